This design comes from an exercise in tuning for small area, a short achievable clock period and few clock cycles per item on the open sky130 flow, not from production work. At most, simulation tests tie the RTL to the original design; equivalence was not proved. The runs stand in the order in which they began. Some may have run side by side, so a run need not build on the results above it, and the first need not be the original design. Some runs may be left out. An edit can pass the tests and still lose a function that they never use. Only the layout flow was run in runs 5, 10, 11, 18 to 23, 28 to 30, 36 and 37; the RTL was not checked for function there. Power is estimated from default activity; no workload was simulated.

===== flow/run.sh =====
#!/bin/bash
# synth_recipe.tcl (not shown) runs the flow's synth.tcl, then flattens the netlist and writes it again
# the make line also repeats each setting of config.mk as NAME=value (left out here)
make -C /OpenROAD-flow-scripts/flow DESIGN_CONFIG=/design/flow/config.mk WORK_HOME=/design/flow/orfs CLKGATE_MAP_FILE= SYNTH_SCRIPT=/design/flow/synth_recipe.tcl finish

===== flow/config.mk =====
export PLATFORM = sky130hd
export DESIGN_NAME = divide
export DESIGN_NICKNAME = divide
export VERILOG_FILES = /design/flow/design.v
export SDC_FILE = /design/flow/constraint.sdc
export NUM_CORES = 4
export LEC_CHECK = 0
export CAP_MARGIN = 20
export CORE_MARGIN = 2
export CORE_UTILIZATION = 40
export SLEW_MARGIN = 20

===== flow/constraint.sdc =====
create_clock -name core_clock -period 6.0 [get_ports {clk}]
set_input_delay 1.2000 -clock core_clock [delete_from_list [all_inputs] [get_ports {clk}]]
set_output_delay 1.2000 -clock core_clock [all_outputs]
set_load 0.01 [all_outputs]

===== flow/design.v =====
module divide(clk, rst, new_inp, dvdend, len_a, dvsor, len_b, quotient, remainder, count_add, count_sub, done);
	input clk;
	input rst;
	input new_inp;
	input [31:0] dvdend, dvsor;
	input [4:0] len_a, len_b;
	output reg [31:0] quotient, remainder;
	output reg done;
	output reg [4:0] count_add, count_sub;
	wire [4:0] shift;
	reg [1:0] state;
	reg [31:0] dvsor_;
	wire [5:0] iter_comp;
	reg [5:0] iter_count;
	wire [31:0] q_1, q_2;
	assign shift = len_a - len_b; 
	assign iter_comp = shift + 1;
	assign q_1 = ((quotient ^ 1'b1) << 1 ) | 1;
	assign q_2 = (quotient << 1) | 1;
	always @(posedge clk)
	begin
		if (rst == 1'b1)
		begin
			done <= 1;
			state <= 2'b00;
			quotient <= 0;
			remainder <= 0;
			count_add <= 0;
			count_sub <= 0;
			iter_count <= 0;
			dvsor_ <= 0;
		end
		else if (state == 2'b00)
		begin
			if (new_inp == 1'b1)
			begin
			done <= 0;
			count_add <= 0;
			iter_count <= 0;
			count_sub <= 0;
			remainder <= dvdend;
			quotient <= 0;
			if (dvsor == 0)
			begin
				quotient <= -1;
				remainder <= -1;
				state <= 2'b11;
			end
			else if (len_a < len_b)
			begin
				state <= 2'b11;
			end
			else
			begin
				dvsor_ <= (dvsor << shift);
				state <= 2'b01;
			end
			end
		end
		else if (state == 2'b01)
		begin
			if(iter_count != iter_comp)
			begin
				if (remainder[31] == 1'b1) 				
				begin
					remainder <= remainder + dvsor_;
					quotient <=  q_1;
					count_add <= count_add + 1;
				end
				else
				begin
					remainder <= remainder - dvsor_;
					quotient <= q_2;
					count_sub <= count_sub + 1;
				end
				dvsor_ <= ( dvsor_ >> 1);
				iter_count <= iter_count + 1;
			end
			else
			begin
				state <= 2'b10;
			end
		end
		else if (state == 2'b10)
		begin
			if (remainder[31] == 1'b1)
			begin
				remainder <= remainder + dvsor;
				quotient <= quotient ^ 1'b1;
				count_add <= count_add + 1;
			end
			state <= 2'b11;
			iter_count <= 0;
		end
		else if (state == 2'b11)
		begin
			state <= 2'b00; 
			done <= 1;
		end
	end
endmodule

==> impl_summary.log, run 1 <==
INFO  metric outcome = finished clean
INFO  metric grt_pass1_wl = 61,050 um
INFO  metric post_dp_cell_area = 0.01286 mm^2
INFO  metric final.period_utilization = 80.36%
INFO  metric grt_max_degree = 73
INFO  metric tritoncts = yes
INFO  metric ys.warnings.count = 1
INFO  metric worst_setup_path_start_kind = register
INFO  metric detail_route.wl_per_cell = 19.61 um
INFO  metric holdBufCountCts = 0
INFO  metric drtIter0Drc = 934
INFO  metric post_synth_xor_area_fraction = 7.695%
INFO  metric max-clock-path-buffers = 2
INFO  metric horizontal_die_dimension = 170.9 um
INFO  metric yosys-top-cells-area = sky130_fd_sc_hd__dfxtp_1, sky130_fd_sc_hd__ha_1, sky130_fd_sc_hd__a21oi_1
INFO  metric rsz0062_at_grt = no
INFO  metric design.core.area = 0.02763 mm^2
INFO  metric synthDistinctLibCells = 86
INFO  metric fin_hold_ws = 0.4908 ns
INFO  metric max_freq = 207.4 MHz
INFO  metric final.setup_skew = 0.01248 ns
INFO  metric timing.setup.critical_path_class = register to register
INFO  metric synth.avg_cell_area = 7.396 um^2
INFO  metric required = 6.29 ns
INFO  metric met2_wirelength = 17,480 um
INFO  metric cts.clk_slew.worst_paths = 0.06 ns
INFO  metric drive_gt1_share = 6.542%
INFO  metric height_of_the_chip = 170.9 um
INFO  metric ios = 152
INFO  metric post-route-drc-count = 0
INFO  metric timing.final.hold_violations = 0
INFO  metric via_count_of_the_first_global_routing_pass = 11,020
INFO  metric cts_repair_resize_count = 0
INFO  metric least_margin_pin_slew = 1.057 ns
INFO  metric synthesis.area = 0.01114 mm^2
INFO  metric grt_util_all_layers = 26.65%
INFO  metric topRoutingLayerUsed = met4
INFO  metric totalNegativeSetupSlack = 0 ns
INFO  metric insertion_delay_of_the_later_clocked_pin_in_the_worst_skew_pair = 0.44 ns
INFO  metric ys_dominant_reg_cell = sky130_fd_sc_hd__dfxtp_1
INFO  metric ctsHtreeMaxLevel = 4
INFO  metric synthAdderAreaFrac = 9.751%
INFO  metric vias_per_cell = 5.928
INFO  metric synth_fp_nets = 1,668
INFO  metric route.met3.wl = 2382 um
INFO  metric synth-seq-cells = 115
INFO  metric cts_num_sinks = 115
INFO  metric number_of_antenna_repair_diodes = 0
INFO  metric met1Wirelength = 17,860 um
INFO  metric crit_fanout = 19
INFO  metric post_route_ant_nets = 0
INFO  metric net_count_final = 1,754
INFO  metric floorplan.initialDensity = 40.31%
INFO  metric worstPathArrival = 5.11 ns
INFO  metric fillerInstances = 2,789
INFO  metric synth-edff-count = 0
INFO  metric maxCapViolCount = 0
INFO  metric setup.worst_path.end_class = register
INFO  metric die_area = 0.02920 mm^2
INFO  metric synth_top_area_share = 20.67%
INFO  metric fp-row-count = 61
INFO  metric finalSetupViolations = 0
INFO  metric post_cts_setup_bufs = 0
INFO  metric synth_simple_gate_area_share = 19.40%
INFO  metric drt-total-wl = 38,890 um
INFO  metric finalInstanceArea = 0.01345 mm^2
INFO  metric hold_path.class = register to register
INFO  metric synthesis.instances = 1,506
INFO  metric sequential_fraction_of_the_synthesis_area = 20.67%
INFO  metric multiplexer_share_of_the_synthesized_area = 5.594%
INFO  metric grt_antenna_before_repair = 0
INFO  metric timing.slew.headroom = 29.56%
INFO  metric detailedRoute.firstPassIterationCount = 5
INFO  metric final_max_tran_viols = 0
INFO  metric vias = 11,760
INFO  metric cts_buffers = 17
INFO  metric dpl.hpwl = 29,160 um
INFO  metric port_buffers = 151
INFO  metric period_minus_slack = 4.822 ns
INFO  metric place_congestion = 0.9559
INFO  metric post-synth-top-area-cell = sky130_fd_sc_hd__dfxtp_1
INFO  metric post_synthesis_compound_gate_area_fraction = 30.87%
INFO  metric synth_async_sr_flop_share = 0%
INFO  metric synth_top_family_by_area = compound AO/OA/AOI/OAI gates
INFO  metric overflow = 0
INFO  metric areaGrowthSynthToFinish = 20.73%
INFO  metric cts_root_buffer = sky130_fd_sc_hd__clkbuf_16
## worst max-delay path: stages (launching register included)
cell	delay, ns
sky130_fd_sc_hd__dfxtp_1	0.86
sky130_fd_sc_hd__clkinv_1	0.70
sky130_fd_sc_hd__o41ai_1	0.25
sky130_fd_sc_hd__xnor2_1	0.13
sky130_fd_sc_hd__ha_1	0.42
sky130_fd_sc_hd__nand3_2	0.12
sky130_fd_sc_hd__or2_0	0.23
sky130_fd_sc_hd__o211a_1	0.29
sky130_fd_sc_hd__a211oi_2	0.30
sky130_fd_sc_hd__a21oi_1	0.18
sky130_fd_sc_hd__o31a_1	0.36
sky130_fd_sc_hd__o21bai_2	0.20
sky130_fd_sc_hd__xor2_1	0.12
sky130_fd_sc_hd__a2111oi_2	0.41
sky130_fd_sc_hd__nor4_2	0.09
## cell families after synthesis
group | count (synthesis)
AO/OA/AOI/OAI | 524
AND/OR/NAND/NOR | 471
buffers and inverters | 159
flip-flops | 115
XOR/XNOR | 97
adder cells (fa/ha/maj) | 85
multiplexers | 55
## through the flow
| step | std cells | setup slack (ns) | util, % |
|---|---|---|---|
| 3_5_place_dp | 1951 | 0.7822 | 46.54 |
| 6_report | 1983 | 1.178 | 48.67 |
| 2_1_floorplan | 1506 | 1.810 | - |
| 4_1_cts | 1983 | 1.214 | 48.64 |
| 5_1_grt | 1983 | 0.9196 | 48.67 |
| 3_3_place_gp | 1951 | 0.8643 | 46.54 |
## sequential cells by signal (all words and copies together), names as in the netlist
register,flops
dvsor_,32
quotient,32
remainder,32
iter_count,6
count_add,5
count_sub,5
state,2
done,1
## path summary, 6_finish.rpt
path	start	end	slack, ns	cells past startpoint
hold reg to reg	dvsor_[31]$_SDFFE_PP0P_	dvsor_[31]$_SDFFE_PP0P_	0.49	2
setup reg to reg	remainder[31]$_SDFFE_PP0P_	remainder[26]$_SDFFE_PP0P_	1.18	14
hold / removal	dvsor_[31]$_SDFFE_PP0P_	dvsor_[31]$_SDFFE_PP0P_	0.49	2
setup / recovery	remainder[31]$_SDFFE_PP0P_	remainder[26]$_SDFFE_PP0P_	1.18	14
## placed cells by master (no fill, tap or decap), types with 6 or more instances in the layout
master	count
sky130_fd_sc_hd__a21oi_1	180
sky130_fd_sc_hd__nor2_1	157
sky130_fd_sc_hd__clkdlybuf4s50_1	150
sky130_fd_sc_hd__nand2_1	141
sky130_fd_sc_hd__dfxtp_1	115
sky130_fd_sc_hd__ha_1	80
sky130_fd_sc_hd__o21ai_0	70
sky130_fd_sc_hd__a211oi_1	64
sky130_fd_sc_hd__xnor2_1	55
sky130_fd_sc_hd__inv_1	52
sky130_fd_sc_hd__mux2i_1	42
sky130_fd_sc_hd__xor2_1	38
sky130_fd_sc_hd__nor3_1	35
sky130_fd_sc_hd__a21o_1	33
sky130_fd_sc_hd__o211ai_1	33
sky130_fd_sc_hd__nand3_1	31
sky130_fd_sc_hd__nand4_1	24
sky130_fd_sc_hd__buf_4	21
sky130_fd_sc_hd__o22ai_1	19
sky130_fd_sc_hd__clkbuf_16	17
sky130_fd_sc_hd__a221oi_1	16
sky130_fd_sc_hd__nor4_1	14
sky130_fd_sc_hd__and2_1	13
sky130_fd_sc_hd__a31oi_1	13
sky130_fd_sc_hd__and3_1	11
sky130_fd_sc_hd__o21bai_1	11
sky130_fd_sc_hd__nor2b_1	9
sky130_fd_sc_hd__mux2_2	8
sky130_fd_sc_hd__a221o_1	7
sky130_fd_sc_hd__o21a_1	6
sky130_fd_sc_hd__o221ai_1	6
sky130_fd_sc_hd__a32oi_1	6
## per-layer routing
layer	vias to the layer above	GRT usage, %
met3	66	4.326
li1	5731	-
met2	416	42.49
met4	0	9.838
met1	5543	36.22
met5	-	0
## cell type report
type | count | area (um^2) | area share, %
Multi-Input combinational cell | 1232 | 8224 | 61.16
Sequential cell | 115 | 2302 | 17.12
Timing Repair Buffer | 171 | 1659 | 12.34
Tap cell | 378 | 473.0 | 3.517
Clock buffer | 17 | 425.4 | 3.164
Inverter | 55 | 206.4 | 1.535
Clock inverter | 15 | 156.4 | 1.163
## Yosys cell counts (all sizes together), types with 7 or more instances
cell    instances
ha             82
a31oi          14
nor2b          10
dfxtp         115
nand2         141
a21oi         183
o21ai          77
a21o           33
o211ai         34
nand4          24
nor2          158
mux2            8
o21a            7
xor2           40
mux2i          42
nor4           16
a211oi         66
and3           11
clkbuf         70
inv            54
a221o           7
o22ai          19
nor3           37
buf            34
a221oi         16
nand3          32
and2           13
o21bai         12
xnor2          57
Testbench counts, summed over its fixed seeds: cycles 47,567, items 4,000.
Power of run 1 is not shown: the default activity estimate is doubtful for this run.
==> run 2, diff against run 1 <==
==> flow/design.v (replaced) <==
module divide(clk, rst, new_inp, dvdend, len_a, dvsor, len_b, quotient, remainder, count_add, count_sub, done);
	input clk;
	input rst;
	input new_inp;
	input [31:0] dvdend, dvsor;
	input [4:0] len_a, len_b;
	output [31:0] quotient, remainder;
	output reg done;
	output reg [4:0] count_add, count_sub;
	reg [30:0] q;       
	reg [30:0] r;       
	reg z;              
	reg [30:0] e;       
	reg [3:0] m;        
	wire [5:0] sd = {1'b0, len_a} - {1'b0, len_b};
	wire bz = (dvsor[30:0] == 31'd0);
	wire lt = sd[5];
	wire [30:0] e0 = dvsor[30:0] << {sd[4:1], 1'b0};
	wire [32:0] t1 = {2'b00, r} - {1'b0, e, 1'b0};
	wire q1 = ~t1[32];
	wire [30:0] r1 = q1 ? t1[30:0] : r;
	wire [31:0] t2 = {1'b0, r1} - {1'b0, e};
	wire q2 = ~t2[31];
	wire [30:0] r2 = q2 ? t2[30:0] : r1;
	wire last = (m == 4'd0);
	wire start = done & new_inp;
	assign quotient = {z, q};
	assign remainder = {z, r};
	always @(posedge clk) begin
		if (done) begin
			e <= e0;
			m <= sd[4:1];
		end else begin
			e <= e >> 2;
			m <= m - 4'd1;
		end
	end
	always @(posedge clk) begin
		if (rst) begin
			done <= 1'b1;
		end else if (start) begin
			r <= dvdend[30:0] | {31{bz}};
			q <= {31{bz}};
			z <= bz;
			count_sub <= (bz | lt) ? 5'd0 : 5'd1;
			count_add <= (bz | lt) ? 5'd0 : sd[4:0] + 5'd1;
			done <= bz | lt;
		end else if (!done) begin
			r <= r2;
			q <= {q[28:0], q1, q2};
			count_add <= count_add - {4'd0, q1} - {4'd0, q2};
			count_sub <= count_sub + {4'd0, q1} + {4'd0, q2 & ~last};
			done <= last;
		end
	end
endmodule
==> run 2 against run 1 <==
Effect of this change: sequential share of layout area grew 6.8 points; first-iteration DRC count shrank 23%; worst hold slack lost 0.011 ns; routed wire length shrank 26%; maximum frequency shrank 16%; global-route usage shrank 3.1 points; largest cell class unchanged; highest routed layer unchanged.
==> impl_summary.log, run 2 <==
INFO  metric overflow = 0 (unchanged)
INFO  metric detailedRoute.firstPassIterationCount = 5 (unchanged)
INFO  metric synthesis.instances = 1,057 (was 1,506)
INFO  metric sequential_fraction_of_the_synthesis_area = 31.28% (was 20.67%)
INFO  metric period_minus_slack = 5.773 ns (was 4.822 ns)
INFO  metric cts_num_sinks = 109 (was 115)
INFO  metric final_max_tran_viols = 0 (unchanged)
INFO  metric number_of_antenna_repair_diodes = 0 (unchanged)
INFO  metric ctsHtreeMaxLevel = 3 (was 4)
INFO  metric worstHoldPathCells = 1 (was 2)
INFO  metric timing.setup.critical_path_class = register to register (unchanged)
INFO  metric final_common_cell = sky130_fd_sc_hd__clkdlybuf4s50_1 (was sky130_fd_sc_hd__a21oi_1)
INFO  metric reg_top3 = e x31, q x31, r x31 (was dvsor_ x32, quotient x32, remainder x32)
INFO  metric grt_max_degree = 50 (was 73)
INFO  metric final-instance-count-excl-fill = 1,584 (was 1,983)
INFO  metric fp-row-count = 55 (was 61)
INFO  metric net_count_final = 1,418 (was 1,754)
INFO  metric timing.final.hold_violations = 0 (unchanged)
INFO  metric required = 6.09 ns (was 6.29 ns)
INFO  metric timing.slew.headroom = 31.18% (was 29.56%)
INFO  metric yosys-top-cells-area = sky130_fd_sc_hd__edfxtp_1, sky130_fd_sc_hd__ha_1, sky130_fd_sc_hd__dfxtp_1 (was sky130_fd_sc_hd__dfxtp_1, sky130_fd_sc_hd__ha_1, sky130_fd_sc_hd__a21oi_1)
INFO  metric vias_per_cell = 5.517 (was 5.928)
INFO  metric crit_fanout = 5 (was 19)
INFO  metric synth_top_area_share = 23.54% (was 20.67%)
INFO  metric worstHoldEndpoint = m[0]$_DFF_P_ (was dvsor_[31]$_SDFFE_PP0P_)
INFO  metric place_inst = 1,564 (was 1,951)
INFO  metric r2r-start = r[5]$_DFFE_PP_ (was remainder[31]$_SDFFE_PP0P_)
INFO  metric maxCapViolCount = 0 (unchanged)
INFO  metric cts_root_buffer = sky130_fd_sc_hd__clkbuf_16 (unchanged)
INFO  metric place_congestion = 0.8879 (was 0.9559)
INFO  metric min-delay-start = m[0]$_DFF_P_ (was dvsor_[31]$_SDFFE_PP0P_)
INFO  metric ys_top_cells_by_count = sky130_fd_sc_hd__a21oi_1, sky130_fd_sc_hd__nand2_1, sky130_fd_sc_hd__edfxtp_1 (was sky130_fd_sc_hd__a21oi_1, sky130_fd_sc_hd__nor2_1, sky130_fd_sc_hd__nand2_1)
INFO  metric critical-path-slowest-cell = sky130_fd_sc_hd__edfxtp_1 (was sky130_fd_sc_hd__dfxtp_1)
INFO  metric dpl.hpwl = 21,930 um (was 29,160 um)
INFO  metric post-synth-top-area-cell = sky130_fd_sc_hd__edfxtp_1 (was sky130_fd_sc_hd__dfxtp_1)
INFO  metric grt_util_all_layers = 23.52% (was 26.65%)
INFO  metric finalSetupViolations = 0 (unchanged)
INFO  metric design.core.area = 0.02278 mm^2 (was 0.02763 mm^2)
INFO  metric regToRegEndpoint = count_sub[4]$_SDFFCE_PP0P_ (was remainder[26]$_SDFFE_PP0P_)
INFO  metric worst_r2r_path_depth = 28 (was 14)
INFO  metric synthDistinctLibCells = 75 (was 86)
INFO  metric totalNegativeSetupSlack = 0 ns (unchanged)
INFO  metric final.period_utilization = 96.22% (was 80.36%)
INFO  metric critical-path-max-stage-delay = 0.44 ns (was 0.86 ns)
INFO  metric outcome = finished clean (unchanged)
INFO  metric cts.clk_slew.worst_paths = 0.09 ns (was 0.06 ns)
INFO  metric port_buffers = 149 (was 151)
INFO  metric synth-edff-count = 73 (was 0)
INFO  metric setup.worst_path.end_class = register (unchanged)
INFO  metric areaGrowthSynthToFinish = 30.94% (was 20.73%)
INFO  metric synth.avg_cell_area = 8.810 um^2 (was 7.396 um^2)
INFO  metric height_of_the_chip = 156.6 um (was 170.9 um)
INFO  metric synthMostInstantiatedCell = sky130_fd_sc_hd__a21oi_1 (unchanged)
INFO  metric drt-total-wl = 28,890 um (was 38,890 um)
INFO  metric worstPathArrival = 5.87 ns (was 5.11 ns)
INFO  metric least_margin_pin_slew = 1.027 ns (was 1.057 ns)
INFO  metric die_area = 0.02452 mm^2 (was 0.02920 mm^2)
INFO  metric hold_path.class = register to register (unchanged)
INFO  metric detail_route.wl_per_cell = 18.24 um (was 19.61 um)
INFO  metric horizontal_die_dimension = 156.6 um (was 170.9 um)
INFO  metric grt_pass1_wl = 45,060 um (was 61,050 um)
INFO  metric ys.warnings.count = 1 (unchanged)
INFO  metric insertion_delay_of_the_later_clocked_pin_in_the_worst_skew_pair = 0.37 ns (was 0.44 ns)
INFO  metric ys_dominant_reg_cell = sky130_fd_sc_hd__edfxtp_1 (was sky130_fd_sc_hd__dfxtp_1)
INFO  metric max_freq = 173.2 MHz (was 207.4 MHz)
INFO  metric floorplan.initialDensity = 40.88% (was 40.31%)
INFO  metric tritoncts = yes (unchanged)
INFO  metric post-route-drc-count = 0 (unchanged)
INFO  metric post_route_ant_nets = 0 (unchanged)
INFO  metric synth-seq-cells = 109 (was 115)
INFO  metric ios = 152 (unchanged)
INFO  metric cts_buffers = 9 (was 17)
INFO  metric worst_setup_path_start_kind = register (unchanged)
INFO  metric mostFrequentLayoutCells = sky130_fd_sc_hd__clkdlybuf4s50_1, sky130_fd_sc_hd__nand2_1, sky130_fd_sc_hd__a21oi_1 (was sky130_fd_sc_hd__a21oi_1, sky130_fd_sc_hd__nor2_1, sky130_fd_sc_hd__clkdlybuf4s50_1)
INFO  metric final.setup_skew = 0.01572 ns (was 0.01248 ns)
INFO  metric synthesis.area = 0.009313 mm^2 (was 0.01114 mm^2)
INFO  metric grt_antenna_before_repair = 0 (unchanged)
INFO  metric drtIter0Drc = 717 (was 934)
INFO  metric synth_fp_nets = 1,209 (was 1,668)
INFO  metric max-clock-path-buffers = 2 (unchanged)
INFO  metric synth_async_sr_flop_share = 0% (unchanged)
INFO  metric drive_gt1_share = 13.53% (was 6.542%)
INFO  metric ff2ff_setup_slack = 0.23 ns (was 1.18 ns)
INFO  metric via_count_of_the_first_global_routing_pass = 8,360 (was 11,020)
INFO  metric vias = 8,739 (was 11,760)
==> run 2: cell count changes in the layout (fill, tap and decap cells not counted), sizes merged, moves of 32 or more <==
| cell | change |
|---|---|
| dfxtp | -79 |
| nor2 | -90 |
| a21oi | -83 |
| nand2 | -44 |
| buf | +77 |
| edfxtp | +73 |
| a211oi | -50 |
| a21o | +32 |
==> run 2: cell families (layout without fill, tap and decap cells) <==
logic type	count (synthesis)	in the layout	share of synthesized area (%)
AO/OA/AOI/OAI	355	355	25.29
XOR/XNOR	68	68	6.476
adder cells (fa/ha/maj)	75	75	10.48
buffers and inverters	107	321	4.783
flip-flops	109	109	31.28
multiplexers	75	75	8.384
AND/OR/NAND/NOR	268	268	13.31
==> run 2: critical path, delay by kind of cell, from the launching register on <==
kind | cells | cell delay (ns)
and+or+nand+nor | 4 | 0.36
xor gates and xnor gates | 1 | 0.14
muxes | 1 | 0.33
adders and majority gates | 4 | 1.10
buffers and inverters | 4 | 0.57
DFF | 1 | 0.44
AOI/OAI and AO/OA | 14 | 2.55
==> run 2: how the worst max path moves through the flow <==
stage / start / end / depth (start not counted)
5_1_grt: r[25]$_DFFE_PP_ / count_sub[4]$_SDFFCE_PP0P_ / 27
3_3_place_gp: r[5]$_DFFE_PP_ / q[0]$_DFFE_PP_ / 23
4_1_cts: r[5]$_DFFE_PP_ / count_add[4]$_DFFE_PP_ / 26
6_report: r[5]$_DFFE_PP_ / count_sub[4]$_SDFFCE_PP0P_ / 28
2_1_floorplan: r[17]$_DFFE_PP_ / count_sub[4]$_SDFFCE_PP0P_ / 28
3_5_place_dp: r[5]$_DFFE_PP_ / count_add[4]$_DFFE_PP_ / 26
==> run 2: area by class of cell <==
class	count	area, um^2
clock inverters	7	93.84
multi-input cells	841	6075
clock buffers	9	225.2
flip-flops and latches	109	2913
inverters	58	220.2
repair buffers	247	2276
well taps	313	391.6
fillers	2167	10580
==> run 2: repair_timing <==
item                       in CTS  in global routing
setup buffers                   0                  4
gates resized for setup         1                 17
hold buffers                    0                  0
pin swaps                       0                  7
setup endpoints to repair       1                 26
==> run 2: per-layer routing <==
metal / track usage [%] / routed length [um] / vias up
met5: 0 / 0 / -
met4: 4.980 / 363 / 0
met3: 3.877 / 1789 / 17
met2: 37.36 / 12790 / 268
met1: 33.64 / 13950 / 4119
li1: - / - / 4335
==> run 2: stage by stage <==
stage	setup slack [ns]	utilization (%)	hold WS (ns)	instance area (um^2)
2_1_floorplan	0.01978	-	0.4367	9339
3_3_place_gp	0.05562	51.63	0.4616	11760
3_5_place_dp	0.01359	51.63	0.4684	11760
4_1_cts	0.001394	53.07	0.4815	12090
5_1_grt	-0.02818	53.53	0.5113	12190
6_report	0.2268	53.53	0.4803	12190
Testbench counts for the RTL of run 2, summed over its fixed seeds: cycles 21,027, items 4,000.
Power of run 2 is not shown: the default activity estimate is doubtful for this run.
==> run 3, diff against run 2 <==
--- a/flow/config.mk
+++ b/flow/config.mk
@@ -8,4 +8,5 @@
 export CAP_MARGIN = 20
 export CORE_MARGIN = 2
 export CORE_UTILIZATION = 40
+export SETUP_SLACK_MARGIN = 2.5
 export SLEW_MARGIN = 20
==> run 3 against run 2 <==
Effect of this change: sequential cell count stayed put; routed wire length is 8.4% higher; utilization is 5.1 points higher; die area stayed put; synthesized cell count stayed put; count of clock-buffer cells in the layout stayed put; register-to-register slack hardly changed; setup slack better by 0.0014 ns.
==> impl_summary.log, run 3 <==
INFO  metric r2r-start = r[5]$_DFFE_PP_ (unchanged)
INFO  metric critical-path-max-stage-delay = 0.45 ns (was 0.44 ns)
INFO  metric seqCellArea = 0.002914 mm^2 (was 0.002913 mm^2)
INFO  metric setup.worst_path.end_class = register (unchanged)
INFO  metric min-delay-start = m[0]$_DFF_P_ (unchanged)
INFO  metric max-clock-path-buffers = 2 (unchanged)
INFO  metric port_buffers = 149 (unchanged)
INFO  metric met2_usage_in_global_routing = 36.48% (was 37.36%)
INFO  metric cts.clk_slew.worst_paths = 0.09 ns (about the same)
INFO  metric synthDistinctLibCells = 75 (unchanged)
INFO  metric sum_of_buffers_and_inverters_on_the_critical_path = 5 (was 4)
INFO  metric die_area = 0.02452 mm^2 (unchanged)
INFO  metric cts_buffers = 9 (unchanged)
INFO  metric fp-row-count = 55 (unchanged)
INFO  metric post-route-drc-count = 0 (unchanged)
INFO  metric synthesis.area = 0.009313 mm^2 (unchanged)
INFO  metric mostFrequentLayoutCells = sky130_fd_sc_hd__clkdlybuf4s50_1, sky130_fd_sc_hd__nand2_1, sky130_fd_sc_hd__buf_4 (was sky130_fd_sc_hd__clkdlybuf4s50_1, sky130_fd_sc_hd__nand2_1, sky130_fd_sc_hd__a21oi_1)
INFO  metric cts_root_buffer = sky130_fd_sc_hd__clkbuf_16 (unchanged)
INFO  metric synth_top_area_share = 23.54% (unchanged)
INFO  metric tritoncts = yes (unchanged)
INFO  metric final_common_cell = sky130_fd_sc_hd__clkdlybuf4s50_1 (unchanged)
INFO  metric detailedRoute.firstPassIterationCount = 5 (unchanged)
INFO  metric reg_top3 = e x31, q x31, r x31 (unchanged)
INFO  metric insertion_delay_of_the_later_clocked_pin_in_the_worst_skew_pair = 0.38 ns (was 0.37 ns)
INFO  metric synth_fp_nets = 1,209 (unchanged)
INFO  metric grt_util_all_layers = 24.19% (was 23.52%)
INFO  metric vias = 9,043 (was 8,739)
INFO  metric synth-edff-count = 73 (unchanged)
INFO  metric multi_input_area = 0.006777 mm^2 (was 0.006075 mm^2)
INFO  metric synth_async_sr_flop_share = 0% (unchanged)
INFO  metric timing.final.hold_violations = 0 (unchanged)
INFO  metric grt-busiest-layer = met2 (unchanged)
INFO  metric dpl.hpwl = 22,070 um (was 21,930 um)
INFO  metric ff2ff_setup_slack = 0.23 ns (about the same)
INFO  metric post_route_ant_nets = 0 (unchanged)
INFO  metric synth_simple_gate_area_share = 13.31% (unchanged)
INFO  metric grt_pass1_wl = 45,980 um (was 45,060 um)
INFO  metric post-synth-top-area-cell = sky130_fd_sc_hd__edfxtp_1 (unchanged)
INFO  metric design.core.area = 0.02278 mm^2 (unchanged)
INFO  metric synthMostInstantiatedCell = sky130_fd_sc_hd__a21oi_1 (unchanged)
INFO  metric vias_per_cell = 5.648 (was 5.517)
INFO  metric worstHoldEndpoint = m[0]$_DFF_P_ (unchanged)
INFO  metric finalSetupViolations = 0 (unchanged)
INFO  metric via_count_of_the_first_global_routing_pass = 8,358 (was 8,360)
INFO  metric ios = 152 (unchanged)
INFO  metric timing.slew.headroom = 53.47% (was 31.18%)
INFO  metric worstHoldPathCells = 1 (unchanged)
INFO  metric maxCapViolCount = 0 (unchanged)
INFO  metric yosys-top-cells-area = sky130_fd_sc_hd__edfxtp_1, sky130_fd_sc_hd__ha_1, sky130_fd_sc_hd__dfxtp_1 (unchanged)
INFO  metric number_of_antenna_repair_diodes = 0 (unchanged)
INFO  metric synthesis.instances = 1,057 (unchanged)
INFO  metric drive_gt1_share = 22.83% (was 13.53%)
INFO  metric ctsHtreeMaxLevel = 3 (unchanged)
INFO  metric grt_met1_usage = 35.57% (was 33.64%)
INFO  metric ys_top_cells_by_count = sky130_fd_sc_hd__a21oi_1, sky130_fd_sc_hd__nand2_1, sky130_fd_sc_hd__edfxtp_1 (unchanged)
INFO  metric net_count_final = 1,435 (was 1,418)
INFO  metric worst_setup_path_start_kind = register (unchanged)
INFO  metric fin_hold_ws = 0.4790 ns (was 0.4803 ns)
INFO  metric totalNegativeSetupSlack = 0 ns (unchanged)
INFO  metric post_synthesis_compound_gate_area_fraction = 25.29% (unchanged)
INFO  metric rsz0062_at_grt = yes
INFO  metric synth.avg_cell_area = 8.810 um^2 (unchanged)
INFO  metric worst_r2r_path_depth = 26 (was 28)
INFO  metric timing.setup.critical_path_class = register to register (unchanged)
INFO  metric required = 6.11 ns (was 6.09 ns)
INFO  metric post_synth_xor_area_fraction = 6.476% (unchanged)
INFO  metric detail_route.wl_per_cell = 19.56 um (was 18.24 um)
INFO  metric period_minus_slack = 5.772 ns (was 5.773 ns)
INFO  metric drtIter0Drc = 686 (was 717)
INFO  metric ys.warnings.count = 1 (unchanged)
INFO  metric grt_max_degree = 45 (was 50)
INFO  metric regToRegEndpoint = count_add[2]$_DFFE_PP_ (was count_sub[4]$_SDFFCE_PP0P_)
INFO  metric place_congestion = 0.9099 (was 0.8879)
INFO  metric least_margin_pin_slew = 0.6978 ns (was 1.027 ns)
INFO  metric synth-seq-cells = 109 (unchanged)
INFO  metric grt.met3_usage = 3.905% (was 3.877%)
INFO  metric critical-path-slowest-cell = sky130_fd_sc_hd__edfxtp_1 (unchanged)
INFO  metric final.period_utilization = 96.20% (was 96.22%)
INFO  metric synth_top_family_by_area = compound AO/OA/AOI/OAI gates (unchanged)
INFO  metric sequential_fraction_of_the_synthesis_area = 31.28% (unchanged)
INFO  metric synthAdderAreaFrac = 10.48% (unchanged)
INFO  metric final_max_tran_viols = 0 (unchanged)
INFO  metric fillerInstances = 1,992 (was 2,167)
INFO  metric drt-total-wl = 31,320 um (was 28,890 um)
INFO  metric multiplexer_share_of_the_synthesized_area = 8.384% (unchanged)
INFO  metric height_of_the_chip = 156.6 um (unchanged)
INFO  metric grt_antenna_before_repair = 0 (unchanged)
INFO  metric worstPathArrival = 5.88 ns (was 5.87 ns)
INFO  metric overflow = 0 (unchanged)
INFO  metric max_freq = 173.3 MHz (was 173.2 MHz)
INFO  metric cts_num_sinks = 109 (unchanged)
INFO  metric outcome = finished clean (unchanged)
INFO  metric crit_fanout = 5 (unchanged)
INFO  metric worst_path_dominant_cell_family = compound AO/OA/AOI/OAI gates (unchanged)
INFO  metric areaGrowthSynthToFinish = 43.48% (was 30.94%)
INFO  metric hold_path.class = register to register (unchanged)
INFO  metric ys_dominant_reg_cell = sky130_fd_sc_hd__edfxtp_1 (unchanged)
INFO  metric floorplan.initialDensity = 40.88% (unchanged)
INFO  metric horizontal_die_dimension = 156.6 um (unchanged)
INFO  metric timing.critical_path.mode_cell = sky130_fd_sc_hd__ha_4
INFO  metric final.setup_skew = 0.01601 ns (was 0.01572 ns)
[run 3: changes by cell type in the layout (fill, tap and decap cells not counted), moves of 7 or more]
cell                      before  now
sky130_fd_sc_hd__a21oi_1      95   71
sky130_fd_sc_hd__ha_1         67   43
sky130_fd_sc_hd__buf_12        3   11
sky130_fd_sc_hd__ha_4          1   20
sky130_fd_sc_hd__a21oi_2       2   25
sky130_fd_sc_hd__buf_4        93   82
sky130_fd_sc_hd__o21ai_1       1    8
sky130_fd_sc_hd__mux2i_2       1   14
sky130_fd_sc_hd__mux2i_1      50   31
sky130_fd_sc_hd__o21ai_0      55   44
[run 3: cell type report]
type                    count  area share [%]
repair buffers            262           20.37
inverters                  58           1.676
multi-input cells         841           50.72
clock inverters             7          0.7023
well taps                 313           2.931
repair inverters            2          0.1124
flip-flops and latches    109           21.81
clock buffers               9           1.686
[run 3: kinds of logic after synthesis]
group,Yosys count
adder cells (fa/ha/maj),75
XOR/XNOR,68
multiplexers,75
AND/OR/NAND/NOR,268
AO/OA/AOI/OAI,355
flip-flops,109
buffers and inverters,107
[run 3: per-stage QoR]
stage               instances  cell area, um^2  setup WS, ns  util (%)
floorplan                1057             9599        0.3590         -
global placement         1523            11700       0.03866     51.37
detailed placement       1523            11700       0.03740     51.37
CTS                      1569            12600        0.2938     55.31
global route             1601            13360       0.04710     58.66
finish                   1601            13360        0.2282     58.66
[run 3: worst max-delay path by stage]
stage | slack (ns) | endpoint | startpoint | depth (start not counted)
finish | 0.23 | count_add[2]$_DFFE_PP_ | r[5]$_DFFE_PP_ | 26
global route | 0.05 | count_add[4]$_DFFE_PP_ | r[5]$_DFFE_PP_ | 29
CTS | 0.29 | count_sub[4]$_SDFFCE_PP0P_ | r[5]$_DFFE_PP_ | 26
detailed placement | 0.04 | count_add[4]$_DFFE_PP_ | r[5]$_DFFE_PP_ | 26
global placement | 0.04 | count_add[4]$_DFFE_PP_ | e[4]$_DFF_P_ | 27
floorplan | 0.36 | count_sub[4]$_SDFFCE_PP0P_ | r[5]$_DFFE_PP_ | 27
[run 3: metal layers]
layer / part of all wire (%) / routed length [um] / vias up
met3: 6.5 / 2035 / 39
met1: 48 / 14880 / 4296
met4: 2.1 / 648 / 0
li1: - / - / 4389
met2: 44 / 13750 / 319
met5: 0 / 0 / -
[run 3: repair_timing]
| action | 4_1_cts | 5_1_grt |
|---|---|---|
| setup endpoints to repair | 74 | 62 |
| setup buffers | 25 | 23 |
| pin swaps | 11 | 29 |
| cloned | 5 | 8 |
| hold buffers | 0 | 0 |
| resized for setup | 60 | 84 |
Power of run 3 is not shown: the default activity estimate is doubtful for this run.
==> run 4, diff against run 3 <==
--- a/flow/config.mk
+++ b/flow/config.mk
@@ -5,8 +5,8 @@
 export SDC_FILE = /design/flow/constraint.sdc
 export NUM_CORES = 4
 export LEC_CHECK = 0
+export ABC_CLOCK_PERIOD_IN_PS = 3000
 export CAP_MARGIN = 20
 export CORE_MARGIN = 2
 export CORE_UTILIZATION = 40
-export SETUP_SLACK_MARGIN = 2.5
 export SLEW_MARGIN = 20
==> run 4 against run 3 <==
Effect of this change: still clean; critical path depth rose by 2; maximum frequency barely moved; sequential share of layout area rose by 2.1 points; area after synthesis did not move; setup slack got worse by 0.0014 ns; largest cell class unchanged; highest routed layer unchanged.
==> impl_summary.log, run 4 <==
INFO  metric final_max_tran_viols = 0 (unchanged)
INFO  metric critical-path-max-stage-delay = 0.44 ns (was 0.45 ns)
INFO  metric final_common_cell = sky130_fd_sc_hd__clkdlybuf4s50_1 (unchanged)
INFO  metric synthesis.instances = 1,057 (unchanged)
INFO  metric setup.worst_path.end_class = register (unchanged)
INFO  metric required = 6.09 ns (was 6.11 ns)
INFO  metric sequential_fraction_of_the_synthesis_area = 31.28% (unchanged)
INFO  metric synthMostInstantiatedCell = sky130_fd_sc_hd__a21oi_1 (unchanged)
INFO  metric tritoncts = yes (unchanged)
INFO  metric floorplan.initialDensity = 40.88% (unchanged)
INFO  metric yosys-top-cells-area = sky130_fd_sc_hd__edfxtp_1, sky130_fd_sc_hd__ha_1, sky130_fd_sc_hd__dfxtp_1 (unchanged)
INFO  metric fp-row-count = 55 (unchanged)
INFO  metric drt-total-wl = 28,890 um (was 31,320 um)
INFO  metric insertion_delay_of_the_later_clocked_pin_in_the_worst_skew_pair = 0.37 ns (was 0.38 ns)
INFO  metric synthesis.area = 0.009313 mm^2 (unchanged)
INFO  metric synth-edff-count = 73 (unchanged)
INFO  metric final.setup_skew = 0.01572 ns (was 0.01601 ns)
INFO  metric synth_fp_nets = 1,209 (unchanged)
INFO  metric worstPathArrival = 5.87 ns (was 5.88 ns)
INFO  metric grt_util_all_layers = 23.52% (was 24.19%)
INFO  metric number_of_antenna_repair_diodes = 0 (unchanged)
INFO  metric critical-path-slowest-cell = sky130_fd_sc_hd__edfxtp_1 (unchanged)
INFO  metric dpl.hpwl = 21,930 um (was 22,070 um)
INFO  metric vias = 8,739 (was 9,043)
INFO  metric max-clock-path-buffers = 2 (unchanged)
INFO  metric detailedRoute.firstPassIterationCount = 5 (unchanged)
INFO  metric design.core.area = 0.02278 mm^2 (unchanged)
INFO  metric hold_path.class = register to register (unchanged)
INFO  metric vias_per_cell = 5.517 (was 5.648)
INFO  metric via_count_of_the_first_global_routing_pass = 8,360 (was 8,358)
INFO  metric place_congestion = 0.8879 (was 0.9099)
INFO  metric synth-seq-cells = 109 (unchanged)
INFO  metric postLayoutCoreUtil = 53.53% (was 58.66%)
INFO  metric areaGrowthSynthToFinish = 30.94% (was 43.48%)
INFO  metric cts.clk_slew.worst_paths = 0.09 ns (about the same)
INFO  metric crit_fanout = 5 (unchanged)
INFO  metric maxCapViolCount = 0 (unchanged)
INFO  metric port_buffers = 149 (unchanged)
INFO  metric drtIter0Drc = 717 (was 686)
INFO  metric outcome = finished clean (unchanged)
INFO  metric ys.warnings.count = 1 (unchanged)
INFO  metric synthDistinctLibCells = 75 (unchanged)
INFO  metric die_area = 0.02452 mm^2 (unchanged)
INFO  metric ys_dominant_reg_cell = sky130_fd_sc_hd__edfxtp_1 (unchanged)
INFO  metric synth.avg_cell_area = 8.810 um^2 (unchanged)
INFO  metric grt_antenna_before_repair = 0 (unchanged)
INFO  metric mostFrequentLayoutCells = sky130_fd_sc_hd__clkdlybuf4s50_1, sky130_fd_sc_hd__nand2_1, sky130_fd_sc_hd__a21oi_1 (was sky130_fd_sc_hd__clkdlybuf4s50_1, sky130_fd_sc_hd__nand2_1, sky130_fd_sc_hd__buf_4)
INFO  metric layout_setup_ws = 0.2268 ns (was 0.2282 ns)
INFO  metric detail_route.wl_per_cell = 18.24 um (was 19.56 um)
INFO  metric synth_async_sr_flop_share = 0% (unchanged)
INFO  metric grt_pass1_wl = 45,060 um (was 45,980 um)
INFO  metric overflow = 0 (unchanged)
INFO  metric finalSetupViolations = 0 (unchanged)
INFO  metric post_route_ant_nets = 0 (unchanged)
INFO  metric worst_setup_path_start_kind = register (unchanged)
INFO  metric horizontal_die_dimension = 156.6 um (unchanged)
INFO  metric cts_buffers = 9 (unchanged)
INFO  metric timing.setup.critical_path_class = register to register (unchanged)
INFO  metric grt_max_degree = 50 (was 45)
INFO  metric final.period_utilization = 96.22% (was 96.20%)
INFO  metric height_of_the_chip = 156.6 um (unchanged)
INFO  metric cts_root_buffer = sky130_fd_sc_hd__clkbuf_16 (unchanged)
INFO  metric net_count_final = 1,418 (was 1,435)
INFO  metric cts_num_sinks = 109 (unchanged)
INFO  metric timing.final.hold_violations = 0 (unchanged)
INFO  metric ios = 152 (unchanged)
INFO  metric max_freq = 173.2 MHz (was 173.3 MHz)
INFO  metric least_margin_pin_slew = 1.027 ns (was 0.6978 ns)
INFO  metric drive_gt1_share = 13.53% (was 22.83%)
INFO  metric totalNegativeSetupSlack = 0 ns (unchanged)
INFO  metric ys_top_cells_by_count = sky130_fd_sc_hd__a21oi_1, sky130_fd_sc_hd__nand2_1, sky130_fd_sc_hd__edfxtp_1 (unchanged)
INFO  metric post-route-drc-count = 0 (unchanged)
INFO  metric ctsHtreeMaxLevel = 3 (unchanged)
INFO  metric synth_top_area_share = 23.54% (unchanged)
INFO  metric fin_hold_ws = 0.4803 ns (was 0.4790 ns)
INFO  metric reg_top3 = e x31, q x31, r x31 (unchanged)
INFO  metric post-synth-top-area-cell = sky130_fd_sc_hd__edfxtp_1 (unchanged)
INFO  metric period_minus_slack = 5.773 ns (was 5.772 ns)
INFO  metric ff2ff_setup_slack = 0.23 ns (about the same)
INFO  metric post-place-ws = 0.01359 ns (was 0.03740 ns)
INFO  metric timing.slew.headroom = 31.18% (was 53.47%)
run 4: area by class of cell:
type	count	area (um^2)
sequential	109	2913
fill	2167	10580
inverter	58	220.2
timing repair buffer	247	2276
clock buffer	9	225.2
tap	313	391.6
multi-input combinational	841	6075
clock inverter	7	93.84
run 4: final timing paths:
path / depth (start not counted) / start / endpoint
setup / recovery: 28 / r[5]$_DFFE_PP_ / count_sub[4]$_SDFFCE_PP0P_
hold / removal: 1 / m[0]$_DFF_P_ / m[0]$_DFF_P_
setup reg to reg: 28 / r[5]$_DFFE_PP_ / count_sub[4]$_SDFFCE_PP0P_
hold reg to reg: 1 / m[0]$_DFF_P_ / m[0]$_DFF_P_
run 4: kinds of logic (layout without fill, tap and decap cells):
| kind of cell | after synthesis | in the layout | synth area share (%) |
|---|---|---|---|
| adders and majority gates | 75 | 75 | 10.48 |
| and+or+nand+nor | 268 | 268 | 13.31 |
| DFF | 109 | 109 | 31.28 |
| xor gates and xnor gates | 68 | 68 | 6.476 |
| muxes | 75 | 75 | 8.384 |
| buffers and inverters | 107 | 321 | 4.783 |
| AOI/OAI and AO/OA | 355 | 355 | 25.29 |
run 4: what timing repair did:
item                                    in CTS  in global routing
resized for setup                            1                 17
gates cloned                                 0                  0
endpoints found under the setup margin       1                 26
hold buffers                                 0                  0
pin swaps                                    0                  7
setup buffers                                0                  4
run 4: routing by layer:
layer,vias to the layer above,share of wire (%),global-route usage [%]
li1,4335,-,-
met1,4119,48,33.64
met2,268,44,37.36
met3,17,6.2,3.877
met4,0,1.3,4.980
met5,-,0,0
run 4: critical path, delay by kind of cell (launching register included):
kind / cells / cell delay, ns
xor+xnor: 1 / 0.14
mux: 1 / 0.33
flops: 1 / 0.44
simple gates: 4 / 0.36
buf+inv: 4 / 0.57
compound gates: 14 / 2.55
fa+ha+maj: 4 / 1.10
run 4: per-stage QoR:
stage,cells,area (um^2)
floorplan,1057,9339
global placement,1564,11760
detailed placement,1564,11760
CTS,1580,12090
global route,1584,12190
finish,1584,12190
Power of run 4 is not shown: the default activity estimate is doubtful for this run.
==> run 5, diff against run 4 <==
==> flow/design.v (replaced) <==
module divide(clk, rst, new_inp, dvdend, len_a, dvsor, len_b, quotient, remainder, count_add, count_sub, done);
	input clk;
	input rst;
	input new_inp;
	input [31:0] dvdend, dvsor;
	input [4:0] len_a, len_b;
	output [31:0] quotient, remainder;
	output reg done;
	output [4:0] count_add, count_sub;
	reg [30:0] q;       
	reg [30:0] r;       
	reg z;              
	reg [30:0] h;       
	reg [3:0] m;        
	reg [4:0] ca;       
	reg [4:0] cs;       
	wire [5:0] sd = {1'b0, len_a} - {1'b0, len_b};
	wire bz = (dvsor[30:0] == 31'd0);
	wire lt = sd[5];
	wire [31:0] t1 = {1'b0, r} - {1'b0, h};
	wire [32:0] t2 = {2'b00, r} - {1'b0, h, 1'b0};
	wire [33:0] xa = {3'b000, r};
	wire [33:0] xb = ~{3'b000, h};
	wire [33:0] xc = ~{2'b00, h, 1'b0};
	wire [33:0] cs_s = xa ^ xb ^ xc;
	wire [33:0] cs_c = {(xa[32:0] & xb[32:0]) | (xa[32:0] & xc[32:0]) | (xb[32:0] & xc[32:0]), 1'b1};
	wire [33:0] t3 = cs_s + cs_c + 34'd1;
	wire c1 = ~t1[31];
	wire c2 = ~t2[32];
	wire c3 = ~t3[33];
	wire d1 = c2;
	wire d0 = c3 | (c1 & ~c2);
	wire [30:0] rn = c3 ? t3[30:0] : c2 ? t2[30:0] : c1 ? t1[30:0] : r;
	wire start = done & new_inp;
	assign quotient = {z, q};
	assign remainder = {z, r};
	assign count_add = ca + {4'd0, ~q[1]} + {4'd0, ~q[0]};
	assign count_sub = cs + {4'd0, q[1]};
	always @(posedge clk) begin
		if (rst)
			done <= 1'b1;
		else if (start)
			done <= bz | lt;
		else if (!done)
			done <= (m == 4'd0);
	end
	always @(posedge clk) begin
		if (done) begin
			h <= dvsor[30:0] << {sd[4:1], 1'b0};
			m <= sd[4:1];
		end else begin
			h <= h >> 2;
			m <= m - 4'd1;
		end
	end
	always @(posedge clk) begin
		if (start) begin
			r <= dvdend[30:0] | {31{bz}};
			q <= {31{bz}};
			z <= bz;
			ca <= bz ? 5'd0 : (lt | sd[0]) ? 5'd30 : 5'd29;
			cs <= bz ? 5'd31 : lt ? 5'd0 : 5'd1;
		end else if (!done) begin
			r <= rn;
			q <= {q[28:0], d1, d0};
			ca <= ca + {4'd0, ~q[1]} + {4'd0, ~q[0]};
			cs <= cs + {4'd0, q[1]} + {4'd0, q[0]};
		end
	end
endmodule
--- a/flow/config.mk
+++ b/flow/config.mk
@@ -5,8 +5,9 @@
 export SDC_FILE = /design/flow/constraint.sdc
 export NUM_CORES = 4
 export LEC_CHECK = 0
-export ABC_CLOCK_PERIOD_IN_PS = 3000
+export ABC_AREA = 1
 export CAP_MARGIN = 20
 export CORE_MARGIN = 2
 export CORE_UTILIZATION = 40
+export SETUP_SLACK_MARGIN = 3
 export SLEW_MARGIN = 20
==> run 5 against run 4 <==
Effect of this change: setup slack improved by 2.6 ns; cell count up 87%; highest routed layer unchanged; largest cell class unchanged; first-iteration DRC count is 110% higher; synthesized cell count increased by 110%; utilization increased by 2.7 points.
==> impl_summary.log, run 5 <==
INFO  metric synth_fp_nets = 2,464 (was 1,209)
INFO  metric cts.clk_slew.worst_paths = 0.09 ns (about the same)
INFO  metric cts_root_buffer = sky130_fd_sc_hd__clkbuf_16 (unchanged)
INFO  metric synth_async_sr_flop_share = 0% (unchanged)
INFO  metric holdBufCountCts = 0 (unchanged)
INFO  metric sequential_fraction_of_the_synthesis_area = 21.20% (was 31.28%)
INFO  metric period_minus_slack = 3.214 ns (was 5.773 ns)
INFO  metric max_freq = 311.2 MHz (was 173.2 MHz)
INFO  metric ys_top_cells_by_count = sky130_fd_sc_hd__nand2_1, sky130_fd_sc_hd__inv_1, sky130_fd_sc_hd__nand3_1 (was sky130_fd_sc_hd__a21oi_1, sky130_fd_sc_hd__nand2_1, sky130_fd_sc_hd__edfxtp_1)
INFO  metric postLayoutCoreUtil = 56.21% (was 53.53%)
INFO  metric design.core.area = 0.03370 mm^2 (was 0.02278 mm^2)
INFO  metric setup.worst_path.end_class = register (unchanged)
INFO  metric least_margin_pin_slew = 0.5342 ns (was 1.027 ns)
INFO  metric floorplan.initialDensity = 40.77% (was 40.88%)
INFO  metric place_congestion = 0.9818 (was 0.8879)
INFO  metric reg_top3 = h x31, q x31, r x31 (was e x31, q x31, r x31)
INFO  metric vias = 15,750 (was 8,739)
INFO  metric detailedRoute.firstPassIterationCount = 6 (was 5)
INFO  metric grt_pass1_wl = 85,830 um (was 45,060 um)
INFO  metric crit_fanout = 6 (was 5)
INFO  metric detail_route.wl_per_cell = 19.79 um (was 18.24 um)
INFO  metric grt_util_all_layers = 31.81% (was 23.52%)
INFO  metric mostFrequentLayoutCells = sky130_fd_sc_hd__nand2_1, sky130_fd_sc_hd__inv_1, sky130_fd_sc_hd__nand3_1 (was sky130_fd_sc_hd__clkdlybuf4s50_1, sky130_fd_sc_hd__nand2_1, sky130_fd_sc_hd__a21oi_1)
INFO  metric insertion_delay_of_the_later_clocked_pin_in_the_worst_skew_pair = 0.38 ns (was 0.37 ns)
INFO  metric hold_path.class = register to register (unchanged)
INFO  metric timing.setup.critical_path_class = register to register (unchanged)
INFO  metric timing.final.hold_violations = 0 (unchanged)
INFO  metric ys.warnings.count = 1 (unchanged)
INFO  metric route.met3.wl = 5303 um (was 1789 um)
INFO  metric fillerInstances = 3,290 (was 2,167)
INFO  metric die_area = 0.03585 mm^2 (was 0.02452 mm^2)
INFO  metric ys_dominant_reg_cell = sky130_fd_sc_hd__edfxtp_1 (unchanged)
INFO  metric port_buffers = 149 (unchanged)
INFO  metric outcome = finished clean (unchanged)
INFO  metric cts_buffers = 9 (unchanged)
INFO  metric final.setup_skew = 0.01715 ns (was 0.01572 ns)
INFO  metric totalNegativeSetupSlack = 0 ns (unchanged)
INFO  metric post_route_ant_nets = 0 (unchanged)
INFO  metric final.period_utilization = 53.56% (was 96.22%)
INFO  metric drt-total-wl = 58,690 um (was 28,890 um)
INFO  metric ctsHtreeMaxLevel = 3 (unchanged)
INFO  metric required = 6.14 ns (was 6.09 ns)
INFO  metric post-synth-top-area-cell = sky130_fd_sc_hd__nand2_1 (was sky130_fd_sc_hd__edfxtp_1)
INFO  metric rsz0062_at_grt = yes
INFO  metric grt_antenna_before_repair = 1 (was 0)
INFO  metric final_common_cell = sky130_fd_sc_hd__nand2_1 (was sky130_fd_sc_hd__clkdlybuf4s50_1)
INFO  metric synthMostInstantiatedCell = sky130_fd_sc_hd__nand2_1 (was sky130_fd_sc_hd__a21oi_1)
INFO  metric ios = 152 (unchanged)
INFO  metric max-clock-path-buffers = 2 (unchanged)
INFO  metric synth.avg_cell_area = 6.106 um^2 (was 8.810 um^2)
INFO  metric areaGrowthSynthToFinish = 37.87% (was 30.94%)
INFO  metric synth-edff-count = 73 (unchanged)
INFO  metric finalSetupViolations = 0 (unchanged)
INFO  metric synthDistinctLibCells = 50 (was 75)
INFO  metric timing.slew.headroom = 64.39% (was 31.18%)
INFO  metric dpl.hpwl = 41,980 um (was 21,930 um)
INFO  metric post-route-drc-count = 0 (unchanged)
INFO  metric cts_num_sinks = 109 (unchanged)
INFO  metric final_max_tran_viols = 0 (unchanged)
INFO  metric synthesis.area = 0.01374 mm^2 (was 0.009313 mm^2)
INFO  metric vias_per_cell = 5.308 (was 5.517)
INFO  metric drive_gt1_share = 17.96% (was 13.53%)
INFO  metric fp-row-count = 67 (was 55)
INFO  metric worst_setup_path_start_kind = register (unchanged)
INFO  metric overflow = 0 (unchanged)
INFO  metric maxCapViolCount = 0 (unchanged)
INFO  metric via_count_of_the_first_global_routing_pass = 14,630 (was 8,360)
INFO  metric grt_max_degree = 45 (was 50)
INFO  metric met2_wirelength = 25,360 um (was 12,790 um)
INFO  metric synthesis.instances = 2,250 (was 1,057)
INFO  metric synth-seq-cells = 109 (unchanged)
INFO  metric tritoncts = yes (unchanged)
INFO  metric synth_top_area_share = 22.24% (was 23.54%)
INFO  metric topRoutingLayerUsed = met4 (unchanged)
INFO  metric yosys-top-cells-area = sky130_fd_sc_hd__nand2_1, sky130_fd_sc_hd__edfxtp_1, sky130_fd_sc_hd__inv_1 (was sky130_fd_sc_hd__edfxtp_1, sky130_fd_sc_hd__ha_1, sky130_fd_sc_hd__dfxtp_1)
INFO  metric net_count_final = 2,726 (was 1,418)
INFO  metric met1Wirelength = 25,650 um (was 13,950 um)
INFO  metric height_of_the_chip = 189.3 um (was 156.6 um)
INFO  metric horizontal_die_dimension = 189.3 um (was 156.6 um)
INFO  metric worstPathArrival = 3.35 ns (was 5.87 ns)
INFO  metric drtIter0Drc = 1,473 (was 717)
INFO  metric ff2ff_setup_slack = 2.79 ns (was 0.23 ns)
==> run 5: cell types whose count changed after synthesis, sizes merged, moves of 24 or more <==
| cell | delta |
|---|---|
| nand3 | +153 |
| nor2 | +95 |
| mux2i | -47 |
| mux2 | -24 |
| fa | +30 |
| a21o | -63 |
| ha | +32 |
| nand2 | +732 |
| xnor2 | -27 |
| inv | +362 |
==> run 5: cell families (layout without fill, tap and decap cells) <==
group / count (synthesis) / in the layout / share of synthesized area, %
buf+inv: 473 / 740 / 13.44
compound gates: 248 / 248 / 10.56
mux: 4 / 4 / 0.2914
other cells: 0 / 1 / 0
simple gates: 1231 / 1231 / 37.05
xor+xnor: 48 / 48 / 3.060
flops: 109 / 109 / 21.20
fa+ha+maj: 137 / 137 / 14.39
==> run 5: routing by layer <==
metal / track usage [%] / up-vias
met5: 0 / -
met2: 49.45 / 659
li1: - / 7639
met3: 5.412 / 96
met4: 11.09 / 0
met1: 44.49 / 7351
==> run 5: area by class of cell <==
cell class	instances	area [um^2]	area share, %
repair buffers	296	3115	16.45
flip-flops and latches	109	2930	15.47
multi-input cells	1668	10220	53.93
diodes	1	2.502	0.01321
clock inverters	7	81.33	0.4293
clock buffers	9	225.2	1.189
repair inverters	4	67.56	0.3567
well taps	448	560.5	2.959
inverters	424	1744	9.207
==> run 5: final timing paths <==
path,to,startpoint,cells past startpoint
worst min register to register,m[0]$_DFF_P_,m[0]$_DFF_P_,1
worst max-delay path,r[11]$_DFFE_PP_,h[17]$_DFF_P_,16
worst min-delay path,m[0]$_DFF_P_,m[0]$_DFF_P_,1
worst max register to register,r[11]$_DFFE_PP_,h[17]$_DFF_P_,16
==> run 5: per-stage QoR <==
| stage | hold slack (ns) | instances | area [um^2] | worst slack, ns |
|---|---|---|---|---|
| final | 0.4847 | 2966 | 18940 | 2.786 |
| after global routing | 0.5327 | 2966 | 18940 | 2.664 |
| after CTS | 0.4820 | 2937 | 18110 | 2.835 |
| after detailed placement | 0.4671 | 2810 | 15680 | 1.787 |
| after global placement | 0.4579 | 2809 | 15660 | 1.786 |
| after floorplan | 0.4348 | 2250 | 13790 | 2.785 |
==> run 5: repair_timing <==
item / CTS / global route
gates resized for setup: 284 / 131
pin swaps: 62 / 43
cloned: 13 / 6
setup endpoints to repair: 142 / 114
setup buffers: 98 / 22
==> run 5: critical path: stages, from the launching register on <==
cell                         delay, ns
sky130_fd_sc_hd__dfxtp_2          0.34
sky130_fd_sc_hd__clkinvlp_4       0.21
sky130_fd_sc_hd__fa_1             0.59
sky130_fd_sc_hd__ha_4             0.23
sky130_fd_sc_hd__nand2_1          0.09
sky130_fd_sc_hd__nand2_1          0.09
sky130_fd_sc_hd__nand2_1          0.08
sky130_fd_sc_hd__nand2_2          0.06
sky130_fd_sc_hd__a21oi_2          0.15
sky130_fd_sc_hd__nor2_1           0.07
sky130_fd_sc_hd__nor2_2           0.21
sky130_fd_sc_hd__nand2_8          0.11
sky130_fd_sc_hd__buf_12           0.16
sky130_fd_sc_hd__buf_8            0.13
sky130_fd_sc_hd__buf_16           0.15
sky130_fd_sc_hd__a21oi_4          0.23
sky130_fd_sc_hd__a21oi_2          0.09
Power of run 5 is left out: the tool's default activity adds up to more than one toggle a clock period on the data nets, which glitch-free logic cannot reach.
==> run 6, diff against run 5 <==
==> flow/design.v (replaced) <==
module divide(clk, rst, new_inp, dvdend, len_a, dvsor, len_b, quotient, remainder, count_add, count_sub, done);
	input clk;
	input rst;
	input new_inp;
	input [31:0] dvdend, dvsor;
	input [4:0] len_a, len_b;
	output [31:0] quotient, remainder;
	output reg done;
	output [4:0] count_add, count_sub;
	reg [30:0] q;       
	reg [30:0] r;       
	reg z;              
	reg [30:0] e;       
	reg [4:0] m;        
	reg [4:0] ca;       
	reg [4:0] cs;       
	wire [5:0] sd = {1'b0, len_a} - {1'b0, len_b};
	wire bz = (dvsor[30:0] == 31'd0);
	wire lt = sd[5];
	wire [31:0] t = {1'b0, r} - {1'b0, e};
	wire qb = ~t[31];
	wire start = done & new_inp;
	assign quotient = {z, q};
	assign remainder = {z, r};
	assign count_add = ca + {4'd0, ~q[0]};
	assign count_sub = cs;
	always @(posedge clk) begin
		if (rst)
			done <= 1'b1;
		else if (start)
			done <= bz | lt;
		else if (!done)
			done <= (m == 5'd0);
	end
	always @(posedge clk) begin
		if (done) begin
			e <= dvsor[30:0] << sd[4:0];
			m <= sd[4:0];
		end else begin
			e <= e >> 1;
			m <= m - 5'd1;
		end
	end
	always @(posedge clk) begin
		if (start) begin
			r <= dvdend[30:0] | {31{bz}};
			q <= {31{bz}};
			z <= bz;
			ca <= bz ? 5'd0 : 5'd31;
			cs <= (bz | lt) ? 5'd0 : 5'd1;
		end else if (!done) begin
			if (qb)
				r <= t[30:0];
			q <= {q[29:0], qb};
			ca <= ca + {4'd0, ~q[0]};
			cs <= cs + {4'd0, q[0]};
		end
	end
endmodule
==> run 6 against run 5 <==
Effect of this change: still clean; die area shrank 38%; global-route usage shrank 8.3 points; via count decreased by 47%; first-iteration DRC count is 54% lower; maximum frequency rose by 11%; synthesized cell count down 43%; area after synthesis down 39%; worst hold slack worse by 0.0093 ns; critical endpoint is now e[28]$_DFF_P_; largest cell class unchanged.
==> impl_summary.log, run 6 <==
INFO  metric overflow = 0 (unchanged)
INFO  metric final_max_tran_viols = 0 (unchanged)
INFO  metric outcome = finished clean (unchanged)
INFO  metric timing.slew.headroom = 56.97% (was 64.39%)
INFO  metric cts_buffers = 9 (unchanged)
INFO  metric drive_gt1_share = 8.623% (was 17.96%)
INFO  metric critical-path-slowest-cell = sky130_fd_sc_hd__clkdlybuf4s50_1 (was sky130_fd_sc_hd__fa_1)
INFO  metric cellLeakagePower = 5.368 nW
INFO  metric required = 6.26 ns (was 6.14 ns)
INFO  metric worstPathArrival = 3.17 ns (was 3.35 ns)
INFO  metric synthMostInstantiatedCell = sky130_fd_sc_hd__nand2_1 (unchanged)
INFO  metric grt_max_degree = 58 (was 45)
INFO  metric sequential_fraction_of_the_synthesis_area = 35.06% (was 21.20%)
INFO  metric max-clock-path-buffers = 2 (unchanged)
INFO  metric sum_of_buffers_and_inverters_on_the_critical_path = 3 (was 4)
INFO  metric timing.setup.critical_path_class = primary input to register (was register to register)
INFO  metric critical-path-max-stage-delay = 0.51 ns (was 0.59 ns)
INFO  metric grt_util_all_layers = 23.46% (was 31.81%)
INFO  metric drt-total-wl = 26,010 um (was 58,690 um)
INFO  metric ys_dominant_reg_cell = sky130_fd_sc_hd__edfxtp_1 (unchanged)
INFO  metric areaGrowthSynthToFinish = 30.99% (was 37.87%)
INFO  metric synth_top_area_share = 26.20% (was 22.24%)
INFO  metric least_margin_pin_slew = 0.6455 ns (was 0.5342 ns)
INFO  metric final.period_utilization = 48.43% (was 53.56%)
INFO  metric insertion_delay_of_the_later_clocked_pin_in_the_worst_skew_pair = 0.37 ns (was 0.38 ns)
INFO  metric via_count_of_the_first_global_routing_pass = 7,825 (was 14,630)
INFO  metric synth_async_sr_flop_share = 0% (unchanged)
INFO  metric fin_hold_ws = 0.4754 ns (was 0.4847 ns)
INFO  metric clockPowerShare = 12.3%
INFO  metric detail_route.wl_per_cell = 15.23 um (was 19.79 um)
INFO  metric power.combinational.fraction = 62.6%
INFO  metric worstHoldPathCells = 1 (unchanged)
INFO  metric min-delay-start = m[0]$_DFF_P_ (unchanged)
INFO  metric r2r-start = r[8]$_DFFE_PP_ (was h[17]$_DFF_P_)
INFO  metric internal_power = 0.002716 W
INFO  metric ys.warnings.count = 1 (unchanged)
INFO  metric cts_num_sinks = 110 (was 109)
INFO  metric die_area = 0.02209 mm^2 (was 0.03585 mm^2)
INFO  metric worstHoldEndpoint = m[0]$_DFF_P_ (unchanged)
INFO  metric number_of_antenna_repair_diodes = 0 (was 1)
INFO  metric net_count_final = 1,554 (was 2,726)
INFO  metric power-per-cell-area = 470.9 mW/mm^2
INFO  metric ios = 152 (unchanged)
INFO  metric synthDistinctLibCells = 41 (was 50)
INFO  metric place_congestion = 0.9116 (was 0.9818)
INFO  metric hold_path.class = register to register (unchanged)
INFO  metric finalInstanceArea = 0.01096 mm^2 (was 0.01894 mm^2)
INFO  metric design.core.area = 0.02036 mm^2 (was 0.03370 mm^2)
INFO  metric totalNegativeSetupSlack = 0 ns (unchanged)
INFO  metric grt_pass1_wl = 40,530 um (was 85,830 um)
INFO  metric yosys-top-cells-area = sky130_fd_sc_hd__edfxtp_1, sky130_fd_sc_hd__nand2_1, sky130_fd_sc_hd__dfxtp_1 (was sky130_fd_sc_hd__nand2_1, sky130_fd_sc_hd__edfxtp_1, sky130_fd_sc_hd__inv_1)
INFO  metric port_buffers = 149 (unchanged)
INFO  metric mostFrequentLayoutCells = sky130_fd_sc_hd__nand2_1, sky130_fd_sc_hd__inv_1, sky130_fd_sc_hd__clkdlybuf4s50_1 (was sky130_fd_sc_hd__nand2_1, sky130_fd_sc_hd__inv_1, sky130_fd_sc_hd__nand3_1)
INFO  metric maxCapViolCount = 0 (unchanged)
INFO  metric crit_fanout = 9 (was 6)
INFO  metric setup.worst_path.end_class = register (unchanged)
INFO  metric worst_r2r_path_depth = 10 (was 16)
INFO  metric post-place-ws = 1.685 ns (was 1.787 ns)
INFO  metric synth_fp_nets = 1,396 (was 2,464)
INFO  metric drtIter0Drc = 681 (was 1,473)
INFO  metric synthesis.area = 0.008366 mm^2 (was 0.01374 mm^2)
INFO  metric post_dp_cell_area = 0.01004 mm^2 (was 0.01568 mm^2)
INFO  metric share_of_total_power_consumed_by_net_switching = 47.37%
INFO  metric p_seq_share = 25.1%
INFO  metric holdBufCountCts = 0 (unchanged)
INFO  metric ff2ff_setup_slack = 3.36 ns (was 2.79 ns)
INFO  metric fp-row-count = 52 (was 67)
INFO  metric worst_setup_path_start_kind = primary input (was register)
INFO  metric tritoncts = yes (unchanged)
INFO  metric post-route-drc-count = 0 (unchanged)
INFO  metric timing.final.hold_violations = 0 (unchanged)
INFO  metric final_common_cell = sky130_fd_sc_hd__nand2_1 (unchanged)
INFO  metric regToRegEndpoint = r[3]$_DFFE_PP_ (was r[11]$_DFFE_PP_)
INFO  metric crit_path_start = len_a[2] (was h[17]$_DFF_P_)
INFO  metric max_freq = 344.1 MHz (was 311.2 MHz)
INFO  metric rsz0062_at_grt = no (was yes)
INFO  metric count_of_cell_instances_traversed_by_the_critical_path = 11 (was 16)
INFO  metric worst_path_dominant_cell_family = buffers and inverters (was adder cells)
INFO  metric synth-seq-cells = 110 (was 109)
INFO  metric synthesis.instances = 1,275 (was 2,250)
INFO  metric vias = 8,423 (was 15,750)
INFO  metric vias_per_cell = 4.931 (was 5.308)
INFO  metric floorplan.initialDensity = 41.08% (was 40.77%)
INFO  metric synth-edff-count = 73 (unchanged)
INFO  metric grt_antenna_before_repair = 0 (was 1)
INFO  metric height_of_the_chip = 148.6 um (was 189.3 um)
INFO  metric ys_top_cells_by_count = sky130_fd_sc_hd__nand2_1, sky130_fd_sc_hd__inv_1, sky130_fd_sc_hd__nand3_1 (unchanged)
INFO  metric total_switching_power = 0.002445 W
INFO  metric layout_setup_ws = 3.094 ns (was 2.786 ns)
INFO  metric period_minus_slack = 2.906 ns (was 3.214 ns)
INFO  metric cp_cell_sequence = clkdlybuf4s50_1, ha_4, a21oi_2, nand2_1, nand2_1, nand2_2, buf_12, buf_12, or2_2, nand3_1, nand3_1 (was clkinvlp_4, fa_1, ha_4, nand2_1, nand2_1, nand2_1, nand2_2, a21oi_2, nor2_1, nor2_2, nand2_8, buf_12, buf_8, buf_16, a21oi_4, a21oi_2)
INFO  metric horizontal_die_dimension = 148.6 um (was 189.3 um)
INFO  metric post_route_ant_nets = 0 (unchanged)
INFO  metric reg_top3 = e x31, q x31, r x31 (was h x31, q x31, r x31)
INFO  metric cts_root_buffer = sky130_fd_sc_hd__clkbuf_16 (unchanged)
INFO  metric synth.avg_cell_area = 6.561 um^2 (was 6.106 um^2)
INFO  metric ctsHtreeMaxLevel = 3 (unchanged)
INFO  metric cts.clk_slew.worst_paths = 0.08 ns (was 0.09 ns)
INFO  metric power.total = 0.005160 W
INFO  metric final.setup_skew = 0.01117 ns (was 0.01715 ns)
INFO  metric power.ir.vdd_worst = 0.1776 mV
INFO  metric dpl.hpwl = 19,580 um (was 41,980 um)
INFO  metric finalSetupViolations = 0 (unchanged)
INFO  metric post-synth-top-area-cell = sky130_fd_sc_hd__edfxtp_1 (was sky130_fd_sc_hd__nand2_1)
INFO  metric detailedRoute.firstPassIterationCount = 6 (unchanged)
## run 6: cell types whose count changed after synthesis, moves of 52 or more
cell	before	now
sky130_fd_sc_hd__ha_1	102	42
sky130_fd_sc_hd__nand3_1	166	114
sky130_fd_sc_hd__inv_1	412	184
sky130_fd_sc_hd__nor2_1	155	92
sky130_fd_sc_hd__nand2_1	814	495
sky130_fd_sc_hd__a21oi_1	114	31
## run 6: routing by layer
layer / global-route usage (%) / share of wire (%)
met1: 32.45 / 47
met2: 38.63 / 47
met3: 2.454 / 4.0
met4: 7.524 / 2.1
met5: 0 / 0
## run 6: area by class of cell
cell class	instances	area, um^2
clock buffer	9	225.2
clock inverter	7	81.33
fill	2058	9407
inverter	187	721.9
multi-input combinational	933	4723
sequential	110	2937
tap	270	337.8
timing repair buffer	187	1894
timing repair inverter	5	37.54
## run 6: what timing repair did
| action | in CTS | in global routing |
|---|---|---|
| setup buffers | 14 | 12 |
| pin swaps | 21 | 21 |
| resized for setup | 72 | 37 |
| cloned | 6 | 2 |
| setup endpoints to repair | 90 | 97 |
## run 6: power groups by stage
| stage | Combinational (W) | Clock (W) | Sequential (W) |
|---|---|---|---|
| 2_1_floorplan | 0.00206 | 0 | 0.00133 |
| 3_3_place_gp | 0.00303 | 0 | 0.00131 |
| 3_5_place_dp | 0.00306 | 0 | 0.00131 |
| 4_1_cts | 0.00315 | 0.000644 | 0.00130 |
| 5_1_grt | 0.00365 | 0.000670 | 0.00132 |
| 6_report | 0.00323 | 0.000634 | 0.00130 |
## run 6: worst max-delay path by stage
stage,to,slack [ns]
3_3_place_gp,e[19]$_DFF_P_,1.74
4_1_cts,r[0]$_DFFE_PP_,2.99
2_1_floorplan,e[22]$_DFF_P_,3.03
3_5_place_dp,e[14]$_DFF_P_,1.69
5_1_grt,e[28]$_DFF_P_,3.00
6_report,e[28]$_DFF_P_,3.09
## run 6: through the flow
| step | cells | utilization, % |
|---|---|---|
| floorplan | 1275 | - |
| global placement | 1658 | 49.31 |
| detailed placement | 1658 | 49.31 |
| CTS | 1694 | 52.56 |
| global route | 1708 | 53.81 |
| finish | 1708 | 53.81 |
## run 6: logic make-up (layout without fill, tap and decap cells)
kind of cell | Yosys count | in the layout | share of synthesized area (%)
flip-flops | 110 | 110 | 35.06
AND/OR/NAND/NOR | 721 | 722 | 34.62
XOR/XNOR | 24 | 24 | 2.603
AO/OA/AOI/OAI | 139 | 139 | 9.303
multiplexers | 4 | 4 | 0.4786
buffers and inverters | 233 | 395 | 11.17
adder cells (fa/ha/maj) | 44 | 44 | 6.760
Testbench counts for the RTL of run 6, summed over its fixed seeds: cycles 36,021, items 4,000.
==> run 7, diff against run 6 <==
--- a/flow/config.mk
+++ b/flow/config.mk
@@ -9,5 +9,5 @@
 export CAP_MARGIN = 20
 export CORE_MARGIN = 2
 export CORE_UTILIZATION = 40
-export SETUP_SLACK_MARGIN = 3
+export SETUP_SLACK_MARGIN = 3.3
 export SLEW_MARGIN = 20
==> run 7 against run 6 <==
Effect of this change: still clean on timing, DRC and antenna; synthesized cell count unchanged; critical path depth down 6; register-to-register slack better by 0.11 ns; power up 8.2%; sequential cell count unchanged; non-clock buffer count up 26; combinational power up 12%; maximum frequency up 2.8%; clock power up 2%; design area up 11%; die area unchanged.
==> impl_summary.log, run 7 <==
INFO  metric synthMostInstantiatedCell = sky130_fd_sc_hd__nand2_1 (unchanged)
INFO  metric design.core.area = 0.02036 mm^2 (unchanged)
INFO  metric vias = 8,837 (was 8,423)
INFO  metric rsz0062_at_grt = yes (was no)
INFO  metric ctsHtreeMaxLevel = 3 (unchanged)
INFO  metric synthAdderAreaFrac = 6.760% (unchanged)
INFO  metric fp-row-count = 52 (unchanged)
INFO  metric fin_hold_ws = 0.4619 ns (was 0.4754 ns)
INFO  metric drive_gt1_share = 19.30% (was 8.623%)
INFO  metric fillerInstances = 1,893 (was 2,058)
INFO  metric cts.clk_slew.worst_paths = 0.09 ns (was 0.08 ns)
INFO  metric sequential_fraction_of_the_synthesis_area = 35.06% (unchanged)
INFO  metric yosys-top-cells-area = sky130_fd_sc_hd__edfxtp_1, sky130_fd_sc_hd__nand2_1, sky130_fd_sc_hd__dfxtp_1 (unchanged)
INFO  metric timing.final.hold_violations = 0 (unchanged)
INFO  metric worst_setup_path_start_kind = register (was primary input)
INFO  metric synthesis.area = 0.008366 mm^2 (unchanged)
INFO  metric vias_per_cell = 5.090 (was 4.931)
INFO  metric synth.avg_cell_area = 6.561 um^2 (unchanged)
INFO  metric share_of_total_power_consumed_by_net_switching = 47.86% (was 47.37%)
INFO  metric totalNegativeSetupSlack = 0 ns (unchanged)
INFO  metric grt_max_degree = 56 (was 58)
INFO  metric outcome = finished clean (unchanged)
INFO  metric synth_top_family_by_area = simple AND/OR/NAND/NOR gates (unchanged)
INFO  metric crit_fanout = 2 (was 9)
INFO  metric post_synth_xor_area_fraction = 2.602% (unchanged)
INFO  metric grt_pass1_wl = 42,410 um (was 40,530 um)
INFO  metric insertion_delay_of_the_later_clocked_pin_in_the_worst_skew_pair = 0.38 ns (was 0.37 ns)
INFO  metric timing.critical_path.mode_cell = sky130_fd_sc_hd__ha_4
INFO  metric ys_dominant_reg_cell = sky130_fd_sc_hd__edfxtp_1 (unchanged)
INFO  metric timing.slew.headroom = 45.88% (was 56.97%)
INFO  metric areaGrowthSynthToFinish = 45.63% (was 30.99%)
INFO  metric hold_path.class = register to register (unchanged)
INFO  metric synth_simple_gate_area_share = 34.62% (unchanged)
INFO  metric setup.worst_path.end_class = primary output (was register)
INFO  metric tritoncts = yes (unchanged)
INFO  metric period_minus_slack = 2.828 ns (was 2.906 ns)
INFO  metric required = 4.80 ns (was 6.26 ns)
INFO  metric net_count_final = 1,582 (was 1,554)
INFO  metric timing.setup.critical_path_class = register to primary output (was primary input to register)
INFO  metric total_switching_power = 0.002672 W (was 0.002445 W)
INFO  metric finalSetupViolations = 0 (unchanged)
INFO  metric port_buffers = 149 (unchanged)
INFO  metric number_of_antenna_repair_diodes = 0 (unchanged)
INFO  metric final_common_cell = sky130_fd_sc_hd__nand2_1 (unchanged)
INFO  metric p_seq_share = 23.5% (was 25.1%)
INFO  metric cts_num_sinks = 110 (unchanged)
INFO  metric ys_top_cells_by_count = sky130_fd_sc_hd__nand2_1, sky130_fd_sc_hd__inv_1, sky130_fd_sc_hd__nand3_1 (unchanged)
INFO  metric synth-seq-cells = 110 (unchanged)
INFO  metric cp_cell_sequence = ha_4, ha_4, buf_4, xor2_2, buf_2 (was clkdlybuf4s50_1, ha_4, a21oi_2, nand2_1, nand2_1, nand2_2, buf_12, buf_12, or2_2, nand3_1, nand3_1)
INFO  metric critical-path-max-stage-delay = 0.45 ns (was 0.51 ns)
INFO  metric ys.warnings.count = 1 (unchanged)
INFO  metric power.ir.vdd_worst = 0.1871 mV (was 0.1776 mV)
INFO  metric max-clock-path-buffers = 2 (unchanged)
INFO  metric via_count_of_the_first_global_routing_pass = 8,018 (was 7,825)
INFO  metric post-synth-top-area-cell = sky130_fd_sc_hd__edfxtp_1 (unchanged)
INFO  metric mostFrequentLayoutCells = sky130_fd_sc_hd__nand2_1, sky130_fd_sc_hd__inv_1, sky130_fd_sc_hd__clkdlybuf4s50_1 (unchanged)
INFO  metric internal_power = 0.002910 W (was 0.002716 W)
INFO  metric grt_util_all_layers = 24.84% (was 23.46%)
INFO  metric place_congestion = 0.8845 (was 0.9116)
INFO  metric detailedRoute.firstPassIterationCount = 5 (was 6)
INFO  metric cellLeakagePower = 6.052 nW (was 5.368 nW)
INFO  metric floorplan.initialDensity = 41.08% (unchanged)
INFO  metric height_of_the_chip = 148.6 um (unchanged)
INFO  metric synthesis.instances = 1,275 (unchanged)
INFO  metric post_route_ant_nets = 0 (unchanged)
INFO  metric synth_fp_nets = 1,396 (unchanged)
INFO  metric cts_root_buffer = sky130_fd_sc_hd__clkbuf_16 (unchanged)
INFO  metric final_max_tran_viols = 0 (unchanged)
INFO  metric max_freq = 353.6 MHz (was 344.1 MHz)
INFO  metric least_margin_pin_slew = 0.8033 ns (was 0.6455 ns)
INFO  metric dpl.hpwl = 19,580 um (about the same)
INFO  metric final.setup_skew = 0.01580 ns (was 0.01117 ns)
INFO  metric drt-total-wl = 28,650 um (was 26,010 um)
INFO  metric horizontal_die_dimension = 148.6 um (unchanged)
INFO  metric multiplexer_share_of_the_synthesized_area = 0.4786% (unchanged)
INFO  metric ios = 152 (unchanged)
INFO  metric post-route-drc-count = 0 (unchanged)
INFO  metric post_synthesis_compound_gate_area_fraction = 9.303% (unchanged)
INFO  metric power.combinational.fraction = 65.0% (was 62.6%)
INFO  metric die_area = 0.02209 mm^2 (unchanged)
INFO  metric overflow = 0 (unchanged)
INFO  metric cts_buffers = 9 (unchanged)
INFO  metric clockPowerShare = 11.5% (was 12.3%)
INFO  metric maxCapViolCount = 0 (unchanged)
INFO  metric power-per-cell-area = 458.2 mW/mm^2 (was 470.9 mW/mm^2)
INFO  metric detail_route.wl_per_cell = 16.50 um (was 15.23 um)
INFO  metric critical-path-slowest-cell = sky130_fd_sc_hd__edfxtp_1 (was sky130_fd_sc_hd__clkdlybuf4s50_1)
INFO  metric synth_async_sr_flop_share = 0% (unchanged)
INFO  metric synthDistinctLibCells = 41 (unchanged)
INFO  metric synth-edff-count = 73 (unchanged)
INFO  metric final.period_utilization = 47.13% (was 48.43%)
INFO  metric reg_top3 = e x31, q x31, r x31 (unchanged)
INFO  metric grt_antenna_before_repair = 0 (unchanged)
INFO  metric worstPathArrival = 1.63 ns (was 3.17 ns)
INFO  metric drtIter0Drc = 567 (was 681)
INFO  metric synth_top_area_share = 26.20% (unchanged)
## run 7: cell types whose count changed in the layout (fill, tap and decap cells not counted), sizes merged
cell,before,now
clkbuf,12,11
inv,186,190
clkinvlp,9,4
nor2,95,96
buf,36,67
clkdlybuf4s15,1,0
dlygate4sd2,5,6
clkdlybuf4s50,139,104
dlymetal6s2s,2,33
clkinv,4,6
## run 7: cells by family after synthesis
| group | count (synthesis) |
|---|---|
| xor gates and xnor gates | 24 |
| muxes | 4 |
| AOI/OAI and AO/OA | 139 |
| buffers and inverters | 233 |
| DFF | 110 |
| and+or+nand+nor | 721 |
| adders and majority gates | 44 |
## run 7: layout make-up
cell class                      count  area (um^2)  share of cell area (%)
Inverter                          187        757.0                   6.213
Tap cell                          270        337.8                   2.773
Multi-Input combinational cell    934         5441                   44.66
Timing Repair inverter              6        55.05                  0.4519
Sequential cell                   110         2937                   24.10
Clock buffer                        9        225.2                   1.849
Timing Repair Buffer              213         2338                   19.19
Clock inverter                      7        91.34                  0.7497
## run 7: worst paths after layout
| check | from | end | slack [ns] | depth (start not counted) |
|---|---|---|---|---|
| worst max-delay path | ca[0]$_DFFE_PP_ | count_add[2] | 3.17 | 5 |
| worst min-delay path | m[0]$_DFF_P_ | m[0]$_DFF_P_ | 0.46 | 1 |
| worst max register to register | r[8]$_DFFE_PP_ | r[11]$_DFFE_PP_ | 3.47 | 9 |
| worst min register to register | m[0]$_DFF_P_ | m[0]$_DFF_P_ | 0.46 | 1 |
## run 7: repair_timing
item / CTS / global route
gates cloned: 11 / 3
setup buffers: 38 / 13
gates resized for setup: 141 / 184
setup endpoints to repair: 164 / 81
pin swaps: 27 / 74
hold buffers: 0 / 0
## run 7: per-layer routing
| layer | GRT usage (%) | up-vias | part of all wire, % |
|---|---|---|---|
| li1 | - | 4421 | - |
| met1 | 32.82 | 4107 | 43 |
| met2 | 42.18 | 258 | 49 |
| met3 | 3.160 | 51 | 4.5 |
| met4 | 8.333 | 0 | 3.1 |
| met5 | 0 | - | 0 |
## run 7: stage by stage
step	setup WS [ns]	instances	cell area (um^2)	power, W	utilization [%]
2_1_floorplan	3.172	1275	8521	0.003423	-
3_3_place_gp	1.767	1655	10120	0.004391	49.71
3_5_place_dp	1.727	1655	10120	0.004410	49.71
4_1_cts	3.175	1720	11320	0.005352	55.61
5_1_grt	3.107	1736	12180	0.006058	59.82
6_report	3.172	1736	12180	0.005582	59.82
## run 7: worst max-delay path, delay by kind of cell (launching register included)
kind                     cells  cell delay (ns)
XOR/XNOR                     1             0.14
adder cells (fa/ha/maj)      2             0.38
flip-flops                   1             0.45
buffers and inverters        2             0.30
## run 7: power groups by stage
stage                     clock network [W]  logic, W  registers (W)
after CTS                          0.000654   0.00340        0.00130
final                              0.000644   0.00363        0.00131
after global placement                    0   0.00308        0.00131
after detailed placement                  0   0.00309        0.00132
after global routing               0.000679   0.00404        0.00133
after floorplan                           0   0.00209        0.00133
==> run 8, diff against run 7 <==
--- a/flow/design.v
+++ b/flow/design.v
@@ -6,14 +6,12 @@
 	input [4:0] len_a, len_b;
 	output [31:0] quotient, remainder;
 	output reg done;
-	output [4:0] count_add, count_sub;
+	output reg [4:0] count_add, count_sub;
 	reg [30:0] q;       
 	reg [30:0] r;       
 	reg z;              
 	reg [30:0] e;       
 	reg [4:0] m;        
-	reg [4:0] ca;       
-	reg [4:0] cs;       
 	wire [5:0] sd = {1'b0, len_a} - {1'b0, len_b};
 	wire bz = (dvsor[30:0] == 31'd0);
 	wire lt = sd[5];
@@ -22,8 +20,6 @@
 	wire start = done & new_inp;
 	assign quotient = {z, q};
 	assign remainder = {z, r};
-	assign count_add = ca + {4'd0, ~q[0]};
-	assign count_sub = cs;
 	always @(posedge clk) begin
 		if (rst)
 			done <= 1'b1;
@@ -46,14 +42,16 @@
 			r <= dvdend[30:0] | {31{bz}};
 			q <= {31{bz}};
 			z <= bz;
-			ca <= bz ? 5'd0 : 5'd31;
-			cs <= (bz | lt) ? 5'd0 : 5'd1;
+			count_add <= 5'd0;
+			count_sub <= (bz | lt) ? 5'd0 : 5'd1;
 		end else if (!done) begin
 			if (qb)
 				r <= t[30:0];
 			q <= {q[29:0], qb};
-			ca <= ca + {4'd0, ~q[0]};
-			cs <= cs + {4'd0, q[0]};
+			if (!qb)
+				count_add <= count_add + 5'd1;
+			else if (m != 5'd0)
+				count_sub <= count_sub + 5'd1;
 		end
 	end
 endmodule
==> flow/flow/run.sh (new file) <==
#!/bin/bash
# The standard layout (standard.sh, all ORFS steps unchanged), except
# that the port buffers buffer_ports inserts are plain buffers (buf_1, sized
# up later by the repair steps when needed) instead of the delay cells it
# picks by default. Make's full output goes to flow.log.
set -euo pipefail
bash standard.sh finish "BUFFER_PORTS_ARGS=-buffer_cell sky130_fd_sc_hd__buf_1" > flow.log 2>&1
==> flow/standard.sh (new file) <==
#!/bin/bash
# synth_recipe.tcl (not shown) runs the flow's synth.tcl, then flattens the netlist and writes it again
# the make line also repeats each setting of config.mk as NAME=value (left out here)
make -C /OpenROAD-flow-scripts/flow DESIGN_CONFIG=/design/flow/config.mk WORK_HOME=/design/flow/orfs CLKGATE_MAP_FILE= SYNTH_SCRIPT=/design/flow/synth_recipe.tcl "${@:-finish}"
removed: flow/run.sh
==> run 8 against run 7 <==
Effect of this change: utilization shrank 11 points; die area grew 1.0%; setup slack gained 0.019 ns; register-to-register slack lost 0.08 ns; combinational power shrank 16%; area after synthesis grew 1.1%; first-iteration DRC count grew 2.5%; cell count shrank 1.0%; non-clock buffer count shrank 30; maximum frequency grew 0.69%; critical path type is now primary input to register; critical endpoint is now e[22]$_DFF_P_; largest cell class unchanged; highest routed layer unchanged.
==> impl_summary.log, run 8 <==
INFO  metric max-clock-path-buffers = 2 (unchanged)
INFO  metric worst_setup_path_start_kind = primary input (was register)
INFO  metric detailedRoute.firstPassIterationCount = 5 (unchanged)
INFO  metric cts_buffers = 9 (unchanged)
INFO  metric design.core.area = 0.02089 mm^2 (was 0.02036 mm^2)
INFO  metric reg_top3 = e x31, q x31, r x31 (unchanged)
INFO  metric maxCapViolCount = 0 (unchanged)
INFO  metric sequential_fraction_of_the_synthesis_area = 34.09% (was 35.06%)
INFO  metric cts_root_buffer = sky130_fd_sc_hd__clkbuf_16 (unchanged)
INFO  metric timing.final.hold_violations = 0 (unchanged)
INFO  metric ys_top_cells_by_count = sky130_fd_sc_hd__nand2_1, sky130_fd_sc_hd__inv_1, sky130_fd_sc_hd__nand3_1 (unchanged)
INFO  metric cts_num_sinks = 110 (unchanged)
INFO  metric fp-row-count = 53 (was 52)
INFO  metric crit_fanout = 6 (was 2)
INFO  metric grt_antenna_before_repair = 0 (unchanged)
INFO  metric drt-total-wl = 25,710 um (was 28,650 um)
INFO  metric timing.slew.headroom = 49.60% (was 45.88%)
INFO  metric die_area = 0.02232 mm^2 (was 0.02209 mm^2)
INFO  metric via_count_of_the_first_global_routing_pass = 7,637 (was 8,018)
INFO  metric worst_r2r_path_depth = 10 (was 9)
INFO  metric horizontal_die_dimension = 149.4 um (was 148.6 um)
INFO  metric dpl.hpwl = 18,730 um (was 19,580 um)
INFO  metric port_buffers = 149 (unchanged)
INFO  metric post_route_ant_nets = 0 (unchanged)
INFO  metric grt_util_all_layers = 22.51% (was 24.84%)
INFO  metric synthDistinctLibCells = 47 (was 41)
INFO  metric synth-seq-cells = 110 (unchanged)
INFO  metric max_freq = 356.1 MHz (was 353.6 MHz)
INFO  metric required = 6.23 ns (was 4.80 ns)
INFO  metric floorplan.initialDensity = 40.48% (was 41.08%)
INFO  metric ios = 152 (unchanged)
INFO  metric power.ir.vdd_worst = 0.1794 mV (was 0.1871 mV)
INFO  metric period_minus_slack = 2.809 ns (was 2.828 ns)
INFO  metric synth.avg_cell_area = 6.555 um^2 (was 6.561 um^2)
INFO  metric multiplexer_share_of_the_synthesized_area = 0.3551% (was 0.4786%)
INFO  metric ys.warnings.count = 1 (unchanged)
INFO  metric rsz0062_at_grt = yes (unchanged)
INFO  metric synthesis.instances = 1,290 (was 1,275)
INFO  metric grt_pass1_wl = 39,210 um (was 42,410 um)
INFO  metric place_congestion = 0.9134 (was 0.8845)
INFO  metric outcome = finished clean (unchanged)
INFO  metric synth_top_family_by_area = simple AND/OR/NAND/NOR gates (unchanged)
INFO  metric power.total = 0.004983 W (was 0.005582 W)
INFO  metric power-per-cell-area = 486.2 mW/mm^2 (was 458.2 mW/mm^2)
INFO  metric synth_simple_gate_area_share = 34.43% (was 34.62%)
INFO  metric regToRegEndpoint = r[12]$_DFFE_PP_ (was r[11]$_DFFE_PP_)
INFO  metric synthMostInstantiatedCell = sky130_fd_sc_hd__nand2_1 (unchanged)
INFO  metric grt_max_degree = 70 (was 56)
INFO  metric finalSetupViolations = 0 (unchanged)
INFO  metric synthAdderAreaFrac = 6.392% (was 6.760%)
INFO  metric net_count_final = 1,557 (was 1,582)
INFO  metric post_synth_xor_area_fraction = 2.042% (was 2.602%)
INFO  metric post_dp_cell_area = 0.009208 mm^2 (was 0.01012 mm^2)
INFO  metric insertion_delay_of_the_later_clocked_pin_in_the_worst_skew_pair = 0.37 ns (was 0.38 ns)
INFO  metric overflow = 0 (unchanged)
INFO  metric crit_path_start = len_a[0] (was ca[0]$_DFFE_PP_)
INFO  metric ys_dominant_reg_cell = sky130_fd_sc_hd__edfxtp_1 (unchanged)
INFO  metric min-delay-start = e[16]$_DFF_P_ (was m[0]$_DFF_P_)
INFO  metric synthesis.area = 0.008456 mm^2 (was 0.008366 mm^2)
INFO  metric drtIter0Drc = 581 (was 567)
INFO  metric final.period_utilization = 46.81% (was 47.13%)
INFO  metric ctsHtreeMaxLevel = 3 (unchanged)
INFO  metric synth_async_sr_flop_share = 0% (unchanged)
INFO  metric detail_route.wl_per_cell = 14.97 um (was 16.50 um)
INFO  metric layout_setup_ws = 3.192 ns (was 3.172 ns)
INFO  metric height_of_the_chip = 149.4 um (was 148.6 um)
INFO  metric least_margin_pin_slew = 0.7559 ns (was 0.8033 ns)
INFO  metric post-place-ws = 2.285 ns (was 1.727 ns)
INFO  metric final.setup_skew = 0.01332 ns (was 0.01580 ns)
INFO  metric finalInstanceArea = 0.01025 mm^2 (was 0.01218 mm^2)
INFO  metric number_of_antenna_repair_diodes = 0 (unchanged)
INFO  metric synth_top_area_share = 24.15% (was 26.20%)
INFO  metric cellLeakagePower = 4.974 nW (was 6.052 nW)
INFO  metric vias_per_cell = 4.970 (was 5.090)
INFO  metric hold_path.class = register to register (unchanged)
INFO  metric totalNegativeSetupSlack = 0 ns (unchanged)
INFO  metric final_common_cell = sky130_fd_sc_hd__nand2_1 (unchanged)
INFO  metric final_max_tran_viols = 0 (unchanged)
INFO  metric cts.clk_slew.worst_paths = 0.09 ns (about the same)
INFO  metric holdBufCountCts = 0 (unchanged)
INFO  metric post-route-drc-count = 0 (unchanged)
INFO  metric setup.worst_path.end_class = register (was primary output)
INFO  metric areaGrowthSynthToFinish = 21.19% (was 45.63%)
INFO  metric timing.setup.critical_path_class = primary input to register (was register to primary output)
INFO  metric post_synthesis_compound_gate_area_fraction = 11.04% (was 9.303%)
INFO  metric setup.worst_path.end = e[22]$_DFF_P_ (was count_add[2])
INFO  metric ff2ff_setup_slack = 3.39 ns (was 3.47 ns)
INFO  metric mostFrequentLayoutCells = sky130_fd_sc_hd__nand2_1, sky130_fd_sc_hd__inv_1, sky130_fd_sc_hd__buf_1 (was sky130_fd_sc_hd__nand2_1, sky130_fd_sc_hd__inv_1, sky130_fd_sc_hd__clkdlybuf4s50_1)
INFO  metric yosys-top-cells-area = sky130_fd_sc_hd__edfxtp_1, sky130_fd_sc_hd__nand2_1, sky130_fd_sc_hd__dfxtp_1 (unchanged)
INFO  metric drive_gt1_share = 9.217% (was 19.30%)
INFO  metric synth_fp_nets = 1,409 (was 1,396)
INFO  metric post-synth-top-area-cell = sky130_fd_sc_hd__edfxtp_1 (unchanged)
INFO  metric tritoncts = yes (unchanged)
INFO  metric r2r-start = r[24]$_DFFE_PP_ (was r[8]$_DFFE_PP_)
INFO  metric synth-edff-count = 68 (was 73)
INFO  metric vias = 8,539 (was 8,837)
INFO  metric worstPathArrival = 3.04 ns (was 1.63 ns)
run 8: changes by cell type in the layout (fill, tap and decap cells not counted), moves of 26 or more:
cell                              previous run  this run
sky130_fd_sc_hd__nand2_1                   442       468
sky130_fd_sc_hd__buf_1                       0       148
sky130_fd_sc_hd__dlymetal6s2s_1             33         0
sky130_fd_sc_hd__clkdlybuf4s50_1           104         0
sky130_fd_sc_hd__nand3_2                    49        17
sky130_fd_sc_hd__nand2_2                    44        13
run 8: worst max-delay path, stage by stage:
cell and delay [ns]:
sky130_fd_sc_hd__buf_8 0.11, sky130_fd_sc_hd__inv_12 0.04, sky130_fd_sc_hd__ha_4 0.11, sky130_fd_sc_hd__inv_2 0.04
sky130_fd_sc_hd__fa_2 0.55, sky130_fd_sc_hd__buf_12 0.14, sky130_fd_sc_hd__buf_12 0.12, sky130_fd_sc_hd__mux2i_4 0.25
sky130_fd_sc_hd__nand2_1 0.09, sky130_fd_sc_hd__o21ai_2 0.08, sky130_fd_sc_hd__nand2_1 0.07, sky130_fd_sc_hd__nand3_1 0.11
sky130_fd_sc_hd__nand3_1 0.12
run 8: worst min-delay path by stage:
stage	to	slack (ns)	depth (start not counted)
final	e[15]$_DFF_P_	0.46	2
after floorplan	e[15]$_DFF_P_	0.43	2
after global placement	e[15]$_DFF_P_	0.44	2
after global routing	e[15]$_DFF_P_	0.48	2
after CTS	e[15]$_DFF_P_	0.46	2
after detailed placement	e[9]$_DFF_P_	0.46	2
run 8: stage by stage:
stage / cells / hold slack [ns] / utilization (%)
floorplan: 1290 / 0.4258 / -
global placement: 1671 / 0.4407 / 44.08
detailed placement: 1671 / 0.4555 / 44.08
CTS: 1704 / 0.4608 / 47.73
global route: 1718 / 0.4793 / 49.06
finish: 1718 / 0.4557 / 49.06
run 8: cell type report:
class,count,area (um^2)
fillers,2214,10640
multi-input cells,940,4928
well taps,275,344.1
clock buffers,9,225.2
flip-flops and latches,110,2883
clock inverters,7,80.08
repair buffers,183,1013
inverters,194,773.2
run 8: repair_timing:
item / in CTS / in global routing
setup buffers: 13 / 12
gates cloned: 4 / 1
resized for setup: 54 / 34
setup endpoints to repair: 63 / 68
pin swaps: 18 / 8
run 8: cell families after synthesis:
logic type	after synthesis
and+or+nand+nor	704
adders and majority gates	42
muxes	3
AOI/OAI and AO/OA	170
buffers and inverters	243
xor gates and xnor gates	18
DFF	110
run 8: where the power goes:
part           leakage, nW  switching (W)  internal [W]
clock                0.146       0.000332      0.000301
sequential            1.04       0.000160       0.00113
combinational         3.79        0.00199       0.00107
run 8: metal layers:
metal | vias to the layer above | wire length (um) | GRT usage [%]
met1 | 3842 | 11770 | 30.55
met3 | 33 | 1155 | 1.957
li1 | 4421 | - | -
met2 | 243 | 12310 | 38.14
met4 | 0 | 472 | 6.714
met5 | - | 0 | 0
Testbench counts for the RTL of run 8, summed over its fixed seeds: cycles 36,021, items 4,000.
==> run 9, diff against run 8 <==
==> flow/flow/run.sh (replaced) <==
#!/bin/bash
# The standard layout (standard.sh: ORFS synthesis and every layout step
# unchanged) with two library choices added to config.mk:
#  - full and half adder cells are not used, so Yosys leaves adders to abc
#    as plain gates (faster than the fa/ha cells);
#  - buffer_ports inserts plain buf_1 port buffers (sized up later by the
#    repair steps where needed) instead of the delay cells it picks by default.
# Make's full output, with every tool's, goes to flow.log; ORFS also keeps
# each step's log under orfs/logs.
set -euo pipefail
cat >> config.mk <<'EOC'
export DONT_USE_CELLS = sky130_fd_sc_hd__fa_1 sky130_fd_sc_hd__fa_2 sky130_fd_sc_hd__fa_4 sky130_fd_sc_hd__ha_1 sky130_fd_sc_hd__ha_2 sky130_fd_sc_hd__ha_4
export BUFFER_PORTS_ARGS = -buffer_cell sky130_fd_sc_hd__buf_1
EOC
bash standard.sh finish > flow.log 2>&1
--- a/flow/config.mk
+++ b/flow/config.mk
@@ -9,5 +9,7 @@
 export CAP_MARGIN = 20
 export CORE_MARGIN = 2
 export CORE_UTILIZATION = 40
-export SETUP_SLACK_MARGIN = 3.3
+export SETUP_SLACK_MARGIN = 3.5
 export SLEW_MARGIN = 20
+export DONT_USE_CELLS = sky130_fd_sc_hd__fa_1 sky130_fd_sc_hd__fa_2 sky130_fd_sc_hd__fa_4 sky130_fd_sc_hd__ha_1 sky130_fd_sc_hd__ha_2 sky130_fd_sc_hd__ha_4
+export BUFFER_PORTS_ARGS = -buffer_cell sky130_fd_sc_hd__buf_1
==> run 9 against run 8 <==
Effect of this change: utilization is 1.3 points higher; clock skew fell by 0.0024 ns; area after synthesis rose by 0.70%; cell count up 8.3%; non-clock buffer count rose by 13; sequential power shrank 5%; critical path depth grew 1; power decreased by 14%; synthesized cell count rose by 9.6%; critical path type unchanged; highest routed layer unchanged.
==> impl_summary.log, run 9 <==
INFO  metric synth.avg_cell_area = 6.022 um^2 (was 6.555 um^2)
INFO  metric post_route_ant_nets = 0 (unchanged)
INFO  metric grt_pass1_wl = 41,000 um (was 39,210 um)
INFO  metric critical-path-max-stage-delay = 0.17 ns (was 0.55 ns)
INFO  metric design.core.area = 0.02096 mm^2 (was 0.02089 mm^2)
INFO  metric net_count_final = 1,657 (was 1,557)
INFO  metric insertion_delay_of_the_later_clocked_pin_in_the_worst_skew_pair = 0.37 ns (about the same)
INFO  metric yosys-top-cells-area = sky130_fd_sc_hd__nand2_1, sky130_fd_sc_hd__edfxtp_1, sky130_fd_sc_hd__dfxtp_1 (was sky130_fd_sc_hd__edfxtp_1, sky130_fd_sc_hd__nand2_1, sky130_fd_sc_hd__dfxtp_1)
INFO  metric cts_buffers = 9 (unchanged)
INFO  metric dpl.hpwl = 19,820 um (was 18,730 um)
INFO  metric fillerInstances = 2,261 (was 2,214)
INFO  metric crit_fanout = 25 (was 6)
INFO  metric max-clock-path-buffers = 2 (unchanged)
INFO  metric outcome = finished clean (unchanged)
INFO  metric ios = 152 (unchanged)
INFO  metric p_seq_share = 28.7% (was 25.8%)
INFO  metric port_buffers = 149 (unchanged)
INFO  metric synthMostInstantiatedCell = sky130_fd_sc_hd__nand2_1 (unchanged)
INFO  metric tritoncts = yes (unchanged)
INFO  metric final.setup_skew = 0.01089 ns (was 0.01332 ns)
INFO  metric die_area = 0.02247 mm^2 (was 0.02232 mm^2)
INFO  metric drtIter0Drc = 758 (was 581)
INFO  metric synth-edff-count = 68 (unchanged)
INFO  metric post-route-drc-count = 0 (unchanged)
INFO  metric final.period_utilization = 41.10% (was 46.81%)
INFO  metric synth_fp_nets = 1,491 (was 1,409)
INFO  metric post_synthesis_compound_gate_area_fraction = 11.20% (was 11.04%)
INFO  metric internal_power = 0.002161 W (was 0.002498 W)
INFO  metric maxCapViolCount = 0 (unchanged)
INFO  metric timing.critical_path.mode_cell = sky130_fd_sc_hd__nand3_1
INFO  metric timing.final.hold_violations = 0 (unchanged)
INFO  metric post-synth-top-area-cell = sky130_fd_sc_hd__nand2_1 (was sky130_fd_sc_hd__edfxtp_1)
INFO  metric postLayoutCoreUtil = 50.31% (was 49.06%)
INFO  metric clockPowerShare = 13.8% (was 12.7%)
INFO  metric ys_dominant_reg_cell = sky130_fd_sc_hd__edfxtp_1 (unchanged)
INFO  metric hold_path.class = register to register (unchanged)
INFO  metric areaGrowthSynthToFinish = 23.82% (was 21.19%)
INFO  metric ys_top_cells_by_count = sky130_fd_sc_hd__nand2_1, sky130_fd_sc_hd__inv_1, sky130_fd_sc_hd__nand3_1 (unchanged)
INFO  metric power-per-cell-area = 406.2 mW/mm^2 (was 486.2 mW/mm^2)
INFO  metric synthesis.area = 0.008514 mm^2 (was 0.008456 mm^2)
INFO  metric total_switching_power = 0.002121 W (was 0.002484 W)
INFO  metric timing.slew.headroom = 47.65% (was 49.60%)
INFO  metric layout_setup_ws = 3.534 ns (was 3.192 ns)
INFO  metric cp_cell_sequence = buf_4, inv_2, nand2_4, nand3_4, nand2_2, nand2_4, nand3_1, nand2_2, buf_12, inv_8, nand2_1, nand3_1, nand3_1, nand2_1 (was buf_8, inv_12, ha_4, inv_2, fa_2, buf_12, buf_12, mux2i_4, nand2_1, o21ai_2, nand2_1, nand3_1, nand3_1)
INFO  metric worst_r2r_path_depth = 15 (was 10)
INFO  metric synth-seq-cells = 110 (unchanged)
INFO  metric fp-row-count = 53 (unchanged)
INFO  metric synthesis.instances = 1,414 (was 1,290)
INFO  metric worstPathArrival = 2.71 ns (was 3.04 ns)
INFO  metric grt_util_all_layers = 23.30% (was 22.51%)
INFO  metric ctsHtreeMaxLevel = 3 (unchanged)
INFO  metric synthDistinctLibCells = 39 (was 47)
INFO  metric synth_top_area_share = 26.36% (was 24.15%)
INFO  metric height_of_the_chip = 149.9 um (was 149.4 um)
INFO  metric share_of_total_power_consumed_by_net_switching = 49.53% (was 49.86%)
INFO  metric sequential_fraction_of_the_synthesis_area = 33.86% (was 34.09%)
INFO  metric grt_max_degree = 80 (was 70)
INFO  metric worstHoldPathCells = 2 (unchanged)
INFO  metric cts.clk_slew.worst_paths = 0.08 ns (was 0.09 ns)
INFO  metric critical-path-slowest-cell = sky130_fd_sc_hd__buf_12 (was sky130_fd_sc_hd__fa_2)
INFO  metric fin_hold_ws = 0.4595 ns (was 0.4557 ns)
INFO  metric cts_num_sinks = 110 (unchanged)
INFO  metric via_count_of_the_first_global_routing_pass = 8,067 (was 7,637)
INFO  metric worst_setup_path_start_kind = primary input (unchanged)
INFO  metric synthAdderAreaFrac = 0% (was 6.392%)
INFO  metric power.combinational.fraction = 57.5% (was 61.5%)
INFO  metric drive_gt1_share = 12.43% (was 9.217%)
INFO  metric mostFrequentLayoutCells = sky130_fd_sc_hd__nand2_1, sky130_fd_sc_hd__inv_1, sky130_fd_sc_hd__buf_1 (unchanged)
INFO  metric detailedRoute.firstPassIterationCount = 5 (unchanged)
INFO  metric grt_antenna_before_repair = 0 (unchanged)
INFO  metric vias_per_cell = 5.010 (was 4.970)
INFO  metric ys.warnings.count = 1 (unchanged)
INFO  metric place_congestion = 0.9337 (was 0.9134)
INFO  metric detail_route.wl_per_cell = 14.73 um (was 14.97 um)
INFO  metric number_of_antenna_repair_diodes = 0 (unchanged)
INFO  metric final_max_tran_viols = 0 (unchanged)
INFO  metric final_common_cell = sky130_fd_sc_hd__nand2_1 (unchanged)
INFO  metric cellLeakagePower = 5.323 nW (was 4.974 nW)
INFO  metric finalSetupViolations = 0 (unchanged)
INFO  metric horizontal_die_dimension = 149.9 um (was 149.4 um)
INFO  metric synth_async_sr_flop_share = 0% (unchanged)
INFO  metric floorplan.initialDensity = 40.63% (was 40.48%)
INFO  metric least_margin_pin_slew = 0.7810 ns (was 0.7559 ns)
INFO  metric vias = 9,319 (was 8,539)
INFO  metric rsz0062_at_grt = yes (unchanged)
INFO  metric timing.setup.critical_path_class = primary input to register (unchanged)
INFO  metric totalNegativeSetupSlack = 0 ns (unchanged)
INFO  metric period_minus_slack = 2.466 ns (was 2.809 ns)
INFO  metric synth_simple_gate_area_share = 41.70% (was 34.43%)
INFO  metric cts_root_buffer = sky130_fd_sc_hd__clkbuf_16 (unchanged)
INFO  metric multiplexer_share_of_the_synthesized_area = 0.1176% (was 0.3551%)
INFO  metric drt-total-wl = 27,400 um (was 25,710 um)
INFO  metric overflow = 0 (unchanged)
INFO  metric power.ir.vdd_worst = 0.1845 mV (was 0.1794 mV)
INFO  metric post_synth_xor_area_fraction = 0.5290% (was 2.042%)
INFO  metric max_freq = 405.6 MHz (was 356.1 MHz)
INFO  metric required = 6.25 ns (was 6.23 ns)
INFO  metric post-place-ws = 2.495 ns (was 2.285 ns)
INFO  metric reg_top3 = e x31, q x31, r x31 (unchanged)
INFO  metric synth_top_family_by_area = simple AND/OR/NAND/NOR gates (unchanged)
INFO  metric setup.worst_path.end_class = register (unchanged)
## run 9: cell count changes after synthesis, moves of 7 or more
cell / before / now
sky130_fd_sc_hd__nor2_1: 80 / 87
sky130_fd_sc_hd__xor2_1: 13 / 1
sky130_fd_sc_hd__o211ai_1: 12 / 1
sky130_fd_sc_hd__nor3_1: 8 / 18
sky130_fd_sc_hd__nand3_1: 99 / 120
sky130_fd_sc_hd__o21ai_0: 96 / 49
sky130_fd_sc_hd__a21oi_1: 33 / 44
sky130_fd_sc_hd__nand2_1: 479 / 598
sky130_fd_sc_hd__a31oi_1: 0 / 11
sky130_fd_sc_hd__ha_1: 40 / 0
sky130_fd_sc_hd__nand3b_1: 9 / 1
sky130_fd_sc_hd__inv_1: 190 / 208
sky130_fd_sc_hd__o21ai_1: 11 / 37
sky130_fd_sc_hd__o21ai_2: 1 / 8
## run 9: layout make-up
type                            count  area (um^2)  share of cell area, %
Clock buffer                        9        225.2                  2.136
Sequential cell                   110         2883                  27.34
Multi-Input combinational cell   1043         5019                  47.60
Timing Repair inverter              4        25.02                 0.2374
Timing Repair Buffer              196         1141                  10.82
Clock inverter                      7        58.81                 0.5578
Tap cell                          275        344.1                  3.264
Inverter                          216        847.1                  8.035
## run 9: timing repair
item,CTS,global route
endpoints found under the setup margin,122,113
cloned,7,7
buffers inserted,9,24
hold buffers,0,0
gates resized for setup,40,104
pin swaps,5,26
## run 9: power groups by stage
stage | clock network, W | logic [W] | registers, W
2_1_floorplan | 0 | 0.00155 | 0.00126
3_3_place_gp | 0 | 0.00218 | 0.00125
3_5_place_dp | 0 | 0.00221 | 0.00125
4_1_cts | 0.000606 | 0.00228 | 0.00123
5_1_grt | 0.000629 | 0.00278 | 0.00126
6_report | 0.000590 | 0.00246 | 0.00123
## run 9: cell families (layout without fill, tap and decap cells)
family                 after synthesis  after routing
AO/OA/AOI/OAI                      171            171
XOR/XNOR                             3              3
buffers and inverters              265            432
flip-flops                         110            110
multiplexers                         1              1
AND/OR/NAND/NOR                    864            868
## run 9: critical path: cells and delay by family
family	cells	cell delay [ns]
buffers and inverters	4	0.44
and+or+nand+nor	10	1.06
## run 9: worst paths after layout
path,startpoint,to,slack (ns)
setup / recovery,len_a[0],e[24]$_DFF_P_,3.53
hold / removal,e[28]$_DFF_P_,e[27]$_DFF_P_,0.46
setup reg to reg,r[6]$_DFFE_PP_,r[14]$_DFFE_PP_,3.64
hold reg to reg,e[28]$_DFF_P_,e[27]$_DFF_P_,0.46
## run 9: stage by stage
stage,instances,power [W],instance area [um^2]
2_1_floorplan,1414,0.002810,8526
3_3_place_gp,1796,0.003432,9225
3_5_place_dp,1797,0.003459,9253
4_1_cts,1829,0.004124,9893
5_1_grt,1860,0.004661,10540
6_report,1860,0.004282,10540
## run 9: metal layers
layer | global-route usage [%] | share of wire [%] | vias to the layer above
met5 | 0 | 0 | -
met1 | 32.81 | 47 | 4228
met4 | 5.613 | 1.6 | 0
met2 | 37.76 | 45 | 258
li1 | - | - | 4803
met3 | 3.262 | 6.0 | 30
==> run 10, diff against run 9 <==
--- a/flow/design.v
+++ b/flow/design.v
@@ -15,8 +15,99 @@
 	wire [5:0] sd = {1'b0, len_a} - {1'b0, len_b};
 	wire bz = (dvsor[30:0] == 31'd0);
 	wire lt = sd[5];
-	wire [31:0] t = {1'b0, r} - {1'b0, e};
-	wire qb = ~t[31];
+	wire [30:0] t;
+	wire qb;
+	wire [31:0] sb_x = {1'd0, r};
+	wire [31:0] sb_y = {1'd0, e};
+	wire [31:0] sb_p = ~(sb_x ^ sb_y);
+	wire [31:0] sb_g = sb_x & ~sb_y;
+	wire sb_G0_0 = sb_g[0] | sb_p[0];
+	wire sb_n1_g = sb_g[1] | (sb_p[1] & sb_G0_0);
+	wire sb_n2_g = sb_g[3] | (sb_p[3] & sb_g[2]);
+	wire sb_n2_p = sb_p[3] & sb_p[2];
+	wire sb_n3_g = sb_g[5] | (sb_p[5] & sb_g[4]);
+	wire sb_n3_p = sb_p[5] & sb_p[4];
+	wire sb_n4_g = sb_g[7] | (sb_p[7] & sb_g[6]);
+	wire sb_n4_p = sb_p[7] & sb_p[6];
+	wire sb_n5_g = sb_g[9] | (sb_p[9] & sb_g[8]);
+	wire sb_n5_p = sb_p[9] & sb_p[8];
+	wire sb_n6_g = sb_g[11] | (sb_p[11] & sb_g[10]);
+	wire sb_n6_p = sb_p[11] & sb_p[10];
+	wire sb_n7_g = sb_g[13] | (sb_p[13] & sb_g[12]);
+	wire sb_n7_p = sb_p[13] & sb_p[12];
+	wire sb_n8_g = sb_g[15] | (sb_p[15] & sb_g[14]);
+	wire sb_n8_p = sb_p[15] & sb_p[14];
+	wire sb_n9_g = sb_g[17] | (sb_p[17] & sb_g[16]);
+	wire sb_n9_p = sb_p[17] & sb_p[16];
+	wire sb_n10_g = sb_g[19] | (sb_p[19] & sb_g[18]);
+	wire sb_n10_p = sb_p[19] & sb_p[18];
+	wire sb_n11_g = sb_g[21] | (sb_p[21] & sb_g[20]);
+	wire sb_n11_p = sb_p[21] & sb_p[20];
+	wire sb_n12_g = sb_g[23] | (sb_p[23] & sb_g[22]);
+	wire sb_n12_p = sb_p[23] & sb_p[22];
+	wire sb_n13_g = sb_g[25] | (sb_p[25] & sb_g[24]);
+	wire sb_n13_p = sb_p[25] & sb_p[24];
+	wire sb_n14_g = sb_g[27] | (sb_p[27] & sb_g[26]);
+	wire sb_n14_p = sb_p[27] & sb_p[26];
+	wire sb_n15_g = sb_g[29] | (sb_p[29] & sb_g[28]);
+	wire sb_n15_p = sb_p[29] & sb_p[28];
+	wire sb_n16_g = sb_g[31] | (sb_p[31] & sb_g[30]);
+	wire sb_n16_p = sb_p[31] & sb_p[30];
+	wire sb_n17_g = sb_n2_g | (sb_n2_p & sb_n1_g);
+	wire sb_n18_g = sb_n4_g | (sb_n4_p & sb_n3_g);
+	wire sb_n18_p = sb_n4_p & sb_n3_p;
+	wire sb_n19_g = sb_n6_g | (sb_n6_p & sb_n5_g);
+	wire sb_n19_p = sb_n6_p & sb_n5_p;
+	wire sb_n20_g = sb_n8_g | (sb_n8_p & sb_n7_g);
+	wire sb_n20_p = sb_n8_p & sb_n7_p;
+	wire sb_n21_g = sb_n10_g | (sb_n10_p & sb_n9_g);
+	wire sb_n21_p = sb_n10_p & sb_n9_p;
+	wire sb_n22_g = sb_n12_g | (sb_n12_p & sb_n11_g);
+	wire sb_n22_p = sb_n12_p & sb_n11_p;
+	wire sb_n23_g = sb_n14_g | (sb_n14_p & sb_n13_g);
+	wire sb_n23_p = sb_n14_p & sb_n13_p;
+	wire sb_n24_g = sb_n16_g | (sb_n16_p & sb_n15_g);
+	wire sb_n24_p = sb_n16_p & sb_n15_p;
+	wire sb_n25_g = sb_n18_g | (sb_n18_p & sb_n17_g);
+	wire sb_n26_g = sb_n20_g | (sb_n20_p & sb_n19_g);
+	wire sb_n26_p = sb_n20_p & sb_n19_p;
+	wire sb_n27_g = sb_n22_g | (sb_n22_p & sb_n21_g);
+	wire sb_n27_p = sb_n22_p & sb_n21_p;
+	wire sb_n28_g = sb_n24_g | (sb_n24_p & sb_n23_g);
+	wire sb_n28_p = sb_n24_p & sb_n23_p;
+	wire sb_n29_g = sb_n26_g | (sb_n26_p & sb_n25_g);
+	wire sb_n30_g = sb_n28_g | (sb_n28_p & sb_n27_g);
+	wire sb_n30_p = sb_n28_p & sb_n27_p;
+	wire sb_n31_g = sb_n30_g | (sb_n30_p & sb_n29_g);
+	wire sb_n32_g = sb_n27_g | (sb_n27_p & sb_n29_g);
+	wire sb_n33_g = sb_n19_g | (sb_n19_p & sb_n25_g);
+	wire sb_n34_g = sb_n21_g | (sb_n21_p & sb_n29_g);
+	wire sb_n35_g = sb_n23_g | (sb_n23_p & sb_n32_g);
+	wire sb_n36_g = sb_n3_g | (sb_n3_p & sb_n17_g);
+	wire sb_n37_g = sb_n5_g | (sb_n5_p & sb_n25_g);
+	wire sb_n38_g = sb_n7_g | (sb_n7_p & sb_n33_g);
+	wire sb_n39_g = sb_n9_g | (sb_n9_p & sb_n29_g);
+	wire sb_n40_g = sb_n11_g | (sb_n11_p & sb_n34_g);
+	wire sb_n41_g = sb_n13_g | (sb_n13_p & sb_n32_g);
+	wire sb_n42_g = sb_n15_g | (sb_n15_p & sb_n35_g);
+	wire sb_n43_g = sb_g[2] | (sb_p[2] & sb_n1_g);
+	wire sb_n44_g = sb_g[4] | (sb_p[4] & sb_n17_g);
+	wire sb_n45_g = sb_g[6] | (sb_p[6] & sb_n36_g);
+	wire sb_n46_g = sb_g[8] | (sb_p[8] & sb_n25_g);
+	wire sb_n47_g = sb_g[10] | (sb_p[10] & sb_n37_g);
+	wire sb_n48_g = sb_g[12] | (sb_p[12] & sb_n33_g);
+	wire sb_n49_g = sb_g[14] | (sb_p[14] & sb_n38_g);
+	wire sb_n50_g = sb_g[16] | (sb_p[16] & sb_n29_g);
+	wire sb_n51_g = sb_g[18] | (sb_p[18] & sb_n39_g);
+	wire sb_n52_g = sb_g[20] | (sb_p[20] & sb_n34_g);
+	wire sb_n53_g = sb_g[22] | (sb_p[22] & sb_n40_g);
+	wire sb_n54_g = sb_g[24] | (sb_p[24] & sb_n32_g);
+	wire sb_n55_g = sb_g[26] | (sb_p[26] & sb_n41_g);
+	wire sb_n56_g = sb_g[28] | (sb_p[28] & sb_n35_g);
+	wire sb_n57_g = sb_g[30] | (sb_p[30] & sb_n42_g);
+	wire [32:0] sb_c = {sb_n31_g, sb_n57_g, sb_n42_g, sb_n56_g, sb_n35_g, sb_n55_g, sb_n41_g, sb_n54_g, sb_n32_g, sb_n53_g, sb_n40_g, sb_n52_g, sb_n34_g, sb_n51_g, sb_n39_g, sb_n50_g, sb_n29_g, sb_n49_g, sb_n38_g, sb_n48_g, sb_n33_g, sb_n47_g, sb_n37_g, sb_n46_g, sb_n25_g, sb_n45_g, sb_n36_g, sb_n44_g, sb_n17_g, sb_n43_g, sb_n1_g, sb_G0_0, 1'b1};
+	assign t = sb_p[30:0] ^ sb_c[30:0];
+	assign qb = sb_c[32];
 	wire start = done & new_inp;
 	assign quotient = {z, q};
 	assign remainder = {z, r};
@@ -46,7 +137,7 @@
 			count_sub <= (bz | lt) ? 5'd0 : 5'd1;
 		end else if (!done) begin
 			if (qb)
-				r <= t[30:0];
+				r <= t;
 			q <= {q[29:0], qb};
 			if (!qb)
 				count_add <= count_add + 5'd1;
--- a/flow/config.mk
+++ b/flow/config.mk
@@ -9,7 +9,7 @@
 export CAP_MARGIN = 20
 export CORE_MARGIN = 2
 export CORE_UTILIZATION = 40
-export SETUP_SLACK_MARGIN = 3.5
+export SETUP_SLACK_MARGIN = 3.45
 export SLEW_MARGIN = 20
 export DONT_USE_CELLS = sky130_fd_sc_hd__fa_1 sky130_fd_sc_hd__fa_2 sky130_fd_sc_hd__fa_4 sky130_fd_sc_hd__ha_1 sky130_fd_sc_hd__ha_2 sky130_fd_sc_hd__ha_4
 export BUFFER_PORTS_ARGS = -buffer_cell sky130_fd_sc_hd__buf_1
==> run 10 against run 9 <==
Effect of this change: combinational power fell by 31%; clock skew is 0.0015 ns higher; routed wire length down 22%; sequential share of layout area up 3.4 points; synthesized cell count is 22% lower; power shrank 18%; critical endpoint is now e[20]$_DFF_P_; largest cell class unchanged; highest routed layer unchanged.
==> impl_summary.log, run 10 <==
INFO  metric synth_async_sr_flop_share = 0% (unchanged)
INFO  metric post-place-ws = 2.023 ns (was 2.495 ns)
INFO  metric grt_antenna_before_repair = 0 (unchanged)
INFO  metric design.core.area = 0.01796 mm^2 (was 0.02096 mm^2)
INFO  metric yosys-top-cells-area = sky130_fd_sc_hd__edfxtp_1, sky130_fd_sc_hd__nand2_1, sky130_fd_sc_hd__dfxtp_1 (was sky130_fd_sc_hd__nand2_1, sky130_fd_sc_hd__edfxtp_1, sky130_fd_sc_hd__dfxtp_1)
INFO  metric setup.worst_path.end_class = register (unchanged)
INFO  metric die_area = 0.01942 mm^2 (was 0.02247 mm^2)
INFO  metric rsz0062_at_grt = yes (unchanged)
INFO  metric fillerInstances = 1,792 (was 2,261)
INFO  metric net_count_final = 1,351 (was 1,657)
INFO  metric crit_fanout = 14 (was 25)
INFO  metric internal_power = 0.001961 W (was 0.002161 W)
INFO  metric power-per-cell-area = 373.8 mW/mm^2 (was 406.2 mW/mm^2)
INFO  metric insertion_delay_of_the_later_clocked_pin_in_the_worst_skew_pair = 0.37 ns (about the same)
INFO  metric p_seq_share = 34.1% (was 28.7%)
INFO  metric tritoncts = yes (unchanged)
INFO  metric final.setup_skew = 0.01235 ns (was 0.01089 ns)
INFO  metric port_buffers = 149 (unchanged)
INFO  metric outcome = finished clean (unchanged)
INFO  metric vias_per_cell = 5.009 (was 5.010)
INFO  metric grt_util_all_layers = 21.47% (was 23.30%)
INFO  metric cts_num_sinks = 110 (unchanged)
INFO  metric detail_route.wl_per_cell = 14.19 um (was 14.73 um)
INFO  metric finalSetupViolations = 0 (unchanged)
INFO  metric power.combinational.fraction = 48.2% (was 57.5%)
INFO  metric maxCapViolCount = 0 (unchanged)
INFO  metric cts.clk_slew.worst_paths = 0.07 ns (was 0.08 ns)
INFO  metric grt_pass1_wl = 33,660 um (was 41,000 um)
INFO  metric synth-edff-count = 68 (unchanged)
INFO  metric timing.critical_path.mode_cell = sky130_fd_sc_hd__nand2_8 (was sky130_fd_sc_hd__nand3_1)
INFO  metric synth_top_area_share = 27.86% (was 26.36%)
INFO  metric horizontal_die_dimension = 139.4 um (was 149.9 um)
INFO  metric timing.setup.critical_path_class = primary input to register (unchanged)
INFO  metric power.ir.vdd_worst = 0.2030 mV (was 0.1845 mV)
INFO  metric floorplan.initialDensity = 40.80% (was 40.63%)
INFO  metric drtIter0Drc = 647 (was 758)
INFO  metric ys_top_cells_by_count = sky130_fd_sc_hd__nand2_1, sky130_fd_sc_hd__inv_1, sky130_fd_sc_hd__nor2_1 (was sky130_fd_sc_hd__nand2_1, sky130_fd_sc_hd__inv_1, sky130_fd_sc_hd__nand3_1)
INFO  metric max_freq = 367.4 MHz (was 405.6 MHz)
INFO  metric critical-path-max-stage-delay = 0.24 ns (was 0.17 ns)
INFO  metric synthesis.area = 0.007330 mm^2 (was 0.008514 mm^2)
INFO  metric critical-path-slowest-cell = sky130_fd_sc_hd__or2_1 (was sky130_fd_sc_hd__buf_12)
INFO  metric synthDistinctLibCells = 43 (was 39)
INFO  metric fin_hold_ws = 0.4649 ns (was 0.4595 ns)
INFO  metric vias = 7,554 (was 9,319)
INFO  metric mostFrequentLayoutCells = sky130_fd_sc_hd__nand2_1, sky130_fd_sc_hd__inv_1, sky130_fd_sc_hd__buf_1 (unchanged)
INFO  metric cellLeakagePower = 4.304 nW (was 5.323 nW)
INFO  metric totalNegativeSetupSlack = 0 ns (unchanged)
INFO  metric ys.warnings.count = 1 (unchanged)
INFO  metric least_margin_pin_slew = 0.4196 ns (was 0.7810 ns)
INFO  metric post-route-drc-count = 0 (unchanged)
INFO  metric synthMostInstantiatedCell = sky130_fd_sc_hd__nand2_1 (unchanged)
INFO  metric share_of_total_power_consumed_by_net_switching = 44.16% (was 49.53%)
INFO  metric detailedRoute.firstPassIterationCount = 5 (unchanged)
INFO  metric fp-row-count = 49 (was 53)
INFO  metric drt-total-wl = 21,400 um (was 27,400 um)
INFO  metric synth.avg_cell_area = 6.627 um^2 (was 6.022 um^2)
INFO  metric synthesis.instances = 1,106 (was 1,414)
INFO  metric ys_dominant_reg_cell = sky130_fd_sc_hd__edfxtp_1 (unchanged)
INFO  metric final_max_tran_viols = 0 (unchanged)
INFO  metric overflow = 0 (unchanged)
INFO  metric total_switching_power = 0.001551 W (was 0.002121 W)
INFO  metric timing.slew.headroom = 71.93% (was 47.65%)
INFO  metric hold_path.class = register to register (unchanged)
INFO  metric synth_fp_nets = 1,183 (was 1,491)
INFO  metric dpl.hpwl = 14,000 um (was 19,820 um)
INFO  metric finalInstanceArea = 0.009395 mm^2 (was 0.01054 mm^2)
INFO  metric timing.final.hold_violations = 0 (unchanged)
INFO  metric post-synth-top-area-cell = sky130_fd_sc_hd__edfxtp_1 (was sky130_fd_sc_hd__nand2_1)
INFO  metric synth-seq-cells = 110 (unchanged)
INFO  metric ctsHtreeMaxLevel = 3 (unchanged)
INFO  metric place_congestion = 0.8888 (was 0.9337)
INFO  metric required = 6.30 ns (was 6.25 ns)
INFO  metric areaGrowthSynthToFinish = 28.18% (was 23.82%)
INFO  metric reg_top3 = e x31, q x31, r x31 (unchanged)
INFO  metric clockPowerShare = 17.7% (was 13.8%)
INFO  metric grt_max_degree = 53 (was 80)
INFO  metric ios = 152 (unchanged)
INFO  metric cp_cell_sequence = buf_8, nand2_8, inv_6, nor2_4, nand2_8, buf_4, nand3_2, nand2_8, buf_12, nand2_1, o21ai_2, or2_1, nand2_1, nand3_1, o21ai_1 (was buf_4, inv_2, nand2_4, nand3_4, nand2_2, nand2_4, nand3_1, nand2_2, buf_12, inv_8, nand2_1, nand3_1, nand3_1, nand2_1)
INFO  metric post_route_ant_nets = 0 (unchanged)
INFO  metric power.total = 0.003512 W (was 0.004282 W)
INFO  metric worst_setup_path_start_kind = primary input (unchanged)
INFO  metric period_minus_slack = 2.722 ns (was 2.466 ns)
INFO  metric worstPathArrival = 3.02 ns (was 2.71 ns)
INFO  metric cts_root_buffer = sky130_fd_sc_hd__clkbuf_16 (unchanged)
INFO  metric layout_setup_ws = 3.278 ns (was 3.534 ns)
INFO  metric final_common_cell = sky130_fd_sc_hd__nand2_1 (unchanged)
INFO  metric post_dp_cell_area = 0.008038 mm^2 (was 0.009253 mm^2)
INFO  metric max-clock-path-buffers = 2 (unchanged)
INFO  metric final.period_utilization = 45.36% (was 41.10%)
INFO  metric cts_buffers = 9 (unchanged)
INFO  metric number_of_antenna_repair_diodes = 0 (unchanged)
INFO  metric height_of_the_chip = 139.4 um (was 149.9 um)
INFO  metric via_count_of_the_first_global_routing_pass = 6,717 (was 8,067)
INFO  metric drive_gt1_share = 13.53% (was 12.43%)
INFO  metric sequential_fraction_of_the_synthesis_area = 39.33% (was 33.86%)
==> run 10: logic make-up (layout without fill, tap and decap cells) <==
logic type      after synthesis  in the layout  share of synthesized area, %
mux                           6              6                        0.8876
buf+inv                     202            369                         11.22
xor+xnor                      4              4                        0.7342
compound gates              220            221                         16.11
flops                       110            110                         39.33
simple gates                564            569                         31.72
==> run 10: what timing repair did <==
item | in CTS | in global routing
resized for setup | 64 | 88
endpoints found under the setup margin | 129 | 118
hold buffers | 0 | 0
setup buffers | 28 | 9
cloned | 11 | 3
pin swaps | 15 | 23
==> run 10: cell type report <==
| cell class | instances | area [um^2] | area share (%) |
|---|---|---|---|
| clock buffers | 9 | 225.2 | 2.397 |
| inverters | 154 | 634.4 | 6.752 |
| clock inverters | 7 | 87.58 | 0.9322 |
| repair buffers | 194 | 1106 | 11.77 |
| repair inverters | 5 | 43.79 | 0.4661 |
| flip-flops and latches | 110 | 2884 | 30.70 |
| multi-input cells | 800 | 4128 | 43.93 |
| well taps | 229 | 286.5 | 3.050 |
==> run 10: routing by layer <==
metal  wire length [um]  global-route usage [%]
met2              10020                   35.17
met1               9855                   29.74
met4                288                   4.891
met3               1237                   3.785
met5                  0                       0
==> run 10: path summary, 6_finish.rpt <==
path	start	endpoint	slack (ns)	depth (start not counted)
max	len_a[1]	e[20]$_DFF_P_	3.28	15
min	count_add[1]$_SDFFE_PP0P_	count_add[1]$_SDFFE_PP0P_	0.46	2
max reg2reg	r[29]$_DFFE_PP_	r[5]$_DFFE_PP_	3.68	12
min reg2reg	count_add[1]$_SDFFE_PP0P_	count_add[1]$_SDFFE_PP0P_	0.46	2
==> run 10: power groups by stage <==
stage                     logic [W]  clock network (W)  registers (W)
after floorplan             0.00108                  0        0.00125
after global placement      0.00148                  0        0.00121
after detailed placement    0.00150                  0        0.00121
after CTS                   0.00161           0.000635        0.00119
after global routing        0.00193           0.000667        0.00122
final                       0.00169           0.000620        0.00120
==> run 10: through the flow <==
step	cells	utilization, %
floorplan	1106	-
global placement	1441	44.74
detailed placement	1441	44.74
CTS	1496	50.08
global route	1508	52.30
finish	1508	52.30
==> run 10: worst max-delay path, delay by kind of cell <==
family,cells,cell delay (ns)
buffers and inverters,4,0.47
and+or+nand+nor,9,1.15
AOI/OAI and AO/OA,2,0.18
==> run 11, diff against run 10 <==
--- a/flow/config.mk
+++ b/flow/config.mk
@@ -9,7 +9,7 @@
 export CAP_MARGIN = 20
 export CORE_MARGIN = 2
 export CORE_UTILIZATION = 40
-export SETUP_SLACK_MARGIN = 3.45
+export SETUP_SLACK_MARGIN = 3.35
 export SLEW_MARGIN = 20
 export DONT_USE_CELLS = sky130_fd_sc_hd__fa_1 sky130_fd_sc_hd__fa_2 sky130_fd_sc_hd__fa_4 sky130_fd_sc_hd__ha_1 sky130_fd_sc_hd__ha_2 sky130_fd_sc_hd__ha_4
 export BUFFER_PORTS_ARGS = -buffer_cell sky130_fd_sc_hd__buf_1
==> run 11 against run 10 <==
Effect of this change: routed wire length rose by 0.96%; power increased by 0.27%; clock power grew 3%; non-clock buffer count up 4; critical endpoint is now e[19]$_DFF_P_.
==> impl_summary.log, run 11 <==
INFO  metric outcome = finished clean (unchanged)
INFO  metric worstPathArrival = 2.91 ns (was 3.02 ns)
INFO  metric post_synthesis_compound_gate_area_fraction = 16.11% (unchanged)
INFO  metric synth.avg_cell_area = 6.627 um^2 (unchanged)
INFO  metric ys_top_cells_by_count = sky130_fd_sc_hd__nand2_1, sky130_fd_sc_hd__inv_1, sky130_fd_sc_hd__nor2_1 (unchanged)
INFO  metric power.ir.vdd_worst = 0.2254 mV (was 0.2030 mV)
INFO  metric grt_max_degree = 53 (unchanged)
INFO  metric grt_util_all_layers = 20.94% (was 21.47%)
INFO  metric final.setup_skew = 0.01104 ns (was 0.01235 ns)
INFO  metric reg_top3 = e x31, q x31, r x31 (unchanged)
INFO  metric synth-seq-cells = 110 (unchanged)
INFO  metric cts_num_sinks = 110 (unchanged)
INFO  metric worst_setup_path_start_kind = primary input (unchanged)
INFO  metric multi_input_area = 0.004083 mm^2 (was 0.004128 mm^2)
INFO  metric overflow = 0 (unchanged)
INFO  metric max_freq = 373.5 MHz (was 367.4 MHz)
INFO  metric vias_per_cell = 5.026 (was 5.009)
INFO  metric horizontal_die_dimension = 139.4 um (unchanged)
INFO  metric ff2ff_setup_slack = 3.58 ns (was 3.68 ns)
INFO  metric ys_dominant_reg_cell = sky130_fd_sc_hd__edfxtp_1 (unchanged)
INFO  metric min-delay-start = count_add[1]$_SDFFE_PP0P_ (unchanged)
INFO  metric detail_route.wl_per_cell = 14.34 um (was 14.19 um)
INFO  metric synthAdderAreaFrac = 0% (unchanged)
INFO  metric synthesis.area = 0.007330 mm^2 (unchanged)
INFO  metric areaGrowthSynthToFinish = 29.00% (was 28.18%)
INFO  metric finalSetupViolations = 0 (unchanged)
INFO  metric height_of_the_chip = 139.4 um (unchanged)
INFO  metric net_count_final = 1,350 (was 1,351)
INFO  metric synthMostInstantiatedCell = sky130_fd_sc_hd__nand2_1 (unchanged)
INFO  metric worst_r2r_path_depth = 15 (was 12)
INFO  metric hold_path.class = register to register (unchanged)
INFO  metric synthesis.instances = 1,106 (unchanged)
INFO  metric synth_top_area_share = 27.86% (unchanged)
INFO  metric ctsHtreeMaxLevel = 3 (unchanged)
INFO  metric post-route-drc-count = 0 (unchanged)
INFO  metric insertion_delay_of_the_later_clocked_pin_in_the_worst_skew_pair = 0.36 ns (was 0.37 ns)
INFO  metric totalNegativeSetupSlack = 0 ns (unchanged)
INFO  metric total_switching_power = 0.001532 W (was 0.001551 W)
INFO  metric fp-row-count = 49 (unchanged)
INFO  metric ys.warnings.count = 1 (unchanged)
INFO  metric synth-edff-count = 68 (unchanged)
INFO  metric crit_fanout = 4 (was 14)
INFO  metric sequential_fraction_of_the_synthesis_area = 39.33% (unchanged)
INFO  metric synth_simple_gate_area_share = 31.72% (unchanged)
INFO  metric grt_pass1_wl = 32,850 um (was 33,660 um)
INFO  metric period_minus_slack = 2.677 ns (was 2.722 ns)
INFO  metric place_congestion = 0.8910 (was 0.8888)
INFO  metric synth_top_family_by_area = simple AND/OR/NAND/NOR gates (unchanged)
INFO  metric multiplexer_share_of_the_synthesized_area = 0.8877% (unchanged)
INFO  metric post-synth-top-area-cell = sky130_fd_sc_hd__edfxtp_1 (unchanged)
INFO  metric detailedRoute.firstPassIterationCount = 6 (was 5)
INFO  metric final.period_utilization = 44.62% (was 45.36%)
INFO  metric setup.worst_path.end_class = register (unchanged)
INFO  metric synth_async_sr_flop_share = 0% (unchanged)
INFO  metric tritoncts = yes (unchanged)
INFO  metric drive_gt1_share = 14.55% (was 13.53%)
INFO  metric share_of_total_power_consumed_by_net_switching = 43.51% (was 44.16%)
INFO  metric regToRegEndpoint = r[17]$_DFFE_PP_ (was r[5]$_DFFE_PP_)
INFO  metric final_common_cell = sky130_fd_sc_hd__nand2_1 (unchanged)
INFO  metric number_of_antenna_repair_diodes = 0 (unchanged)
INFO  metric internal_power = 0.001989 W (was 0.001961 W)
INFO  metric drt-total-wl = 21,610 um (was 21,400 um)
INFO  metric ios = 152 (unchanged)
INFO  metric fillerInstances = 1,779 (was 1,792)
INFO  metric cts_buffers = 9 (unchanged)
INFO  metric least_margin_pin_slew = 0.4409 ns (was 0.4196 ns)
INFO  metric timing.final.hold_violations = 0 (unchanged)
INFO  metric grt_antenna_before_repair = 0 (unchanged)
INFO  metric synthDistinctLibCells = 43 (unchanged)
INFO  metric die_area = 0.01942 mm^2 (unchanged)
INFO  metric port_buffers = 149 (unchanged)
INFO  metric dpl.hpwl = 14,390 um (was 14,000 um)
INFO  metric holdBufCountCts = 0 (unchanged)
INFO  metric maxCapViolCount = 0 (unchanged)
INFO  metric post_synth_xor_area_fraction = 0.7340% (unchanged)
INFO  metric design.core.area = 0.01796 mm^2 (unchanged)
INFO  metric max-clock-path-buffers = 2 (unchanged)
INFO  metric floorplan.initialDensity = 40.80% (unchanged)
INFO  metric p_seq_share = 34.0% (was 34.1%)
INFO  metric post_route_ant_nets = 0 (unchanged)
INFO  metric fin_hold_ws = 0.4659 ns (was 0.4649 ns)
INFO  metric timing.slew.headroom = 70.61% (was 71.93%)
INFO  metric power.combinational.fraction = 47.9% (was 48.2%)
INFO  metric yosys-top-cells-area = sky130_fd_sc_hd__edfxtp_1, sky130_fd_sc_hd__nand2_1, sky130_fd_sc_hd__dfxtp_1 (unchanged)
INFO  metric rsz0062_at_grt = yes (unchanged)
INFO  metric cts_root_buffer = sky130_fd_sc_hd__clkbuf_16 (unchanged)
INFO  metric clockPowerShare = 18.1% (was 17.7%)
INFO  metric cellLeakagePower = 4.356 nW (was 4.304 nW)
INFO  metric synth_fp_nets = 1,183 (unchanged)
INFO  metric worstHoldEndpoint = count_add[1]$_SDFFE_PP0P_ (unchanged)
INFO  metric timing.setup.critical_path_class = primary input to register (unchanged)
INFO  metric required = 6.23 ns (was 6.30 ns)
INFO  metric final_max_tran_viols = 0 (unchanged)
INFO  metric cts.clk_slew.worst_paths = 0.07 ns (about the same)
INFO  metric vias = 7,574 (was 7,554)
INFO  metric r2r-start = r[1]$_DFFE_PP_ (was r[29]$_DFFE_PP_)
INFO  metric mostFrequentLayoutCells = sky130_fd_sc_hd__nand2_1, sky130_fd_sc_hd__inv_1, sky130_fd_sc_hd__buf_1 (unchanged)
INFO  metric power-per-cell-area = 372.4 mW/mm^2 (was 373.8 mW/mm^2)
INFO  metric seqCellArea = 0.002884 mm^2 (unchanged)
INFO  metric via_count_of_the_first_global_routing_pass = 6,730 (was 6,717)
INFO  metric worstHoldPathCells = 2 (unchanged)
INFO  metric drtIter0Drc = 594 (was 647)
==> run 11: cell counts after synthesis <==
No cell type changed its count.
==> run 11: cell families (layout without fill, tap and decap cells) <==
group / count (synthesis) / count (layout)
xor+xnor: 4 / 4
mux: 6 / 6
simple gates: 564 / 566
compound gates: 220 / 220
buf+inv: 202 / 372
flops: 110 / 110
==> run 11: layout make-up <==
cell class,instances,share of cell area [%]
Clock buffer,9,2.382
Clock inverter,7,0.9395
Inverter,154,6.656
Multi-Input combinational cell,796,43.18
Sequential cell,110,30.50
Tap cell,229,3.030
Timing Repair Buffer,198,13.02
Timing Repair inverter,4,0.2911
==> run 11: power by group through the flow <==
stage          sequential [W]  combinational [W]  clock, W
3_5_place_dp          0.00121            0.00152         0
6_report              0.00120            0.00169  0.000638
4_1_cts               0.00120            0.00159  0.000652
2_1_floorplan         0.00125            0.00107         0
5_1_grt               0.00122            0.00192  0.000677
3_3_place_gp          0.00121            0.00148         0
==> run 11: how the worst max path moves through the flow <==
| stage | startpoint | to | slack (ns) | depth (start not counted) |
|---|---|---|---|---|
| after detailed placement | len_b[1] | e[24]$_DFF_P_ | 2.33 | 15 |
| after CTS | len_b[0] | e[24]$_DFF_P_ | 3.33 | 12 |
| after global placement | len_b[1] | e[24]$_DFF_P_ | 2.35 | 15 |
| after floorplan | len_b[1] | e[24]$_DFF_P_ | 3.37 | 14 |
| final | len_b[1] | e[19]$_DFF_P_ | 3.32 | 15 |
| after global routing | len_b[1] | e[17]$_DFF_P_ | 3.21 | 15 |
==> run 11: stage by stage <==
stage | worst slack (ns) | cell area, um^2 | utilization, % | instances | total power, W
final | 3.323 | 9455 | 52.64 | 1507 | 0.003522
after global routing | 3.213 | 9455 | 52.64 | 1507 | 0.003815
after CTS | 3.326 | 8816 | 49.08 | 1489 | 0.003438
after detailed placement | 2.330 | 8029 | 44.70 | 1444 | 0.002726
after global placement | 2.352 | 7999 | 44.53 | 1442 | 0.002687
after floorplan | 3.372 | 7341 | - | 1106 | 0.002319
==> run 11: routing by layer <==
metal	vias up	track usage (%)	routed length (um)
met2	244	35.32	10240
met1	3386	27.89	9608
met3	24	3.923	1421
li1	3920	-	-
met4	0	4.997	338
met5	-	0	0
==> run 11: timing repair <==
| item | CTS | global route |
|---|---|---|
| setup endpoints to repair | 118 | 104 |
| cloned | 6 | 4 |
| pin swaps | 12 | 28 |
| resized for setup | 46 | 136 |
| setup buffers | 23 | 14 |
==> run 11: worst max-delay path, cell delays in order <==
cell and delay (ns):
sky130_fd_sc_hd__buf_1 0.08, sky130_fd_sc_hd__inv_2 0.06, sky130_fd_sc_hd__nor2_4 0.16, sky130_fd_sc_hd__nor2_4 0.07, sky130_fd_sc_hd__nand2_4 0.11, sky130_fd_sc_hd__nand2_4 0.08, sky130_fd_sc_hd__a21oi_4 0.16, sky130_fd_sc_hd__nor2_2 0.06
sky130_fd_sc_hd__nor2_4 0.20, sky130_fd_sc_hd__xnor2_4 0.18, sky130_fd_sc_hd__buf_6 0.13, sky130_fd_sc_hd__buf_4 0.12, sky130_fd_sc_hd__nand3_1 0.10, sky130_fd_sc_hd__nand3_2 0.09, sky130_fd_sc_hd__o21ai_0 0.08
==> run 12, diff against run 11 <==
==> flow/design.v (replaced) <==
module divide(clk, rst, new_inp, dvdend, len_a, dvsor, len_b, quotient, remainder, count_add, count_sub, done);
	input clk;
	input rst;
	input new_inp;
	input [31:0] dvdend, dvsor;
	input [4:0] len_a, len_b;
	output [31:0] quotient, remainder;
	output reg done;
	output reg [4:0] count_add, count_sub;
	reg [30:0] q;       
	reg [30:0] r;       
	reg z;              
	reg [30:0] h;       
	reg [3:0] m;        
	wire [5:0] sd = {1'b0, len_a} - {1'b0, len_b};
	wire bz = (dvsor[30:0] == 31'd0);
	wire lt = sd[5];
	wire [33:0] xa = {3'b000, r};
	wire [33:0] xb = ~{3'b000, h};
	wire [33:0] xc = ~{2'b00, h, 1'b0};
	wire [33:0] cs_s = xa ^ xb ^ xc;
	wire [33:0] cs_c = {(xa[32:0] & xb[32:0]) | (xa[32:0] & xc[32:0]) | (xb[32:0] & xc[32:0]), 1'b1};
	wire [31:0] a1_a = {1'b0,r};
	wire [31:0] a1_b = ~{1'b0,h};
	wire [31:0] a1_p = a1_a ^ a1_b;
	wire [31:0] a1_g = a1_a & a1_b;
	wire a1_gc = a1_g[0] | a1_p[0];
	wire a1_n1_g = a1_g[1] | (a1_p[1] & a1_gc);
	wire a1_n2_g = a1_g[3] | (a1_p[3] & a1_g[2]);
	wire a1_n2_p = a1_p[3] & a1_p[2];
	wire a1_n3_g = a1_g[5] | (a1_p[5] & a1_g[4]);
	wire a1_n3_p = a1_p[5] & a1_p[4];
	wire a1_n4_g = a1_g[7] | (a1_p[7] & a1_g[6]);
	wire a1_n4_p = a1_p[7] & a1_p[6];
	wire a1_n5_g = a1_g[9] | (a1_p[9] & a1_g[8]);
	wire a1_n5_p = a1_p[9] & a1_p[8];
	wire a1_n6_g = a1_g[11] | (a1_p[11] & a1_g[10]);
	wire a1_n6_p = a1_p[11] & a1_p[10];
	wire a1_n7_g = a1_g[13] | (a1_p[13] & a1_g[12]);
	wire a1_n7_p = a1_p[13] & a1_p[12];
	wire a1_n8_g = a1_g[15] | (a1_p[15] & a1_g[14]);
	wire a1_n8_p = a1_p[15] & a1_p[14];
	wire a1_n9_g = a1_g[17] | (a1_p[17] & a1_g[16]);
	wire a1_n9_p = a1_p[17] & a1_p[16];
	wire a1_n10_g = a1_g[19] | (a1_p[19] & a1_g[18]);
	wire a1_n10_p = a1_p[19] & a1_p[18];
	wire a1_n11_g = a1_g[21] | (a1_p[21] & a1_g[20]);
	wire a1_n11_p = a1_p[21] & a1_p[20];
	wire a1_n12_g = a1_g[23] | (a1_p[23] & a1_g[22]);
	wire a1_n12_p = a1_p[23] & a1_p[22];
	wire a1_n13_g = a1_g[25] | (a1_p[25] & a1_g[24]);
	wire a1_n13_p = a1_p[25] & a1_p[24];
	wire a1_n14_g = a1_g[27] | (a1_p[27] & a1_g[26]);
	wire a1_n14_p = a1_p[27] & a1_p[26];
	wire a1_n15_g = a1_g[29] | (a1_p[29] & a1_g[28]);
	wire a1_n15_p = a1_p[29] & a1_p[28];
	wire a1_n16_g = a1_g[31] | (a1_p[31] & a1_g[30]);
	wire a1_n16_p = a1_p[31] & a1_p[30];
	wire a1_n17_g = a1_n2_g | (a1_n2_p & a1_n1_g);
	wire a1_n18_g = a1_n4_g | (a1_n4_p & a1_n3_g);
	wire a1_n18_p = a1_n4_p & a1_n3_p;
	wire a1_n19_g = a1_n6_g | (a1_n6_p & a1_n5_g);
	wire a1_n19_p = a1_n6_p & a1_n5_p;
	wire a1_n20_g = a1_n8_g | (a1_n8_p & a1_n7_g);
	wire a1_n20_p = a1_n8_p & a1_n7_p;
	wire a1_n21_g = a1_n10_g | (a1_n10_p & a1_n9_g);
	wire a1_n21_p = a1_n10_p & a1_n9_p;
	wire a1_n22_g = a1_n12_g | (a1_n12_p & a1_n11_g);
	wire a1_n22_p = a1_n12_p & a1_n11_p;
	wire a1_n23_g = a1_n14_g | (a1_n14_p & a1_n13_g);
	wire a1_n23_p = a1_n14_p & a1_n13_p;
	wire a1_n24_g = a1_n16_g | (a1_n16_p & a1_n15_g);
	wire a1_n24_p = a1_n16_p & a1_n15_p;
	wire a1_n25_g = a1_n18_g | (a1_n18_p & a1_n17_g);
	wire a1_n26_g = a1_n20_g | (a1_n20_p & a1_n19_g);
	wire a1_n26_p = a1_n20_p & a1_n19_p;
	wire a1_n27_g = a1_n22_g | (a1_n22_p & a1_n21_g);
	wire a1_n27_p = a1_n22_p & a1_n21_p;
	wire a1_n28_g = a1_n24_g | (a1_n24_p & a1_n23_g);
	wire a1_n28_p = a1_n24_p & a1_n23_p;
	wire a1_n29_g = a1_n26_g | (a1_n26_p & a1_n25_g);
	wire a1_n30_g = a1_n28_g | (a1_n28_p & a1_n27_g);
	wire a1_n30_p = a1_n28_p & a1_n27_p;
	wire a1_n31_g = a1_n30_g | (a1_n30_p & a1_n29_g);
	wire a1_n32_g = a1_n27_g | (a1_n27_p & a1_n29_g);
	wire a1_n33_g = a1_n19_g | (a1_n19_p & a1_n25_g);
	wire a1_n34_g = a1_n21_g | (a1_n21_p & a1_n29_g);
	wire a1_n35_g = a1_n23_g | (a1_n23_p & a1_n32_g);
	wire a1_n36_g = a1_n3_g | (a1_n3_p & a1_n17_g);
	wire a1_n37_g = a1_n5_g | (a1_n5_p & a1_n25_g);
	wire a1_n38_g = a1_n7_g | (a1_n7_p & a1_n33_g);
	wire a1_n39_g = a1_n9_g | (a1_n9_p & a1_n29_g);
	wire a1_n40_g = a1_n11_g | (a1_n11_p & a1_n34_g);
	wire a1_n41_g = a1_n13_g | (a1_n13_p & a1_n32_g);
	wire a1_n42_g = a1_n15_g | (a1_n15_p & a1_n35_g);
	wire a1_n43_g = a1_g[2] | (a1_p[2] & a1_n1_g);
	wire a1_n44_g = a1_g[4] | (a1_p[4] & a1_n17_g);
	wire a1_n45_g = a1_g[6] | (a1_p[6] & a1_n36_g);
	wire a1_n46_g = a1_g[8] | (a1_p[8] & a1_n25_g);
	wire a1_n47_g = a1_g[10] | (a1_p[10] & a1_n37_g);
	wire a1_n48_g = a1_g[12] | (a1_p[12] & a1_n33_g);
	wire a1_n49_g = a1_g[14] | (a1_p[14] & a1_n38_g);
	wire a1_n50_g = a1_g[16] | (a1_p[16] & a1_n29_g);
	wire a1_n51_g = a1_g[18] | (a1_p[18] & a1_n39_g);
	wire a1_n52_g = a1_g[20] | (a1_p[20] & a1_n34_g);
	wire a1_n53_g = a1_g[22] | (a1_p[22] & a1_n40_g);
	wire a1_n54_g = a1_g[24] | (a1_p[24] & a1_n32_g);
	wire a1_n55_g = a1_g[26] | (a1_p[26] & a1_n41_g);
	wire a1_n56_g = a1_g[28] | (a1_p[28] & a1_n35_g);
	wire a1_n57_g = a1_g[30] | (a1_p[30] & a1_n42_g);
	wire [32:0] a1_c = {a1_n31_g, a1_n57_g, a1_n42_g, a1_n56_g, a1_n35_g, a1_n55_g, a1_n41_g, a1_n54_g, a1_n32_g, a1_n53_g, a1_n40_g, a1_n52_g, a1_n34_g, a1_n51_g, a1_n39_g, a1_n50_g, a1_n29_g, a1_n49_g, a1_n38_g, a1_n48_g, a1_n33_g, a1_n47_g, a1_n37_g, a1_n46_g, a1_n25_g, a1_n45_g, a1_n36_g, a1_n44_g, a1_n17_g, a1_n43_g, a1_n1_g, a1_gc, 1'b1};
	wire [31:0] a1_s = a1_p ^ a1_c[31:0];
	wire a1_co = a1_c[32];
	wire [31:0] a2_a = {1'b0,r};
	wire [31:0] a2_b = ~{h,1'b0};
	wire [31:0] a2_p = a2_a ^ a2_b;
	wire [31:0] a2_g = a2_a & a2_b;
	wire a2_gc = a2_g[0] | a2_p[0];
	wire a2_n1_g = a2_g[1] | (a2_p[1] & a2_gc);
	wire a2_n2_g = a2_g[3] | (a2_p[3] & a2_g[2]);
	wire a2_n2_p = a2_p[3] & a2_p[2];
	wire a2_n3_g = a2_g[5] | (a2_p[5] & a2_g[4]);
	wire a2_n3_p = a2_p[5] & a2_p[4];
	wire a2_n4_g = a2_g[7] | (a2_p[7] & a2_g[6]);
	wire a2_n4_p = a2_p[7] & a2_p[6];
	wire a2_n5_g = a2_g[9] | (a2_p[9] & a2_g[8]);
	wire a2_n5_p = a2_p[9] & a2_p[8];
	wire a2_n6_g = a2_g[11] | (a2_p[11] & a2_g[10]);
	wire a2_n6_p = a2_p[11] & a2_p[10];
	wire a2_n7_g = a2_g[13] | (a2_p[13] & a2_g[12]);
	wire a2_n7_p = a2_p[13] & a2_p[12];
	wire a2_n8_g = a2_g[15] | (a2_p[15] & a2_g[14]);
	wire a2_n8_p = a2_p[15] & a2_p[14];
	wire a2_n9_g = a2_g[17] | (a2_p[17] & a2_g[16]);
	wire a2_n9_p = a2_p[17] & a2_p[16];
	wire a2_n10_g = a2_g[19] | (a2_p[19] & a2_g[18]);
	wire a2_n10_p = a2_p[19] & a2_p[18];
	wire a2_n11_g = a2_g[21] | (a2_p[21] & a2_g[20]);
	wire a2_n11_p = a2_p[21] & a2_p[20];
	wire a2_n12_g = a2_g[23] | (a2_p[23] & a2_g[22]);
	wire a2_n12_p = a2_p[23] & a2_p[22];
	wire a2_n13_g = a2_g[25] | (a2_p[25] & a2_g[24]);
	wire a2_n13_p = a2_p[25] & a2_p[24];
	wire a2_n14_g = a2_g[27] | (a2_p[27] & a2_g[26]);
	wire a2_n14_p = a2_p[27] & a2_p[26];
	wire a2_n15_g = a2_g[29] | (a2_p[29] & a2_g[28]);
	wire a2_n15_p = a2_p[29] & a2_p[28];
	wire a2_n16_g = a2_g[31] | (a2_p[31] & a2_g[30]);
	wire a2_n16_p = a2_p[31] & a2_p[30];
	wire a2_n17_g = a2_n2_g | (a2_n2_p & a2_n1_g);
	wire a2_n18_g = a2_n4_g | (a2_n4_p & a2_n3_g);
	wire a2_n18_p = a2_n4_p & a2_n3_p;
	wire a2_n19_g = a2_n6_g | (a2_n6_p & a2_n5_g);
	wire a2_n19_p = a2_n6_p & a2_n5_p;
	wire a2_n20_g = a2_n8_g | (a2_n8_p & a2_n7_g);
	wire a2_n20_p = a2_n8_p & a2_n7_p;
	wire a2_n21_g = a2_n10_g | (a2_n10_p & a2_n9_g);
	wire a2_n21_p = a2_n10_p & a2_n9_p;
	wire a2_n22_g = a2_n12_g | (a2_n12_p & a2_n11_g);
	wire a2_n22_p = a2_n12_p & a2_n11_p;
	wire a2_n23_g = a2_n14_g | (a2_n14_p & a2_n13_g);
	wire a2_n23_p = a2_n14_p & a2_n13_p;
	wire a2_n24_g = a2_n16_g | (a2_n16_p & a2_n15_g);
	wire a2_n24_p = a2_n16_p & a2_n15_p;
	wire a2_n25_g = a2_n18_g | (a2_n18_p & a2_n17_g);
	wire a2_n26_g = a2_n20_g | (a2_n20_p & a2_n19_g);
	wire a2_n26_p = a2_n20_p & a2_n19_p;
	wire a2_n27_g = a2_n22_g | (a2_n22_p & a2_n21_g);
	wire a2_n27_p = a2_n22_p & a2_n21_p;
	wire a2_n28_g = a2_n24_g | (a2_n24_p & a2_n23_g);
	wire a2_n28_p = a2_n24_p & a2_n23_p;
	wire a2_n29_g = a2_n26_g | (a2_n26_p & a2_n25_g);
	wire a2_n30_g = a2_n28_g | (a2_n28_p & a2_n27_g);
	wire a2_n30_p = a2_n28_p & a2_n27_p;
	wire a2_n31_g = a2_n30_g | (a2_n30_p & a2_n29_g);
	wire a2_n32_g = a2_n27_g | (a2_n27_p & a2_n29_g);
	wire a2_n33_g = a2_n19_g | (a2_n19_p & a2_n25_g);
	wire a2_n34_g = a2_n21_g | (a2_n21_p & a2_n29_g);
	wire a2_n35_g = a2_n23_g | (a2_n23_p & a2_n32_g);
	wire a2_n36_g = a2_n3_g | (a2_n3_p & a2_n17_g);
	wire a2_n37_g = a2_n5_g | (a2_n5_p & a2_n25_g);
	wire a2_n38_g = a2_n7_g | (a2_n7_p & a2_n33_g);
	wire a2_n39_g = a2_n9_g | (a2_n9_p & a2_n29_g);
	wire a2_n40_g = a2_n11_g | (a2_n11_p & a2_n34_g);
	wire a2_n41_g = a2_n13_g | (a2_n13_p & a2_n32_g);
	wire a2_n42_g = a2_n15_g | (a2_n15_p & a2_n35_g);
	wire a2_n43_g = a2_g[2] | (a2_p[2] & a2_n1_g);
	wire a2_n44_g = a2_g[4] | (a2_p[4] & a2_n17_g);
	wire a2_n45_g = a2_g[6] | (a2_p[6] & a2_n36_g);
	wire a2_n46_g = a2_g[8] | (a2_p[8] & a2_n25_g);
	wire a2_n47_g = a2_g[10] | (a2_p[10] & a2_n37_g);
	wire a2_n48_g = a2_g[12] | (a2_p[12] & a2_n33_g);
	wire a2_n49_g = a2_g[14] | (a2_p[14] & a2_n38_g);
	wire a2_n50_g = a2_g[16] | (a2_p[16] & a2_n29_g);
	wire a2_n51_g = a2_g[18] | (a2_p[18] & a2_n39_g);
	wire a2_n52_g = a2_g[20] | (a2_p[20] & a2_n34_g);
	wire a2_n53_g = a2_g[22] | (a2_p[22] & a2_n40_g);
	wire a2_n54_g = a2_g[24] | (a2_p[24] & a2_n32_g);
	wire a2_n55_g = a2_g[26] | (a2_p[26] & a2_n41_g);
	wire a2_n56_g = a2_g[28] | (a2_p[28] & a2_n35_g);
	wire a2_n57_g = a2_g[30] | (a2_p[30] & a2_n42_g);
	wire [32:0] a2_c = {a2_n31_g, a2_n57_g, a2_n42_g, a2_n56_g, a2_n35_g, a2_n55_g, a2_n41_g, a2_n54_g, a2_n32_g, a2_n53_g, a2_n40_g, a2_n52_g, a2_n34_g, a2_n51_g, a2_n39_g, a2_n50_g, a2_n29_g, a2_n49_g, a2_n38_g, a2_n48_g, a2_n33_g, a2_n47_g, a2_n37_g, a2_n46_g, a2_n25_g, a2_n45_g, a2_n36_g, a2_n44_g, a2_n17_g, a2_n43_g, a2_n1_g, a2_gc, 1'b1};
	wire [31:0] a2_s = a2_p ^ a2_c[31:0];
	wire a2_co = a2_c[32];
	wire [33:0] a3_a = cs_s;
	wire [33:0] a3_b = cs_c;
	wire [33:0] a3_p = a3_a ^ a3_b;
	wire [33:0] a3_g = a3_a & a3_b;
	wire a3_gc = a3_g[0] | a3_p[0];
	wire a3_n1_g = a3_g[1] | (a3_p[1] & a3_gc);
	wire a3_n2_g = a3_g[3] | (a3_p[3] & a3_g[2]);
	wire a3_n2_p = a3_p[3] & a3_p[2];
	wire a3_n3_g = a3_g[5] | (a3_p[5] & a3_g[4]);
	wire a3_n3_p = a3_p[5] & a3_p[4];
	wire a3_n4_g = a3_g[7] | (a3_p[7] & a3_g[6]);
	wire a3_n4_p = a3_p[7] & a3_p[6];
	wire a3_n5_g = a3_g[9] | (a3_p[9] & a3_g[8]);
	wire a3_n5_p = a3_p[9] & a3_p[8];
	wire a3_n6_g = a3_g[11] | (a3_p[11] & a3_g[10]);
	wire a3_n6_p = a3_p[11] & a3_p[10];
	wire a3_n7_g = a3_g[13] | (a3_p[13] & a3_g[12]);
	wire a3_n7_p = a3_p[13] & a3_p[12];
	wire a3_n8_g = a3_g[15] | (a3_p[15] & a3_g[14]);
	wire a3_n8_p = a3_p[15] & a3_p[14];
	wire a3_n9_g = a3_g[17] | (a3_p[17] & a3_g[16]);
	wire a3_n9_p = a3_p[17] & a3_p[16];
	wire a3_n10_g = a3_g[19] | (a3_p[19] & a3_g[18]);
	wire a3_n10_p = a3_p[19] & a3_p[18];
	wire a3_n11_g = a3_g[21] | (a3_p[21] & a3_g[20]);
	wire a3_n11_p = a3_p[21] & a3_p[20];
	wire a3_n12_g = a3_g[23] | (a3_p[23] & a3_g[22]);
	wire a3_n12_p = a3_p[23] & a3_p[22];
	wire a3_n13_g = a3_g[25] | (a3_p[25] & a3_g[24]);
	wire a3_n13_p = a3_p[25] & a3_p[24];
	wire a3_n14_g = a3_g[27] | (a3_p[27] & a3_g[26]);
	wire a3_n14_p = a3_p[27] & a3_p[26];
	wire a3_n15_g = a3_g[29] | (a3_p[29] & a3_g[28]);
	wire a3_n15_p = a3_p[29] & a3_p[28];
	wire a3_n16_g = a3_g[31] | (a3_p[31] & a3_g[30]);
	wire a3_n16_p = a3_p[31] & a3_p[30];
	wire a3_n17_g = a3_g[33] | (a3_p[33] & a3_g[32]);
	wire a3_n17_p = a3_p[33] & a3_p[32];
	wire a3_n18_g = a3_n2_g | (a3_n2_p & a3_n1_g);
	wire a3_n19_g = a3_n4_g | (a3_n4_p & a3_n3_g);
	wire a3_n19_p = a3_n4_p & a3_n3_p;
	wire a3_n20_g = a3_n6_g | (a3_n6_p & a3_n5_g);
	wire a3_n20_p = a3_n6_p & a3_n5_p;
	wire a3_n21_g = a3_n8_g | (a3_n8_p & a3_n7_g);
	wire a3_n21_p = a3_n8_p & a3_n7_p;
	wire a3_n22_g = a3_n10_g | (a3_n10_p & a3_n9_g);
	wire a3_n22_p = a3_n10_p & a3_n9_p;
	wire a3_n23_g = a3_n12_g | (a3_n12_p & a3_n11_g);
	wire a3_n23_p = a3_n12_p & a3_n11_p;
	wire a3_n24_g = a3_n14_g | (a3_n14_p & a3_n13_g);
	wire a3_n24_p = a3_n14_p & a3_n13_p;
	wire a3_n25_g = a3_n16_g | (a3_n16_p & a3_n15_g);
	wire a3_n25_p = a3_n16_p & a3_n15_p;
	wire a3_n26_g = a3_n19_g | (a3_n19_p & a3_n18_g);
	wire a3_n27_g = a3_n21_g | (a3_n21_p & a3_n20_g);
	wire a3_n27_p = a3_n21_p & a3_n20_p;
	wire a3_n28_g = a3_n23_g | (a3_n23_p & a3_n22_g);
	wire a3_n28_p = a3_n23_p & a3_n22_p;
	wire a3_n29_g = a3_n25_g | (a3_n25_p & a3_n24_g);
	wire a3_n29_p = a3_n25_p & a3_n24_p;
	wire a3_n30_g = a3_n27_g | (a3_n27_p & a3_n26_g);
	wire a3_n31_g = a3_n29_g | (a3_n29_p & a3_n28_g);
	wire a3_n31_p = a3_n29_p & a3_n28_p;
	wire a3_n32_g = a3_n31_g | (a3_n31_p & a3_n30_g);
	wire a3_n33_g = a3_n28_g | (a3_n28_p & a3_n30_g);
	wire a3_n34_g = a3_n20_g | (a3_n20_p & a3_n26_g);
	wire a3_n35_g = a3_n22_g | (a3_n22_p & a3_n30_g);
	wire a3_n36_g = a3_n24_g | (a3_n24_p & a3_n33_g);
	wire a3_n37_g = a3_n3_g | (a3_n3_p & a3_n18_g);
	wire a3_n38_g = a3_n5_g | (a3_n5_p & a3_n26_g);
	wire a3_n39_g = a3_n7_g | (a3_n7_p & a3_n34_g);
	wire a3_n40_g = a3_n9_g | (a3_n9_p & a3_n30_g);
	wire a3_n41_g = a3_n11_g | (a3_n11_p & a3_n35_g);
	wire a3_n42_g = a3_n13_g | (a3_n13_p & a3_n33_g);
	wire a3_n43_g = a3_n15_g | (a3_n15_p & a3_n36_g);
	wire a3_n44_g = a3_n17_g | (a3_n17_p & a3_n32_g);
	wire a3_n45_g = a3_g[2] | (a3_p[2] & a3_n1_g);
	wire a3_n46_g = a3_g[4] | (a3_p[4] & a3_n18_g);
	wire a3_n47_g = a3_g[6] | (a3_p[6] & a3_n37_g);
	wire a3_n48_g = a3_g[8] | (a3_p[8] & a3_n26_g);
	wire a3_n49_g = a3_g[10] | (a3_p[10] & a3_n38_g);
	wire a3_n50_g = a3_g[12] | (a3_p[12] & a3_n34_g);
	wire a3_n51_g = a3_g[14] | (a3_p[14] & a3_n39_g);
	wire a3_n52_g = a3_g[16] | (a3_p[16] & a3_n30_g);
	wire a3_n53_g = a3_g[18] | (a3_p[18] & a3_n40_g);
	wire a3_n54_g = a3_g[20] | (a3_p[20] & a3_n35_g);
	wire a3_n55_g = a3_g[22] | (a3_p[22] & a3_n41_g);
	wire a3_n56_g = a3_g[24] | (a3_p[24] & a3_n33_g);
	wire a3_n57_g = a3_g[26] | (a3_p[26] & a3_n42_g);
	wire a3_n58_g = a3_g[28] | (a3_p[28] & a3_n36_g);
	wire a3_n59_g = a3_g[30] | (a3_p[30] & a3_n43_g);
	wire a3_n60_g = a3_g[32] | (a3_p[32] & a3_n32_g);
	wire [34:0] a3_c = {a3_n44_g, a3_n60_g, a3_n32_g, a3_n59_g, a3_n43_g, a3_n58_g, a3_n36_g, a3_n57_g, a3_n42_g, a3_n56_g, a3_n33_g, a3_n55_g, a3_n41_g, a3_n54_g, a3_n35_g, a3_n53_g, a3_n40_g, a3_n52_g, a3_n30_g, a3_n51_g, a3_n39_g, a3_n50_g, a3_n34_g, a3_n49_g, a3_n38_g, a3_n48_g, a3_n26_g, a3_n47_g, a3_n37_g, a3_n46_g, a3_n18_g, a3_n45_g, a3_n1_g, a3_gc, 1'b1};
	wire [33:0] a3_s = a3_p ^ a3_c[33:0];
	wire a3_co = a3_c[34];
	wire c1 = a1_co;    
	wire c2 = a2_co;    
	wire c3 = a3_co;    
	wire d1 = c2;
	wire d0 = c3 | (c1 & ~c2);
	wire [30:0] rn = c3 ? a3_s[30:0] : c2 ? a2_s[30:0] : a1_s[30:0];
	wire last = (m == 4'd0);
	wire start = done & new_inp;
	assign quotient = {z, q};
	assign remainder = {z, r};
	always @(posedge clk) begin
		if (rst)
			done <= 1'b1;
		else if (start)
			done <= bz | lt;
		else if (!done)
			done <= last;
	end
	always @(posedge clk) begin
		if (done) begin
			h <= dvsor[30:0] << {sd[4:1], 1'b0};
			m <= sd[4:1];
		end else begin
			h <= h >> 2;
			m <= m - 4'd1;
		end
	end
	always @(posedge clk) begin
		if (start) begin
			r <= dvdend[30:0] | {31{bz}};
			q <= {31{bz}};
			z <= bz;
			count_add <= (bz | lt | sd[0]) ? 5'd0 : 5'd31;
			count_sub <= (bz | lt) ? 5'd0 : 5'd1;
		end else if (!done) begin
			if (c1)
				r <= rn;
			q <= {q[28:0], d1, d0};
			count_add <= count_add + {4'd0, ~d1} + {4'd0, ~d0};
			count_sub <= count_sub + {4'd0, d1} + {4'd0, d0 & ~last};
		end
	end
endmodule
--- a/flow/config.mk
+++ b/flow/config.mk
@@ -9,7 +9,7 @@
 export CAP_MARGIN = 20
 export CORE_MARGIN = 2
 export CORE_UTILIZATION = 40
-export SETUP_SLACK_MARGIN = 3.35
+export SETUP_SLACK_MARGIN = 3.2
 export SLEW_MARGIN = 20
 export DONT_USE_CELLS = sky130_fd_sc_hd__fa_1 sky130_fd_sc_hd__fa_2 sky130_fd_sc_hd__fa_4 sky130_fd_sc_hd__ha_1 sky130_fd_sc_hd__ha_2 sky130_fd_sc_hd__ha_4
 export BUFFER_PORTS_ARGS = -buffer_cell sky130_fd_sc_hd__buf_1
==> run 12 against run 11 <==
Effect of this change: critical path type unchanged; cell count rose by 60%; sequential cell count fell by 1; routed wire length is 79% higher; non-clock buffer count increased by 74; global-route usage grew 4.5 points; largest cell class unchanged; area after synthesis is 46% higher; synthesized cell count grew 65%; die area increased by 45%; maximum frequency fell by 6.3%; clock skew is 0.016 ns higher; via count rose by 70%; critical path depth unchanged.
==> impl_summary.log, run 12 <==
INFO  metric outcome = finished clean (unchanged)
INFO  metric detail_route.wl_per_cell = 16.03 um (was 14.34 um)
INFO  metric tritoncts = yes (unchanged)
INFO  metric net_count_final = 2,151 (was 1,350)
INFO  metric ys_dominant_reg_cell = sky130_fd_sc_hd__edfxtp_1 (unchanged)
INFO  metric vias_per_cell = 5.335 (was 5.026)
INFO  metric cts_num_sinks = 109 (was 110)
INFO  metric least_margin_pin_slew = 0.6202 ns (was 0.4409 ns)
INFO  metric final.setup_skew = 0.02685 ns (was 0.01104 ns)
INFO  metric ctsHtreeMaxLevel = 3 (unchanged)
INFO  metric post-synth-top-area-cell = sky130_fd_sc_hd__nand2_1 (was sky130_fd_sc_hd__edfxtp_1)
INFO  metric ys_top_cells_by_count = sky130_fd_sc_hd__nand2_1, sky130_fd_sc_hd__nand3_1, sky130_fd_sc_hd__inv_1 (was sky130_fd_sc_hd__nand2_1, sky130_fd_sc_hd__inv_1, sky130_fd_sc_hd__nor2_1)
INFO  metric synth-seq-cells = 109 (was 110)
INFO  metric hold_path.class = register to register (unchanged)
INFO  metric max-clock-path-buffers = 2 (unchanged)
INFO  metric insertion_delay_of_the_later_clocked_pin_in_the_worst_skew_pair = 0.37 ns (was 0.36 ns)
INFO  metric synthesis.area = 0.01071 mm^2 (was 0.007330 mm^2)
INFO  metric cp_cell_sequence = buf_6, inv_4, or2_4, nand3_4, nand2_2, and3_4, nor2_4, nor2_4, nor2_4, xor2_2, buf_6, clkinvlp_4, nand3_2, nand3_4, o21ai_1 (was buf_1, inv_2, nor2_4, nor2_4, nand2_4, nand2_4, a21oi_4, nor2_2, nor2_4, xnor2_4, buf_6, buf_4, nand3_1, nand3_2, o21ai_0)
INFO  metric drt-total-wl = 38,700 um (was 21,610 um)
INFO  metric rsz0062_at_grt = yes (unchanged)
INFO  metric overflow = 0 (unchanged)
INFO  metric ios = 152 (unchanged)
INFO  metric areaGrowthSynthToFinish = 34.42% (was 29.00%)
INFO  metric synth.avg_cell_area = 5.853 um^2 (was 6.627 um^2)
INFO  metric synthesis.instances = 1,830 (was 1,106)
INFO  metric drive_gt1_share = 26.46% (was 14.55%)
INFO  metric post_route_ant_nets = 0 (unchanged)
INFO  metric final.period_utilization = 47.64% (was 44.62%)
INFO  metric critical-path-max-stage-delay = 0.26 ns (was 0.20 ns)
INFO  metric grt_pass1_wl = 57,430 um (was 32,850 um)
INFO  metric port_buffers = 149 (unchanged)
INFO  metric yosys-top-cells-area = sky130_fd_sc_hd__nand2_1, sky130_fd_sc_hd__edfxtp_1, sky130_fd_sc_hd__nand3_1 (was sky130_fd_sc_hd__edfxtp_1, sky130_fd_sc_hd__nand2_1, sky130_fd_sc_hd__dfxtp_1)
INFO  metric ys.warnings.count = 1 (unchanged)
INFO  metric totalNegativeSetupSlack = 0 ns (unchanged)
INFO  metric via_count_of_the_first_global_routing_pass = 11,070 (was 6,730)
INFO  metric cts.clk_slew.worst_paths = 0.09 ns (was 0.07 ns)
INFO  metric dpl.hpwl = 25,440 um (was 14,390 um)
INFO  metric mostFrequentLayoutCells = sky130_fd_sc_hd__nand2_1, sky130_fd_sc_hd__buf_1, sky130_fd_sc_hd__inv_1 (was sky130_fd_sc_hd__nand2_1, sky130_fd_sc_hd__inv_1, sky130_fd_sc_hd__buf_1)
INFO  metric maxCapViolCount = 0 (unchanged)
INFO  metric worstPathArrival = 3.16 ns (was 2.91 ns)
INFO  metric timing.slew.headroom = 58.66% (was 70.61%)
INFO  metric vias = 12,880 (was 7,574)
INFO  metric max_freq = 349.8 MHz (was 373.5 MHz)
INFO  metric floorplan.initialDensity = 40.87% (was 40.80%)
INFO  metric period_minus_slack = 2.859 ns (was 2.677 ns)
INFO  metric post-route-drc-count = 0 (unchanged)
INFO  metric finalInstanceArea = 0.01440 mm^2 (was 0.009455 mm^2)
INFO  metric crit_fanout = 7 (was 4)
INFO  metric timing.critical_path.mode_cell = sky130_fd_sc_hd__nor2_4 (unchanged)
INFO  metric fp-row-count = 59 (was 49)
INFO  metric synth_async_sr_flop_share = 0% (unchanged)
INFO  metric reg_top3 = h x31, q x31, r x31 (was e x31, q x31, r x31)
INFO  metric detailedRoute.firstPassIterationCount = 6 (unchanged)
INFO  metric timing.setup.critical_path_class = primary input to register (unchanged)
INFO  metric synth_fp_nets = 1,907 (was 1,183)
INFO  metric finalSetupViolations = 0 (unchanged)
INFO  metric grt_max_degree = 68 (was 53)
INFO  metric critical-path-slowest-cell = sky130_fd_sc_hd__or2_4 (was sky130_fd_sc_hd__nor2_4)
INFO  metric design.core.area = 0.02621 mm^2 (was 0.01796 mm^2)
INFO  metric cts_root_buffer = sky130_fd_sc_hd__clkbuf_16 (unchanged)
INFO  metric grt_util_all_layers = 25.43% (was 20.94%)
INFO  metric cts_buffers = 9 (unchanged)
INFO  metric horizontal_die_dimension = 167.6 um (was 139.4 um)
INFO  metric required = 6.30 ns (was 6.23 ns)
INFO  metric final_common_cell = sky130_fd_sc_hd__nand2_1 (unchanged)
INFO  metric die_area = 0.02810 mm^2 (was 0.01942 mm^2)
INFO  metric setup.worst_path.end_class = register (unchanged)
INFO  metric sequential_fraction_of_the_synthesis_area = 27.19% (was 39.33%)
INFO  metric synth_top_area_share = 24.53% (was 27.86%)
INFO  metric final_max_tran_viols = 0 (unchanged)
INFO  metric synth-edff-count = 73 (was 68)
INFO  metric height_of_the_chip = 167.6 um (was 139.4 um)
INFO  metric synthDistinctLibCells = 53 (was 43)
INFO  metric number_of_antenna_repair_diodes = 0 (unchanged)
INFO  metric worst_setup_path_start_kind = primary input (unchanged)
INFO  metric synthMostInstantiatedCell = sky130_fd_sc_hd__nand2_1 (unchanged)
INFO  metric grt_antenna_before_repair = 0 (unchanged)
INFO  metric drtIter0Drc = 945 (was 594)
INFO  metric timing.final.hold_violations = 0 (unchanged)
INFO  metric place_congestion = 0.8909 (was 0.8910)
INFO  metric post_dp_cell_area = 0.01156 mm^2 (was 0.008029 mm^2)
## run 12: cell types whose count changed in the layout (fill, tap and decap cells not counted), sizes merged, moves of 8 or more
cell,delta
clkinvlp,+9
buf,+77
a21boi,+8
nor2,+28
xnor2,+13
inv,+63
nand2,+379
xor2,+22
a31oi,+12
nand3,+128
a21oi,+34
o211ai,+11
## run 12: timing repair
item / in CTS / in global routing
endpoints found under the setup margin: 135 / 102
gates resized for setup: 118 / 334
buffers inserted: 44 / 65
pin swaps: 32 / 97
gates cloned: 14 / 5
hold buffers: 0 / 0
## run 12: cell type report
| type | instances | area, um^2 |
|---|---|---|
| fillers | 2632 | 11810 |
| multi-input cells | 1454 | 8000 |
| flip-flops and latches | 109 | 2942 |
| repair buffers | 272 | 1714 |
| inverters | 217 | 914.6 |
| well taps | 335 | 419.2 |
| clock buffers | 9 | 225.2 |
| clock inverters | 7 | 96.34 |
| repair inverters | 11 | 87.58 |
## run 12: stage by stage
| step | worst slack, ns | cells | hold slack [ns] | util, % |
|---|---|---|---|---|
| after CTS | 3.174 | 2344 | 0.4887 | 48.65 |
| final | 3.141 | 2414 | 0.4920 | 54.94 |
| after global routing | 3.014 | 2414 | 0.5158 | 54.94 |
| after global placement | 1.973 | 2270 | 0.4679 | 44.13 |
| after floorplan | 3.110 | 1830 | 0.4490 | - |
| after detailed placement | 1.915 | 2270 | 0.4705 | 44.13 |
## run 12: logic make-up after synthesis
kind of cell           Yosys count  synth area share, %
buffers and inverters          269                9.613
AO/OA/AOI/OAI                  294                15.71
XOR/XNOR                        39                3.189
flip-flops                     109                27.19
multiplexers                     6               0.5607
AND/OR/NAND/NOR               1113                43.73
## run 12: critical path, delay by kind of cell
family          cells  cell delay (ns)
xor+xnor            1             0.19
simple gates        9             1.17
buf+inv             4             0.48
compound gates      1             0.09
## run 12: path summary, 6_finish.rpt
| path | from | end | slack, ns | cells after the start |
|---|---|---|---|---|
| worst min register to register | m[0]$_DFF_P_ | m[0]$_DFF_P_ | 0.49 | 1 |
| worst max register to register | r[6]$_DFFE_PP_ | r[28]$_DFFE_PP_ | 3.20 | 21 |
| worst min-delay path | m[0]$_DFF_P_ | m[0]$_DFF_P_ | 0.49 | 1 |
| worst max-delay path | len_a[1] | h[18]$_DFF_P_ | 3.14 | 15 |
## run 12: metal layers
| layer | track usage, % | up-vias | share of wire (%) | routed length (um) |
|---|---|---|---|---|
| met3 | 4.491 | 58 | 6.7 | 2598 |
| met1 | 35.90 | 5891 | 46 | 17710 |
| met4 | 6.843 | 0 | 2.3 | 883 |
| met5 | 0 | - | 0 | 0 |
| met2 | 40.09 | 459 | 45 | 17500 |
| li1 | - | 6470 | - | - |
Testbench counts for the RTL of run 12, summed over its fixed seeds: cycles 21,027, items 4,000.
Power of run 12 is not shown: the default activity estimate is doubtful for this run.
==> run 13, diff against run 12 <==
--- a/flow/config.mk
+++ b/flow/config.mk
@@ -9,7 +9,7 @@
 export CAP_MARGIN = 20
 export CORE_MARGIN = 2
 export CORE_UTILIZATION = 40
-export SETUP_SLACK_MARGIN = 3.2
+export SETUP_SLACK_MARGIN = 3.0
 export SLEW_MARGIN = 20
 export DONT_USE_CELLS = sky130_fd_sc_hd__fa_1 sky130_fd_sc_hd__fa_2 sky130_fd_sc_hd__fa_4 sky130_fd_sc_hd__ha_1 sky130_fd_sc_hd__ha_2 sky130_fd_sc_hd__ha_4
 export BUFFER_PORTS_ARGS = -buffer_cell sky130_fd_sc_hd__buf_1
==> run 13 against run 12 <==
Effect of this change: global-route usage decreased by 0.91 points; synthesized cell count unchanged; sequential cell count unchanged; sequential share of layout area grew 1.6 points; routed wire length shrank 5.2%; design area down 7.4%; cell count is 1.9% lower; clock skew is 0.0063 ns lower; via count is 1.6% lower.
==> impl_summary.log, run 13 <==
INFO  metric synth_async_sr_flop_share = 0% (unchanged)
INFO  metric post_route_ant_nets = 0 (unchanged)
INFO  metric horizontal_die_dimension = 167.6 um (unchanged)
INFO  metric period_minus_slack = 2.926 ns (was 2.859 ns)
INFO  metric required = 6.26 ns (was 6.30 ns)
INFO  metric ctsHtreeMaxLevel = 3 (unchanged)
INFO  metric holdBufCountCts = 0 (unchanged)
INFO  metric vias_per_cell = 5.353 (was 5.335)
INFO  metric timing.final.hold_violations = 0 (unchanged)
INFO  metric fillerInstances = 2,743 (was 2,632)
INFO  metric totalNegativeSetupSlack = 0 ns (unchanged)
INFO  metric outcome = finished clean (unchanged)
INFO  metric synthMostInstantiatedCell = sky130_fd_sc_hd__nand2_1 (unchanged)
INFO  metric drive_gt1_share = 18.45% (was 26.46%)
INFO  metric height_of_the_chip = 167.6 um (unchanged)
INFO  metric ios = 152 (unchanged)
INFO  metric synthesis.instances = 1,830 (unchanged)
INFO  metric grt_antenna_before_repair = 0 (unchanged)
INFO  metric design.core.area = 0.02621 mm^2 (unchanged)
INFO  metric floorplan.initialDensity = 40.87% (unchanged)
INFO  metric hold_path.class = register to register (unchanged)
INFO  metric final_max_tran_viols = 0 (unchanged)
INFO  metric detailedRoute.firstPassIterationCount = 5 (was 6)
INFO  metric overflow = 0 (unchanged)
INFO  metric grt_pass1_wl = 55,480 um (was 57,430 um)
INFO  metric ys_top_cells_by_count = sky130_fd_sc_hd__nand2_1, sky130_fd_sc_hd__nand3_1, sky130_fd_sc_hd__inv_1 (unchanged)
INFO  metric final_common_cell = sky130_fd_sc_hd__nand2_1 (unchanged)
INFO  metric final.setup_skew = 0.02058 ns (was 0.02685 ns)
INFO  metric cts_root_buffer = sky130_fd_sc_hd__clkbuf_16 (unchanged)
INFO  metric synthesis.area = 0.01071 mm^2 (unchanged)
INFO  metric synth_fp_nets = 1,907 (unchanged)
INFO  metric cts_buffers = 9 (unchanged)
INFO  metric fp-row-count = 59 (unchanged)
INFO  metric insertion_delay_of_the_later_clocked_pin_in_the_worst_skew_pair = 0.38 ns (was 0.37 ns)
INFO  metric final.period_utilization = 48.76% (was 47.64%)
INFO  metric ys.warnings.count = 1 (unchanged)
INFO  metric vias = 12,680 (was 12,880)
INFO  metric sequential_fraction_of_the_synthesis_area = 27.19% (unchanged)
INFO  metric via_count_of_the_first_global_routing_pass = 10,700 (was 11,070)
INFO  metric synth-edff-count = 73 (unchanged)
INFO  metric synth_top_area_share = 24.53% (unchanged)
INFO  metric drtIter0Drc = 1,113 (was 945)
INFO  metric synth-seq-cells = 109 (unchanged)
INFO  metric least_margin_pin_slew = 0.7823 ns (was 0.6202 ns)
INFO  metric ys_dominant_reg_cell = sky130_fd_sc_hd__edfxtp_1 (unchanged)
INFO  metric mostFrequentLayoutCells = sky130_fd_sc_hd__nand2_1, sky130_fd_sc_hd__nand3_1, sky130_fd_sc_hd__inv_1 (was sky130_fd_sc_hd__nand2_1, sky130_fd_sc_hd__buf_1, sky130_fd_sc_hd__inv_1)
INFO  metric grt_max_degree = 67 (was 68)
INFO  metric synth.avg_cell_area = 5.853 um^2 (unchanged)
INFO  metric number_of_antenna_repair_diodes = 0 (unchanged)
INFO  metric grt_util_all_layers = 24.53% (was 25.43%)
INFO  metric dpl.hpwl = 25,430 um (was 25,440 um)
INFO  metric worstPathArrival = 3.19 ns (was 3.16 ns)
INFO  metric rsz0062_at_grt = yes (unchanged)
INFO  metric cts.clk_slew.worst_paths = 0.10 ns (was 0.09 ns)
INFO  metric finalSetupViolations = 0 (unchanged)
INFO  metric reg_top3 = h x31, q x31, r x31 (unchanged)
INFO  metric net_count_final = 2,105 (was 2,151)
INFO  metric cts_num_sinks = 109 (unchanged)
INFO  metric post-synth-top-area-cell = sky130_fd_sc_hd__nand2_1 (unchanged)
INFO  metric detail_route.wl_per_cell = 15.50 um (was 16.03 um)
INFO  metric timing.slew.headroom = 47.85% (was 58.66%)
INFO  metric worst_setup_path_start_kind = primary input (unchanged)
INFO  metric setup.worst_path.end_class = register (unchanged)
INFO  metric timing.setup.critical_path_class = primary input to register (unchanged)
INFO  metric place_congestion = 0.9033 (was 0.8909)
INFO  metric crit_fanout = 6 (was 7)
INFO  metric maxCapViolCount = 0 (unchanged)
INFO  metric tritoncts = yes (unchanged)
INFO  metric drt-total-wl = 36,690 um (was 38,700 um)
INFO  metric die_area = 0.02810 mm^2 (unchanged)
INFO  metric max_freq = 341.8 MHz (was 349.8 MHz)
INFO  metric port_buffers = 149 (unchanged)
INFO  metric yosys-top-cells-area = sky130_fd_sc_hd__nand2_1, sky130_fd_sc_hd__edfxtp_1, sky130_fd_sc_hd__nand3_1 (unchanged)
INFO  metric post-route-drc-count = 0 (unchanged)
INFO  metric synthDistinctLibCells = 53 (unchanged)
INFO  metric max-clock-path-buffers = 2 (unchanged)
INFO  metric areaGrowthSynthToFinish = 24.48% (was 34.42%)
==> run 13: metal layers <==
| layer | vias up | global-route usage (%) | routed length (um) |
|---|---|---|---|
| li1 | 6372 | - | - |
| met1 | 5810 | 36.17 | 17330 |
| met2 | 447 | 37.63 | 16080 |
| met3 | 47 | 3.640 | 2598 |
| met4 | 0 | 5.822 | 694 |
| met5 | - | 0 | 0 |
==> run 13: cells by family (layout without fill, tap and decap cells) <==
logic type	after synthesis	in the layout	synth area share [%]
compound gates	294	294	15.71
xor+xnor	39	39	3.189
buf+inv	269	470	9.613
flops	109	109	27.19
mux	6	6	0.5607
simple gates	1113	1115	43.73
==> run 13: metrics by stage <==
stage	cell area [um^2]	instances	util [%]	worst slack (ns)	hold slack (ns)
2_1_floorplan	10710	1830	-	3.002	0.4490
3_3_place_gp	11540	2270	44.02	1.892	0.4677
3_5_place_dp	11540	2270	44.02	1.880	0.4706
4_1_cts	12050	2296	45.99	2.854	0.4903
5_1_grt	13330	2368	50.88	2.897	0.5247
6_report	13330	2368	50.88	3.074	0.4881
==> run 13: critical path: stages <==
cell and delay [ns]:
sky130_fd_sc_hd__buf_1 0.07, sky130_fd_sc_hd__inv_1 0.05, sky130_fd_sc_hd__or2_4 0.24, sky130_fd_sc_hd__nand3_4 0.07, sky130_fd_sc_hd__nand2_1 0.08, sky130_fd_sc_hd__and3_4 0.18
sky130_fd_sc_hd__nor2_4 0.19, sky130_fd_sc_hd__buf_12 0.16, sky130_fd_sc_hd__clkinvlp_4 0.14, sky130_fd_sc_hd__buf_6 0.15, sky130_fd_sc_hd__o21ai_0 0.18, sky130_fd_sc_hd__or2_1 0.18
sky130_fd_sc_hd__a21oi_2 0.07, sky130_fd_sc_hd__o21ai_2 0.11, sky130_fd_sc_hd__o21ai_0 0.11
==> run 13: area by class of cell <==
type	count	area, um^2	share of cell area (%)
clock buffers	9	225.2	1.689
clock inverters	7	101.3	0.7601
inverters	217	879.6	6.597
multi-input cells	1454	7416	55.62
flip-flops and latches	109	2932	21.99
well taps	335	419.2	3.143
repair buffers	230	1310	9.825
repair inverters	7	51.30	0.3847
==> run 13: worst paths after layout <==
| kind | from | to | slack, ns | cells after the start |
|---|---|---|---|---|
| max | len_a[1] | h[22]$_DFF_P_ | 3.07 | 15 |
| min | m[2]$_DFF_P_ | m[2]$_DFF_P_ | 0.49 | 2 |
| max reg2reg | r[5]$_DFFE_PP_ | r[0]$_DFFE_PP_ | 3.11 | 13 |
| min reg2reg | m[2]$_DFF_P_ | m[2]$_DFF_P_ | 0.49 | 2 |
==> run 13: timing repair <==
action,4_1_cts,5_1_grt
resized for setup,30,212
pin swaps,1,62
endpoints found under the setup margin,100,107
gates cloned,5,9
buffers inserted,5,63
Power of run 13 is not shown: the default activity estimate is doubtful for this run.
==> run 14, diff against run 13 <==
--- a/flow/config.mk
+++ b/flow/config.mk
@@ -9,7 +9,7 @@
 export CAP_MARGIN = 20
 export CORE_MARGIN = 2
 export CORE_UTILIZATION = 40
-export SETUP_SLACK_MARGIN = 3.0
+export SETUP_SLACK_MARGIN = 3.4
 export SLEW_MARGIN = 20
 export DONT_USE_CELLS = sky130_fd_sc_hd__fa_1 sky130_fd_sc_hd__fa_2 sky130_fd_sc_hd__fa_4 sky130_fd_sc_hd__ha_1 sky130_fd_sc_hd__ha_2 sky130_fd_sc_hd__ha_4
 export BUFFER_PORTS_ARGS = -buffer_cell sky130_fd_sc_hd__buf_1
==> run 14 against run 13 <==
Effect of this change: still clean on timing, DRC and antenna; design area increased by 19%; global-route usage up 3.2 points; setup slack improved by 0.016 ns; worst hold slack better by 0.00084 ns; count of clock-buffer cells in the layout unchanged; clock skew increased by 0.0061 ns; non-clock buffer count rose by 122; critical endpoint is now h[18]$_DFF_P_.
==> impl_summary.log, run 14 <==
INFO  metric outcome = finished clean (unchanged)
INFO  metric drive_gt1_share = 33.95% (was 18.45%)
INFO  metric finalSetupViolations = 0 (unchanged)
INFO  metric ctsHtreeMaxLevel = 3 (unchanged)
INFO  metric post_dp_cell_area = 0.01156 mm^2 (was 0.01154 mm^2)
INFO  metric max-clock-path-buffers = 2 (unchanged)
INFO  metric insertion_delay_of_the_later_clocked_pin_in_the_worst_skew_pair = 0.38 ns (about the same)
INFO  metric holdBufCountCts = 0 (unchanged)
INFO  metric worst_setup_path_start_kind = primary input (unchanged)
INFO  metric post_route_ant_nets = 0 (unchanged)
INFO  metric least_margin_pin_slew = 0.6319 ns (was 0.7823 ns)
INFO  metric dpl.hpwl = 24,950 um (was 25,430 um)
INFO  metric post-synth-top-area-cell = sky130_fd_sc_hd__nand2_1 (unchanged)
INFO  metric areaGrowthSynthToFinish = 48.08% (was 24.48%)
INFO  metric synth_fp_nets = 1,907 (unchanged)
INFO  metric horizontal_die_dimension = 167.6 um (unchanged)
INFO  metric max_freq = 343.6 MHz (was 341.8 MHz)
INFO  metric setup.worst_path.end_class = register (unchanged)
INFO  metric synthesis.area = 0.01071 mm^2 (unchanged)
INFO  metric overflow = 0 (unchanged)
INFO  metric hold_path.class = register to register (unchanged)
INFO  metric totalNegativeSetupSlack = 0 ns (unchanged)
INFO  metric finalInstanceArea = 0.01586 mm^2 (was 0.01333 mm^2)
INFO  metric synth_top_area_share = 24.53% (unchanged)
INFO  metric grt_util_all_layers = 27.68% (was 24.53%)
INFO  metric final_common_cell = sky130_fd_sc_hd__nand2_1 (unchanged)
INFO  metric port_buffers = 149 (unchanged)
INFO  metric ios = 152 (unchanged)
INFO  metric final.setup_skew = 0.02668 ns (was 0.02058 ns)
INFO  metric synth-seq-cells = 109 (unchanged)
INFO  metric cts.clk_slew.worst_paths = 0.10 ns (about the same)
INFO  metric mostFrequentLayoutCells = sky130_fd_sc_hd__nand2_1, sky130_fd_sc_hd__buf_1, sky130_fd_sc_hd__nand2_2, sky130_fd_sc_hd__buf_4, sky130_fd_sc_hd__inv_1 (was sky130_fd_sc_hd__nand2_1, sky130_fd_sc_hd__nand3_1, sky130_fd_sc_hd__inv_1)
INFO  metric required = 6.27 ns (was 6.26 ns)
INFO  metric design.core.area = 0.02621 mm^2 (unchanged)
INFO  metric drt-total-wl = 43,240 um (was 36,690 um)
INFO  metric synthesis.instances = 1,830 (unchanged)
INFO  metric synthDistinctLibCells = 53 (unchanged)
INFO  metric rsz0062_at_grt = yes (unchanged)
INFO  metric fin_hold_ws = 0.4889 ns (was 0.4881 ns)
INFO  metric fp-row-count = 59 (unchanged)
INFO  metric timing.final.hold_violations = 0 (unchanged)
INFO  metric sequential_fraction_of_the_synthesis_area = 27.19% (unchanged)
INFO  metric post-route-drc-count = 0 (unchanged)
INFO  metric cts_buffers = 9 (unchanged)
INFO  metric die_area = 0.02810 mm^2 (unchanged)
INFO  metric detail_route.wl_per_cell = 17.31 um (was 15.50 um)
INFO  metric net_count_final = 2,234 (was 2,105)
INFO  metric number_of_antenna_repair_diodes = 0 (unchanged)
INFO  metric height_of_the_chip = 167.6 um (unchanged)
INFO  metric crit_fanout = 6 (unchanged)
INFO  metric final-instance-count-excl-fill = 2,497 (was 2,368)
INFO  metric synthMostInstantiatedCell = sky130_fd_sc_hd__nand2_1 (unchanged)
INFO  metric yosys-top-cells-area = sky130_fd_sc_hd__nand2_1, sky130_fd_sc_hd__edfxtp_1, sky130_fd_sc_hd__nand3_1 (unchanged)
INFO  metric tritoncts = yes (unchanged)
INFO  metric timing.slew.headroom = 57.87% (was 47.85%)
INFO  metric synth_async_sr_flop_share = 0% (unchanged)
INFO  metric drtIter0Drc = 1,112 (was 1,113)
INFO  metric grt_max_degree = 68 (was 67)
INFO  metric ys_dominant_reg_cell = sky130_fd_sc_hd__edfxtp_1 (unchanged)
INFO  metric timing.setup.critical_path_class = primary input to register (unchanged)
INFO  metric synth-edff-count = 73 (unchanged)
INFO  metric place_congestion = 0.9023 (was 0.9033)
INFO  metric floorplan.initialDensity = 40.87% (unchanged)
INFO  metric via_count_of_the_first_global_routing_pass = 11,900 (was 10,700)
INFO  metric detailedRoute.firstPassIterationCount = 6 (was 5)
INFO  metric place_inst = 2,269 (was 2,270)
INFO  metric reg_top3 = h x31, q x31, r x31 (unchanged)
INFO  metric final_max_tran_viols = 0 (unchanged)
INFO  metric grt_pass1_wl = 61,900 um (was 55,480 um)
INFO  metric fillerInstances = 2,355 (was 2,743)
INFO  metric grt_antenna_before_repair = 0 (unchanged)
INFO  metric vias = 13,500 (was 12,680)
INFO  metric cts_root_buffer = sky130_fd_sc_hd__clkbuf_16 (unchanged)
INFO  metric worstPathArrival = 3.18 ns (was 3.19 ns)
INFO  metric ys_top_cells_by_count = sky130_fd_sc_hd__nand2_1, sky130_fd_sc_hd__nand3_1, sky130_fd_sc_hd__inv_1 (unchanged)
INFO  metric cts_num_sinks = 109 (unchanged)
INFO  metric maxCapViolCount = 0 (unchanged)
INFO  metric final.period_utilization = 48.50% (was 48.76%)
INFO  metric period_minus_slack = 2.910 ns (was 2.926 ns)
INFO  metric ys.warnings.count = 1 (unchanged)
INFO  metric synth.avg_cell_area = 5.853 um^2 (unchanged)
INFO  metric vias_per_cell = 5.407 (was 5.353)
[run 14: repair_timing]
item / in CTS / in global routing
endpoints found under the hold margin: 0 / 0
gates resized for setup: 302 / 316
gates cloned: 21 / 7
endpoints found under the setup margin: 138 / 137
buffers inserted: 129 / 55
pin swaps: 92 / 126
[run 14: worst max-delay path, stage by stage]
cell	delay (ns)
sky130_fd_sc_hd__buf_6	0.07
sky130_fd_sc_hd__inv_4	0.02
sky130_fd_sc_hd__or2_4	0.26
sky130_fd_sc_hd__nand3_4	0.07
sky130_fd_sc_hd__nand2_2	0.06
sky130_fd_sc_hd__and3_4	0.17
sky130_fd_sc_hd__nor2_4	0.13
sky130_fd_sc_hd__buf_6	0.14
sky130_fd_sc_hd__buf_16	0.10
sky130_fd_sc_hd__clkinvlp_4	0.17
sky130_fd_sc_hd__buf_4	0.19
sky130_fd_sc_hd__nand2_1	0.10
sky130_fd_sc_hd__o21ai_1	0.11
sky130_fd_sc_hd__nand2_1	0.10
sky130_fd_sc_hd__nand3_2	0.11
sky130_fd_sc_hd__nand3_4	0.10
sky130_fd_sc_hd__o21ai_2	0.05
[run 14: area by class of cell]
cell class / instances / area [um^2] / area share, %
timing repair buffer: 352 / 2659 / 16.76
inverter: 217 / 963.4 / 6.074
timing repair inverter: 14 / 132.6 / 0.8362
multi-input combinational: 1454 / 8422 / 53.10
tap: 335 / 419.2 / 2.643
clock inverter: 7 / 96.34 / 0.6074
clock buffer: 9 / 225.2 / 1.420
sequential: 109 / 2944 / 18.56
[run 14: stage by stage]
step,setup slack [ns],util [%]
final,3.090,60.53
after global routing,2.985,60.53
after floorplan,3.111,-
after detailed placement,2.062,44.13
after global placement,2.081,44.13
after CTS,3.218,54.25
[run 14: kinds of logic (layout without fill, tap and decap cells)]
kind of cell,after synthesis,in the layout,share of synthesized area [%]
AOI/OAI and AO/OA,294,294,15.71
DFF,109,109,27.19
muxes,6,6,0.5607
buffers and inverters,269,599,9.613
and+or+nand+nor,1113,1115,43.73
xor gates and xnor gates,39,39,3.189
[run 14: path summary, 6_finish.rpt]
kind	slack [ns]	depth (start not counted)	endpoint	start
max reg2reg	3.17	18	r[19]$_DFFE_PP_	r[17]$_DFFE_PP_
max	3.09	17	h[18]$_DFF_P_	len_a[1]
min	0.49	1	m[0]$_DFF_P_	m[0]$_DFF_P_
min reg2reg	0.49	1	m[0]$_DFF_P_	m[0]$_DFF_P_
[run 14: metal layers]
layer  up-vias  GRT usage [%]  part of all wire [%]
li1       6640              -                     -
met1      6166          37.91                    42
met2       573          43.41                    45
met3       122          4.774                   8.1
met4         0          11.04                   4.5
met5         -              0                     0
Power of run 14 is not shown: the default activity estimate is doubtful for this run.
==> run 15, diff against run 14 <==
--- a/flow/config.mk
+++ b/flow/config.mk
@@ -9,7 +9,7 @@
 export CAP_MARGIN = 20
 export CORE_MARGIN = 2
 export CORE_UTILIZATION = 40
-export SETUP_SLACK_MARGIN = 3.4
+export SETUP_SLACK_MARGIN = 2.3
 export SLEW_MARGIN = 20
 export DONT_USE_CELLS = sky130_fd_sc_hd__fa_1 sky130_fd_sc_hd__fa_2 sky130_fd_sc_hd__fa_4 sky130_fd_sc_hd__ha_1 sky130_fd_sc_hd__ha_2 sky130_fd_sc_hd__ha_4
 export BUFFER_PORTS_ARGS = -buffer_cell sky130_fd_sc_hd__buf_1
==> run 15 against run 14 <==
Effect of this change: die area is the same; critical path depth decreased by 2; synthesized cell count unchanged; area after synthesis is the same; sequential share of layout area increased by 5.9 points; sequential cell count unchanged; global-route usage down 4.0 points; utilization is 15 points lower; critical path type unchanged; highest routed layer unchanged.
==> impl_summary.log, run 15 <==
INFO  metric outcome = finished clean (unchanged)
INFO  metric height_of_the_chip = 167.6 um (unchanged)
INFO  metric place_congestion = 0.9308 (was 0.9023)
INFO  metric yosys-top-cells-area = sky130_fd_sc_hd__nand2_1, sky130_fd_sc_hd__edfxtp_1, sky130_fd_sc_hd__nand3_1 (unchanged)
INFO  metric final.setup_skew = 0.01691 ns (was 0.02668 ns)
INFO  metric crit_fanout = 42 (was 6)
INFO  metric dpl.hpwl = 25,280 um (was 24,950 um)
INFO  metric synth.avg_cell_area = 5.853 um^2 (unchanged)
INFO  metric vias_per_cell = 5.188 (was 5.407)
INFO  metric floorplan.initialDensity = 40.87% (unchanged)
INFO  metric critical-path-max-stage-delay = 0.34 ns (was 0.26 ns)
INFO  metric multi_input_area = 0.006777 mm^2 (was 0.008422 mm^2)
INFO  metric port_buffers = 149 (unchanged)
INFO  metric least_margin_pin_slew = 1.001 ns (was 0.6319 ns)
INFO  metric detail_route.wl_per_cell = 14.59 um (was 17.31 um)
INFO  metric timing.critical_path.mode_cell = sky130_fd_sc_hd__o21ai_0
INFO  metric design.core.area = 0.02621 mm^2 (unchanged)
INFO  metric areaGrowthSynthToFinish = 11.18% (was 48.08%)
INFO  metric synth_top_area_share = 24.53% (unchanged)
INFO  metric synth_async_sr_flop_share = 0% (unchanged)
INFO  metric synth_fp_nets = 1,907 (unchanged)
INFO  metric period_minus_slack = 3.442 ns (was 2.910 ns)
INFO  metric final_max_tran_viols = 0 (unchanged)
INFO  metric ys.warnings.count = 1 (unchanged)
INFO  metric reg_top3 = h x31, q x31, r x31 (unchanged)
INFO  metric drtIter0Drc = 892 (was 1,112)
INFO  metric maxCapViolCount = 0 (unchanged)
INFO  metric tritoncts = yes (unchanged)
INFO  metric post_route_ant_nets = 0 (unchanged)
INFO  metric post-place-ws = 1.878 ns (was 2.062 ns)
INFO  metric vias = 11,880 (was 13,500)
INFO  metric post-synth-top-area-cell = sky130_fd_sc_hd__nand2_1 (unchanged)
INFO  metric worst_path_dominant_cell_family = compound AO/OA/AOI/OAI gates (was simple AND/OR/NAND/NOR gates)
INFO  metric cp_cell_sequence = buf_1, inv_1, or2_1, nand2_1, nand3_1, nand2_1, buf_4, clkinvlp_4, or2_2, o21ai_0, inv_1, o21ai_0, o21ai_0, o21ai_1, o21ai_0 (was buf_6, inv_4, or2_4, nand3_4, nand2_2, and3_4, nor2_4, buf_6, buf_16, clkinvlp_4, buf_4, nand2_1, o21ai_1, nand2_1, nand3_2, nand3_4, o21ai_2)
INFO  metric grt_pass1_wl = 54,030 um (was 61,900 um)
INFO  metric ctsHtreeMaxLevel = 3 (unchanged)
INFO  metric timing.slew.headroom = 33.16% (was 57.87%)
INFO  metric synthMostInstantiatedCell = sky130_fd_sc_hd__nand2_1 (unchanged)
INFO  metric cts_buffers = 9 (unchanged)
INFO  metric synth-seq-cells = 109 (unchanged)
INFO  metric horizontal_die_dimension = 167.6 um (unchanged)
INFO  metric finalSetupViolations = 0 (unchanged)
INFO  metric drive_gt1_share = 7.877% (was 33.95%)
INFO  metric post-route-drc-count = 0 (unchanged)
INFO  metric fp-row-count = 59 (unchanged)
INFO  metric topRoutingLayerUsed = met4 (unchanged)
INFO  metric synthesis.instances = 1,830 (unchanged)
INFO  metric worst_setup_path_start_kind = primary input (unchanged)
INFO  metric via_count_of_the_first_global_routing_pass = 10,530 (was 11,900)
INFO  metric net_count_final = 2,027 (was 2,234)
INFO  metric critical-path-slowest-cell = sky130_fd_sc_hd__buf_4 (was sky130_fd_sc_hd__or2_4)
INFO  metric ys_dominant_reg_cell = sky130_fd_sc_hd__edfxtp_1 (unchanged)
INFO  metric cts_num_sinks = 109 (unchanged)
INFO  metric max_freq = 290.6 MHz (was 343.6 MHz)
INFO  metric setup.worst_path.end_class = register (unchanged)
INFO  metric rsz0062_at_grt = no (was yes)
INFO  metric max-clock-path-buffers = 2 (unchanged)
INFO  metric hold_path.class = register to register (unchanged)
INFO  metric final.period_utilization = 57.36% (was 48.50%)
INFO  metric sum_of_buffers_and_inverters_on_the_critical_path = 5 (was 6)
INFO  metric seqCellArea = 0.002913 mm^2 (was 0.002944 mm^2)
INFO  metric synth-edff-count = 73 (unchanged)
INFO  metric overflow = 0 (unchanged)
INFO  metric layout_setup_ws = 2.558 ns (was 3.090 ns)
INFO  metric postLayoutCoreUtil = 45.44% (was 60.53%)
INFO  metric timing.setup.critical_path_class = primary input to register (unchanged)
INFO  metric detailedRoute.firstPassIterationCount = 6 (unchanged)
INFO  metric worstPathArrival = 3.68 ns (was 3.18 ns)
INFO  metric met2_wirelength = 14,110 um (was 19,430 um)
INFO  metric fillerInstances = 2,779 (was 2,355)
INFO  metric mostFrequentLayoutCells = sky130_fd_sc_hd__nand2_1, sky130_fd_sc_hd__nand3_1, sky130_fd_sc_hd__inv_1 (was sky130_fd_sc_hd__nand2_1, sky130_fd_sc_hd__buf_1, sky130_fd_sc_hd__nand2_2, sky130_fd_sc_hd__buf_4, sky130_fd_sc_hd__inv_1)
INFO  metric route.met3.wl = 2210 um (was 3508 um)
INFO  metric cts.clk_slew.worst_paths = 0.09 ns (was 0.10 ns)
INFO  metric drt-total-wl = 33,410 um (was 43,240 um)
INFO  metric grt_antenna_before_repair = 0 (unchanged)
INFO  metric final_common_cell = sky130_fd_sc_hd__nand2_1 (unchanged)
INFO  metric grt_max_degree = 53 (was 68)
INFO  metric number_of_antenna_repair_diodes = 0 (unchanged)
INFO  metric cts_root_buffer = sky130_fd_sc_hd__clkbuf_16 (unchanged)
INFO  metric totalNegativeSetupSlack = 0 ns (unchanged)
INFO  metric met1Wirelength = 16,420 um (was 18,330 um)
INFO  metric ys_top_cells_by_count = sky130_fd_sc_hd__nand2_1, sky130_fd_sc_hd__nand3_1, sky130_fd_sc_hd__inv_1 (unchanged)
INFO  metric die_area = 0.02810 mm^2 (unchanged)
INFO  metric insertion_delay_of_the_later_clocked_pin_in_the_worst_skew_pair = 0.37 ns (was 0.38 ns)
INFO  metric grt_util_all_layers = 23.72% (was 27.68%)
INFO  metric holdBufCountCts = 0 (unchanged)
INFO  metric sequential_fraction_of_the_synthesis_area = 27.19% (unchanged)
INFO  metric ios = 152 (unchanged)
INFO  metric required = 6.23 ns (was 6.27 ns)
INFO  metric timing.final.hold_violations = 0 (unchanged)
INFO  metric synthesis.area = 0.01071 mm^2 (unchanged)
INFO  metric synthDistinctLibCells = 53 (unchanged)
run 15: tightest hold or removal path: cells and delay by family, from the launching register on:
kind,cells,cell delay (ns)
AO/OA/AOI/OAI,1,0.07
AND/OR/NAND/NOR,1,0.06
flip-flops,1,0.32
run 15: cells by family after synthesis:
| kind of cell | share of synthesized area, % |
|---|---|
| flops | 27.19 |
| xor+xnor | 3.189 |
| mux | 0.5607 |
| simple gates | 43.73 |
| compound gates | 15.71 |
| buf+inv | 9.613 |
run 15: path summary, 6_finish.rpt:
| check | cells after the start | endpoint | slack [ns] | startpoint |
|---|---|---|---|---|
| worst max-delay path | 15 | h[22]$_DFF_P_ | 2.56 | len_a[1] |
| worst min-delay path | 2 | m[2]$_DFF_P_ | 0.49 | m[2]$_DFF_P_ |
| worst max register to register | 16 | r[17]$_DFFE_PP_ | 2.63 | r[1]$_DFFE_PP_ |
| worst min register to register | 2 | m[2]$_DFF_P_ | 0.49 | m[2]$_DFF_P_ |
run 15: timing repair:
item                                    CTS  global route
gates cloned                              0             1
resized for setup                         1             6
buffers inserted                          0             4
endpoints found under the setup margin    1            55
run 15: metrics by stage:
| stage | hold WS (ns) | cells | cell area (um^2) |
|---|---|---|---|
| 2_1_floorplan | 0.4490 | 1830 | 10710 |
| 6_report | 0.4882 | 2290 | 11910 |
| 5_1_grt | 0.5265 | 2290 | 11910 |
| 3_5_place_dp | 0.4705 | 2269 | 11530 |
| 3_3_place_gp | 0.4682 | 2269 | 11530 |
| 4_1_cts | 0.4884 | 2285 | 11860 |
run 15: layout make-up:
type / count / area share, %
Clock buffer: 9 / 1.891
Timing Repair Buffer: 160 / 5.390
Multi-Input combinational cell: 1452 / 56.90
Clock inverter: 7 / 0.8510
Timing Repair inverter: 1 / 0.04203
Tap cell: 335 / 3.520
Sequential cell: 109 / 24.46
Inverter: 217 / 6.945
run 15: metal layers:
| layer | vias up | track usage [%] |
|---|---|---|
| met5 | - | 0 |
| met4 | 0 | 6.389 |
| met3 | 39 | 3.782 |
| met2 | 362 | 36.44 |
| met1 | 5284 | 34.47 |
| li1 | 6196 | - |
Power of run 15 is not shown: the default activity estimate is doubtful for this run.
==> run 16, diff against run 15 <==
--- a/flow/config.mk
+++ b/flow/config.mk
@@ -9,7 +9,7 @@
 export CAP_MARGIN = 20
 export CORE_MARGIN = 2
 export CORE_UTILIZATION = 40
-export SETUP_SLACK_MARGIN = 2.3
+export SETUP_SLACK_MARGIN = 1.8
 export SLEW_MARGIN = 20
 export DONT_USE_CELLS = sky130_fd_sc_hd__fa_1 sky130_fd_sc_hd__fa_2 sky130_fd_sc_hd__fa_4 sky130_fd_sc_hd__ha_1 sky130_fd_sc_hd__ha_2 sky130_fd_sc_hd__ha_4
 export BUFFER_PORTS_ARGS = -buffer_cell sky130_fd_sc_hd__buf_1
==> run 16 against run 15 <==
Effect of this change: worst hold slack hardly changed; critical path depth stayed put; first-iteration DRC count is 8.4% lower; synthesized cell count stayed put; global-route usage stayed put; sequential cell count stayed put; die area stayed put; setup slack worse by 0.36 ns; design area is 0.42% lower; area after synthesis stayed put; count of clock-buffer cells in the layout stayed put; critical path type unchanged; critical endpoint unchanged.
==> impl_summary.log, run 16 <==
INFO  metric synthesis.area = 0.01071 mm^2 (unchanged)
INFO  metric grt_pass1_wl = 54,030 um (unchanged)
INFO  metric drive_gt1_share = 7.436% (was 7.877%)
INFO  metric dpl.hpwl = 25,280 um (unchanged)
INFO  metric horizontal_die_dimension = 167.6 um (unchanged)
INFO  metric timing.setup.critical_path_class = primary input to register (unchanged)
INFO  metric synth_async_sr_flop_share = 0% (unchanged)
INFO  metric synth-seq-cells = 109 (unchanged)
INFO  metric insertion_delay_of_the_later_clocked_pin_in_the_worst_skew_pair = 0.37 ns (about the same)
INFO  metric reg_top3 = h x31, q x31, r x31 (unchanged)
INFO  metric post_cts_setup_bufs = 0 (unchanged)
INFO  metric yosys-top-cells-area = sky130_fd_sc_hd__nand2_1, sky130_fd_sc_hd__edfxtp_1, sky130_fd_sc_hd__nand3_1 (unchanged)
INFO  metric timing.final.hold_violations = 0 (unchanged)
INFO  metric ff2ff_setup_slack = 2.34 ns (was 2.63 ns)
INFO  metric fp-row-count = 59 (unchanged)
INFO  metric place_congestion = 0.9308 (unchanged)
INFO  metric port_buffers = 149 (unchanged)
INFO  metric outcome = finished clean (unchanged)
INFO  metric cts_buffers = 9 (unchanged)
INFO  metric max_freq = 263.0 MHz (was 290.6 MHz)
INFO  metric holdBufCountCts = 0 (unchanged)
INFO  metric design.core.area = 0.02621 mm^2 (unchanged)
INFO  metric post_route_ant_nets = 0 (unchanged)
INFO  metric grt_max_degree = 53 (unchanged)
INFO  metric detailedRoute.firstPassIterationCount = 5 (was 6)
INFO  metric maxCapViolCount = 0 (unchanged)
INFO  metric timing.slew.headroom = 34.05% (was 33.16%)
INFO  metric sum_of_buffers_and_inverters_on_the_critical_path = 5 (unchanged)
INFO  metric worstPathArrival = 4.03 ns (was 3.68 ns)
INFO  metric final.setup_skew = 0.01717 ns (was 0.01691 ns)
INFO  metric crit_fanout = 42 (unchanged)
INFO  metric synth_fp_nets = 1,907 (unchanged)
INFO  metric hold_path.class = register to register (unchanged)
INFO  metric totalNegativeSetupSlack = 0 ns (unchanged)
INFO  metric synth-edff-count = 73 (unchanged)
INFO  metric ios = 152 (unchanged)
INFO  metric ys.warnings.count = 1 (unchanged)
INFO  metric final_max_tran_viols = 0 (unchanged)
INFO  metric period_minus_slack = 3.802 ns (was 3.442 ns)
INFO  metric sequential_fraction_of_the_synthesis_area = 27.19% (unchanged)
INFO  metric net_count_final = 2,022 (was 2,027)
INFO  metric detail_route.wl_per_cell = 14.59 um (about the same)
INFO  metric post-synth-top-area-cell = sky130_fd_sc_hd__nand2_1 (unchanged)
INFO  metric cp_cell_sequence = buf_1, inv_1, or2_1, nand2_1, nand3_1, nand2_1, buf_4, clkinv_1, or2_2, o21ai_0, inv_1, o21ai_0, o21ai_0, o21ai_1, o21ai_0 (was buf_1, inv_1, or2_1, nand2_1, nand3_1, nand2_1, buf_4, clkinvlp_4, or2_2, o21ai_0, inv_1, o21ai_0, o21ai_0, o21ai_1, o21ai_0)
INFO  metric via_count_of_the_first_global_routing_pass = 10,530 (unchanged)
INFO  metric worst_setup_path_start_kind = primary input (unchanged)
INFO  metric critical-path-max-stage-delay = 0.46 ns (was 0.34 ns)
INFO  metric synth_top_area_share = 24.53% (unchanged)
INFO  metric cts.clk_slew.worst_paths = 0.09 ns (about the same)
INFO  metric tritoncts = yes (unchanged)
INFO  metric finalSetupViolations = 0 (unchanged)
INFO  metric synthesis.instances = 1,830 (unchanged)
INFO  metric drt-total-wl = 33,350 um (was 33,410 um)
INFO  metric grt_antenna_before_repair = 0 (unchanged)
INFO  metric cts_root_buffer = sky130_fd_sc_hd__clkbuf_16 (unchanged)
INFO  metric drtIter0Drc = 817 (was 892)
INFO  metric number_of_antenna_repair_diodes = 0 (unchanged)
INFO  metric final_common_cell = sky130_fd_sc_hd__nand2_1 (unchanged)
INFO  metric max-clock-path-buffers = 2 (unchanged)
INFO  metric required = 6.23 ns (about the same)
INFO  metric floorplan.initialDensity = 40.87% (unchanged)
INFO  metric critical-path-slowest-cell = sky130_fd_sc_hd__clkinv_1 (was sky130_fd_sc_hd__buf_4)
INFO  metric vias_per_cell = 5.175 (was 5.188)
INFO  metric ys_dominant_reg_cell = sky130_fd_sc_hd__edfxtp_1 (unchanged)
INFO  metric cts_num_sinks = 109 (unchanged)
INFO  metric overflow = 0 (unchanged)
INFO  metric synthMostInstantiatedCell = sky130_fd_sc_hd__nand2_1 (unchanged)
INFO  metric ys_top_cells_by_count = sky130_fd_sc_hd__nand2_1, sky130_fd_sc_hd__nand3_1, sky130_fd_sc_hd__inv_1 (unchanged)
INFO  metric post-route-drc-count = 0 (unchanged)
INFO  metric rsz0062_at_grt = no (unchanged)
INFO  metric vias = 11,830 (was 11,880)
INFO  metric timing.critical_path.mode_cell = sky130_fd_sc_hd__o21ai_0 (unchanged)
INFO  metric least_margin_pin_slew = 0.9881 ns (was 1.001 ns)
INFO  metric worst_path_dominant_cell_family = compound AO/OA/AOI/OAI gates (unchanged)
INFO  metric synthDistinctLibCells = 53 (unchanged)
INFO  metric mostFrequentLayoutCells = sky130_fd_sc_hd__nand2_1, sky130_fd_sc_hd__nand3_1, sky130_fd_sc_hd__inv_1 (unchanged)
INFO  metric cts_repair_resize_count = 0 (was 1)
INFO  metric areaGrowthSynthToFinish = 10.71% (was 11.18%)
INFO  metric final.period_utilization = 63.36% (was 57.36%)
INFO  metric synth.avg_cell_area = 5.853 um^2 (unchanged)
INFO  metric height_of_the_chip = 167.6 um (unchanged)
INFO  metric die_area = 0.02810 mm^2 (unchanged)
INFO  metric ctsHtreeMaxLevel = 3 (unchanged)
INFO  metric grt_util_all_layers = 23.72% (unchanged)
INFO  metric setup.worst_path.end_class = register (unchanged)
[run 16: changes by cell type in the layout (fill, tap and decap cells not counted)]
cell / before / now
sky130_fd_sc_hd__inv_6: 2 / 1
sky130_fd_sc_hd__nand2_2: 34 / 33
sky130_fd_sc_hd__nand2_1: 698 / 699
sky130_fd_sc_hd__clkinvlp_4: 2 / 0
sky130_fd_sc_hd__buf_4: 11 / 7
sky130_fd_sc_hd__inv_1: 162 / 164
sky130_fd_sc_hd__clkinv_1: 2 / 3
sky130_fd_sc_hd__clkinvlp_2: 1 / 0
[run 16: cell type report]
type	count	area, um^2
Tap cell	335	419.2
Sequential cell	109	2913
Clock buffer	9	225.2
Timing Repair Buffer	156	611.8
Clock inverter	7	101.3
Inverter	217	814.5
Multi-Input combinational cell	1452	6774
Fill cell	2781	14350
[run 16: worst paths after layout]
kind	start	end	depth (start not counted)
setup / recovery	len_a[1]	h[22]$_DFF_P_	15
setup reg to reg	r[15]$_DFFE_PP_	r[28]$_DFFE_PP_	18
hold / removal	m[2]$_DFF_P_	m[2]$_DFF_P_	2
hold reg to reg	m[2]$_DFF_P_	m[2]$_DFF_P_	2
[run 16: through the flow]
step	utilization, %	area (um^2)	hold WS, ns	std cells	setup slack (ns)
floorplan	-	10710	0.4490	1830	2.959
global placement	44.01	11530	0.4682	2269	1.903
detailed placement	44.01	11530	0.4705	2269	1.878
CTS	45.25	11860	0.4884	2285	2.279
global route	45.25	11860	0.5265	2285	1.951
finish	45.25	11860	0.4881	2285	2.198
[run 16: cells by family (layout without fill, tap and decap cells)]
kind of cell,count (synthesis),count (layout),share of synthesized area [%]
XOR/XNOR,39,39,3.189
buffers and inverters,269,389,9.613
AO/OA/AOI/OAI,294,294,15.71
flip-flops,109,109,27.19
AND/OR/NAND/NOR,1113,1113,43.73
multiplexers,6,6,0.5607
[run 16: metal layers]
metal / wire, um / global-route usage [%] / vias to the layer above
met5: 0 / 0 / -
met4: 674 / 6.389 / 0
met3: 2247 / 3.782 / 37
met2: 14070 / 36.44 / 363
met1: 16350 / 34.47 / 5228
li1: - / - / 6198
[run 16: tightest hold or removal path: cells and delay by family, from the launching register on]
kind	cells	cell delay, ns
AND/OR/NAND/NOR	1	0.06
flip-flops	1	0.32
AO/OA/AOI/OAI	1	0.07
Power of run 16 is not shown: the default activity estimate is doubtful for this run.
==> run 17, diff against run 16 <==
--- a/flow/config.mk
+++ b/flow/config.mk
@@ -9,7 +9,7 @@
 export CAP_MARGIN = 20
 export CORE_MARGIN = 2
 export CORE_UTILIZATION = 40
-export SETUP_SLACK_MARGIN = 1.8
+export SETUP_SLACK_MARGIN = 2.7
 export SLEW_MARGIN = 20
 export DONT_USE_CELLS = sky130_fd_sc_hd__fa_1 sky130_fd_sc_hd__fa_2 sky130_fd_sc_hd__fa_4 sky130_fd_sc_hd__ha_1 sky130_fd_sc_hd__ha_2 sky130_fd_sc_hd__ha_4
 export BUFFER_PORTS_ARGS = -buffer_cell sky130_fd_sc_hd__buf_1
==> run 17 against run 16 <==
Effect of this change: setup slack improved by 0.66 ns; clock skew increased by 0.0045 ns; worst hold slack got worse by 0.00069 ns; still clean on timing, DRC and antenna; highest routed layer unchanged; design area increased by 1.7%.
==> impl_summary.log, run 17 <==
INFO  metric via_count_of_the_first_global_routing_pass = 10,560 (was 10,530)
INFO  metric regToRegEndpoint = r[28]$_DFFE_PP_ (unchanged)
INFO  metric sequential_fraction_of_the_synthesis_area = 27.19% (unchanged)
INFO  metric grt_antenna_before_repair = 0 (unchanged)
INFO  metric cts_root_buffer = sky130_fd_sc_hd__clkbuf_16 (unchanged)
INFO  metric worstHoldPathCells = 2 (unchanged)
INFO  metric multi_input_area = 0.006829 mm^2 (was 0.006774 mm^2)
INFO  metric final.setup_skew = 0.02163 ns (was 0.01717 ns)
INFO  metric hold_path.class = register to register (unchanged)
INFO  metric number_of_antenna_repair_diodes = 0 (unchanged)
INFO  metric post-route-drc-count = 0 (unchanged)
INFO  metric worstPathArrival = 3.39 ns (was 4.03 ns)
INFO  metric fillerInstances = 2,776 (was 2,781)
INFO  metric ys.warnings.count = 1 (unchanged)
INFO  metric grt_util_all_layers = 23.79% (was 23.72%)
INFO  metric seqCellArea = 0.002914 mm^2 (was 0.002913 mm^2)
INFO  metric cts.clk_slew.worst_paths = 0.09 ns (about the same)
INFO  metric detail_route.wl_per_cell = 14.82 um (was 14.59 um)
INFO  metric finalSetupViolations = 0 (unchanged)
INFO  metric holdBufCountCts = 0 (unchanged)
INFO  metric floorplan.initialDensity = 40.87% (unchanged)
INFO  metric drive_gt1_share = 8.749% (was 7.436%)
INFO  metric route.met3.wl = 2269 um (was 2247 um)
INFO  metric overflow = 0 (unchanged)
INFO  metric worst_r2r_path_depth = 16 (was 18)
INFO  metric maxCapViolCount = 0 (unchanged)
INFO  metric min-delay-start = m[2]$_DFF_P_ (unchanged)
INFO  metric setup.worst_path.end_class = register (unchanged)
INFO  metric tritoncts = yes (unchanged)
INFO  metric worst_setup_path_start_kind = primary input (unchanged)
INFO  metric post_route_ant_nets = 0 (unchanged)
INFO  metric outcome = finished clean (unchanged)
INFO  metric required = 6.25 ns (was 6.23 ns)
INFO  metric synthMostInstantiatedCell = sky130_fd_sc_hd__nand2_1 (unchanged)
INFO  metric synthesis.instances = 1,830 (unchanged)
INFO  metric vias_per_cell = 5.211 (was 5.175)
INFO  metric drt-total-wl = 34,110 um (was 33,350 um)
INFO  metric timing.final.hold_violations = 0 (unchanged)
INFO  metric ff2ff_setup_slack = 2.98 ns (was 2.34 ns)
INFO  metric least_margin_pin_slew = 1.007 ns (was 0.9881 ns)
INFO  metric synthesis.area = 0.01071 mm^2 (unchanged)
INFO  metric synth_top_area_share = 24.53% (unchanged)
INFO  metric timing.setup.critical_path_class = primary input to register (unchanged)
INFO  metric ys_dominant_reg_cell = sky130_fd_sc_hd__edfxtp_1 (unchanged)
INFO  metric max-clock-path-buffers = 2 (unchanged)
INFO  metric ios = 152 (unchanged)
INFO  metric port_buffers = 149 (unchanged)
INFO  metric final_max_tran_viols = 0 (unchanged)
INFO  metric detailedRoute.firstPassIterationCount = 8 (was 5)
INFO  metric reg_top3 = h x31, q x31, r x31 (unchanged)
INFO  metric crit_fanout = 13 (was 42)
INFO  metric areaGrowthSynthToFinish = 12.58% (was 10.71%)
INFO  metric totalNegativeSetupSlack = 0 ns (unchanged)
INFO  metric met2_wirelength = 14,770 um (was 14,070 um)
INFO  metric post-synth-top-area-cell = sky130_fd_sc_hd__nand2_1 (unchanged)
INFO  metric yosys-top-cells-area = sky130_fd_sc_hd__nand2_1, sky130_fd_sc_hd__edfxtp_1, sky130_fd_sc_hd__nand3_1 (unchanged)
INFO  metric topRoutingLayerUsed = met4 (unchanged)
INFO  metric worstHoldEndpoint = m[2]$_DFF_P_ (unchanged)
INFO  metric crit_path_start = len_a[1] (unchanged)
INFO  metric mostFrequentLayoutCells = sky130_fd_sc_hd__nand2_1, sky130_fd_sc_hd__nand3_1, sky130_fd_sc_hd__inv_1 (unchanged)
INFO  metric insertion_delay_of_the_later_clocked_pin_in_the_worst_skew_pair = 0.38 ns (was 0.37 ns)
INFO  metric layout_setup_ws = 2.855 ns (was 2.198 ns)
INFO  metric r2r-start = r[12]$_DFFE_PP_ (was r[15]$_DFFE_PP_)
INFO  metric max_freq = 318.0 MHz (was 263.0 MHz)
INFO  metric grt_pass1_wl = 54,160 um (was 54,030 um)
INFO  metric die_area = 0.02810 mm^2 (unchanged)
INFO  metric design.core.area = 0.02621 mm^2 (unchanged)
INFO  metric final_common_cell = sky130_fd_sc_hd__nand2_1 (unchanged)
INFO  metric ys_top_cells_by_count = sky130_fd_sc_hd__nand2_1, sky130_fd_sc_hd__nand3_1, sky130_fd_sc_hd__inv_1 (unchanged)
INFO  metric final.period_utilization = 52.42% (was 63.36%)
INFO  metric met1Wirelength = 16,550 um (was 16,350 um)
INFO  metric fp-row-count = 59 (unchanged)
INFO  metric net_count_final = 2,038 (was 2,022)
INFO  metric rsz0062_at_grt = yes (was no)
INFO  metric timing.slew.headroom = 32.76% (was 34.05%)
INFO  metric postLayoutCoreUtil = 46.02% (was 45.25%)
INFO  metric place_congestion = 0.9308 (unchanged)
INFO  metric synth_fp_nets = 1,907 (unchanged)
INFO  metric height_of_the_chip = 167.6 um (unchanged)
INFO  metric cts_buffers = 9 (unchanged)
INFO  metric dpl.hpwl = 25,280 um (unchanged)
INFO  metric ctsHtreeMaxLevel = 3 (unchanged)
INFO  metric grt_max_degree = 53 (unchanged)
INFO  metric vias = 11,990 (was 11,830)
INFO  metric cts_num_sinks = 109 (unchanged)
INFO  metric drtIter0Drc = 919 (was 817)
INFO  metric horizontal_die_dimension = 167.6 um (unchanged)
INFO  metric post-place-ws = 1.878 ns (unchanged)
INFO  metric synth.avg_cell_area = 5.853 um^2 (unchanged)
INFO  metric period_minus_slack = 3.145 ns (was 3.802 ns)
INFO  metric synth-edff-count = 73 (unchanged)
INFO  metric synth_async_sr_flop_share = 0% (unchanged)
INFO  metric synth-seq-cells = 109 (unchanged)
INFO  metric synthDistinctLibCells = 53 (unchanged)
==> run 17: metrics by stage <==
step	cell area [um^2]	instances	hold WS, ns
floorplan	10710	1830	0.4490
global placement	11530	2269	0.4682
detailed placement	11530	2269	0.4705
CTS	11900	2287	0.4885
global route	12060	2301	0.5265
finish	12060	2301	0.4874
==> run 17: how the worst max path moves through the flow <==
stage	slack, ns	end	cells after the start
floorplan	2.96	r[10]$_DFFE_PP_	3
global placement	1.90	h[21]$_DFF_P_	13
detailed placement	1.88	h[21]$_DFF_P_	13
CTS	2.68	h[21]$_DFF_P_	13
global route	2.69	h[16]$_DFF_P_	15
finish	2.85	h[24]$_DFF_P_	15
==> run 17: metal layers <==
layer  up-vias  GRT usage [%]
li1       6224              -
met4         0          6.389
met1      5383          34.50
met5         -              0
met2       355          36.64
met3        29          3.782
==> run 17: critical path: stages <==
cell and delay, ns:
sky130_fd_sc_hd__buf_1 0.06, sky130_fd_sc_hd__inv_1 0.04, sky130_fd_sc_hd__or2_1 0.23, sky130_fd_sc_hd__nand3_1 0.09, sky130_fd_sc_hd__nand2_1 0.06, sky130_fd_sc_hd__and3_1 0.15
sky130_fd_sc_hd__nor2_1 0.21, sky130_fd_sc_hd__buf_6 0.23, sky130_fd_sc_hd__clkinvlp_4 0.21, sky130_fd_sc_hd__nand2_1 0.09, sky130_fd_sc_hd__o21ai_0 0.12, sky130_fd_sc_hd__a21oi_1 0.37
sky130_fd_sc_hd__nand2_1 0.09, sky130_fd_sc_hd__nand3_1 0.12, sky130_fd_sc_hd__o21ai_0 0.09
==> run 17: kinds of logic after synthesis <==
logic type      synth area share [%]
flops                          27.19
simple gates                   43.73
buf+inv                        9.613
mux                           0.5607
xor+xnor                       3.189
compound gates                 15.71
==> run 17: layout make-up <==
cell class                 instances  area share (%)
multi-input combinational       1454           56.63
sequential                       109           24.16
inverter                         217           6.931
timing repair buffer             167           5.904
tap                              335           3.476
clock buffer                       9           1.868
clock inverter                     7          0.8404
timing repair inverter             3          0.1868
==> run 17: what timing repair did <==
item	4_1_cts	5_1_grt
cloned	1	5
gates resized for setup	12	23
endpoints found under the setup margin	66	79
setup buffers	1	9
pin swaps	0	2
Power of run 17 is not shown: the default activity estimate is doubtful for this run.
==> run 18, diff against run 17 <==
--- a/flow/design.v
+++ b/flow/design.v
@@ -15,6 +15,11 @@
 	wire [5:0] sd = {1'b0, len_a} - {1'b0, len_b};
 	wire bz = (dvsor[30:0] == 31'd0);
 	wire lt = sd[5];
+	wire [3:0] fs = len_a[4:1] - len_b[4:1] - {3'd0, len_b[0] & ~len_a[0]};
+	wire [30:0] sh1 = fs[0] ? {dvsor[28:0], 2'b00} : dvsor[30:0];
+	wire [30:0] sh2 = fs[1] ? {sh1[26:0], 4'h0} : sh1;
+	wire [30:0] sh3 = fs[2] ? {sh2[22:0], 8'h00} : sh2;
+	wire [30:0] h0 = fs[3] ? {sh3[14:0], 16'h0000} : sh3;
 	wire [33:0] xa = {3'b000, r};
 	wire [33:0] xb = ~{3'b000, h};
 	wire [33:0] xc = ~{2'b00, h, 1'b0};
@@ -317,7 +322,7 @@
 	end
 	always @(posedge clk) begin
 		if (done) begin
-			h <= dvsor[30:0] << {sd[4:1], 1'b0};
+			h <= h0;
 			m <= sd[4:1];
 		end else begin
 			h <= h >> 2;
--- a/flow/config.mk
+++ b/flow/config.mk
@@ -9,7 +9,7 @@
 export CAP_MARGIN = 20
 export CORE_MARGIN = 2
 export CORE_UTILIZATION = 40
-export SETUP_SLACK_MARGIN = 2.7
+export SETUP_SLACK_MARGIN = 2.8
 export SLEW_MARGIN = 20
 export DONT_USE_CELLS = sky130_fd_sc_hd__fa_1 sky130_fd_sc_hd__fa_2 sky130_fd_sc_hd__fa_4 sky130_fd_sc_hd__ha_1 sky130_fd_sc_hd__ha_2 sky130_fd_sc_hd__ha_4
 export BUFFER_PORTS_ARGS = -buffer_cell sky130_fd_sc_hd__buf_1
==> run 18 against run 17 <==
Effect of this change: utilization rose by 0.35 points; setup slack better by 0.11 ns; sequential cell count is the same; non-clock buffer count rose by 10; via count decreased by 1.0%; sequential share of layout area fell by 0.092 points; synthesized cell count fell by 1.2%; design area rose by 0.47%; maximum frequency increased by 3.6%; clock skew shrank 0.0093 ns; count of clock-buffer cells in the layout did not move.
==> impl_summary.log, run 18 <==
INFO  metric regToRegEndpoint = r[2]$_DFFE_PP_ (was r[28]$_DFFE_PP_)
INFO  metric grt_pass1_wl = 53,210 um (was 54,160 um)
INFO  metric least_margin_pin_slew = 0.9885 ns (was 1.007 ns)
INFO  metric synth-edff-count = 73 (unchanged)
INFO  metric worstHoldEndpoint = m[1]$_DFF_P_ (was m[2]$_DFF_P_)
INFO  metric holdBufCountCts = 0 (unchanged)
INFO  metric synthMostInstantiatedCell = sky130_fd_sc_hd__nand2_1 (unchanged)
INFO  metric timing.final.hold_violations = 0 (unchanged)
INFO  metric timing.setup.critical_path_class = primary input to register (unchanged)
INFO  metric post_dp_cell_area = 0.01149 mm^2 (was 0.01153 mm^2)
INFO  metric ios = 152 (unchanged)
INFO  metric max_freq = 329.5 MHz (was 318.0 MHz)
INFO  metric final_common_cell = sky130_fd_sc_hd__nand2_1 (unchanged)
INFO  metric ff2ff_setup_slack = 2.98 ns (about the same)
INFO  metric ctsHtreeMaxLevel = 3 (unchanged)
INFO  metric crit_fanout = 39 (was 13)
INFO  metric cts_num_sinks = 109 (unchanged)
INFO  metric mostFrequentLayoutCells = sky130_fd_sc_hd__nand2_1, sky130_fd_sc_hd__nor2_1, sky130_fd_sc_hd__inv_1 (was sky130_fd_sc_hd__nand2_1, sky130_fd_sc_hd__nand3_1, sky130_fd_sc_hd__inv_1)
INFO  metric die_area = 0.02799 mm^2 (was 0.02810 mm^2)
INFO  metric finalInstanceArea = 0.01212 mm^2 (was 0.01206 mm^2)
INFO  metric cts_buffers = 9 (unchanged)
INFO  metric floorplan.initialDensity = 40.82% (was 40.87%)
INFO  metric required = 6.24 ns (was 6.25 ns)
INFO  metric ys_dominant_reg_cell = sky130_fd_sc_hd__edfxtp_1 (unchanged)
INFO  metric min-delay-start = m[1]$_DFF_P_ (was m[2]$_DFF_P_)
INFO  metric setup.worst_path.end_class = register (unchanged)
INFO  metric post-route-drc-count = 0 (unchanged)
INFO  metric fillerInstances = 2,862 (was 2,776)
INFO  metric yosys-top-cells-area = sky130_fd_sc_hd__nand2_1, sky130_fd_sc_hd__edfxtp_1, sky130_fd_sc_hd__nor2_1 (was sky130_fd_sc_hd__nand2_1, sky130_fd_sc_hd__edfxtp_1, sky130_fd_sc_hd__nand3_1)
INFO  metric outcome = finished clean (unchanged)
INFO  metric tritoncts = yes (unchanged)
INFO  metric net_count_final = 2,026 (was 2,038)
INFO  metric multi_input_area = 0.006804 mm^2 (was 0.006829 mm^2)
INFO  metric finalSetupViolations = 0 (unchanged)
INFO  metric synth_top_area_share = 21.60% (was 24.53%)
INFO  metric max-clock-path-buffers = 2 (unchanged)
INFO  metric drive_gt1_share = 9.621% (was 8.749%)
INFO  metric insertion_delay_of_the_later_clocked_pin_in_the_worst_skew_pair = 0.38 ns (about the same)
INFO  metric synthDistinctLibCells = 49 (was 53)
INFO  metric critical-path-max-stage-delay = 0.50 ns (was 0.37 ns)
INFO  metric grt_antenna_before_repair = 0 (unchanged)
INFO  metric r2r-start = r[27]$_DFFE_PP_ (was r[12]$_DFFE_PP_)
INFO  metric vias_per_cell = 5.185 (was 5.211)
INFO  metric design.core.area = 0.02613 mm^2 (was 0.02621 mm^2)
INFO  metric via_count_of_the_first_global_routing_pass = 10,290 (was 10,560)
INFO  metric final.setup_skew = 0.01235 ns (was 0.02163 ns)
INFO  metric post-synth-top-area-cell = sky130_fd_sc_hd__nand2_1 (unchanged)
INFO  metric port_buffers = 149 (unchanged)
INFO  metric height_of_the_chip = 167.3 um (was 167.6 um)
INFO  metric detailedRoute.firstPassIterationCount = 22 (was 8)
INFO  metric synth_async_sr_flop_share = 0% (unchanged)
INFO  metric final_max_tran_viols = 0 (unchanged)
INFO  metric critical-path-slowest-cell = sky130_fd_sc_hd__o21ai_0 (was sky130_fd_sc_hd__a21oi_1)
INFO  metric cp_cell_sequence = buf_1, inv_1, nand2_1, inv_1, nor2_1, or2_2, nand2_8, clkinvlp_4, buf_4, nand2_1, o21ai_0, inv_1, o21ai_0, o21ai_0, o22ai_1 (was buf_1, inv_1, or2_1, nand3_1, nand2_1, and3_1, nor2_1, buf_6, clkinvlp_4, nand2_1, o21ai_0, a21oi_1, nand2_1, nand3_1, o21ai_0)
INFO  metric worstHoldPathCells = 2 (unchanged)
INFO  metric reg_top3 = h x31, q x31, r x31 (unchanged)
INFO  metric ys_top_cells_by_count = sky130_fd_sc_hd__nand2_1, sky130_fd_sc_hd__nor2_1, sky130_fd_sc_hd__inv_1 (was sky130_fd_sc_hd__nand2_1, sky130_fd_sc_hd__nand3_1, sky130_fd_sc_hd__inv_1)
INFO  metric hold_path.class = register to register (unchanged)
INFO  metric number_of_antenna_repair_diodes = 0 (unchanged)
INFO  metric worst_r2r_path_depth = 15 (was 16)
INFO  metric areaGrowthSynthToFinish = 13.57% (was 12.58%)
INFO  metric overflow = 0 (unchanged)
INFO  metric worst_setup_path_start_kind = primary input (unchanged)
INFO  metric rsz0062_at_grt = yes (unchanged)
INFO  metric grt_util_all_layers = 23.64% (was 23.79%)
INFO  metric synthesis.instances = 1,808 (was 1,830)
INFO  metric synth-seq-cells = 109 (unchanged)
INFO  metric place_congestion = 0.9087 (was 0.9308)
INFO  metric vias = 11,870 (was 11,990)
INFO  metric cts_root_buffer = sky130_fd_sc_hd__clkbuf_16 (unchanged)
INFO  metric totalNegativeSetupSlack = 0 ns (unchanged)
INFO  metric maxCapViolCount = 0 (unchanged)
INFO  metric timing.slew.headroom = 34.10% (was 32.76%)
INFO  metric period_minus_slack = 3.035 ns (was 3.145 ns)
INFO  metric worstPathArrival = 3.27 ns (was 3.39 ns)
INFO  metric final.period_utilization = 50.58% (was 52.42%)
INFO  metric drt-total-wl = 33,940 um (was 34,110 um)
INFO  metric fp-row-count = 59 (unchanged)
INFO  metric dpl.hpwl = 25,480 um (was 25,280 um)
INFO  metric post_route_ant_nets = 0 (unchanged)
INFO  metric detail_route.wl_per_cell = 14.83 um (was 14.82 um)
INFO  metric synth.avg_cell_area = 5.900 um^2 (was 5.853 um^2)
INFO  metric drtIter0Drc = 841 (was 919)
INFO  metric sequential_fraction_of_the_synthesis_area = 27.30% (was 27.19%)
INFO  metric cts.clk_slew.worst_paths = 0.09 ns (about the same)
INFO  metric synthesis.area = 0.01067 mm^2 (was 0.01071 mm^2)
INFO  metric horizontal_die_dimension = 167.3 um (was 167.6 um)
INFO  metric grt_max_degree = 42 (was 53)
INFO  metric seqCellArea = 0.002917 mm^2 (was 0.002914 mm^2)
INFO  metric synth_fp_nets = 1,885 (was 1,907)
INFO  metric ys.warnings.count = 1 (unchanged)
-- run 18: cells by family (layout without fill, tap and decap cells) --
family | after synthesis | after routing | share of synthesized area (%)
AO/OA/AOI/OAI | 312 | 313 | 17.00
buffers and inverters | 273 | 417 | 9.876
AND/OR/NAND/NOR | 1072 | 1073 | 42.27
XOR/XNOR | 39 | 39 | 3.272
flip-flops | 109 | 109 | 27.30
multiplexers | 3 | 3 | 0.2815
-- run 18: cell type report --
class	count	share of cell area, %
multi-input cells	1428	56.16
flip-flops and latches	109	24.07
repair buffers	177	6.413
clock inverters	7	0.7952
well taps	335	3.460
inverters	221	7.054
clock buffers	9	1.859
repair inverters	3	0.1859
-- run 18: worst max-delay path by stage --
stage / from / end / slack [ns]
after floorplan: len_b[1] / h[20]$_DFF_P_ / 3.00
after global placement: len_b[1] / h[30]$_SDFF_PN0_ / 1.79
after detailed placement: len_b[1] / h[30]$_SDFF_PN0_ / 1.72
after CTS: h[23]$_DFF_P_ / count_sub[4]$_SDFFCE_PP0P_ / 2.81
after global routing: len_b[1] / h[23]$_DFF_P_ / 2.73
final: len_b[1] / h[13]$_DFF_P_ / 2.97
-- run 18: per-stage QoR --
step / utilization, % / std cells / setup slack (ns) / hold slack [ns]
global route: 46.36 / 2289 / 2.725 / 0.5141
floorplan: - / 1808 / 3.005 / 0.4490
CTS: 45.53 / 2270 / 2.806 / 0.4876
finish: 46.36 / 2289 / 2.965 / 0.4929
global placement: 43.98 / 2249 / 1.790 / 0.4690
detailed placement: 43.98 / 2249 / 1.721 / 0.4765
-- run 18: worst max-delay path, delay by kind of cell --
| kind | cells | cell delay [ns] |
|---|---|---|
| AOI/OAI and AO/OA | 4 | 0.86 |
| buffers and inverters | 6 | 0.53 |
| and+or+nand+nor | 5 | 0.68 |
-- run 18: repair_timing --
item / 4_1_cts / 5_1_grt
buffers inserted: 1 / 18
cloned: 4 / 1
endpoints found under the hold margin: 0 / 0
setup endpoints to repair: 92 / 88
gates resized for setup: 15 / 26
pin swaps: 1 / 4
-- run 18: routing by layer --
metal | vias to the layer above | part of all wire (%) | routed length, um | track usage (%)
met3 | 33 | 6.9 | 2354 | 3.971
met5 | - | 0 | 0 | 0
met1 | 5308 | 49 | 16520 | 34.69
li1 | 6176 | - | - | -
met4 | 0 | 1.2 | 416 | 4.688
met2 | 351 | 43 | 14640 | 36.64
Power of run 18 is not shown: the default activity estimate is doubtful for this run.
==> run 19, diff against run 18 <==
--- a/flow/config.mk
+++ b/flow/config.mk
@@ -9,7 +9,7 @@
 export CAP_MARGIN = 20
 export CORE_MARGIN = 2
 export CORE_UTILIZATION = 40
-export SETUP_SLACK_MARGIN = 2.8
+export SETUP_SLACK_MARGIN = 2.9
 export SLEW_MARGIN = 20
 export DONT_USE_CELLS = sky130_fd_sc_hd__fa_1 sky130_fd_sc_hd__fa_2 sky130_fd_sc_hd__fa_4 sky130_fd_sc_hd__ha_1 sky130_fd_sc_hd__ha_2 sky130_fd_sc_hd__ha_4
 export BUFFER_PORTS_ARGS = -buffer_cell sky130_fd_sc_hd__buf_1
==> run 19 against run 18 <==
Effect of this change: non-clock buffer count grew 12; count of clock-buffer cells in the layout stayed put; area after synthesis is the same; synthesized cell count did not move; global-route usage rose by 0.28 points; sequential share of layout area shrank 0.39 points; sequential cell count stayed put; register-to-register slack better by 0.06 ns; cell count up 0.66%; via count grew 1.4%.
==> impl_summary.log, run 19 <==
INFO  metric outcome = finished clean (unchanged)
INFO  metric net_count_final = 2,041 (was 2,026)
INFO  metric cts.clk_slew.worst_paths = 0.09 ns (about the same)
INFO  metric synth-seq-cells = 109 (unchanged)
INFO  metric synthMostInstantiatedCell = sky130_fd_sc_hd__nand2_1 (unchanged)
INFO  metric met1Wirelength = 16,440 um (was 16,520 um)
INFO  metric synthDistinctLibCells = 49 (unchanged)
INFO  metric via_count_of_the_first_global_routing_pass = 10,390 (was 10,290)
INFO  metric cp_cell_sequence = inv_1, nand2_1, nand2_1, o21ai_1, a21oi_1, inv_1, a21oi_1, nand2_1, a21oi_4, buf_4, nor2_1, a32o_1, o211ai_1, nand2_1 (was buf_1, inv_1, nand2_1, inv_1, nor2_1, or2_2, nand2_8, clkinvlp_4, buf_4, nand2_1, o21ai_0, inv_1, o21ai_0, o21ai_0, o22ai_1)
INFO  metric insertion_delay_of_the_later_clocked_pin_in_the_worst_skew_pair = 0.38 ns (about the same)
INFO  metric timing.slew.headroom = 34.47% (was 34.10%)
INFO  metric die_area = 0.02799 mm^2 (unchanged)
INFO  metric detail_route.wl_per_cell = 14.86 um (was 14.83 um)
INFO  metric maxCapViolCount = 0 (unchanged)
INFO  metric overflow = 0 (unchanged)
INFO  metric horizontal_die_dimension = 167.3 um (unchanged)
INFO  metric floorplan.initialDensity = 40.82% (unchanged)
INFO  metric finalInstanceArea = 0.01233 mm^2 (was 0.01212 mm^2)
INFO  metric vias = 12,030 (was 11,870)
INFO  metric reg_top3 = h x31, q x31, r x31 (unchanged)
INFO  metric ys_top_cells_by_count = sky130_fd_sc_hd__nand2_1, sky130_fd_sc_hd__nor2_1, sky130_fd_sc_hd__inv_1 (unchanged)
INFO  metric yosys-top-cells-area = sky130_fd_sc_hd__nand2_1, sky130_fd_sc_hd__edfxtp_1, sky130_fd_sc_hd__nor2_1 (unchanged)
INFO  metric post-synth-top-area-cell = sky130_fd_sc_hd__nand2_1 (unchanged)
INFO  metric period_minus_slack = 2.965 ns (was 3.035 ns)
INFO  metric drive_gt1_share = 11.38% (was 9.621%)
INFO  metric synth_top_area_share = 21.60% (unchanged)
INFO  metric ios = 152 (unchanged)
INFO  metric hold_path.class = register to register (unchanged)
INFO  metric cts_buffers = 9 (unchanged)
INFO  metric final_common_cell = sky130_fd_sc_hd__nand2_1 (unchanged)
INFO  metric timing.critical_path.mode_cell = sky130_fd_sc_hd__nand2_1
INFO  metric worst_setup_path_start_kind = register (was primary input)
INFO  metric cts_num_sinks = 109 (unchanged)
INFO  metric cts_root_buffer = sky130_fd_sc_hd__clkbuf_16 (unchanged)
INFO  metric ctsHtreeMaxLevel = 3 (unchanged)
INFO  metric holdBufCountCts = 0 (unchanged)
INFO  metric grt_max_degree = 42 (unchanged)
INFO  metric critical-path-max-stage-delay = 0.47 ns (was 0.50 ns)
INFO  metric critical-path-slowest-cell = sky130_fd_sc_hd__edfxtp_1 (was sky130_fd_sc_hd__o21ai_0)
INFO  metric max_freq = 337.3 MHz (was 329.5 MHz)
INFO  metric final_max_tran_viols = 0 (unchanged)
INFO  metric max-clock-path-buffers = 2 (unchanged)
INFO  metric worst_path_dominant_cell_family = compound AO/OA/AOI/OAI gates (unchanged)
INFO  metric timing.final.hold_violations = 0 (unchanged)
INFO  metric final.period_utilization = 49.41% (was 50.58%)
INFO  metric areaGrowthSynthToFinish = 15.60% (was 13.57%)
INFO  metric ys_dominant_reg_cell = sky130_fd_sc_hd__edfxtp_1 (unchanged)
INFO  metric fp-row-count = 59 (unchanged)
INFO  metric setup.worst_path.end_class = register (unchanged)
INFO  metric synth_async_sr_flop_share = 0% (unchanged)
INFO  metric dpl.hpwl = 25,480 um (unchanged)
INFO  metric post-route-drc-count = 0 (unchanged)
INFO  metric place_congestion = 0.9087 (unchanged)
INFO  metric synth_fp_nets = 1,885 (unchanged)
INFO  metric least_margin_pin_slew = 0.9830 ns (was 0.9885 ns)
INFO  metric detailedRoute.firstPassIterationCount = 16 (was 22)
INFO  metric grt_pass1_wl = 53,790 um (was 53,210 um)
INFO  metric met2_wirelength = 14,830 um (was 14,640 um)
INFO  metric height_of_the_chip = 167.3 um (unchanged)
INFO  metric route.met3.wl = 2477 um (was 2354 um)
INFO  metric totalNegativeSetupSlack = 0 ns (unchanged)
INFO  metric sum_of_buffers_and_inverters_on_the_critical_path = 3 (was 6)
INFO  metric fillerInstances = 2,847 (was 2,862)
INFO  metric sequential_fraction_of_the_synthesis_area = 27.30% (unchanged)
INFO  metric drtIter0Drc = 881 (was 841)
INFO  metric finalSetupViolations = 0 (unchanged)
INFO  metric rsz0062_at_grt = yes (unchanged)
INFO  metric mostFrequentLayoutCells = sky130_fd_sc_hd__nand2_1, sky130_fd_sc_hd__nor2_1, sky130_fd_sc_hd__inv_1 (unchanged)
INFO  metric topRoutingLayerUsed = met4 (unchanged)
INFO  metric timing.setup.critical_path_class = register to register (was primary input to register)
INFO  metric final-instance-count-excl-fill = 2,304 (was 2,289)
INFO  metric synthesis.instances = 1,808 (unchanged)
INFO  metric synth-edff-count = 73 (unchanged)
INFO  metric design.core.area = 0.02613 mm^2 (unchanged)
INFO  metric worstPathArrival = 3.10 ns (was 3.27 ns)
INFO  metric post_route_ant_nets = 0 (unchanged)
INFO  metric synth.avg_cell_area = 5.900 um^2 (unchanged)
INFO  metric vias_per_cell = 5.222 (was 5.185)
INFO  metric drt-total-wl = 34,240 um (was 33,940 um)
INFO  metric required = 6.13 ns (was 6.24 ns)
INFO  metric post_dp_cell_area = 0.01149 mm^2 (unchanged)
INFO  metric place_inst = 2,249 (unchanged)
INFO  metric final.setup_skew = 0.01231 ns (was 0.01235 ns)
INFO  metric fin_hold_ws = 0.4916 ns (was 0.4929 ns)
INFO  metric tritoncts = yes (unchanged)
INFO  metric synthesis.area = 0.01067 mm^2 (unchanged)
INFO  metric grt_antenna_before_repair = 0 (unchanged)
INFO  metric number_of_antenna_repair_diodes = 0 (unchanged)
INFO  metric grt_util_all_layers = 23.92% (was 23.64%)
INFO  metric ys.warnings.count = 1 (unchanged)
INFO  metric port_buffers = 149 (unchanged)
INFO  metric crit_fanout = 18 (was 39)
-- run 19: metal layers --
metal / vias to the layer above / GRT usage [%]
met4: 0 / 5.860
met3: 38 / 3.451
met1: 5382 / 34.89
li1: 6217 / -
met2: 395 / 37.24
met5: - / 0
-- run 19: path summary, 6_finish.rpt --
check | startpoint | endpoint | slack [ns] | cells past startpoint
worst max-delay path | r[25]$_DFFE_PP_ | r[2]$_DFFE_PP_ | 3.04 | 14
worst min-delay path | m[0]$_DFF_P_ | m[0]$_DFF_P_ | 0.49 | 1
worst max register to register | r[25]$_DFFE_PP_ | r[2]$_DFFE_PP_ | 3.04 | 14
worst min register to register | m[0]$_DFF_P_ | m[0]$_DFF_P_ | 0.49 | 1
-- run 19: cells by family (layout without fill, tap and decap cells) --
logic type	after synthesis	in the layout	share of synthesized area (%)
buffers and inverters	273	432	9.876
flip-flops	109	109	27.30
XOR/XNOR	39	39	3.272
AO/OA/AOI/OAI	312	313	17.00
AND/OR/NAND/NOR	1072	1073	42.27
multiplexers	3	3	0.2815
-- run 19: final cells by class --
class / count / area, um^2 / share of cell area (%)
clock inverters: 7 / 96.34 / 0.7813
inverters: 221 / 864.6 / 7.011
clock buffers: 9 / 225.2 / 1.826
repair inverters: 6 / 42.54 / 0.3450
flip-flops and latches: 109 / 2920 / 23.68
well taps: 335 / 419.2 / 3.399
repair buffers: 189 / 867.1 / 7.031
multi-input cells: 1428 / 6897 / 55.93
-- run 19: through the flow --
stage | setup slack [ns] | utilization (%)
CTS | 2.930 | 45.91
global placement | 1.790 | 43.98
finish | 3.035 | 47.19
global route | 2.864 | 47.19
detailed placement | 1.721 | 43.98
floorplan | 3.005 | -
-- run 19: timing repair --
item                                    in CTS  in global routing
pin swaps                                    3                  4
resized for setup                           20                 61
hold endpoints to repair                     0                  0
buffers inserted                            11                 20
cloned                                       5                  3
endpoints found under the setup margin      93                 85
Power of run 19 is not shown: the default activity estimate is doubtful for this run.
==> run 20, diff against run 19 <==
==> flow/design.v (replaced) <==
module divide(clk, rst, new_inp, dvdend, len_a, dvsor, len_b, quotient, remainder, count_add, count_sub, done);
	input clk;
	input rst;
	input new_inp;
	input [31:0] dvdend, dvsor;
	input [4:0] len_a, len_b;
	output [31:0] quotient, remainder;
	output reg done;
	output reg [4:0] count_add, count_sub;
	reg [30:0] q;       
	reg [30:0] r;       
	reg z;              
	reg [30:0] h;       
	reg [3:0] m;        
	wire [5:0] sd = {1'b0, len_a} - {1'b0, len_b};
	wire bz = (dvsor[30:0] == 31'd0);
	wire lt = sd[5];
	wire [3:0] fs = len_a[4:1] - len_b[4:1] - {3'd0, len_b[0] & ~len_a[0]};
	wire [30:0] sh1 = fs[0] ? {dvsor[28:0], 2'b00} : dvsor[30:0];
	wire [30:0] sh2 = fs[1] ? {sh1[26:0], 4'h0} : sh1;
	wire [30:0] sh3 = fs[2] ? {sh2[22:0], 8'h00} : sh2;
	wire [30:0] h0 = fs[3] ? {sh3[14:0], 16'h0000} : sh3;
	wire [33:0] xa = {3'b000, r};
	wire [33:0] xb = ~{3'b000, h};
	wire [33:0] xc = ~{2'b00, h, 1'b0};
	wire [33:0] cs_s = xa ^ xb ^ xc;
	wire [33:0] cs_c = {(xa[32:0] & xb[32:0]) | (xa[32:0] & xc[32:0]) | (xb[32:0] & xc[32:0]), 1'b1};
	wire [31:0] a1_a = {1'b0,r};
	wire [31:0] a1_b = ~{1'b0,h};
	wire [31:0] a1_p = a1_a ^ a1_b;
	wire [31:0] a1_g = a1_a & a1_b;
	wire [31:0] a1_t = a1_a | a1_b;
	wire a1_gc = a1_t[0];
	wire a1_n1_g = a1_g[1] | (a1_t[1] & a1_gc);
	wire a1_n2_g = a1_g[3] | (a1_t[3] & a1_g[2]);
	wire a1_n2_p = a1_t[3] & a1_t[2];
	wire a1_n3_g = a1_g[5] | (a1_t[5] & a1_g[4]);
	wire a1_n3_p = a1_t[5] & a1_t[4];
	wire a1_n4_g = a1_g[7] | (a1_t[7] & a1_g[6]);
	wire a1_n4_p = a1_t[7] & a1_t[6];
	wire a1_n5_g = a1_g[9] | (a1_t[9] & a1_g[8]);
	wire a1_n5_p = a1_t[9] & a1_t[8];
	wire a1_n6_g = a1_g[11] | (a1_t[11] & a1_g[10]);
	wire a1_n6_p = a1_t[11] & a1_t[10];
	wire a1_n7_g = a1_g[13] | (a1_t[13] & a1_g[12]);
	wire a1_n7_p = a1_t[13] & a1_t[12];
	wire a1_n8_g = a1_g[15] | (a1_t[15] & a1_g[14]);
	wire a1_n8_p = a1_t[15] & a1_t[14];
	wire a1_n9_g = a1_g[17] | (a1_t[17] & a1_g[16]);
	wire a1_n9_p = a1_t[17] & a1_t[16];
	wire a1_n10_g = a1_g[19] | (a1_t[19] & a1_g[18]);
	wire a1_n10_p = a1_t[19] & a1_t[18];
	wire a1_n11_g = a1_g[21] | (a1_t[21] & a1_g[20]);
	wire a1_n11_p = a1_t[21] & a1_t[20];
	wire a1_n12_g = a1_g[23] | (a1_t[23] & a1_g[22]);
	wire a1_n12_p = a1_t[23] & a1_t[22];
	wire a1_n13_g = a1_g[25] | (a1_t[25] & a1_g[24]);
	wire a1_n13_p = a1_t[25] & a1_t[24];
	wire a1_n14_g = a1_g[27] | (a1_t[27] & a1_g[26]);
	wire a1_n14_p = a1_t[27] & a1_t[26];
	wire a1_n15_g = a1_g[29] | (a1_t[29] & a1_g[28]);
	wire a1_n15_p = a1_t[29] & a1_t[28];
	wire a1_n16_g = a1_g[31] | (a1_t[31] & a1_g[30]);
	wire a1_n16_p = a1_t[31] & a1_t[30];
	wire a1_n17_g = a1_n2_g | (a1_n2_p & a1_n1_g);
	wire a1_n18_g = a1_n4_g | (a1_n4_p & a1_n3_g);
	wire a1_n18_p = a1_n4_p & a1_n3_p;
	wire a1_n19_g = a1_n6_g | (a1_n6_p & a1_n5_g);
	wire a1_n19_p = a1_n6_p & a1_n5_p;
	wire a1_n20_g = a1_n8_g | (a1_n8_p & a1_n7_g);
	wire a1_n20_p = a1_n8_p & a1_n7_p;
	wire a1_n21_g = a1_n10_g | (a1_n10_p & a1_n9_g);
	wire a1_n21_p = a1_n10_p & a1_n9_p;
	wire a1_n22_g = a1_n12_g | (a1_n12_p & a1_n11_g);
	wire a1_n22_p = a1_n12_p & a1_n11_p;
	wire a1_n23_g = a1_n14_g | (a1_n14_p & a1_n13_g);
	wire a1_n23_p = a1_n14_p & a1_n13_p;
	wire a1_n24_g = a1_n16_g | (a1_n16_p & a1_n15_g);
	wire a1_n24_p = a1_n16_p & a1_n15_p;
	wire a1_n25_g = a1_n18_g | (a1_n18_p & a1_n17_g);
	wire a1_n26_g = a1_n20_g | (a1_n20_p & a1_n19_g);
	wire a1_n26_p = a1_n20_p & a1_n19_p;
	wire a1_n27_g = a1_n22_g | (a1_n22_p & a1_n21_g);
	wire a1_n27_p = a1_n22_p & a1_n21_p;
	wire a1_n28_g = a1_n24_g | (a1_n24_p & a1_n23_g);
	wire a1_n28_p = a1_n24_p & a1_n23_p;
	wire a1_n29_g = a1_n26_g | (a1_n26_p & a1_n25_g);
	wire a1_n30_g = a1_n28_g | (a1_n28_p & a1_n27_g);
	wire a1_n30_p = a1_n28_p & a1_n27_p;
	wire a1_n31_g = a1_n30_g | (a1_n30_p & a1_n29_g);
	wire a1_n32_g = a1_n27_g | (a1_n27_p & a1_n29_g);
	wire a1_n33_g = a1_n19_g | (a1_n19_p & a1_n25_g);
	wire a1_n34_g = a1_n21_g | (a1_n21_p & a1_n29_g);
	wire a1_n35_g = a1_n23_g | (a1_n23_p & a1_n32_g);
	wire a1_n36_g = a1_n3_g | (a1_n3_p & a1_n17_g);
	wire a1_n37_g = a1_n5_g | (a1_n5_p & a1_n25_g);
	wire a1_n38_g = a1_n7_g | (a1_n7_p & a1_n33_g);
	wire a1_n39_g = a1_n9_g | (a1_n9_p & a1_n29_g);
	wire a1_n40_g = a1_n11_g | (a1_n11_p & a1_n34_g);
	wire a1_n41_g = a1_n13_g | (a1_n13_p & a1_n32_g);
	wire a1_n42_g = a1_n15_g | (a1_n15_p & a1_n35_g);
	wire a1_n43_g = a1_g[2] | (a1_t[2] & a1_n1_g);
	wire a1_n44_g = a1_g[4] | (a1_t[4] & a1_n17_g);
	wire a1_n45_g = a1_g[6] | (a1_t[6] & a1_n36_g);
	wire a1_n46_g = a1_g[8] | (a1_t[8] & a1_n25_g);
	wire a1_n47_g = a1_g[10] | (a1_t[10] & a1_n37_g);
	wire a1_n48_g = a1_g[12] | (a1_t[12] & a1_n33_g);
	wire a1_n49_g = a1_g[14] | (a1_t[14] & a1_n38_g);
	wire a1_n50_g = a1_g[16] | (a1_t[16] & a1_n29_g);
	wire a1_n51_g = a1_g[18] | (a1_t[18] & a1_n39_g);
	wire a1_n52_g = a1_g[20] | (a1_t[20] & a1_n34_g);
	wire a1_n53_g = a1_g[22] | (a1_t[22] & a1_n40_g);
	wire a1_n54_g = a1_g[24] | (a1_t[24] & a1_n32_g);
	wire a1_n55_g = a1_g[26] | (a1_t[26] & a1_n41_g);
	wire a1_n56_g = a1_g[28] | (a1_t[28] & a1_n35_g);
	wire a1_n57_g = a1_g[30] | (a1_t[30] & a1_n42_g);
	wire [32:0] a1_c = {a1_n31_g, a1_n57_g, a1_n42_g, a1_n56_g, a1_n35_g, a1_n55_g, a1_n41_g, a1_n54_g, a1_n32_g, a1_n53_g, a1_n40_g, a1_n52_g, a1_n34_g, a1_n51_g, a1_n39_g, a1_n50_g, a1_n29_g, a1_n49_g, a1_n38_g, a1_n48_g, a1_n33_g, a1_n47_g, a1_n37_g, a1_n46_g, a1_n25_g, a1_n45_g, a1_n36_g, a1_n44_g, a1_n17_g, a1_n43_g, a1_n1_g, a1_gc, 1'b1};
	wire [31:0] a1_s = a1_p ^ a1_c[31:0];
	wire a1_co = a1_c[32];
	wire [31:0] a2_a = {1'b0,r};
	wire [31:0] a2_b = ~{h,1'b0};
	wire [31:0] a2_p = a2_a ^ a2_b;
	wire [31:0] a2_g = a2_a & a2_b;
	wire [31:0] a2_t = a2_a | a2_b;
	wire a2_gc = a2_t[0];
	wire a2_n1_g = a2_g[1] | (a2_t[1] & a2_gc);
	wire a2_n2_g = a2_g[3] | (a2_t[3] & a2_g[2]);
	wire a2_n2_p = a2_t[3] & a2_t[2];
	wire a2_n3_g = a2_g[5] | (a2_t[5] & a2_g[4]);
	wire a2_n3_p = a2_t[5] & a2_t[4];
	wire a2_n4_g = a2_g[7] | (a2_t[7] & a2_g[6]);
	wire a2_n4_p = a2_t[7] & a2_t[6];
	wire a2_n5_g = a2_g[9] | (a2_t[9] & a2_g[8]);
	wire a2_n5_p = a2_t[9] & a2_t[8];
	wire a2_n6_g = a2_g[11] | (a2_t[11] & a2_g[10]);
	wire a2_n6_p = a2_t[11] & a2_t[10];
	wire a2_n7_g = a2_g[13] | (a2_t[13] & a2_g[12]);
	wire a2_n7_p = a2_t[13] & a2_t[12];
	wire a2_n8_g = a2_g[15] | (a2_t[15] & a2_g[14]);
	wire a2_n8_p = a2_t[15] & a2_t[14];
	wire a2_n9_g = a2_g[17] | (a2_t[17] & a2_g[16]);
	wire a2_n9_p = a2_t[17] & a2_t[16];
	wire a2_n10_g = a2_g[19] | (a2_t[19] & a2_g[18]);
	wire a2_n10_p = a2_t[19] & a2_t[18];
	wire a2_n11_g = a2_g[21] | (a2_t[21] & a2_g[20]);
	wire a2_n11_p = a2_t[21] & a2_t[20];
	wire a2_n12_g = a2_g[23] | (a2_t[23] & a2_g[22]);
	wire a2_n12_p = a2_t[23] & a2_t[22];
	wire a2_n13_g = a2_g[25] | (a2_t[25] & a2_g[24]);
	wire a2_n13_p = a2_t[25] & a2_t[24];
	wire a2_n14_g = a2_g[27] | (a2_t[27] & a2_g[26]);
	wire a2_n14_p = a2_t[27] & a2_t[26];
	wire a2_n15_g = a2_g[29] | (a2_t[29] & a2_g[28]);
	wire a2_n15_p = a2_t[29] & a2_t[28];
	wire a2_n16_g = a2_g[31] | (a2_t[31] & a2_g[30]);
	wire a2_n16_p = a2_t[31] & a2_t[30];
	wire a2_n17_g = a2_n2_g | (a2_n2_p & a2_n1_g);
	wire a2_n18_g = a2_n4_g | (a2_n4_p & a2_n3_g);
	wire a2_n18_p = a2_n4_p & a2_n3_p;
	wire a2_n19_g = a2_n6_g | (a2_n6_p & a2_n5_g);
	wire a2_n19_p = a2_n6_p & a2_n5_p;
	wire a2_n20_g = a2_n8_g | (a2_n8_p & a2_n7_g);
	wire a2_n20_p = a2_n8_p & a2_n7_p;
	wire a2_n21_g = a2_n10_g | (a2_n10_p & a2_n9_g);
	wire a2_n21_p = a2_n10_p & a2_n9_p;
	wire a2_n22_g = a2_n12_g | (a2_n12_p & a2_n11_g);
	wire a2_n22_p = a2_n12_p & a2_n11_p;
	wire a2_n23_g = a2_n14_g | (a2_n14_p & a2_n13_g);
	wire a2_n23_p = a2_n14_p & a2_n13_p;
	wire a2_n24_g = a2_n16_g | (a2_n16_p & a2_n15_g);
	wire a2_n24_p = a2_n16_p & a2_n15_p;
	wire a2_n25_g = a2_n18_g | (a2_n18_p & a2_n17_g);
	wire a2_n26_g = a2_n20_g | (a2_n20_p & a2_n19_g);
	wire a2_n26_p = a2_n20_p & a2_n19_p;
	wire a2_n27_g = a2_n22_g | (a2_n22_p & a2_n21_g);
	wire a2_n27_p = a2_n22_p & a2_n21_p;
	wire a2_n28_g = a2_n24_g | (a2_n24_p & a2_n23_g);
	wire a2_n28_p = a2_n24_p & a2_n23_p;
	wire a2_n29_g = a2_n26_g | (a2_n26_p & a2_n25_g);
	wire a2_n30_g = a2_n28_g | (a2_n28_p & a2_n27_g);
	wire a2_n30_p = a2_n28_p & a2_n27_p;
	wire a2_n31_g = a2_n30_g | (a2_n30_p & a2_n29_g);
	wire a2_n32_g = a2_n27_g | (a2_n27_p & a2_n29_g);
	wire a2_n33_g = a2_n19_g | (a2_n19_p & a2_n25_g);
	wire a2_n34_g = a2_n21_g | (a2_n21_p & a2_n29_g);
	wire a2_n35_g = a2_n23_g | (a2_n23_p & a2_n32_g);
	wire a2_n36_g = a2_n3_g | (a2_n3_p & a2_n17_g);
	wire a2_n37_g = a2_n5_g | (a2_n5_p & a2_n25_g);
	wire a2_n38_g = a2_n7_g | (a2_n7_p & a2_n33_g);
	wire a2_n39_g = a2_n9_g | (a2_n9_p & a2_n29_g);
	wire a2_n40_g = a2_n11_g | (a2_n11_p & a2_n34_g);
	wire a2_n41_g = a2_n13_g | (a2_n13_p & a2_n32_g);
	wire a2_n42_g = a2_n15_g | (a2_n15_p & a2_n35_g);
	wire a2_n43_g = a2_g[2] | (a2_t[2] & a2_n1_g);
	wire a2_n44_g = a2_g[4] | (a2_t[4] & a2_n17_g);
	wire a2_n45_g = a2_g[6] | (a2_t[6] & a2_n36_g);
	wire a2_n46_g = a2_g[8] | (a2_t[8] & a2_n25_g);
	wire a2_n47_g = a2_g[10] | (a2_t[10] & a2_n37_g);
	wire a2_n48_g = a2_g[12] | (a2_t[12] & a2_n33_g);
	wire a2_n49_g = a2_g[14] | (a2_t[14] & a2_n38_g);
	wire a2_n50_g = a2_g[16] | (a2_t[16] & a2_n29_g);
	wire a2_n51_g = a2_g[18] | (a2_t[18] & a2_n39_g);
	wire a2_n52_g = a2_g[20] | (a2_t[20] & a2_n34_g);
	wire a2_n53_g = a2_g[22] | (a2_t[22] & a2_n40_g);
	wire a2_n54_g = a2_g[24] | (a2_t[24] & a2_n32_g);
	wire a2_n55_g = a2_g[26] | (a2_t[26] & a2_n41_g);
	wire a2_n56_g = a2_g[28] | (a2_t[28] & a2_n35_g);
	wire a2_n57_g = a2_g[30] | (a2_t[30] & a2_n42_g);
	wire [32:0] a2_c = {a2_n31_g, a2_n57_g, a2_n42_g, a2_n56_g, a2_n35_g, a2_n55_g, a2_n41_g, a2_n54_g, a2_n32_g, a2_n53_g, a2_n40_g, a2_n52_g, a2_n34_g, a2_n51_g, a2_n39_g, a2_n50_g, a2_n29_g, a2_n49_g, a2_n38_g, a2_n48_g, a2_n33_g, a2_n47_g, a2_n37_g, a2_n46_g, a2_n25_g, a2_n45_g, a2_n36_g, a2_n44_g, a2_n17_g, a2_n43_g, a2_n1_g, a2_gc, 1'b1};
	wire [31:0] a2_s = a2_p ^ a2_c[31:0];
	wire a2_co = a2_c[32];
	wire [33:0] a3_a = cs_s;
	wire [33:0] a3_b = cs_c;
	wire [33:0] a3_p = a3_a ^ a3_b;
	wire [33:0] a3_g = a3_a & a3_b;
	wire [33:0] a3_t = a3_a | a3_b;
	wire a3_gc = a3_t[0];
	wire a3_n1_g = a3_g[1] | (a3_t[1] & a3_gc);
	wire a3_n2_g = a3_g[3] | (a3_t[3] & a3_g[2]);
	wire a3_n2_p = a3_t[3] & a3_t[2];
	wire a3_n3_g = a3_g[5] | (a3_t[5] & a3_g[4]);
	wire a3_n3_p = a3_t[5] & a3_t[4];
	wire a3_n4_g = a3_g[7] | (a3_t[7] & a3_g[6]);
	wire a3_n4_p = a3_t[7] & a3_t[6];
	wire a3_n5_g = a3_g[9] | (a3_t[9] & a3_g[8]);
	wire a3_n5_p = a3_t[9] & a3_t[8];
	wire a3_n6_g = a3_g[11] | (a3_t[11] & a3_g[10]);
	wire a3_n6_p = a3_t[11] & a3_t[10];
	wire a3_n7_g = a3_g[13] | (a3_t[13] & a3_g[12]);
	wire a3_n7_p = a3_t[13] & a3_t[12];
	wire a3_n8_g = a3_g[15] | (a3_t[15] & a3_g[14]);
	wire a3_n8_p = a3_t[15] & a3_t[14];
	wire a3_n9_g = a3_g[17] | (a3_t[17] & a3_g[16]);
	wire a3_n9_p = a3_t[17] & a3_t[16];
	wire a3_n10_g = a3_g[19] | (a3_t[19] & a3_g[18]);
	wire a3_n10_p = a3_t[19] & a3_t[18];
	wire a3_n11_g = a3_g[21] | (a3_t[21] & a3_g[20]);
	wire a3_n11_p = a3_t[21] & a3_t[20];
	wire a3_n12_g = a3_g[23] | (a3_t[23] & a3_g[22]);
	wire a3_n12_p = a3_t[23] & a3_t[22];
	wire a3_n13_g = a3_g[25] | (a3_t[25] & a3_g[24]);
	wire a3_n13_p = a3_t[25] & a3_t[24];
	wire a3_n14_g = a3_g[27] | (a3_t[27] & a3_g[26]);
	wire a3_n14_p = a3_t[27] & a3_t[26];
	wire a3_n15_g = a3_g[29] | (a3_t[29] & a3_g[28]);
	wire a3_n15_p = a3_t[29] & a3_t[28];
	wire a3_n16_g = a3_g[31] | (a3_t[31] & a3_g[30]);
	wire a3_n16_p = a3_t[31] & a3_t[30];
	wire a3_n17_g = a3_g[33] | (a3_t[33] & a3_g[32]);
	wire a3_n17_p = a3_t[33] & a3_t[32];
	wire a3_n18_g = a3_n2_g | (a3_n2_p & a3_n1_g);
	wire a3_n19_g = a3_n4_g | (a3_n4_p & a3_n3_g);
	wire a3_n19_p = a3_n4_p & a3_n3_p;
	wire a3_n20_g = a3_n6_g | (a3_n6_p & a3_n5_g);
	wire a3_n20_p = a3_n6_p & a3_n5_p;
	wire a3_n21_g = a3_n8_g | (a3_n8_p & a3_n7_g);
	wire a3_n21_p = a3_n8_p & a3_n7_p;
	wire a3_n22_g = a3_n10_g | (a3_n10_p & a3_n9_g);
	wire a3_n22_p = a3_n10_p & a3_n9_p;
	wire a3_n23_g = a3_n12_g | (a3_n12_p & a3_n11_g);
	wire a3_n23_p = a3_n12_p & a3_n11_p;
	wire a3_n24_g = a3_n14_g | (a3_n14_p & a3_n13_g);
	wire a3_n24_p = a3_n14_p & a3_n13_p;
	wire a3_n25_g = a3_n16_g | (a3_n16_p & a3_n15_g);
	wire a3_n25_p = a3_n16_p & a3_n15_p;
	wire a3_n26_g = a3_n19_g | (a3_n19_p & a3_n18_g);
	wire a3_n27_g = a3_n21_g | (a3_n21_p & a3_n20_g);
	wire a3_n27_p = a3_n21_p & a3_n20_p;
	wire a3_n28_g = a3_n23_g | (a3_n23_p & a3_n22_g);
	wire a3_n28_p = a3_n23_p & a3_n22_p;
	wire a3_n29_g = a3_n25_g | (a3_n25_p & a3_n24_g);
	wire a3_n29_p = a3_n25_p & a3_n24_p;
	wire a3_n30_g = a3_n27_g | (a3_n27_p & a3_n26_g);
	wire a3_n31_g = a3_n29_g | (a3_n29_p & a3_n28_g);
	wire a3_n31_p = a3_n29_p & a3_n28_p;
	wire a3_n32_g = a3_n31_g | (a3_n31_p & a3_n30_g);
	wire a3_n33_g = a3_n28_g | (a3_n28_p & a3_n30_g);
	wire a3_n34_g = a3_n20_g | (a3_n20_p & a3_n26_g);
	wire a3_n35_g = a3_n22_g | (a3_n22_p & a3_n30_g);
	wire a3_n36_g = a3_n24_g | (a3_n24_p & a3_n33_g);
	wire a3_n37_g = a3_n3_g | (a3_n3_p & a3_n18_g);
	wire a3_n38_g = a3_n5_g | (a3_n5_p & a3_n26_g);
	wire a3_n39_g = a3_n7_g | (a3_n7_p & a3_n34_g);
	wire a3_n40_g = a3_n9_g | (a3_n9_p & a3_n30_g);
	wire a3_n41_g = a3_n11_g | (a3_n11_p & a3_n35_g);
	wire a3_n42_g = a3_n13_g | (a3_n13_p & a3_n33_g);
	wire a3_n43_g = a3_n15_g | (a3_n15_p & a3_n36_g);
	wire a3_n44_g = a3_n17_g | (a3_n17_p & a3_n32_g);
	wire a3_n45_g = a3_g[2] | (a3_t[2] & a3_n1_g);
	wire a3_n46_g = a3_g[4] | (a3_t[4] & a3_n18_g);
	wire a3_n47_g = a3_g[6] | (a3_t[6] & a3_n37_g);
	wire a3_n48_g = a3_g[8] | (a3_t[8] & a3_n26_g);
	wire a3_n49_g = a3_g[10] | (a3_t[10] & a3_n38_g);
	wire a3_n50_g = a3_g[12] | (a3_t[12] & a3_n34_g);
	wire a3_n51_g = a3_g[14] | (a3_t[14] & a3_n39_g);
	wire a3_n52_g = a3_g[16] | (a3_t[16] & a3_n30_g);
	wire a3_n53_g = a3_g[18] | (a3_t[18] & a3_n40_g);
	wire a3_n54_g = a3_g[20] | (a3_t[20] & a3_n35_g);
	wire a3_n55_g = a3_g[22] | (a3_t[22] & a3_n41_g);
	wire a3_n56_g = a3_g[24] | (a3_t[24] & a3_n33_g);
	wire a3_n57_g = a3_g[26] | (a3_t[26] & a3_n42_g);
	wire a3_n58_g = a3_g[28] | (a3_t[28] & a3_n36_g);
	wire a3_n59_g = a3_g[30] | (a3_t[30] & a3_n43_g);
	wire a3_n60_g = a3_g[32] | (a3_t[32] & a3_n32_g);
	wire [34:0] a3_c = {a3_n44_g, a3_n60_g, a3_n32_g, a3_n59_g, a3_n43_g, a3_n58_g, a3_n36_g, a3_n57_g, a3_n42_g, a3_n56_g, a3_n33_g, a3_n55_g, a3_n41_g, a3_n54_g, a3_n35_g, a3_n53_g, a3_n40_g, a3_n52_g, a3_n30_g, a3_n51_g, a3_n39_g, a3_n50_g, a3_n34_g, a3_n49_g, a3_n38_g, a3_n48_g, a3_n26_g, a3_n47_g, a3_n37_g, a3_n46_g, a3_n18_g, a3_n45_g, a3_n1_g, a3_gc, 1'b1};
	wire [33:0] a3_s = a3_p ^ a3_c[33:0];
	wire a3_co = a3_c[34];
	wire c1 = a1_co;    
	wire c2 = a2_co;    
	wire c3 = a3_co;    
	wire d1 = c2;
	wire d0 = c3 | (c1 & ~c2);
	wire [30:0] rn = c3 ? a3_s[30:0] : c2 ? a2_s[30:0] : a1_s[30:0];
	wire last = (m == 4'd0);
	wire start = done & new_inp;
	assign quotient = {z, q};
	assign remainder = {z, r};
	always @(posedge clk) begin
		if (rst)
			done <= 1'b1;
		else if (start)
			done <= bz | lt;
		else if (!done)
			done <= last;
	end
	always @(posedge clk) begin
		if (done) begin
			h <= h0;
			m <= sd[4:1];
		end else begin
			h <= h >> 2;
			m <= m - 4'd1;
		end
	end
	always @(posedge clk) begin
		if (start) begin
			r <= dvdend[30:0] | {31{bz}};
			q <= {31{bz}};
			z <= bz;
			count_add <= (bz | lt | sd[0]) ? 5'd0 : 5'd31;
			count_sub <= (bz | lt) ? 5'd0 : 5'd1;
		end else if (!done) begin
			if (c1)
				r <= rn;
			q <= {q[28:0], d1, d0};
			count_add <= count_add + {4'd0, ~d1} + {4'd0, ~d0};
			count_sub <= count_sub + {4'd0, d1} + {4'd0, d0 & ~last};
		end
	end
endmodule
--- a/flow/config.mk
+++ b/flow/config.mk
@@ -9,7 +9,7 @@
 export CAP_MARGIN = 20
 export CORE_MARGIN = 2
 export CORE_UTILIZATION = 40
-export SETUP_SLACK_MARGIN = 2.9
+export SETUP_SLACK_MARGIN = 2.8
 export SLEW_MARGIN = 20
 export DONT_USE_CELLS = sky130_fd_sc_hd__fa_1 sky130_fd_sc_hd__fa_2 sky130_fd_sc_hd__fa_4 sky130_fd_sc_hd__ha_1 sky130_fd_sc_hd__ha_2 sky130_fd_sc_hd__ha_4
 export BUFFER_PORTS_ARGS = -buffer_cell sky130_fd_sc_hd__buf_1
==> run 20 against run 19 <==
Effect of this change: clock skew up 0.0031 ns; sequential share of layout area up 0.63 points; sequential cell count unchanged; first-iteration DRC count up 16%; cell count down 2.5%; global-route usage down 0.24 points; design area down 2.8%; synthesized cell count down 2.7%; worst hold slack worse by 0.025 ns; via count down 2.8%; largest cell class unchanged; highest routed layer unchanged.
==> impl_summary.log, run 20 <==
INFO  metric outcome = finished clean (unchanged)
INFO  metric fillerInstances = 2,819 (was 2,847)
INFO  metric post_route_ant_nets = 0 (unchanged)
INFO  metric fp-row-count = 59 (unchanged)
INFO  metric cts_root_buffer = sky130_fd_sc_hd__clkbuf_16 (unchanged)
INFO  metric floorplan.initialDensity = 40.46% (was 40.82%)
INFO  metric grt_max_degree = 42 (unchanged)
INFO  metric period_minus_slack = 3.076 ns (was 2.965 ns)
INFO  metric cts_num_sinks = 109 (unchanged)
INFO  metric post-synth-top-area-cell = sky130_fd_sc_hd__nand2_1 (unchanged)
INFO  metric synthesis.instances = 1,759 (was 1,808)
INFO  metric vias_per_cell = 5.207 (was 5.222)
INFO  metric worst_setup_path_start_kind = primary input (was register)
INFO  metric net_count_final = 1,983 (was 2,041)
INFO  metric crit_fanout = 32 (was 18)
INFO  metric insertion_delay_of_the_later_clocked_pin_in_the_worst_skew_pair = 0.38 ns (about the same)
INFO  metric setup.worst_path.end_class = register (unchanged)
INFO  metric place_congestion = 0.9300 (was 0.9087)
INFO  metric grt_util_all_layers = 23.68% (was 23.92%)
INFO  metric grt_pass1_wl = 53,160 um (was 53,790 um)
INFO  metric via_count_of_the_first_global_routing_pass = 10,620 (was 10,390)
INFO  metric critical-path-slowest-cell = sky130_fd_sc_hd__nor4_2 (was sky130_fd_sc_hd__edfxtp_1)
INFO  metric critical-path-max-stage-delay = 0.29 ns (was 0.47 ns)
INFO  metric post_dp_cell_area = 0.01130 mm^2 (was 0.01149 mm^2)
INFO  metric met2_wirelength = 15,150 um (was 14,830 um)
INFO  metric ff2ff_setup_slack = 3.02 ns (was 3.04 ns)
INFO  metric drtIter0Drc = 1,020 (was 881)
INFO  metric max-clock-path-buffers = 2 (unchanged)
INFO  metric least_margin_pin_slew = 1.024 ns (was 0.9830 ns)
INFO  metric regToRegEndpoint = r[14]$_DFFE_PP_ (was r[2]$_DFFE_PP_)
INFO  metric rsz0062_at_grt = yes (unchanged)
INFO  metric synth_async_sr_flop_share = 0% (unchanged)
INFO  metric totalNegativeSetupSlack = 0 ns (unchanged)
INFO  metric met1Wirelength = 15,700 um (was 16,440 um)
INFO  metric final_common_cell = sky130_fd_sc_hd__nand2_1 (unchanged)
INFO  metric ctsHtreeMaxLevel = 3 (unchanged)
INFO  metric height_of_the_chip = 165.7 um (was 167.3 um)
INFO  metric maxCapViolCount = 0 (unchanged)
INFO  metric horizontal_die_dimension = 165.7 um (was 167.3 um)
INFO  metric timing.slew.headroom = 31.72% (was 34.47%)
INFO  metric drt-total-wl = 33,800 um (was 34,240 um)
INFO  metric ys_top_cells_by_count = sky130_fd_sc_hd__nand2_1, sky130_fd_sc_hd__nor2_1, sky130_fd_sc_hd__inv_1 (unchanged)
INFO  metric worst_r2r_path_depth = 21 (was 14)
INFO  metric synthMostInstantiatedCell = sky130_fd_sc_hd__nand2_1 (unchanged)
INFO  metric reg_top3 = h x31, q x31, r x31 (unchanged)
INFO  metric route.met3.wl = 2352 um (was 2477 um)
INFO  metric hold_path.class = register to register (unchanged)
INFO  metric cts.clk_slew.worst_paths = 0.09 ns (about the same)
INFO  metric vias = 11,700 (was 12,030)
INFO  metric synth-seq-cells = 109 (unchanged)
INFO  metric ys_dominant_reg_cell = sky130_fd_sc_hd__edfxtp_1 (unchanged)
INFO  metric required = 6.13 ns (about the same)
INFO  metric final.period_utilization = 51.26% (was 49.41%)
INFO  metric topRoutingLayerUsed = met4 (unchanged)
INFO  metric holdBufCountCts = 0 (unchanged)
INFO  metric post-route-drc-count = 0 (unchanged)
INFO  metric r2r-start = r[1]$_DFFE_PP_ (was r[25]$_DFFE_PP_)
INFO  metric cp_cell_sequence = buf_1, nor4_2, nand4_1, nor2_1, buf_6, nor2_2, buf_4, inv_1, buf_4, nor2_1, nand2_2, o21ai_0 (was inv_1, nand2_1, nand2_1, o21ai_1, a21oi_1, inv_1, a21oi_1, nand2_1, a21oi_4, buf_4, nor2_1, a32o_1, o211ai_1, nand2_1)
INFO  metric final_max_tran_viols = 0 (unchanged)
INFO  metric synthesis.area = 0.01045 mm^2 (was 0.01067 mm^2)
INFO  metric number_of_antenna_repair_diodes = 0 (unchanged)
INFO  metric max_freq = 325.1 MHz (was 337.3 MHz)
INFO  metric worstPathArrival = 3.20 ns (was 3.10 ns)
INFO  metric mostFrequentLayoutCells = sky130_fd_sc_hd__nand2_1, sky130_fd_sc_hd__nor2_1, sky130_fd_sc_hd__inv_1 (unchanged)
INFO  metric tritoncts = yes (unchanged)
INFO  metric ios = 152 (unchanged)
INFO  metric design.core.area = 0.02584 mm^2 (was 0.02613 mm^2)
INFO  metric finalSetupViolations = 0 (unchanged)
INFO  metric cts_buffers = 9 (unchanged)
INFO  metric synth_fp_nets = 1,836 (was 1,885)
INFO  metric ys.warnings.count = 1 (unchanged)
INFO  metric timing.setup.critical_path_class = primary input to register (was register to register)
INFO  metric synth-edff-count = 73 (unchanged)
INFO  metric timing.final.hold_violations = 0 (unchanged)
INFO  metric crit_path_start = dvsor[3] (was r[25]$_DFFE_PP_)
INFO  metric synthDistinctLibCells = 49 (unchanged)
INFO  metric final.setup_skew = 0.01539 ns (was 0.01231 ns)
INFO  metric yosys-top-cells-area = sky130_fd_sc_hd__nand2_1, sky130_fd_sc_hd__edfxtp_1, sky130_fd_sc_hd__nor2_1 (unchanged)
INFO  metric fin_hold_ws = 0.4668 ns (was 0.4916 ns)
INFO  metric sequential_fraction_of_the_synthesis_area = 27.87% (was 27.30%)
INFO  metric detailedRoute.firstPassIterationCount = 5 (was 16)
INFO  metric overflow = 0 (unchanged)
INFO  metric port_buffers = 149 (unchanged)
INFO  metric drive_gt1_share = 8.948% (was 11.38%)
INFO  metric areaGrowthSynthToFinish = 14.66% (was 15.60%)
INFO  metric synth.avg_cell_area = 5.942 um^2 (was 5.900 um^2)
INFO  metric dpl.hpwl = 25,040 um (was 25,480 um)
INFO  metric die_area = 0.02744 mm^2 (was 0.02799 mm^2)
INFO  metric synth_top_area_share = 21.33% (was 21.60%)
INFO  metric setup.worst_path.end = count_add[0]$_DFFE_PP_ (was r[2]$_DFFE_PP_)
INFO  metric detail_route.wl_per_cell = 15.05 um (was 14.86 um)
INFO  metric grt_antenna_before_repair = 0 (unchanged)
INFO  metric finalInstanceArea = 0.01199 mm^2 (was 0.01233 mm^2)
==> run 20: cell types whose count changed after synthesis, sizes merged, moves of 6 or more <==
cell / before / now
inv: 219 / 209
nand3: 166 / 106
xnor2: 19 / 26
xor2: 20 / 36
nand2: 660 / 616
o21ai: 132 / 162
o211ai: 12 / 6
nor2: 218 / 227
nor3: 4 / 12
==> run 20: cell families (layout without fill, tap and decap cells) <==
group | count (synthesis) | in the layout | share of synthesized area [%]
AO/OA/AOI/OAI | 335 | 335 | 18.11
XOR/XNOR | 62 | 62 | 5.267
buffers and inverters | 263 | 414 | 9.768
flip-flops | 109 | 109 | 27.87
multiplexers | 2 | 2 | 0.1915
AND/OR/NAND/NOR | 988 | 989 | 38.80
==> run 20: metrics by stage <==
stage               instances  setup slack, ns  utilization, %
finish                   2246            2.924           46.39
global route             2246            2.778           46.39
CTS                      2221            2.814           45.18
detailed placement       2204            1.685           43.75
global placement         2204            1.735           43.75
floorplan                1759            2.975               -
==> run 20: worst min path at each step <==
stage	cells after the start	from	slack (ns)	to
after CTS	2	m[3]$_DFF_P_	0.47	m[3]$_DFF_P_
final	2	m[3]$_DFF_P_	0.47	m[3]$_DFF_P_
after floorplan	2	m[3]$_DFF_P_	0.44	m[3]$_DFF_P_
after global routing	2	m[3]$_DFF_P_	0.49	m[3]$_DFF_P_
after detailed placement	2	m[3]$_DFF_P_	0.46	m[3]$_DFF_P_
after global placement	2	m[3]$_DFF_P_	0.45	m[3]$_DFF_P_
==> run 20: final cells by class <==
class	instances	area (um^2)	area share, %
clock inverter	6	72.57	0.6055
tap	335	419.2	3.497
timing repair inverter	1	7.507	0.06264
timing repair buffer	184	879.6	7.339
inverter	213	827.0	6.901
clock buffer	10	250.2	2.088
sequential	109	2914	24.31
multi-input combinational	1388	6615	55.19
==> run 20: what timing repair did <==
| action | in CTS | in global routing |
|---|---|---|
| endpoints found under the setup margin | 69 | 85 |
| resized for setup | 12 | 25 |
| setup buffers | 0 | 23 |
| cloned | 1 | 2 |
| pin swaps | 0 | 4 |
==> run 20: layer usage <==
metal,vias up,global-route usage [%]
met3,39,3.321
met2,350,38.97
li1,6017,-
met4,0,6.314
met5,-,0
met1,5290,32.66
==> run 20: critical path: cells and delay by family <==
family	cells	cell delay [ns]
buf+inv	5	0.91
simple gates	6	0.96
compound gates	1	0.11
Power of run 20 is not shown: the default activity estimate is doubtful for this run.
==> run 21, diff against run 20 <==
--- a/flow/design.v
+++ b/flow/design.v
@@ -12,9 +12,8 @@
 	reg z;              
 	reg [30:0] h;       
 	reg [3:0] m;        
-	wire [5:0] sd = {1'b0, len_a} - {1'b0, len_b};
 	wire bz = (dvsor[30:0] == 31'd0);
-	wire lt = sd[5];
+	wire lt = len_a < len_b;
 	wire [3:0] fs = len_a[4:1] - len_b[4:1] - {3'd0, len_b[0] & ~len_a[0]};
 	wire [30:0] sh1 = fs[0] ? {dvsor[28:0], 2'b00} : dvsor[30:0];
 	wire [30:0] sh2 = fs[1] ? {sh1[26:0], 4'h0} : sh1;
@@ -326,7 +325,7 @@
 	always @(posedge clk) begin
 		if (done) begin
 			h <= h0;
-			m <= sd[4:1];
+			m <= fs;
 		end else begin
 			h <= h >> 2;
 			m <= m - 4'd1;
@@ -337,7 +336,7 @@
 			r <= dvdend[30:0] | {31{bz}};
 			q <= {31{bz}};
 			z <= bz;
-			count_add <= (bz | lt | sd[0]) ? 5'd0 : 5'd31;
+			count_add <= (bz | lt | len_a[0] ^ len_b[0]) ? 5'd0 : 5'd31;
 			count_sub <= (bz | lt) ? 5'd0 : 5'd1;
 		end else if (!done) begin
 			if (c1)
==> run 21 against run 20 <==
Effect of this change: still clean on timing, DRC and antenna; routed wire length is 1.7% higher; critical path depth is 1 higher; worst hold slack better by 0.018 ns; register-to-register slack better by 0.02 ns; setup slack worse by 0.083 ns; critical endpoint is now count_add[1]$_DFFE_PP_.
==> impl_summary.log, run 21 <==
INFO  metric rsz0062_at_grt = yes (unchanged)
INFO  metric timing.slew.headroom = 37.91% (was 31.72%)
INFO  metric mostFrequentLayoutCells = sky130_fd_sc_hd__nand2_1, sky130_fd_sc_hd__inv_1, sky130_fd_sc_hd__nor2_1 (was sky130_fd_sc_hd__nand2_1, sky130_fd_sc_hd__nor2_1, sky130_fd_sc_hd__inv_1)
INFO  metric vias = 11,700 (about the same)
INFO  metric drt-total-wl = 34,360 um (was 33,800 um)
INFO  metric critical-path-max-stage-delay = 0.30 ns (was 0.29 ns)
INFO  metric timing.final.hold_violations = 0 (unchanged)
INFO  metric detailedRoute.firstPassIterationCount = 7 (was 5)
INFO  metric synthesis.instances = 1,765 (was 1,759)
INFO  metric die_area = 0.02772 mm^2 (was 0.02744 mm^2)
INFO  metric areaGrowthSynthToFinish = 15.41% (was 14.66%)
INFO  metric floorplan.initialDensity = 40.64% (was 40.46%)
INFO  metric ys_top_cells_by_count = sky130_fd_sc_hd__nand2_1, sky130_fd_sc_hd__inv_1, sky130_fd_sc_hd__nor2_1 (was sky130_fd_sc_hd__nand2_1, sky130_fd_sc_hd__nor2_1, sky130_fd_sc_hd__inv_1)
INFO  metric yosys-top-cells-area = sky130_fd_sc_hd__nand2_1, sky130_fd_sc_hd__edfxtp_1, sky130_fd_sc_hd__dfxtp_1 (was sky130_fd_sc_hd__nand2_1, sky130_fd_sc_hd__edfxtp_1, sky130_fd_sc_hd__nor2_1)
INFO  metric crit_fanout = 5 (was 32)
INFO  metric worstPathArrival = 3.27 ns (was 3.20 ns)
INFO  metric cp_cell_sequence = buf_1, nand2_4, xor2_1, inv_1, nand2_1, o21ai_1, or2_4, a21boi_4, o21ai_4, o2111ai_4, nor2_1, nand2_1, o21ai_0 (was buf_1, nor4_2, nand4_1, nor2_1, buf_6, nor2_2, buf_4, inv_1, buf_4, nor2_1, nand2_2, o21ai_0)
INFO  metric final-instance-count-excl-fill = 2,253 (was 2,246)
INFO  metric synth-edff-count = 73 (unchanged)
INFO  metric worstHoldPathCells = 2 (unchanged)
INFO  metric setup.worst_path.end_class = register (unchanged)
INFO  metric timing.setup.critical_path_class = primary input to register (unchanged)
INFO  metric max-clock-path-buffers = 2 (unchanged)
INFO  metric number_of_antenna_repair_diodes = 0 (unchanged)
INFO  metric timing.critical_path.mode_cell = sky130_fd_sc_hd__nand2_1
INFO  metric seqCellArea = 0.002918 mm^2 (was 0.002914 mm^2)
INFO  metric ys_dominant_reg_cell = sky130_fd_sc_hd__edfxtp_1 (unchanged)
INFO  metric count_of_cell_instances_traversed_by_the_critical_path = 13 (was 12)
INFO  metric via_count_of_the_first_global_routing_pass = 10,410 (was 10,620)
INFO  metric maxCapViolCount = 0 (unchanged)
INFO  metric vias_per_cell = 5.192 (was 5.207)
INFO  metric final_common_cell = sky130_fd_sc_hd__nand2_1 (unchanged)
INFO  metric max_freq = 316.6 MHz (was 325.1 MHz)
INFO  metric multi_input_area = 0.006736 mm^2 (was 0.006615 mm^2)
INFO  metric place_inst = 2,207 (was 2,204)
INFO  metric ys.warnings.count = 1 (unchanged)
INFO  metric synthesis.area = 0.01056 mm^2 (was 0.01045 mm^2)
INFO  metric overflow = 0 (unchanged)
INFO  metric worst_setup_path_start_kind = primary input (unchanged)
INFO  metric port_buffers = 149 (unchanged)
INFO  metric required = 6.11 ns (was 6.13 ns)
INFO  metric synth.avg_cell_area = 5.984 um^2 (was 5.942 um^2)
INFO  metric crit_path_start = len_b[0] (was dvsor[3])
INFO  metric grt_util_all_layers = 23.77% (was 23.68%)
INFO  metric cts_num_sinks = 109 (unchanged)
INFO  metric cts.clk_slew.worst_paths = 0.09 ns (about the same)
INFO  metric sum_of_buffers_and_inverters_on_the_critical_path = 2 (was 5)
INFO  metric holdBufCountCts = 0 (unchanged)
INFO  metric height_of_the_chip = 166.5 um (was 165.7 um)
INFO  metric ctsHtreeMaxLevel = 3 (unchanged)
INFO  metric design.core.area = 0.02598 mm^2 (was 0.02584 mm^2)
INFO  metric synthDistinctLibCells = 53 (was 49)
INFO  metric synth_async_sr_flop_share = 0% (unchanged)
INFO  metric synth-seq-cells = 109 (unchanged)
INFO  metric grt_antenna_before_repair = 0 (unchanged)
INFO  metric fp-row-count = 59 (unchanged)
INFO  metric sequential_fraction_of_the_synthesis_area = 27.58% (was 27.87%)
INFO  metric finalSetupViolations = 0 (unchanged)
INFO  metric place_congestion = 0.9153 (was 0.9300)
INFO  metric final.setup_skew = 0.02035 ns (was 0.01539 ns)
INFO  metric post-route-drc-count = 0 (unchanged)
INFO  metric tritoncts = yes (unchanged)
INFO  metric horizontal_die_dimension = 166.5 um (was 165.7 um)
INFO  metric synth_top_area_share = 24.10% (was 21.33%)
INFO  metric grt_max_degree = 65 (was 42)
INFO  metric detail_route.wl_per_cell = 15.25 um (was 15.05 um)
INFO  metric period_minus_slack = 3.159 ns (was 3.076 ns)
INFO  metric grt_pass1_wl = 53,280 um (was 53,160 um)
INFO  metric drive_gt1_share = 8.916% (was 8.948%)
INFO  metric final.period_utilization = 52.64% (was 51.26%)
INFO  metric dpl.hpwl = 25,000 um (was 25,040 um)
INFO  metric synth_fp_nets = 1,842 (was 1,836)
INFO  metric worst_path_dominant_cell_family = compound AO/OA/AOI/OAI gates (was simple AND/OR/NAND/NOR gates)
INFO  metric post_route_ant_nets = 0 (unchanged)
INFO  metric drtIter0Drc = 912 (was 1,020)
INFO  metric ios = 152 (unchanged)
INFO  metric totalNegativeSetupSlack = 0 ns (unchanged)
INFO  metric critical-path-slowest-cell = sky130_fd_sc_hd__o2111ai_4 (was sky130_fd_sc_hd__nor4_2)
INFO  metric post-synth-top-area-cell = sky130_fd_sc_hd__nand2_1 (unchanged)
INFO  metric cts_buffers = 9 (unchanged)
INFO  metric hold_path.class = register to register (unchanged)
INFO  metric synthMostInstantiatedCell = sky130_fd_sc_hd__nand2_1 (unchanged)
INFO  metric least_margin_pin_slew = 0.9304 ns (was 1.024 ns)
INFO  metric net_count_final = 1,990 (was 1,983)
INFO  metric insertion_delay_of_the_later_clocked_pin_in_the_worst_skew_pair = 0.38 ns (about the same)
INFO  metric r2r-start = r[1]$_DFFE_PP_ (unchanged)
INFO  metric final_max_tran_viols = 0 (unchanged)
INFO  metric worst_r2r_path_depth = 15 (was 21)
INFO  metric min-delay-start = m[1]$_DFF_P_ (was m[3]$_DFF_P_)
INFO  metric outcome = finished clean (unchanged)
INFO  metric cts_root_buffer = sky130_fd_sc_hd__clkbuf_16 (unchanged)
INFO  metric reg_top3 = h x31, q x31, r x31 (unchanged)
INFO  metric fillerInstances = 2,769 (was 2,819)
run 21: worst paths after layout:
check / endpoint / slack (ns)
worst min-delay path: m[1]$_DFF_P_ / 0.48
worst max-delay path: count_add[1]$_DFFE_PP_ / 2.84
worst min register to register: m[1]$_DFF_P_ / 0.48
worst max register to register: r[5]$_DFFE_PP_ / 3.04
run 21: through the flow:
| stage | hold slack, ns | utilization [%] | area (um^2) | worst slack [ns] |
|---|---|---|---|---|
| 3_5_place_dp | 0.4793 | 43.80 | 11380 | 1.670 |
| 3_3_place_gp | 0.4714 | 43.80 | 11380 | 1.705 |
| 2_1_floorplan | 0.4498 | - | 10560 | 2.834 |
| 5_1_grt | 0.5146 | 46.91 | 12190 | 2.701 |
| 6_report | 0.4844 | 46.91 | 12190 | 2.841 |
| 4_1_cts | 0.4888 | 45.61 | 11850 | 2.816 |
run 21: repair_timing:
action                                  CTS  global route
cloned                                    2             3
setup buffers                             7            18
endpoints found under the setup margin   62            79
pin swaps                                 1             6
gates resized for setup                  28            53
run 21: final cells by class:
cell class                 count  share of cell area, %
clock buffer                   9                  1.848
clock inverter                 7                 0.7083
inverter                     215                  7.021
multi-input combinational   1389                  55.27
sequential                   109                  23.94
tap                          335                  3.439
timing repair buffer         187                  7.658
timing repair inverter         2                 0.1232
run 21: worst min-delay path, cell delays in order, from the launching register on:
cell and delay (ns):
sky130_fd_sc_hd__dfxtp_1 0.31, sky130_fd_sc_hd__nand2_1 0.05, sky130_fd_sc_hd__a31oi_1 0.08
run 21: cell families after synthesis:
family | share of synthesized area (%)
buffers and inverters | 10.02
xor gates and xnor gates | 5.473
and+or+nand+nor | 38.53
muxes | 0.1896
AOI/OAI and AO/OA | 18.21
DFF | 27.58
run 21: per-layer routing:
metal	vias up	global-route usage (%)	wire (um)
li1	6020	-	-
met4	0	6.747	805
met1	5288	32.38	15860
met2	351	39.97	15780
met3	39	2.590	1917
met5	-	0	0
Power of run 21 is not shown: the default activity estimate is doubtful for this run.
==> run 22, diff against run 21 <==
--- a/flow/design.v
+++ b/flow/design.v
@@ -12,8 +12,9 @@
 	reg z;              
 	reg [30:0] h;       
 	reg [3:0] m;        
+	wire [5:0] sd = {1'b0, len_a} - {1'b0, len_b};
 	wire bz = (dvsor[30:0] == 31'd0);
-	wire lt = len_a < len_b;
+	wire lt = sd[5];
 	wire [3:0] fs = len_a[4:1] - len_b[4:1] - {3'd0, len_b[0] & ~len_a[0]};
 	wire [30:0] sh1 = fs[0] ? {dvsor[28:0], 2'b00} : dvsor[30:0];
 	wire [30:0] sh2 = fs[1] ? {sh1[26:0], 4'h0} : sh1;
@@ -325,7 +326,7 @@
 	always @(posedge clk) begin
 		if (done) begin
 			h <= h0;
-			m <= fs;
+			m <= sd[4:1];
 		end else begin
 			h <= h >> 2;
 			m <= m - 4'd1;
@@ -336,7 +337,7 @@
 			r <= dvdend[30:0] | {31{bz}};
 			q <= {31{bz}};
 			z <= bz;
-			count_add <= (bz | lt | len_a[0] ^ len_b[0]) ? 5'd0 : 5'd31;
+			count_add <= (bz | lt | sd[0]) ? 5'd0 : 5'd31;
 			count_sub <= (bz | lt) ? 5'd0 : 5'd1;
 		end else if (!done) begin
 			if (c1)
--- a/flow/config.mk
+++ b/flow/config.mk
@@ -8,7 +8,7 @@
 export ABC_AREA = 1
 export CAP_MARGIN = 20
 export CORE_MARGIN = 2
-export CORE_UTILIZATION = 40
+export CORE_UTILIZATION = 55
 export SETUP_SLACK_MARGIN = 2.8
 export SLEW_MARGIN = 20
 export DONT_USE_CELLS = sky130_fd_sc_hd__fa_1 sky130_fd_sc_hd__fa_2 sky130_fd_sc_hd__fa_4 sky130_fd_sc_hd__ha_1 sky130_fd_sc_hd__ha_2 sky130_fd_sc_hd__ha_4
==> run 22 against run 21 <==
Effect of this change: utilization is 16 points higher; worst hold slack worse by 0.013 ns; routed wire length is 5.5% lower; clock skew is 0.0062 ns lower; first-iteration DRC count is 8.0% lower; die area is 27% lower; cell count is 4.8% lower; design area is 2.7% lower.
==> impl_summary.log, run 22 <==
INFO  metric synth-edff-count = 73 (unchanged)
INFO  metric timing.setup.critical_path_class = primary input to register (unchanged)
INFO  metric required = 6.22 ns (was 6.11 ns)
INFO  metric outcome = finished clean (unchanged)
INFO  metric setup.worst_path.end_class = register (unchanged)
INFO  metric final-instance-count-excl-fill = 2,145 (was 2,253)
INFO  metric rsz0062_at_grt = yes (unchanged)
INFO  metric synth_simple_gate_area_share = 38.80% (was 38.53%)
INFO  metric post_dp_cell_area = 0.01119 mm^2 (was 0.01138 mm^2)
INFO  metric cts_root_buffer = sky130_fd_sc_hd__clkbuf_16 (unchanged)
INFO  metric hold_path.class = register to register (unchanged)
INFO  metric detail_route.wl_per_cell = 15.13 um (was 15.25 um)
INFO  metric timing.final.hold_violations = 0 (unchanged)
INFO  metric max_freq = 325.3 MHz (was 316.6 MHz)
INFO  metric synthDistinctLibCells = 49 (was 53)
INFO  metric drive_gt1_share = 9.110% (was 8.916%)
INFO  metric final.period_utilization = 51.23% (was 52.64%)
INFO  metric design.core.area = 0.01871 mm^2 (was 0.02598 mm^2)
INFO  metric areaGrowthSynthToFinish = 13.44% (was 15.41%)
INFO  metric overflow = 0 (unchanged)
INFO  metric post-route-drc-count = 0 (unchanged)
INFO  metric synth-seq-cells = 109 (unchanged)
INFO  metric final_common_cell = sky130_fd_sc_hd__nand2_1 (unchanged)
INFO  metric place_inst = 2,104 (was 2,207)
INFO  metric totalNegativeSetupSlack = 0 ns (unchanged)
INFO  metric least_margin_pin_slew = 1.013 ns (was 0.9304 ns)
INFO  metric vias = 11,670 (was 11,700)
INFO  metric grt_util_all_layers = 31.40% (was 23.77%)
INFO  metric met1Wirelength = 14,720 um (was 15,860 um)
INFO  metric post_synth_xor_area_fraction = 5.267% (was 5.473%)
INFO  metric synth_top_area_share = 21.33% (was 24.10%)
INFO  metric synthAdderAreaFrac = 0% (unchanged)
INFO  metric finalSetupViolations = 0 (unchanged)
INFO  metric place_congestion = 0.9328 (was 0.9153)
INFO  metric mostFrequentLayoutCells = sky130_fd_sc_hd__nand2_1, sky130_fd_sc_hd__nor2_1, sky130_fd_sc_hd__inv_1 (was sky130_fd_sc_hd__nand2_1, sky130_fd_sc_hd__inv_1, sky130_fd_sc_hd__nor2_1)
INFO  metric floorplan.initialDensity = 55.88% (was 40.64%)
INFO  metric height_of_the_chip = 141.9 um (was 166.5 um)
INFO  metric post-synth-top-area-cell = sky130_fd_sc_hd__nand2_1 (unchanged)
INFO  metric worst_setup_path_start_kind = primary input (unchanged)
INFO  metric final.setup_skew = 0.01416 ns (was 0.02035 ns)
INFO  metric met2_wirelength = 14,890 um (was 15,780 um)
INFO  metric route.met3.wl = 2199 um (was 1917 um)
INFO  metric net_count_final = 1,982 (was 1,990)
INFO  metric sequential_fraction_of_the_synthesis_area = 27.87% (was 27.58%)
INFO  metric holdBufCountCts = 0 (unchanged)
INFO  metric cts.clk_slew.worst_paths = 0.09 ns (about the same)
INFO  metric synthesis.instances = 1,759 (was 1,765)
INFO  metric ff2ff_setup_slack = 2.99 ns (was 3.04 ns)
INFO  metric period_minus_slack = 3.074 ns (was 3.159 ns)
INFO  metric grt_pass1_wl = 50,430 um (was 53,280 um)
INFO  metric tritoncts = yes (unchanged)
INFO  metric grt_max_degree = 48 (was 65)
INFO  metric synthMostInstantiatedCell = sky130_fd_sc_hd__nand2_1 (unchanged)
INFO  metric grt_antenna_before_repair = 2 (was 0)
INFO  metric synth_async_sr_flop_share = 0% (unchanged)
INFO  metric dpl.hpwl = 23,760 um (was 25,000 um)
INFO  metric maxCapViolCount = 0 (unchanged)
INFO  metric cts_num_sinks = 109 (unchanged)
INFO  metric detailedRoute.firstPassIterationCount = 5 (was 7)
INFO  metric timing.slew.headroom = 32.48% (was 37.91%)
INFO  metric ys_dominant_reg_cell = sky130_fd_sc_hd__edfxtp_1 (unchanged)
INFO  metric die_area = 0.02012 mm^2 (was 0.02772 mm^2)
INFO  metric synthesis.area = 0.01045 mm^2 (was 0.01056 mm^2)
INFO  metric synth_top_family_by_area = simple AND/OR/NAND/NOR gates (unchanged)
INFO  metric yosys-top-cells-area = sky130_fd_sc_hd__nand2_1, sky130_fd_sc_hd__edfxtp_1, sky130_fd_sc_hd__nor2_1 (was sky130_fd_sc_hd__nand2_1, sky130_fd_sc_hd__edfxtp_1, sky130_fd_sc_hd__dfxtp_1)
INFO  metric reg_top3 = h x31, q x31, r x31 (unchanged)
INFO  metric cts_buffers = 9 (unchanged)
INFO  metric drtIter0Drc = 839 (was 912)
INFO  metric vias_per_cell = 5.442 (was 5.192)
INFO  metric post_synthesis_compound_gate_area_fraction = 18.11% (was 18.21%)
INFO  metric fillerInstances = 1,928 (was 2,769)
INFO  metric ys.warnings.count = 1 (unchanged)
INFO  metric worstHoldPathCells = 2 (unchanged)
INFO  metric post_route_ant_nets = 0 (unchanged)
INFO  metric drt-total-wl = 32,450 um (was 34,360 um)
INFO  metric multiplexer_share_of_the_synthesized_area = 0.1915% (was 0.1896%)
INFO  metric ios = 152 (unchanged)
INFO  metric topRoutingLayerUsed = met4 (unchanged)
INFO  metric port_buffers = 149 (unchanged)
INFO  metric horizontal_die_dimension = 141.9 um (was 166.5 um)
INFO  metric insertion_delay_of_the_later_clocked_pin_in_the_worst_skew_pair = 0.37 ns (was 0.38 ns)
INFO  metric worstPathArrival = 3.29 ns (was 3.27 ns)
INFO  metric final_max_tran_viols = 0 (unchanged)
INFO  metric finalInstanceArea = 0.01186 mm^2 (was 0.01219 mm^2)
INFO  metric ys_top_cells_by_count = sky130_fd_sc_hd__nand2_1, sky130_fd_sc_hd__nor2_1, sky130_fd_sc_hd__inv_1 (was sky130_fd_sc_hd__nand2_1, sky130_fd_sc_hd__inv_1, sky130_fd_sc_hd__nor2_1)
INFO  metric ctsHtreeMaxLevel = 3 (unchanged)
INFO  metric via_count_of_the_first_global_routing_pass = 10,210 (was 10,410)
INFO  metric synth_fp_nets = 1,836 (was 1,842)
INFO  metric synth.avg_cell_area = 5.942 um^2 (was 5.984 um^2)
INFO  metric crit_fanout = 37 (was 5)
INFO  metric max-clock-path-buffers = 2 (unchanged)
INFO  metric worst_r2r_path_depth = 15 (unchanged)
INFO  metric fp-row-count = 50 (was 59)
==> run 22: cell types whose count changed after synthesis, moves of 7 or more <==
cell                       change
sky130_fd_sc_hd__nor2_1       +70
sky130_fd_sc_hd__clkbuf_1     +11
sky130_fd_sc_hd__inv_1        -17
sky130_fd_sc_hd__buf_2        -10
sky130_fd_sc_hd__o22ai_1       +7
sky130_fd_sc_hd__inv_2        +13
sky130_fd_sc_hd__nand2_1      -84
sky130_fd_sc_hd__o21ai_1       +7
==> run 22: metal layers <==
layer	global-route usage, %	up-vias
met2	52.68	392
met1	43.46	5217
li1	-	6027
met5	0	-
met3	3.746	37
met4	7.368	0
==> run 22: layout make-up <==
cell class | count | area (um^2) | share of cell area, %
Multi-Input combinational cell | 1388 | 6644 | 56.03
Timing Repair inverter | 2 | 15.01 | 0.1266
Sequential cell | 109 | 2913 | 24.56
Inverter | 213 | 822.0 | 6.933
Clock inverter | 6 | 77.57 | 0.6542
Clock buffer | 10 | 250.2 | 2.110
Timing Repair Buffer | 182 | 840.8 | 7.091
Tap cell | 234 | 292.8 | 2.469
Antenna cell | 1 | 2.502 | 0.02110
==> run 22: path summary, 6_finish.rpt <==
path / from / endpoint
setup / recovery: len_b[1] / h[26]$_DFF_P_
hold / removal: m[3]$_DFF_P_ / m[3]$_DFF_P_
setup reg to reg: r[1]$_DFFE_PP_ / r[11]$_DFFE_PP_
hold reg to reg: m[3]$_DFF_P_ / m[3]$_DFF_P_
==> run 22: cells by family (layout without fill, tap and decap cells) <==
| logic type | count (synthesis) | count (layout) |
|---|---|---|
| buffers and inverters | 263 | 413 |
| XOR/XNOR | 62 | 62 |
| AND/OR/NAND/NOR | 988 | 989 |
| multiplexers | 2 | 2 |
| other | 0 | 1 |
| flip-flops | 109 | 109 |
| AO/OA/AOI/OAI | 335 | 335 |
==> run 22: worst max-delay path, stage by stage <==
cell	delay (ns)
sky130_fd_sc_hd__buf_1	0.06
sky130_fd_sc_hd__inv_1	0.04
sky130_fd_sc_hd__nand2_1	0.09
sky130_fd_sc_hd__inv_1	0.06
sky130_fd_sc_hd__o21ai_1	0.32
sky130_fd_sc_hd__nand2_8	0.23
sky130_fd_sc_hd__clkinvlp_4	0.21
sky130_fd_sc_hd__buf_4	0.12
sky130_fd_sc_hd__o21ai_0	0.10
sky130_fd_sc_hd__nand2_1	0.08
sky130_fd_sc_hd__nand2_1	0.06
sky130_fd_sc_hd__o21ai_0	0.48
sky130_fd_sc_hd__o221ai_1	0.22
==> run 22: through the flow <==
step | hold slack [ns] | util, % | worst slack (ns)
after global routing | 0.4926 | 63.39 | 2.710
after detailed placement | 0.4595 | 59.80 | 1.833
after global placement | 0.4497 | 59.80 | 1.869
after floorplan | 0.4395 | - | 2.975
after CTS | 0.4739 | 61.87 | 2.751
final | 0.4714 | 63.39 | 2.926
==> run 22: repair_timing <==
action	CTS	global route
setup endpoints to repair	79	80
pin swaps	0	5
resized for setup	17	27
setup buffers	0	20
gates cloned	1	3
Power of run 22 is not shown: the default activity estimate is doubtful for this run.
==> run 23, diff against run 22 <==
--- a/flow/config.mk
+++ b/flow/config.mk
@@ -8,7 +8,8 @@
 export ABC_AREA = 1
 export CAP_MARGIN = 20
 export CORE_MARGIN = 2
-export CORE_UTILIZATION = 55
+export CORE_UTILIZATION = 40
+export GPL_TIMING_DRIVEN = 1
 export SETUP_SLACK_MARGIN = 2.8
 export SLEW_MARGIN = 20
 export DONT_USE_CELLS = sky130_fd_sc_hd__fa_1 sky130_fd_sc_hd__fa_2 sky130_fd_sc_hd__fa_4 sky130_fd_sc_hd__ha_1 sky130_fd_sc_hd__ha_2 sky130_fd_sc_hd__ha_4
==> run 23 against run 22 <==
Effect of this change: maximum frequency barely moved; die area up 36%; clock skew rose by 0.0012 ns; global-route usage decreased by 7.7 points; sequential cell count unchanged.
==> impl_summary.log, run 23 <==
INFO  metric mostFrequentLayoutCells = sky130_fd_sc_hd__nand2_1, sky130_fd_sc_hd__nor2_1, sky130_fd_sc_hd__inv_1 (unchanged)
INFO  metric worst_setup_path_start_kind = primary input (unchanged)
INFO  metric design.core.area = 0.02584 mm^2 (was 0.01871 mm^2)
INFO  metric cts_buffers = 9 (unchanged)
INFO  metric synthesis.area = 0.01045 mm^2 (unchanged)
INFO  metric net_count_final = 1,983 (was 1,982)
INFO  metric die_area = 0.02744 mm^2 (was 0.02012 mm^2)
INFO  metric reg_top3 = h x31, q x31, r x31 (unchanged)
INFO  metric outcome = finished clean (unchanged)
INFO  metric ios = 152 (unchanged)
INFO  metric maxCapViolCount = 0 (unchanged)
INFO  metric final.setup_skew = 0.01539 ns (was 0.01416 ns)
INFO  metric horizontal_die_dimension = 165.7 um (was 141.9 um)
INFO  metric holdBufCountCts = 0 (unchanged)
INFO  metric ys.warnings.count = 1 (unchanged)
INFO  metric drt-total-wl = 33,800 um (was 32,450 um)
INFO  metric grt_pass1_wl = 53,160 um (was 50,430 um)
INFO  metric dpl.hpwl = 25,040 um (was 23,760 um)
INFO  metric tritoncts = yes (unchanged)
INFO  metric ctsHtreeMaxLevel = 3 (unchanged)
INFO  metric critical-path-slowest-cell = sky130_fd_sc_hd__nor4_2 (was sky130_fd_sc_hd__o21ai_0)
INFO  metric required = 6.13 ns (was 6.22 ns)
INFO  metric vias = 11,700 (was 11,670)
INFO  metric synthDistinctLibCells = 49 (unchanged)
INFO  metric synth-seq-cells = 109 (unchanged)
INFO  metric hold_path.class = register to register (unchanged)
INFO  metric least_margin_pin_slew = 1.024 ns (was 1.013 ns)
INFO  metric via_count_of_the_first_global_routing_pass = 10,620 (was 10,210)
INFO  metric cp_cell_sequence = buf_1, nor4_2, nand4_1, nor2_1, buf_6, nor2_2, buf_4, inv_1, buf_4, nor2_1, nand2_2, o21ai_0 (was buf_1, inv_1, nand2_1, inv_1, o21ai_1, nand2_8, clkinvlp_4, buf_4, o21ai_0, nand2_1, nand2_1, o21ai_0, o221ai_1)
INFO  metric totalNegativeSetupSlack = 0 ns (unchanged)
INFO  metric synth_fp_nets = 1,836 (unchanged)
INFO  metric drive_gt1_share = 8.948% (was 9.110%)
INFO  metric timing.setup.critical_path_class = primary input to register (unchanged)
INFO  metric final_common_cell = sky130_fd_sc_hd__nand2_1 (unchanged)
INFO  metric synth_async_sr_flop_share = 0% (unchanged)
INFO  metric fp-row-count = 59 (was 50)
INFO  metric max_freq = 325.1 MHz (was 325.3 MHz)
INFO  metric synth_top_area_share = 21.33% (unchanged)
INFO  metric cts.clk_slew.worst_paths = 0.09 ns (about the same)
INFO  metric post-route-drc-count = 0 (unchanged)
INFO  metric detail_route.wl_per_cell = 15.05 um (was 15.13 um)
INFO  metric number_of_antenna_repair_diodes = 0 (was 1)
INFO  metric post_route_ant_nets = 0 (unchanged)
INFO  metric floorplan.initialDensity = 40.46% (was 55.88%)
INFO  metric final_max_tran_viols = 0 (unchanged)
INFO  metric place_congestion = 0.9300 (was 0.9328)
INFO  metric period_minus_slack = 3.076 ns (was 3.074 ns)
INFO  metric synthesis.instances = 1,759 (unchanged)
INFO  metric grt_max_degree = 42 (was 48)
INFO  metric setup.worst_path.end_class = register (unchanged)
INFO  metric cts_root_buffer = sky130_fd_sc_hd__clkbuf_16 (unchanged)
INFO  metric cts_num_sinks = 109 (unchanged)
INFO  metric synth.avg_cell_area = 5.942 um^2 (unchanged)
INFO  metric rsz0062_at_grt = yes (unchanged)
INFO  metric timing.final.hold_violations = 0 (unchanged)
INFO  metric port_buffers = 149 (unchanged)
INFO  metric insertion_delay_of_the_later_clocked_pin_in_the_worst_skew_pair = 0.38 ns (was 0.37 ns)
INFO  metric height_of_the_chip = 165.7 um (was 141.9 um)
INFO  metric post-synth-top-area-cell = sky130_fd_sc_hd__nand2_1 (unchanged)
INFO  metric drtIter0Drc = 1,020 (was 839)
INFO  metric areaGrowthSynthToFinish = 14.66% (was 13.44%)
INFO  metric timing.slew.headroom = 31.72% (was 32.48%)
INFO  metric ys_top_cells_by_count = sky130_fd_sc_hd__nand2_1, sky130_fd_sc_hd__nor2_1, sky130_fd_sc_hd__inv_1 (unchanged)
INFO  metric sequential_fraction_of_the_synthesis_area = 27.87% (unchanged)
INFO  metric critical-path-max-stage-delay = 0.29 ns (was 0.48 ns)
INFO  metric synthMostInstantiatedCell = sky130_fd_sc_hd__nand2_1 (unchanged)
INFO  metric grt_antenna_before_repair = 0 (was 2)
INFO  metric finalSetupViolations = 0 (unchanged)
INFO  metric worstPathArrival = 3.20 ns (was 3.29 ns)
INFO  metric vias_per_cell = 5.207 (was 5.442)
INFO  metric final.period_utilization = 51.26% (was 51.23%)
INFO  metric max-clock-path-buffers = 2 (unchanged)
INFO  metric grt_util_all_layers = 23.68% (was 31.40%)
INFO  metric ys_dominant_reg_cell = sky130_fd_sc_hd__edfxtp_1 (unchanged)
INFO  metric crit_fanout = 32 (was 37)
INFO  metric yosys-top-cells-area = sky130_fd_sc_hd__nand2_1, sky130_fd_sc_hd__edfxtp_1, sky130_fd_sc_hd__nor2_1 (unchanged)
INFO  metric detailedRoute.firstPassIterationCount = 5 (unchanged)
INFO  metric synth-edff-count = 73 (unchanged)
INFO  metric fillerInstances = 2,819 (was 1,928)
INFO  metric overflow = 0 (unchanged)
==> run 23: cell families (layout without fill, tap and decap cells) <==
logic type / after synthesis / after routing / synth area share [%]
simple gates: 988 / 989 / 38.80
mux: 2 / 2 / 0.1915
compound gates: 335 / 335 / 18.11
xor+xnor: 62 / 62 / 5.267
buf+inv: 263 / 414 / 9.768
flops: 109 / 109 / 27.87
==> run 23: path summary, 6_finish.rpt <==
| path | start | endpoint | slack (ns) | cells past startpoint |
|---|---|---|---|---|
| max | dvsor[3] | count_add[0]$_DFFE_PP_ | 2.92 | 12 |
| min | m[3]$_DFF_P_ | m[3]$_DFF_P_ | 0.47 | 2 |
| max reg2reg | r[1]$_DFFE_PP_ | r[14]$_DFFE_PP_ | 3.02 | 21 |
| min reg2reg | m[3]$_DFF_P_ | m[3]$_DFF_P_ | 0.47 | 2 |
==> run 23: per-stage QoR <==
| step | cell area [um^2] | std cells | hold slack [ns] | worst slack (ns) | utilization (%) |
|---|---|---|---|---|---|
| floorplan | 10450 | 1759 | 0.4395 | 2.975 | - |
| global placement | 11300 | 2204 | 0.4486 | 1.735 | 43.75 |
| detailed placement | 11300 | 2204 | 0.4600 | 1.685 | 43.75 |
| CTS | 11670 | 2221 | 0.4747 | 2.814 | 45.18 |
| global route | 11990 | 2246 | 0.4874 | 2.778 | 46.39 |
| finish | 11990 | 2246 | 0.4668 | 2.924 | 46.39 |
==> run 23: area by class of cell <==
type                       instances  area (um^2)  area share (%)
clock buffer                      10        250.2           2.088
clock inverter                     6        72.57          0.6055
inverter                         213        827.0           6.901
multi-input combinational       1388         6615           55.19
sequential                       109         2914           24.31
tap                              335        419.2           3.497
timing repair buffer             184        879.6           7.339
timing repair inverter             1        7.507         0.06264
==> run 23: what timing repair did <==
action                                  in CTS  in global routing
pin swaps                                    0                  4
resized for setup                           12                 25
gates cloned                                 1                  2
buffers inserted                             0                 23
endpoints found under the setup margin      69                 85
==> run 23: per-layer routing <==
metal | track usage (%) | wire length, um | up-vias
li1 | - | - | 6017
met1 | 32.66 | 15700 | 5290
met2 | 38.97 | 15150 | 350
met3 | 3.321 | 2352 | 39
met4 | 6.314 | 593 | 0
met5 | 0 | 0 | -
==> run 23: worst max-delay path, delay by kind of cell <==
kind | cells | cell delay (ns)
simple gates | 6 | 0.96
compound gates | 1 | 0.11
buf+inv | 5 | 0.91
Power of run 23 is not shown: the default activity estimate is doubtful for this run.
==> run 24, diff against run 23 <==
--- a/flow/design.v
+++ b/flow/design.v
@@ -12,9 +12,8 @@
 	reg z;              
 	reg [30:0] h;       
 	reg [3:0] m;        
-	wire [5:0] sd = {1'b0, len_a} - {1'b0, len_b};
-	wire bz = (dvsor[30:0] == 31'd0);
-	wire lt = sd[5];
+	wire bz = (len_b == 5'd1) & ~dvsor[0];
+	wire lt = len_a < len_b;
 	wire [3:0] fs = len_a[4:1] - len_b[4:1] - {3'd0, len_b[0] & ~len_a[0]};
 	wire [30:0] sh1 = fs[0] ? {dvsor[28:0], 2'b00} : dvsor[30:0];
 	wire [30:0] sh2 = fs[1] ? {sh1[26:0], 4'h0} : sh1;
@@ -326,7 +325,7 @@
 	always @(posedge clk) begin
 		if (done) begin
 			h <= h0;
-			m <= sd[4:1];
+			m <= fs;
 		end else begin
 			h <= h >> 2;
 			m <= m - 4'd1;
@@ -337,7 +336,7 @@
 			r <= dvdend[30:0] | {31{bz}};
 			q <= {31{bz}};
 			z <= bz;
-			count_add <= (bz | lt | sd[0]) ? 5'd0 : 5'd31;
+			count_add <= (bz | lt | len_a[0] ^ len_b[0]) ? 5'd0 : 5'd31;
 			count_sub <= (bz | lt) ? 5'd0 : 5'd1;
 		end else if (!done) begin
 			if (c1)
--- a/flow/config.mk
+++ b/flow/config.mk
@@ -9,8 +9,7 @@
 export CAP_MARGIN = 20
 export CORE_MARGIN = 2
 export CORE_UTILIZATION = 40
-export GPL_TIMING_DRIVEN = 1
-export SETUP_SLACK_MARGIN = 2.8
+export SETUP_SLACK_MARGIN = 2.9
 export SLEW_MARGIN = 20
 export DONT_USE_CELLS = sky130_fd_sc_hd__fa_1 sky130_fd_sc_hd__fa_2 sky130_fd_sc_hd__fa_4 sky130_fd_sc_hd__ha_1 sky130_fd_sc_hd__ha_2 sky130_fd_sc_hd__ha_4
 export BUFFER_PORTS_ARGS = -buffer_cell sky130_fd_sc_hd__buf_1
==> run 24 against run 23 <==
Effect of this change: clock skew increased by 0.0035 ns; routed wire length increased by 0.31%; worst hold slack improved by 0.025 ns; first-iteration DRC count is 12% higher; area after synthesis about the same; sequential cell count unchanged; global-route usage decreased by 0.085 points; setup slack gained 0.043 ns; utilization increased by 0.89 points; register-to-register slack improved by 0.08 ns.
==> impl_summary.log, run 24 <==
INFO  metric detailedRoute.firstPassIterationCount = 5 (unchanged)
INFO  metric drt-total-wl = 33,900 um (was 33,800 um)
INFO  metric ys_top_cells_by_count = sky130_fd_sc_hd__nand2_1, sky130_fd_sc_hd__nor2_1, sky130_fd_sc_hd__inv_1 (unchanged)
INFO  metric ys.warnings.count = 1 (unchanged)
INFO  metric synth_top_area_share = 21.57% (was 21.33%)
INFO  metric grt_pass1_wl = 50,740 um (was 53,160 um)
INFO  metric worst_r2r_path_depth = 21 (unchanged)
INFO  metric post-route-drc-count = 0 (unchanged)
INFO  metric crit_fanout = 5 (was 32)
INFO  metric ctsHtreeMaxLevel = 3 (unchanged)
INFO  metric final_max_tran_viols = 0 (unchanged)
INFO  metric synthesis.area = 0.01044 mm^2 (was 0.01045 mm^2)
INFO  metric post_dp_cell_area = 0.01128 mm^2 (was 0.01130 mm^2)
INFO  metric layout_setup_ws = 2.967 ns (was 2.924 ns)
INFO  metric post_route_ant_nets = 0 (unchanged)
INFO  metric synth-seq-cells = 109 (unchanged)
INFO  metric max_freq = 329.7 MHz (was 325.1 MHz)
INFO  metric min-delay-start = m[0]$_DFF_P_ (was m[3]$_DFF_P_)
INFO  metric design.core.area = 0.02584 mm^2 (unchanged)
INFO  metric period_minus_slack = 3.033 ns (was 3.076 ns)
INFO  metric die_area = 0.02742 mm^2 (was 0.02744 mm^2)
INFO  metric r2r-start = h[15]$_DFF_P_ (was r[1]$_DFFE_PP_)
INFO  metric post-synth-top-area-cell = sky130_fd_sc_hd__nand2_1 (unchanged)
INFO  metric totalNegativeSetupSlack = 0 ns (unchanged)
INFO  metric height_of_the_chip = 165.6 um (was 165.7 um)
INFO  metric maxCapViolCount = 0 (unchanged)
INFO  metric holdBufCountCts = 0 (unchanged)
INFO  metric worstPathArrival = 3.16 ns (was 3.20 ns)
INFO  metric outcome = finished clean (unchanged)
INFO  metric port_buffers = 149 (unchanged)
INFO  metric drtIter0Drc = 1,145 (was 1,020)
INFO  metric floorplan.initialDensity = 40.42% (was 40.46%)
INFO  metric mostFrequentLayoutCells = sky130_fd_sc_hd__nand2_1, sky130_fd_sc_hd__nor2_1, sky130_fd_sc_hd__inv_1 (unchanged)
INFO  metric fp-row-count = 59 (unchanged)
INFO  metric synthesis.instances = 1,744 (was 1,759)
INFO  metric timing.slew.headroom = 31.36% (was 31.72%)
INFO  metric timing.setup.critical_path_class = primary input to register (unchanged)
INFO  metric seqCellArea = 0.002913 mm^2 (was 0.002914 mm^2)
INFO  metric final.setup_skew = 0.01891 ns (was 0.01539 ns)
INFO  metric grt_antenna_before_repair = 0 (unchanged)
INFO  metric ios = 152 (unchanged)
INFO  metric place_congestion = 0.9275 (was 0.9300)
INFO  metric vias_per_cell = 5.193 (was 5.207)
INFO  metric synthMostInstantiatedCell = sky130_fd_sc_hd__nand2_1 (unchanged)
INFO  metric synth_fp_nets = 1,821 (was 1,836)
INFO  metric reg_top3 = h x31, q x31, r x31 (unchanged)
INFO  metric required = 6.13 ns (about the same)
INFO  metric synthDistinctLibCells = 49 (unchanged)
INFO  metric setup.worst_path.end_class = register (unchanged)
INFO  metric worst_setup_path_start_kind = primary input (unchanged)
INFO  metric synth-edff-count = 73 (unchanged)
INFO  metric yosys-top-cells-area = sky130_fd_sc_hd__nand2_1, sky130_fd_sc_hd__edfxtp_1, sky130_fd_sc_hd__nor2_1 (unchanged)
INFO  metric drive_gt1_share = 10.52% (was 8.948%)
INFO  metric rsz0062_at_grt = yes (unchanged)
INFO  metric number_of_antenna_repair_diodes = 0 (unchanged)
INFO  metric synth_async_sr_flop_share = 0% (unchanged)
INFO  metric multi_input_area = 0.006782 mm^2 (was 0.006615 mm^2)
INFO  metric cts_num_sinks = 109 (unchanged)
INFO  metric areaGrowthSynthToFinish = 16.97% (was 14.66%)
INFO  metric timing.final.hold_violations = 0 (unchanged)
INFO  metric max-clock-path-buffers = 2 (unchanged)
INFO  metric least_margin_pin_slew = 1.030 ns (was 1.024 ns)
INFO  metric grt_max_degree = 51 (was 42)
INFO  metric cts_root_buffer = sky130_fd_sc_hd__clkbuf_16 (unchanged)
INFO  metric detail_route.wl_per_cell = 15.16 um (was 15.05 um)
INFO  metric crit_path_start = len_b[0] (was dvsor[3])
INFO  metric sequential_fraction_of_the_synthesis_area = 27.89% (was 27.87%)
INFO  metric finalInstanceArea = 0.01221 mm^2 (was 0.01199 mm^2)
INFO  metric hold_path.class = register to register (unchanged)
INFO  metric net_count_final = 1,973 (was 1,983)
INFO  metric cts_buffers = 9 (unchanged)
INFO  metric horizontal_die_dimension = 165.6 um (was 165.7 um)
INFO  metric final.period_utilization = 50.55% (was 51.26%)
INFO  metric dpl.hpwl = 24,450 um (was 25,040 um)
INFO  metric insertion_delay_of_the_later_clocked_pin_in_the_worst_skew_pair = 0.38 ns (about the same)
INFO  metric cts.clk_slew.worst_paths = 0.09 ns (about the same)
INFO  metric grt_util_all_layers = 23.60% (was 23.68%)
INFO  metric finalSetupViolations = 0 (unchanged)
INFO  metric fillerInstances = 2,784 (was 2,819)
INFO  metric overflow = 0 (unchanged)
INFO  metric synth.avg_cell_area = 5.988 um^2 (was 5.942 um^2)
INFO  metric vias = 11,610 (was 11,700)
INFO  metric final_common_cell = sky130_fd_sc_hd__nand2_1 (unchanged)
INFO  metric tritoncts = yes (unchanged)
INFO  metric postLayoutCoreUtil = 47.27% (was 46.39%)
INFO  metric ys_dominant_reg_cell = sky130_fd_sc_hd__edfxtp_1 (unchanged)
INFO  metric via_count_of_the_first_global_routing_pass = 9,985 (was 10,620)
INFO  metric post-place-ws = 1.905 ns (was 1.685 ns)
INFO  metric worstHoldPathCells = 1 (was 2)
[run 24: changes by cell type after synthesis, sizes merged, moves of 8 or more]
cell,delta
buf,+11
nor2,-11
nand3,+11
mux2i,+8
a21oi,-12
clkbuf,-11
o21ai,-16
nand2,+11
[run 24: cells by family after synthesis]
group	count (synthesis)	share of synthesized area [%]
AO/OA/AOI/OAI	311	17.25
XOR/XNOR	64	5.368
adder cells (fa/ha/maj)	1	0.09586
buffers and inverters	260	9.681
flip-flops	109	27.89
multiplexers	10	0.9586
AND/OR/NAND/NOR	989	38.75
[run 24: critical path, stage by stage]
cell,delay [ns]
sky130_fd_sc_hd__clkbuf_2,0.11
sky130_fd_sc_hd__nand2_4,0.09
sky130_fd_sc_hd__xor2_1,0.14
sky130_fd_sc_hd__inv_1,0.07
sky130_fd_sc_hd__nand2_2,0.10
sky130_fd_sc_hd__o21ai_2,0.07
sky130_fd_sc_hd__or2_4,0.28
sky130_fd_sc_hd__a21boi_4,0.23
sky130_fd_sc_hd__o21ai_2,0.12
sky130_fd_sc_hd__maj3_2,0.37
sky130_fd_sc_hd__nand2_4,0.12
sky130_fd_sc_hd__a21oi_4,0.05
sky130_fd_sc_hd__nand2_4,0.12
sky130_fd_sc_hd__o21ai_1,0.08
[run 24: layer usage]
| layer | share of wire [%] | wire length (um) | GRT usage (%) | vias up |
|---|---|---|---|---|
| met2 | 44 | 15020 | 36.91 | 362 |
| li1 | - | - | - | 5960 |
| met5 | 0 | 0 | 0 | - |
| met3 | 6.4 | 2166 | 2.997 | 37 |
| met1 | 48 | 16210 | 34.28 | 5253 |
| met4 | 1.5 | 501 | 5.995 | 0 |
[run 24: area by class of cell]
cell class	instances	share of cell area, %
inverters	210	6.812
repair buffers	185	7.693
well taps	335	3.432
multi-input cells	1378	55.52
flip-flops and latches	109	23.85
clock buffers	9	1.844
repair inverters	3	0.1844
clock inverters	7	0.6658
[run 24: timing repair]
action                     in CTS  in global routing
pin swaps                       6                 14
cloned                          4                  5
setup endpoints to repair      89                 91
setup buffers                   8                 17
hold endpoints to repair        0                  0
resized for setup              31                 71
[run 24: path summary, 6_finish.rpt]
| check | endpoint | slack, ns |
|---|---|---|
| max | count_add[2]$_DFFE_PP_ | 2.97 |
| min | m[0]$_DFF_P_ | 0.49 |
| max reg2reg | count_add[4]$_DFFE_PP_ | 3.10 |
| min reg2reg | m[0]$_DFF_P_ | 0.49 |
[run 24: through the flow]
step                      hold slack (ns)  instances
after detailed placement           0.4775       2186
after floorplan                    0.4490       1744
final                              0.4923       2236
after CTS                          0.4915       2214
after global routing               0.5313       2236
after global placement             0.4709       2186
Testbench counts for the RTL of run 24, summed over its fixed seeds: cycles 21,027, items 4,000.
Power of run 24 is not shown: the default activity estimate is doubtful for this run.
==> run 25, diff against run 24 <==
--- a/flow/config.mk
+++ b/flow/config.mk
@@ -9,7 +9,7 @@
 export CAP_MARGIN = 20
 export CORE_MARGIN = 2
 export CORE_UTILIZATION = 40
-export SETUP_SLACK_MARGIN = 2.9
+export SETUP_SLACK_MARGIN = 2.8
 export SLEW_MARGIN = 20
 export DONT_USE_CELLS = sky130_fd_sc_hd__fa_1 sky130_fd_sc_hd__fa_2 sky130_fd_sc_hd__fa_4 sky130_fd_sc_hd__ha_1 sky130_fd_sc_hd__ha_2 sky130_fd_sc_hd__ha_4
 export BUFFER_PORTS_ARGS = -buffer_cell sky130_fd_sc_hd__buf_1
==> run 25 against run 24 <==
Effect of this change: register-to-register slack worse by 0.06 ns; maximum frequency is 0.19% lower; highest routed layer unchanged; non-clock buffer count is 5 lower; via count rose by 0.14%; critical endpoint unchanged; area after synthesis is the same; first-iteration DRC count down 5.9%.
==> impl_summary.log, run 25 <==
INFO  metric outcome = finished clean (unchanged)
INFO  metric synth-seq-cells = 109 (unchanged)
INFO  metric final.setup_skew = 0.01976 ns (was 0.01891 ns)
INFO  metric synth-edff-count = 73 (unchanged)
INFO  metric insertion_delay_of_the_later_clocked_pin_in_the_worst_skew_pair = 0.38 ns (about the same)
INFO  metric port_buffers = 149 (unchanged)
INFO  metric synthesis.instances = 1,744 (unchanged)
INFO  metric timing.setup.critical_path_class = primary input to register (unchanged)
INFO  metric synthDistinctLibCells = 49 (unchanged)
INFO  metric overflow = 0 (unchanged)
INFO  metric count_of_cell_instances_traversed_by_the_critical_path = 15 (was 14)
INFO  metric net_count_final = 1,968 (was 1,973)
INFO  metric ys_top_cells_by_count = sky130_fd_sc_hd__nand2_1, sky130_fd_sc_hd__nor2_1, sky130_fd_sc_hd__inv_1 (unchanged)
INFO  metric hold_path.class = register to register (unchanged)
INFO  metric vias_per_cell = 5.212 (was 5.193)
INFO  metric die_area = 0.02742 mm^2 (unchanged)
INFO  metric holdBufCountCts = 0 (unchanged)
INFO  metric worst_setup_path_start_kind = primary input (unchanged)
INFO  metric synthesis.area = 0.01044 mm^2 (unchanged)
INFO  metric rsz0062_at_grt = no (was yes)
INFO  metric place_congestion = 0.9275 (unchanged)
INFO  metric drt-total-wl = 33,770 um (was 33,900 um)
INFO  metric tritoncts = yes (unchanged)
INFO  metric cts_root_buffer = sky130_fd_sc_hd__clkbuf_16 (unchanged)
INFO  metric timing.final.hold_violations = 0 (unchanged)
INFO  metric drtIter0Drc = 1,077 (was 1,145)
INFO  metric least_margin_pin_slew = 1.025 ns (was 1.030 ns)
INFO  metric max-clock-path-buffers = 2 (unchanged)
INFO  metric maxCapViolCount = 0 (unchanged)
INFO  metric synth_top_area_share = 21.57% (unchanged)
INFO  metric areaGrowthSynthToFinish = 15.46% (was 16.97%)
INFO  metric finalSetupViolations = 0 (unchanged)
INFO  metric final_common_cell = sky130_fd_sc_hd__nand2_1 (unchanged)
INFO  metric ys.warnings.count = 1 (unchanged)
INFO  metric height_of_the_chip = 165.6 um (unchanged)
INFO  metric post_route_ant_nets = 0 (unchanged)
INFO  metric grt_antenna_before_repair = 0 (unchanged)
INFO  metric mostFrequentLayoutCells = sky130_fd_sc_hd__nand2_1, sky130_fd_sc_hd__nor2_1, sky130_fd_sc_hd__inv_1 (unchanged)
INFO  metric synth_async_sr_flop_share = 0% (unchanged)
INFO  metric detail_route.wl_per_cell = 15.14 um (was 15.16 um)
INFO  metric worstPathArrival = 3.16 ns (about the same)
INFO  metric yosys-top-cells-area = sky130_fd_sc_hd__nand2_1, sky130_fd_sc_hd__edfxtp_1, sky130_fd_sc_hd__nor2_1 (unchanged)
INFO  metric ios = 152 (unchanged)
INFO  metric timing.slew.headroom = 31.67% (was 31.36%)
INFO  metric cp_cell_sequence = clkbuf_2, inv_1, nand2_2, xor2_1, inv_1, nand2_2, o21ai_2, or2_4, a21boi_4, o21ai_2, maj3_2, nand2_4, a21oi_1, nand2_2, o21ai_1 (was clkbuf_2, nand2_4, xor2_1, inv_1, nand2_2, o21ai_2, or2_4, a21boi_4, o21ai_2, maj3_2, nand2_4, a21oi_4, nand2_4, o21ai_1)
INFO  metric final.period_utilization = 50.64% (was 50.55%)
INFO  metric design.core.area = 0.02584 mm^2 (unchanged)
INFO  metric worstHoldPathCells = 1 (unchanged)
INFO  metric grt_max_degree = 51 (unchanged)
INFO  metric cts.clk_slew.worst_paths = 0.10 ns (was 0.09 ns)
INFO  metric cts_buffers = 9 (unchanged)
INFO  metric floorplan.initialDensity = 40.42% (unchanged)
INFO  metric dpl.hpwl = 24,450 um (unchanged)
INFO  metric fillerInstances = 2,800 (was 2,784)
INFO  metric final_max_tran_viols = 0 (unchanged)
INFO  metric grt_pass1_wl = 50,540 um (was 50,740 um)
INFO  metric max_freq = 329.1 MHz (was 329.7 MHz)
INFO  metric vias = 11,630 (was 11,610)
INFO  metric synth.avg_cell_area = 5.988 um^2 (unchanged)
INFO  metric critical-path-slowest-cell = sky130_fd_sc_hd__maj3_2 (unchanged)
INFO  metric totalNegativeSetupSlack = 0 ns (unchanged)
INFO  metric setup.worst_path.end_class = register (unchanged)
INFO  metric number_of_antenna_repair_diodes = 0 (unchanged)
INFO  metric post-synth-top-area-cell = sky130_fd_sc_hd__nand2_1 (unchanged)
INFO  metric worst_path_dominant_cell_family = simple AND/OR/NAND/NOR gates (unchanged)
INFO  metric required = 6.12 ns (was 6.13 ns)
INFO  metric crit_fanout = 5 (unchanged)
INFO  metric worst_r2r_path_depth = 20 (was 21)
INFO  metric reg_top3 = h x31, q x31, r x31 (unchanged)
INFO  metric critical-path-max-stage-delay = 0.37 ns (about the same)
INFO  metric via_count_of_the_first_global_routing_pass = 9,938 (was 9,985)
INFO  metric fp-row-count = 59 (unchanged)
INFO  metric ctsHtreeMaxLevel = 3 (unchanged)
INFO  metric synth_fp_nets = 1,821 (unchanged)
INFO  metric detailedRoute.firstPassIterationCount = 6 (was 5)
INFO  metric period_minus_slack = 3.039 ns (was 3.033 ns)
INFO  metric grt_util_all_layers = 23.49% (was 23.60%)
INFO  metric timing.critical_path.mode_cell = sky130_fd_sc_hd__nand2_2 (was sky130_fd_sc_hd__nand2_4)
INFO  metric synthMostInstantiatedCell = sky130_fd_sc_hd__nand2_1 (unchanged)
INFO  metric sum_of_buffers_and_inverters_on_the_critical_path = 3 (was 2)
INFO  metric sequential_fraction_of_the_synthesis_area = 27.89% (unchanged)
INFO  metric cts_num_sinks = 109 (unchanged)
INFO  metric horizontal_die_dimension = 165.6 um (unchanged)
INFO  metric ys_dominant_reg_cell = sky130_fd_sc_hd__edfxtp_1 (unchanged)
INFO  metric drive_gt1_share = 9.599% (was 10.52%)
INFO  metric post-route-drc-count = 0 (unchanged)
==> run 25: cell counts after synthesis <==
No cell type changed its count.
==> run 25: worst reg2reg max path: cells and delay by family, from the launching register on <==
kind            cells  cell delay, ns
buf+inv             4            0.56
flops               1            0.45
simple gates       12            1.11
compound gates      4            0.60
==> run 25: routing by layer <==
metal	wire length (um)	GRT usage (%)	vias up
met5	0	0	-
met4	648	6.152	0
met3	2310	2.947	43
met2	14760	36.68	364
met1	16050	34.14	5280
li1	-	-	5941
==> run 25: logic make-up after synthesis <==
logic type / synth area share, %
DFF: 27.89
xor gates and xnor gates: 5.368
muxes: 0.9586
AOI/OAI and AO/OA: 17.25
buffers and inverters: 9.681
adders and majority gates: 0.09586
and+or+nand+nor: 38.75
==> run 25: final timing paths <==
kind                  start                     end  slack (ns)
max                len_a[0]  count_add[2]$_DFFE_PP_        2.96
min            m[0]$_DFF_P_            m[0]$_DFF_P_        0.49
max reg2reg  r[1]$_DFFE_PP_         r[21]$_DFFE_PP_        3.04
min reg2reg    m[0]$_DFF_P_            m[0]$_DFF_P_        0.49
==> run 25: what timing repair did <==
item	4_1_cts	5_1_grt
endpoints found under the setup margin	85	79
buffers inserted	5	15
gates resized for setup	23	42
pin swaps	1	10
cloned	3	6
==> run 25: cell type report <==
cell class / count / area, um^2 / share of cell area, %
timing repair inverter: 3 / 22.52 / 0.1868
sequential: 109 / 2913 / 24.16
multi-input combinational: 1378 / 6675 / 55.37
clock buffer: 9 / 225.2 / 1.868
inverter: 210 / 824.5 / 6.839
tap: 335 / 419.2 / 3.477
timing repair buffer: 180 / 895.9 / 7.430
clock inverter: 7 / 81.33 / 0.6746
==> run 25: per-stage QoR <==
stage          worst slack, ns  hold slack (ns)  area [um^2]  util [%]  instances
2_1_floorplan            2.953           0.4490        10440         -       1744
3_3_place_gp             1.931           0.4709        11280     43.65       2186
3_5_place_dp             1.905           0.4775        11280     43.65       2186
4_1_cts                  2.763           0.4916        11710     45.33       2210
5_1_grt                  2.794           0.5313        12060     46.66       2231
6_report                 2.961           0.4916        12060     46.66       2231
Power of run 25 is not shown: the default activity estimate is doubtful for this run.
==> run 26, diff against run 25 <==
--- a/flow/config.mk
+++ b/flow/config.mk
@@ -6,10 +6,10 @@
 export NUM_CORES = 4
 export LEC_CHECK = 0
 export ABC_AREA = 1
-export CAP_MARGIN = 20
+export CAP_MARGIN = 0
 export CORE_MARGIN = 2
 export CORE_UTILIZATION = 40
 export SETUP_SLACK_MARGIN = 2.8
-export SLEW_MARGIN = 20
+export SLEW_MARGIN = 0
 export DONT_USE_CELLS = sky130_fd_sc_hd__fa_1 sky130_fd_sc_hd__fa_2 sky130_fd_sc_hd__fa_4 sky130_fd_sc_hd__ha_1 sky130_fd_sc_hd__ha_2 sky130_fd_sc_hd__ha_4
 export BUFFER_PORTS_ARGS = -buffer_cell sky130_fd_sc_hd__buf_1
==> run 26 against run 25 <==
Effect of this change: still clean; design area stayed put; first-iteration DRC count did not move; clock skew unchanged; worst hold slack is the same; non-clock buffer count is the same; count of clock-buffer cells in the layout did not move; sequential share of layout area unchanged.
==> impl_summary.log, run 26 <==
INFO  metric outcome = finished clean (unchanged)
INFO  metric synth.avg_cell_area = 5.988 um^2 (unchanged)
INFO  metric cts_root_buffer = sky130_fd_sc_hd__clkbuf_16 (unchanged)
INFO  metric worstPathArrival = 3.16 ns (about the same)
INFO  metric synth-edff-count = 73 (unchanged)
INFO  metric cp_cell_sequence = clkbuf_2, inv_1, nand2_2, xor2_1, inv_1, nand2_2, o21ai_2, or2_4, a21boi_4, o21ai_2, maj3_2, nand2_4, a21oi_1, nand2_2, o21ai_1 (unchanged)
INFO  metric grt_max_degree = 51 (unchanged)
INFO  metric reg_top3 = h x31, q x31, r x31 (unchanged)
INFO  metric setup.worst_path.end_class = register (unchanged)
INFO  metric place_congestion = 0.9275 (unchanged)
INFO  metric max_freq = 329.1 MHz (unchanged)
INFO  metric drtIter0Drc = 1,077 (unchanged)
INFO  metric detail_route.wl_per_cell = 15.14 um (unchanged)
INFO  metric worst_setup_path_start_kind = primary input (unchanged)
INFO  metric detailedRoute.firstPassIterationCount = 6 (unchanged)
INFO  metric critical-path-max-stage-delay = 0.37 ns (about the same)
INFO  metric max-clock-path-buffers = 2 (unchanged)
INFO  metric synth_async_sr_flop_share = 0% (unchanged)
INFO  metric worst_r2r_path_depth = 20 (unchanged)
INFO  metric synth_fp_nets = 1,821 (unchanged)
INFO  metric synthesis.instances = 1,744 (unchanged)
INFO  metric synthDistinctLibCells = 49 (unchanged)
INFO  metric via_count_of_the_first_global_routing_pass = 9,938 (unchanged)
INFO  metric post-synth-top-area-cell = sky130_fd_sc_hd__nand2_1 (unchanged)
INFO  metric areaGrowthSynthToFinish = 15.46% (unchanged)
INFO  metric synth_top_area_share = 21.57% (unchanged)
INFO  metric ys_dominant_reg_cell = sky130_fd_sc_hd__edfxtp_1 (unchanged)
INFO  metric yosys-top-cells-area = sky130_fd_sc_hd__nand2_1, sky130_fd_sc_hd__edfxtp_1, sky130_fd_sc_hd__nor2_1 (unchanged)
INFO  metric r2r-start = r[1]$_DFFE_PP_ (unchanged)
INFO  metric dpl.hpwl = 24,450 um (unchanged)
INFO  metric ctsHtreeMaxLevel = 3 (unchanged)
INFO  metric crit_fanout = 5 (unchanged)
INFO  metric drive_gt1_share = 9.599% (unchanged)
INFO  metric final_max_tran_viols = 0 (unchanged)
INFO  metric post-route-drc-count = 0 (unchanged)
INFO  metric number_of_antenna_repair_diodes = 0 (unchanged)
INFO  metric maxCapViolCount = 0 (unchanged)
INFO  metric timing.slew.headroom = 31.67% (unchanged)
INFO  metric floorplan.initialDensity = 40.42% (unchanged)
INFO  metric worstHoldPathCells = 1 (unchanged)
INFO  metric grt_util_all_layers = 23.49% (unchanged)
INFO  metric sequential_fraction_of_the_synthesis_area = 27.89% (unchanged)
INFO  metric critical-path-slowest-cell = sky130_fd_sc_hd__maj3_2 (unchanged)
INFO  metric height_of_the_chip = 165.6 um (unchanged)
INFO  metric final.period_utilization = 50.64% (unchanged)
INFO  metric drt-total-wl = 33,770 um (unchanged)
INFO  metric synthMostInstantiatedCell = sky130_fd_sc_hd__nand2_1 (unchanged)
INFO  metric rsz0062_at_grt = no (unchanged)
INFO  metric horizontal_die_dimension = 165.6 um (unchanged)
INFO  metric die_area = 0.02742 mm^2 (unchanged)
INFO  metric totalNegativeSetupSlack = 0 ns (unchanged)
INFO  metric synth-seq-cells = 109 (unchanged)
INFO  metric cts_buffers = 9 (unchanged)
INFO  metric synthesis.area = 0.01044 mm^2 (unchanged)
INFO  metric overflow = 0 (unchanged)
INFO  metric vias_per_cell = 5.212 (unchanged)
INFO  metric timing.critical_path.mode_cell = sky130_fd_sc_hd__nand2_2 (unchanged)
INFO  metric final.setup_skew = 0.01976 ns (unchanged)
INFO  metric crit_path_start = len_a[0] (unchanged)
INFO  metric insertion_delay_of_the_later_clocked_pin_in_the_worst_skew_pair = 0.38 ns (about the same)
INFO  metric grt_pass1_wl = 50,540 um (unchanged)
INFO  metric ios = 152 (unchanged)
INFO  metric required = 6.12 ns (about the same)
INFO  metric period_minus_slack = 3.039 ns (unchanged)
INFO  metric design.core.area = 0.02584 mm^2 (unchanged)
INFO  metric cts.clk_slew.worst_paths = 0.10 ns (about the same)
INFO  metric net_count_final = 1,968 (unchanged)
INFO  metric hold_path.class = register to register (unchanged)
INFO  metric timing.final.hold_violations = 0 (unchanged)
INFO  metric final_common_cell = sky130_fd_sc_hd__nand2_1 (unchanged)
INFO  metric min-delay-start = m[0]$_DFF_P_ (unchanged)
INFO  metric port_buffers = 149 (unchanged)
INFO  metric post_route_ant_nets = 0 (unchanged)
INFO  metric grt_antenna_before_repair = 0 (unchanged)
INFO  metric ys.warnings.count = 1 (unchanged)
INFO  metric tritoncts = yes (unchanged)
INFO  metric finalSetupViolations = 0 (unchanged)
INFO  metric least_margin_pin_slew = 1.025 ns (unchanged)
INFO  metric ys_top_cells_by_count = sky130_fd_sc_hd__nand2_1, sky130_fd_sc_hd__nor2_1, sky130_fd_sc_hd__inv_1 (unchanged)
INFO  metric cts_num_sinks = 109 (unchanged)
INFO  metric fp-row-count = 59 (unchanged)
INFO  metric vias = 11,630 (unchanged)
INFO  metric timing.setup.critical_path_class = primary input to register (unchanged)
INFO  metric mostFrequentLayoutCells = sky130_fd_sc_hd__nand2_1, sky130_fd_sc_hd__nor2_1, sky130_fd_sc_hd__inv_1 (unchanged)
run 26: cell counts in the layout (fill, tap and decap cells not counted):
Identical to the previous run, type by type.
run 26: logic make-up after synthesis:
kind of cell	count (synthesis)	synth area share (%)
compound gates	311	17.25
flops	109	27.89
buf+inv	260	9.681
mux	10	0.9586
xor+xnor	64	5.368
simple gates	989	38.75
fa+ha+maj	1	0.09586
run 26: worst paths after layout:
kind                                  to  slack (ns)
setup reg to reg         r[21]$_DFFE_PP_        3.04
setup / recovery  count_add[2]$_DFFE_PP_        2.96
hold / removal              m[0]$_DFF_P_        0.49
hold reg to reg             m[0]$_DFF_P_        0.49
run 26: critical path: cells and delay by family:
family	cells	cell delay, ns
and+or+nand+nor	5	0.70
AOI/OAI and AO/OA	5	0.53
adders and majority gates	1	0.37
xor gates and xnor gates	1	0.15
buffers and inverters	3	0.20
run 26: per-stage QoR:
step                      hold slack [ns]  instance area (um^2)  worst slack, ns  instances  util, %
after floorplan                    0.4490                 10440            2.953       1744        -
after global placement             0.4709                 11280            1.931       2186    43.65
after detailed placement           0.4775                 11280            1.905       2186    43.65
after CTS                          0.4916                 11710            2.763       2210    45.33
after global routing               0.5313                 12060            2.794       2231    46.66
final                              0.4916                 12060            2.961       2231    46.66
run 26: routing by layer:
layer / vias to the layer above / share of wire (%) / track usage [%]
met5: - / 0 / 0
met4: 0 / 1.9 / 6.152
met3: 43 / 6.8 / 2.947
met2: 364 / 44 / 36.68
met1: 5280 / 48 / 34.14
li1: 5941 / - / -
run 26: timing repair:
item / in CTS / in global routing
resized for setup: 23 / 42
buffers inserted: 5 / 15
endpoints found under the setup margin: 85 / 79
hold buffers: 0 / 0
pin swaps: 1 / 10
cloned: 3 / 6
run 26: cell type report:
cell class	instances	area (um^2)
Fill cell	2800	13780
Multi-Input combinational cell	1378	6675
Clock buffer	9	225.2
Inverter	210	824.5
Sequential cell	109	2913
Timing Repair inverter	3	22.52
Clock inverter	7	81.33
Tap cell	335	419.2
Timing Repair Buffer	180	895.9
Power of run 26 is not shown: the default activity estimate is doubtful for this run.
==> run 27, diff against run 26 <==
--- a/flow/config.mk
+++ b/flow/config.mk
@@ -6,10 +6,11 @@
 export NUM_CORES = 4
 export LEC_CHECK = 0
 export ABC_AREA = 1
-export CAP_MARGIN = 0
+export CAP_MARGIN = 20
 export CORE_MARGIN = 2
 export CORE_UTILIZATION = 40
 export SETUP_SLACK_MARGIN = 2.8
-export SLEW_MARGIN = 0
+export SLEW_MARGIN = 20
+export TNS_END_PERCENT = 20
 export DONT_USE_CELLS = sky130_fd_sc_hd__fa_1 sky130_fd_sc_hd__fa_2 sky130_fd_sc_hd__fa_4 sky130_fd_sc_hd__ha_1 sky130_fd_sc_hd__ha_2 sky130_fd_sc_hd__ha_4
 export BUFFER_PORTS_ARGS = -buffer_cell sky130_fd_sc_hd__buf_1
==> run 27 against run 26 <==
Effect of this change: still clean on timing, DRC and antenna; non-clock buffer count decreased by 8; clock skew decreased by 0.0013 ns; routed wire length decreased by 1.1%; area after synthesis unchanged; sequential cell count unchanged; synthesized cell count unchanged; global-route usage barely moved; die area is the same; count of clock-buffer cells in the layout unchanged; design area fell by 0.86%; via count decreased by 0.62%.
==> impl_summary.log, run 27 <==
INFO  metric grt_util_all_layers = 23.50% (was 23.49%)
INFO  metric via_count_of_the_first_global_routing_pass = 9,938 (unchanged)
INFO  metric drive_gt1_share = 8.797% (was 9.599%)
INFO  metric synth_fp_nets = 1,821 (unchanged)
INFO  metric place_congestion = 0.9275 (unchanged)
INFO  metric vias_per_cell = 5.201 (was 5.212)
INFO  metric vias = 11,560 (was 11,630)
INFO  metric post_dp_cell_area = 0.01128 mm^2 (unchanged)
INFO  metric ys_dominant_reg_cell = sky130_fd_sc_hd__edfxtp_1 (unchanged)
INFO  metric timing.setup.critical_path_class = primary input to register (unchanged)
INFO  metric tritoncts = yes (unchanged)
INFO  metric synth.avg_cell_area = 5.988 um^2 (unchanged)
INFO  metric timing.slew.headroom = 31.25% (was 31.67%)
INFO  metric cts_buffers = 9 (unchanged)
INFO  metric yosys-top-cells-area = sky130_fd_sc_hd__nand2_1, sky130_fd_sc_hd__edfxtp_1, sky130_fd_sc_hd__nor2_1 (unchanged)
INFO  metric synthesis.area = 0.01044 mm^2 (unchanged)
INFO  metric final_common_cell = sky130_fd_sc_hd__nand2_1 (unchanged)
INFO  metric synthesis.instances = 1,744 (unchanged)
INFO  metric worstPathArrival = 3.23 ns (was 3.16 ns)
INFO  metric fp-row-count = 59 (unchanged)
INFO  metric synthMostInstantiatedCell = sky130_fd_sc_hd__nand2_1 (unchanged)
INFO  metric totalNegativeSetupSlack = 0 ns (unchanged)
INFO  metric synth-seq-cells = 109 (unchanged)
INFO  metric ctsHtreeMaxLevel = 3 (unchanged)
INFO  metric net_count_final = 1,959 (was 1,968)
INFO  metric horizontal_die_dimension = 165.6 um (unchanged)
INFO  metric finalInstanceArea = 0.01195 mm^2 (was 0.01206 mm^2)
INFO  metric sequential_fraction_of_the_synthesis_area = 27.89% (unchanged)
INFO  metric die_area = 0.02742 mm^2 (unchanged)
INFO  metric final_max_tran_viols = 0 (unchanged)
INFO  metric ios = 152 (unchanged)
INFO  metric hold_path.class = register to register (unchanged)
INFO  metric ys_top_cells_by_count = sky130_fd_sc_hd__nand2_1, sky130_fd_sc_hd__nor2_1, sky130_fd_sc_hd__inv_1 (unchanged)
INFO  metric overflow = 0 (unchanged)
INFO  metric synth-edff-count = 73 (unchanged)
INFO  metric max-clock-path-buffers = 2 (unchanged)
INFO  metric synthDistinctLibCells = 49 (unchanged)
INFO  metric finalSetupViolations = 0 (unchanged)
INFO  metric crit_fanout = 5 (unchanged)
INFO  metric areaGrowthSynthToFinish = 14.46% (was 15.46%)
INFO  metric mostFrequentLayoutCells = sky130_fd_sc_hd__nand2_1, sky130_fd_sc_hd__nor2_1, sky130_fd_sc_hd__inv_1 (unchanged)
INFO  metric grt_pass1_wl = 50,560 um (was 50,540 um)
INFO  metric synth_async_sr_flop_share = 0% (unchanged)
INFO  metric fin_hold_ws = 0.4922 ns (was 0.4916 ns)
INFO  metric outcome = finished clean (unchanged)
INFO  metric floorplan.initialDensity = 40.42% (unchanged)
INFO  metric critical-path-slowest-cell = sky130_fd_sc_hd__maj3_2 (unchanged)
INFO  metric final.period_utilization = 51.63% (was 50.64%)
INFO  metric final-instance-count-excl-fill = 2,222 (was 2,231)
INFO  metric worst_setup_path_start_kind = primary input (unchanged)
INFO  metric final.setup_skew = 0.01846 ns (was 0.01976 ns)
INFO  metric post-synth-top-area-cell = sky130_fd_sc_hd__nand2_1 (unchanged)
INFO  metric critical-path-max-stage-delay = 0.38 ns (was 0.37 ns)
INFO  metric port_buffers = 149 (unchanged)
INFO  metric fillerInstances = 2,798 (was 2,800)
INFO  metric rsz0062_at_grt = yes (was no)
INFO  metric grt_antenna_before_repair = 0 (unchanged)
INFO  metric synth_top_area_share = 21.57% (unchanged)
INFO  metric dpl.hpwl = 24,450 um (unchanged)
INFO  metric insertion_delay_of_the_later_clocked_pin_in_the_worst_skew_pair = 0.38 ns (about the same)
INFO  metric post_route_ant_nets = 0 (unchanged)
INFO  metric cts_root_buffer = sky130_fd_sc_hd__clkbuf_16 (unchanged)
INFO  metric timing.critical_path.mode_cell = sky130_fd_sc_hd__nand2_2 (unchanged)
INFO  metric detailedRoute.firstPassIterationCount = 6 (unchanged)
INFO  metric setup.worst_path.end_class = register (unchanged)
INFO  metric period_minus_slack = 3.098 ns (was 3.039 ns)
INFO  metric detail_route.wl_per_cell = 15.03 um (was 15.14 um)
INFO  metric design.core.area = 0.02584 mm^2 (unchanged)
INFO  metric ys.warnings.count = 1 (unchanged)
INFO  metric number_of_antenna_repair_diodes = 0 (unchanged)
INFO  metric grt_max_degree = 51 (unchanged)
INFO  metric max_freq = 322.8 MHz (was 329.1 MHz)
INFO  metric maxCapViolCount = 0 (unchanged)
INFO  metric timing.final.hold_violations = 0 (unchanged)
INFO  metric drt-total-wl = 33,390 um (was 33,770 um)
INFO  metric post-route-drc-count = 0 (unchanged)
INFO  metric height_of_the_chip = 165.6 um (unchanged)
INFO  metric place_inst = 2,186 (unchanged)
INFO  metric drtIter0Drc = 1,061 (was 1,077)
INFO  metric least_margin_pin_slew = 1.030 ns (was 1.025 ns)
INFO  metric cts_num_sinks = 109 (unchanged)
INFO  metric reg_top3 = h x31, q x31, r x31 (unchanged)
INFO  metric cp_cell_sequence = buf_1, inv_1, nand2_2, xor2_1, inv_1, nand2_2, o21ai_1, or2_1, a21boi_2, o21ai_2, maj3_2, nand2_4, a21oi_1, nand2_2, o21ai_1 (was clkbuf_2, inv_1, nand2_2, xor2_1, inv_1, nand2_2, o21ai_2, or2_4, a21boi_4, o21ai_2, maj3_2, nand2_4, a21oi_1, nand2_2, o21ai_1)
INFO  metric cts.clk_slew.worst_paths = 0.09 ns (was 0.10 ns)
INFO  metric required = 6.13 ns (was 6.12 ns)
## run 27: cell counts after synthesis
Identical to the previous run, type by type.
## run 27: cells by family (layout without fill, tap and decap cells)
logic type | after synthesis | count (layout) | synth area share (%)
adders and majority gates | 1 | 1 | 0.09586
AOI/OAI and AO/OA | 311 | 312 | 17.25
muxes | 10 | 10 | 0.9586
DFF | 109 | 109 | 27.89
buffers and inverters | 260 | 401 | 9.681
and+or+nand+nor | 989 | 990 | 38.75
xor gates and xnor gates | 64 | 64 | 5.368
## run 27: critical path, delay by kind of cell
kind                       cells  cell delay (ns)
xor gates and xnor gates       1             0.14
adders and majority gates      1             0.38
buffers and inverters          3             0.21
and+or+nand+nor                5             0.71
AOI/OAI and AO/OA              5             0.59
## run 27: per-stage QoR
stage | utilization [%] | setup slack (ns)
global placement | 43.65 | 1.931
floorplan | - | 2.953
global route | 46.26 | 2.730
detailed placement | 43.65 | 1.905
CTS | 45.28 | 2.753
finish | 46.26 | 2.902
## run 27: layer usage
metal	part of all wire [%]	GRT usage, %	up-vias
li1	-	-	5926
met1	48	34.08	5208
met2	44	36.67	385
met3	6.6	2.947	37
met4	1.7	6.387	0
met5	0	0	-
## run 27: final timing paths
kind | start | slack (ns) | endpoint | cells after the start
worst max-delay path | len_a[0] | 2.90 | count_add[0]$_DFFE_PP_ | 15
worst min-delay path | m[0]$_DFF_P_ | 0.49 | m[0]$_DFF_P_ | 1
worst min register to register | m[0]$_DFF_P_ | 0.49 | m[0]$_DFF_P_ | 1
worst max register to register | r[16]$_DFFE_PP_ | 2.98 | r[19]$_DFFE_PP_ | 17
## run 27: what timing repair did
action                                  4_1_cts  5_1_grt
pin swaps                                     1        7
hold buffers                                  0        0
cloned                                        3        5
hold endpoints to repair                      0        0
endpoints found under the setup margin       85       85
resized for setup                            19       36
setup buffers                                 5        7
## run 27: area by class of cell
| type | instances | area [um^2] | share of cell area (%) |
|---|---|---|---|
| timing repair buffer | 172 | 834.6 | 6.982 |
| timing repair inverter | 3 | 22.52 | 0.1884 |
| clock buffer | 9 | 225.2 | 1.884 |
| multi-input combinational | 1377 | 6638 | 55.53 |
| sequential | 109 | 2913 | 24.37 |
| tap | 335 | 419.2 | 3.507 |
| clock inverter | 7 | 81.33 | 0.6804 |
| inverter | 210 | 819.5 | 6.856 |
Power of run 27 is not shown: the default activity estimate is doubtful for this run.
==> run 28, diff against run 27 <==
--- a/flow/design.v
+++ b/flow/design.v
@@ -12,6 +12,7 @@
 	reg z;              
 	reg [30:0] h;       
 	reg [3:0] m;        
+	reg vf;             
 	wire bz = (len_b == 5'd1) & ~dvsor[0];
 	wire lt = len_a < len_b;
 	wire [3:0] fs = len_a[4:1] - len_b[4:1] - {3'd0, len_b[0] & ~len_a[0]};
@@ -336,13 +337,15 @@
 			r <= dvdend[30:0] | {31{bz}};
 			q <= {31{bz}};
 			z <= bz;
-			count_add <= (bz | lt | len_a[0] ^ len_b[0]) ? 5'd0 : 5'd31;
+			vf <= ~(len_a[0] ^ len_b[0]);
+			count_add <= 5'd0;
 			count_sub <= (bz | lt) ? 5'd0 : 5'd1;
 		end else if (!done) begin
 			if (c1)
 				r <= rn;
 			q <= {q[28:0], d1, d0};
-			count_add <= count_add + {4'd0, ~d1} + {4'd0, ~d0};
+			vf <= 1'b0;
+			count_add <= count_add + {4'd0, ~d1 & ~vf} + {4'd0, ~d0};
 			count_sub <= count_sub + {4'd0, d1} + {4'd0, d0 & ~last};
 		end
 	end
--- a/flow/config.mk
+++ b/flow/config.mk
@@ -11,6 +11,5 @@
 export CORE_UTILIZATION = 40
 export SETUP_SLACK_MARGIN = 2.8
 export SLEW_MARGIN = 20
-export TNS_END_PERCENT = 20
 export DONT_USE_CELLS = sky130_fd_sc_hd__fa_1 sky130_fd_sc_hd__fa_2 sky130_fd_sc_hd__fa_4 sky130_fd_sc_hd__ha_1 sky130_fd_sc_hd__ha_2 sky130_fd_sc_hd__ha_4
 export BUFFER_PORTS_ARGS = -buffer_cell sky130_fd_sc_hd__buf_1
==> run 28 against run 27 <==
Effect of this change: maximum frequency up 0.25%; first-iteration DRC count is 7.4% lower; utilization increased by 1.1 points; die area rose by 1.2%; area after synthesis is 1.3% higher; global-route usage is 0.11 points lower; routed wire length is 2.3% higher; sequential cell count rose by 1; still clean; sequential share of layout area is 0.85 points lower; setup slack improved by 0.0076 ns; design area is 3.0% higher.
==> impl_summary.log, run 28 <==
INFO  metric outcome = finished clean (unchanged)
INFO  metric port_buffers = 149 (unchanged)
INFO  metric ys_top_cells_by_count = sky130_fd_sc_hd__nand2_1, sky130_fd_sc_hd__inv_1, sky130_fd_sc_hd__o21ai_0 (was sky130_fd_sc_hd__nand2_1, sky130_fd_sc_hd__nor2_1, sky130_fd_sc_hd__inv_1)
INFO  metric detail_route.wl_per_cell = 15.11 um (was 15.03 um)
INFO  metric sequential_fraction_of_the_synthesis_area = 27.35% (was 27.89%)
INFO  metric holdBufCountCts = 0 (unchanged)
INFO  metric floorplan.initialDensity = 40.70% (was 40.42%)
INFO  metric post-synth-top-area-cell = sky130_fd_sc_hd__nand2_1 (unchanged)
INFO  metric crit_fanout = 8 (was 5)
INFO  metric grt_util_all_layers = 23.39% (was 23.50%)
INFO  metric design.core.area = 0.02598 mm^2 (was 0.02584 mm^2)
INFO  metric synth-seq-cells = 110 (was 109)
INFO  metric yosys-top-cells-area = sky130_fd_sc_hd__nand2_1, sky130_fd_sc_hd__edfxtp_1, sky130_fd_sc_hd__o21ai_0 (was sky130_fd_sc_hd__nand2_1, sky130_fd_sc_hd__edfxtp_1, sky130_fd_sc_hd__nor2_1)
INFO  metric net_count_final = 1,997 (was 1,959)
INFO  metric synth.avg_cell_area = 6.006 um^2 (was 5.988 um^2)
INFO  metric grt_pass1_wl = 52,900 um (was 50,560 um)
INFO  metric synth_fp_nets = 1,838 (was 1,821)
INFO  metric max-clock-path-buffers = 2 (unchanged)
INFO  metric timing.slew.headroom = 38.12% (was 31.25%)
INFO  metric tritoncts = yes (unchanged)
INFO  metric overflow = 0 (unchanged)
INFO  metric synthesis.instances = 1,761 (was 1,744)
INFO  metric via_count_of_the_first_global_routing_pass = 10,330 (was 9,938)
INFO  metric detailedRoute.firstPassIterationCount = 8 (was 6)
INFO  metric drive_gt1_share = 10.65% (was 8.797%)
INFO  metric reg_top3 = h x31, q x31, r x31 (unchanged)
INFO  metric sum_of_buffers_and_inverters_on_the_critical_path = 5 (was 3)
INFO  metric worstHoldEndpoint = m[2]$_DFF_P_ (was m[0]$_DFF_P_)
INFO  metric dpl.hpwl = 24,260 um (was 24,450 um)
INFO  metric place_congestion = 0.9425 (was 0.9275)
INFO  metric ys.warnings.count = 1 (unchanged)
INFO  metric synthDistinctLibCells = 59 (was 49)
INFO  metric final.period_utilization = 51.50% (was 51.63%)
INFO  metric post_route_ant_nets = 0 (unchanged)
INFO  metric insertion_delay_of_the_later_clocked_pin_in_the_worst_skew_pair = 0.37 ns (was 0.38 ns)
INFO  metric worstHoldPathCells = 2 (was 1)
INFO  metric critical-path-slowest-cell = sky130_fd_sc_hd__or2_4 (was sky130_fd_sc_hd__maj3_2)
INFO  metric final_common_cell = sky130_fd_sc_hd__nand2_1 (unchanged)
INFO  metric synth-edff-count = 69 (was 73)
INFO  metric timing.setup.critical_path_class = primary input to register (unchanged)
INFO  metric fp-row-count = 59 (unchanged)
INFO  metric rsz0062_at_grt = yes (unchanged)
INFO  metric drt-total-wl = 34,150 um (was 33,390 um)
INFO  metric finalSetupViolations = 0 (unchanged)
INFO  metric cts_buffers = 9 (unchanged)
INFO  metric worstPathArrival = 3.38 ns (was 3.23 ns)
INFO  metric synth_async_sr_flop_share = 0% (unchanged)
INFO  metric die_area = 0.02776 mm^2 (was 0.02742 mm^2)
INFO  metric setup.worst_path.end_class = register (unchanged)
INFO  metric synth_top_area_share = 23.35% (was 21.57%)
INFO  metric ys_dominant_reg_cell = sky130_fd_sc_hd__edfxtp_1 (unchanged)
INFO  metric timing.final.hold_violations = 0 (unchanged)
INFO  metric mostFrequentLayoutCells = sky130_fd_sc_hd__nand2_1, sky130_fd_sc_hd__inv_1, sky130_fd_sc_hd__o21ai_0 (was sky130_fd_sc_hd__nand2_1, sky130_fd_sc_hd__nor2_1, sky130_fd_sc_hd__inv_1)
INFO  metric post-route-drc-count = 0 (unchanged)
INFO  metric r2r-start = r[22]$_DFFE_PP_ (was r[16]$_DFFE_PP_)
INFO  metric cts_root_buffer = sky130_fd_sc_hd__clkbuf_16 (unchanged)
INFO  metric critical-path-max-stage-delay = 0.26 ns (was 0.38 ns)
INFO  metric height_of_the_chip = 166.6 um (was 165.6 um)
INFO  metric period_minus_slack = 3.090 ns (was 3.098 ns)
INFO  metric final.setup_skew = 0.009680 ns (was 0.01846 ns)
INFO  metric ff2ff_setup_slack = 3.01 ns (was 2.98 ns)
INFO  metric maxCapViolCount = 0 (unchanged)
INFO  metric worst_path_dominant_cell_family = simple AND/OR/NAND/NOR gates (unchanged)
INFO  metric synthMostInstantiatedCell = sky130_fd_sc_hd__nand2_1 (unchanged)
INFO  metric worst_r2r_path_depth = 17 (unchanged)
INFO  metric vias = 11,640 (was 11,560)
INFO  metric fillerInstances = 2,767 (was 2,798)
INFO  metric grt_max_degree = 69 (was 51)
INFO  metric cts_num_sinks = 110 (was 109)
INFO  metric hold_path.class = register to register (unchanged)
INFO  metric grt_antenna_before_repair = 0 (unchanged)
INFO  metric worst_setup_path_start_kind = primary input (unchanged)
INFO  metric final_max_tran_viols = 0 (unchanged)
INFO  metric min-delay-start = m[2]$_DFF_P_ (was m[0]$_DFF_P_)
INFO  metric fin_hold_ws = 0.4873 ns (was 0.4922 ns)
INFO  metric totalNegativeSetupSlack = 0 ns (unchanged)
INFO  metric regToRegEndpoint = r[26]$_DFFE_PP_ (was r[19]$_DFFE_PP_)
INFO  metric cts.clk_slew.worst_paths = 0.09 ns (about the same)
INFO  metric timing.critical_path.mode_cell = sky130_fd_sc_hd__nand2_2 (unchanged)
INFO  metric required = 6.29 ns (was 6.13 ns)
INFO  metric horizontal_die_dimension = 166.6 um (was 165.6 um)
INFO  metric number_of_antenna_repair_diodes = 0 (unchanged)
INFO  metric ctsHtreeMaxLevel = 3 (unchanged)
INFO  metric synthesis.area = 0.01058 mm^2 (was 0.01044 mm^2)
INFO  metric ios = 152 (unchanged)
INFO  metric drtIter0Drc = 983 (was 1,061)
INFO  metric vias_per_cell = 5.152 (was 5.201)
INFO  metric areaGrowthSynthToFinish = 16.41% (was 14.46%)
INFO  metric least_margin_pin_slew = 0.9283 ns (was 1.030 ns)
INFO  metric cp_cell_sequence = buf_1, inv_1, nand2_2, xor2_1, or2_1, o21a_1, or2_4, nand3_4, nand2_2, xnor2_2, buf_6, buf_4, clkinvlp_4, nand2_1, o211ai_1, o221ai_1 (was buf_1, inv_1, nand2_2, xor2_1, inv_1, nand2_2, o21ai_1, or2_1, a21boi_2, o21ai_2, maj3_2, nand2_4, a21oi_1, nand2_2, o21ai_1)
INFO  metric max_freq = 323.6 MHz (was 322.8 MHz)
==> run 28: cell types whose count changed in the layout (fill, tap and decap cells not counted), sizes merged, moves of 4 or more <==
cell      delta
nor2        -63
nand2       +56
o21ai       +39
nand3       -30
buf         +25
a31oi       -12
a21oi        +6
clkinvlp     +6
a21boi       -5
dfxtp        +5
o211ai       +5
edfxtp       -4
o21a         +4
o21bai       +4
==> run 28: what timing repair did <==
action                                  4_1_cts  5_1_grt
gates resized for setup                      26       55
gates cloned                                  4        6
pin swaps                                     2       11
endpoints found under the setup margin       71       68
buffers inserted                             11       24
==> run 28: how the worst max path moves through the flow <==
stage	start	end	slack (ns)	cells after the start
6_report	len_a[0]	h[20]$_DFF_P_	2.91	16
5_1_grt	len_a[0]	h[24]$_DFF_P_	2.75	16
4_1_cts	len_b[0]	h[26]$_DFF_P_	2.79	13
2_1_floorplan	len_a[0]	h[25]$_DFF_P_	2.81	16
3_5_place_dp	len_b[0]	h[17]$_DFF_P_	2.00	13
3_3_place_gp	len_a[0]	h[19]$_DFF_P_	2.01	14
==> run 28: through the flow <==
stage | cell area (um^2) | setup slack [ns] | cells | utilization [%]
floorplan | 10580 | 2.809 | 1761 | -
global placement | 11370 | 2.009 | 2199 | 43.76
detailed placement | 11370 | 1.998 | 2199 | 43.76
CTS | 11890 | 2.789 | 2230 | 45.75
global route | 12310 | 2.753 | 2260 | 47.38
finish | 12310 | 2.910 | 2260 | 47.38
==> run 28: area by class of cell <==
cell class / count / area, um^2 / area share, %
repair inverters: 5 / 37.54 / 0.3049
repair buffers: 196 / 984.7 / 7.998
flip-flops and latches: 110 / 2895 / 23.52
well taps: 335 / 419.2 / 3.404
clock inverters: 7 / 93.84 / 0.7622
inverters: 218 / 848.3 / 6.890
clock buffers: 9 / 225.2 / 1.829
multi-input cells: 1380 / 6808 / 55.29
==> run 28: routing by layer <==
layer	vias to the layer above	track usage [%]	share of wire, %
met5	-	0	0
met4	0	6.147	1.9
met3	36	2.875	6.3
met2	368	38.25	46
met1	5229	32.73	46
li1	6011	-	-
==> run 28: cell families after synthesis <==
family | synth area share [%]
AOI/OAI and AO/OA | 19.70
muxes | 0.6625
and+or+nand+nor | 36.78
buffers and inverters | 10.21
xor gates and xnor gates | 5.300
DFF | 27.35
==> run 28: worst min-delay path: cells and delay by family, from the launching register on <==
family,cells,cell delay [ns]
AO/OA/AOI/OAI,1,0.07
AND/OR/NAND/NOR,1,0.06
flip-flops,1,0.32
Power of run 28 is not shown: the default activity estimate is doubtful for this run.
==> run 29, diff against run 28 <==
--- a/flow/config.mk
+++ b/flow/config.mk
@@ -9,7 +9,7 @@
 export CAP_MARGIN = 20
 export CORE_MARGIN = 2
 export CORE_UTILIZATION = 40
-export SETUP_SLACK_MARGIN = 2.8
+export SETUP_SLACK_MARGIN = 2.75
 export SLEW_MARGIN = 20
 export DONT_USE_CELLS = sky130_fd_sc_hd__fa_1 sky130_fd_sc_hd__fa_2 sky130_fd_sc_hd__fa_4 sky130_fd_sc_hd__ha_1 sky130_fd_sc_hd__ha_2 sky130_fd_sc_hd__ha_4
 export BUFFER_PORTS_ARGS = -buffer_cell sky130_fd_sc_hd__buf_1
==> run 29 against run 28 <==
Effect of this change: cell count down 0.27%; design area down 0.93%; via count down 0.71%; area after synthesis unchanged; register-to-register slack worse by 0.05 ns; synthesized cell count unchanged; clock skew up 0.00056 ns; sequential share of layout area up 0.20 points; still clean on timing, DRC and antenna; routed wire length down 0.90%; sequential cell count unchanged; setup slack worse by 0.023 ns; critical endpoint is now h[21]$_DFF_P_.
==> impl_summary.log, run 29 <==
INFO  metric outcome = finished clean (unchanged)
INFO  metric floorplan.initialDensity = 40.70% (unchanged)
INFO  metric insertion_delay_of_the_later_clocked_pin_in_the_worst_skew_pair = 0.37 ns (about the same)
INFO  metric vias_per_cell = 5.129 (was 5.152)
INFO  metric grt_max_degree = 69 (unchanged)
INFO  metric cts.clk_slew.worst_paths = 0.09 ns (about the same)
INFO  metric grt_pass1_wl = 52,670 um (was 52,900 um)
INFO  metric synth-seq-cells = 110 (unchanged)
INFO  metric overflow = 0 (unchanged)
INFO  metric rsz0062_at_grt = yes (unchanged)
INFO  metric sequential_fraction_of_the_synthesis_area = 27.35% (unchanged)
INFO  metric fp-row-count = 59 (unchanged)
INFO  metric net_count_final = 1,991 (was 1,997)
INFO  metric grt_antenna_before_repair = 0 (unchanged)
INFO  metric synthAdderAreaFrac = 0% (unchanged)
INFO  metric timing.slew.headroom = 38.54% (was 38.12%)
INFO  metric regToRegEndpoint = r[26]$_DFFE_PP_ (unchanged)
INFO  metric cts_buffers = 9 (unchanged)
INFO  metric finalSetupViolations = 0 (unchanged)
INFO  metric setup.worst_path.end = h[21]$_DFF_P_ (was h[20]$_DFF_P_)
INFO  metric number_of_antenna_repair_diodes = 0 (unchanged)
INFO  metric worst_r2r_path_depth = 17 (unchanged)
INFO  metric detailedRoute.firstPassIterationCount = 5 (was 8)
INFO  metric synth_simple_gate_area_share = 36.78% (unchanged)
INFO  metric ctsHtreeMaxLevel = 3 (unchanged)
INFO  metric yosys-top-cells-area = sky130_fd_sc_hd__nand2_1, sky130_fd_sc_hd__edfxtp_1, sky130_fd_sc_hd__o21ai_0 (unchanged)
INFO  metric synth.avg_cell_area = 6.006 um^2 (unchanged)
INFO  metric mostFrequentLayoutCells = sky130_fd_sc_hd__nand2_1, sky130_fd_sc_hd__inv_1, sky130_fd_sc_hd__o21ai_0 (unchanged)
INFO  metric drtIter0Drc = 894 (was 983)
INFO  metric reg_top3 = h x31, q x31, r x31 (unchanged)
INFO  metric cts_root_buffer = sky130_fd_sc_hd__clkbuf_16 (unchanged)
INFO  metric period_minus_slack = 3.113 ns (was 3.090 ns)
INFO  metric crit_path_start = len_b[0] (was len_a[0])
INFO  metric final.setup_skew = 0.01024 ns (was 0.009680 ns)
INFO  metric drive_gt1_share = 9.745% (was 10.65%)
INFO  metric max_freq = 321.2 MHz (was 323.6 MHz)
INFO  metric worst_setup_path_start_kind = primary input (unchanged)
INFO  metric horizontal_die_dimension = 166.6 um (unchanged)
INFO  metric via_count_of_the_first_global_routing_pass = 10,260 (was 10,330)
INFO  metric required = 6.29 ns (about the same)
INFO  metric synth-edff-count = 69 (unchanged)
INFO  metric hold_path.class = register to register (unchanged)
INFO  metric place_congestion = 0.9425 (unchanged)
INFO  metric synth_async_sr_flop_share = 0% (unchanged)
INFO  metric max-clock-path-buffers = 2 (unchanged)
INFO  metric port_buffers = 149 (unchanged)
INFO  metric totalNegativeSetupSlack = 0 ns (unchanged)
INFO  metric final.period_utilization = 51.89% (was 51.50%)
INFO  metric ys_top_cells_by_count = sky130_fd_sc_hd__nand2_1, sky130_fd_sc_hd__inv_1, sky130_fd_sc_hd__o21ai_0 (unchanged)
INFO  metric synthMostInstantiatedCell = sky130_fd_sc_hd__nand2_1 (unchanged)
INFO  metric multiplexer_share_of_the_synthesized_area = 0.6625% (unchanged)
INFO  metric synthDistinctLibCells = 59 (unchanged)
INFO  metric maxCapViolCount = 0 (unchanged)
INFO  metric synth_top_area_share = 23.35% (unchanged)
INFO  metric cts_num_sinks = 110 (unchanged)
INFO  metric final_common_cell = sky130_fd_sc_hd__nand2_1 (unchanged)
INFO  metric post-synth-top-area-cell = sky130_fd_sc_hd__nand2_1 (unchanged)
INFO  metric post_synthesis_compound_gate_area_fraction = 19.70% (unchanged)
INFO  metric tritoncts = yes (unchanged)
INFO  metric final_max_tran_viols = 0 (unchanged)
INFO  metric die_area = 0.02776 mm^2 (unchanged)
INFO  metric ios = 152 (unchanged)
INFO  metric timing.setup.critical_path_class = primary input to register (unchanged)
INFO  metric synthesis.instances = 1,761 (unchanged)
INFO  metric holdBufCountCts = 0 (unchanged)
INFO  metric post_synth_xor_area_fraction = 5.300% (unchanged)
INFO  metric design.core.area = 0.02598 mm^2 (unchanged)
INFO  metric height_of_the_chip = 166.6 um (unchanged)
INFO  metric synthesis.area = 0.01058 mm^2 (unchanged)
INFO  metric r2r-start = r[22]$_DFFE_PP_ (unchanged)
INFO  metric post-route-drc-count = 0 (unchanged)
INFO  metric synth_fp_nets = 1,838 (unchanged)
INFO  metric dpl.hpwl = 24,260 um (unchanged)
INFO  metric setup.worst_path.end_class = register (unchanged)
INFO  metric final-instance-count-excl-fill = 2,254 (was 2,260)
INFO  metric worstPathArrival = 3.40 ns (was 3.38 ns)
INFO  metric grt_util_all_layers = 23.30% (was 23.39%)
INFO  metric areaGrowthSynthToFinish = 15.32% (was 16.41%)
INFO  metric ys.warnings.count = 1 (unchanged)
INFO  metric synth_top_family_by_area = simple AND/OR/NAND/NOR gates (unchanged)
INFO  metric fin_hold_ws = 0.5031 ns (was 0.4873 ns)
INFO  metric post_route_ant_nets = 0 (unchanged)
INFO  metric ys_dominant_reg_cell = sky130_fd_sc_hd__edfxtp_1 (unchanged)
INFO  metric drt-total-wl = 33,840 um (was 34,150 um)
INFO  metric crit_fanout = 37 (was 8)
INFO  metric ff2ff_setup_slack = 2.96 ns (was 3.01 ns)
INFO  metric vias = 11,560 (was 11,640)
INFO  metric detail_route.wl_per_cell = 15.01 um (was 15.11 um)
INFO  metric place_inst = 2,199 (unchanged)
INFO  metric timing.final.hold_violations = 0 (unchanged)
INFO  metric least_margin_pin_slew = 0.9218 ns (was 0.9283 ns)
run 29: through the flow:
| step | utilization (%) | setup slack (ns) | area (um^2) |
|---|---|---|---|
| 4_1_cts | 45.57 | 2.732 | 11840 |
| 3_5_place_dp | 43.76 | 1.998 | 11370 |
| 5_1_grt | 46.94 | 2.667 | 12200 |
| 2_1_floorplan | - | 2.809 | 10580 |
| 6_report | 46.94 | 2.887 | 12200 |
| 3_3_place_gp | 43.76 | 2.009 | 11370 |
run 29: cell type report:
| type | instances | area (um^2) |
|---|---|---|
| well taps | 335 | 419.2 |
| inverters | 218 | 848.3 |
| clock inverters | 7 | 93.84 |
| clock buffers | 9 | 225.2 |
| repair buffers | 191 | 950.9 |
| fillers | 2771 | 13790 |
| multi-input cells | 1380 | 6739 |
| flip-flops and latches | 110 | 2893 |
| repair inverters | 4 | 27.53 |
run 29: metal layers:
layer	track usage, %	vias up	routed length (um)
met2	37.85	326	15400
met3	2.614	34	1820
met1	32.96	5211	16000
li1	-	5990	-
met5	0	-	0
met4	6.072	0	632
run 29: worst min path at each step:
stage | start | endpoint | slack, ns | cells after the start
after floorplan | m[0]$_DFF_P_ | m[0]$_DFF_P_ | 0.43 | 1
after global placement | m[0]$_DFF_P_ | m[0]$_DFF_P_ | 0.45 | 1
after detailed placement | m[2]$_DFF_P_ | m[2]$_DFF_P_ | 0.48 | 2
after CTS | m[2]$_DFF_P_ | m[2]$_DFF_P_ | 0.49 | 2
after global routing | m[1]$_DFF_P_ | m[1]$_DFF_P_ | 0.53 | 2
final | m[1]$_DFF_P_ | m[1]$_DFF_P_ | 0.50 | 2
run 29: logic make-up (layout without fill, tap and decap cells):
logic type | Yosys count | after routing
flops | 110 | 110
buf+inv | 274 | 429
compound gates | 355 | 355
xor+xnor | 61 | 61
mux | 7 | 7
simple gates | 954 | 957
run 29: repair_timing:
item	4_1_cts	5_1_grt
pin swaps	1	6
endpoints found under the setup margin	69	67
gates cloned	4	5
gates resized for setup	18	39
setup buffers	8	22
run 29: critical path, stage by stage:
cell                       delay (ns)
sky130_fd_sc_hd__buf_1           0.11
sky130_fd_sc_hd__nand2_1         0.09
sky130_fd_sc_hd__xor2_1          0.15
sky130_fd_sc_hd__or2_1           0.22
sky130_fd_sc_hd__o21a_1          0.12
sky130_fd_sc_hd__or2_4           0.25
sky130_fd_sc_hd__nand3_2         0.08
sky130_fd_sc_hd__nand2_2         0.16
sky130_fd_sc_hd__buf_12          0.21
sky130_fd_sc_hd__o21ai_0         0.31
sky130_fd_sc_hd__nand2_1         0.25
sky130_fd_sc_hd__o221ai_2        0.23
Power of run 29 is not shown: the default activity estimate is doubtful for this run.
==> run 30, diff against run 29 <==
--- a/flow/design.v
+++ b/flow/design.v
@@ -12,7 +12,6 @@
 	reg z;              
 	reg [30:0] h;       
 	reg [3:0] m;        
-	reg vf;             
 	wire bz = (len_b == 5'd1) & ~dvsor[0];
 	wire lt = len_a < len_b;
 	wire [3:0] fs = len_a[4:1] - len_b[4:1] - {3'd0, len_b[0] & ~len_a[0]};
@@ -310,9 +309,13 @@
 	wire c3 = a3_co;    
 	wire d1 = c2;
 	wire d0 = c3 | (c1 & ~c2);
-	wire [30:0] rn = c3 ? a3_s[30:0] : c2 ? a2_s[30:0] : a1_s[30:0];
-	wire last = (m == 4'd0);
 	wire start = done & new_inp;
+	wire sel3 = ~start & c3;
+	wire sel2 = ~start & c2 & ~c3;
+	wire sel1 = ~start & ~c2;
+	wire [30:0] rn = ({31{start}} & (dvdend[30:0] | {31{bz}})) | ({31{sel3}} & a3_s[30:0])
+		| ({31{sel2}} & a2_s[30:0]) | ({31{sel1}} & a1_s[30:0]);
+	wire last = (m == 4'd0);
 	assign quotient = {z, q};
 	assign remainder = {z, r};
 	always @(posedge clk) begin
@@ -332,20 +335,18 @@
 			m <= m - 4'd1;
 		end
 	end
+	always @(posedge clk)
+		if (start | (~done & c1))
+			r <= rn;
 	always @(posedge clk) begin
 		if (start) begin
-			r <= dvdend[30:0] | {31{bz}};
 			q <= {31{bz}};
 			z <= bz;
-			vf <= ~(len_a[0] ^ len_b[0]);
-			count_add <= 5'd0;
+			count_add <= (bz | lt | len_a[0] ^ len_b[0]) ? 5'd0 : 5'd31;
 			count_sub <= (bz | lt) ? 5'd0 : 5'd1;
 		end else if (!done) begin
-			if (c1)
-				r <= rn;
 			q <= {q[28:0], d1, d0};
-			vf <= 1'b0;
-			count_add <= count_add + {4'd0, ~d1 & ~vf} + {4'd0, ~d0};
+			count_add <= count_add + {4'd0, ~d1} + {4'd0, ~d0};
 			count_sub <= count_sub + {4'd0, d1} + {4'd0, d0 & ~last};
 		end
 	end
--- a/flow/config.mk
+++ b/flow/config.mk
@@ -9,7 +9,7 @@
 export CAP_MARGIN = 20
 export CORE_MARGIN = 2
 export CORE_UTILIZATION = 40
-export SETUP_SLACK_MARGIN = 2.75
+export SETUP_SLACK_MARGIN = 2.8
 export SLEW_MARGIN = 20
 export DONT_USE_CELLS = sky130_fd_sc_hd__fa_1 sky130_fd_sc_hd__fa_2 sky130_fd_sc_hd__fa_4 sky130_fd_sc_hd__ha_1 sky130_fd_sc_hd__ha_2 sky130_fd_sc_hd__ha_4
 export BUFFER_PORTS_ARGS = -buffer_cell sky130_fd_sc_hd__buf_1
==> run 30 against run 29 <==
Effect of this change: sequential cell count down 1; area after synthesis fell by 1.9%; still clean on timing, DRC and antenna; worst hold slack got worse by 0.023 ns; via count decreased by 0.45%; global-route usage rose by 1.3 points; count of clock-buffer cells in the layout did not move; cell count fell by 2.1%; register-to-register slack barely moved; synthesized cell count down 3.7%; maximum frequency fell by 1.1%.
==> impl_summary.log, run 30 <==
INFO  metric fin_hold_ws = 0.4799 ns (was 0.5031 ns)
INFO  metric post-synth-top-area-cell = sky130_fd_sc_hd__nand2_1 (unchanged)
INFO  metric drive_gt1_share = 11.51% (was 9.745%)
INFO  metric maxCapViolCount = 0 (unchanged)
INFO  metric totalNegativeSetupSlack = 0 ns (unchanged)
INFO  metric sequential_fraction_of_the_synthesis_area = 28.07% (was 27.35%)
INFO  metric overflow = 0 (unchanged)
INFO  metric critical-path-max-stage-delay = 0.27 ns (was 0.31 ns)
INFO  metric regToRegEndpoint = r[20]$_DFFE_PP_ (was r[26]$_DFFE_PP_)
INFO  metric ctsHtreeMaxLevel = 3 (unchanged)
INFO  metric post-route-drc-count = 0 (unchanged)
INFO  metric post_synth_xor_area_fraction = 4.136% (was 5.300%)
INFO  metric net_count_final = 1,949 (was 1,991)
INFO  metric least_margin_pin_slew = 1.035 ns (was 0.9218 ns)
INFO  metric worstPathArrival = 3.43 ns (was 3.40 ns)
INFO  metric outcome = finished clean (unchanged)
INFO  metric finalInstanceArea = 0.01219 mm^2 (was 0.01220 mm^2)
INFO  metric grt.met3_usage = 3.172% (was 2.614%)
INFO  metric drt-total-wl = 33,980 um (was 33,840 um)
INFO  metric required = 6.28 ns (was 6.29 ns)
INFO  metric vias = 11,510 (was 11,560)
INFO  metric post_route_ant_nets = 0 (unchanged)
INFO  metric clockPowerShare = 9.2%
INFO  metric port_buffers = 149 (unchanged)
INFO  metric vias_per_cell = 5.215 (was 5.129)
INFO  metric synthesis.instances = 1,696 (was 1,761)
INFO  metric critical-path-slowest-cell = sky130_fd_sc_hd__or2_1 (was sky130_fd_sc_hd__o21ai_0)
INFO  metric ios = 152 (unchanged)
INFO  metric synth-seq-cells = 109 (was 110)
INFO  metric mostFrequentLayoutCells = sky130_fd_sc_hd__nand2_1, sky130_fd_sc_hd__inv_1, sky130_fd_sc_hd__buf_1 (was sky130_fd_sc_hd__nand2_1, sky130_fd_sc_hd__inv_1, sky130_fd_sc_hd__o21ai_0)
INFO  metric post_synthesis_compound_gate_area_fraction = 18.19% (was 19.70%)
INFO  metric floorplan.initialDensity = 40.97% (was 40.70%)
INFO  metric power-per-cell-area = 588.8 mW/mm^2
INFO  metric setup.worst_path.end_class = register (unchanged)
INFO  metric fillerInstances = 2,666 (was 2,771)
INFO  metric timing.slew.headroom = 31.01% (was 38.54%)
INFO  metric ff2ff_setup_slack = 2.97 ns (was 2.96 ns)
INFO  metric total_switching_power = 0.003893 W
INFO  metric synthesis.area = 0.01038 mm^2 (was 0.01058 mm^2)
INFO  metric met2_usage_in_global_routing = 38.24% (was 37.85%)
INFO  metric via_count_of_the_first_global_routing_pass = 10,040 (was 10,260)
INFO  metric horizontal_die_dimension = 165.1 um (was 166.6 um)
INFO  metric areaGrowthSynthToFinish = 17.51% (was 15.32%)
INFO  metric tritoncts = yes (unchanged)
INFO  metric power.combinational.fraction = 70.1%
INFO  metric yosys-top-cells-area = sky130_fd_sc_hd__nand2_1, sky130_fd_sc_hd__edfxtp_1, sky130_fd_sc_hd__dfxtp_1 (was sky130_fd_sc_hd__nand2_1, sky130_fd_sc_hd__edfxtp_1, sky130_fd_sc_hd__o21ai_0)
INFO  metric dpl.hpwl = 25,240 um (was 24,260 um)
INFO  metric synth.avg_cell_area = 6.119 um^2 (was 6.006 um^2)
INFO  metric grt-busiest-layer = met2 (unchanged)
INFO  metric height_of_the_chip = 165.1 um (was 166.6 um)
INFO  metric synthMostInstantiatedCell = sky130_fd_sc_hd__nand2_1 (unchanged)
INFO  metric grt_pass1_wl = 52,230 um (was 52,670 um)
INFO  metric power.ir.vdd_worst = 0.2716 mV
INFO  metric grt_util_all_layers = 24.60% (was 23.30%)
INFO  metric cp_cell_sequence = buf_1, inv_1, nand2_2, xor2_1, inv_1, nand2_2, o21ai_2, or2_1, a21boi_2, buf_4, xnor2_4, buf_12, clkinvlp_4, buf_6, a21oi_2, o21ai_1, o21ai_1, nand2_1, o221ai_2 (was buf_1, nand2_1, xor2_1, or2_1, o21a_1, or2_4, nand3_2, nand2_2, buf_12, o21ai_0, nand2_1, o221ai_2)
INFO  metric r2r-start = r[1]$_DFFE_PP_ (was r[22]$_DFFE_PP_)
INFO  metric die_area = 0.02725 mm^2 (was 0.02776 mm^2)
INFO  metric worst_r2r_path_depth = 21 (was 17)
INFO  metric drtIter0Drc = 925 (was 894)
INFO  metric crit_path_start = len_a[0] (was len_b[0])
INFO  metric max-clock-path-buffers = 2 (unchanged)
INFO  metric final.setup_skew = 0.01860 ns (was 0.01024 ns)
INFO  metric final_common_cell = sky130_fd_sc_hd__nand2_1 (unchanged)
INFO  metric cts_buffers = 9 (unchanged)
INFO  metric timing.final.hold_violations = 0 (unchanged)
INFO  metric rsz0062_at_grt = yes (unchanged)
INFO  metric synth_fp_nets = 1,773 (was 1,838)
INFO  metric detailedRoute.firstPassIterationCount = 5 (unchanged)
INFO  metric period_minus_slack = 3.149 ns (was 3.113 ns)
INFO  metric synth_top_family_by_area = simple AND/OR/NAND/NOR gates (unchanged)
INFO  metric ys.warnings.count = 1 (unchanged)
INFO  metric place_congestion = 0.9287 (was 0.9425)
INFO  metric crit_fanout = 7 (was 37)
INFO  metric synth_top_area_share = 22.32% (was 23.35%)
INFO  metric max_freq = 317.6 MHz (was 321.2 MHz)
INFO  metric sum_of_buffers_and_inverters_on_the_critical_path = 7 (was 2)
INFO  metric synth_simple_gate_area_share = 38.34% (was 36.78%)
INFO  metric finalSetupViolations = 0 (unchanged)
INFO  metric final_max_tran_viols = 0 (unchanged)
INFO  metric fp-row-count = 58 (was 59)
INFO  metric timing.setup.critical_path_class = primary input to register (unchanged)
INFO  metric p_seq_share = 20.7%
INFO  metric cellLeakagePower = 6.108 nW
INFO  metric share_of_total_power_consumed_by_net_switching = 54.22%
INFO  metric cts.clk_slew.worst_paths = 0.07 ns (was 0.09 ns)
INFO  metric grt_antenna_before_repair = 1 (was 0)
INFO  metric cts_num_sinks = 109 (was 110)
INFO  metric post_dp_cell_area = 0.01119 mm^2 (was 0.01137 mm^2)
INFO  metric final.period_utilization = 52.48% (was 51.89%)
INFO  metric worst_path_dominant_cell_family = buffers and inverters (was simple AND/OR/NAND/NOR gates)
INFO  metric synthDistinctLibCells = 50 (was 59)
INFO  metric detail_route.wl_per_cell = 15.40 um (was 15.01 um)
INFO  metric synthAdderAreaFrac = 0.09646% (was 0%)
INFO  metric grt_met1_usage = 35.55% (was 32.96%)
INFO  metric design.core.area = 0.02533 mm^2 (was 0.02598 mm^2)
INFO  metric insertion_delay_of_the_later_clocked_pin_in_the_worst_skew_pair = 0.37 ns (about the same)
INFO  metric count_of_cell_instances_traversed_by_the_critical_path = 19 (was 12)
INFO  metric hold_path.class = register to register (unchanged)
INFO  metric synth_async_sr_flop_share = 0% (unchanged)
INFO  metric ys_dominant_reg_cell = sky130_fd_sc_hd__edfxtp_1 (unchanged)
INFO  metric number_of_antenna_repair_diodes = 0 (unchanged)
INFO  metric reg_top3 = h x31, q x31, r x31 (unchanged)
INFO  metric ys_top_cells_by_count = sky130_fd_sc_hd__nand2_1, sky130_fd_sc_hd__inv_1, sky130_fd_sc_hd__nor2_1, sky130_fd_sc_hd__o21ai_0, sky130_fd_sc_hd__nand3_1 (was sky130_fd_sc_hd__nand2_1, sky130_fd_sc_hd__inv_1, sky130_fd_sc_hd__o21ai_0)
INFO  metric worst_setup_path_start_kind = primary input (unchanged)
INFO  metric setup.worst_path.end = h[24]$_DFF_P_ (was h[21]$_DFF_P_)
INFO  metric internal_power = 0.003287 W
INFO  metric grt_max_degree = 44 (was 69)
INFO  metric cts_root_buffer = sky130_fd_sc_hd__clkbuf_16 (unchanged)
INFO  metric synth-edff-count = 73 (was 69)
INFO  metric multiplexer_share_of_the_synthesized_area = 1.157% (was 0.6625%)
## run 30: final cells by class
type,instances,area [um^2],area share [%]
clock buffers,9,225.2,1.847
flip-flops and latches,109,2913,23.89
well taps,330,412.9,3.386
repair inverters,3,22.52,0.1847
multi-input cells,1325,6595,54.08
clock inverters,7,81.33,0.6669
inverters,215,835.8,6.854
repair buffers,209,1109,9.091
## run 30: per-stage QoR
step | std cells | setup WS, ns | util, % | total power [W]
floorplan | 1696 | 2.910 | - | 0.004994
global placement | 2135 | 2.071 | 44.17 | 0.006041
detailed placement | 2135 | 2.033 | 44.17 | 0.006109
CTS | 2169 | 2.698 | 46.32 | 0.006897
global route | 2207 | 2.668 | 48.15 | 0.007880
finish | 2207 | 2.851 | 48.15 | 0.007180
## run 30: what timing repair did
item | in CTS | in global routing
setup endpoints to repair | 75 | 82
pin swaps | 2 | 12
gates cloned | 4 | 2
gates resized for setup | 30 | 58
setup buffers | 14 | 36
hold buffers | 0 | 0
## run 30: kinds of logic after synthesis
logic type | after synthesis
and+or+nand+nor | 945
DFF | 109
AOI/OAI and AO/OA | 317
buffers and inverters | 263
adders and majority gates | 1
muxes | 12
xor gates and xnor gates | 49
## run 30: worst min-delay path by stage
stage          cells past startpoint            to  slack [ns]         start
4_1_cts                            2  m[1]$_DFF_P_        0.49  m[1]$_DFF_P_
3_5_place_dp                       1  m[0]$_DFF_P_        0.48  m[0]$_DFF_P_
2_1_floorplan                      1  m[0]$_DFF_P_        0.45  m[0]$_DFF_P_
3_3_place_gp                       2  m[1]$_DFF_P_        0.47  m[1]$_DFF_P_
6_report                           2  m[1]$_DFF_P_        0.48  m[1]$_DFF_P_
5_1_grt                            1  m[0]$_DFF_P_        0.51  m[0]$_DFF_P_
## run 30: worst register-to-register path, stage by stage, from the launching register on
cell and delay (ns):
sky130_fd_sc_hd__edfxtp_1 0.46, sky130_fd_sc_hd__inv_1 0.13, sky130_fd_sc_hd__nand2_1 0.09, sky130_fd_sc_hd__inv_2 0.08, sky130_fd_sc_hd__nand2_1 0.06, sky130_fd_sc_hd__nand2_2 0.08
sky130_fd_sc_hd__nand2_1 0.06, sky130_fd_sc_hd__nand4_1 0.06, sky130_fd_sc_hd__nand2_1 0.12, sky130_fd_sc_hd__nand2_1 0.10, sky130_fd_sc_hd__nand2_2 0.13, sky130_fd_sc_hd__nand2_2 0.11
sky130_fd_sc_hd__nand2_4 0.09, sky130_fd_sc_hd__a21oi_4 0.26, sky130_fd_sc_hd__inv_2 0.07, sky130_fd_sc_hd__nor2_2 0.11, sky130_fd_sc_hd__buf_8 0.25, sky130_fd_sc_hd__clkinvlp_4 0.17
sky130_fd_sc_hd__buf_4 0.18, sky130_fd_sc_hd__a21oi_1 0.10, sky130_fd_sc_hd__o21ai_0 0.09, sky130_fd_sc_hd__o2111ai_1 0.09
## run 30: metal layers
layer / wire length, um / vias up
met5: 0 / -
met4: 888 / 0
met3: 2399 / 44
met2: 14580 / 366
met1: 16110 / 5176
li1: - / 5923
## run 30: power by group through the flow
| stage | Clock (W) | Combinational (W) | Sequential, W |
|---|---|---|---|
| 2_1_floorplan | 0 | 0.00353 | 0.00147 |
| 3_3_place_gp | 0 | 0.00455 | 0.00149 |
| 3_5_place_dp | 0 | 0.00462 | 0.00149 |
| 4_1_cts | 0.000670 | 0.00475 | 0.00148 |
| 5_1_grt | 0.000696 | 0.00567 | 0.00152 |
| 6_report | 0.000663 | 0.00503 | 0.00148 |
==> run 31, diff against run 30 <==
--- a/flow/design.v
+++ b/flow/design.v
@@ -309,13 +309,9 @@
 	wire c3 = a3_co;    
 	wire d1 = c2;
 	wire d0 = c3 | (c1 & ~c2);
-	wire start = done & new_inp;
-	wire sel3 = ~start & c3;
-	wire sel2 = ~start & c2 & ~c3;
-	wire sel1 = ~start & ~c2;
-	wire [30:0] rn = ({31{start}} & (dvdend[30:0] | {31{bz}})) | ({31{sel3}} & a3_s[30:0])
-		| ({31{sel2}} & a2_s[30:0]) | ({31{sel1}} & a1_s[30:0]);
+	wire [30:0] rn = c3 ? a3_s[30:0] : c2 ? a2_s[30:0] : a1_s[30:0];
 	wire last = (m == 4'd0);
+	wire start = done & new_inp;
 	assign quotient = {z, q};
 	assign remainder = {z, r};
 	always @(posedge clk) begin
@@ -335,16 +331,16 @@
 			m <= m - 4'd1;
 		end
 	end
-	always @(posedge clk)
-		if (start | (~done & c1))
-			r <= rn;
 	always @(posedge clk) begin
 		if (start) begin
+			r <= dvdend[30:0] | {31{bz}};
 			q <= {31{bz}};
 			z <= bz;
 			count_add <= (bz | lt | len_a[0] ^ len_b[0]) ? 5'd0 : 5'd31;
 			count_sub <= (bz | lt) ? 5'd0 : 5'd1;
 		end else if (!done) begin
+			if (c1)
+				r <= rn;
 			q <= {q[28:0], d1, d0};
 			count_add <= count_add + {4'd0, ~d1} + {4'd0, ~d0};
 			count_sub <= count_sub + {4'd0, d1} + {4'd0, d0 & ~last};
--- a/flow/config.mk
+++ b/flow/config.mk
@@ -9,7 +9,7 @@
 export CAP_MARGIN = 20
 export CORE_MARGIN = 2
 export CORE_UTILIZATION = 40
-export SETUP_SLACK_MARGIN = 2.8
+export SETUP_SLACK_MARGIN = 2.7
 export SLEW_MARGIN = 20
 export DONT_USE_CELLS = sky130_fd_sc_hd__fa_1 sky130_fd_sc_hd__fa_2 sky130_fd_sc_hd__fa_4 sky130_fd_sc_hd__ha_1 sky130_fd_sc_hd__ha_2 sky130_fd_sc_hd__ha_4
 export BUFFER_PORTS_ARGS = -buffer_cell sky130_fd_sc_hd__buf_1
==> run 31 against run 30 <==
Effect of this change: maximum frequency up 0.33%; sequential cell count unchanged; critical path depth down 4; count of clock-buffer cells in the layout unchanged; global-route usage down 1.1 points.
==> impl_summary.log, run 31 <==
INFO  metric grt_util_all_layers = 23.46% (was 24.60%)
INFO  metric timing.slew.headroom = 30.99% (was 31.01%)
INFO  metric finalInstanceArea = 0.01187 mm^2 (was 0.01219 mm^2)
INFO  metric synth_top_area_share = 21.57% (was 22.32%)
INFO  metric drtIter0Drc = 1,123 (was 925)
INFO  metric die_area = 0.02742 mm^2 (was 0.02725 mm^2)
INFO  metric timing.final.hold_violations = 0 (unchanged)
INFO  metric regToRegEndpoint = count_add[4]$_DFFE_PP_ (was r[20]$_DFFE_PP_)
INFO  metric detail_route.wl_per_cell = 14.96 um (was 15.40 um)
INFO  metric drive_gt1_share = 8.439% (was 11.51%)
INFO  metric grt_pass1_wl = 50,470 um (was 52,230 um)
INFO  metric setup.worst_path.end_class = register (unchanged)
INFO  metric ctsHtreeMaxLevel = 3 (unchanged)
INFO  metric setup.worst_path.end = count_add[0]$_DFFE_PP_ (was h[24]$_DFF_P_)
INFO  metric floorplan.initialDensity = 40.42% (was 40.97%)
INFO  metric synthesis.area = 0.01044 mm^2 (was 0.01038 mm^2)
INFO  metric synthesis.instances = 1,744 (was 1,696)
INFO  metric port_buffers = 149 (unchanged)
INFO  metric worstPathArrival = 3.26 ns (was 3.43 ns)
INFO  metric post-route-drc-count = 0 (unchanged)
INFO  metric number_of_antenna_repair_diodes = 0 (unchanged)
INFO  metric synthAdderAreaFrac = 0.09585% (was 0.09646%)
INFO  metric required = 6.12 ns (was 6.28 ns)
INFO  metric tritoncts = yes (unchanged)
INFO  metric final_max_tran_viols = 0 (unchanged)
INFO  metric final.setup_skew = 0.01585 ns (was 0.01860 ns)
INFO  metric height_of_the_chip = 165.6 um (was 165.1 um)
INFO  metric r2r-start = r[15]$_DFFE_PP_ (was r[1]$_DFFE_PP_)
INFO  metric final.period_utilization = 52.31% (was 52.48%)
INFO  metric synth_async_sr_flop_share = 0% (unchanged)
INFO  metric worst_setup_path_start_kind = primary input (unchanged)
INFO  metric synth_simple_gate_area_share = 38.75% (was 38.34%)
INFO  metric vias_per_cell = 5.175 (was 5.215)
INFO  metric finalSetupViolations = 0 (unchanged)
INFO  metric maxCapViolCount = 0 (unchanged)
INFO  metric place_inst = 2,186 (was 2,135)
INFO  metric reg_top3 = h x31, q x31, r x31 (unchanged)
INFO  metric horizontal_die_dimension = 165.6 um (was 165.1 um)
INFO  metric max-clock-path-buffers = 2 (unchanged)
INFO  metric post_synth_xor_area_fraction = 5.368% (was 4.136%)
INFO  metric final_common_cell = sky130_fd_sc_hd__nand2_1 (unchanged)
INFO  metric synth-edff-count = 73 (unchanged)
INFO  metric via_count_of_the_first_global_routing_pass = 9,914 (was 10,040)
INFO  metric synthDistinctLibCells = 49 (was 50)
INFO  metric ff2ff_setup_slack = 2.97 ns (about the same)
INFO  metric timing.setup.critical_path_class = primary input to register (unchanged)
INFO  metric worst_r2r_path_depth = 22 (was 21)
INFO  metric mostFrequentLayoutCells = sky130_fd_sc_hd__nand2_1, sky130_fd_sc_hd__nor2_1, sky130_fd_sc_hd__inv_1 (was sky130_fd_sc_hd__nand2_1, sky130_fd_sc_hd__inv_1, sky130_fd_sc_hd__buf_1)
INFO  metric crit_path_start = len_a[0] (unchanged)
INFO  metric cp_cell_sequence = buf_1, inv_1, nand2_1, xor2_1, inv_1, nand2_1, o21ai_0, or2_1, a21boi_2, o21ai_2, maj3_2, nand2_4, a21oi_1, nand2_2, o21ai_1 (was buf_1, inv_1, nand2_2, xor2_1, inv_1, nand2_2, o21ai_2, or2_1, a21boi_2, buf_4, xnor2_4, buf_12, clkinvlp_4, buf_6, a21oi_2, o21ai_1, o21ai_1, nand2_1, o221ai_2)
INFO  metric sum_of_buffers_and_inverters_on_the_critical_path = 3 (was 7)
INFO  metric sequential_fraction_of_the_synthesis_area = 27.89% (was 28.07%)
INFO  metric synthMostInstantiatedCell = sky130_fd_sc_hd__nand2_1 (unchanged)
INFO  metric count_of_cell_instances_traversed_by_the_critical_path = 15 (was 19)
INFO  metric rsz0062_at_grt = yes (unchanged)
INFO  metric grt_max_degree = 51 (was 44)
INFO  metric net_count_final = 1,956 (was 1,949)
INFO  metric outcome = finished clean (unchanged)
INFO  metric final-instance-count-excl-fill = 2,219 (was 2,207)
INFO  metric least_margin_pin_slew = 1.035 ns (about the same)
INFO  metric post_dp_cell_area = 0.01128 mm^2 (was 0.01119 mm^2)
INFO  metric totalNegativeSetupSlack = 0 ns (unchanged)
INFO  metric areaGrowthSynthToFinish = 13.64% (was 17.51%)
INFO  metric cts.clk_slew.worst_paths = 0.09 ns (was 0.07 ns)
INFO  metric multiplexer_share_of_the_synthesized_area = 0.9585% (was 1.157%)
INFO  metric synth-seq-cells = 109 (unchanged)
INFO  metric cts_buffers = 9 (unchanged)
INFO  metric cts_root_buffer = sky130_fd_sc_hd__clkbuf_16 (unchanged)
INFO  metric yosys-top-cells-area = sky130_fd_sc_hd__nand2_1, sky130_fd_sc_hd__edfxtp_1, sky130_fd_sc_hd__nor2_1 (was sky130_fd_sc_hd__nand2_1, sky130_fd_sc_hd__edfxtp_1, sky130_fd_sc_hd__dfxtp_1)
INFO  metric synth_top_family_by_area = simple AND/OR/NAND/NOR gates (unchanged)
INFO  metric ys.warnings.count = 1 (unchanged)
INFO  metric drt-total-wl = 33,210 um (was 33,980 um)
INFO  metric vias = 11,480 (was 11,510)
INFO  metric ys_top_cells_by_count = sky130_fd_sc_hd__nand2_1, sky130_fd_sc_hd__nor2_1, sky130_fd_sc_hd__inv_1 (was sky130_fd_sc_hd__nand2_1, sky130_fd_sc_hd__inv_1, sky130_fd_sc_hd__nor2_1, sky130_fd_sc_hd__o21ai_0, sky130_fd_sc_hd__nand3_1)
INFO  metric critical-path-slowest-cell = sky130_fd_sc_hd__maj3_2 (was sky130_fd_sc_hd__or2_1)
INFO  metric period_minus_slack = 3.139 ns (was 3.149 ns)
INFO  metric critical-path-max-stage-delay = 0.38 ns (was 0.27 ns)
INFO  metric design.core.area = 0.02584 mm^2 (was 0.02533 mm^2)
INFO  metric ios = 152 (unchanged)
INFO  metric synth_fp_nets = 1,821 (was 1,773)
INFO  metric worst_path_dominant_cell_family = simple AND/OR/NAND/NOR gates (was buffers and inverters)
INFO  metric fillerInstances = 2,804 (was 2,666)
INFO  metric overflow = 0 (unchanged)
INFO  metric synth.avg_cell_area = 5.988 um^2 (was 6.119 um^2)
INFO  metric cts_num_sinks = 109 (unchanged)
INFO  metric max_freq = 318.6 MHz (was 317.6 MHz)
INFO  metric grt_antenna_before_repair = 0 (was 1)
INFO  metric hold_path.class = register to register (unchanged)
INFO  metric post_synthesis_compound_gate_area_fraction = 17.25% (was 18.19%)
INFO  metric place_congestion = 0.9275 (was 0.9287)
INFO  metric crit_fanout = 5 (was 7)
INFO  metric post_route_ant_nets = 0 (unchanged)
INFO  metric seqCellArea = 0.002913 mm^2 (unchanged)
INFO  metric ys_dominant_reg_cell = sky130_fd_sc_hd__edfxtp_1 (unchanged)
INFO  metric post-synth-top-area-cell = sky130_fd_sc_hd__nand2_1 (unchanged)
INFO  metric multi_input_area = 0.006626 mm^2 (was 0.006595 mm^2)
INFO  metric insertion_delay_of_the_later_clocked_pin_in_the_worst_skew_pair = 0.37 ns (about the same)
INFO  metric fp-row-count = 59 (was 58)
INFO  metric detailedRoute.firstPassIterationCount = 9 (was 5)
INFO  metric dpl.hpwl = 24,450 um (was 25,240 um)
==> run 31: cell count changes after synthesis, sizes merged, moves of 7 or more <==
cell,change
a21boi,+8
a31oi,+13
clkbuf,+7
inv,-7
nand2,-11
nand3,-7
nand3b,-11
nand4,-8
nor2,+80
o2111ai,-16
o22ai,+8
xnor2,+13
==> run 31: worst min path at each step <==
| stage | from | end | slack [ns] | cells past startpoint |
|---|---|---|---|---|
| 2_1_floorplan | m[0]$_DFF_P_ | m[0]$_DFF_P_ | 0.45 | 1 |
| 3_3_place_gp | m[0]$_DFF_P_ | m[0]$_DFF_P_ | 0.47 | 1 |
| 3_5_place_dp | m[0]$_DFF_P_ | m[0]$_DFF_P_ | 0.48 | 1 |
| 4_1_cts | m[0]$_DFF_P_ | m[0]$_DFF_P_ | 0.49 | 1 |
| 5_1_grt | m[0]$_DFF_P_ | m[0]$_DFF_P_ | 0.53 | 1 |
| 6_report | m[0]$_DFF_P_ | m[0]$_DFF_P_ | 0.49 | 1 |
==> run 31: worst register-to-register path: cells and delay by family (launching register included) <==
family	cells	cell delay, ns
AOI/OAI and AO/OA	1	0.16
and+or+nand+nor	18	1.96
DFF	1	0.45
buffers and inverters	3	0.23
==> run 31: routing by layer <==
metal | wire (um) | track usage (%)
met1 | 16160 | 34.06
met4 | 476 | 6.230
met3 | 2054 | 2.897
met5 | 0 | 0
met2 | 14520 | 36.65
==> run 31: repair_timing <==
item / 4_1_cts / 5_1_grt
endpoints found under the setup margin: 82 / 69
gates cloned: 2 / 4
gates resized for setup: 16 / 31
hold endpoints to repair: 0 / 0
hold buffers: 0 / 0
setup buffers: 4 / 7
pin swaps: 1 / 6
==> run 31: through the flow <==
stage,utilization (%),worst slack (ns),hold slack (ns)
after global placement,43.65,1.931,0.4709
after CTS,45.19,2.687,0.4918
after global routing,45.93,2.600,0.5318
after detailed placement,43.65,1.905,0.4775
final,45.93,2.861,0.4907
after floorplan,-,2.953,0.4490
==> run 31: cell families after synthesis <==
| group | after synthesis |
|---|---|
| fa+ha+maj | 1 |
| mux | 10 |
| simple gates | 989 |
| compound gates | 311 |
| flops | 109 |
| xor+xnor | 64 |
| buf+inv | 260 |
==> run 31: area by class of cell <==
type | count | share of cell area, %
clock inverters | 7 | 0.6854
well taps | 335 | 3.532
multi-input cells | 1377 | 55.84
repair buffers | 169 | 6.442
clock buffers | 9 | 1.898
inverters | 210 | 6.864
flip-flops and latches | 109 | 24.55
repair inverters | 3 | 0.1898
Testbench counts for the RTL of run 31, summed over its fixed seeds: cycles 21,027, items 4,000.
Power of run 31 is not shown: the default activity estimate is doubtful for this run.
==> run 32, diff against run 31 <==
--- a/flow/config.mk
+++ b/flow/config.mk
@@ -9,7 +9,8 @@
 export CAP_MARGIN = 20
 export CORE_MARGIN = 2
 export CORE_UTILIZATION = 40
-export SETUP_SLACK_MARGIN = 2.7
+export PLACE_DENSITY = 0.8
+export SETUP_SLACK_MARGIN = 2.8
 export SLEW_MARGIN = 20
 export DONT_USE_CELLS = sky130_fd_sc_hd__fa_1 sky130_fd_sc_hd__fa_2 sky130_fd_sc_hd__fa_4 sky130_fd_sc_hd__ha_1 sky130_fd_sc_hd__ha_2 sky130_fd_sc_hd__ha_4
 export BUFFER_PORTS_ARGS = -buffer_cell sky130_fd_sc_hd__buf_1
==> run 32 against run 31 <==
Effect of this change: design area is 1.6% higher; area after synthesis is the same; worst hold slack got worse by 0.0015 ns; routed wire length decreased by 1.3%; global-route usage is 0.70 points lower; register-to-register slack gained 0.09 ns; sequential cell count unchanged; non-clock buffer count rose by 18; count of clock-buffer cells in the layout unchanged; clock skew about the same.
==> impl_summary.log, run 32 <==
INFO  metric outcome = finished clean (unchanged)
INFO  metric post_route_ant_nets = 0 (unchanged)
INFO  metric overflow = 0 (unchanged)
INFO  metric floorplan.initialDensity = 40.42% (unchanged)
INFO  metric totalNegativeSetupSlack = 0 ns (unchanged)
INFO  metric detail_route.wl_per_cell = 14.66 um (was 14.96 um)
INFO  metric worst_setup_path_start_kind = primary input (unchanged)
INFO  metric max_freq = 318.4 MHz (was 318.6 MHz)
INFO  metric grt_util_all_layers = 22.75% (was 23.46%)
INFO  metric detailedRoute.firstPassIterationCount = 6 (was 9)
INFO  metric crit_fanout = 9 (was 5)
INFO  metric cts.clk_slew.worst_paths = 0.09 ns (about the same)
INFO  metric setup.worst_path.end_class = register (unchanged)
INFO  metric synth-seq-cells = 109 (unchanged)
INFO  metric fillerInstances = 2,673 (was 2,804)
INFO  metric ys_dominant_reg_cell = sky130_fd_sc_hd__edfxtp_1 (unchanged)
INFO  metric areaGrowthSynthToFinish = 15.41% (was 13.64%)
INFO  metric finalSetupViolations = 0 (unchanged)
INFO  metric height_of_the_chip = 165.6 um (unchanged)
INFO  metric yosys-top-cells-area = sky130_fd_sc_hd__nand2_1, sky130_fd_sc_hd__edfxtp_1, sky130_fd_sc_hd__nor2_1 (unchanged)
INFO  metric place_inst = 2,187 (was 2,186)
INFO  metric ys_top_cells_by_count = sky130_fd_sc_hd__nand2_1, sky130_fd_sc_hd__nor2_1, sky130_fd_sc_hd__inv_1 (unchanged)
INFO  metric port_buffers = 149 (unchanged)
INFO  metric fp-row-count = 59 (unchanged)
INFO  metric final-instance-count-excl-fill = 2,235 (was 2,219)
INFO  metric hold_path.class = register to register (unchanged)
INFO  metric maxCapViolCount = 0 (unchanged)
INFO  metric ff2ff_setup_slack = 3.06 ns (was 2.97 ns)
INFO  metric reg_top3 = h x31, q x31, r x31 (unchanged)
INFO  metric via_count_of_the_first_global_routing_pass = 10,150 (was 9,914)
INFO  metric max-clock-path-buffers = 2 (unchanged)
INFO  metric synth.avg_cell_area = 5.988 um^2 (unchanged)
INFO  metric final_max_tran_viols = 0 (unchanged)
INFO  metric synthesis.area = 0.01044 mm^2 (unchanged)
INFO  metric synthDistinctLibCells = 49 (unchanged)
INFO  metric timing.final.hold_violations = 0 (unchanged)
INFO  metric number_of_antenna_repair_diodes = 0 (unchanged)
INFO  metric worstPathArrival = 3.38 ns (was 3.26 ns)
INFO  metric post-route-drc-count = 0 (unchanged)
INFO  metric net_count_final = 1,972 (was 1,956)
INFO  metric post_dp_cell_area = 0.01128 mm^2 (unchanged)
INFO  metric ys.warnings.count = 1 (unchanged)
INFO  metric ios = 152 (unchanged)
INFO  metric dpl.hpwl = 24,230 um (was 24,450 um)
INFO  metric holdBufCountCts = 0 (unchanged)
INFO  metric grt_max_degree = 42 (was 51)
INFO  metric timing.slew.headroom = 34.87% (was 30.99%)
INFO  metric finalInstanceArea = 0.01205 mm^2 (was 0.01187 mm^2)
INFO  metric cts_num_sinks = 109 (unchanged)
INFO  metric insertion_delay_of_the_later_clocked_pin_in_the_worst_skew_pair = 0.37 ns (about the same)
INFO  metric required = 6.24 ns (was 6.12 ns)
INFO  metric place_congestion = 0.9755 (was 0.9275)
INFO  metric final_common_cell = sky130_fd_sc_hd__nand2_1 (unchanged)
INFO  metric final.setup_skew = 0.01611 ns (was 0.01585 ns)
INFO  metric synth_fp_nets = 1,821 (unchanged)
INFO  metric die_area = 0.02742 mm^2 (unchanged)
INFO  metric synth-edff-count = 73 (unchanged)
INFO  metric sequential_fraction_of_the_synthesis_area = 27.89% (unchanged)
INFO  metric vias_per_cell = 5.292 (was 5.175)
INFO  metric vias = 11,830 (was 11,480)
INFO  metric drt-total-wl = 32,780 um (was 33,210 um)
INFO  metric synthesis.instances = 1,744 (unchanged)
INFO  metric grt_pass1_wl = 49,790 um (was 50,470 um)
INFO  metric synth_top_area_share = 21.57% (unchanged)
INFO  metric grt_antenna_before_repair = 0 (unchanged)
INFO  metric rsz0062_at_grt = no (was yes)
INFO  metric drtIter0Drc = 1,216 (was 1,123)
INFO  metric cts_buffers = 9 (unchanged)
INFO  metric mostFrequentLayoutCells = sky130_fd_sc_hd__nand2_1, sky130_fd_sc_hd__nor2_1, sky130_fd_sc_hd__inv_1 (unchanged)
INFO  metric drive_gt1_share = 9.684% (was 8.439%)
INFO  metric ctsHtreeMaxLevel = 3 (unchanged)
INFO  metric timing.setup.critical_path_class = primary input to register (unchanged)
INFO  metric horizontal_die_dimension = 165.6 um (unchanged)
INFO  metric least_margin_pin_slew = 0.9770 ns (was 1.035 ns)
INFO  metric synth_async_sr_flop_share = 0% (unchanged)
INFO  metric tritoncts = yes (unchanged)
INFO  metric cts_root_buffer = sky130_fd_sc_hd__clkbuf_16 (unchanged)
INFO  metric period_minus_slack = 3.141 ns (was 3.139 ns)
INFO  metric final.period_utilization = 52.35% (was 52.31%)
INFO  metric design.core.area = 0.02584 mm^2 (unchanged)
INFO  metric post-synth-top-area-cell = sky130_fd_sc_hd__nand2_1 (unchanged)
INFO  metric synthMostInstantiatedCell = sky130_fd_sc_hd__nand2_1 (unchanged)
## run 32: worst paths after layout
check | cells after the start | from | end
min reg2reg | 2 | m[2]$_DFF_P_ | m[2]$_DFF_P_
max reg2reg | 15 | r[1]$_DFFE_PP_ | r[5]$_DFFE_PP_
max | 16 | len_a[0] | h[19]$_DFF_P_
min | 2 | m[2]$_DFF_P_ | m[2]$_DFF_P_
## run 32: area by class of cell
class                           count  area (um^2)  share of cell area [%]
Clock buffer                        9        225.2                   1.869
Clock inverter                      7        91.34                  0.7579
Inverter                          210        820.8                   6.811
Multi-Input combinational cell   1376         6646                   55.15
Sequential cell                   109         2913                   24.17
Tap cell                          335        419.2                   3.478
Timing Repair Buffer              187        920.9                   7.641
Timing Repair inverter              2        15.01                  0.1246
## run 32: timing repair
item,in CTS,in global routing
setup buffers,10,17
pin swaps,1,8
gates cloned,1,4
setup endpoints to repair,114,80
resized for setup,25,35
## run 32: cells by family after synthesis
| kind of cell | share of synthesized area, % |
|---|---|
| DFF | 27.89 |
| and+or+nand+nor | 38.75 |
| xor gates and xnor gates | 5.368 |
| buffers and inverters | 9.681 |
| AOI/OAI and AO/OA | 17.25 |
| adders and majority gates | 0.09586 |
| muxes | 0.9586 |
## run 32: worst max-delay path, stage by stage
cell and delay [ns]:
sky130_fd_sc_hd__buf_1 0.11, sky130_fd_sc_hd__inv_1 0.06, sky130_fd_sc_hd__nand2_2 0.09, sky130_fd_sc_hd__xor2_1 0.14, sky130_fd_sc_hd__inv_1 0.06, sky130_fd_sc_hd__nand2_1 0.10
sky130_fd_sc_hd__o21ai_2 0.07, sky130_fd_sc_hd__or2_4 0.26, sky130_fd_sc_hd__a21boi_2 0.17, sky130_fd_sc_hd__buf_4 0.14, sky130_fd_sc_hd__xnor2_2 0.13, sky130_fd_sc_hd__buf_12 0.17
sky130_fd_sc_hd__clkinvlp_4 0.14, sky130_fd_sc_hd__buf_4 0.18, sky130_fd_sc_hd__a21oi_1 0.20, sky130_fd_sc_hd__o221ai_1 0.15
## run 32: stage by stage
step | setup WS [ns] | hold slack [ns] | util, %
4_1_cts | 2.781 | 0.4866 | 45.51
6_report | 2.859 | 0.4892 | 46.64
5_1_grt | 2.771 | 0.5192 | 46.64
3_5_place_dp | 1.910 | 0.4732 | 43.65
2_1_floorplan | 2.953 | 0.4490 | -
3_3_place_gp | 1.967 | 0.4699 | 43.65
## run 32: per-layer routing
layer / vias up / share of wire (%) / global-route usage, %
met5: - / 0 / 0
met4: 0 / 3.0 / 7.994
met3: 61 / 7.2 / 2.872
met2: 455 / 46 / 37.53
met1: 5362 / 44 / 30.64
li1: 5949 / - / -
Power of run 32 is not shown: the default activity estimate is doubtful for this run.
==> run 33, diff against run 32 <==
--- a/flow/config.mk
+++ b/flow/config.mk
@@ -9,7 +9,7 @@
 export CAP_MARGIN = 20
 export CORE_MARGIN = 2
 export CORE_UTILIZATION = 40
-export PLACE_DENSITY = 0.8
+export GPL_ROUTABILITY_DRIVEN = 0
 export SETUP_SLACK_MARGIN = 2.8
 export SLEW_MARGIN = 20
 export DONT_USE_CELLS = sky130_fd_sc_hd__fa_1 sky130_fd_sc_hd__fa_2 sky130_fd_sc_hd__fa_4 sky130_fd_sc_hd__ha_1 sky130_fd_sc_hd__ha_2 sky130_fd_sc_hd__ha_4
==> run 33 against run 32 <==
Effect of this change: die area stayed put; utilization hardly changed; register-to-register slack worse by 0.02 ns; non-clock buffer count is 7 lower; first-iteration DRC count is 11% lower; routed wire length is 3.0% higher; synthesized cell count stayed put; largest cell class unchanged; count of clock-buffer cells in the layout stayed put.
==> impl_summary.log, run 33 <==
INFO  metric ys_dominant_reg_cell = sky130_fd_sc_hd__edfxtp_1 (unchanged)
INFO  metric die_area = 0.02742 mm^2 (unchanged)
INFO  metric totalNegativeSetupSlack = 0 ns (unchanged)
INFO  metric hold_path.class = register to register (unchanged)
INFO  metric detailedRoute.firstPassIterationCount = 6 (unchanged)
INFO  metric critical-path-max-stage-delay = 0.37 ns (was 0.26 ns)
INFO  metric maxCapViolCount = 0 (unchanged)
INFO  metric post-route-drc-count = 0 (unchanged)
INFO  metric worst_setup_path_start_kind = primary input (unchanged)
INFO  metric design.core.area = 0.02584 mm^2 (unchanged)
INFO  metric insertion_delay_of_the_later_clocked_pin_in_the_worst_skew_pair = 0.38 ns (was 0.37 ns)
INFO  metric cts.clk_slew.worst_paths = 0.10 ns (was 0.09 ns)
INFO  metric worst_path_dominant_cell_family = simple AND/OR/NAND/NOR gates (was buffers and inverters)
INFO  metric synth_async_sr_flop_share = 0% (unchanged)
INFO  metric grt_antenna_before_repair = 0 (unchanged)
INFO  metric outcome = finished clean (unchanged)
INFO  metric synth_fp_nets = 1,821 (unchanged)
INFO  metric route.met3.wl = 2310 um (was 2358 um)
INFO  metric height_of_the_chip = 165.6 um (unchanged)
INFO  metric synth_top_area_share = 21.57% (unchanged)
INFO  metric drive_gt1_share = 9.599% (was 9.684%)
INFO  metric areaGrowthSynthToFinish = 15.46% (was 15.41%)
INFO  metric post-synth-top-area-cell = sky130_fd_sc_hd__nand2_1 (unchanged)
INFO  metric final.period_utilization = 50.64% (was 52.35%)
INFO  metric via_count_of_the_first_global_routing_pass = 9,938 (was 10,150)
INFO  metric vias = 11,630 (was 11,830)
INFO  metric timing.critical_path.mode_cell = sky130_fd_sc_hd__nand2_2
INFO  metric yosys-top-cells-area = sky130_fd_sc_hd__nand2_1, sky130_fd_sc_hd__edfxtp_1, sky130_fd_sc_hd__nor2_1 (unchanged)
INFO  metric postLayoutCoreUtil = 46.66% (was 46.64%)
INFO  metric met1Wirelength = 16,050 um (was 14,490 um)
INFO  metric synthDistinctLibCells = 49 (unchanged)
INFO  metric grt_max_degree = 51 (was 42)
INFO  metric worstPathArrival = 3.16 ns (was 3.38 ns)
INFO  metric grt_util_all_layers = 23.49% (was 22.75%)
INFO  metric detail_route.wl_per_cell = 15.14 um (was 14.66 um)
INFO  metric sum_of_buffers_and_inverters_on_the_critical_path = 3 (was 7)
INFO  metric cts_num_sinks = 109 (unchanged)
INFO  metric tritoncts = yes (unchanged)
INFO  metric place_inst = 2,186 (was 2,187)
INFO  metric topRoutingLayerUsed = met4 (unchanged)
INFO  metric vias_per_cell = 5.212 (was 5.292)
INFO  metric max_freq = 329.1 MHz (was 318.4 MHz)
INFO  metric dpl.hpwl = 24,450 um (was 24,230 um)
INFO  metric crit_fanout = 5 (was 9)
INFO  metric horizontal_die_dimension = 165.6 um (unchanged)
INFO  metric timing.setup.critical_path_class = primary input to register (unchanged)
INFO  metric met2_wirelength = 14,760 um (was 14,940 um)
INFO  metric final_common_cell = sky130_fd_sc_hd__nand2_1 (unchanged)
INFO  metric fillerInstances = 2,800 (was 2,673)
INFO  metric synthMostInstantiatedCell = sky130_fd_sc_hd__nand2_1 (unchanged)
INFO  metric post_route_ant_nets = 0 (unchanged)
INFO  metric required = 6.12 ns (was 6.24 ns)
INFO  metric ys_top_cells_by_count = sky130_fd_sc_hd__nand2_1, sky130_fd_sc_hd__nor2_1, sky130_fd_sc_hd__inv_1 (unchanged)
INFO  metric post-place-ws = 1.905 ns (was 1.910 ns)
INFO  metric timing.slew.headroom = 31.67% (was 34.87%)
INFO  metric port_buffers = 149 (unchanged)
INFO  metric synthesis.area = 0.01044 mm^2 (unchanged)
INFO  metric synth-seq-cells = 109 (unchanged)
INFO  metric timing.final.hold_violations = 0 (unchanged)
INFO  metric max-clock-path-buffers = 2 (unchanged)
INFO  metric net_count_final = 1,968 (was 1,972)
INFO  metric setup.worst_path.end_class = register (unchanged)
INFO  metric number_of_antenna_repair_diodes = 0 (unchanged)
INFO  metric mostFrequentLayoutCells = sky130_fd_sc_hd__nand2_1, sky130_fd_sc_hd__nor2_1, sky130_fd_sc_hd__inv_1 (unchanged)
INFO  metric cts_buffers = 9 (unchanged)
INFO  metric reg_top3 = h x31, q x31, r x31 (unchanged)
INFO  metric synthesis.instances = 1,744 (unchanged)
INFO  metric rsz0062_at_grt = no (unchanged)
INFO  metric cp_cell_sequence = clkbuf_2, inv_1, nand2_2, xor2_1, inv_1, nand2_2, o21ai_2, or2_4, a21boi_4, o21ai_2, maj3_2, nand2_4, a21oi_1, nand2_2, o21ai_1 (was buf_1, inv_1, nand2_2, xor2_1, inv_1, nand2_1, o21ai_2, or2_4, a21boi_2, buf_4, xnor2_2, buf_12, clkinvlp_4, buf_4, a21oi_1, o221ai_1)
INFO  metric final-instance-count-excl-fill = 2,231 (was 2,235)
INFO  metric floorplan.initialDensity = 40.42% (unchanged)
INFO  metric ctsHtreeMaxLevel = 3 (unchanged)
INFO  metric synth-edff-count = 73 (unchanged)
INFO  metric period_minus_slack = 3.039 ns (was 3.141 ns)
INFO  metric ios = 152 (unchanged)
INFO  metric drt-total-wl = 33,770 um (was 32,780 um)
INFO  metric layout_setup_ws = 2.961 ns (was 2.859 ns)
INFO  metric synth.avg_cell_area = 5.988 um^2 (unchanged)
INFO  metric cts_root_buffer = sky130_fd_sc_hd__clkbuf_16 (unchanged)
INFO  metric least_margin_pin_slew = 1.025 ns (was 0.9770 ns)
INFO  metric finalSetupViolations = 0 (unchanged)
INFO  metric ys.warnings.count = 1 (unchanged)
INFO  metric overflow = 0 (unchanged)
INFO  metric final_max_tran_viols = 0 (unchanged)
INFO  metric critical-path-slowest-cell = sky130_fd_sc_hd__maj3_2 (was sky130_fd_sc_hd__or2_4)
INFO  metric drtIter0Drc = 1,077 (was 1,216)
INFO  metric final.setup_skew = 0.01976 ns (was 0.01611 ns)
INFO  metric fp-row-count = 59 (unchanged)
INFO  metric sequential_fraction_of_the_synthesis_area = 27.89% (unchanged)
INFO  metric grt_pass1_wl = 50,540 um (was 49,790 um)
[run 33: cell types whose count changed in the layout (fill, tap and decap cells not counted), sizes merged]
cell,delta
buf,-9
clkbuf,+2
inv,+4
clkinv,-3
a21oi,+1
nand2,+1
[run 33: per-layer routing]
metal / GRT usage (%) / vias to the layer above
met1: 34.14 / 5280
li1: - / 5941
met4: 6.152 / 0
met3: 2.947 / 43
met5: 0 / -
met2: 36.68 / 364
[run 33: final timing paths]
check	start	end	slack, ns	cells after the start
min reg2reg	m[0]$_DFF_P_	m[0]$_DFF_P_	0.49	1
max	len_a[0]	count_add[2]$_DFFE_PP_	2.96	15
min	m[0]$_DFF_P_	m[0]$_DFF_P_	0.49	1
max reg2reg	r[1]$_DFFE_PP_	r[21]$_DFFE_PP_	3.04	20
[run 33: layout make-up]
class / instances / area [um^2] / area share [%]
Clock buffer: 9 / 225.2 / 1.868
Clock inverter: 7 / 81.33 / 0.6746
Inverter: 210 / 824.5 / 6.839
Multi-Input combinational cell: 1378 / 6675 / 55.37
Sequential cell: 109 / 2913 / 24.16
Tap cell: 335 / 419.2 / 3.477
Timing Repair Buffer: 180 / 895.9 / 7.430
Timing Repair inverter: 3 / 22.52 / 0.1868
[run 33: logic make-up after synthesis]
group | count (synthesis) | synth area share (%)
simple gates | 989 | 38.75
buf+inv | 260 | 9.681
mux | 10 | 0.9586
compound gates | 311 | 17.25
xor+xnor | 64 | 5.368
fa+ha+maj | 1 | 0.09586
flops | 109 | 27.89
[run 33: per-stage QoR]
step	instance area, um^2	hold slack (ns)
CTS	11710	0.4916
global route	12060	0.5313
detailed placement	11280	0.4775
global placement	11280	0.4709
finish	12060	0.4916
floorplan	10440	0.4490
[run 33: timing repair]
item                       in CTS  in global routing
gates resized for setup        23                 42
pin swaps                       1                 10
setup endpoints to repair      85                 79
setup buffers                   5                 15
hold buffers                    0                  0
cloned                          3                  6
Power of run 33 is not shown: the default activity estimate is doubtful for this run.
==> run 34, diff against run 33 <==
--- a/flow/config.mk
+++ b/flow/config.mk
@@ -9,8 +9,7 @@
 export CAP_MARGIN = 20
 export CORE_MARGIN = 2
 export CORE_UTILIZATION = 40
-export GPL_ROUTABILITY_DRIVEN = 0
-export SETUP_SLACK_MARGIN = 2.8
+export SETUP_SLACK_MARGIN = 2.75
 export SLEW_MARGIN = 20
 export DONT_USE_CELLS = sky130_fd_sc_hd__fa_1 sky130_fd_sc_hd__fa_2 sky130_fd_sc_hd__fa_4 sky130_fd_sc_hd__ha_1 sky130_fd_sc_hd__ha_2 sky130_fd_sc_hd__ha_4
 export BUFFER_PORTS_ARGS = -buffer_cell sky130_fd_sc_hd__buf_1
==> run 34 against run 33 <==
Effect of this change: worst hold slack hardly changed; non-clock buffer count is 5 lower; via count is 0.68% lower; design area is 0.68% lower; first-iteration DRC count is 2.8% lower; critical path depth stayed put; cell count is 0.22% lower; count of clock-buffer cells in the layout stayed put; synthesized cell count stayed put; setup slack worse by 0.034 ns; global-route usage hardly changed; clock skew is 0.0015 ns lower; critical path type unchanged.
==> impl_summary.log, run 34 <==
INFO  metric ff2ff_setup_slack = 2.99 ns (was 3.04 ns)
INFO  metric detailedRoute.firstPassIterationCount = 7 (was 6)
INFO  metric ys.warnings.count = 1 (unchanged)
INFO  metric reg_top3 = h x31, q x31, r x31 (unchanged)
INFO  metric areaGrowthSynthToFinish = 14.68% (was 15.46%)
INFO  metric max-clock-path-buffers = 2 (unchanged)
INFO  metric crit_fanout = 5 (unchanged)
INFO  metric grt_max_degree = 51 (unchanged)
INFO  metric fp-row-count = 59 (unchanged)
INFO  metric ys_top_cells_by_count = sky130_fd_sc_hd__nand2_1, sky130_fd_sc_hd__nor2_1, sky130_fd_sc_hd__inv_1 (unchanged)
INFO  metric synth-seq-cells = 109 (unchanged)
INFO  metric holdBufCountCts = 0 (unchanged)
INFO  metric least_margin_pin_slew = 1.021 ns (was 1.025 ns)
INFO  metric final_max_tran_viols = 0 (unchanged)
INFO  metric timing.final.hold_violations = 0 (unchanged)
INFO  metric mostFrequentLayoutCells = sky130_fd_sc_hd__nand2_1, sky130_fd_sc_hd__nor2_1, sky130_fd_sc_hd__inv_1 (unchanged)
INFO  metric die_area = 0.02742 mm^2 (unchanged)
INFO  metric synth_async_sr_flop_share = 0% (unchanged)
INFO  metric insertion_delay_of_the_later_clocked_pin_in_the_worst_skew_pair = 0.38 ns (about the same)
INFO  metric final-instance-count-excl-fill = 2,226 (was 2,231)
INFO  metric synth_top_area_share = 21.57% (unchanged)
INFO  metric cts_num_sinks = 109 (unchanged)
INFO  metric rsz0062_at_grt = no (unchanged)
INFO  metric cts_root_buffer = sky130_fd_sc_hd__clkbuf_16 (unchanged)
INFO  metric drive_gt1_share = 9.096% (was 9.599%)
INFO  metric totalNegativeSetupSlack = 0 ns (unchanged)
INFO  metric port_buffers = 149 (unchanged)
INFO  metric ys_dominant_reg_cell = sky130_fd_sc_hd__edfxtp_1 (unchanged)
INFO  metric synthDistinctLibCells = 49 (unchanged)
INFO  metric worstHoldPathCells = 1 (unchanged)
INFO  metric height_of_the_chip = 165.6 um (unchanged)
INFO  metric r2r-start = r[19]$_DFFE_PP_ (was r[1]$_DFFE_PP_)
INFO  metric final_common_cell = sky130_fd_sc_hd__nand2_1 (unchanged)
INFO  metric post_dp_cell_area = 0.01128 mm^2 (unchanged)
INFO  metric drt-total-wl = 33,550 um (was 33,770 um)
INFO  metric dpl.hpwl = 24,450 um (unchanged)
INFO  metric setup.worst_path.end_class = register (unchanged)
INFO  metric tritoncts = yes (unchanged)
INFO  metric design.core.area = 0.02584 mm^2 (unchanged)
INFO  metric sequential_fraction_of_the_synthesis_area = 27.89% (unchanged)
INFO  metric place_congestion = 0.9275
INFO  metric max_freq = 325.5 MHz (was 329.1 MHz)
INFO  metric cts.clk_slew.worst_paths = 0.09 ns (was 0.10 ns)
INFO  metric hold_path.class = register to register (unchanged)
INFO  metric timing.slew.headroom = 31.94% (was 31.67%)
INFO  metric detail_route.wl_per_cell = 15.07 um (was 15.14 um)
INFO  metric synth-edff-count = 73 (unchanged)
INFO  metric post-route-drc-count = 0 (unchanged)
INFO  metric finalSetupViolations = 0 (unchanged)
INFO  metric maxCapViolCount = 0 (unchanged)
INFO  metric cts_buffers = 9 (unchanged)
INFO  metric regToRegEndpoint = count_add[4]$_DFFE_PP_ (was r[21]$_DFFE_PP_)
INFO  metric number_of_antenna_repair_diodes = 0 (unchanged)
INFO  metric vias_per_cell = 5.188 (was 5.212)
INFO  metric net_count_final = 1,963 (was 1,968)
INFO  metric worst_r2r_path_depth = 22 (was 20)
INFO  metric grt_pass1_wl = 50,560 um (was 50,540 um)
INFO  metric post_route_ant_nets = 0 (unchanged)
INFO  metric finalInstanceArea = 0.01198 mm^2 (was 0.01206 mm^2)
INFO  metric drtIter0Drc = 1,047 (was 1,077)
INFO  metric final.period_utilization = 51.21% (was 50.64%)
INFO  metric ios = 152 (unchanged)
INFO  metric yosys-top-cells-area = sky130_fd_sc_hd__nand2_1, sky130_fd_sc_hd__edfxtp_1, sky130_fd_sc_hd__nor2_1 (unchanged)
INFO  metric setup.worst_path.end = count_add[0]$_DFFE_PP_ (was count_add[2]$_DFFE_PP_)
INFO  metric required = 6.13 ns (was 6.12 ns)
INFO  metric via_count_of_the_first_global_routing_pass = 9,942 (was 9,938)
INFO  metric ctsHtreeMaxLevel = 3 (unchanged)
INFO  metric synthesis.area = 0.01044 mm^2 (unchanged)
INFO  metric outcome = finished clean (unchanged)
INFO  metric horizontal_die_dimension = 165.6 um (unchanged)
INFO  metric post-synth-top-area-cell = sky130_fd_sc_hd__nand2_1 (unchanged)
INFO  metric synthMostInstantiatedCell = sky130_fd_sc_hd__nand2_1 (unchanged)
INFO  metric grt_util_all_layers = 23.50% (was 23.49%)
INFO  metric min-delay-start = m[0]$_DFF_P_ (unchanged)
INFO  metric synth_fp_nets = 1,821 (unchanged)
INFO  metric synthesis.instances = 1,744 (unchanged)
INFO  metric postLayoutCoreUtil = 46.35% (was 46.66%)
INFO  metric vias = 11,550 (was 11,630)
INFO  metric worstPathArrival = 3.20 ns (was 3.16 ns)
INFO  metric timing.setup.critical_path_class = primary input to register (unchanged)
INFO  metric floorplan.initialDensity = 40.42% (unchanged)
INFO  metric worst_setup_path_start_kind = primary input (unchanged)
INFO  metric overflow = 0 (unchanged)
INFO  metric place_inst = 2,186 (unchanged)
INFO  metric period_minus_slack = 3.072 ns (was 3.039 ns)
INFO  metric final.setup_skew = 0.01822 ns (was 0.01976 ns)
INFO  metric grt_antenna_before_repair = 0 (unchanged)
INFO  metric crit_path_start = len_a[0] (unchanged)
INFO  metric synth.avg_cell_area = 5.988 um^2 (unchanged)
run 34: cell counts after synthesis:
Identical to the previous run, type by type.
run 34: how the worst min path moves through the flow:
stage                               to  slack (ns)
after floorplan           m[0]$_DFF_P_        0.45
after global placement    m[0]$_DFF_P_        0.47
final                     m[0]$_DFF_P_        0.49
after global routing      m[0]$_DFF_P_        0.53
after detailed placement  m[0]$_DFF_P_        0.48
after CTS                 m[0]$_DFF_P_        0.49
run 34: final cells by class:
cell class,instances,area (um^2)
multi-input cells,1378,6663
flip-flops and latches,109,2913
fillers,2798,13860
repair inverters,3,22.52
clock inverters,7,81.33
repair buffers,175,827.0
clock buffers,9,225.2
inverters,210,824.5
well taps,335,419.2
run 34: through the flow:
stage,hold WS [ns],setup WS (ns)
floorplan,0.4490,2.953
global placement,0.4709,1.931
detailed placement,0.4775,1.905
CTS,0.4916,2.753
global route,0.5313,2.750
finish,0.4918,2.928
run 34: routing by layer:
layer	GRT usage [%]	vias up	share of wire, %
li1	-	5928	-
met1	34.07	5210	48
met2	36.67	371	44
met3	2.922	40	6.3
met4	6.426	0	2.1
met5	0	-	0
run 34: critical path, cell delays in order:
cell and delay, ns:
sky130_fd_sc_hd__buf_1 0.09, sky130_fd_sc_hd__inv_1 0.05, sky130_fd_sc_hd__nand2_2 0.08, sky130_fd_sc_hd__xor2_1 0.15, sky130_fd_sc_hd__inv_1 0.06, sky130_fd_sc_hd__nand2_1 0.08, sky130_fd_sc_hd__o21ai_1 0.09, sky130_fd_sc_hd__or2_4 0.29
sky130_fd_sc_hd__a21boi_4 0.21, sky130_fd_sc_hd__o21ai_2 0.10, sky130_fd_sc_hd__maj3_2 0.37, sky130_fd_sc_hd__nand2_4 0.11, sky130_fd_sc_hd__a21oi_1 0.06, sky130_fd_sc_hd__nand2_2 0.16, sky130_fd_sc_hd__o21ai_1 0.10
run 34: repair_timing:
item / 4_1_cts / 5_1_grt
buffers inserted: 4 / 12
pin swaps: 1 / 9
gates resized for setup: 21 / 39
setup endpoints to repair: 83 / 80
cloned: 3 / 5
run 34: kinds of logic (layout without fill, tap and decap cells):
| group | Yosys count | count (layout) | synth area share (%) |
|---|---|---|---|
| fa+ha+maj | 1 | 1 | 0.09586 |
| xor+xnor | 64 | 64 | 5.368 |
| simple gates | 989 | 991 | 38.75 |
| mux | 10 | 10 | 0.9586 |
| buf+inv | 260 | 404 | 9.681 |
| flops | 109 | 109 | 27.89 |
| compound gates | 311 | 312 | 17.25 |
Power of run 34 is not shown: the default activity estimate is doubtful for this run.
==> run 35, diff against run 34 <==
--- a/flow/config.mk
+++ b/flow/config.mk
@@ -9,7 +9,7 @@
 export CAP_MARGIN = 20
 export CORE_MARGIN = 2
 export CORE_UTILIZATION = 40
-export SETUP_SLACK_MARGIN = 2.75
+export SETUP_SLACK_MARGIN = 2.85
 export SLEW_MARGIN = 20
 export DONT_USE_CELLS = sky130_fd_sc_hd__fa_1 sky130_fd_sc_hd__fa_2 sky130_fd_sc_hd__fa_4 sky130_fd_sc_hd__ha_1 sky130_fd_sc_hd__ha_2 sky130_fd_sc_hd__ha_4
 export BUFFER_PORTS_ARGS = -buffer_cell sky130_fd_sc_hd__buf_1
==> run 35 against run 34 <==
Effect of this change: still clean on timing, DRC and antenna; via count rose by 1.0%; die area did not move; first-iteration DRC count rose by 18%; design area rose by 1.6%.
==> impl_summary.log, run 35 <==
INFO  metric outcome = finished clean (unchanged)
INFO  metric final.setup_skew = 0.01903 ns (was 0.01822 ns)
INFO  metric synthMostInstantiatedCell = sky130_fd_sc_hd__nand2_1 (unchanged)
INFO  metric post_route_ant_nets = 0 (unchanged)
INFO  metric crit_path_start = len_a[0] (unchanged)
INFO  metric synth_async_sr_flop_share = 0% (unchanged)
INFO  metric synth_top_area_share = 21.57% (unchanged)
INFO  metric design.core.area = 0.02584 mm^2 (unchanged)
INFO  metric fin_hold_ws = 0.4918 ns (about the same)
INFO  metric least_margin_pin_slew = 1.013 ns (was 1.021 ns)
INFO  metric r2r-start = r[1]$_DFFE_PP_ (was r[19]$_DFFE_PP_)
INFO  metric fp-row-count = 59 (unchanged)
INFO  metric worstPathArrival = 3.30 ns (was 3.20 ns)
INFO  metric vias = 11,670 (was 11,550)
INFO  metric layout_setup_ws = 2.953 ns (was 2.928 ns)
INFO  metric rsz0062_at_grt = yes (was no)
INFO  metric cts_root_buffer = sky130_fd_sc_hd__clkbuf_16 (unchanged)
INFO  metric mostFrequentLayoutCells = sky130_fd_sc_hd__nand2_1, sky130_fd_sc_hd__nor2_1, sky130_fd_sc_hd__inv_1 (unchanged)
INFO  metric ctsHtreeMaxLevel = 3 (unchanged)
INFO  metric post-synth-top-area-cell = sky130_fd_sc_hd__nand2_1 (unchanged)
INFO  metric regToRegEndpoint = count_add[4]$_DFFE_PP_ (unchanged)
INFO  metric timing.slew.headroom = 32.44% (was 31.94%)
INFO  metric multi_input_area = 0.006736 mm^2 (was 0.006663 mm^2)
INFO  metric required = 6.25 ns (was 6.13 ns)
INFO  metric totalNegativeSetupSlack = 0 ns (unchanged)
INFO  metric yosys-top-cells-area = sky130_fd_sc_hd__nand2_1, sky130_fd_sc_hd__edfxtp_1, sky130_fd_sc_hd__nor2_1 (unchanged)
INFO  metric synth_fp_nets = 1,821 (unchanged)
INFO  metric grt_max_degree = 51 (unchanged)
INFO  metric ios = 152 (unchanged)
INFO  metric final.period_utilization = 50.78% (was 51.21%)
INFO  metric grt_antenna_before_repair = 0 (unchanged)
INFO  metric height_of_the_chip = 165.6 um (unchanged)
INFO  metric synthesis.area = 0.01044 mm^2 (unchanged)
INFO  metric timing.final.hold_violations = 0 (unchanged)
INFO  metric timing.setup.critical_path_class = primary input to register (unchanged)
INFO  metric max-clock-path-buffers = 2 (unchanged)
INFO  metric seqCellArea = 0.002913 mm^2 (unchanged)
INFO  metric drtIter0Drc = 1,238 (was 1,047)
INFO  metric period_minus_slack = 3.047 ns (was 3.072 ns)
INFO  metric floorplan.initialDensity = 40.42% (unchanged)
INFO  metric overflow = 0 (unchanged)
INFO  metric ys_dominant_reg_cell = sky130_fd_sc_hd__edfxtp_1 (unchanged)
INFO  metric worstHoldEndpoint = m[0]$_DFF_P_ (unchanged)
INFO  metric net_count_final = 1,973 (was 1,963)
INFO  metric synth-seq-cells = 109 (unchanged)
INFO  metric fillerInstances = 2,779 (was 2,798)
INFO  metric ff2ff_setup_slack = 3.09 ns (was 2.99 ns)
INFO  metric synthesis.instances = 1,744 (unchanged)
INFO  metric reg_top3 = h x31, q x31, r x31 (unchanged)
INFO  metric detail_route.wl_per_cell = 15.13 um (was 15.07 um)
INFO  metric dpl.hpwl = 24,450 um (unchanged)
INFO  metric insertion_delay_of_the_later_clocked_pin_in_the_worst_skew_pair = 0.38 ns (about the same)
INFO  metric synth.avg_cell_area = 5.988 um^2 (unchanged)
INFO  metric post-place-ws = 1.905 ns (unchanged)
INFO  metric horizontal_die_dimension = 165.6 um (unchanged)
INFO  metric cts_buffers = 9 (unchanged)
INFO  metric die_area = 0.02742 mm^2 (unchanged)
INFO  metric sequential_fraction_of_the_synthesis_area = 27.89% (unchanged)
INFO  metric crit_fanout = 6 (was 5)
INFO  metric via_count_of_the_first_global_routing_pass = 9,981 (was 9,942)
INFO  metric final_max_tran_viols = 0 (unchanged)
INFO  metric tritoncts = yes (unchanged)
INFO  metric drt-total-wl = 33,830 um (was 33,550 um)
INFO  metric ys_top_cells_by_count = sky130_fd_sc_hd__nand2_1, sky130_fd_sc_hd__nor2_1, sky130_fd_sc_hd__inv_1 (unchanged)
INFO  metric min-delay-start = m[0]$_DFF_P_ (unchanged)
INFO  metric place_congestion = 0.9275 (unchanged)
INFO  metric maxCapViolCount = 0 (unchanged)
INFO  metric synthDistinctLibCells = 49 (unchanged)
INFO  metric finalSetupViolations = 0 (unchanged)
INFO  metric grt_pass1_wl = 50,620 um (was 50,560 um)
INFO  metric synth-edff-count = 73 (unchanged)
INFO  metric drive_gt1_share = 10.15% (was 9.096%)
INFO  metric cts_num_sinks = 109 (unchanged)
INFO  metric post-route-drc-count = 0 (unchanged)
INFO  metric worst_setup_path_start_kind = primary input (unchanged)
INFO  metric ys.warnings.count = 1 (unchanged)
INFO  metric port_buffers = 149 (unchanged)
INFO  metric setup.worst_path.end_class = register (unchanged)
INFO  metric vias_per_cell = 5.217 (was 5.188)
INFO  metric worstHoldPathCells = 1 (unchanged)
INFO  metric detailedRoute.firstPassIterationCount = 5 (was 7)
INFO  metric final_common_cell = sky130_fd_sc_hd__nand2_1 (unchanged)
INFO  metric worst_r2r_path_depth = 20 (was 22)
INFO  metric hold_path.class = register to register (unchanged)
INFO  metric max_freq = 328.2 MHz (was 325.5 MHz)
INFO  metric cts.clk_slew.worst_paths = 0.09 ns (about the same)
INFO  metric areaGrowthSynthToFinish = 16.52% (was 14.68%)
INFO  metric postLayoutCoreUtil = 47.09% (was 46.35%)
INFO  metric grt_util_all_layers = 23.52% (was 23.50%)
INFO  metric number_of_antenna_repair_diodes = 0 (unchanged)
run 35: cell counts after synthesis:
No cell type changed its count.
run 35: cell type report:
cell class                      count  area share, %
Clock buffer                        9          1.851
Multi-Input combinational cell   1378          55.36
Timing Repair inverter              3         0.1851
Inverter                          210          6.817
Clock inverter                      7         0.6684
Sequential cell                   109          23.94
Tap cell                          335          3.445
Timing Repair Buffer              185          7.733
run 35: how the worst max path moves through the flow:
stage,end,slack (ns)
detailed placement,h[28]$_DFF_P_,1.91
floorplan,h[22]$_DFF_P_,2.95
CTS,h[29]$_SDFF_PN0_,2.83
finish,h[26]$_DFF_P_,2.95
global placement,h[28]$_DFF_P_,1.93
global route,h[26]$_DFF_P_,2.78
run 35: critical path: stages:
cell and delay [ns]:
sky130_fd_sc_hd__clkbuf_2 0.10, sky130_fd_sc_hd__inv_1 0.05, sky130_fd_sc_hd__nand2_2 0.08, sky130_fd_sc_hd__xor2_1 0.15, sky130_fd_sc_hd__inv_1 0.07, sky130_fd_sc_hd__nand2_2 0.07
sky130_fd_sc_hd__o21ai_2 0.06, sky130_fd_sc_hd__or2_4 0.28, sky130_fd_sc_hd__a21boi_4 0.20, sky130_fd_sc_hd__buf_12 0.13, sky130_fd_sc_hd__xnor2_4 0.13, sky130_fd_sc_hd__buf_12 0.15
sky130_fd_sc_hd__clkinvlp_4 0.17, sky130_fd_sc_hd__o21ai_1 0.29, sky130_fd_sc_hd__o221ai_1 0.16
run 35: metal layers:
metal	GRT usage, %	up-vias	routed length, um
li1	-	5957	-
met1	34.12	5278	16170
met2	36.78	384	14840
met3	2.947	46	2162
met4	6.230	0	659
met5	0	-	0
run 35: stage by stage:
| stage | instance area, um^2 | instances |
|---|---|---|
| floorplan | 10440 | 1744 |
| global placement | 11280 | 2186 |
| detailed placement | 11280 | 2186 |
| CTS | 11730 | 2211 |
| global route | 12170 | 2236 |
| finish | 12170 | 2236 |
run 35: kinds of logic (layout without fill, tap and decap cells):
group,count (synthesis),in the layout,share of synthesized area [%]
AND/OR/NAND/NOR,989,991,38.75
AO/OA/AOI/OAI,311,312,17.25
buffers and inverters,260,414,9.681
flip-flops,109,109,27.89
XOR/XNOR,64,64,5.368
multiplexers,10,10,0.9586
adder cells (fa/ha/maj),1,1,0.09586
run 35: timing repair:
item,CTS,global route
hold buffers,0,0
buffers inserted,5,20
gates cloned,4,5
setup endpoints to repair,88,85
gates resized for setup,27,58
pin swaps,1,10
hold endpoints to repair,0,0
Power of run 35 is not shown: the default activity estimate is doubtful for this run.
==> run 36, diff against run 35 <==
--- a/flow/design.v
+++ b/flow/design.v
@@ -6,12 +6,14 @@
 	input [4:0] len_a, len_b;
 	output [31:0] quotient, remainder;
 	output reg done;
-	output reg [4:0] count_add, count_sub;
+	output [4:0] count_add, count_sub;
 	reg [30:0] q;       
 	reg [30:0] r;       
 	reg z;              
 	reg [30:0] h;       
 	reg [3:0] m;        
+	reg [4:0] ca;       
+	reg [4:0] cs;       
 	wire bz = (len_b == 5'd1) & ~dvsor[0];
 	wire lt = len_a < len_b;
 	wire [3:0] fs = len_a[4:1] - len_b[4:1] - {3'd0, len_b[0] & ~len_a[0]};
@@ -314,6 +316,8 @@
 	wire start = done & new_inp;
 	assign quotient = {z, q};
 	assign remainder = {z, r};
+	assign count_add = ca + {4'd0, ~q[1]} + {4'd0, ~q[0]};
+	assign count_sub = cs + {4'd0, q[1]};
 	always @(posedge clk) begin
 		if (rst)
 			done <= 1'b1;
@@ -336,14 +340,14 @@
 			r <= dvdend[30:0] | {31{bz}};
 			q <= {31{bz}};
 			z <= bz;
-			count_add <= (bz | lt | len_a[0] ^ len_b[0]) ? 5'd0 : 5'd31;
-			count_sub <= (bz | lt) ? 5'd0 : 5'd1;
+			ca <= bz ? 5'd0 : (lt | len_a[0] ^ len_b[0]) ? 5'd30 : 5'd29;
+			cs <= bz ? 5'd31 : lt ? 5'd0 : 5'd1;
 		end else if (!done) begin
 			if (c1)
 				r <= rn;
 			q <= {q[28:0], d1, d0};
-			count_add <= count_add + {4'd0, ~d1} + {4'd0, ~d0};
-			count_sub <= count_sub + {4'd0, d1} + {4'd0, d0 & ~last};
+			ca <= ca + {4'd0, ~q[1]} + {4'd0, ~q[0]};
+			cs <= cs + {4'd0, q[1]} + {4'd0, q[0]};
 		end
 	end
 endmodule
--- a/flow/config.mk
+++ b/flow/config.mk
@@ -9,7 +9,7 @@
 export CAP_MARGIN = 20
 export CORE_MARGIN = 2
 export CORE_UTILIZATION = 40
-export SETUP_SLACK_MARGIN = 2.85
+export SETUP_SLACK_MARGIN = 2.8
 export SLEW_MARGIN = 20
 export DONT_USE_CELLS = sky130_fd_sc_hd__fa_1 sky130_fd_sc_hd__fa_2 sky130_fd_sc_hd__fa_4 sky130_fd_sc_hd__ha_1 sky130_fd_sc_hd__ha_2 sky130_fd_sc_hd__ha_4
 export BUFFER_PORTS_ARGS = -buffer_cell sky130_fd_sc_hd__buf_1
==> run 36 against run 35 <==
Effect of this change: still clean on timing, DRC and antenna; via count down 2.3%; die area up 1.7%; clock skew down 0.0015 ns; routed wire length down 3.8%; global-route usage down 0.96 points; design area up 0.89%; sequential share of layout area down 0.21 points; synthesized cell count up 1.0%; first-iteration DRC count down 41%; critical endpoint is now count_add[4]; largest cell class unchanged.
==> impl_summary.log, run 36 <==
INFO  metric outcome = finished clean (unchanged)
INFO  metric met2_wirelength = 14,640 um (was 14,840 um)
INFO  metric port_buffers = 149 (unchanged)
INFO  metric worstPathArrival = 1.95 ns (was 3.30 ns)
INFO  metric worst_setup_path_start_kind = register (was primary input)
INFO  metric period_minus_slack = 3.150 ns (was 3.047 ns)
INFO  metric reg_top3 = h x31, q x31, r x31 (unchanged)
INFO  metric height_of_the_chip = 167.0 um (was 165.6 um)
INFO  metric ys_dominant_reg_cell = sky130_fd_sc_hd__edfxtp_1 (unchanged)
INFO  metric crit_fanout = 3 (was 6)
INFO  metric dpl.hpwl = 24,370 um (was 24,450 um)
INFO  metric via_count_of_the_first_global_routing_pass = 10,260 (was 9,981)
INFO  metric post-place-ws = 1.865 ns (was 1.905 ns)
INFO  metric least_margin_pin_slew = 0.9357 ns (was 1.013 ns)
INFO  metric synth.avg_cell_area = 6.028 um^2 (was 5.988 um^2)
INFO  metric final.setup_skew = 0.01757 ns (was 0.01903 ns)
INFO  metric cts_buffers = 9 (unchanged)
INFO  metric ios = 152 (unchanged)
INFO  metric grt_util_all_layers = 22.56% (was 23.52%)
INFO  metric overflow = 0 (unchanged)
INFO  metric fp-row-count = 59 (unchanged)
INFO  metric rsz0062_at_grt = yes (unchanged)
INFO  metric drtIter0Drc = 726 (was 1,238)
INFO  metric timing.setup.critical_path_class = register to primary output (was primary input to register)
INFO  metric ys_top_cells_by_count = sky130_fd_sc_hd__nand2_1, sky130_fd_sc_hd__inv_1, sky130_fd_sc_hd__nor2_1 (was sky130_fd_sc_hd__nand2_1, sky130_fd_sc_hd__nor2_1, sky130_fd_sc_hd__inv_1)
INFO  metric design.core.area = 0.02606 mm^2 (was 0.02584 mm^2)
INFO  metric topRoutingLayerUsed = met4 (unchanged)
INFO  metric cts.clk_slew.worst_paths = 0.10 ns (was 0.09 ns)
INFO  metric vias_per_cell = 5.048 (was 5.217)
INFO  metric post-route-drc-count = 0 (unchanged)
INFO  metric tritoncts = yes (unchanged)
INFO  metric max_freq = 317.5 MHz (was 328.2 MHz)
INFO  metric insertion_delay_of_the_later_clocked_pin_in_the_worst_skew_pair = 0.38 ns (about the same)
INFO  metric areaGrowthSynthToFinish = 15.59% (was 16.52%)
INFO  metric timing.slew.headroom = 37.40% (was 32.44%)
INFO  metric route.met3.wl = 1909 um (was 2162 um)
INFO  metric layout_setup_ws = 2.850 ns (was 2.953 ns)
INFO  metric cts_root_buffer = sky130_fd_sc_hd__clkbuf_16 (unchanged)
INFO  metric synthesis.area = 0.01062 mm^2 (was 0.01044 mm^2)
INFO  metric drt-total-wl = 32,540 um (was 33,830 um)
INFO  metric sequential_fraction_of_the_synthesis_area = 27.42% (was 27.89%)
INFO  metric timing.final.hold_violations = 0 (unchanged)
INFO  metric met1Wirelength = 15,370 um (was 16,170 um)
INFO  metric final_common_cell = sky130_fd_sc_hd__nand2_1 (unchanged)
INFO  metric maxCapViolCount = 0 (unchanged)
INFO  metric grt_max_degree = 50 (was 51)
INFO  metric drive_gt1_share = 9.256% (was 10.15%)
INFO  metric max-clock-path-buffers = 2 (unchanged)
INFO  metric ctsHtreeMaxLevel = 3 (unchanged)
INFO  metric number_of_antenna_repair_diodes = 0 (unchanged)
INFO  metric finalSetupViolations = 0 (unchanged)
INFO  metric yosys-top-cells-area = sky130_fd_sc_hd__nand2_1, sky130_fd_sc_hd__edfxtp_1, sky130_fd_sc_hd__inv_1 (was sky130_fd_sc_hd__nand2_1, sky130_fd_sc_hd__edfxtp_1, sky130_fd_sc_hd__nor2_1)
INFO  metric synth_top_area_share = 23.43% (was 21.57%)
INFO  metric place_congestion = 0.9135 (was 0.9275)
INFO  metric detail_route.wl_per_cell = 14.41 um (was 15.13 um)
INFO  metric hold_path.class = register to register (unchanged)
INFO  metric holdBufCountCts = 0 (unchanged)
INFO  metric die_area = 0.02787 mm^2 (was 0.02742 mm^2)
INFO  metric floorplan.initialDensity = 40.76% (was 40.42%)
INFO  metric cts_num_sinks = 109 (unchanged)
INFO  metric fin_hold_ws = 0.4730 ns (was 0.4918 ns)
INFO  metric final_max_tran_viols = 0 (unchanged)
INFO  metric mostFrequentLayoutCells = sky130_fd_sc_hd__nand2_1, sky130_fd_sc_hd__inv_1, sky130_fd_sc_hd__nor2_1, sky130_fd_sc_hd__buf_1, sky130_fd_sc_hd__a21oi_1 (was sky130_fd_sc_hd__nand2_1, sky130_fd_sc_hd__nor2_1, sky130_fd_sc_hd__inv_1)
INFO  metric synth-edff-count = 73 (unchanged)
INFO  metric synth_async_sr_flop_share = 0% (unchanged)
INFO  metric grt_antenna_before_repair = 1 (was 0)
INFO  metric horizontal_die_dimension = 167.0 um (was 165.6 um)
INFO  metric synth-seq-cells = 109 (unchanged)
INFO  metric synthesis.instances = 1,762 (was 1,744)
INFO  metric totalNegativeSetupSlack = 0 ns (unchanged)
INFO  metric final.period_utilization = 52.50% (was 50.78%)
INFO  metric vias = 11,400 (was 11,670)
INFO  metric post_route_ant_nets = 0 (unchanged)
INFO  metric synth_fp_nets = 1,839 (was 1,821)
INFO  metric ys.warnings.count = 1 (unchanged)
INFO  metric required = 4.80 ns (was 6.25 ns)
INFO  metric setup.worst_path.end_class = primary output (was register)
INFO  metric detailedRoute.firstPassIterationCount = 7 (was 5)
INFO  metric postLayoutCoreUtil = 47.11% (was 47.09%)
INFO  metric synthDistinctLibCells = 54 (was 49)
INFO  metric fillerInstances = 2,819 (was 2,779)
INFO  metric net_count_final = 1,995 (was 1,973)
INFO  metric post-synth-top-area-cell = sky130_fd_sc_hd__nand2_1 (unchanged)
INFO  metric seqCellArea = 0.002913 mm^2 (unchanged)
INFO  metric synthMostInstantiatedCell = sky130_fd_sc_hd__nand2_1 (unchanged)
INFO  metric grt_pass1_wl = 51,230 um (was 50,620 um)
INFO  metric multi_input_area = 0.006807 mm^2 (was 0.006736 mm^2)
run 36: cell count changes in the layout (fill, tap and decap cells not counted), moves of 19 or more:
cell / change
sky130_fd_sc_hd__a21oi_1: +31
sky130_fd_sc_hd__o21ai_0: -26
sky130_fd_sc_hd__nor2_1: -65
sky130_fd_sc_hd__inv_2: -20
sky130_fd_sc_hd__inv_1: +41
sky130_fd_sc_hd__nand3_1: -19
sky130_fd_sc_hd__nand2_1: +63
run 36: final cells by class:
type / instances / area share [%]
multi-input combinational: 1379 / 55.44
sequential: 109 / 23.73
inverter: 229 / 7.419
timing repair buffer: 188 / 7.236
tap: 335 / 3.414
clock buffer: 9 / 1.834
clock inverter: 7 / 0.8255
timing repair inverter: 2 / 0.1019
run 36: critical path: stages (launching register included):
cell	delay (ns)
sky130_fd_sc_hd__edfxtp_1	0.49
sky130_fd_sc_hd__xor2_2	0.20
sky130_fd_sc_hd__nor2_1	0.14
sky130_fd_sc_hd__a21oi_2	0.06
sky130_fd_sc_hd__nor2_2	0.12
sky130_fd_sc_hd__inv_2	0.06
sky130_fd_sc_hd__nor2_4	0.10
sky130_fd_sc_hd__nand2_2	0.10
sky130_fd_sc_hd__xnor2_2	0.15
sky130_fd_sc_hd__buf_2	0.15
run 36: final timing paths:
kind / startpoint / end / slack [ns] / depth (start not counted)
worst max-delay path: q[0]$_DFFE_PP_ / count_add[4] / 2.85 / 9
worst min-delay path: m[0]$_DFF_P_ / m[0]$_DFF_P_ / 0.47 / 1
worst max register to register: r[1]$_DFFE_PP_ / r[0]$_DFFE_PP_ / 3.05 / 20
worst min register to register: m[0]$_DFF_P_ / m[0]$_DFF_P_ / 0.47 / 1
run 36: what timing repair did:
action                     CTS  global route
hold endpoints to repair     0             0
gates cloned                 1             5
setup endpoints to repair   68            71
pin swaps                    1             9
gates resized for setup     25            49
buffers inserted             3            26
run 36: layer usage:
layer	global-route usage [%]	vias up
li1	-	5924
met1	31.28	5163
met2	36.46	273
met3	3.826	39
met4	5.735	0
met5	0	-
run 36: cell families after synthesis:
| logic type | count (synthesis) | share of synthesized area [%] |
|---|---|---|
| buffers and inverters | 277 | 10.53 |
| muxes | 9 | 0.8482 |
| xor gates and xnor gates | 92 | 7.657 |
| and+or+nand+nor | 982 | 37.83 |
| DFF | 109 | 27.42 |
| AOI/OAI and AO/OA | 293 | 15.71 |
run 36: through the flow:
step | instance area [um^2] | cells
global route | 12280 | 2258
global placement | 11430 | 2206
CTS | 11910 | 2227
floorplan | 10630 | 1762
detailed placement | 11440 | 2207
finish | 12280 | 2258
Power of run 36 is not shown: the default activity estimate is doubtful for this run.
==> run 37, diff against run 36 <==
--- a/flow/config.mk
+++ b/flow/config.mk
@@ -9,7 +9,7 @@
 export CAP_MARGIN = 20
 export CORE_MARGIN = 2
 export CORE_UTILIZATION = 40
-export SETUP_SLACK_MARGIN = 2.8
+export SETUP_SLACK_MARGIN = 2.9
 export SLEW_MARGIN = 20
 export DONT_USE_CELLS = sky130_fd_sc_hd__fa_1 sky130_fd_sc_hd__fa_2 sky130_fd_sc_hd__fa_4 sky130_fd_sc_hd__ha_1 sky130_fd_sc_hd__ha_2 sky130_fd_sc_hd__ha_4
 export BUFFER_PORTS_ARGS = -buffer_cell sky130_fd_sc_hd__buf_1
==> run 37 against run 36 <==
Effect of this change: die area stayed put; synthesized cell count stayed put; global-route usage is 0.32 points higher.
==> impl_summary.log, run 37 <==
INFO  metric outcome = finished clean (unchanged)
INFO  metric cts_num_sinks = 109 (unchanged)
INFO  metric required = 4.80 ns (about the same)
INFO  metric horizontal_die_dimension = 167.0 um (unchanged)
INFO  metric insertion_delay_of_the_later_clocked_pin_in_the_worst_skew_pair = 0.38 ns (about the same)
INFO  metric areaGrowthSynthToFinish = 17.10% (was 15.59%)
INFO  metric timing.critical_path.mode_cell = sky130_fd_sc_hd__nor2_2
INFO  metric height_of_the_chip = 167.0 um (unchanged)
INFO  metric sequential_fraction_of_the_synthesis_area = 27.42% (unchanged)
INFO  metric ios = 152 (unchanged)
INFO  metric regToRegEndpoint = r[0]$_DFFE_PP_ (unchanged)
INFO  metric die_area = 0.02787 mm^2 (unchanged)
INFO  metric post-synth-top-area-cell = sky130_fd_sc_hd__nand2_1 (unchanged)
INFO  metric least_margin_pin_slew = 0.9539 ns (was 0.9357 ns)
INFO  metric synthDistinctLibCells = 54 (unchanged)
INFO  metric timing.slew.headroom = 36.18% (was 37.40%)
INFO  metric totalNegativeSetupSlack = 0 ns (unchanged)
INFO  metric ff2ff_setup_slack = 3.08 ns (was 3.05 ns)
INFO  metric rsz0062_at_grt = yes (unchanged)
INFO  metric worst_path_dominant_cell_family = flip-flops (unchanged)
INFO  metric grt_antenna_before_repair = 1 (unchanged)
INFO  metric grt_util_all_layers = 22.89% (was 22.56%)
INFO  metric worstPathArrival = 2.00 ns (was 1.95 ns)
INFO  metric ctsHtreeMaxLevel = 3 (unchanged)
INFO  metric finalSetupViolations = 0 (unchanged)
INFO  metric setup.worst_path.end_class = primary output (unchanged)
INFO  metric setup.worst_path.end = count_add[4] (unchanged)
INFO  metric final_common_cell = sky130_fd_sc_hd__nand2_1 (unchanged)
INFO  metric cts_buffers = 9 (unchanged)
INFO  metric sum_of_buffers_and_inverters_on_the_critical_path = 2 (unchanged)
INFO  metric final.period_utilization = 53.33% (was 52.50%)
INFO  metric max_freq = 312.5 MHz (was 317.5 MHz)
INFO  metric synth-edff-count = 73 (unchanged)
INFO  metric reg_top3 = h x31, q x31, r x31 (unchanged)
INFO  metric place_congestion = 0.9135 (unchanged)
INFO  metric number_of_antenna_repair_diodes = 0 (unchanged)
INFO  metric overflow = 0 (unchanged)
INFO  metric ys_top_cells_by_count = sky130_fd_sc_hd__nand2_1, sky130_fd_sc_hd__inv_1, sky130_fd_sc_hd__nor2_1 (unchanged)
INFO  metric fp-row-count = 59 (unchanged)
INFO  metric drtIter0Drc = 834 (was 726)
INFO  metric detail_route.wl_per_cell = 14.73 um (was 14.41 um)
INFO  metric crit_fanout = 3 (unchanged)
INFO  metric synth_fp_nets = 1,839 (unchanged)
INFO  metric timing.setup.critical_path_class = register to primary output (unchanged)
INFO  metric synth_top_area_share = 23.43% (unchanged)
INFO  metric port_buffers = 149 (unchanged)
INFO  metric hold_path.class = register to register (unchanged)
INFO  metric r2r-start = h[30]$_SDFF_PN0_ (was r[1]$_DFFE_PP_)
INFO  metric count_of_cell_instances_traversed_by_the_critical_path = 9 (unchanged)
INFO  metric max-clock-path-buffers = 2 (unchanged)
INFO  metric worst_r2r_path_depth = 15 (was 20)
INFO  metric timing.final.hold_violations = 0 (unchanged)
INFO  metric synth-seq-cells = 109 (unchanged)
INFO  metric cts.clk_slew.worst_paths = 0.10 ns (about the same)
INFO  metric cp_cell_sequence = xor2_2, nor2_2, a21oi_2, nor2_2, inv_2, nor2_4, nand2_2, xnor2_2, buf_2 (was xor2_2, nor2_1, a21oi_2, nor2_2, inv_2, nor2_4, nand2_2, xnor2_2, buf_2)
INFO  metric critical-path-slowest-cell = sky130_fd_sc_hd__edfxtp_1 (unchanged)
INFO  metric synthesis.area = 0.01062 mm^2 (unchanged)
INFO  metric grt_max_degree = 50 (unchanged)
INFO  metric crit_path_start = q[0]$_DFFE_PP_ (unchanged)
INFO  metric vias_per_cell = 5.080 (was 5.048)
INFO  metric worst_setup_path_start_kind = register (unchanged)
INFO  metric detailedRoute.firstPassIterationCount = 6 (was 7)
INFO  metric post_route_ant_nets = 0 (unchanged)
INFO  metric synthMostInstantiatedCell = sky130_fd_sc_hd__nand2_1 (unchanged)
INFO  metric post-route-drc-count = 0 (unchanged)
INFO  metric dpl.hpwl = 24,370 um (unchanged)
INFO  metric vias = 11,530 (was 11,400)
INFO  metric ys.warnings.count = 1 (unchanged)
INFO  metric floorplan.initialDensity = 40.76% (unchanged)
INFO  metric period_minus_slack = 3.200 ns (was 3.150 ns)
INFO  metric tritoncts = yes (unchanged)
INFO  metric maxCapViolCount = 0 (unchanged)
INFO  metric drive_gt1_share = 10.59% (was 9.256%)
INFO  metric ys_dominant_reg_cell = sky130_fd_sc_hd__edfxtp_1 (unchanged)
INFO  metric net_count_final = 2,007 (was 1,995)
INFO  metric final_max_tran_viols = 0 (unchanged)
INFO  metric holdBufCountCts = 0 (unchanged)
INFO  metric via_count_of_the_first_global_routing_pass = 10,320 (was 10,260)
INFO  metric mostFrequentLayoutCells = sky130_fd_sc_hd__nand2_1, sky130_fd_sc_hd__inv_1, sky130_fd_sc_hd__buf_1 (was sky130_fd_sc_hd__nand2_1, sky130_fd_sc_hd__inv_1, sky130_fd_sc_hd__nor2_1, sky130_fd_sc_hd__buf_1, sky130_fd_sc_hd__a21oi_1)
INFO  metric synth.avg_cell_area = 6.028 um^2 (unchanged)
INFO  metric design.core.area = 0.02606 mm^2 (unchanged)
INFO  metric critical-path-max-stage-delay = 0.51 ns (was 0.49 ns)
INFO  metric synth_async_sr_flop_share = 0% (unchanged)
INFO  metric grt_pass1_wl = 51,830 um (was 51,230 um)
INFO  metric synthesis.instances = 1,762 (unchanged)
INFO  metric cts_root_buffer = sky130_fd_sc_hd__clkbuf_16 (unchanged)
INFO  metric drt-total-wl = 33,440 um (was 32,540 um)
INFO  metric final.setup_skew = 0.01603 ns (was 0.01757 ns)
INFO  metric yosys-top-cells-area = sky130_fd_sc_hd__nand2_1, sky130_fd_sc_hd__edfxtp_1, sky130_fd_sc_hd__inv_1 (unchanged)
-- run 37: worst reg2reg max path, stage by stage, from the launching register on --
cell and delay, ns:
sky130_fd_sc_hd__dfxtp_1 0.50, sky130_fd_sc_hd__inv_2 0.20, sky130_fd_sc_hd__nand2_1 0.11, sky130_fd_sc_hd__nand2_1 0.10, sky130_fd_sc_hd__xor2_1 0.17, sky130_fd_sc_hd__nand2_1 0.08, sky130_fd_sc_hd__o21ai_1 0.09, sky130_fd_sc_hd__nor2_1 0.16
sky130_fd_sc_hd__inv_1 0.05, sky130_fd_sc_hd__nor2_1 0.27, sky130_fd_sc_hd__nand3_2 0.15, sky130_fd_sc_hd__nand2_4 0.15, sky130_fd_sc_hd__nand2_8 0.14, sky130_fd_sc_hd__inv_16 0.16, sky130_fd_sc_hd__nor2_4 0.06, sky130_fd_sc_hd__a21oi_2 0.21
-- run 37: cell type report --
| type | count | area, um^2 |
|---|---|---|
| clock buffer | 9 | 225.2 |
| clock inverter | 7 | 101.3 |
| fill | 2808 | 13620 |
| inverter | 229 | 900.9 |
| multi-input combinational | 1379 | 6868 |
| sequential | 109 | 2913 |
| tap | 335 | 419.2 |
| timing repair buffer | 199 | 989.7 |
| timing repair inverter | 3 | 21.27 |
-- run 37: metal layers --
layer	vias to the layer above	GRT usage (%)	part of all wire, %
met3	42	3.351	6.9
li1	5950	-	-
met4	0	5.772	1.9
met2	329	37.29	45
met1	5210	31.83	46
met5	-	0	0
-- run 37: worst min-delay path by stage --
| stage | startpoint | end | slack [ns] | cells after the start |
|---|---|---|---|---|
| 3_5_place_dp | m[0]$_DFF_P_ | m[0]$_DFF_P_ | 0.47 | 1 |
| 6_report | m[0]$_DFF_P_ | m[0]$_DFF_P_ | 0.47 | 1 |
| 2_1_floorplan | m[0]$_DFF_P_ | m[0]$_DFF_P_ | 0.43 | 1 |
| 5_1_grt | m[0]$_DFF_P_ | m[0]$_DFF_P_ | 0.49 | 1 |
| 4_1_cts | m[0]$_DFF_P_ | m[0]$_DFF_P_ | 0.48 | 1 |
| 3_3_place_gp | m[0]$_DFF_P_ | m[0]$_DFF_P_ | 0.45 | 1 |
-- run 37: through the flow --
step | cell area, um^2 | setup WS, ns | hold WS, ns | cells | util, %
detailed placement | 11440 | 1.865 | 0.4663 | 2207 | 43.91
global placement | 11430 | 1.918 | 0.4547 | 2206 | 43.85
CTS | 12010 | 2.839 | 0.4817 | 2237 | 46.08
global route | 12440 | 2.722 | 0.4937 | 2270 | 47.73
finish | 12440 | 2.800 | 0.4735 | 2270 | 47.73
floorplan | 10630 | 3.010 | 0.4341 | 1762 | -
-- run 37: logic make-up (layout without fill, tap and decap cells) --
group	Yosys count	after routing	share of synthesized area, %
and+or+nand+nor	982	985	37.83
AOI/OAI and AO/OA	293	293	15.71
buffers and inverters	277	447	10.53
DFF	109	109	27.42
xor gates and xnor gates	92	92	7.657
muxes	9	9	0.8482
-- run 37: what timing repair did --
item / in CTS / in global routing
pin swaps: 4 / 13
gates resized for setup: 37 / 55
endpoints found under the setup margin: 83 / 94
buffers inserted: 11 / 28
gates cloned: 3 / 5
Power of run 37 is not shown: the default activity estimate is doubtful for this run.
==> run 38, diff against run 37 <==
--- a/flow/design.v
+++ b/flow/design.v
@@ -6,14 +6,12 @@
 	input [4:0] len_a, len_b;
 	output [31:0] quotient, remainder;
 	output reg done;
-	output [4:0] count_add, count_sub;
+	output reg [4:0] count_add, count_sub;
 	reg [30:0] q;       
 	reg [30:0] r;       
 	reg z;              
 	reg [30:0] h;       
 	reg [3:0] m;        
-	reg [4:0] ca;       
-	reg [4:0] cs;       
 	wire bz = (len_b == 5'd1) & ~dvsor[0];
 	wire lt = len_a < len_b;
 	wire [3:0] fs = len_a[4:1] - len_b[4:1] - {3'd0, len_b[0] & ~len_a[0]};
@@ -316,8 +314,6 @@
 	wire start = done & new_inp;
 	assign quotient = {z, q};
 	assign remainder = {z, r};
-	assign count_add = ca + {4'd0, ~q[1]} + {4'd0, ~q[0]};
-	assign count_sub = cs + {4'd0, q[1]};
 	always @(posedge clk) begin
 		if (rst)
 			done <= 1'b1;
@@ -340,14 +336,14 @@
 			r <= dvdend[30:0] | {31{bz}};
 			q <= {31{bz}};
 			z <= bz;
-			ca <= bz ? 5'd0 : (lt | len_a[0] ^ len_b[0]) ? 5'd30 : 5'd29;
-			cs <= bz ? 5'd31 : lt ? 5'd0 : 5'd1;
+			count_add <= (bz | lt | len_a[0] ^ len_b[0]) ? 5'd0 : 5'd31;
+			count_sub <= (bz | lt) ? 5'd0 : 5'd1;
 		end else if (!done) begin
 			if (c1)
 				r <= rn;
 			q <= {q[28:0], d1, d0};
-			ca <= ca + {4'd0, ~q[1]} + {4'd0, ~q[0]};
-			cs <= cs + {4'd0, q[1]} + {4'd0, q[0]};
+			count_add <= count_add + {4'd0, ~d1} + {4'd0, ~d0};
+			count_sub <= count_sub + {4'd0, d1} + {4'd0, d0 & ~last};
 		end
 	end
 endmodule
--- a/flow/config.mk
+++ b/flow/config.mk
@@ -8,8 +8,8 @@
 export ABC_AREA = 1
 export CAP_MARGIN = 20
 export CORE_MARGIN = 2
-export CORE_UTILIZATION = 40
-export SETUP_SLACK_MARGIN = 2.9
+export CORE_UTILIZATION = 30
+export SETUP_SLACK_MARGIN = 2.8
 export SLEW_MARGIN = 20
 export DONT_USE_CELLS = sky130_fd_sc_hd__fa_1 sky130_fd_sc_hd__fa_2 sky130_fd_sc_hd__fa_4 sky130_fd_sc_hd__ha_1 sky130_fd_sc_hd__ha_2 sky130_fd_sc_hd__ha_4
 export BUFFER_PORTS_ARGS = -buffer_cell sky130_fd_sc_hd__buf_1
==> run 38 against run 37 <==
Effect of this change: still clean; clock skew down 0.0035 ns; count of clock-buffer cells in the layout unchanged; sequential cell count unchanged; die area up 30%; critical endpoint is now count_add[0]$_DFFE_PP_; largest cell class unchanged.
==> impl_summary.log, run 38 <==
INFO  metric die_area = 0.03632 mm^2 (was 0.02787 mm^2)
INFO  metric worst_setup_path_start_kind = primary input (was register)
INFO  metric cts_num_sinks = 109 (unchanged)
INFO  metric final_common_cell = sky130_fd_sc_hd__nand2_1 (unchanged)
INFO  metric timing.final.hold_violations = 0 (unchanged)
INFO  metric net_count_final = 1,968 (was 2,007)
INFO  metric synthesis.instances = 1,744 (was 1,762)
INFO  metric vias = 11,460 (was 11,530)
INFO  metric detail_route.wl_per_cell = 14.94 um (was 14.73 um)
INFO  metric grt_antenna_before_repair = 0 (was 1)
INFO  metric met1Wirelength = 16,970 um (was 15,300 um)
INFO  metric yosys-top-cells-area = sky130_fd_sc_hd__nand2_1, sky130_fd_sc_hd__edfxtp_1, sky130_fd_sc_hd__nor2_1 (was sky130_fd_sc_hd__nand2_1, sky130_fd_sc_hd__edfxtp_1, sky130_fd_sc_hd__inv_1)
INFO  metric number_of_antenna_repair_diodes = 0 (unchanged)
INFO  metric grt_max_degree = 42 (was 50)
INFO  metric topRoutingLayerUsed = met4 (unchanged)
INFO  metric worstPathArrival = 3.20 ns (was 2.00 ns)
INFO  metric final_max_tran_viols = 0 (unchanged)
INFO  metric least_margin_pin_slew = 1.029 ns (was 0.9539 ns)
INFO  metric required = 6.12 ns (was 4.80 ns)
INFO  metric maxCapViolCount = 0 (unchanged)
INFO  metric totalNegativeSetupSlack = 0 ns (unchanged)
INFO  metric fillerInstances = 3,823 (was 2,808)
INFO  metric timing.setup.critical_path_class = primary input to register (was register to primary output)
INFO  metric ctsHtreeMaxLevel = 3 (unchanged)
INFO  metric height_of_the_chip = 190.6 um (was 167.0 um)
INFO  metric fp-row-count = 68 (was 59)
INFO  metric synth_async_sr_flop_share = 0% (unchanged)
INFO  metric cts.clk_slew.worst_paths = 0.09 ns (was 0.10 ns)
INFO  metric insertion_delay_of_the_later_clocked_pin_in_the_worst_skew_pair = 0.37 ns (was 0.38 ns)
INFO  metric grt_pass1_wl = 54,190 um (was 51,830 um)
INFO  metric post_route_ant_nets = 0 (unchanged)
INFO  metric route.met3.wl = 1792 um (was 2299 um)
INFO  metric dpl.hpwl = 25,870 um (was 24,370 um)
INFO  metric max_freq = 324.2 MHz (was 312.5 MHz)
INFO  metric sequential_fraction_of_the_synthesis_area = 27.89% (was 27.42%)
INFO  metric final.setup_skew = 0.01254 ns (was 0.01603 ns)
INFO  metric vias_per_cell = 4.875 (was 5.080)
INFO  metric synth_top_area_share = 21.57% (was 23.43%)
INFO  metric post-synth-top-area-cell = sky130_fd_sc_hd__nand2_1 (unchanged)
INFO  metric synthDistinctLibCells = 49 (was 54)
INFO  metric ys.warnings.count = 1 (unchanged)
INFO  metric ios = 152 (unchanged)
INFO  metric port_buffers = 149 (unchanged)
INFO  metric ys_top_cells_by_count = sky130_fd_sc_hd__nand2_1, sky130_fd_sc_hd__nor2_1, sky130_fd_sc_hd__inv_1 (was sky130_fd_sc_hd__nand2_1, sky130_fd_sc_hd__inv_1, sky130_fd_sc_hd__nor2_1)
INFO  metric via_count_of_the_first_global_routing_pass = 10,260 (was 10,320)
INFO  metric synthMostInstantiatedCell = sky130_fd_sc_hd__nand2_1 (unchanged)
INFO  metric finalSetupViolations = 0 (unchanged)
INFO  metric synth-seq-cells = 109 (unchanged)
INFO  metric tritoncts = yes (unchanged)
INFO  metric cts_buffers = 9 (unchanged)
INFO  metric cts_root_buffer = sky130_fd_sc_hd__clkbuf_16 (unchanged)
INFO  metric period_minus_slack = 3.084 ns (was 3.200 ns)
INFO  metric detailedRoute.firstPassIterationCount = 5 (was 6)
INFO  metric hold_path.class = register to register (unchanged)
INFO  metric synth-edff-count = 73 (unchanged)
INFO  metric place_congestion = 0.9073 (was 0.9135)
INFO  metric overflow = 0 (unchanged)
INFO  metric synthesis.area = 0.01044 mm^2 (was 0.01062 mm^2)
INFO  metric mostFrequentLayoutCells = sky130_fd_sc_hd__nand2_1, sky130_fd_sc_hd__nor2_1, sky130_fd_sc_hd__inv_1 (was sky130_fd_sc_hd__nand2_1, sky130_fd_sc_hd__inv_1, sky130_fd_sc_hd__buf_1)
INFO  metric met2_wirelength = 15,910 um (was 15,210 um)
INFO  metric setup.worst_path.end_class = register (was primary output)
INFO  metric drt-total-wl = 35,130 um (was 33,440 um)
INFO  metric drtIter0Drc = 967 (was 834)
INFO  metric synth_fp_nets = 1,821 (was 1,839)
INFO  metric final.period_utilization = 51.41% (was 53.33%)
INFO  metric holdBufCountCts = 0 (unchanged)
INFO  metric reg_top3 = h x31, q x31, r x31 (unchanged)
INFO  metric max-clock-path-buffers = 2 (unchanged)
INFO  metric floorplan.initialDensity = 30.38% (was 40.76%)
INFO  metric synth.avg_cell_area = 5.988 um^2 (was 6.028 um^2)
INFO  metric areaGrowthSynthToFinish = 16.68% (was 17.10%)
INFO  metric post-route-drc-count = 0 (unchanged)
INFO  metric timing.slew.headroom = 31.42% (was 36.18%)
INFO  metric rsz0062_at_grt = no (was yes)
INFO  metric crit_fanout = 5 (was 3)
INFO  metric horizontal_die_dimension = 190.6 um (was 167.0 um)
INFO  metric outcome = finished clean (unchanged)
INFO  metric drive_gt1_share = 9.652% (was 10.59%)
INFO  metric ys_dominant_reg_cell = sky130_fd_sc_hd__edfxtp_1 (unchanged)
INFO  metric design.core.area = 0.03437 mm^2 (was 0.02606 mm^2)
INFO  metric grt_util_all_layers = 18.84% (was 22.89%)
## run 38: changes by cell type after synthesis, moves of 14 or more
cell | previous run | this run
sky130_fd_sc_hd__o21ai_0 | 103 | 134
sky130_fd_sc_hd__nand3_1 | 94 | 114
sky130_fd_sc_hd__a21oi_1 | 96 | 66
sky130_fd_sc_hd__inv_2 | 25 | 47
sky130_fd_sc_hd__o22ai_1 | 9 | 23
sky130_fd_sc_hd__xor2_1 | 54 | 37
sky130_fd_sc_hd__nor2_1 | 150 | 213
sky130_fd_sc_hd__nand2_1 | 663 | 600
sky130_fd_sc_hd__inv_1 | 203 | 160
## run 38: layer usage
layer	vias up	global-route usage [%]
met5	-	0
met4	0	4.383
met3	23	2.006
met2	296	30.64
met1	5187	26.71
li1	5955	-
## run 38: kinds of logic (layout without fill, tap and decap cells)
family | count (synthesis) | in the layout | synth area share [%]
compound gates | 311 | 312 | 17.25
xor+xnor | 64 | 64 | 5.368
fa+ha+maj | 1 | 1 | 0.09586
buf+inv | 260 | 410 | 9.681
flops | 109 | 109 | 27.89
mux | 10 | 10 | 0.9586
simple gates | 989 | 990 | 38.75
## run 38: final timing paths
kind / slack, ns / start / depth (start not counted) / end
hold reg to reg: 0.49 / m[2]$_DFF_P_ / 2 / m[2]$_DFF_P_
setup reg to reg: 3.05 / r[23]$_DFFE_PP_ / 19 / r[15]$_DFFE_PP_
hold / removal: 0.49 / m[2]$_DFF_P_ / 2 / m[2]$_DFF_P_
setup / recovery: 2.92 / len_b[1] / 13 / count_add[0]$_DFFE_PP_
## run 38: critical path, cell delays in order
cell	delay, ns
sky130_fd_sc_hd__buf_1	0.17
sky130_fd_sc_hd__xor2_1	0.16
sky130_fd_sc_hd__inv_1	0.07
sky130_fd_sc_hd__nand2_2	0.09
sky130_fd_sc_hd__o21ai_2	0.07
sky130_fd_sc_hd__or2_4	0.27
sky130_fd_sc_hd__a21boi_4	0.20
sky130_fd_sc_hd__o21ai_2	0.11
sky130_fd_sc_hd__maj3_2	0.39
sky130_fd_sc_hd__nand2_4	0.12
sky130_fd_sc_hd__a21oi_1	0.06
sky130_fd_sc_hd__nand2_2	0.20
sky130_fd_sc_hd__o21ai_1	0.10
## run 38: stage by stage
stage	worst slack (ns)	util (%)	hold slack (ns)	area, um^2	instances
2_1_floorplan	2.953	-	0.4490	10440	1744
3_3_place_gp	1.896	33.27	0.4695	11440	2307
3_5_place_dp	1.907	33.27	0.4791	11440	2307
4_1_cts	2.797	34.55	0.4888	11880	2334
5_1_grt	2.799	35.45	0.5109	12180	2351
6_report	2.916	35.45	0.4867	12180	2351
## run 38: final cells by class
class                   count  area, um^2  share of cell area (%)
well taps                 455       569.3                   4.672
flip-flops and latches    109        2913                   23.91
repair buffers            182       880.8                   7.229
repair inverters            2       15.01                  0.1232
clock buffers               9       225.2                   1.848
inverters                 210       824.5                   6.767
multi-input cells        1377        6675                   54.79
clock inverters             7       81.33                  0.6675
## run 38: repair_timing
action | in CTS | in global routing
hold endpoints to repair | 0 | 0
endpoints found under the setup margin | 82 | 86
gates cloned | 3 | 3
setup buffers | 8 | 14
resized for setup | 24 | 44
pin swaps | 1 | 9
Testbench counts for the RTL of run 38, summed over its fixed seeds: cycles 21,027, items 4,000.
Power of run 38 is not shown: the default activity estimate is doubtful for this run.

## port drivers added, routing unchanged
The flow's constraints put no driver on any port. The routed layouts listed below were extracted and timed again, unchanged, in two steps. Step 1 (the two cells are an assumption about what drives the block):
set clk [get_ports {clk}]
set_driving_cell -lib_cell sky130_fd_sc_hd__clkbuf_16 $clk
set_driving_cell -lib_cell sky130_fd_sc_hd__buf_2 [delete_from_list [all_inputs] $clk]
Step 2 adds t to the input delays and takes it off the output delays; t is the mean of the earliest and latest rising clock arrival at the registers after step 1. Input paths then give back, and output paths get back, about the clock's delay inside the block. Three values: ideal ports, drivers, drivers and shift; two values: the first two.
run | shift t [ns] | setup WS [ns] | worst slew at a driven data input, ns
run 1 | 0.485 | 1.178 / 1.178 / 0.762 | 0.04
run 2 | 0.412 | 0.227 / 0.227 / 0.227 | 0.04
run 3 | 0.416 | 0.228 / 0.228 / 0.228 | 0.06
run 4 | 0.412 | 0.227 / 0.227 / 0.227 | 0.04
run 5 | 0.421 | 2.786 / 2.786 / 2.590 | 0.06
run 6 | 0.410 | 3.094 / 3.081 / 2.704 | 0.08
run 7 | 0.414 | 3.172 / 3.127 / 2.816 | 0.08
run 8 | 0.413 | 3.191 / 3.192 / 2.779 | 0.07
run 9 | 0.401 | 3.534 / 3.546 / 3.144 | 0.05
run 10 | 0.405 | 3.278 / 3.272 / 2.867 | 0.05
run 11 | 0.397 | 3.323 / 3.341 / 2.944 | 0.07
run 12 | 0.410 | 3.141 / 3.151 / 2.741 | 0.05
run 13 | 0.422 | 3.074 / 3.102 / 2.680 | 0.04
run 14 | 0.423 | 3.090 / 3.108 / 2.684 | 0.07
run 15 | 0.418 | 2.558 / 2.585 / 2.166 | 0.05
run 16 | 0.417 | 2.198 / 2.225 / 1.807 | 0.05
run 17 | 0.418 | 2.855 / 2.882 / 2.464 | 0.05
run 18 | 0.421 | 2.965 / 2.978 / 2.575 | 0.05
run 19 | 0.424 | 3.035 / 3.035 / 2.663 | 0.05
run 20 | 0.415 | 2.924 / 2.951 / 2.536 | 0.04
run 21 | 0.416 | 2.841 / 2.868 / 2.451 | 0.04
run 22 | 0.412 | 2.926 / 2.955 / 2.543 | 0.07
run 23 | 0.415 | 2.924 / 2.951 / 2.536 | 0.04
run 24 | 0.418 | 2.967 / 2.990 / 2.571 | 0.05
run 25 | 0.416 | 2.961 / 2.988 / 2.572 | 0.05
run 26 | 0.416 | 2.961 / 2.988 / 2.572 | 0.05
run 27 | 0.416 | 2.902 / 2.929 / 2.512 | 0.06
run 28 | 0.415 | 2.910 / 2.934 / 2.519 | 0.06
run 29 | 0.417 | 2.887 / 2.915 / 2.498 | 0.06
run 30 | 0.409 | 2.851 / 2.879 / 2.470 | 0.06
run 31 | 0.416 | 2.861 / 2.891 / 2.475 | 0.06
run 32 | 0.412 | 2.859 / 2.883 / 2.471 | 0.05
run 33 | 0.416 | 2.961 / 2.988 / 2.572 | 0.05
run 34 | 0.417 | 2.928 / 2.954 / 2.537 | 0.06
run 35 | 0.416 | 2.953 / 2.979 / 2.563 | 0.05
run 36 | 0.420 | 2.850 / 2.802 / 2.578 | 0.06
run 37 | 0.420 | 2.800 / 2.752 / 2.585 | 0.05
run 38 | 0.416 | 2.916 / 2.942 / 2.526 | 0.05
After both steps setup and hold are still met in every run listed. The setup slack of run 1, which loses most, moves by 0.000 ns with the drivers and by -0.416 ns with both steps.
